Context: an optimization exercise on an open-source flow, tuned for small area, a short achievable clock period and few clock cycles per item. The choices shown serve that exercise and are no tape-out recipe.
Where RTL was checked, it was by simulation tests only, not by an equivalence proof against the original.
Order is by start time. A run may have started before the one above it ended, and the first run may already hold edits.
The series may have gaps, and a smaller design here may also do less where the tests do not look.
No functional check of the RTL was part of runs 2, 3, 9, 16, 19 to 24, 26 and 33.

## design.v

```verilog
module invert (input wire i, output wire o);
   assign o = !i;
endmodule
module and2 (input wire i0, i1, output wire o);
  assign o = i0 & i1;
endmodule
module or2 (input wire i0, i1, output wire o);
  assign o = i0 | i1;
endmodule
module xor2 (input wire i0, i1, output wire o);
  assign o = i0 ^ i1;
endmodule
module nand2 (input wire i0, i1, output wire o);
   wire t;
   and2 and2_0 (i0, i1, t);
   invert invert_0 (t, o);
endmodule
module nor2 (input wire i0, i1, output wire o);
   wire t;
   or2 or2_0 (i0, i1, t);
   invert invert_0 (t, o);
endmodule
module xnor2 (input wire i0, i1, output wire o);
   wire t;
   xor2 xor2_0 (i0, i1, t);
   invert invert_0 (t, o);
endmodule
module and3 (input wire i0, i1, i2, output wire o);
   wire t;
   and2 and2_0 (i0, i1, t);
   and2 and2_1 (i2, t, o);
endmodule
module or3 (input wire i0, i1, i2, output wire o);
   wire t;
   or2 or2_0 (i0, i1, t);
   or2 or2_1 (i2, t, o);
endmodule
module nor3 (input wire i0, i1, i2, output wire o);
   wire t;
   or2 or2_0 (i0, i1, t);
   nor2 nor2_0 (i2, t, o);
endmodule
module nand3 (input wire i0, i1, i2, output wire o);
   wire t;
   and2 and2_0 (i0, i1, t);
   nand2 nand2_1 (i2, t, o);
endmodule
module xor3 (input wire i0, i1, i2, output wire o);
   wire t;
   xor2 xor2_0 (i0, i1, t);
   xor2 xor2_1 (i2, t, o);
endmodule
module xnor3 (input wire i0, i1, i2, output wire o);
   wire t;
   xor2 xor2_0 (i0, i1, t);
   xnor2 xnor2_0 (i2, t, o);
endmodule
module mux2 (input wire i0, i1, j, output wire o);
  assign o = (j==0)?i0:i1;
endmodule
module mux4 (input wire [0:3] i, input wire j1, j0, output wire o);
  wire  t0, t1;
  mux2 mux2_0 (i[0], i[1], j1, t0);
  mux2 mux2_1 (i[2], i[3], j1, t1);
  mux2 mux2_2 (t0, t1, j0, o);
endmodule
module mux8 (input wire [0:7] i, input wire j2, j1, j0, output wire o);
  wire  t0, t1;
  mux4 mux4_0 (i[0:3], j2, j1, t0);
  mux4 mux4_1 (i[4:7], j2, j1, t1);
  mux2 mux2_0 (t0, t1, j0, o);
endmodule
module demux2 (input wire i, j, output wire o0, o1);
  assign o0 = (j==0)?i:1'b0;
  assign o1 = (j==1)?i:1'b0;
endmodule
module demux4 (input wire i, j1, j0, output wire [0:3] o);
  wire  t0, t1;
  demux2 demux2_0 (i, j1, t0, t1);
  demux2 demux2_1 (t0, j0, o[0], o[1]);
  demux2 demux2_2 (t1, j0, o[2], o[3]);
endmodule
module demux8 (input wire i, j2, j1, j0, output wire [0:7] o);
  wire  t0, t1;
  demux2 demux2_0 (i, j2, t0, t1);
  demux4 demux4_0 (t0, j1, j0, o[0:3]);
  demux4 demux4_1 (t1, j1, j0, o[4:7]);
endmodule
module df (input wire clk, in, output wire out);
  reg df_out;
  always@(posedge clk) df_out <= in;
  assign out = df_out;
endmodule
module dfr (input wire clk, reset, in, output wire out);
  wire reset_, df_in;
  invert invert_0 (reset, reset_);
  and2 and2_0 (in, reset_, df_in);
  df df_0 (clk, df_in, out);
endmodule
module dfrl (input wire clk, reset, load, in, output wire out);
  wire _in;
  mux2 mux2_0(out, in, load, _in);
  dfr dfr_1(clk, reset, _in, out);
endmodule
module dfs (input wire clk, set, in, output wire out);
  wire dfr_in,dfr_out;
  invert invert_0(in, dfr_in);
  invert invert_1(dfr_out, out);
  dfr dfr_2(clk, set, dfr_in, dfr_out);
endmodule
module dfsl (input wire clk, set, load, in, output wire out);
  wire _in;
  mux2 mux2_0(out, in, load, _in);
  dfs dfs_1(clk, set, _in, out);
endmodule
module addsub (input wire addsub, i0, i1, cin, output wire sumdiff, cout);
  wire t;
  fa _i0 (i0, t, cin, sumdiff, cout);
  xor2 _i1 (i1, addsub, t);
endmodule
module fa (input wire i0, i1, cin, output wire sum, cout);
   wire t0, t1, t2;
   xor3 _i0 (i0, i1, cin, sum);
   and2 _i1 (i0, i1, t0);
   and2 _i2 (i1, cin, t1);
   and2 _i3 (cin, i0, t2);
   or3 _i4 (t0, t1, t2, cout);
endmodule
module alu_slice (input wire [1:0] op, input wire i0, i1, cin, output wire o, cout);
   wire t_sumdiff, t_and, t_or, t_andor;
   addsub _i0 (op[0], i0, i1, cin, t_sumdiff, cout);
   and2 _i1 (i0, i1, t_and);
   or2 _i2 (i0, i1, t_or);
   mux2 _i3 (t_and, t_or, op[0], t_andor);
   mux2 _i4 (t_sumdiff, t_andor, op[1], o);
endmodule
module alu (input wire [1:0] op, input wire [15:0] i0, i1,
    output wire [15:0] o, output wire cout);
   wire	[14:0] c;
   alu_slice _i0 (op, i0[0], i1[0], op[0] , o[0], c[0]);
   alu_slice _i1 (op, i0[1], i1[1], c[0], o[1], c[1]);
   alu_slice _i2 (op, i0[2], i1[2], c[1], o[2], c[2]);
   alu_slice _i3 (op, i0[3], i1[3], c[2], o[3], c[3]);
   alu_slice _i4 (op, i0[4], i1[4], c[3], o[4], c[4]);
   alu_slice _i5 (op, i0[5], i1[5], c[4], o[5], c[5]);
   alu_slice _i6 (op, i0[6], i1[6], c[5], o[6], c[6]);
   alu_slice _i7 (op, i0[7], i1[7], c[6], o[7], c[7]);
   alu_slice _i8 (op, i0[8], i1[8], c[7], o[8], c[8]);
   alu_slice _i9 (op, i0[9], i1[9], c[8], o[9], c[9]);
   alu_slice _i10 (op, i0[10], i1[10], c[9] , o[10], c[10]);
   alu_slice _i11 (op, i0[11], i1[11], c[10], o[11], c[11]);
   alu_slice _i12 (op, i0[12], i1[12], c[11], o[12], c[12]);
   alu_slice _i13 (op, i0[13], i1[13], c[12], o[13], c[13]);
   alu_slice _i14 (op, i0[14], i1[14], c[13], o[14], c[14]);
   alu_slice _i15 (op, i0[15], i1[15], c[14], o[15], cout);
endmodule
module pc_slice (input wire clk, reset, cin, load, inc, sub, offset,
  output wire cout, pc);
  wire in, inc_;
  invert invert_0 (inc, inc_);
  and2 and2_0 (offset, inc_, t);
  addsub addsub_0 (sub, pc, t, cin, in, cout);
  dfrl dfrl_0 (clk, reset, load, in, pc);
endmodule
module pc_slice0 (input wire clk, reset, cin, load, inc, sub, offset,
  output wire cout, pc);
  wire in;
  or2 or2_0 (offset, inc, t);
  addsub addsub_0 (sub, pc, t, cin, in, cout);
  dfrl dfrl_0 (clk, reset, load, in, pc);
endmodule
module pc (input wire clk, reset, inc, add, sub, input wire [15:0] offset,
  output wire [15:0] pc);
  wire load; wire [15:0] c;
  or3 or3_0 (inc, add, sub, load);
  pc_slice0 pc_slice_0 (clk, reset, sub, load, inc, sub, offset[0], c[0], pc[0]);
  pc_slice pc_slice_1 (clk, reset, c[0], load, inc, sub, offset[1], c[1], pc[1]);
  pc_slice pc_slice_2 (clk, reset, c[1], load, inc, sub, offset[2], c[2], pc[2]);
  pc_slice pc_slice_3 (clk, reset, c[2], load, inc, sub, offset[3], c[3], pc[3]);
  pc_slice pc_slice_4 (clk, reset, c[3], load, inc, sub, offset[4], c[4], pc[4]);
  pc_slice pc_slice_5 (clk, reset, c[4], load, inc, sub, offset[5], c[5], pc[5]);
  pc_slice pc_slice_6 (clk, reset, c[5], load, inc, sub, offset[6], c[6], pc[6]);
  pc_slice pc_slice_7 (clk, reset, c[6], load, inc, sub, offset[7], c[7], pc[7]);
  pc_slice pc_slice_8 (clk, reset, c[7], load, inc, sub, offset[8], c[8], pc[8]);
  pc_slice pc_slice_9 (clk, reset, c[8], load, inc, sub, offset[9], c[9], pc[9]);
  pc_slice pc_slice_10 (clk, reset, c[9], load, inc, sub, offset[10], c[10], pc[10]);
  pc_slice pc_slice_11 (clk, reset, c[10], load, inc, sub, offset[11], c[11], pc[11]);
  pc_slice pc_slice_12 (clk, reset, c[11], load, inc, sub, offset[12], c[12], pc[12]);
  pc_slice pc_slice_13 (clk, reset, c[12], load, inc, sub, offset[13], c[13], pc[13]);
  pc_slice pc_slice_14 (clk, reset, c[13], load, inc, sub, offset[14], c[14], pc[14]);
  pc_slice pc_slice_15 (clk, reset, c[14], load, inc, sub, offset[15], c[15], pc[15]);
endmodule
module reg_file_2_1 (input wire clk, reset, wr, rd_addr_a, rd_addr_b, wr_addr, d_in, output wire d_out_a, d_out_b);
  wire l0, l1, o0, o1;
  dfrl dfrl_0 (clk, reset, l0, d_in, o0);
  dfrl dfrl_1 (clk, reset, l1, d_in, o1);
  mux2 mux2_a (o0, o1, rd_addr_a, d_out_a);
  mux2 mux2_b (o0, o1, rd_addr_b, d_out_b);
  demux2 demux2_0 (wr, wr_addr, l0, l1);
endmodule
module _reg_file_2_1 (input wire clk, reset, wr, rd_addr_a, rd_addr_b, wr_addr, d_in, output wire d_out_a, d_out_b);
  wire l0, l1, o0, o1;
  dfsl dfsl_0 (clk, reset, l0, d_in, o0);
  dfrl dfrl_1 (clk, reset, l1, d_in, o1);
  mux2 mux2_a (o0, o1, rd_addr_a, d_out_a);
  mux2 mux2_b (o0, o1, rd_addr_b, d_out_b);
  demux2 demux2_0 (wr, wr_addr, l0, l1);
endmodule
module _reg_file_4_1 (input wire clk, reset, wr, input wire [1:0] rd_addr_a, rd_addr_b, wr_addr, input wire d_in, output wire d_out_a, d_out_b);
  wire wr0, wr1, o0_a, o0_b, o1_a, o1_b;
  _reg_file_2_1 reg_file_2_1_0 (clk, reset, wr0, rd_addr_a[0], rd_addr_b[0], wr_addr[0],
  d_in, o0_a, o0_b);
  reg_file_2_1 reg_file_2_1_1 (clk, reset, wr1, rd_addr_a[0], rd_addr_b[0], wr_addr[0],
  d_in, o1_a, o1_b);
  mux2 mux2_a (o0_a, o1_a, rd_addr_a[1], d_out_a);
  mux2 mux2_b (o0_b, o1_b, rd_addr_b[1], d_out_b);
  demux2 demux2_0 (wr, wr_addr[1], wr0, wr1);
endmodule
module reg_file_4_1 (input wire clk, reset, wr, input wire [1:0] rd_addr_a, rd_addr_b, wr_addr, input wire d_in, output wire d_out_a, d_out_b);
  wire wr0, wr1, o0_a, o0_b, o1_a, o1_b;
  reg_file_2_1 reg_file_2_1_0 (clk, reset, wr0, rd_addr_a[0], rd_addr_b[0], wr_addr[0],
  d_in, o0_a, o0_b);
  reg_file_2_1 reg_file_2_1_1 (clk, reset, wr1, rd_addr_a[0], rd_addr_b[0], wr_addr[0],
  d_in, o1_a, o1_b);
  mux2 mux2_a (o0_a, o1_a, rd_addr_a[1], d_out_a);
  mux2 mux2_b (o0_b, o1_b, rd_addr_b[1], d_out_b);
  demux2 demux2_0 (wr, wr_addr[1], wr0, wr1);
endmodule
module reg_file_8_1 (input wire clk, reset, wr, input wire [2:0] rd_addr_a, rd_addr_b, wr_addr, input wire d_in, output wire d_out_a, d_out_b);
  wire wr0, wr1, o0_a, o0_b, o1_a, o1_b;
  _reg_file_4_1 reg_file_4_1_0 (clk, reset, wr0, rd_addr_a[1:0], rd_addr_b[1:0], wr_addr[1:0],
  d_in, o0_a, o0_b);
  reg_file_4_1 reg_file_4_1_1 (clk, reset, wr1, rd_addr_a[1:0], rd_addr_b[1:0], wr_addr[1:0],
  d_in, o1_a, o1_b);
  mux2 mux2_a (o0_a, o1_a, rd_addr_a[2], d_out_a);
  mux2 mux2_b (o0_b, o1_b, rd_addr_b[2], d_out_b);
  demux2 demux2_0 (wr, wr_addr[2], wr0, wr1);
endmodule
module reg_file_8_4 (input wire clk, reset, wr, input wire [2:0] rd_addr_a, rd_addr_b, wr_addr, input wire [3:0] d_in, output wire [3:0] d_out_a, d_out_b);
  reg_file_8_1 reg_file_8_1_0 (clk, reset, wr, rd_addr_a, rd_addr_b, wr_addr,
  d_in[0], d_out_a[0], d_out_b[0]);
  reg_file_8_1 reg_file_8_1_1 (clk, reset, wr, rd_addr_a, rd_addr_b, wr_addr,
  d_in[1], d_out_a[1], d_out_b[1]);
  reg_file_8_1 reg_file_8_1_2 (clk, reset, wr, rd_addr_a, rd_addr_b, wr_addr,
  d_in[2], d_out_a[2], d_out_b[2]);
  reg_file_8_1 reg_file_8_1_3 (clk, reset, wr, rd_addr_a, rd_addr_b, wr_addr,
  d_in[3], d_out_a[3], d_out_b[3]);
endmodule
module reg_file (input wire clk, reset, wr, input wire [2:0] rd_addr_a, rd_addr_b, wr_addr, input wire [15:0] d_in, output wire [15:0] d_out_a, d_out_b);
  reg_file_8_4 reg_file_8_4_0 (clk, reset, wr, rd_addr_a, rd_addr_b, wr_addr,
  d_in[3:0], d_out_a[3:0], d_out_b[3:0]);
  reg_file_8_4 reg_file_8_4_1 (clk, reset, wr, rd_addr_a, rd_addr_b, wr_addr,
  d_in[7:4], d_out_a[7:4], d_out_b[7:4]);
  reg_file_8_4 reg_file_8_4_2 (clk, reset, wr, rd_addr_a, rd_addr_b, wr_addr,
  d_in[11:8], d_out_a[11:8], d_out_b[11:8]);
  reg_file_8_4 reg_file_8_4_3 (clk, reset, wr, rd_addr_a, rd_addr_b, wr_addr,
  d_in[15:12], d_out_a[15:12], d_out_b[15:12]);
endmodule
module mux2_4 (input wire [3:0] i0, i1, input wire j, output wire [3:0] o);
  mux2 mux2_0 (i0[0], i1[0], j, o[0]);
  mux2 mux2_1 (i0[1], i1[1], j, o[1]);
  mux2 mux2_2 (i0[2], i1[2], j, o[2]);
  mux2 mux2_3 (i0[3], i1[3], j, o[3]);
endmodule
module mux2_16 (input wire [15:0] i0, i1, input wire j, output wire [15:0] o);
  mux2_4 mux2_4_0 (i0[3:0], i1[3:0], j, o[3:0]);
  mux2_4 mux2_4_1 (i0[7:4], i1[7:4], j, o[7:4]);
  mux2_4 mux2_4_2 (i0[11:8], i1[11:8], j, o[11:8]);
  mux2_4 mux2_4_3 (i0[15:12], i1[15:12], j, o[15:12]);
endmodule
module reg_alu (input wire clk, reset, sel, wr, input wire [1:0] op, input wire [2:0] rd_addr_a,
  rd_addr_b, wr_addr, input wire [15:0] d_in, output wire [15:0] d_out_a, d_out_b, output wire cout,
  output wire [15:0] d_wr);
  wire [15:0] d_in_alu, d_in_reg; wire cout_0;
  alu alu_0 (op, d_out_a, d_out_b, d_in_alu, cout_0);
  reg_file reg_file_0 (clk, reset, wr, rd_addr_a, rd_addr_b, wr_addr, d_in_reg, d_out_a, d_out_b);
  mux2_16 mux2_16_0 (d_in, d_in_alu, sel, d_in_reg);
  dfr dfr_0 (clk, reset, cout_0, cout);
  assign d_wr = d_in_reg;
endmodule
module ir (input wire clk, reset, load, input wire [15:0] din, output wire [15:0] dout);
  dfrl dfrl_0 (clk, reset, load, din['h0], dout['h0]);
dfrl dfrl_1 (clk, reset, load, din['h1], dout['h1]);
 dfrl dfrl_2 (clk, reset, load, din['h2], dout['h2]);
dfrl dfrl_3 (clk, reset, load, din['h3], dout['h3]);
dfrl dfrl_4 (clk, reset, load, din['h4], dout['h4]);
dfrl dfrl_5 (clk, reset, load, din['h5], dout['h5]);
dfrl dfrl_6 (clk, reset, load, din['h6], dout['h6]);
dfrl dfrl_7 (clk, reset, load, din['h7], dout['h7]);
dfrl dfrl_8 (clk, reset, load, din['h8], dout['h8]);
dfrl dfrl_9 (clk, reset, load, din['h9], dout['h9]);
dfrl dfrl_a (clk, reset, load, din['ha], dout['ha]);
dfrl dfrl_b (clk, reset, load, din['hb], dout['hb]);
dfrl dfrl_c (clk, reset, load, din['hc], dout['hc]);
 dfrl dfrl_d (clk, reset, load, din['hd], dout['hd]);
dfrl dfrl_e (clk, reset, load, din['he], dout['he]);
 dfrl dfrl_f (clk, reset, load, din['hf], dout['hf]);
endmodule
module nor5 (input wire [0:4] i, output wire o);
wire t;
 or3 or3_0 (i[0], i[1], i[2], t);
 nor3 nor3_0 (t, i[3], i[4], o);
endmodule
module control_logic (input wire clk, reset, input wire [15:0] cur_ins, output wire [2:0] rd_addr_a, rd_addr_b, wr_addr, output wire [1:0] op, output wire pc_inc, load_ir, wr_reg);
wire t, alu_ins;
 dfsl fetch (clk, reset, 1'b1, wr_reg, pc_inc);
assign load_ir=pc_inc;
dfrl dec_exec (clk, reset, 1'b1, load_ir, t);
nor5 nor5_0 (cur_ins[15:11], alu_ins);
and2 and2_0 (t, alu_ins, wr_reg);
assign rd_addr_a = cur_ins[2:0];
assign rd_addr_b = cur_ins[5:3];
assign wr_addr = cur_ins[8:6];
assign op = cur_ins[10:9];
endmodule
module mproc (input wire clk, reset, input wire [15:0] ins, output wire [15:0] addr,
  output wire wb_en, output wire [2:0] wb_addr, output wire [15:0] wb_data, output wire cout);
  wire pc_inc, load_ir, wr_reg; wire [2:0] rd_addr_a, rd_addr_b, wr_addr; wire [1:0] op; wire [15:0] cur_ins, d_out_a, d_out_b;
  pc pc_0 (clk, reset, pc_inc, 1'b0, 1'b0, 16'b0, addr);
  ir ir_0 (clk, reset, load_ir, ins, cur_ins);
  control_logic control_logic_0 (clk, reset, cur_ins, rd_addr_a, rd_addr_b, wr_addr, op, pc_inc, load_ir, wr_reg);
  reg_alu reg_alu_0 (clk, reset, 1'b1, wr_reg, op, rd_addr_a, rd_addr_b, wr_addr, 16'b0, d_out_a, d_out_b, cout, wb_data);
  assign wb_en = wr_reg;
  assign wb_addr = wr_addr;
endmodule
```

## run.sh

```bash
#!/bin/bash
# synth_recipe.tcl (not shown) runs the flow's synth.tcl, then flattens the netlist and writes it again
# the make line also repeats each setting of config.mk as NAME=value (left out here)
make -C /OpenROAD-flow-scripts/flow DESIGN_CONFIG=/design/flow/config.mk WORK_HOME=/design/flow/orfs CLKGATE_MAP_FILE= SYNTH_SCRIPT=/design/flow/synth_recipe.tcl finish
```

## config.mk

```make
export PLATFORM = sky130hd
export DESIGN_NAME = mproc
export DESIGN_NICKNAME = mproc
export VERILOG_FILES = /design/flow/design.v
export SDC_FILE = /design/flow/constraint.sdc
export NUM_CORES = 4
export LEC_CHECK = 0
export CAP_MARGIN = 20
export CORE_MARGIN = 2
export CORE_UTILIZATION = 40
export SLEW_MARGIN = 20
```

## constraint.sdc

```tcl
create_clock -name core_clock -period 11.0 [get_ports {clk}]
set_input_delay 2.2000 -clock core_clock [delete_from_list [all_inputs] [get_ports {clk}]]
set_output_delay 2.2000 -clock core_clock [all_outputs]
set_load 0.01 [all_outputs]
```

==> flow_summary.ini, run 1 <==
[run_status]
outcome = complete, no violations

[routing]
routed_wl_mm = 31.60
wl_per_cell_microns = 21.31
route.met3.wl_mm = 2.060
viasPerCell = 5.809
drt-met1-wl_mm = 14.25
route.met2.wl_mm = 14.38
firstDrtPassIters = 5
highest_layer = met4
vias = 8615
drc = 0
drtAntennaViolNets = 0
drt_iter0_markers = 814

[clock_network]
cts.hold.buffers_added = 0
clockBufferDepth = 2
clk_pin_slew_worst_paths_ns = 0.07
htree_levels = 4
insertion_delay_ns = 0.45
root_buffer = clkbuf_16
clock_sink_count = 163
cts_buffers = 17
cts_tree = yes
cts_setup_buffers = 0

[final_layout]
final_core_util_pct = 45.21
drive_gt1_share_pct = 19.86
multiInputGateArea_sq_um = 6427
fillCellCount = 2462
antennaDiodeCount = 0
final_common_cell = nand2_1
mostFrequentLayoutCells = nand2_1, dfxtp_1, mux2i_1
seqCellArea_sq_um = 3274
areaGrowthSynthToFinish_pct = 11.82
num-nets-final = 1183

[sta]
fmax_mhz = 94.20
period_share_pct = 96.51
worst_pin_slew_ns = 1.032
setup_viol = 0
finalHoldViolations = 0
fin_crit_ns = 10.62
setup_tns_ns = 0
maxSlewHeadroom_pct = 31.22
slew_violations = 0
skew_ns = 0.01932
rsz0062_at_grt = no

[synthesis]
yosys.area_share.adder_pct = 5.710
syn_nets = 1209
ys.flop_type = dfxtp_1
synthXorXnorAreaFrac_pct = 0.8361
synth.distinct_cells = 54
synth-compound-area-share_pct = 27.01
synthSimpleGateAreaFrac_pct = 11.73
ys_ff_latch = 163
synthMuxAreaShare_pct = 15.28
avgSynthCellArea_sq_um = 9.022
synthTopCellsByArea = dfxtp_1, mux2i_1, a211oi_2
synth_area_sq_um = 10480
ys_seq_area_share_pct = 31.15
synth_edf_count = 0
syn_inst = 1161
synth_top_area_share_pct = 31.15
synth_top_family_by_area = compound AO/OA/AOI/OAI gates
async_flop_share_pct = 0
synth_warnings = 3
yosysTopAreaCell = dfxtp_1

[global_route]
grt_max_degree = 99
antenna_found_initial = 0
grt_pass1_vias = 8401
track_usage_pct = 22.90
grt_pass1_wl_mm = 49.31
grt.overflow.total = 0

[floorplanning]
die_y_microns = 165.8
core_sq_um = 25910
start_util_pct = 40.43
die-width_microns = 165.8
ioPinCount = 55
rows = 59
dieArea_sq_um = 27500

[worst_setup_path]
crit_path_end_kind = primary output
r2r_cells = 25
worstPathArrival_ns = 8.42
crit_start = ir_0.dfrl_5.dfr_1.df_0.df_out$_DFF_P_
critPathRequiredTime_ns = 8.80
path_class = register to primary output
cp-start-kind = register
r2r_start = ir_0.dfrl_5.dfr_1.df_0.df_out$_DFF_P_
cp_max_fo = 5

[min_path]
holdCritPathClass = register to register
holdPathStages = 2

[placement]
place.gp.congestion = 0.8562
io_buffers = 54
hpwl_mm = 19.79

[job]
drv_cap = 0
Yosys cell counts, types with 2 or more instances:
cell	instances
mux2_1	11
o211ai_1	17
buf_6	7
nand3_1	5
nor2_1	66
a211oi_2	79
o21ai_0	113
mux2_2	8
a22oi_1	9
inv_1	20
buf_12	2
a211oi_1	49
nor3_2	2
a221oi_2	5
o21ai_4	3
a21o_1	5
clkbuf_1	63
mux2i_1	116
or2_1	3
ha_1	15
fa_1	15
xnor2_1	10
o211ai_2	5
buf_4	40
a31oi_1	9
nor2b_1	19
o22ai_1	9
and2_1	6
dfxtp_1	163
nand2_1	166
mux4_2	10
nand2b_1	12
buf_1	8
buf_2	20
o21ai_1	21
a22oi_2	4
o2bb2ai_1	8
o21a_1	10
maj3_4	8
a21oi_1	4
a21bo_1	2
o21ai_2	2
final timing paths:
path | slack (ns) | end
worst max-delay path | 0.38 | wb_data[15]
worst min-delay path | 0.52 | register
worst max register to register | 2.37 | register
worst min register to register | 0.52 | register
through the flow:
step | setup slack (ns) | cells | hold slack, ns | instance area [sq um]
floorplan | 0.8471 | 1161 | 0.4844 | 10480
global placement | 0.1380 | 1450 | 0.4956 | 11030
finish | 0.3838 | 1483 | 0.5234 | 11710
detailed placement | 0.09606 | 1450 | 0.5072 | 11030
global route | 0.01488 | 1483 | 0.5366 | 11710
CTS | 0.02634 | 1483 | 0.5169 | 11710
critical path, cell delays in order, from the launching register on:
cell,delay [ns]
dfxtp_4,0.41
mux4_2,0.54
mux2i_4,0.18
nand2_1,0.07
nand2_1,0.10
fa_1,0.20
fa_1,0.18
inv_1,0.06
fa_2,0.42
fa_1,0.47
fa_2,0.43
fa_2,0.42
fa_1,0.45
fa_1,0.46
fa_1,0.47
fa_2,0.44
fa_1,0.47
fa_2,0.44
fa_1,0.47
fa_1,0.46
inv_1,0.10
fa_1,0.40
inv_1,0.07
mux2i_1,0.06
clkbuf_2,0.17
layout make-up:
| cell class | instances | area share, % |
|---|---|---|
| clock buffer | 17 | 3.632 |
| clock inverter | 15 | 1.677 |
| inverter | 22 | 0.7050 |
| multi-input combinational | 836 | 54.87 |
| sequential | 163 | 27.95 |
| tap | 335 | 3.578 |
| timing repair buffer | 95 | 7.584 |
routing by layer:
| layer | track usage [%] | vias up |
|---|---|---|
| met2 | 36.14 | 312 |
| met3 | 4.218 | 62 |
| met1 | 31.20 | 4150 |
| met4 | 8.771 | 0 |
| met5 | 0 | - |
| li1 | - | 4091 |
timing repair:
item	CTS	global route
cloned	1	0
resized for setup	10	4
endpoints found under the setup margin	2	2
pin swaps	0	0
logic make-up after synthesis:
group / Yosys count
buf+inv: 162
mux: 145
flops: 163
simple gates: 287
compound gates: 356
fa+ha+maj: 38
xor+xnor: 10
Testbench counts, summed over its fixed seeds: cycles 13,466, instrs 6,733.
Power of run 1 is not shown: the default activity estimate is doubtful for this run.
==> run 2: changes to the inputs <==
==> design.v (replaced) <==
module alu (input wire [1:0] op, input wire [15:0] i0, i1,
    output wire [15:0] o, output wire cout);
  wire [16:0] s = {1'b0, i0} + {1'b0, i1 ^ {16{op[0]}}} + {16'b0, op[0]};
  assign cout = s[16];
  assign o = op[1] ? (op[0] ? (i0 | i1) : (i0 & i1)) : s[15:0];
endmodule
module pc (input wire clk, reset, output reg [15:0] pc);
  always @(posedge clk)
    if (reset) pc <= 16'd0;
    else pc <= pc + 16'd1;
endmodule
module reg_alu (input wire clk, reset, ex, input wire [10:0] ir,
  output reg wb_en, output reg [2:0] wb_addr, output reg [15:0] wb_data, output reg cout);
  reg [15:0] r [0:7];
  reg c;
  wire [15:0] a = r[ir[2:0]];
  wire [15:0] b = r[ir[5:3]];
  wire [15:0] res;
  wire co;
  integer i;
  alu alu_0 (ir[10:9], a, b, res, co);
  always @(posedge clk) begin
    for (i = 0; i < 8; i = i + 1)
      if (reset) r[i] <= (i == 0) ? 16'hffff : 16'h0000;
      else if (ex && ir[8:6] == i) r[i] <= res;
    wb_en <= ex & ~reset;
    wb_addr <= ir[8:6];
    wb_data <= res;
    c <= co;
    cout <= c;
  end
endmodule
module mproc (input wire clk, reset, input wire [15:0] ins, output wire [15:0] addr,
  output wire wb_en, output wire [2:0] wb_addr, output wire [15:0] wb_data, output wire cout);
  wire [10:0] ir;
  wire halt_ir, ex;
  pc pc_0 (clk, reset, addr);
  ir ir_0 (clk, reset, ins, ir, halt_ir, ex);
  reg_alu reg_alu_0 (clk, reset, ex, ir, wb_en, wb_addr, wb_data, cout);
endmodule
module ir (input wire clk, reset, input wire [15:0] ins, output reg [10:0] ir,
  output reg halt_ir, output wire ex);
  reg valid, halted;
  always @(posedge clk) begin
    ir <= ins[10:0];
    halt_ir <= |ins[15:11];
    if (reset) begin
      valid <= 1'b0;
      halted <= 1'b0;
    end else begin
      valid <= 1'b1;
      if (valid & halt_ir) halted <= 1'b1;
    end
  end
  assign ex = valid & ~halt_ir & ~halted;
endmodule
==> flow_summary.ini, run 2 <==
[synthesis]
yosys.area_share.adder_pct = 3.948
synth-compound-area-share_pct = 22.73
synth_edf_count = 0
ys.flop_type = dfxtp_1
synthXorXnorAreaFrac_pct = 2.978
synthTopCellsByArea = dfxtp_1, mux4_2, nor2_1
synthSimpleGateAreaFrac_pct = 13.88
async_flop_share_pct = 0
yosysMostFrequentCell = dfxtp_1
ys_ff_latch = 180
yosysTopAreaCell = dfxtp_1
syn_inst = 1042
synth_warnings = 4
synthMuxAreaShare_pct = 12.59
yosys-top-cells-count = dfxtp_1, nor2_1, nand2_1
synth.distinct_cells = 77
synth_area_sq_um = 9412
synth_top_area_share_pct = 38.29
synth_top_family_by_area = compound AO/OA/AOI/OAI gates
syn_nets = 1077
avgSynthCellArea_sq_um = 9.032
ys_seq_area_share_pct = 38.29

[worst_setup_path]
critPathSlowestCell = nor2b_1
crit_top_cell = nor2b_1
cp_num_buf_inv = 2
path_cells = buf_4 > nor2b_1 > a22oi_1 > nor2_1 > o32a_1 > xnor2_1 > inv_1 > fa_1 > nor2b_1 > o21a_1 > o21ai_0 > a31oi_1 > a211o_1 > a211oi_1 > o22ai_2 > o22ai_1
cp_max_fo = 40
crit_path_end_kind = register
worstPathArrival_ns = 4.89
crit_family = compound AO/OA/AOI/OAI gates
cpPeakStageDelay_ns = 0.75
path_class = register to register
critPathRequiredTime_ns = 11.30
reg2reg_slack_ns = 6.41
cp-start-kind = register

[final_layout]
multiInputGateArea_sq_um = 5308
reg_top3 = reg_alu_0.r (128), pc_0.pc (16), reg_alu_0.wb_data (16)
antennaDiodeCount = 0
final_common_cell = dfxtp_1
regMostFlops = reg_alu_0.r
num-nets-final = 1087
seqCellArea_sq_um = 3608
largest_reg_flops = 128
fillCellCount = 2244
drive_gt1_share_pct = 13.33
mostFrequentLayoutCells = dfxtp_1, nor2_1, nand2_1
areaGrowthSynthToFinish_pct = 14.62

[routing]
drt_iter0_markers = 590
drc = 0
firstDrtPassIters = 5
drtAntennaViolNets = 0
wl_per_cell_microns = 18.79
viasPerCell = 5.691
vias = 7876
routed_wl_mm = 26.01

[sta]
skew_ns = 0.01299
maxSlewHeadroom_pct = 35.11
rsz0062_at_grt = no
finalHoldViolations = 0
slew_violations = 0
fin_crit_ns = 4.591
fmax_mhz = 217.8
setup_viol = 0
worst_pin_slew_ns = 0.9680
period_share_pct = 41.74
setup_tns_ns = 0

[global_route]
antenna_found_initial = 0
grt_pass1_wl_mm = 41.59
grt_util_met3_pct = 3.469
grt_pass1_vias = 7398
grt.overflow.total = 0
busiest_layer = met2
track_usage_pct = 21.53
grt_max_degree = 66
grt_use_met1_pct = 30.01
use_met2_pct = 33.83

[clock_network]
cts.hold.buffers_added = 0
clk_pin_slew_worst_paths_ns = 0.08
htree_levels = 4
root_buffer = clkbuf_16
insertion_delay_ns = 0.45
cts_buffers = 17
cts_setup_buffers = 0
cts_tree = yes
cts-resized-gates = 0
clockBufferDepth = 2
clock_sink_count = 180

[floorplanning]
ioPinCount = 55
start_util_pct = 40.46
die-width_microns = 157.4
core_sq_um = 23260
rows = 56
dieArea_sq_um = 24770
die_y_microns = 157.4

[min_path]
holdCritPathClass = register to register

[placement]
place.gp.congestion = 0.9478
hpwl_mm = 16.37
io_buffers = 54

[job]
drv_cap = 0

[run_status]
outcome = complete, no violations
[run 2: worst paths after layout]
| kind | start | endpoint | cells after the start |
|---|---|---|---|
| min | reg_alu_0.c$_DFF_P_ | reg_alu_0.cout$_DFF_P_ | 0 |
| max reg2reg | ir_0.ir[5]$_DFF_P_ | reg_alu_0.r[7][14]$_SDFFE_PP0P_ | 16 |
| min reg2reg | reg_alu_0.c$_DFF_P_ | reg_alu_0.cout$_DFF_P_ | 0 |
| max | ir_0.ir[5]$_DFF_P_ | reg_alu_0.r[7][14]$_SDFFE_PP0P_ | 16 |
[run 2: per-stage QoR]
step,utilization [%],instance area (sq um),cells,hold WS [ns],worst slack (ns)
global placement,43.66,10160,1352,0.3119,6.600
global route,46.37,10790,1384,0.3514,6.025
CTS,46.37,10790,1384,0.3326,6.465
detailed placement,43.66,10160,1352,0.3158,6.489
floorplan,-,9412,1042,0.3096,7.505
finish,46.37,10790,1384,0.3304,6.409
[run 2: layer usage]
metal | routed length, microns | up-vias | part of all wire (%)
met3 | 1269 | 44 | 4.9
met2 | 11760 | 243 | 45
met1 | 12340 | 3784 | 47
li1 | - | 3805 | -
met4 | 634 | 0 | 2.4
met5 | 0 | - | 0
[run 2: layout make-up]
cell class / instances / area share [%]
Tap cell: 319 / 3.700
Sequential cell: 180 / 33.45
Timing Repair Buffer: 73 / 6.309
Clock buffer: 17 / 3.943
Clock inverter: 15 / 1.902
Multi-Input combinational cell: 737 / 49.20
Inverter: 43 / 1.496
[run 2: kinds of logic (layout without fill, tap and decap cells)]
kind of cell    Yosys count  count (layout)
simple gates            288             288
fa+ha+maj                32              32
mux                      81              81
compound gates          304             304
flops                   180             180
buf+inv                 125             148
xor+xnor                 32              32
[run 2: worst register-to-register path, stage by stage, from the launching register on]
cell      delay (ns)
dfxtp_1         0.31
buf_4           0.42
nor2b_1         0.76
a22oi_1         0.16
nor2_1          0.14
o32a_1          0.21
xnor2_1         0.16
inv_1           0.10
fa_1            0.41
nor2b_1         0.16
o21a_1          0.14
o21ai_0         0.10
a31oi_1         0.43
a211o_1         0.27
a211oi_1        0.12
o22ai_2         0.41
o22ai_1         0.14
Power of run 2 is not shown: the default activity estimate is doubtful for this run.
==> run 3: changes to the inputs <==
--- a/design.v
+++ b/design.v
@@ -1,2 +1,8 @@
+module rf_bit (input wire clk, we, nwe, d, output reg q);
+  always @(posedge clk) q <= (q & nwe) | (d & we);
+endmodule
+module rd_bit (input wire [7:0] s, input wire [7:0] r, output wire o);
+  assign o = |(s & r);
+endmodule
 module alu (input wire [1:0] op, input wire [15:0] i0, i1,
     output wire [15:0] o, output wire cout);
@@ -12,16 +18,29 @@
 module reg_alu (input wire clk, reset, ex, input wire [10:0] ir,
   output reg wb_en, output reg [2:0] wb_addr, output reg [15:0] wb_data, output reg cout);
-  reg [15:0] r [0:7];
+  wire [15:0] q [0:7];
   reg c;
-  wire [15:0] a = r[ir[2:0]];
-  wire [15:0] b = r[ir[5:3]];
-  wire [15:0] res;
+  wire [15:0] a, b, res, d0, dn;
   wire co;
-  integer i;
+  wire [7:0] sa, sb, we, nwe;
+  assign sa = 8'd1 << ir[2:0];
+  assign sb = 8'd1 << ir[5:3];
+  assign we = ({8{ex}} & (8'd1 << ir[8:6])) | {8{reset}};
+  assign nwe = ~we;
+  assign d0 = res | {16{reset}};
+  assign dn = res & ~{16{reset}};
+  genvar i, j;
+  generate
+    for (i = 0; i < 8; i = i + 1) begin : g_reg
+      for (j = 0; j < 16; j = j + 1) begin : g_bit
+        rf_bit u (clk, we[i], nwe[i], (i == 0) ? d0[j] : dn[j], q[i][j]);
+      end
+    end
+    for (j = 0; j < 16; j = j + 1) begin : g_rd
+      rd_bit ua (sa, {q[7][j], q[6][j], q[5][j], q[4][j], q[3][j], q[2][j], q[1][j], q[0][j]}, a[j]);
+      rd_bit ub (sb, {q[7][j], q[6][j], q[5][j], q[4][j], q[3][j], q[2][j], q[1][j], q[0][j]}, b[j]);
+    end
+  endgenerate
   alu alu_0 (ir[10:9], a, b, res, co);
   always @(posedge clk) begin
-    for (i = 0; i < 8; i = i + 1)
-      if (reset) r[i] <= (i == 0) ? 16'hffff : 16'h0000;
-      else if (ex && ir[8:6] == i) r[i] <= res;
     wb_en <= ex & ~reset;
     wb_addr <= ir[8:6];
==> flow/run.sh (new file) <==
#!/bin/bash
MARGIN=$(cat flow/margin.txt)
bash standard.sh SETUP_SLACK_MARGIN=$MARGIN finish > standard.log 2>&1
==> flow/margin.txt (new file) <==
7.6
==> standard.sh (new file) <==
#!/bin/bash
# synth_recipe.tcl (not shown) runs the flow's synth.tcl, then flattens the netlist and writes it again
# the make line also repeats each setting of config.mk as NAME=value (left out here)
make -C /OpenROAD-flow-scripts/flow DESIGN_CONFIG=/design/flow/config.mk WORK_HOME=/design/flow/orfs CLKGATE_MAP_FILE= SYNTH_SCRIPT=/design/flow/synth_recipe.tcl "${@:-finish}"
--- a/config.mk
+++ b/config.mk
@@ -10,2 +10,3 @@
 export CORE_UTILIZATION = 40
 export SLEW_MARGIN = 20
+export SYNTH_HIERARCHICAL = 1
removed: run.sh
==> flow_summary.ini, run 3 <==
[run_status]
outcome = complete, no violations

[worst_setup_path]
reg2reg_slack_ns = 7.38
worstPathArrival_ns = 3.95
r2r_end = reg_alu_0.g_reg[0].g_bit[14].u.q$_DFF_P_
cp-start-kind = register
r2r_start = ir_0.ir[4]$_DFF_P_
path_cells = buf_6 > and3b_4 > buf_4 > a22oi_1 > nand4_1 > xor2_1 > ha_1 > a21o_1 > o41a_1 > a2111o_1 > and3_4 > or2_4 > a22o_1
r2r_cells = 13
cp_num_buf_inv = 2
critPathRequiredTime_ns = 11.33
cpPeakStageDelay_ns = 0.41
path_class = register to register
crit_family = compound AO/OA/AOI/OAI gates
cp_max_fo = 6
critPathSlowestCell = o41a_1
worstSetupPathDepth = 13
crit_path_end_kind = register

[routing]
routed_wl_mm = 28.23
drc = 0
firstDrtPassIters = 6
wl_per_cell_microns = 22.71
drtAntennaViolNets = 0
vias = 7925
viasPerCell = 6.376
drt_iter0_markers = 881

[clock_network]
clk_pin_slew_worst_paths_ns = 0.07
cts_tree = yes
root_buffer = clkbuf_16
cts_buffers = 17
clockBufferDepth = 2
insertion_delay_ns = 0.43
htree_levels = 4
cts.hold.buffers_added = 0
clock_sink_count = 180

[floorplanning]
core_sq_um = 20170
die-width_microns = 146.9
start_util_pct = 40.51
rows = 52
dieArea_sq_um = 21590
die_y_microns = 146.9
ioPinCount = 55

[synthesis]
synth_edf_count = 0
synth.distinct_cells = 64
synthTopCellsByArea = dfxtp_1, a22o_1, a22oi_1
synth_top_area_share_pct = 44.10
syn_inst = 805
ys.flop_type = dfxtp_1
synth_area_sq_um = 8170
ys_seq_area_share_pct = 44.10
yosysTopAreaCell = dfxtp_1
avgSynthCellArea_sq_um = 10.15
yosysMostFrequentCell = dfxtp_1
async_flop_share_pct = 0
synth_warnings = 10
ys_ff_latch = 180
yosys-top-cells-count = dfxtp_1, a22o_1, a22oi_1
syn_nets = 840

[placement]
dpl_cell_area_sq_um = 9189
io_buffers = 54
place.gp.congestion = 0.8158
hpwl_mm = 16.02

[final_layout]
areaGrowthSynthToFinish_pct = 33.43
reg_top3 = reg_alu_0.g.g_bit.u.q (128), pc_0.pc (16), reg_alu_0.wb_data (16)
antennaDiodeCount = 0
final_common_cell = dfxtp_1
drive_gt1_share_pct = 25.28
num-nets-final = 995
largest_reg_flops = 128
mostFrequentLayoutCells = dfxtp_1, a22o_1, a22oi_1
fillCellCount = 1767
final_area_sq_um = 10900
seqCellArea_sq_um = 3633
multiInputGateArea_sq_um = 4964
regMostFlops = reg_alu_0.g.g_bit.u.q

[sta]
setup_viol = 0
setup_tns_ns = 0
fin_crit_ns = 3.620
fmax_mhz = 276.2
worst_pin_slew_ns = 0.6723
whs_ns = 0.3291
skew_ns = 0.008197
rsz0062_at_grt = yes
slew_violations = 0
period_share_pct = 32.91
finalHoldViolations = 0
maxSlewHeadroom_pct = 55.18

[global_route]
grt.overflow.total = 0
track_usage_pct = 25.73
antenna_found_initial = 0
grt_pass1_wl_mm = 43.09
grt_pass1_vias = 7363
grt_max_degree = 68

[min_path]
holdPathStages = 0
hold_path.startpoint = reg_alu_0.c$_DFF_P_
holdPathEnd = reg_alu_0.cout$_DFF_P_
holdCritPathClass = register to register

[job]
drv_cap = 0
## run 3: changes by cell type in the layout (fill, tap and decap cells not counted), moves of 31 or more
cell	before	now
a22oi_1	8	122
a21oi_1	66	13
dlygate4sd2_1	0	37
nor2_1	118	33
inv_1	38	7
nand4_1	4	36
a22o_1	10	128
o21ai_0	53	15
a211oi_1	42	0
mux2i_1	36	1
nand2_1	68	22
buf_4	20	86
clkdlybuf4s50_1	53	16
## run 3: worst max-delay path by stage
stage	to	slack, ns	from
after detailed placement	reg_alu_0.g_reg[2].g_bit[12].u.q$_DFF_P_	6.59	ir_0.ir[4]$_DFF_P_
after floorplan	reg_alu_0.g_reg[5].g_bit[0].u.q$_DFF_P_	7.51	reset
after global placement	reg_alu_0.g_reg[2].g_bit[12].u.q$_DFF_P_	6.66	ir_0.ir[4]$_DFF_P_
after CTS	reg_alu_0.g_reg[0].g_bit[14].u.q$_DFF_P_	7.44	ir_0.ir[4]$_DFF_P_
final	reg_alu_0.g_reg[0].g_bit[14].u.q$_DFF_P_	7.38	ir_0.ir[4]$_DFF_P_
after global routing	reg_alu_0.g_reg[0].g_bit[15].u.q$_DFF_P_	7.27	ir_0.ir[4]$_DFF_P_
## run 3: area by class of cell
class	count	area share, %
clock buffers	22	4.350
well taps	270	3.099
repair buffers	154	12.34
multi-input cells	600	45.53
clock inverters	10	1.113
flip-flops and latches	180	33.33
inverters	7	0.2410
## run 3: per-stage QoR
stage / cells / setup WS [ns] / util [%]
2_1_floorplan: 805 / 7.505 / -
4_1_cts: 1227 / 7.436 / 52.74
3_5_place_dp: 1128 / 6.594 / 45.56
3_3_place_gp: 1128 / 6.661 / 45.56
5_1_grt: 1243 / 7.273 / 54.05
6_report: 1243 / 7.380 / 54.05
## run 3: cell families after synthesis
kind of cell               share of synthesized area (%)
buffers and inverters                              1.547
DFF                                                44.10
AOI/OAI and AO/OA                                  32.47
xor gates and xnor gates                           3.537
muxes                                             0.4287
and+or+nand+nor                                    13.87
adders and majority gates                          4.043
## run 3: modules after synthesis, one instance, submodules excluded, excerpt
module   area (sq um)  copies in the design  cells
reg_alu         968.4                     1    100
ir              312.8                     1     21
rf_bit          28.78                   128      2
pc              699.4                     1     76
rd_bit          36.28                    32      5
alu              1345                     1    192
## run 3: timing repair
action / in CTS / in global routing
buffers inserted: 66 / 16
gates resized for setup: 135 / 30
endpoints found under the setup margin: 171 / 117
pin swaps: 30 / 54
gates cloned: 1 / 0
## run 3: metal layers
metal | routed length, microns | part of all wire (%) | track usage (%)
met1 | 12570 | 45 | 36.79
met2 | 12070 | 43 | 37.82
met3 | 2757 | 9.8 | 6.242
met4 | 839 | 3.0 | 9.327
met5 | 0 | 0 | 0
Power of run 3 is not shown: the default activity estimate is doubtful for this run.
==> run 4: changes to the inputs <==
==> design.v (replaced) <==
module rf_bit (input wire clk, we, nwe, d, output reg q);
  always @(posedge clk) q <= (q & nwe) | (d & we);
endmodule
module rf_bit_s (input wire clk, we, nwe, s, d, output reg q);
  always @(posedge clk) q <= (q & nwe) | (d & we) | s;
endmodule
module rd_bit (input wire [7:0] s, input wire [7:0] r, output wire o);
  assign o = |(s & r);
endmodule
module alu (input wire [1:0] op, input wire [15:0] i0, i1,
    output wire [15:0] o, output wire cout);
  wire [16:0] s = {1'b0, i0} + {1'b0, i1 ^ {16{op[0]}}} + {16'b0, op[0]};
  assign cout = s[16];
  assign o = op[1] ? (op[0] ? (i0 | i1) : (i0 & i1)) : s[15:0];
endmodule
module pc (input wire clk, reset, output reg [15:0] pc);
  always @(posedge clk)
    if (reset) pc <= 16'd0;
    else pc <= pc + 16'd1;
endmodule
module reg_alu (input wire clk, reset, ex, input wire [7:0] sa, sb, input wire [2:0] d,
  input wire [1:0] op, output reg wb_en, output reg [2:0] wb_addr, output reg [15:0] wb_data,
  output reg cout);
  wire [15:0] q [0:7];
  reg c;
  wire [15:0] a, b, res;
  wire co;
  wire [7:0] wr, we, nwe;
  assign wr = {8{ex}} & (8'd1 << d);
  assign we = wr & ~{8{reset}};
  assign nwe = ~(wr | {8{reset}});
  genvar i, j;
  generate
    for (j = 0; j < 16; j = j + 1) begin : g_bit0
      rf_bit_s u (clk, we[0], nwe[0], reset, res[j], q[0][j]);
    end
    for (i = 1; i < 8; i = i + 1) begin : g_reg
      for (j = 0; j < 16; j = j + 1) begin : g_bit
        rf_bit u (clk, we[i], nwe[i], res[j], q[i][j]);
      end
    end
    for (j = 0; j < 16; j = j + 1) begin : g_rd
      rd_bit ua (sa, {q[7][j], q[6][j], q[5][j], q[4][j], q[3][j], q[2][j], q[1][j], q[0][j]}, a[j]);
      rd_bit ub (sb, {q[7][j], q[6][j], q[5][j], q[4][j], q[3][j], q[2][j], q[1][j], q[0][j]}, b[j]);
    end
  endgenerate
  alu alu_0 (op, a, b, res, co);
  always @(posedge clk) begin
    wb_en <= ex & ~reset;
    wb_addr <= d;
    wb_data <= res;
    c <= co;
    cout <= c;
  end
endmodule
module mproc (input wire clk, reset, input wire [15:0] ins, output wire [15:0] addr,
  output wire wb_en, output wire [2:0] wb_addr, output wire [15:0] wb_data, output wire cout);
  wire [7:0] sa, sb;
  wire [2:0] d;
  wire [1:0] op;
  wire ex;
  pc pc_0 (clk, reset, addr);
  ir ir_0 (clk, reset, ins, sa, sb, d, op, ex);
  reg_alu reg_alu_0 (clk, reset, ex, sa, sb, d, op, wb_en, wb_addr, wb_data, cout);
endmodule
module ir (input wire clk, reset, input wire [15:0] ins, output reg [7:0] sa, sb,
  output reg [2:0] d, output reg [1:0] op, output wire ex);
  reg valid, halted, halt_ir;
  always @(posedge clk) begin
    sa <= 8'd1 << ins[2:0];
    sb <= 8'd1 << ins[5:3];
    d <= ins[8:6];
    op <= ins[10:9];
    halt_ir <= |ins[15:11];
    if (reset) begin
      valid <= 1'b0;
      halted <= 1'b0;
    end else begin
      valid <= 1'b1;
      if (valid & halt_ir) halted <= 1'b1;
    end
  end
  assign ex = valid & ~halt_ir & ~halted;
endmodule
==> flow/run.sh (replaced) <==
#!/bin/bash
# Layout flow: the standard synthesis unchanged, then the standard ORFS
# steps with these changes (all from flow/params.sh):
#  - repair_timing is asked to leave a setup margin (SETUP_SLACK_MARGIN); the
#    design is still laid out and signed off at the design's clock period,
#    the margin only makes the resizer work harder;
#  - ports are buffered with plain buffers, and delay cells are not used as
#    buffers;
#  - optional extra ORFS settings (EXTRA).
set -uo pipefail
source flow/params.sh
bash standard.sh synth > synth.log 2>&1 || exit 1
export DONT_USE_CELLS="$EXTRA_DONT_USE"
bash standard.sh SETUP_SLACK_MARGIN=$MARGIN "BUFFER_PORTS_ARGS=$BUFFER_PORTS_ARGS" $EXTRA finish > layout.log 2>&1
==> flow/params.sh (new file) <==
MARGIN=7.8
BUFFER_PORTS_ARGS="-buffer_cell sky130_fd_sc_hd__buf_2"
EXTRA_DONT_USE="sky130_fd_sc_hd__dlygate4sd1_1 sky130_fd_sc_hd__dlygate4sd2_1 sky130_fd_sc_hd__dlygate4sd3_1 sky130_fd_sc_hd__clkdlybuf4s15_1 sky130_fd_sc_hd__clkdlybuf4s15_2 sky130_fd_sc_hd__clkdlybuf4s18_1 sky130_fd_sc_hd__clkdlybuf4s18_2 sky130_fd_sc_hd__clkdlybuf4s25_1 sky130_fd_sc_hd__clkdlybuf4s25_2 sky130_fd_sc_hd__clkdlybuf4s50_1 sky130_fd_sc_hd__clkdlybuf4s50_2 sky130_fd_sc_hd__dlymetal6s2s_1 sky130_fd_sc_hd__dlymetal6s4s_1 sky130_fd_sc_hd__dlymetal6s6s_1"
EXTRA=""
removed: flow/margin.txt
==> flow_summary.ini, run 4 <==
[final_layout]
num-nets-final = 917
final_common_cell = dfxtp_1
fillCellCount = 1889
regMostFlops = reg_alu_0.g.g_bit.u.q
areaGrowthSynthToFinish_pct = 21.96
final_area_sq_um = 9973
mostFrequentLayoutCells = dfxtp_1, a22oi_1, a22o_1
drive_gt1_share_pct = 21.79
seqCellArea_sq_um = 3875
final_core_util_pct = 49.45
multiInputGateArea_sq_um = 4521
largest_reg_flops = 112
antennaDiodeCount = 0

[global_route]
grt_pass1_vias = 7009
antenna_found_initial = 0
grt.overflow.total = 0
track_usage_pct = 24.30
grt_max_degree = 50
grt_pass1_wl_mm = 40.43

[floorplanning]
ioPinCount = 55
die_y_microns = 147.0
rows = 52
core_sq_um = 20170
start_util_pct = 40.55
dieArea_sq_um = 21600
die-width_microns = 147.0

[worst_setup_path]
critPathRequiredTime_ns = 11.33
cp-start-kind = register
r2r_start = ir_0.sb[0]$_SDFF_PP0_
worstPathArrival_ns = 3.56
cp_max_fo = 16
reg2reg_slack_ns = 7.77
path_class = register to register
r2r_cells = 10
crit_path_end_kind = register
r2r_end = reg_alu_0.g_bit0[14].u.q$_DFF_P_

[job]
drv_cap = 0

[synthesis]
ys_seq_area_share_pct = 46.51
async_flop_share_pct = 0
yosysTopAreaCell = dfxtp_1
syn_nets = 822
synth_warnings = 11
yosys-top-cells-count = dfxtp_1, a22oi_1, a22o_1
yosysMostFrequentCell = dfxtp_1
synth_top_area_share_pct = 46.51
ys.flop_type = dfxtp_1
synthTopCellsByArea = dfxtp_1, a22o_1, a22oi_1
synth.distinct_cells = 65
synth_area_sq_um = 8178
synth_edf_count = 0
ys_ff_latch = 190
syn_inst = 787
avgSynthCellArea_sq_um = 10.39

[placement]
hpwl_mm = 15.75
io_buffers = 54
dpl_cell_area_sq_um = 8890
place.gp.congestion = 0.8439

[clock_network]
clockBufferDepth = 2
cts_tree = yes
clock_sink_count = 190
insertion_delay_ns = 0.44
cts.hold.buffers_added = 0
cts_buffers = 17
root_buffer = clkbuf_16
htree_levels = 4
clk_pin_slew_worst_paths_ns = 0.07

[min_path]
holdPathEnd = reg_alu_0.cout$_DFF_P_
hold_path.startpoint = reg_alu_0.c$_DFF_P_
holdCritPathClass = register to register
holdPathStages = 0

[sta]
fin_crit_ns = 3.232
worst_pin_slew_ns = 0.8083
setup_viol = 0
rsz0062_at_grt = yes
period_share_pct = 29.38
fmax_mhz = 309.4
maxSlewHeadroom_pct = 45.86
skew_ns = 0.01023
slew_violations = 0
finalHoldViolations = 0
setup_tns_ns = 0

[run_status]
outcome = complete, no violations

[routing]
wl_per_cell_microns = 22.78
viasPerCell = 6.393
firstDrtPassIters = 5
drc = 0
routed_wl_mm = 26.53
drt_iter0_markers = 773
vias = 7448
drtAntennaViolNets = 0
==> run 4: cell count changes after synthesis, moves of 7 or more <==
cell and delta:
a221o_1 +16, a22o_1 -16, dfxtp_1 +10, nor2b_1 -10
or2_1 -10, xnor2_1 -7
==> run 4: area by class of cell <==
type,count,share of cell area (%)
multi-input combinational,576,45.33
clock inverter,12,1.480
inverter,7,0.2635
tap,270,3.387
timing repair buffer,90,6.110
sequential,190,38.85
clock buffer,20,4.579
==> run 4: Yosys stat by module, one instance, submodules excluded, a selection <==
module    cell area (sq um)  copies in the design
ir                    635.6                     1
rd_bit                36.28                    32
pc                    721.9                     1
alu                    1350                     1
rf_bit                28.78                   112
rf_bit_s              30.03                    16
reg_alu               605.6                     1
==> run 4: kinds of logic after synthesis <==
| logic type | synth area share [%] |
|---|---|
| muxes | 0.7956 |
| xor gates and xnor gates | 2.570 |
| DFF | 46.51 |
| buffers and inverters | 1.102 |
| and+or+nand+nor | 12.10 |
| AOI/OAI and AO/OA | 32.88 |
| adders and majority gates | 4.039 |
==> run 4: how the worst max path moves through the flow <==
stage | startpoint | end | slack (ns) | depth (start not counted)
after CTS | ir_0.sb[0]$_SDFF_PP0_ | reg_alu_0.g_bit0[14].u.q$_DFF_P_ | 7.80 | 10
after global placement | reset | reg_alu_0.g_reg[2].g_bit[8].u.q$_DFF_P_ | 6.70 | 4
after detailed placement | reset | reg_alu_0.g_reg[2].g_bit[4].u.q$_DFF_P_ | 6.70 | 4
after global routing | ir_0.sb[2]$_SDFF_PP0_ | reg_alu_0.g_bit0[14].u.q$_DFF_P_ | 7.68 | 10
after floorplan | reset | reg_alu_0.g_reg[3].g_bit[0].u.q$_DFF_P_ | 7.72 | 3
final | ir_0.sb[0]$_SDFF_PP0_ | reg_alu_0.g_bit0[14].u.q$_DFF_P_ | 7.77 | 10
==> run 4: layer usage <==
layer / routed length, microns / track usage [%] / up-vias
li1: - / - / 3421
met1: 11580 / 33.14 / 3617
met2: 12090 / 38.80 / 347
met3: 2133 / 4.348 / 63
met4: 729 / 8.846 / 0
met5: 0 / 0 / -
==> run 4: timing repair <==
action,in CTS,in global routing
setup endpoints to repair,153,49
buffers inserted,17,6
gates cloned,0,0
pin swaps,11,5
gates resized for setup,70,9
==> run 4: critical path: stages, from the launching register on <==
cell      delay, ns
dfxtp_4        0.44
a22oi_1        0.24
nand4_1        0.18
xor2_1         0.19
ha_1           0.36
a21oi_1        0.18
nor2_1         0.10
o41a_1         0.43
a2111o_1       0.39
and3_2         0.26
a221o_1        0.33
==> run 4: through the flow <==
step | instances | setup slack [ns] | hold WS [ns]
after global routing | 1165 | 7.681 | 0.3367
final | 1165 | 7.768 | 0.3292
after global placement | 1110 | 6.699 | 0.3126
after CTS | 1159 | 7.800 | 0.3314
after floorplan | 787 | 7.721 | 0.3096
after detailed placement | 1110 | 6.699 | 0.3157
Testbench counts for the RTL of run 4, summed over its fixed seeds: cycles 6,861, instrs 6,733.
Power of run 4 is not shown: the default activity estimate is doubtful for this run.
==> run 5: changes to the inputs <==
--- a/flow/run.sh
+++ b/flow/run.sh
@@ -12,3 +12,3 @@
 bash standard.sh synth > synth.log 2>&1 || exit 1
 export DONT_USE_CELLS="$EXTRA_DONT_USE"
-bash standard.sh SETUP_SLACK_MARGIN=$MARGIN "BUFFER_PORTS_ARGS=$BUFFER_PORTS_ARGS" $EXTRA finish > layout.log 2>&1
+bash standard.sh SETUP_SLACK_MARGIN=$MARGIN "BUFFER_PORTS_ARGS=$BUFFER_PORTS_ARGS" "${EXTRA[@]}" finish > layout.log 2>&1
==> flow/params.sh (replaced) <==
MARGIN=7.8
BUFFER_PORTS_ARGS="-buffer_cell sky130_fd_sc_hd__buf_2"
EXTRA_DONT_USE="sky130_fd_sc_hd__dlygate4sd1_1 sky130_fd_sc_hd__dlygate4sd2_1 sky130_fd_sc_hd__dlygate4sd3_1 sky130_fd_sc_hd__clkdlybuf4s15_1 sky130_fd_sc_hd__clkdlybuf4s15_2 sky130_fd_sc_hd__clkdlybuf4s18_1 sky130_fd_sc_hd__clkdlybuf4s18_2 sky130_fd_sc_hd__clkdlybuf4s25_1 sky130_fd_sc_hd__clkdlybuf4s25_2 sky130_fd_sc_hd__clkdlybuf4s50_1 sky130_fd_sc_hd__clkdlybuf4s50_2 sky130_fd_sc_hd__dlymetal6s2s_1 sky130_fd_sc_hd__dlymetal6s4s_1 sky130_fd_sc_hd__dlymetal6s6s_1"
EXTRA=("CTS_BUF_LIST=sky130_fd_sc_hd__clkbuf_4 sky130_fd_sc_hd__clkbuf_8")
==> flow_summary.ini, run 5 <==
[final_layout]
num-nets-final = 951
final_core_util_pct = 50.75
antennaDiodeCount = 0
regMostFlops = reg_alu_0.g.g_bit.u.q
largest_reg_flops = 112
multiInputGateArea_sq_um = 4612
seqCellArea_sq_um = 3890
drive_gt1_share_pct = 26.80
mostFrequentLayoutCells = dfxtp_1, a22oi_1, a22o_1
final_common_cell = dfxtp_1
fillCellCount = 1863
areaGrowthSynthToFinish_pct = 25.17

[clock_network]
htree_levels = 4
clockBufferDepth = 2
cts_buffers = 17
clk_pin_slew_worst_paths_ns = 0.10
clock_sink_count = 190
cts.hold.buffers_added = 0
root_buffer = clkbuf_8
cts_tree = yes
insertion_delay_ns = 0.49

[placement]
io_buffers = 54
hpwl_mm = 15.75
place.gp.congestion = 0.8439

[sta]
rsz0062_at_grt = yes
setup_viol = 0
fin_crit_ns = 3.221
worst_pin_slew_ns = 0.7792
setup_tns_ns = 0
maxSlewHeadroom_pct = 47.81
fmax_mhz = 310.5
finalHoldViolations = 0
slew_violations = 0
skew_ns = 0.01722
period_share_pct = 29.28

[synthesis]
ys.flop_type = dfxtp_1
yosys-top-cells-count = dfxtp_1, a22oi_1, a22o_1
synth_area_sq_um = 8178
async_flop_share_pct = 0
ys_seq_area_share_pct = 46.51
ys_ff_latch = 190
syn_inst = 787
yosysMostFrequentCell = dfxtp_1
synthTopCellsByArea = dfxtp_1, a22o_1, a22oi_1
synth_top_area_share_pct = 46.51
avgSynthCellArea_sq_um = 10.39
yosysTopAreaCell = dfxtp_1
synth_warnings = 11
synth_edf_count = 0
syn_nets = 822
synth.distinct_cells = 65

[global_route]
track_usage_pct = 24.73
grt_max_degree = 50
grt_pass1_vias = 7147
grt_pass1_wl_mm = 41.06
antenna_found_initial = 0
grt.overflow.total = 0

[worst_setup_path]
worstPathArrival_ns = 3.60
reg2reg_slack_ns = 7.78
r2r_start = ir_0.sb[0]$_SDFF_PP0_
r2r_cells = 12
r2r_end = reg_alu_0.g_bit0[13].u.q$_DFF_P_
endpoint = reg_alu_0.g_bit0[13].u.q$_DFF_P_
cp_max_fo = 6
crit_path_end_kind = register
critPathRequiredTime_ns = 11.38
crit_start = ir_0.sb[0]$_SDFF_PP0_
cp-start-kind = register
path_class = register to register

[floorplanning]
start_util_pct = 40.55
ioPinCount = 55
die_y_microns = 147.0
dieArea_sq_um = 21600
rows = 52
core_sq_um = 20170
die-width_microns = 147.0

[job]
drv_cap = 0

[routing]
vias = 7657
drt_iter0_markers = 746
routed_wl_mm = 27.38
drtAntennaViolNets = 0
firstDrtPassIters = 6
viasPerCell = 6.386
drc = 0
wl_per_cell_microns = 22.84

[run_status]
outcome = complete, no violations

[min_path]
holdCritPathClass = register to register
-- run 5: cell counts after synthesis --
No cell type changed its count.
-- run 5: timing repair --
item / 4_1_cts / 5_1_grt
endpoints found under the setup margin: 156 / 113
pin swaps: 11 / 17
gates resized for setup: 77 / 42
gates cloned: 0 / 1
buffers inserted: 34 / 22
-- run 5: stage by stage --
step / cell area (sq um) / setup WS, ns / hold WS (ns) / instances
finish: 10240 / 7.779 / 0.3346 / 1199
global route: 10240 / 7.709 / 0.3433 / 1199
CTS: 9843 / 7.803 / 0.3373 / 1176
detailed placement: 8890 / 6.699 / 0.3157 / 1110
global placement: 8885 / 6.699 / 0.3126 / 1110
floorplan: 8234 / 7.721 / 0.3096 / 787
-- run 5: layer usage --
metal / GRT usage (%) / wire length (microns) / vias to the layer above
met5: 0 / 0 / -
met4: 9.279 / 840 / 0
met3: 4.534 / 2248 / 80
met2: 39.53 / 12560 / 386
met1: 33.50 / 11740 / 3697
li1: - / - / 3494
-- run 5: cell families (layout without fill, tap and decap cells) --
family	after synthesis	after routing	share of synthesized area, %
compound gates	345	345	32.88
flops	190	190	46.51
simple gates	173	173	12.10
fa+ha+maj	28	28	4.039
xor+xnor	24	24	2.570
buf+inv	21	163	1.102
mux	6	6	0.7956
-- run 5: worst min path at each step --
stage,startpoint,to,cells after the start
floorplan,reg_alu_0.c$_DFF_P_,reg_alu_0.cout$_DFF_P_,0
global placement,reg_alu_0.c$_DFF_P_,reg_alu_0.cout$_DFF_P_,0
detailed placement,reg_alu_0.c$_DFF_P_,reg_alu_0.cout$_DFF_P_,0
CTS,reg_alu_0.c$_DFF_P_,reg_alu_0.cout$_DFF_P_,0
global route,reg_alu_0.c$_DFF_P_,reg_alu_0.cout$_DFF_P_,0
finish,reg_alu_0.c$_DFF_P_,reg_alu_0.cout$_DFF_P_,0
-- run 5: final cells by class --
type                    instances  area share (%)
clock inverters                12           1.442
flip-flops and latches        190           38.00
inverters                       7          0.2567
clock buffers                  20           2.628
repair buffers                124           9.314
multi-input cells             576           45.06
well taps                     270           3.300
-- run 5: critical path, stage by stage (launching register included) --
cell      delay [ns]
dfxtp_4         0.39
buf_6           0.16
a22oi_2         0.20
nand4_1         0.19
xor2_2          0.21
ha_4            0.28
a211o_1         0.31
a21o_1          0.22
a31oi_4         0.30
o2111a_1        0.28
a211oi_2        0.06
buf_4           0.18
a221o_1         0.31
-- run 5: modules after synthesis, one instance, submodules excluded, excerpt --
module,times used,cells,area (sq um)
rf_bit_s,16,2,30.03
rd_bit,32,5,36.28
ir,1,48,635.6
reg_alu,1,51,605.6
rf_bit,112,2,28.78
pc,1,80,721.9
alu,1,192,1350
Power of run 5 is not shown: the default activity estimate is doubtful for this run.
==> run 6: changes to the inputs <==
==> flow/params.sh (replaced) <==
MARGIN=7.8
BUFFER_PORTS_ARGS="-buffer_cell sky130_fd_sc_hd__buf_2"
EXTRA_DONT_USE="sky130_fd_sc_hd__dlygate4sd1_1 sky130_fd_sc_hd__dlygate4sd2_1 sky130_fd_sc_hd__dlygate4sd3_1 sky130_fd_sc_hd__clkdlybuf4s15_1 sky130_fd_sc_hd__clkdlybuf4s15_2 sky130_fd_sc_hd__clkdlybuf4s18_1 sky130_fd_sc_hd__clkdlybuf4s18_2 sky130_fd_sc_hd__clkdlybuf4s25_1 sky130_fd_sc_hd__clkdlybuf4s25_2 sky130_fd_sc_hd__clkdlybuf4s50_1 sky130_fd_sc_hd__clkdlybuf4s50_2 sky130_fd_sc_hd__dlymetal6s2s_1 sky130_fd_sc_hd__dlymetal6s4s_1 sky130_fd_sc_hd__dlymetal6s6s_1"
EXTRA=("CTS_CLUSTER_SIZE=50" "CTS_CLUSTER_DIAMETER=200")
==> flow_summary.ini, run 6 <==
[sta]
maxSlewHeadroom_pct = 45.86
slew_violations = 0
skew_ns = 0.01023
rsz0062_at_grt = yes
setup_tns_ns = 0
worst_pin_slew_ns = 0.8083
period_share_pct = 29.38
fmax_mhz = 309.4
fin_crit_ns = 3.232
setup_viol = 0
finalHoldViolations = 0

[final_layout]
num-nets-final = 917
fillCellCount = 1889
final_area_sq_um = 9973
largest_reg_flops = 112
final_common_cell = dfxtp_1
drive_gt1_share_pct = 21.79
regMostFlops = reg_alu_0.g.g_bit.u.q
areaGrowthSynthToFinish_pct = 21.96
mostFrequentLayoutCells = dfxtp_1, a22oi_1, a22o_1
antennaDiodeCount = 0

[synthesis]
synth_edf_count = 0
synth_warnings = 11
ys_ff_latch = 190
async_flop_share_pct = 0
yosysTopAreaCell = dfxtp_1
yosys-top-cells-count = dfxtp_1, a22oi_1, a22o_1
synth.distinct_cells = 65
yosysMostFrequentCell = dfxtp_1
avgSynthCellArea_sq_um = 10.39
ys_seq_area_share_pct = 46.51
synth_top_area_share_pct = 46.51
syn_nets = 822
synthTopCellsByArea = dfxtp_1, a22o_1, a22oi_1
syn_inst = 787
ys.flop_type = dfxtp_1
synth_area_sq_um = 8178

[clock_network]
clk_pin_slew_worst_paths_ns = 0.07
htree_levels = 4
cts_tree = yes
cts_buffers = 17
clock_sink_count = 190
clockBufferDepth = 2
root_buffer = clkbuf_16
cts.hold.buffers_added = 0
insertion_delay_ns = 0.44

[floorplanning]
rows = 52
core_sq_um = 20170
die-width_microns = 147.0
dieArea_sq_um = 21600
die_y_microns = 147.0
ioPinCount = 55
start_util_pct = 40.55

[routing]
drt_iter0_markers = 773
viasPerCell = 6.393
routed_wl_mm = 26.53
drc = 0
firstDrtPassIters = 5
wl_per_cell_microns = 22.78
vias = 7448
drtAntennaViolNets = 0

[global_route]
grt_pass1_vias = 7009
grt.overflow.total = 0
grt_max_degree = 50
grt_pass1_wl_mm = 40.43
track_usage_pct = 24.30
antenna_found_initial = 0

[worst_setup_path]
cpPeakStageDelay_ns = 0.44
path_class = register to register
crit_path_end_kind = register
worstPathArrival_ns = 3.56
path_cells = a22oi_1 > nand4_1 > xor2_1 > ha_1 > a21oi_1 > nor2_1 > o41a_1 > a2111o_1 > and3_2 > a221o_1
cp_max_fo = 16
critPathRequiredTime_ns = 11.33
cp-start-kind = register
cp_num_buf_inv = 0
critPathSlowestCell = dfxtp_4
crit_family = compound AO/OA/AOI/OAI gates

[placement]
io_buffers = 54
place.gp.congestion = 0.8439
dpl_cell_area_sq_um = 8890
hpwl_mm = 15.75

[run_status]
outcome = complete, no violations

[min_path]
holdCritPathClass = register to register

[job]
drv_cap = 0
==> run 6: Yosys stat by module, one instance, submodules excluded, a selection <==
module    times used  cells inside  area [sq um]  flip-flops and latches
ir                 1            48         635.6                      24
pc                 1            80         721.9                      16
reg_alu            1            51         605.6                      22
alu                1           192          1350                       0
rf_bit_s          16             2         30.03                       1
rd_bit            32             5         36.28                       0
rf_bit           112             2         28.78                       1
==> run 6: path summary, 6_finish.rpt <==
| check | cells past startpoint | from | slack, ns | end |
|---|---|---|---|---|
| max reg2reg | 10 | ir_0.sb[0]$_SDFF_PP0_ | 7.77 | reg_alu_0.g_bit0[14].u.q$_DFF_P_ |
| min | 0 | reg_alu_0.c$_DFF_P_ | 0.33 | reg_alu_0.cout$_DFF_P_ |
| min reg2reg | 0 | reg_alu_0.c$_DFF_P_ | 0.33 | reg_alu_0.cout$_DFF_P_ |
| max | 10 | ir_0.sb[0]$_SDFF_PP0_ | 7.77 | reg_alu_0.g_bit0[14].u.q$_DFF_P_ |
==> run 6: layout make-up <==
type                    count  area [sq um]  share of cell area [%]
multi-input cells         576          4521                   45.33
well taps                 270         337.8                   3.387
flip-flops and latches    190          3875                   38.85
repair buffers             90         609.3                   6.110
clock buffers              20         456.7                   4.579
inverters                   7         26.28                  0.2635
clock inverters            12         147.6                   1.480
==> run 6: worst register-to-register path, stage by stage (launching register included) <==
cell and delay [ns]:
dfxtp_4 0.44, a22oi_1 0.25, nand4_1 0.18, xor2_1 0.19, ha_1 0.36, a21oi_1 0.19
nor2_1 0.10, o41a_1 0.43, a2111o_1 0.39, and3_2 0.26, a221o_1 0.33
==> run 6: kinds of logic after synthesis <==
family / share of synthesized area (%)
AOI/OAI and AO/OA: 32.88
DFF: 46.51
and+or+nand+nor: 12.10
adders and majority gates: 4.039
xor gates and xnor gates: 2.570
buffers and inverters: 1.102
muxes: 0.7956
==> run 6: layer usage <==
layer	part of all wire (%)	vias up	track usage [%]	routed length, microns
li1	-	3421	-	-
met1	44	3617	33.14	11580
met2	46	347	38.80	12090
met3	8.0	63	4.348	2133
met4	2.7	0	8.846	729
met5	0	-	0	0
==> run 6: per-stage QoR <==
| stage | setup slack [ns] | utilization [%] | cells | hold WS [ns] |
|---|---|---|---|---|
| global route | 7.681 | 49.45 | 1165 | 0.3367 |
| CTS | 7.800 | 49.08 | 1159 | 0.3314 |
| detailed placement | 6.699 | 44.08 | 1110 | 0.3157 |
| floorplan | 7.721 | - | 787 | 0.3096 |
| finish | 7.768 | 49.45 | 1165 | 0.3292 |
| global placement | 6.699 | 44.05 | 1110 | 0.3126 |
==> run 6: timing repair <==
item,4_1_cts,5_1_grt
buffers inserted,17,6
resized for setup,70,9
pin swaps,11,5
setup endpoints to repair,153,49
Power of run 6 is not shown: the default activity estimate is doubtful for this run.
==> run 7: changes to the inputs <==
==> flow/params.sh (replaced) <==
MARGIN=7.8
BUFFER_PORTS_ARGS="-buffer_cell sky130_fd_sc_hd__buf_2"
EXTRA_DONT_USE="sky130_fd_sc_hd__dlygate4sd1_1 sky130_fd_sc_hd__dlygate4sd2_1 sky130_fd_sc_hd__dlygate4sd3_1 sky130_fd_sc_hd__clkdlybuf4s15_1 sky130_fd_sc_hd__clkdlybuf4s15_2 sky130_fd_sc_hd__clkdlybuf4s18_1 sky130_fd_sc_hd__clkdlybuf4s18_2 sky130_fd_sc_hd__clkdlybuf4s25_1 sky130_fd_sc_hd__clkdlybuf4s25_2 sky130_fd_sc_hd__clkdlybuf4s50_1 sky130_fd_sc_hd__clkdlybuf4s50_2 sky130_fd_sc_hd__dlymetal6s2s_1 sky130_fd_sc_hd__dlymetal6s4s_1 sky130_fd_sc_hd__dlymetal6s6s_1"
EXTRA=("CTS_CLUSTER_SIZE=30" "CTS_CLUSTER_DIAMETER=100")
==> flow_summary.ini, run 7 <==
[synthesis]
synth_top_family_by_area = compound AO/OA/AOI/OAI gates
yosysTopAreaCell = dfxtp_1
yosysMostFrequentCell = dfxtp_1
ys_ff_latch = 190
ys_seq_area_share_pct = 46.51
synthMuxAreaShare_pct = 0.7956
synthTopCellsByArea = dfxtp_1, a22o_1, a22oi_1
syn_nets = 822
synthSimpleGateAreaFrac_pct = 12.10
synth_area_sq_um = 8178
synth-compound-area-share_pct = 32.88
yosys.area_share.adder_pct = 4.039
syn_inst = 787
synth.distinct_cells = 65
synthXorXnorAreaFrac_pct = 2.570
avgSynthCellArea_sq_um = 10.39
ys.flop_type = dfxtp_1
async_flop_share_pct = 0
yosys-top-cells-count = dfxtp_1, a22oi_1, a22o_1
synth_warnings = 11
synth_edf_count = 0
synth_top_area_share_pct = 46.51

[worst_setup_path]
critPathRequiredTime_ns = 11.33
r2r_end = reg_alu_0.g_bit0[14].u.q$_DFF_P_
r2r_start = ir_0.sb[0]$_SDFF_PP0_
crit_start = ir_0.sb[0]$_SDFF_PP0_
worstPathArrival_ns = 3.56
reg2reg_slack_ns = 7.77
crit_path_end_kind = register
endpoint = reg_alu_0.g_bit0[14].u.q$_DFF_P_
cp_max_fo = 16
r2r_cells = 10
cp-start-kind = register
path_class = register to register

[global_route]
grt.overflow.total = 0
grt_pass1_wl_mm = 40.43
track_usage_pct = 24.30
grt_pass1_vias = 7009
grt_max_degree = 50
antenna_found_initial = 0

[final_layout]
regMostFlops = reg_alu_0.g.g_bit.u.q
antennaDiodeCount = 0
final_area_sq_um = 9973
areaGrowthSynthToFinish_pct = 21.96
largest_reg_flops = 112
seqCellArea_sq_um = 3875
multiInputGateArea_sq_um = 4521
drive_gt1_share_pct = 21.79
num-nets-final = 917
mostFrequentLayoutCells = dfxtp_1, a22oi_1, a22o_1
final_common_cell = dfxtp_1
fillCellCount = 1889

[sta]
setup_slack_ns = 7.768
slew_violations = 0
rsz0062_at_grt = yes
worst_pin_slew_ns = 0.8083
period_share_pct = 29.38
fmax_mhz = 309.4
setup_viol = 0
fin_crit_ns = 3.232
skew_ns = 0.01023
finalHoldViolations = 0
maxSlewHeadroom_pct = 45.86
setup_tns_ns = 0

[routing]
drtAntennaViolNets = 0
drt_iter0_markers = 773
wl_per_cell_microns = 22.78
firstDrtPassIters = 5
drc = 0
vias = 7448
viasPerCell = 6.393
routed_wl_mm = 26.53

[floorplanning]
rows = 52
ioPinCount = 55
die_y_microns = 147.0
dieArea_sq_um = 21600
start_util_pct = 40.55
die-width_microns = 147.0
core_sq_um = 20170

[clock_network]
cts_tree = yes
htree_levels = 4
clk_pin_slew_worst_paths_ns = 0.07
clock_sink_count = 190
cts_buffers = 17
clockBufferDepth = 2
cts.hold.buffers_added = 0
insertion_delay_ns = 0.44
root_buffer = clkbuf_16

[placement]
place.gp.congestion = 0.8439
dpl_cell_area_sq_um = 8890
io_buffers = 54
hpwl_mm = 15.75
pre_cts_ws_ns = 6.699

[run_status]
outcome = complete, no violations

[job]
drv_cap = 0

[min_path]
holdCritPathClass = register to register
==> run 7: how the worst min path moves through the flow <==
stage / from / to / slack [ns] / depth (start not counted)
global placement: reg_alu_0.c$_DFF_P_ / reg_alu_0.cout$_DFF_P_ / 0.31 / 0
finish: reg_alu_0.c$_DFF_P_ / reg_alu_0.cout$_DFF_P_ / 0.33 / 0
detailed placement: reg_alu_0.c$_DFF_P_ / reg_alu_0.cout$_DFF_P_ / 0.32 / 0
CTS: reg_alu_0.c$_DFF_P_ / reg_alu_0.cout$_DFF_P_ / 0.33 / 0
floorplan: reg_alu_0.c$_DFF_P_ / reg_alu_0.cout$_DFF_P_ / 0.31 / 0
global route: reg_alu_0.c$_DFF_P_ / reg_alu_0.cout$_DFF_P_ / 0.34 / 0
==> run 7: timing repair <==
item,4_1_cts,5_1_grt
buffers inserted,17,6
gates cloned,0,0
resized for setup,70,9
pin swaps,11,5
setup endpoints to repair,153,49
==> run 7: final cells by class <==
class / instances / share of cell area [%]
multi-input combinational: 576 / 45.33
sequential: 190 / 38.85
clock buffer: 20 / 4.579
tap: 270 / 3.387
clock inverter: 12 / 1.480
inverter: 7 / 0.2635
timing repair buffer: 90 / 6.110
==> run 7: modules after synthesis (local to each module, per instance), a selection <==
module | flip-flops and latches | cell area (sq um)
pc | 16 | 721.9
rf_bit_s | 1 | 30.03
ir | 24 | 635.6
rd_bit | 0 | 36.28
alu | 0 | 1350
reg_alu | 22 | 605.6
rf_bit | 1 | 28.78
==> run 7: kinds of logic (layout without fill, tap and decap cells) <==
| family | Yosys count | in the layout |
|---|---|---|
| xor gates and xnor gates | 24 | 24 |
| adders and majority gates | 28 | 28 |
| and+or+nand+nor | 173 | 173 |
| DFF | 190 | 190 |
| AOI/OAI and AO/OA | 345 | 345 |
| buffers and inverters | 21 | 129 |
| muxes | 6 | 6 |
==> run 7: routing by layer <==
metal,part of all wire (%),routed length (microns),GRT usage (%)
met1,44,11580,33.14
met3,8.0,2133,4.348
met4,2.7,729,8.846
met2,46,12090,38.80
met5,0,0,0
==> run 7: worst max-delay path, cell delays in order, from the launching register on <==
cell	delay, ns
dfxtp_4	0.44
a22oi_1	0.24
nand4_1	0.18
xor2_1	0.19
ha_1	0.36
a21oi_1	0.18
nor2_1	0.10
o41a_1	0.43
a2111o_1	0.39
and3_2	0.26
a221o_1	0.33
==> run 7: per-stage QoR <==
step / utilization, % / hold WS, ns / cells
finish: 49.45 / 0.3292 / 1165
global route: 49.45 / 0.3367 / 1165
CTS: 49.08 / 0.3314 / 1159
detailed placement: 44.08 / 0.3157 / 1110
global placement: 44.05 / 0.3126 / 1110
floorplan: - / 0.3096 / 787
Power of run 7 is not shown: the default activity estimate is doubtful for this run.
==> run 8: changes to the inputs <==
==> flow/params.sh (replaced) <==
MARGIN=7.8
BUFFER_PORTS_ARGS="-buffer_cell sky130_fd_sc_hd__buf_2"
EXTRA_DONT_USE="sky130_fd_sc_hd__dlygate4sd1_1 sky130_fd_sc_hd__dlygate4sd2_1 sky130_fd_sc_hd__dlygate4sd3_1 sky130_fd_sc_hd__clkdlybuf4s15_1 sky130_fd_sc_hd__clkdlybuf4s15_2 sky130_fd_sc_hd__clkdlybuf4s18_1 sky130_fd_sc_hd__clkdlybuf4s18_2 sky130_fd_sc_hd__clkdlybuf4s25_1 sky130_fd_sc_hd__clkdlybuf4s25_2 sky130_fd_sc_hd__clkdlybuf4s50_1 sky130_fd_sc_hd__clkdlybuf4s50_2 sky130_fd_sc_hd__dlymetal6s2s_1 sky130_fd_sc_hd__dlymetal6s4s_1 sky130_fd_sc_hd__dlymetal6s6s_1"
EXTRA=()
==> flow_summary.ini, run 8 <==
[global_route]
grt_pass1_wl_mm = 40.43
grt.overflow.total = 0
track_usage_pct = 24.30
grt_pass1_vias = 7009
grt_max_degree = 50
antenna_found_initial = 0

[placement]
hpwl_mm = 15.75
place.gp.congestion = 0.8439
io_buffers = 54
pre_cts_ws_ns = 6.699

[worst_setup_path]
reg2reg_slack_ns = 7.77
r2r_start = ir_0.sb[0]$_SDFF_PP0_
worstPathArrival_ns = 3.56
critPathRequiredTime_ns = 11.33
crit_path_end_kind = register
crit_family = compound AO/OA/AOI/OAI gates
path_class = register to register
cp_max_fo = 16
r2r_end = reg_alu_0.g_bit0[14].u.q$_DFF_P_
r2r_cells = 10
path_cells = a22oi_1 > nand4_1 > xor2_1 > ha_1 > a21oi_1 > nor2_1 > o41a_1 > a2111o_1 > and3_2 > a221o_1
critPathSlowestCell = dfxtp_4
cp_num_buf_inv = 0
cpPeakStageDelay_ns = 0.44
cp-start-kind = register

[final_layout]
areaGrowthSynthToFinish_pct = 21.96
drive_gt1_share_pct = 21.79
largest_reg_flops = 112
num-nets-final = 917
mostFrequentLayoutCells = dfxtp_1, a22oi_1, a22o_1
final_core_util_pct = 49.45
final_common_cell = dfxtp_1
regMostFlops = reg_alu_0.g.g_bit.u.q
antennaDiodeCount = 0

[synthesis]
synth-compound-area-share_pct = 32.88
synthTopCellsByArea = dfxtp_1, a22o_1, a22oi_1
async_flop_share_pct = 0
synth.distinct_cells = 65
avgSynthCellArea_sq_um = 10.39
yosys.area_share.adder_pct = 4.039
yosysTopAreaCell = dfxtp_1
synthSimpleGateAreaFrac_pct = 12.10
synthMuxAreaShare_pct = 0.7956
synth_area_sq_um = 8178
yosysMostFrequentCell = dfxtp_1
synth_top_family_by_area = compound AO/OA/AOI/OAI gates
ys_seq_area_share_pct = 46.51
syn_nets = 822
ys.flop_type = dfxtp_1
syn_inst = 787
ys_ff_latch = 190
synth_edf_count = 0
yosys-top-cells-count = dfxtp_1, a22oi_1, a22o_1
synth_top_area_share_pct = 46.51
synth_warnings = 11
synthXorXnorAreaFrac_pct = 2.570

[routing]
wl_per_cell_microns = 22.78
firstDrtPassIters = 5
routed_wl_mm = 26.53
drt_iter0_markers = 773
drtAntennaViolNets = 0
drc = 0
viasPerCell = 6.393
vias = 7448

[sta]
setup_viol = 0
maxSlewHeadroom_pct = 45.86
fin_crit_ns = 3.232
period_share_pct = 29.38
worst_pin_slew_ns = 0.8083
setup_slack_ns = 7.768
setup_tns_ns = 0
slew_violations = 0
finalHoldViolations = 0
rsz0062_at_grt = yes
fmax_mhz = 309.4
skew_ns = 0.01023

[clock_network]
clk_pin_slew_worst_paths_ns = 0.07
cts.hold.buffers_added = 0
insertion_delay_ns = 0.44
cts_tree = yes
cts_buffers = 17
clock_sink_count = 190
root_buffer = clkbuf_16
htree_levels = 4
clockBufferDepth = 2

[floorplanning]
core_sq_um = 20170
rows = 52
die-width_microns = 147.0
dieArea_sq_um = 21600
ioPinCount = 55
die_y_microns = 147.0
start_util_pct = 40.55

[min_path]
holdPathEnd = reg_alu_0.cout$_DFF_P_
hold_path.startpoint = reg_alu_0.c$_DFF_P_
holdPathStages = 0
holdCritPathClass = register to register

[run_status]
outcome = complete, no violations

[job]
drv_cap = 0
-- run 8: per-layer routing --
metal / vias up / GRT usage [%] / share of wire [%]
li1: 3421 / - / -
met1: 3617 / 33.14 / 44
met2: 347 / 38.80 / 46
met3: 63 / 4.348 / 8.0
met4: 0 / 8.846 / 2.7
met5: - / 0 / 0
-- run 8: cell type report --
| type | count | area (sq um) |
|---|---|---|
| repair buffers | 90 | 609.3 |
| inverters | 7 | 26.28 |
| fillers | 1889 | 10200 |
| clock inverters | 12 | 147.6 |
| multi-input cells | 576 | 4521 |
| flip-flops and latches | 190 | 3875 |
| well taps | 270 | 337.8 |
| clock buffers | 20 | 456.7 |
-- run 8: kinds of logic after synthesis --
group,count (synthesis)
compound gates,345
flops,190
simple gates,173
fa+ha+maj,28
xor+xnor,24
buf+inv,21
mux,6
-- run 8: timing repair --
item	in CTS	in global routing
buffers inserted	17	6
hold endpoints to repair	0	0
setup endpoints to repair	153	49
pin swaps	11	5
gates resized for setup	70	9
-- run 8: how the worst max path moves through the flow --
stage	from	end	slack, ns	cells after the start
after floorplan	reset	reg_alu_0.g_reg[3].g_bit[0].u.q$_DFF_P_	7.72	3
after global routing	ir_0.sb[2]$_SDFF_PP0_	reg_alu_0.g_bit0[14].u.q$_DFF_P_	7.68	10
after global placement	reset	reg_alu_0.g_reg[2].g_bit[8].u.q$_DFF_P_	6.70	4
after detailed placement	reset	reg_alu_0.g_reg[2].g_bit[4].u.q$_DFF_P_	6.70	4
after CTS	ir_0.sb[0]$_SDFF_PP0_	reg_alu_0.g_bit0[14].u.q$_DFF_P_	7.80	10
final	ir_0.sb[0]$_SDFF_PP0_	reg_alu_0.g_bit0[14].u.q$_DFF_P_	7.77	10
-- run 8: through the flow --
| stage | hold slack, ns | cells | area (sq um) |
|---|---|---|---|
| 3_3_place_gp | 0.3126 | 1110 | 8885 |
| 2_1_floorplan | 0.3096 | 787 | 8234 |
| 3_5_place_dp | 0.3157 | 1110 | 8890 |
| 5_1_grt | 0.3367 | 1165 | 9973 |
| 6_report | 0.3292 | 1165 | 9973 |
| 4_1_cts | 0.3314 | 1159 | 9899 |
-- run 8: worst reg2reg max path: stages (launching register included) --
cell and delay [ns]:
dfxtp_4 0.44, a22oi_1 0.25, nand4_1 0.18, xor2_1 0.19, ha_1 0.36, a21oi_1 0.19, nor2_1 0.10, o41a_1 0.43
a2111o_1 0.39, and3_2 0.26, a221o_1 0.33
-- run 8: modules after synthesis (local to each module, per instance), a selection --
module | cell area, sq um | flops+latches
alu | 1350 | 0
pc | 721.9 | 16
ir | 635.6 | 24
reg_alu | 605.6 | 22
rd_bit | 36.28 | 0
rf_bit_s | 30.03 | 1
rf_bit | 28.78 | 1
Power of run 8 is not shown: the default activity estimate is doubtful for this run.
==> run 9: changes to the inputs <==
--- a/design.v
+++ b/design.v
@@ -8,9 +8,402 @@
   assign o = |(s & r);
 endmodule
+module g_inv (input wire a, output wire y);
+  assign y = ~a;
+endmodule
+module g_nand2 (input wire a, b, output wire y);
+  assign y = ~(a & b);
+endmodule
+module g_nor2 (input wire a, b, output wire y);
+  assign y = ~(a | b);
+endmodule
+module g_andn (input wire a, b, output wire y);
+  assign y = a & ~b;
+endmodule
+module g_xor2 (input wire a, b, output wire y);
+  assign y = a ^ b;
+endmodule
+module g_xnor2 (input wire a, b, output wire y);
+  assign y = ~(a ^ b);
+endmodule
+module g_aoi21 (input wire a1, a2, b1, output wire y);
+  assign y = ~((a1 & a2) | b1);
+endmodule
+module g_oai21 (input wire a1, a2, b1, output wire y);
+  assign y = ~((a1 | a2) & b1);
+endmodule
+module alu_y (input wire a, b, input wire [1:0] op, output wire y);
+  assign y = op[1] ? ((a & b) | (op[0] & (a | b))) : (a ^ b ^ op[0]);
+endmodule
 module alu (input wire [1:0] op, input wire [15:0] i0, i1,
     output wire [15:0] o, output wire cout);
-  wire [16:0] s = {1'b0, i0} + {1'b0, i1 ^ {16{op[0]}}} + {16'b0, op[0]};
-  assign cout = s[16];
-  assign o = op[1] ? (op[0] ? (i0 | i1) : (i0 & i1)) : s[15:0];
+  wire bx0;
+  wire gn0;
+  wire pn0;
+  wire y0;
+  wire bx1;
+  wire gn1;
+  wire pn1;
+  wire y1;
+  wire bx2;
+  wire gn2;
+  wire pn2;
+  wire y2;
+  wire bx3;
+  wire gn3;
+  wire pn3;
+  wire y3;
+  wire bx4;
+  wire gn4;
+  wire pn4;
+  wire y4;
+  wire bx5;
+  wire gn5;
+  wire pn5;
+  wire y5;
+  wire bx6;
+  wire gn6;
+  wire pn6;
+  wire y6;
+  wire bx7;
+  wire gn7;
+  wire pn7;
+  wire y7;
+  wire bx8;
+  wire gn8;
+  wire pn8;
+  wire y8;
+  wire bx9;
+  wire gn9;
+  wire pn9;
+  wire y9;
+  wire bx10;
+  wire gn10;
+  wire pn10;
+  wire y10;
+  wire bx11;
+  wire gn11;
+  wire pn11;
+  wire y11;
+  wire bx12;
+  wire gn12;
+  wire pn12;
+  wire y12;
+  wire bx13;
+  wire gn13;
+  wire pn13;
+  wire y13;
+  wire bx14;
+  wire gn14;
+  wire pn14;
+  wire y14;
+  wire bx15;
+  wire gn15;
+  wire pn15;
+  wire y15;
+  wire nsub;
+  wire g1_1;
+  wire g1_2;
+  wire p1_2;
+  wire g1_3;
+  wire p1_3;
+  wire g1_4;
+  wire p1_4;
+  wire g1_5;
+  wire p1_5;
+  wire g1_6;
+  wire p1_6;
+  wire g1_7;
+  wire p1_7;
+  wire g1_8;
+  wire p1_8;
+  wire g1_9;
+  wire p1_9;
+  wire g1_10;
+  wire p1_10;
+  wire g1_11;
+  wire p1_11;
+  wire g1_12;
+  wire p1_12;
+  wire g1_13;
+  wire p1_13;
+  wire g1_14;
+  wire p1_14;
+  wire g1_15;
+  wire p1_15;
+  wire g1_16;
+  wire p1_16;
+  wire g2_2;
+  wire g2_3;
+  wire g2_4;
+  wire p2_4;
+  wire g2_5;
+  wire p2_5;
+  wire g2_6;
+  wire p2_6;
+  wire g2_7;
+  wire p2_7;
+  wire g2_8;
+  wire p2_8;
+  wire g2_9;
+  wire p2_9;
+  wire g2_10;
+  wire p2_10;
+  wire g2_11;
+  wire p2_11;
+  wire g2_12;
+  wire p2_12;
+  wire g2_13;
+  wire p2_13;
+  wire g2_14;
+  wire p2_14;
+  wire g2_15;
+  wire p2_15;
+  wire g2_16;
+  wire p2_16;
+  wire g3_4;
+  wire n_g1_1;
+  wire g3_5;
+  wire g3_6;
+  wire g3_7;
+  wire g3_8;
+  wire p3_8;
+  wire g3_9;
+  wire p3_9;
+  wire g3_10;
+  wire p3_10;
+  wire g3_11;
+  wire p3_11;
+  wire g3_12;
+  wire p3_12;
+  wire g3_13;
+  wire p3_13;
+  wire g3_14;
+  wire p3_14;
+  wire g3_15;
+  wire p3_15;
+  wire g3_16;
+  wire p3_16;
+  wire g4_8;
+  wire g4_9;
+  wire n_g2_2;
+  wire g4_10;
+  wire n_g2_3;
+  wire g4_11;
+  wire g4_12;
+  wire g4_13;
+  wire g4_14;
+  wire g4_15;
+  wire g4_16;
+  wire p4_16;
+  wire g5_16;
+  wire ca0;
+  wire ca1;
+  wire ca2;
+  wire ca3;
+  wire ca4;
+  wire ca5;
+  wire ca6;
+  wire ca7;
+  wire ca8;
+  wire ca9;
+  wire ca10;
+  wire ca11;
+  wire ca12;
+  wire ca13;
+  wire ca14;
+  wire ca15;
+  g_xor2 u1 (i1[0], op[0], bx0);
+  g_nand2 u2 (i0[0], bx0, gn0);
+  g_xnor2 u3 (i0[0], bx0, pn0);
+  alu_y u4 (i0[0], i1[0], op, y0);
+  g_xor2 u5 (i1[1], op[0], bx1);
+  g_nand2 u6 (i0[1], bx1, gn1);
+  g_xnor2 u7 (i0[1], bx1, pn1);
+  alu_y u8 (i0[1], i1[1], op, y1);
+  g_xor2 u9 (i1[2], op[0], bx2);
+  g_nand2 u10 (i0[2], bx2, gn2);
+  g_xnor2 u11 (i0[2], bx2, pn2);
+  alu_y u12 (i0[2], i1[2], op, y2);
+  g_xor2 u13 (i1[3], op[0], bx3);
+  g_nand2 u14 (i0[3], bx3, gn3);
+  g_xnor2 u15 (i0[3], bx3, pn3);
+  alu_y u16 (i0[3], i1[3], op, y3);
+  g_xor2 u17 (i1[4], op[0], bx4);
+  g_nand2 u18 (i0[4], bx4, gn4);
+  g_xnor2 u19 (i0[4], bx4, pn4);
+  alu_y u20 (i0[4], i1[4], op, y4);
+  g_xor2 u21 (i1[5], op[0], bx5);
+  g_nand2 u22 (i0[5], bx5, gn5);
+  g_xnor2 u23 (i0[5], bx5, pn5);
+  alu_y u24 (i0[5], i1[5], op, y5);
+  g_xor2 u25 (i1[6], op[0], bx6);
+  g_nand2 u26 (i0[6], bx6, gn6);
+  g_xnor2 u27 (i0[6], bx6, pn6);
+  alu_y u28 (i0[6], i1[6], op, y6);
+  g_xor2 u29 (i1[7], op[0], bx7);
+  g_nand2 u30 (i0[7], bx7, gn7);
+  g_xnor2 u31 (i0[7], bx7, pn7);
+  alu_y u32 (i0[7], i1[7], op, y7);
+  g_xor2 u33 (i1[8], op[0], bx8);
+  g_nand2 u34 (i0[8], bx8, gn8);
+  g_xnor2 u35 (i0[8], bx8, pn8);
+  alu_y u36 (i0[8], i1[8], op, y8);
+  g_xor2 u37 (i1[9], op[0], bx9);
+  g_nand2 u38 (i0[9], bx9, gn9);
+  g_xnor2 u39 (i0[9], bx9, pn9);
+  alu_y u40 (i0[9], i1[9], op, y9);
+  g_xor2 u41 (i1[10], op[0], bx10);
+  g_nand2 u42 (i0[10], bx10, gn10);
+  g_xnor2 u43 (i0[10], bx10, pn10);
+  alu_y u44 (i0[10], i1[10], op, y10);
+  g_xor2 u45 (i1[11], op[0], bx11);
+  g_nand2 u46 (i0[11], bx11, gn11);
+  g_xnor2 u47 (i0[11], bx11, pn11);
+  alu_y u48 (i0[11], i1[11], op, y11);
+  g_xor2 u49 (i1[12], op[0], bx12);
+  g_nand2 u50 (i0[12], bx12, gn12);
+  g_xnor2 u51 (i0[12], bx12, pn12);
+  alu_y u52 (i0[12], i1[12], op, y12);
+  g_xor2 u53 (i1[13], op[0], bx13);
+  g_nand2 u54 (i0[13], bx13, gn13);
+  g_xnor2 u55 (i0[13], bx13, pn13);
+  alu_y u56 (i0[13], i1[13], op, y13);
+  g_xor2 u57 (i1[14], op[0], bx14);
+  g_nand2 u58 (i0[14], bx14, gn14);
+  g_xnor2 u59 (i0[14], bx14, pn14);
+  alu_y u60 (i0[14], i1[14], op, y14);
+  g_xor2 u61 (i1[15], op[0], bx15);
+  g_nand2 u62 (i0[15], bx15, gn15);
+  g_xnor2 u63 (i0[15], bx15, pn15);
+  alu_y u64 (i0[15], i1[15], op, y15);
+  g_inv u65 (op[0], nsub);
+  g_oai21 u66 (pn0, nsub, gn0, g1_1);
+  g_oai21 u67 (pn1, gn0, gn1, g1_2);
+  g_nor2 u68 (pn1, pn0, p1_2);
+  g_oai21 u69 (pn2, gn1, gn2, g1_3);
+  g_nor2 u70 (pn2, pn1, p1_3);
+  g_oai21 u71 (pn3, gn2, gn3, g1_4);
+  g_nor2 u72 (pn3, pn2, p1_4);
+  g_oai21 u73 (pn4, gn3, gn4, g1_5);
+  g_nor2 u74 (pn4, pn3, p1_5);
+  g_oai21 u75 (pn5, gn4, gn5, g1_6);
+  g_nor2 u76 (pn5, pn4, p1_6);
+  g_oai21 u77 (pn6, gn5, gn6, g1_7);
+  g_nor2 u78 (pn6, pn5, p1_7);
+  g_oai21 u79 (pn7, gn6, gn7, g1_8);
+  g_nor2 u80 (pn7, pn6, p1_8);
+  g_oai21 u81 (pn8, gn7, gn8, g1_9);
+  g_nor2 u82 (pn8, pn7, p1_9);
+  g_oai21 u83 (pn9, gn8, gn9, g1_10);
+  g_nor2 u84 (pn9, pn8, p1_10);
+  g_oai21 u85 (pn10, gn9, gn10, g1_11);
+  g_nor2 u86 (pn10, pn9, p1_11);
+  g_oai21 u87 (pn11, gn10, gn11, g1_12);
+  g_nor2 u88 (pn11, pn10, p1_12);
+  g_oai21 u89 (pn12, gn11, gn12, g1_13);
+  g_nor2 u90 (pn12, pn11, p1_13);
+  g_oai21 u91 (pn13, gn12, gn13, g1_14);
+  g_nor2 u92 (pn13, pn12, p1_14);
+  g_oai21 u93 (pn14, gn13, gn14, g1_15);
+  g_nor2 u94 (pn14, pn13, p1_15);
+  g_oai21 u95 (pn15, gn14, gn15, g1_16);
+  g_nor2 u96 (pn15, pn14, p1_16);
+  g_aoi21 u97 (p1_2, op[0], g1_2, g2_2);
+  g_aoi21 u98 (p1_3, g1_1, g1_3, g2_3);
+  g_aoi21 u99 (p1_4, g1_2, g1_4, g2_4);
+  g_nand2 u100 (p1_4, p1_2, p2_4);
+  g_aoi21 u101 (p1_5, g1_3, g1_5, g2_5);
+  g_nand2 u102 (p1_5, p1_3, p2_5);
+  g_aoi21 u103 (p1_6, g1_4, g1_6, g2_6);
+  g_nand2 u104 (p1_6, p1_4, p2_6);
+  g_aoi21 u105 (p1_7, g1_5, g1_7, g2_7);
+  g_nand2 u106 (p1_7, p1_5, p2_7);
+  g_aoi21 u107 (p1_8, g1_6, g1_8, g2_8);
+  g_nand2 u108 (p1_8, p1_6, p2_8);
+  g_aoi21 u109 (p1_9, g1_7, g1_9, g2_9);
+  g_nand2 u110 (p1_9, p1_7, p2_9);
+  g_aoi21 u111 (p1_10, g1_8, g1_10, g2_10);
+  g_nand2 u112 (p1_10, p1_8, p2_10);
+  g_aoi21 u113 (p1_11, g1_9, g1_11, g2_11);
+  g_nand2 u114 (p1_11, p1_9, p2_11);
+  g_aoi21 u115 (p1_12, g1_10, g1_12, g2_12);
+  g_nand2 u116 (p1_12, p1_10, p2_12);
+  g_aoi21 u117 (p1_13, g1_11, g1_13, g2_13);
+  g_nand2 u118 (p1_13, p1_11, p2_13);
+  g_aoi21 u119 (p1_14, g1_12, g1_14, g2_14);
+  g_nand2 u120 (p1_14, p1_12, p2_14);
+  g_aoi21 u121 (p1_15, g1_13, g1_15, g2_15);
+  g_nand2 u122 (p1_15, p1_13, p2_15);
+  g_aoi21 u123 (p1_16, g1_14, g1_16, g2_16);
+  g_nand2 u124 (p1_16, p1_14, p2_16);
+  g_oai21 u125 (p2_4, nsub, g2_4, g3_4);
+  g_inv u126 (g1_1, n_g1_1);
+  g_oai21 u127 (p2_5, n_g1_1, g2_5, g3_5);
+  g_oai21 u128 (p2_6, g2_2, g2_6, g3_6);
+  g_oai21 u129 (p2_7, g2_3, g2_7, g3_7);
+  g_oai21 u130 (p2_8, g2_4, g2_8, g3_8);
+  g_nor2 u131 (p2_8, p2_4, p3_8);
+  g_oai21 u132 (p2_9, g2_5, g2_9, g3_9);
+  g_nor2 u133 (p2_9, p2_5, p3_9);
+  g_oai21 u134 (p2_10, g2_6, g2_10, g3_10);
+  g_nor2 u135 (p2_10, p2_6, p3_10);
+  g_oai21 u136 (p2_11, g2_7, g2_11, g3_11);
+  g_nor2 u137 (p2_11, p2_7, p3_11);
+  g_oai21 u138 (p2_12, g2_8, g2_12, g3_12);
+  g_nor2 u139 (p2_12, p2_8, p3_12);
+  g_oai21 u140 (p2_13, g2_9, g2_13, g3_13);
+  g_nor2 u141 (p2_13, p2_9, p3_13);
+  g_oai21 u142 (p2_14, g2_10, g2_14, g3_14);
+  g_nor2 u143 (p2_14, p2_10, p3_14);
+  g_oai21 u144 (p2_15, g2_11, g2_15, g3_15);
+  g_nor2 u145 (p2_15, p2_11, p3_15);
+  g_oai21 u146 (p2_16, g2_12, g2_16, g3_16);
+  g_nor2 u147 (p2_16, p2_12, p3_16);
+  g_aoi21 u148 (p3_8, op[0], g3_8, g4_8);
+  g_aoi21 u149 (p3_9, g1_1, g3_9, g4_9);
+  g_inv u150 (g2_2, n_g2_2);
+  g_aoi21 u151 (p3_10, n_g2_2, g3_10, g4_10);
+  g_inv u152 (g2_3, n_g2_3);
+  g_aoi21 u153 (p3_11, n_g2_3, g3_11, g4_11);
+  g_aoi21 u154 (p3_12, g3_4, g3_12, g4_12);
+  g_aoi21 u155 (p3_13, g3_5, g3_13, g4_13);
+  g_aoi21 u156 (p3_14, g3_6, g3_14, g4_14);
+  g_aoi21 u157 (p3_15, g3_7, g3_15, g4_15);
+  g_aoi21 u158 (p3_16, g3_8, g3_16, g4_16);
+  g_nand2 u159 (p3_16, p3_8, p4_16);
+  g_oai21 u160 (p4_16, nsub, g4_16, g5_16);
+  g_andn u161 (op[0], op[1], ca0);
+  g_xor2 u162 (y0, ca0, o[0]);
+  g_andn u163 (g1_1, op[1], ca1);
+  g_xor2 u164 (y1, ca1, o[1]);
+  g_nor2 u165 (g2_2, op[1], ca2);
+  g_xor2 u166 (y2, ca2, o[2]);
+  g_nor2 u167 (g2_3, op[1], ca3);
+  g_xor2 u168 (y3, ca3, o[3]);
+  g_andn u169 (g3_4, op[1], ca4);
+  g_xor2 u170 (y4, ca4, o[4]);
+  g_andn u171 (g3_5, op[1], ca5);
+  g_xor2 u172 (y5, ca5, o[5]);
+  g_andn u173 (g3_6, op[1], ca6);
+  g_xor2 u174 (y6, ca6, o[6]);
+  g_andn u175 (g3_7, op[1], ca7);
+  g_xor2 u176 (y7, ca7, o[7]);
+  g_nor2 u177 (g4_8, op[1], ca8);
+  g_xor2 u178 (y8, ca8, o[8]);
+  g_nor2 u179 (g4_9, op[1], ca9);
+  g_xor2 u180 (y9, ca9, o[9]);
+  g_nor2 u181 (g4_10, op[1], ca10);
+  g_xor2 u182 (y10, ca10, o[10]);
+  g_nor2 u183 (g4_11, op[1], ca11);
+  g_xor2 u184 (y11, ca11, o[11]);
+  g_nor2 u185 (g4_12, op[1], ca12);
+  g_xor2 u186 (y12, ca12, o[12]);
+  g_nor2 u187 (g4_13, op[1], ca13);
+  g_xor2 u188 (y13, ca13, o[13]);
+  g_nor2 u189 (g4_14, op[1], ca14);
+  g_xor2 u190 (y14, ca14, o[14]);
+  g_nor2 u191 (g4_15, op[1], ca15);
+  g_xor2 u192 (y15, ca15, o[15]);
+  assign cout = g5_16;
 endmodule
 module pc (input wire clk, reset, output reg [15:0] pc);
==> flow_summary.ini, run 9 <==
[run_status]
outcome = complete, no violations

[sta]
fmax_mhz = 314.7
slew_violations = 0
fin_crit_ns = 3.178
maxSlewHeadroom_pct = 30.88
period_share_pct = 28.89
worst_pin_slew_ns = 1.037
finalHoldViolations = 0
setup_tns_ns = 0
rsz0062_at_grt = yes
setup_viol = 0
skew_ns = 0.009442

[worst_setup_path]
critPathRequiredTime_ns = 8.80
cp-start-kind = register
critPathSlowestCell = dfxtp_4
cpPeakStageDelay_ns = 0.40
cp_max_fo = 6
r2r_end = reg_alu_0.g_bit0[13].u.q$_DFF_P_
r2r_cells = 11
path_class = register to primary output
r2r_start = ir_0.sb[0]$_SDFF_PP0_
path_cells = buf_2
cp_num_buf_inv = 1
crit_path_end_kind = primary output
reg2reg_slack_ns = 7.87
crit_family = flip-flops
worstPathArrival_ns = 0.98

[routing]
routed_wl_mm = 25.52
firstDrtPassIters = 5
drc = 0
viasPerCell = 6.171
vias = 7263
drt_iter0_markers = 696
drtAntennaViolNets = 0
wl_per_cell_microns = 21.69

[synthesis]
ys_seq_area_share_pct = 44.71
yosysTopAreaCell = dfxtp_1
async_flop_share_pct = 0
synth_warnings = 11
yosys-top-cells-count = dfxtp_1, a22oi_1, a22o_1
synth_edf_count = 0
syn_inst = 803
synthTopCellsByArea = dfxtp_1, a22o_1, a22oi_1
ys_ff_latch = 190
synth_area_sq_um = 8507
avgSynthCellArea_sq_um = 10.59
ys.flop_type = dfxtp_1
synth_top_area_share_pct = 44.71
synth.distinct_cells = 43
yosysMostFrequentCell = dfxtp_1
syn_nets = 838

[clock_network]
htree_levels = 4
insertion_delay_ns = 0.44
cts_buffers = 17
cts_tree = yes
root_buffer = clkbuf_16
clk_pin_slew_worst_paths_ns = 0.07
cts.hold.buffers_added = 0
clock_sink_count = 190
clockBufferDepth = 2

[floorplanning]
die-width_microns = 149.8
ioPinCount = 55
core_sq_um = 20960
start_util_pct = 40.60
rows = 53
dieArea_sq_um = 22450
die_y_microns = 149.8

[global_route]
grt.overflow.total = 0
track_usage_pct = 23.03
antenna_found_initial = 0
grt_pass1_vias = 6975
grt_pass1_wl_mm = 39.70
grt_max_degree = 50

[min_path]
holdCritPathClass = register to register
holdPathEnd = reg_alu_0.cout$_DFF_P_
holdPathStages = 0
hold_path.startpoint = reg_alu_0.c$_DFF_P_

[placement]
io_buffers = 54
place.gp.congestion = 0.8550
hpwl_mm = 16.93

[final_layout]
antennaDiodeCount = 0
regMostFlops = reg_alu_0.g.g_bit.u.q
num-nets-final = 924
final_common_cell = dfxtp_1
areaGrowthSynthToFinish_pct = 21.61
mostFrequentLayoutCells = dfxtp_1, a22oi_1, a22o_1
largest_reg_flops = 112
drive_gt1_share_pct = 24.83

[job]
drv_cap = 0
==> run 9: changes by cell type after synthesis, sizes merged, moves of 11 or more <==
cell	change
xnor2	+14
nand2	+11
maj3	-11
xor2	+13
fa	+15
mux2	+16
ha	-15
nor2	+20
==> run 9: cells by family (layout without fill, tap and decap cells) <==
kind of cell,after synthesis,after routing,synth area share (%)
AO/OA/AOI/OAI,333,333,30.49
flip-flops,190,190,44.71
AND/OR/NAND/NOR,180,180,11.71
XOR/XNOR,51,52,5.251
multiplexers,20,20,3.353
adder cells (fa/ha/maj),17,17,3.912
buffers and inverters,12,110,0.5737
==> run 9: final cells by class <==
class                      count  area [sq um]
inverter                       7         26.28
fill                        1927         10610
sequential                   190          3856
tap                          275         344.1
clock inverter                12         101.3
clock buffer                  20         466.7
multi-input combinational    602          5059
timing repair buffer          71         491.7
==> run 9: worst max path at each step <==
stage	start	end	depth (start not counted)
6_report	pc_0.pc[2]$_SDFF_PP0_	addr[2]	1
5_1_grt	ir_0.sb[0]$_SDFF_PP0_	reg_alu_0.g_reg[5].g_bit[8].u.q$_DFF_P_	11
4_1_cts	pc_0.pc[4]$_SDFF_PP0_	addr[4]	1
3_5_place_dp	reset	reg_alu_0.g_reg[2].g_bit[13].u.q$_DFF_P_	4
3_3_place_gp	reset	reg_alu_0.g_reg[1].g_bit[4].u.q$_DFF_P_	3
2_1_floorplan	reset	reg_alu_0.g_reg[3].g_bit[0].u.q$_DFF_P_	3
==> run 9: per-module statistics from Yosys, one instance, submodules excluded, excerpt <==
| module | cell area [sq um] | flip-flops and latches | cells | copies in the design |
|---|---|---|---|---|
| g_inv | 3.754 | 0 | 1 | 4 |
| reg_alu | 605.6 | 22 | 51 | 1 |
| g_nor2 | 3.754 | 0 | 1 | 34 |
| g_xor2 | 8.758 | 0 | 1 | 32 |
| ir | 635.6 | 24 | 48 | 1 |
| pc | 721.9 | 16 | 80 | 1 |
| rf_bit | 28.78 | 1 | 2 | 112 |
| alu_y | 35.03 | 0 | 2 | 16 |
| g_nand2 | 3.754 | 0 | 1 | 30 |
| g_aoi21 | 8.758 | 0 | 1 | 24 |
| g_andn | 13.76 | 0 | 1 | 6 |
| g_xnor2 | 8.758 | 0 | 1 | 16 |
==> run 9: per-stage QoR <==
stage / util, % / cell area [sq um] / setup WS (ns) / std cells / hold slack (ns)
after floorplan: - / 8563 / 7.721 / 803 / 0.3096
after global placement: 43.85 / 9189 / 6.855 / 1130 / 0.3131
after CTS: 48.34 / 10130 / 7.800 / 1172 / 0.3314
after detailed placement: 43.87 / 9193 / 6.844 / 1130 / 0.3154
after global routing: 49.37 / 10340 / 7.655 / 1177 / 0.3344
final: 49.37 / 10340 / 7.822 / 1177 / 0.3284
==> run 9: repair_timing <==
item | 4_1_cts | 5_1_grt
endpoints found under the setup margin | 153 | 133
pin swaps | 7 | 10
gates resized for setup | 54 | 23
setup buffers | 10 | 4
gates cloned | 0 | 1
==> run 9: per-layer routing <==
layer	GRT usage (%)	vias to the layer above	part of all wire, %	wire length, microns
li1	-	3345	-	-
met5	0	-	0	0
met4	6.934	0	2.1	529
met3	4.878	45	6.8	1745
met1	33.03	3577	47	12070
met2	34.77	296	44	11180
Power of run 9 is not shown: the default activity estimate is doubtful for this run.
==> run 10: changes to the inputs <==
==> design.v (replaced) <==
module rf_bit (input wire clk, we, nwe, d, output reg q);
  always @(posedge clk) q <= (q & nwe) | (d & we);
endmodule
module rf_bit_s (input wire clk, we, nwe, s, d, output reg q);
  always @(posedge clk) q <= (q & nwe) | (d & we) | s;
endmodule
module rd_bit (input wire [7:0] s, input wire [7:0] r, output wire o);
  assign o = |(s & r);
endmodule
module g_inv (input wire a, output wire y);
  assign y = ~a;
endmodule
module g_nand2 (input wire a, b, output wire y);
  assign y = ~(a & b);
endmodule
module g_nor2 (input wire a, b, output wire y);
  assign y = ~(a | b);
endmodule
module g_andn (input wire a, b, output wire y);
  assign y = a & ~b;
endmodule
module g_xor2 (input wire a, b, output wire y);
  assign y = a ^ b;
endmodule
module g_xnor2 (input wire a, b, output wire y);
  assign y = ~(a ^ b);
endmodule
module g_aoi21 (input wire a1, a2, b1, output wire y);
  assign y = ~((a1 & a2) | b1);
endmodule
module g_oai21 (input wire a1, a2, b1, output wire y);
  assign y = ~((a1 | a2) & b1);
endmodule
module g_maj3 (input wire a, b, c, output wire y);
  assign y = (a & b) | (c & (a | b));
endmodule
module g_a2bb2oi (input wire a1, a2, b1, b2, output wire y);
  assign y = ~((~a1 & ~a2) | (b1 & b2));
endmodule
module alu (input wire [1:0] op, input wire [15:0] i0, i1,
    output wire [15:0] o, output wire cout);
  wire nop1;
  wire bx0;
  wire gn0;
  wire pn0;
  wire l0;
  wire yn0;
  wire bx1;
  wire gn1;
  wire pn1;
  wire l1;
  wire yn1;
  wire bx2;
  wire gn2;
  wire pn2;
  wire l2;
  wire yn2;
  wire bx3;
  wire gn3;
  wire pn3;
  wire l3;
  wire yn3;
  wire bx4;
  wire gn4;
  wire pn4;
  wire l4;
  wire yn4;
  wire bx5;
  wire gn5;
  wire pn5;
  wire l5;
  wire yn5;
  wire bx6;
  wire gn6;
  wire pn6;
  wire l6;
  wire yn6;
  wire bx7;
  wire gn7;
  wire pn7;
  wire l7;
  wire yn7;
  wire bx8;
  wire gn8;
  wire pn8;
  wire l8;
  wire yn8;
  wire bx9;
  wire gn9;
  wire pn9;
  wire l9;
  wire yn9;
  wire bx10;
  wire gn10;
  wire pn10;
  wire l10;
  wire yn10;
  wire bx11;
  wire gn11;
  wire pn11;
  wire l11;
  wire yn11;
  wire bx12;
  wire gn12;
  wire pn12;
  wire l12;
  wire yn12;
  wire bx13;
  wire gn13;
  wire pn13;
  wire l13;
  wire yn13;
  wire bx14;
  wire gn14;
  wire pn14;
  wire l14;
  wire yn14;
  wire bx15;
  wire gn15;
  wire pn15;
  wire l15;
  wire yn15;
  wire nsub;
  wire g1_1;
  wire g1_2;
  wire p1_2;
  wire g1_3;
  wire p1_3;
  wire g1_4;
  wire p1_4;
  wire g1_5;
  wire p1_5;
  wire g1_6;
  wire p1_6;
  wire g1_7;
  wire p1_7;
  wire g1_8;
  wire p1_8;
  wire g1_9;
  wire p1_9;
  wire g1_10;
  wire p1_10;
  wire g1_11;
  wire p1_11;
  wire g1_12;
  wire p1_12;
  wire g1_13;
  wire p1_13;
  wire g1_14;
  wire p1_14;
  wire g1_15;
  wire p1_15;
  wire g1_16;
  wire p1_16;
  wire g2_2;
  wire g2_3;
  wire g2_4;
  wire p2_4;
  wire g2_5;
  wire p2_5;
  wire g2_6;
  wire p2_6;
  wire g2_7;
  wire p2_7;
  wire g2_8;
  wire p2_8;
  wire g2_9;
  wire p2_9;
  wire g2_10;
  wire p2_10;
  wire g2_11;
  wire p2_11;
  wire g2_12;
  wire p2_12;
  wire g2_13;
  wire p2_13;
  wire g2_14;
  wire p2_14;
  wire g2_15;
  wire p2_15;
  wire g2_16;
  wire p2_16;
  wire g3_4;
  wire n_g1_1;
  wire g3_5;
  wire g3_6;
  wire g3_7;
  wire g3_8;
  wire p3_8;
  wire g3_9;
  wire p3_9;
  wire g3_10;
  wire p3_10;
  wire g3_11;
  wire p3_11;
  wire g3_12;
  wire p3_12;
  wire g3_13;
  wire p3_13;
  wire g3_14;
  wire p3_14;
  wire g3_15;
  wire p3_15;
  wire g3_16;
  wire p3_16;
  wire g4_8;
  wire g4_9;
  wire n_g2_2;
  wire g4_10;
  wire n_g2_3;
  wire g4_11;
  wire g4_12;
  wire g4_13;
  wire g4_14;
  wire g4_15;
  wire g4_16;
  wire p4_16;
  wire g5_16;
  wire ca0;
  wire ca1;
  wire ca2;
  wire ca3;
  wire ca4;
  wire ca5;
  wire ca6;
  wire ca7;
  wire ca8;
  wire ca9;
  wire ca10;
  wire ca11;
  wire ca12;
  wire ca13;
  wire ca14;
  wire ca15;
  g_inv u1 (op[1], nop1);
  g_xor2 u2 (i1[0], op[0], bx0);
  g_nand2 u3 (i0[0], bx0, gn0);
  g_xnor2 u4 (i0[0], bx0, pn0);
  g_maj3 u5 (i0[0], i1[0], op[0], l0);
  g_a2bb2oi u6 (op[1], pn0, op[1], l0, yn0);
  g_xor2 u7 (i1[1], op[0], bx1);
  g_nand2 u8 (i0[1], bx1, gn1);
  g_xnor2 u9 (i0[1], bx1, pn1);
  g_maj3 u10 (i0[1], i1[1], op[0], l1);
  g_a2bb2oi u11 (op[1], pn1, op[1], l1, yn1);
  g_xor2 u12 (i1[2], op[0], bx2);
  g_nand2 u13 (i0[2], bx2, gn2);
  g_xnor2 u14 (i0[2], bx2, pn2);
  g_maj3 u15 (i0[2], i1[2], op[0], l2);
  g_a2bb2oi u16 (op[1], pn2, op[1], l2, yn2);
  g_xor2 u17 (i1[3], op[0], bx3);
  g_nand2 u18 (i0[3], bx3, gn3);
  g_xnor2 u19 (i0[3], bx3, pn3);
  g_maj3 u20 (i0[3], i1[3], op[0], l3);
  g_a2bb2oi u21 (op[1], pn3, op[1], l3, yn3);
  g_xor2 u22 (i1[4], op[0], bx4);
  g_nand2 u23 (i0[4], bx4, gn4);
  g_xnor2 u24 (i0[4], bx4, pn4);
  g_maj3 u25 (i0[4], i1[4], op[0], l4);
  g_a2bb2oi u26 (op[1], pn4, op[1], l4, yn4);
  g_xor2 u27 (i1[5], op[0], bx5);
  g_nand2 u28 (i0[5], bx5, gn5);
  g_xnor2 u29 (i0[5], bx5, pn5);
  g_maj3 u30 (i0[5], i1[5], op[0], l5);
  g_a2bb2oi u31 (op[1], pn5, op[1], l5, yn5);
  g_xor2 u32 (i1[6], op[0], bx6);
  g_nand2 u33 (i0[6], bx6, gn6);
  g_xnor2 u34 (i0[6], bx6, pn6);
  g_maj3 u35 (i0[6], i1[6], op[0], l6);
  g_a2bb2oi u36 (op[1], pn6, op[1], l6, yn6);
  g_xor2 u37 (i1[7], op[0], bx7);
  g_nand2 u38 (i0[7], bx7, gn7);
  g_xnor2 u39 (i0[7], bx7, pn7);
  g_maj3 u40 (i0[7], i1[7], op[0], l7);
  g_a2bb2oi u41 (op[1], pn7, op[1], l7, yn7);
  g_xor2 u42 (i1[8], op[0], bx8);
  g_nand2 u43 (i0[8], bx8, gn8);
  g_xnor2 u44 (i0[8], bx8, pn8);
  g_maj3 u45 (i0[8], i1[8], op[0], l8);
  g_a2bb2oi u46 (op[1], pn8, op[1], l8, yn8);
  g_xor2 u47 (i1[9], op[0], bx9);
  g_nand2 u48 (i0[9], bx9, gn9);
  g_xnor2 u49 (i0[9], bx9, pn9);
  g_maj3 u50 (i0[9], i1[9], op[0], l9);
  g_a2bb2oi u51 (op[1], pn9, op[1], l9, yn9);
  g_xor2 u52 (i1[10], op[0], bx10);
  g_nand2 u53 (i0[10], bx10, gn10);
  g_xnor2 u54 (i0[10], bx10, pn10);
  g_maj3 u55 (i0[10], i1[10], op[0], l10);
  g_a2bb2oi u56 (op[1], pn10, op[1], l10, yn10);
  g_xor2 u57 (i1[11], op[0], bx11);
  g_nand2 u58 (i0[11], bx11, gn11);
  g_xnor2 u59 (i0[11], bx11, pn11);
  g_maj3 u60 (i0[11], i1[11], op[0], l11);
  g_a2bb2oi u61 (op[1], pn11, op[1], l11, yn11);
  g_xor2 u62 (i1[12], op[0], bx12);
  g_nand2 u63 (i0[12], bx12, gn12);
  g_xnor2 u64 (i0[12], bx12, pn12);
  g_maj3 u65 (i0[12], i1[12], op[0], l12);
  g_a2bb2oi u66 (op[1], pn12, op[1], l12, yn12);
  g_xor2 u67 (i1[13], op[0], bx13);
  g_nand2 u68 (i0[13], bx13, gn13);
  g_xnor2 u69 (i0[13], bx13, pn13);
  g_maj3 u70 (i0[13], i1[13], op[0], l13);
  g_a2bb2oi u71 (op[1], pn13, op[1], l13, yn13);
  g_xor2 u72 (i1[14], op[0], bx14);
  g_nand2 u73 (i0[14], bx14, gn14);
  g_xnor2 u74 (i0[14], bx14, pn14);
  g_maj3 u75 (i0[14], i1[14], op[0], l14);
  g_a2bb2oi u76 (op[1], pn14, op[1], l14, yn14);
  g_xor2 u77 (i1[15], op[0], bx15);
  g_nand2 u78 (i0[15], bx15, gn15);
  g_xnor2 u79 (i0[15], bx15, pn15);
  g_maj3 u80 (i0[15], i1[15], op[0], l15);
  g_a2bb2oi u81 (op[1], pn15, op[1], l15, yn15);
  g_inv u82 (op[0], nsub);
  g_oai21 u83 (pn0, nsub, gn0, g1_1);
  g_oai21 u84 (pn1, gn0, gn1, g1_2);
  g_nor2 u85 (pn1, pn0, p1_2);
  g_oai21 u86 (pn2, gn1, gn2, g1_3);
  g_nor2 u87 (pn2, pn1, p1_3);
  g_oai21 u88 (pn3, gn2, gn3, g1_4);
  g_nor2 u89 (pn3, pn2, p1_4);
  g_oai21 u90 (pn4, gn3, gn4, g1_5);
  g_nor2 u91 (pn4, pn3, p1_5);
  g_oai21 u92 (pn5, gn4, gn5, g1_6);
  g_nor2 u93 (pn5, pn4, p1_6);
  g_oai21 u94 (pn6, gn5, gn6, g1_7);
  g_nor2 u95 (pn6, pn5, p1_7);
  g_oai21 u96 (pn7, gn6, gn7, g1_8);
  g_nor2 u97 (pn7, pn6, p1_8);
  g_oai21 u98 (pn8, gn7, gn8, g1_9);
  g_nor2 u99 (pn8, pn7, p1_9);
  g_oai21 u100 (pn9, gn8, gn9, g1_10);
  g_nor2 u101 (pn9, pn8, p1_10);
  g_oai21 u102 (pn10, gn9, gn10, g1_11);
  g_nor2 u103 (pn10, pn9, p1_11);
  g_oai21 u104 (pn11, gn10, gn11, g1_12);
  g_nor2 u105 (pn11, pn10, p1_12);
  g_oai21 u106 (pn12, gn11, gn12, g1_13);
  g_nor2 u107 (pn12, pn11, p1_13);
  g_oai21 u108 (pn13, gn12, gn13, g1_14);
  g_nor2 u109 (pn13, pn12, p1_14);
  g_oai21 u110 (pn14, gn13, gn14, g1_15);
  g_nor2 u111 (pn14, pn13, p1_15);
  g_oai21 u112 (pn15, gn14, gn15, g1_16);
  g_nor2 u113 (pn15, pn14, p1_16);
  g_aoi21 u114 (p1_2, op[0], g1_2, g2_2);
  g_aoi21 u115 (p1_3, g1_1, g1_3, g2_3);
  g_aoi21 u116 (p1_4, g1_2, g1_4, g2_4);
  g_nand2 u117 (p1_4, p1_2, p2_4);
  g_aoi21 u118 (p1_5, g1_3, g1_5, g2_5);
  g_nand2 u119 (p1_5, p1_3, p2_5);
  g_aoi21 u120 (p1_6, g1_4, g1_6, g2_6);
  g_nand2 u121 (p1_6, p1_4, p2_6);
  g_aoi21 u122 (p1_7, g1_5, g1_7, g2_7);
  g_nand2 u123 (p1_7, p1_5, p2_7);
  g_aoi21 u124 (p1_8, g1_6, g1_8, g2_8);
  g_nand2 u125 (p1_8, p1_6, p2_8);
  g_aoi21 u126 (p1_9, g1_7, g1_9, g2_9);
  g_nand2 u127 (p1_9, p1_7, p2_9);
  g_aoi21 u128 (p1_10, g1_8, g1_10, g2_10);
  g_nand2 u129 (p1_10, p1_8, p2_10);
  g_aoi21 u130 (p1_11, g1_9, g1_11, g2_11);
  g_nand2 u131 (p1_11, p1_9, p2_11);
  g_aoi21 u132 (p1_12, g1_10, g1_12, g2_12);
  g_nand2 u133 (p1_12, p1_10, p2_12);
  g_aoi21 u134 (p1_13, g1_11, g1_13, g2_13);
  g_nand2 u135 (p1_13, p1_11, p2_13);
  g_aoi21 u136 (p1_14, g1_12, g1_14, g2_14);
  g_nand2 u137 (p1_14, p1_12, p2_14);
  g_aoi21 u138 (p1_15, g1_13, g1_15, g2_15);
  g_nand2 u139 (p1_15, p1_13, p2_15);
  g_aoi21 u140 (p1_16, g1_14, g1_16, g2_16);
  g_nand2 u141 (p1_16, p1_14, p2_16);
  g_oai21 u142 (p2_4, nsub, g2_4, g3_4);
  g_inv u143 (g1_1, n_g1_1);
  g_oai21 u144 (p2_5, n_g1_1, g2_5, g3_5);
  g_oai21 u145 (p2_6, g2_2, g2_6, g3_6);
  g_oai21 u146 (p2_7, g2_3, g2_7, g3_7);
  g_oai21 u147 (p2_8, g2_4, g2_8, g3_8);
  g_nor2 u148 (p2_8, p2_4, p3_8);
  g_oai21 u149 (p2_9, g2_5, g2_9, g3_9);
  g_nor2 u150 (p2_9, p2_5, p3_9);
  g_oai21 u151 (p2_10, g2_6, g2_10, g3_10);
  g_nor2 u152 (p2_10, p2_6, p3_10);
  g_oai21 u153 (p2_11, g2_7, g2_11, g3_11);
  g_nor2 u154 (p2_11, p2_7, p3_11);
  g_oai21 u155 (p2_12, g2_8, g2_12, g3_12);
  g_nor2 u156 (p2_12, p2_8, p3_12);
  g_oai21 u157 (p2_13, g2_9, g2_13, g3_13);
  g_nor2 u158 (p2_13, p2_9, p3_13);
  g_oai21 u159 (p2_14, g2_10, g2_14, g3_14);
  g_nor2 u160 (p2_14, p2_10, p3_14);
  g_oai21 u161 (p2_15, g2_11, g2_15, g3_15);
  g_nor2 u162 (p2_15, p2_11, p3_15);
  g_oai21 u163 (p2_16, g2_12, g2_16, g3_16);
  g_nor2 u164 (p2_16, p2_12, p3_16);
  g_aoi21 u165 (p3_8, op[0], g3_8, g4_8);
  g_aoi21 u166 (p3_9, g1_1, g3_9, g4_9);
  g_inv u167 (g2_2, n_g2_2);
  g_aoi21 u168 (p3_10, n_g2_2, g3_10, g4_10);
  g_inv u169 (g2_3, n_g2_3);
  g_aoi21 u170 (p3_11, n_g2_3, g3_11, g4_11);
  g_aoi21 u171 (p3_12, g3_4, g3_12, g4_12);
  g_aoi21 u172 (p3_13, g3_5, g3_13, g4_13);
  g_aoi21 u173 (p3_14, g3_6, g3_14, g4_14);
  g_aoi21 u174 (p3_15, g3_7, g3_15, g4_15);
  g_aoi21 u175 (p3_16, g3_8, g3_16, g4_16);
  g_nand2 u176 (p3_16, p3_8, p4_16);
  g_oai21 u177 (p4_16, nsub, g4_16, g5_16);
  g_nand2 u178 (op[0], nop1, ca0);
  g_xor2 u179 (yn0, ca0, o[0]);
  g_nand2 u180 (g1_1, nop1, ca1);
  g_xor2 u181 (yn1, ca1, o[1]);
  g_nor2 u182 (g2_2, op[1], ca2);
  g_xnor2 u183 (yn2, ca2, o[2]);
  g_nor2 u184 (g2_3, op[1], ca3);
  g_xnor2 u185 (yn3, ca3, o[3]);
  g_nand2 u186 (g3_4, nop1, ca4);
  g_xor2 u187 (yn4, ca4, o[4]);
  g_nand2 u188 (g3_5, nop1, ca5);
  g_xor2 u189 (yn5, ca5, o[5]);
  g_nand2 u190 (g3_6, nop1, ca6);
  g_xor2 u191 (yn6, ca6, o[6]);
  g_nand2 u192 (g3_7, nop1, ca7);
  g_xor2 u193 (yn7, ca7, o[7]);
  g_nor2 u194 (g4_8, op[1], ca8);
  g_xnor2 u195 (yn8, ca8, o[8]);
  g_nor2 u196 (g4_9, op[1], ca9);
  g_xnor2 u197 (yn9, ca9, o[9]);
  g_nor2 u198 (g4_10, op[1], ca10);
  g_xnor2 u199 (yn10, ca10, o[10]);
  g_nor2 u200 (g4_11, op[1], ca11);
  g_xnor2 u201 (yn11, ca11, o[11]);
  g_nor2 u202 (g4_12, op[1], ca12);
  g_xnor2 u203 (yn12, ca12, o[12]);
  g_nor2 u204 (g4_13, op[1], ca13);
  g_xnor2 u205 (yn13, ca13, o[13]);
  g_nor2 u206 (g4_14, op[1], ca14);
  g_xnor2 u207 (yn14, ca14, o[14]);
  g_nor2 u208 (g4_15, op[1], ca15);
  g_xnor2 u209 (yn15, ca15, o[15]);
  assign cout = g5_16;
endmodule
module pc (input wire clk, reset, output reg [15:0] cnt);
  wire [16:0] c;
  assign c[0] = 1'b1;
  genvar i;
  generate
    for (i = 0; i < 16; i = i + 1) begin : g
      assign c[i+1] = c[i] & cnt[i];
    end
  endgenerate
  always @(posedge clk) cnt <= (cnt ^ c[15:0]) & ~{16{reset}};
endmodule
module reg_alu (input wire clk, reset, ex, input wire [7:0] sa, sb, input wire [2:0] d,
  input wire [1:0] op, output reg wb_en, output reg [2:0] wb_addr, output reg [15:0] wb_data,
  output reg cout);
  wire [15:0] q [0:7];
  reg c;
  wire [15:0] a, b, res;
  wire co;
  wire [7:0] wr, we, nwe;
  assign wr = {8{ex}} & (8'd1 << d);
  assign we = wr & ~{8{reset}};
  assign nwe = ~(wr | {8{reset}});
  genvar i, j;
  generate
    for (j = 0; j < 16; j = j + 1) begin : g_bit0
      rf_bit_s u (clk, we[0], nwe[0], reset, res[j], q[0][j]);
    end
    for (i = 1; i < 8; i = i + 1) begin : g_reg
      for (j = 0; j < 16; j = j + 1) begin : g_bit
        rf_bit u (clk, we[i], nwe[i], res[j], q[i][j]);
      end
    end
    for (j = 0; j < 16; j = j + 1) begin : g_rd
      rd_bit ua (sa, {q[7][j], q[6][j], q[5][j], q[4][j], q[3][j], q[2][j], q[1][j], q[0][j]}, a[j]);
      rd_bit ub (sb, {q[7][j], q[6][j], q[5][j], q[4][j], q[3][j], q[2][j], q[1][j], q[0][j]}, b[j]);
    end
  endgenerate
  alu alu_0 (op, a, b, res, co);
  always @(posedge clk) begin
    wb_en <= ex & ~reset;
    wb_addr <= d;
    wb_data <= res;
    c <= co;
    cout <= c;
  end
endmodule
module mproc (input wire clk, reset, input wire [15:0] ins, output wire [15:0] addr,
  output wire wb_en, output wire [2:0] wb_addr, output wire [15:0] wb_data, output wire cout);
  wire [7:0] sa, sb;
  wire [2:0] d;
  wire [1:0] op;
  wire ex;
  pc pc_0 (clk, reset, addr);
  ir ir_0 (clk, reset, ins, sa, sb, d, op, ex);
  reg_alu reg_alu_0 (clk, reset, ex, sa, sb, d, op, wb_en, wb_addr, wb_data, cout);
endmodule
module ir (input wire clk, reset, input wire [15:0] ins, output reg [7:0] sa, sb,
  output reg [2:0] d, output reg [1:0] op, output wire ex);
  reg valid, halted, halt_ir;
  always @(posedge clk) begin
    sa <= 8'd1 << ins[2:0];
    sb <= 8'd1 << ins[5:3];
    d <= ins[8:6];
    op <= ins[10:9];
    halt_ir <= |ins[15:11];
    if (reset) begin
      valid <= 1'b0;
      halted <= 1'b0;
    end else begin
      valid <= 1'b1;
      if (valid & halt_ir) halted <= 1'b1;
    end
  end
  assign ex = valid & ~halt_ir & ~halted;
endmodule
==> flow_summary.ini, run 10 <==
[run_status]
outcome = complete, no violations

[routing]
drtAntennaViolNets = 0
drc = 0
firstDrtPassIters = 6
viasPerCell = 6.234
routed_wl_mm = 26.02
vias = 7150
wl_per_cell_microns = 22.68
drt_iter0_markers = 714

[synthesis]
avgSynthCellArea_sq_um = 10.64
yosys-top-cells-count = dfxtp_1, a22oi_1, a22o_1
synth_warnings = 11
ys.flop_type = dfxtp_1
syn_nets = 805
synth_edf_count = 0
ys_seq_area_share_pct = 46.24
synthTopCellsByArea = dfxtp_1, a22o_1, a22oi_1
yosysMostFrequentCell = dfxtp_1
synth_top_area_share_pct = 46.24
syn_inst = 773
async_flop_share_pct = 0
yosysTopAreaCell = dfxtp_1
synth_area_sq_um = 8227
synth.distinct_cells = 31
ys_ff_latch = 190

[sta]
slew_violations = 0
skew_ns = 0.009317
fin_crit_ns = 3.158
setup_viol = 0
maxSlewHeadroom_pct = 44.65
fmax_mhz = 316.6
period_share_pct = 28.71
setup_slack_ns = 7.842
worst_pin_slew_ns = 0.8275
finalHoldViolations = 0
rsz0062_at_grt = yes
setup_tns_ns = 0

[worst_setup_path]
path_cells = a22oi_1 > nand4_1 > xor2_1 > xnor2_1 > nor2_1 > a21oi_2 > o21ai_1 > a21oi_2 > nor2_1 > xnor2_4 > a221o_1
cp-start-kind = register
cp_max_fo = 16
crit_path_end_kind = register
critPathSlowestCell = dfxtp_2
worstPathArrival_ns = 3.48
path_class = register to register
cpPeakStageDelay_ns = 0.47
critPathRequiredTime_ns = 11.32

[global_route]
track_usage_pct = 24.09
grt_max_degree = 46
grt_pass1_wl_mm = 39.88
grt.overflow.total = 0
antenna_found_initial = 0
grt_pass1_vias = 6788

[placement]
hpwl_mm = 16.36
dpl_cell_area_sq_um = 8930
place.gp.congestion = 0.8983
pre_cts_ws_ns = 6.821
placed_cells = 1099
io_buffers = 54

[clock_network]
cts.hold.buffers_added = 0
insertion_delay_ns = 0.44
clock_sink_count = 190
htree_levels = 4
clk_pin_slew_worst_paths_ns = 0.07
clockBufferDepth = 2
root_buffer = clkbuf_16
cts_buffers = 17
cts_tree = yes

[final_layout]
mostFrequentLayoutCells = dfxtp_1, a22oi_1, a22o_1
final_common_cell = dfxtp_1
regMostFlops = reg_alu_0.g.g_bit.u.q
areaGrowthSynthToFinish_pct = 22.45
num-nets-final = 896
drive_gt1_share_pct = 27.82
final_area_sq_um = 10070
final_cell_count_no_fill = 1147
antennaDiodeCount = 0
largest_reg_flops = 112

[job]
drv_cap = 0

[floorplanning]
start_util_pct = 40.66
rows = 52
ioPinCount = 55
die-width_microns = 147.4
core_sq_um = 20230
dieArea_sq_um = 21730
die_y_microns = 147.4

[min_path]
holdCritPathClass = register to register
==> run 10: metrics by stage <==
step	util [%]	hold WS, ns
finish	49.78	0.3420
floorplan	-	0.3096
global placement	44.09	0.3406
global route	49.78	0.3602
detailed placement	44.13	0.3341
CTS	48.83	0.3507
==> run 10: final cells by class <==
type	count	area (sq um)
tap	270	337.8
clock buffer	18	439.2
inverter	6	22.52
multi-input combinational	573	4786
timing repair buffer	76	504.2
fill	1873	10160
sequential	190	3847
clock inverter	14	136.4
==> run 10: final timing paths <==
path	startpoint	endpoint	slack (ns)	depth (start not counted)
max	ir_0.sb[6]$_SDFF_PN0_	reg_alu_0.g_bit0[13].u.q$_DFF_P_	7.84	11
min	reg_alu_0.c$_DFF_P_	reg_alu_0.cout$_DFF_P_	0.34	0
max reg2reg	ir_0.sb[6]$_SDFF_PN0_	reg_alu_0.g_bit0[13].u.q$_DFF_P_	7.84	11
min reg2reg	reg_alu_0.c$_DFF_P_	reg_alu_0.cout$_DFF_P_	0.34	0
==> run 10: Yosys stat by module (local to each module, per instance), excerpt <==
module	copies in the design	cells inside	cell area (sq um)	flops+latches
ir	1	49	638.1	24
reg_alu	1	51	605.6	22
rd_bit	32	5	36.28	0
rf_bit_s	16	2	30.03	1
g_a2bb2oi	16	1	15.01	0
g_maj3	16	1	11.26	0
g_xnor2	26	1	8.758	0
g_xor2	22	1	8.758	0
g_nor2	34	1	3.754	0
==> run 10: cells by family after synthesis <==
group | synth area share, %
DFF | 46.24
adders and majority gates | 4.319
and+or+nand+nor | 10.13
AOI/OAI and AO/OA | 33.51
xor gates and xnor gates | 5.217
buffers and inverters | 0.5931
==> run 10: what timing repair did <==
action | 4_1_cts | 5_1_grt
buffers inserted | 13 | 3
setup endpoints to repair | 143 | 106
pin swaps | 8 | 3
gates resized for setup | 45 | 31
==> run 10: routing by layer <==
layer	global-route usage (%)	wire [microns]	vias up
met4	9.135	842	0
met2	37.90	11870	362
met1	32.96	10940	3451
met3	4.630	2367	63
met5	0	0	-
li1	-	-	3274
==> run 10: critical path: cells and delay by family, from the launching register on <==
kind	cells	cell delay [ns]
AO/OA/AOI/OAI	5	1.12
flip-flops	1	0.47
XOR/XNOR	3	0.90
AND/OR/NAND/NOR	3	0.54
Testbench counts for the RTL of run 10, summed over its fixed seeds: cycles 6,861, instrs 6,733.
Power of run 10 is not shown: the default activity estimate is doubtful for this run.
==> run 11: changes to the inputs <==
==> flow/params.sh (replaced) <==
MARGIN=8.0
BUFFER_PORTS_ARGS="-buffer_cell sky130_fd_sc_hd__buf_2"
EXTRA_DONT_USE="sky130_fd_sc_hd__dlygate4sd1_1 sky130_fd_sc_hd__dlygate4sd2_1 sky130_fd_sc_hd__dlygate4sd3_1 sky130_fd_sc_hd__clkdlybuf4s15_1 sky130_fd_sc_hd__clkdlybuf4s15_2 sky130_fd_sc_hd__clkdlybuf4s18_1 sky130_fd_sc_hd__clkdlybuf4s18_2 sky130_fd_sc_hd__clkdlybuf4s25_1 sky130_fd_sc_hd__clkdlybuf4s25_2 sky130_fd_sc_hd__clkdlybuf4s50_1 sky130_fd_sc_hd__clkdlybuf4s50_2 sky130_fd_sc_hd__dlymetal6s2s_1 sky130_fd_sc_hd__dlymetal6s4s_1 sky130_fd_sc_hd__dlymetal6s6s_1"
EXTRA=()
==> flow_summary.ini, run 11 <==
[min_path]
hold_path.startpoint = reg_alu_0.c$_DFF_P_
holdCritPathClass = register to register

[final_layout]
areaGrowthSynthToFinish_pct = 33.51
fillCellCount = 1705
final_common_cell = dfxtp_1
mostFrequentLayoutCells = dfxtp_1, a22oi_1, a22o_1
num-nets-final = 924
drive_gt1_share_pct = 36.91
regMostFlops = reg_alu_0.g.g_bit.u.q
largest_reg_flops = 112
final_cell_count_no_fill = 1175
final_area_sq_um = 10980
antennaDiodeCount = 0

[synthesis]
syn_inst = 773
yosysMostFrequentCell = dfxtp_1
async_flop_share_pct = 0
synth_top_area_share_pct = 46.24
ys_ff_latch = 190
avgSynthCellArea_sq_um = 10.64
syn_nets = 805
synth_warnings = 11
synth_area_sq_um = 8227
yosysTopAreaCell = dfxtp_1
ys_seq_area_share_pct = 46.24
synth.distinct_cells = 31
ys.flop_type = dfxtp_1
synth_edf_count = 0
yosys-top-cells-count = dfxtp_1, a22oi_1, a22o_1
synthTopCellsByArea = dfxtp_1, a22o_1, a22oi_1

[job]
drv_cap = 0

[sta]
worst_pin_slew_ns = 0.8461
finalHoldViolations = 0
slew_violations = 0
rsz0062_at_grt = yes
period_share_pct = 28.10
setup_tns_ns = 0
maxSlewHeadroom_pct = 43.35
fin_crit_ns = 3.092
setup_viol = 0
skew_ns = 0.007672
fmax_mhz = 323.5

[routing]
wl_per_cell_microns = 23.30
routed_wl_mm = 27.38
firstDrtPassIters = 6
drtAntennaViolNets = 0
viasPerCell = 6.323
drt_iter0_markers = 905
vias = 7429
drc = 0

[worst_setup_path]
path_class = register to primary output
r2r_start = pc_0.cnt[0]$_DFF_P_
critPathRequiredTime_ns = 8.80
critPathSlowestCell = dfxtp_2
path_cells = buf_6
cpPeakStageDelay_ns = 0.35
crit_path_end_kind = primary output
cp_max_fo = 3
cp_num_buf_inv = 1
cp-start-kind = register
crit_start = pc_0.cnt[0]$_DFF_P_
crit_family = flip-flops
worstPathArrival_ns = 0.89

[global_route]
antenna_found_initial = 0
grt_pass1_vias = 6986
track_usage_pct = 24.66
grt_max_degree = 44
grt.overflow.total = 0
grt_pass1_wl_mm = 41.01

[clock_network]
clock_sink_count = 190
clockBufferDepth = 2
cts_buffers = 17
htree_levels = 4
insertion_delay_ns = 0.43
clk_pin_slew_worst_paths_ns = 0.07
root_buffer = clkbuf_16
cts_tree = yes

[floorplanning]
die-width_microns = 147.4
ioPinCount = 55
core_sq_um = 20230
start_util_pct = 40.66
dieArea_sq_um = 21730
die_y_microns = 147.4
rows = 52

[placement]
io_buffers = 54
dpl_cell_area_sq_um = 8946
place.gp.congestion = 0.8496
hpwl_mm = 16.17
placed_cells = 1099

[run_status]
outcome = complete, no violations
-- run 11: cell counts after synthesis --
Identical to the previous run, type by type.
-- run 11: final cells by class --
cell class | count | area [sq um] | area share (%)
timing repair buffer | 103 | 1056 | 9.615
clock buffer | 19 | 442.9 | 4.033
sequential | 190 | 3875 | 35.28
tap | 270 | 337.8 | 3.076
inverter | 6 | 22.52 | 0.2051
multi-input combinational | 574 | 5049 | 45.97
clock inverter | 13 | 200.2 | 1.823
-- run 11: per-stage QoR --
step                utilization [%]  hold slack, ns  worst slack, ns
floorplan                         -          0.3096            7.721
CTS                           51.57          0.3317            7.884
finish                        54.28          0.3301            7.908
global placement              44.14          0.3110            6.737
detailed placement            44.21          0.3154            6.794
global route                  54.28          0.3391            7.874
-- run 11: timing repair --
item | 4_1_cts | 5_1_grt
pin swaps | 14 | 20
endpoints found under the hold margin | 0 | 0
gates resized for setup | 103 | 76
hold buffers | 0 | 0
cloned | 5 | 1
endpoints found under the setup margin | 182 | 161
buffers inserted | 24 | 14
-- run 11: metal layers --
metal / GRT usage [%] / up-vias / share of wire (%) / routed length (microns)
met2: 39.91 / 410 / 47 / 12960
met1: 32.39 / 3601 / 41 / 11120
li1: - / 3343 / - / -
met5: 0 / - / 0 / 0
met4: 10.96 / 0 / 3.5 / 956
met3: 4.414 / 75 / 8.6 / 2341
-- run 11: logic make-up (layout without fill, tap and decap cells) --
kind of cell,Yosys count,after routing,share of synthesized area [%]
AO/OA/AOI/OAI,335,335,33.51
flip-flops,190,190,46.24
AND/OR/NAND/NOR,159,159,10.13
XOR/XNOR,49,50,5.217
adder cells (fa/ha/maj),30,30,4.319
buffers and inverters,10,141,0.5931
-- run 11: per-module statistics from Yosys (local to each module, per instance), a selection --
module	cells inside	area, sq um
g_aoi21	1	8.758
g_nand2	1	3.754
g_a2bb2oi	1	15.01
rf_bit	2	28.78
g_oai21	1	5.005
g_inv	1	3.754
g_maj3	1	11.26
pc	48	635.6
rd_bit	5	36.28
ir	49	638.1
rf_bit_s	2	30.03
-- run 11: worst paths after layout --
path	endpoint	slack, ns	cells after the start
setup / recovery	addr[0]	7.91	1
hold / removal	reg_alu_0.cout$_DFF_P_	0.33	0
setup reg to reg	pc_0.cnt[15]$_DFF_P_	8.06	16
hold reg to reg	reg_alu_0.cout$_DFF_P_	0.33	0
Power of run 11 is not shown: the default activity estimate is doubtful for this run.
==> run 12: changes to the inputs <==
==> flow/run.sh (replaced) <==
#!/bin/bash
# Layout flow: the standard synthesis unchanged, then the standard ORFS
# steps with these changes (settings in flow/params.sh):
#  - repair_timing is asked to leave a setup margin (SETUP_SLACK_MARGIN); the
#    design is still laid out and signed off at the design's clock period,
#    the margin only makes the resizer work harder;
#  - ports are buffered with plain buffers, and delay cells are not used as
#    buffers;
#  - clock tree buffers as set in CTS_ARGS;
#  - after global routing, cells are downsized where that keeps the setup
#    margin (flow/downsize.tcl).
# Each tool's output goes to its own log in this folder.
set -uo pipefail
source flow/params.sh
export FLOWDIR=$PWD/flow
export RES=$PWD/orfs/results/$FLOW_PLATFORM/mproc/base
bash standard.sh synth > synth.log 2>&1 || exit 1
export DONT_USE_CELLS="$EXTRA_DONT_USE"
VARS=(SETUP_SLACK_MARGIN=$MARGIN "BUFFER_PORTS_ARGS=$BUFFER_PORTS_ARGS" "${EXTRA[@]}")
bash standard.sh "${VARS[@]}" grt > layout_to_grt.log 2>&1 || exit 1
if [[ -n "${DOWNSIZE_MARGIN:-}" ]]; then
  export DOWNSIZE_MARGIN DOWNSIZE_HOLD_MARGIN
  openroad -no_init -exit flow/downsize_step.tcl > downsize.log 2>&1 || exit 1
fi
bash standard.sh "${VARS[@]}" finish > layout_finish.log 2>&1
==> flow/downsize.tcl (new file) <==
# Area recovery that keeps a setup margin: try each instance at the smallest
# smaller drive strength of the same cell that keeps the worst setup slack at
# or above the margin, hold slack at or above 0 and no max slew/capacitance
# violation; keep the change only then.
proc cell_area {m} { return [expr {[$m getWidth] * [$m getHeight] / 1e6}] }
proc core_area {} {
  set a 0
  foreach i [[ord::get_db_block] getInsts] {
    set m [$i getMaster]
    if {[$m getType] eq "CORE"} { set a [expr {$a + [cell_area $m]}] }
  }
  return $a
}
proc downsize {margin hold_margin} {
  set db [ord::get_db]
  set block [ord::get_db_block]
  set base_slew [sta::max_slew_violation_count]
  set base_cap [sta::max_capacitance_violation_count]
  set cands {}
  foreach inst [$block getInsts] {
    set m [$inst getMaster]
    if {[$m getType] ne "CORE"} continue
    set name [$m getName]
    if {![regexp {^(sky130_fd_sc_hd__[a-z0-9]+)_([0-9]+)$} $name -> base size]} continue
    if {[string match "*clkbuf*" $base] || [string match "*clkinv*" $base]} continue
    if {[string match "*dly*" $base] || [string match "*conb*" $base]} continue
    set smaller {}
    foreach s {0 1 2 3 4 6 8 12 16} {
      if {$s >= $size} break
      set mm [$db findMaster ${base}_$s]
      if {$mm eq "NULL"} continue
      if {[llength [get_lib_cells -quiet ${base}_$s]] == 0} continue
      lappend smaller $mm
    }
    if {[llength $smaller] == 0} continue
    lappend cands [list [expr {[cell_area $m] - [cell_area [lindex $smaller 0]]}] $inst $smaller]
  }
  set cands [lsort -real -decreasing -index 0 $cands]
  set n 0
  foreach c $cands {
    lassign $c gain inst smaller
    set orig [$inst getMaster]
    set iname [$inst getName]
    foreach mm $smaller {
      replace_cell $iname [$mm getName]
      if {[worst_slack -max] >= $margin && [worst_slack -min] >= $hold_margin
          && [sta::max_slew_violation_count] <= $base_slew
          && [sta::max_capacitance_violation_count] <= $base_cap} {
        incr n
        break
      }
      replace_cell $iname [$orig getName]
    }
  }
  return $n
}
==> flow/downsize_step.tcl (new file) <==
# Runs between ORFS's global route and detailed route: area recovery on the
# globally routed design (flow/downsize.tcl), keeping the setup margin.
set plat $::env(FLOW_HOME)/platforms/sky130hd
set res $::env(RES)
read_liberty $plat/lib/sky130_fd_sc_hd__tt_025C_1v80.lib
read_db $res/5_1_grt.odb
read_sdc $res/5_1_grt.sdc
source $plat/setRC.tcl
set_propagated_clock [all_clocks]
estimate_parasitics -global_routing
source $::env(FLOWDIR)/downsize.tcl
puts "before: area [core_area] setup ws [worst_slack -max] hold ws [worst_slack -min]"
set n [downsize $::env(DOWNSIZE_MARGIN) $::env(DOWNSIZE_HOLD_MARGIN)]
puts "after: $n resized, area [core_area] setup ws [worst_slack -max] hold ws [worst_slack -min]"
write_db $res/5_1_grt.odb
==> flow/params.sh (replaced) <==
MARGIN=7.8
BUFFER_PORTS_ARGS="-buffer_cell sky130_fd_sc_hd__buf_2"
EXTRA_DONT_USE="sky130_fd_sc_hd__dlygate4sd1_1 sky130_fd_sc_hd__dlygate4sd2_1 sky130_fd_sc_hd__dlygate4sd3_1 sky130_fd_sc_hd__clkdlybuf4s15_1 sky130_fd_sc_hd__clkdlybuf4s15_2 sky130_fd_sc_hd__clkdlybuf4s18_1 sky130_fd_sc_hd__clkdlybuf4s18_2 sky130_fd_sc_hd__clkdlybuf4s25_1 sky130_fd_sc_hd__clkdlybuf4s25_2 sky130_fd_sc_hd__clkdlybuf4s50_1 sky130_fd_sc_hd__clkdlybuf4s50_2 sky130_fd_sc_hd__dlymetal6s2s_1 sky130_fd_sc_hd__dlymetal6s4s_1 sky130_fd_sc_hd__dlymetal6s6s_1"
EXTRA=("CTS_ARGS=-sink_clustering_enable -repair_clock_nets -buf_list sky130_fd_sc_hd__clkbuf_8 -root_buf sky130_fd_sc_hd__clkbuf_16")
DOWNSIZE_MARGIN=7.75
DOWNSIZE_HOLD_MARGIN=0.05
==> flow_summary.ini, run 12 <==
[run_status]
outcome = finished with violations
failed_checks = max-capacitance violations, max-slew violations

[final_layout]
regMostFlops = reg_alu_0.g.g_bit.u.q
num-nets-final = 895
largest_reg_flops = 112
antennaDiodeCount = 0
drive_gt1_share_pct = 7.991
mostFrequentLayoutCells = dfxtp_1, a22oi_1, a22o_1
areaGrowthSynthToFinish_pct = 12.50
final_common_cell = dfxtp_1

[synthesis]
synth_edf_count = 0
avgSynthCellArea_sq_um = 10.64
syn_nets = 805
synth_warnings = 11
ys_ff_latch = 190
ys.flop_type = dfxtp_1
synth_area_sq_um = 8227
yosys-top-cells-count = dfxtp_1, a22oi_1, a22o_1
synth.distinct_cells = 31
synth_top_area_share_pct = 46.24
yosysTopAreaCell = dfxtp_1
yosysMostFrequentCell = dfxtp_1
async_flop_share_pct = 0
synthTopCellsByArea = dfxtp_1, a22o_1, a22oi_1
ys_seq_area_share_pct = 46.24
syn_inst = 773

[job]
drv_cap = 1

[placement]
place.gp.congestion = 0.8983
hpwl_mm = 16.36
io_buffers = 54

[routing]
wl_per_cell_microns = 22.70
viasPerCell = 6.216
drt_iter0_markers = 823
drc = 0
firstDrtPassIters = 6
routed_wl_mm = 26.01
vias = 7124
drtAntennaViolNets = 0

[global_route]
grt_pass1_vias = 6757
grt_pass1_wl_mm = 39.56
grt.overflow.total = 0
track_usage_pct = 23.86
antenna_found_initial = 0
grt_max_degree = 46

[sta]
fmax_mhz = 271.4
fin_crit_ns = 3.685
setup_viol = 0
finalHoldViolations = 0
skew_ns = 0.02903
period_share_pct = 33.50
slew_violations = 44
maxSlewHeadroom_pct = -21.21
setup_tns_ns = 0
rsz0062_at_grt = yes
worst_pin_slew_ns = 1.818

[clock_network]
clockBufferDepth = 2
clock_sink_count = 190
root_buffer = clkbuf_16
clk_pin_slew_worst_paths_ns = 0.10
cts.hold.buffers_added = 0
cts_buffers = 17
cts_tree = yes
insertion_delay_ns = 0.40
htree_levels = 4

[worst_setup_path]
crit_path_end_kind = register
path_class = register to register
critPathRequiredTime_ns = 11.29
cpPeakStageDelay_ns = 0.95
path_cells = a22oi_1 > nand4_1 > xnor2_2 > o21ai_0 > a21oi_1 > o21ai_0 > a21oi_1 > nor2_1 > xnor2_4 > a221o_1
critPathSlowestCell = dfxtp_1
cp_max_fo = 16
worstPathArrival_ns = 3.97
r2r_cells = 10
cp-start-kind = register

[floorplanning]
die-width_microns = 147.4
core_sq_um = 20230
dieArea_sq_um = 21730
start_util_pct = 40.66
ioPinCount = 55
rows = 52
die_y_microns = 147.4

[min_path]
holdCritPathClass = register to register
holdPathStages = 0
[run 12: cell types whose count changed in the layout (fill, tap and decap cells not counted), sizes merged]
cell	previous run	this run
buf	100	75
clkinv	1	5
bufinv	4	1
bufbuf	2	0
clkbuf	20	18
clkinvlp	3	4
inv	11	10
xnor2	28	27
[run 12: worst paths after layout]
path	start	endpoint	slack [ns]
worst max-delay path	ir_0.sa[7]$_SDFF_PN0_	reg_alu_0.g_bit0[15].u.q$_DFF_P_	7.31
worst min-delay path	reg_alu_0.c$_DFF_P_	reg_alu_0.cout$_DFF_P_	0.35
worst max register to register	ir_0.sa[7]$_SDFF_PN0_	reg_alu_0.g_bit0[15].u.q$_DFF_P_	7.31
worst min register to register	reg_alu_0.c$_DFF_P_	reg_alu_0.cout$_DFF_P_	0.35
[run 12: stage by stage]
| step | std cells | util (%) | setup WS [ns] | area (sq um) | hold slack [ns] |
|---|---|---|---|---|---|
| 2_1_floorplan | 773 | - | 7.721 | 8283 | 0.3096 |
| 3_3_place_gp | 1099 | 44.09 | 6.847 | 8921 | 0.3406 |
| 3_5_place_dp | 1099 | 44.13 | 6.821 | 8930 | 0.3341 |
| 4_1_cts | 1143 | 47.89 | 7.812 | 9691 | 0.3552 |
| 5_1_grt | 1146 | 48.86 | 7.735 | 9886 | 0.3649 |
| 6_report | 1146 | 45.74 | 7.315 | 9255 | 0.3485 |
[run 12: worst max-delay path, delay by kind of cell, from the launching register on]
kind / cells / cell delay (ns)
compound gates: 6 / 1.70
flops: 1 / 0.95
xor+xnor: 2 / 0.32
simple gates: 2 / 0.58
[run 12: final cells by class]
type / count / area (sq um)
clock buffers: 18 / 259.0
clock inverters: 14 / 126.4
fillers: 2037 / 10980
inverters: 6 / 22.52
multi-input cells: 573 / 4384
flip-flops and latches: 190 / 3819
well taps: 270 / 337.8
repair buffers: 75 / 306.5
[run 12: Yosys stat by module (local to each module, per instance), excerpt]
module     times used  cell area [sq um]  cells
rd_bit             32              36.28      5
rf_bit_s           16              30.03      2
rf_bit            112              28.78      2
reg_alu             1              605.6     51
g_xor2             22              8.758      1
ir                  1              638.1     49
pc                  1              635.6     48
g_maj3             16              11.26      1
g_nor2             34              3.754      1
g_inv               5              3.754      1
g_a2bb2oi          16              15.01      1
g_xnor2            26              8.758      1
[run 12: cells by family (layout without fill, tap and decap cells)]
family          after synthesis  in the layout  share of synthesized area [%]
fa+ha+maj                    30             30                          4.319
buf+inv                      10            113                         0.5931
simple gates                159            159                          10.13
xor+xnor                     49             49                          5.217
flops                       190            190                          46.24
compound gates              335            335                          33.51
[run 12: layer usage]
layer	GRT usage, %	up-vias	wire length (microns)
met3	4.630	47	2333
met5	0	-	0
met1	32.63	3450	11110
met2	37.36	367	11840
li1	-	3260	-
met4	9.423	0	723
[run 12: what timing repair did]
action	CTS	global route
endpoints found under the setup margin	144	110
pin swaps	6	5
resized for setup	44	31
setup buffers	12	3
Power of run 12 is not shown: the default activity estimate is doubtful for this run.
==> run 13: changes to the inputs <==
==> flow/params.sh (replaced) <==
MARGIN=8.0
BUFFER_PORTS_ARGS="-buffer_cell sky130_fd_sc_hd__buf_2"
EXTRA_DONT_USE="sky130_fd_sc_hd__dlygate4sd1_1 sky130_fd_sc_hd__dlygate4sd2_1 sky130_fd_sc_hd__dlygate4sd3_1 sky130_fd_sc_hd__clkdlybuf4s15_1 sky130_fd_sc_hd__clkdlybuf4s15_2 sky130_fd_sc_hd__clkdlybuf4s18_1 sky130_fd_sc_hd__clkdlybuf4s18_2 sky130_fd_sc_hd__clkdlybuf4s25_1 sky130_fd_sc_hd__clkdlybuf4s25_2 sky130_fd_sc_hd__clkdlybuf4s50_1 sky130_fd_sc_hd__clkdlybuf4s50_2 sky130_fd_sc_hd__dlymetal6s2s_1 sky130_fd_sc_hd__dlymetal6s4s_1 sky130_fd_sc_hd__dlymetal6s6s_1"
EXTRA=("CTS_ARGS=-sink_clustering_enable -repair_clock_nets -buf_list sky130_fd_sc_hd__clkbuf_8 -root_buf sky130_fd_sc_hd__clkbuf_16")
DOWNSIZE_MARGIN=7.95
DOWNSIZE_HOLD_MARGIN=0.05
==> flow_summary.ini, run 13 <==
[final_layout]
final_common_cell = dfxtp_1
num-nets-final = 920
mostFrequentLayoutCells = dfxtp_1, a22oi_1, a22o_1
largest_reg_flops = 112
areaGrowthSynthToFinish_pct = 31.13
regMostFlops = reg_alu_0.g.g_bit.u.q
drive_gt1_share_pct = 36.40
antennaDiodeCount = 0

[synthesis]
async_flop_share_pct = 0
yosysMostFrequentCell = dfxtp_1
synthTopCellsByArea = dfxtp_1, a22o_1, a22oi_1
synth_warnings = 11
syn_nets = 805
synth_edf_count = 0
avgSynthCellArea_sq_um = 10.64
ys.flop_type = dfxtp_1
synth.distinct_cells = 31
synth_area_sq_um = 8227
syn_inst = 773
ys_ff_latch = 190
yosysTopAreaCell = dfxtp_1
ys_seq_area_share_pct = 46.24
yosys-top-cells-count = dfxtp_1, a22oi_1, a22o_1
synth_top_area_share_pct = 46.24

[global_route]
grt_pass1_wl_mm = 40.95
grt.overflow.total = 0
grt_max_degree = 44
track_usage_pct = 24.66
grt_pass1_vias = 7035
antenna_found_initial = 0

[sta]
finalHoldViolations = 0
period_share_pct = 27.88
worst_pin_slew_ns = 0.8323
setup_tns_ns = 0
setup_viol = 0
rsz0062_at_grt = yes
fmax_mhz = 326.1
fin_crit_ns = 3.067
slew_violations = 0
maxSlewHeadroom_pct = 44.32
skew_ns = 0.01350

[worst_setup_path]
path_cells = buf_6
cp-start-kind = register
path_class = register to primary output
crit_family = flip-flops
worstPathArrival_ns = 0.87
cpPeakStageDelay_ns = 0.37
cp_max_fo = 3
cp_num_buf_inv = 1
critPathRequiredTime_ns = 8.80
reg2reg_slack_ns = 8.06
crit_path_end_kind = primary output
critPathSlowestCell = dfxtp_2

[clock_network]
clk_pin_slew_worst_paths_ns = 0.10
htree_levels = 4
insertion_delay_ns = 0.40
cts_buffers = 17
root_buffer = clkbuf_16
clock_sink_count = 190
cts_tree = yes
clockBufferDepth = 2

[job]
drv_cap = 0

[routing]
wl_per_cell_microns = 23.24
drc = 0
vias = 7405
drt_iter0_markers = 880
firstDrtPassIters = 7
viasPerCell = 6.324
routed_wl_mm = 27.21
drtAntennaViolNets = 0

[floorplanning]
start_util_pct = 40.66
core_sq_um = 20230
ioPinCount = 55
die_y_microns = 147.4
dieArea_sq_um = 21730
die-width_microns = 147.4
rows = 52

[min_path]
holdCritPathClass = register to register

[run_status]
outcome = complete, no violations

[placement]
place.gp.congestion = 0.8496
hpwl_mm = 16.17
io_buffers = 54
[run 13: cell families after synthesis]
family          Yosys count  share of synthesized area, %
compound gates          335                         33.51
xor+xnor                 49                         5.217
fa+ha+maj                30                         4.319
buf+inv                  10                        0.5931
flops                   190                         46.24
simple gates            159                         10.13
[run 13: Yosys stat by module, one instance, submodules excluded, a selection]
module,flops+latches,times used,cell area (sq um),cells inside
ir,24,1,638.1,49
pc,16,1,635.6,48
reg_alu,22,1,605.6,51
rd_bit,0,32,36.28,5
rf_bit,1,112,28.78,2
g_a2bb2oi,0,16,15.01,1
g_xnor2,0,26,8.758,1
g_aoi21,0,24,8.758,1
g_nor2,0,34,3.754,1
g_nand2,0,36,3.754,1
[run 13: timing repair]
action / CTS / global route
pin swaps: 15 / 13
hold buffers: 0 / 0
endpoints found under the setup margin: 182 / 169
cloned: 4 / 1
setup buffers: 24 / 11
resized for setup: 102 / 68
[run 13: worst paths after layout]
check,from,endpoint,cells after the start
setup / recovery,pc_0.cnt[0]$_DFF_P_,addr[0],1
hold / removal,reg_alu_0.c$_DFF_P_,reg_alu_0.cout$_DFF_P_,0
setup reg to reg,pc_0.cnt[0]$_DFF_P_,pc_0.cnt[15]$_DFF_P_,16
hold reg to reg,reg_alu_0.c$_DFF_P_,reg_alu_0.cout$_DFF_P_,0
[run 13: through the flow]
| stage | setup slack [ns] | hold slack [ns] | cell area (sq um) | instances | util, % |
|---|---|---|---|---|---|
| finish | 7.933 | 0.3345 | 10790 | 1171 | 53.31 |
| global route | 7.895 | 0.3457 | 10790 | 1171 | 53.31 |
| CTS | 7.915 | 0.3378 | 10280 | 1159 | 50.80 |
| detailed placement | 6.794 | 0.3154 | 8946 | 1099 | 44.21 |
| global placement | 6.737 | 0.3110 | 8932 | 1099 | 44.14 |
| floorplan | 7.721 | 0.3096 | 8295 | 773 | - |
[run 13: per-layer routing]
metal	global-route usage (%)	routed length (microns)	part of all wire, %	vias to the layer above
met3	4.167	2021	7.4	95
met2	39.95	12700	47	371
li1	-	-	-	3328
met4	11.59	1267	4.7	0
met1	32.27	11220	41	3611
met5	0	0	0	-
[run 13: layout make-up]
class | count | area [sq um]
inverter | 6 | 22.52
sequential | 190 | 3875
fill | 1735 | 9447
multi-input combinational | 574 | 5041
clock buffer | 18 | 259.0
clock inverter | 14 | 203.9
timing repair buffer | 99 | 1049
tap | 270 | 337.8
Power of run 13 is not shown: the default activity estimate is doubtful for this run.
==> run 14: changes to the inputs <==
--- a/flow/run.sh
+++ b/flow/run.sh
@@ -14,12 +14,10 @@
 source flow/params.sh
 export FLOWDIR=$PWD/flow
-export RES=$PWD/orfs/results/$FLOW_PLATFORM/mproc/base
 bash standard.sh synth > synth.log 2>&1 || exit 1
 export DONT_USE_CELLS="$EXTRA_DONT_USE"
 VARS=(SETUP_SLACK_MARGIN=$MARGIN "BUFFER_PORTS_ARGS=$BUFFER_PORTS_ARGS" "${EXTRA[@]}")
-bash standard.sh "${VARS[@]}" grt > layout_to_grt.log 2>&1 || exit 1
 if [[ -n "${DOWNSIZE_MARGIN:-}" ]]; then
   export DOWNSIZE_MARGIN DOWNSIZE_HOLD_MARGIN
-  openroad -no_init -exit flow/downsize_step.tcl > downsize.log 2>&1 || exit 1
+  VARS+=("POST_GLOBAL_ROUTE_TCL=$FLOWDIR/downsize_hook.tcl")
 fi
-bash standard.sh "${VARS[@]}" finish > layout_finish.log 2>&1
+bash standard.sh "${VARS[@]}" finish > layout.log 2>&1
--- a/flow/downsize.tcl
+++ b/flow/downsize.tcl
@@ -1,3 +1,4 @@
-# Area recovery that keeps a setup margin: try each instance at the smallest
+# Area recovery that keeps a setup margin (global-routing parasitics are
+# re-estimated after every change): try each instance at the smallest
 # smaller drive strength of the same cell that keeps the worst setup slack at
 # or above the margin, hold slack at or above 0 and no max slew/capacitance
@@ -44,4 +45,5 @@
     foreach mm $smaller {
       replace_cell $iname [$mm getName]
+      estimate_parasitics -global_routing
       if {[worst_slack -max] >= $margin && [worst_slack -min] >= $hold_margin
           && [sta::max_slew_violation_count] <= $base_slew
@@ -51,4 +53,5 @@
       }
       replace_cell $iname [$orig getName]
+      estimate_parasitics -global_routing
     }
   }
==> flow/downsize_hook.tcl (new file) <==
# POST_GLOBAL_ROUTE_TCL hook (runs inside ORFS's global_route.tcl after its
# repairs): area recovery on the globally routed design (flow/downsize.tcl)
# that keeps the setup margin, then detailed placement and incremental global
# routing of what changed, as ORFS does after its own repairs.
source $::env(FLOWDIR)/downsize.tcl
estimate_parasitics -global_routing
set ws [worst_slack -max]
set target [expr {min($::env(DOWNSIZE_MARGIN), $ws)}]
puts "downsize: before: area [core_area] setup ws $ws hold ws [worst_slack -min] target $target"
set n [downsize $target $::env(DOWNSIZE_HOLD_MARGIN)]
puts "downsize: after: $n resized, area [core_area] setup ws [worst_slack -max] hold ws [worst_slack -min]"
global_route -start_incremental
detailed_placement
global_route -end_incremental
estimate_parasitics -global_routing
puts "downsize: after reroute: setup ws [worst_slack -max] hold ws [worst_slack -min]"
==> flow/params.sh (replaced) <==
MARGIN=8.0
BUFFER_PORTS_ARGS="-buffer_cell sky130_fd_sc_hd__buf_2"
EXTRA_DONT_USE="sky130_fd_sc_hd__dlygate4sd1_1 sky130_fd_sc_hd__dlygate4sd2_1 sky130_fd_sc_hd__dlygate4sd3_1 sky130_fd_sc_hd__clkdlybuf4s15_1 sky130_fd_sc_hd__clkdlybuf4s15_2 sky130_fd_sc_hd__clkdlybuf4s18_1 sky130_fd_sc_hd__clkdlybuf4s18_2 sky130_fd_sc_hd__clkdlybuf4s25_1 sky130_fd_sc_hd__clkdlybuf4s25_2 sky130_fd_sc_hd__clkdlybuf4s50_1 sky130_fd_sc_hd__clkdlybuf4s50_2 sky130_fd_sc_hd__dlymetal6s2s_1 sky130_fd_sc_hd__dlymetal6s4s_1 sky130_fd_sc_hd__dlymetal6s6s_1"
EXTRA=("CTS_ARGS=-sink_clustering_enable -repair_clock_nets -buf_list sky130_fd_sc_hd__clkbuf_8 -root_buf sky130_fd_sc_hd__clkbuf_16")
DOWNSIZE_MARGIN=8.0
DOWNSIZE_HOLD_MARGIN=0.05
removed: flow/downsize_step.tcl
==> flow_summary.ini, run 14 <==
[sta]
slew_violations = 0
setup_viol = 0
period_share_pct = 28.10
worst_pin_slew_ns = 0.8397
skew_ns = 0.03170
fin_crit_ns = 3.090
finalHoldViolations = 0
setup_tns_ns = 0
fmax_mhz = 323.6
maxSlewHeadroom_pct = 43.83

[routing]
viasPerCell = 6.309
vias = 7388
drc = 0
drtAntennaViolNets = 0
wl_per_cell_microns = 23.41
drt_iter0_markers = 808
firstDrtPassIters = 5
routed_wl_mm = 27.41

[final_layout]
final_cell_count_no_fill = 1171
drive_gt1_share_pct = 20.09
regMostFlops = reg_alu_0.g.g_bit.u.q
antennaDiodeCount = 0
largest_reg_flops = 112
final_common_cell = dfxtp_1
mostFrequentLayoutCells = dfxtp_1, a22oi_1, a22o_1
areaGrowthSynthToFinish_pct = 18.39
final_core_util_pct = 48.13
num-nets-final = 920
fillCellCount = 1932

[synthesis]
ys.flop_type = dfxtp_1
ys_ff_latch = 190
avgSynthCellArea_sq_um = 10.64
yosysMostFrequentCell = dfxtp_1
synth_warnings = 11
synth.distinct_cells = 31
synth_top_area_share_pct = 46.24
synth_edf_count = 0
ys_seq_area_share_pct = 46.24
synth_area_sq_um = 8227
yosys-top-cells-count = dfxtp_1, a22oi_1, a22o_1
async_flop_share_pct = 0
syn_nets = 805
syn_inst = 773
yosysTopAreaCell = dfxtp_1
synthTopCellsByArea = dfxtp_1, a22o_1, a22oi_1

[clock_network]
cts-resized-gates = 102
cts.hold.buffers_added = 0
cts_setup_buffers = 24
clock_sink_count = 190
clk_pin_slew_worst_paths_ns = 0.08
clockBufferDepth = 2
root_buffer = clkbuf_16
insertion_delay_ns = 0.40
cts_tree = yes
htree_levels = 4
cts_buffers = 17

[worst_setup_path]
crit_path_end_kind = register
critPathRequiredTime_ns = 11.33
path_class = input port to register
path_cells = buf_6 > or3b_4 > buf_2 > nor2_1 > buf_4 > a22o_1
cp-start-kind = input port
critPathSlowestCell = or3b_4
cp_num_buf_inv = 3
worstPathArrival_ns = 3.42
cp_max_fo = 10
crit_family = simple AND/OR/NAND/NOR gates
cpPeakStageDelay_ns = 0.39

[floorplanning]
ioPinCount = 55
dieArea_sq_um = 21730
core_sq_um = 20230
rows = 52
start_util_pct = 40.66
die-width_microns = 147.4
die_y_microns = 147.4

[global_route]
grt.overflow.total = 0
grt_max_degree = 44
antenna_found_initial = 0
grt_pass1_vias = 7035
track_usage_pct = 24.66
grt_pass1_wl_mm = 40.95

[placement]
placed_cells = 1099
hpwl_mm = 16.17
io_buffers = 54
place.gp.congestion = 0.8496

[run_status]
outcome = complete, no violations

[min_path]
holdCritPathClass = register to register

[job]
drv_cap = 0
[run 14: kinds of logic (layout without fill, tap and decap cells)]
logic type,count (synthesis),in the layout,share of synthesized area [%]
simple gates,159,159,10.13
flops,190,190,46.24
xor+xnor,49,50,5.217
buf+inv,10,137,0.5931
fa+ha+maj,30,30,4.319
compound gates,335,335,33.51
[run 14: worst reg2reg max path: stages (launching register included)]
cell and delay, ns:
dfxtp_2 0.35, ha_2 0.17, ha_1 0.17, ha_2 0.16, ha_2 0.16, ha_2 0.16
ha_2 0.16, ha_2 0.17, ha_2 0.17, ha_2 0.17, ha_2 0.16, ha_2 0.17
ha_2 0.16, ha_2 0.16, ha_1 0.26, nor2b_1 0.13
[run 14: per-module statistics from Yosys, one instance, submodules excluded, a selection]
| module | cell area [sq um] | cells | flip-flops and latches |
|---|---|---|---|
| g_nand2 | 3.754 | 1 | 0 |
| g_inv | 3.754 | 1 | 0 |
| rf_bit_s | 30.03 | 2 | 1 |
| rd_bit | 36.28 | 5 | 0 |
| rf_bit | 28.78 | 2 | 1 |
| g_maj3 | 11.26 | 1 | 0 |
| g_aoi21 | 8.758 | 1 | 0 |
| g_xnor2 | 8.758 | 1 | 0 |
| g_xor2 | 8.758 | 1 | 0 |
[run 14: area by class of cell]
class	instances	area [sq um]	share of cell area, %
Clock buffer	18	259.0	2.659
Timing Repair Buffer	99	550.5	5.653
Clock inverter	14	128.9	1.323
Multi-Input combinational cell	574	4582	47.05
Tap cell	270	337.8	3.469
Inverter	6	22.52	0.2312
Sequential cell	190	3859	39.62
[run 14: per-stage QoR]
step	area (sq um)	hold slack (ns)	setup WS (ns)
after floorplan	8295	0.3096	7.721
after global placement	8932	0.3110	6.737
after detailed placement	8946	0.3154	6.794
after CTS	10280	0.3378	7.915
final	9739	0.3279	7.910
[run 14: routing by layer]
| layer | share of wire (%) | up-vias | global-route usage (%) | wire length, microns |
|---|---|---|---|---|
| li1 | - | 3319 | - | - |
| met1 | 42 | 3610 | 32.27 | 11420 |
| met2 | 46 | 378 | 39.95 | 12710 |
| met3 | 7.5 | 81 | 4.167 | 2056 |
| met4 | 4.5 | 0 | 11.59 | 1223 |
| met5 | 0 | - | 0 | 0 |
[run 14: path summary, 6_finish.rpt]
| kind | startpoint | endpoint | slack [ns] | cells after the start |
|---|---|---|---|---|
| worst max-delay path | reset | reg_alu_0.g_reg[3].g_bit[10].u.q$_DFF_P_ | 7.91 | 6 |
| worst min-delay path | reg_alu_0.c$_DFF_P_ | reg_alu_0.cout$_DFF_P_ | 0.33 | 0 |
| worst max register to register | pc_0.cnt[0]$_DFF_P_ | pc_0.cnt[14]$_DFF_P_ | 8.00 | 15 |
| worst min register to register | reg_alu_0.c$_DFF_P_ | reg_alu_0.cout$_DFF_P_ | 0.33 | 0 |
Power of run 14 is not shown: the default activity estimate is doubtful for this run.
==> run 15: changes to the inputs <==
==> flow/params.sh (replaced) <==
MARGIN=7.8
BUFFER_PORTS_ARGS="-buffer_cell sky130_fd_sc_hd__buf_2"
EXTRA_DONT_USE="sky130_fd_sc_hd__dlygate4sd1_1 sky130_fd_sc_hd__dlygate4sd2_1 sky130_fd_sc_hd__dlygate4sd3_1 sky130_fd_sc_hd__clkdlybuf4s15_1 sky130_fd_sc_hd__clkdlybuf4s15_2 sky130_fd_sc_hd__clkdlybuf4s18_1 sky130_fd_sc_hd__clkdlybuf4s18_2 sky130_fd_sc_hd__clkdlybuf4s25_1 sky130_fd_sc_hd__clkdlybuf4s25_2 sky130_fd_sc_hd__clkdlybuf4s50_1 sky130_fd_sc_hd__clkdlybuf4s50_2 sky130_fd_sc_hd__dlymetal6s2s_1 sky130_fd_sc_hd__dlymetal6s4s_1 sky130_fd_sc_hd__dlymetal6s6s_1"
EXTRA=("CTS_ARGS=-sink_clustering_enable -repair_clock_nets -buf_list sky130_fd_sc_hd__clkbuf_8 -root_buf sky130_fd_sc_hd__clkbuf_16")
DOWNSIZE_MARGIN=7.8
DOWNSIZE_HOLD_MARGIN=0.05
==> flow_summary.ini, run 15 <==
[worst_setup_path]
cp_max_fo = 45
critPathRequiredTime_ns = 11.33
path_class = input port to register
reg2reg_slack_ns = 7.82
worstPathArrival_ns = 3.54
crit_path_end_kind = register
cp-start-kind = input port

[synthesis]
avgSynthCellArea_sq_um = 10.64
yosys-top-cells-count = dfxtp_1, a22oi_1, a22o_1
synth_top_area_share_pct = 46.24
ys.flop_type = dfxtp_1
syn_inst = 773
syn_nets = 805
synth.distinct_cells = 31
synth_edf_count = 0
synth_area_sq_um = 8227
synthTopCellsByArea = dfxtp_1, a22o_1, a22oi_1
synth_warnings = 11
yosysTopAreaCell = dfxtp_1
async_flop_share_pct = 0
ys_ff_latch = 190
yosysMostFrequentCell = dfxtp_1
ys_seq_area_share_pct = 46.24

[floorplanning]
core_sq_um = 20230
start_util_pct = 40.66
rows = 52
dieArea_sq_um = 21730
die-width_microns = 147.4
ioPinCount = 55
die_y_microns = 147.4

[job]
drv_cap = 0

[min_path]
holdCritPathClass = register to register

[routing]
viasPerCell = 6.238
vias = 7149
drc = 0
drt_iter0_markers = 854
firstDrtPassIters = 6
drtAntennaViolNets = 0
routed_wl_mm = 26.09
wl_per_cell_microns = 22.77

[final_layout]
regMostFlops = reg_alu_0.g.g_bit.u.q
num-nets-final = 895
drive_gt1_share_pct = 11.76
seqCellArea_sq_um = 3841
multiInputGateArea_sq_um = 4429
final_common_cell = dfxtp_1
antennaDiodeCount = 0
final_area_sq_um = 9320
areaGrowthSynthToFinish_pct = 13.29
largest_reg_flops = 112
fillCellCount = 2017
mostFrequentLayoutCells = dfxtp_1, a22oi_1, a22o_1

[sta]
whs_ns = 0.3468
fin_crit_ns = 3.210
setup_slack_ns = 7.790
fmax_mhz = 311.5
slew_violations = 0
maxSlewHeadroom_pct = 30.88
setup_viol = 0
setup_tns_ns = 0
period_share_pct = 29.18
worst_pin_slew_ns = 1.037
finalHoldViolations = 0
skew_ns = 0.02649

[clock_network]
root_buffer = clkbuf_16
htree_levels = 4
cts-resized-gates = 44
cts_tree = yes
clk_pin_slew_worst_paths_ns = 0.09
cts_setup_buffers = 12
insertion_delay_ns = 0.39
cts_buffers = 17
clock_sink_count = 190
cts.hold.buffers_added = 0
clockBufferDepth = 2

[global_route]
grt_pass1_vias = 6757
grt_max_degree = 46
track_usage_pct = 23.86
grt_pass1_wl_mm = 39.56
grt.overflow.total = 0
antenna_found_initial = 0

[placement]
hpwl_mm = 16.36
pre_cts_ws_ns = 6.821
dpl_cell_area_sq_um = 8930
place.gp.congestion = 0.8983
io_buffers = 54

[run_status]
outcome = complete, no violations
run 15: cell types whose count changed in the layout (fill, tap and decap cells not counted), sizes merged:
cell,previous run,this run
buf,95,75
clkinv,1,5
bufbuf,3,0
bufinv,4,1
inv,12,10
clkbuf,19,18
clkinvlp,3,4
xnor2,28,27
run 15: cell type report:
class | instances | area share [%]
Timing Repair Buffer | 75 | 3.477
Clock inverter | 14 | 1.141
Multi-Input combinational cell | 573 | 47.52
Tap cell | 270 | 3.625
Inverter | 6 | 0.2416
Clock buffer | 18 | 2.779
Sequential cell | 190 | 41.21
run 15: worst paths after layout:
| check | startpoint | end | cells after the start |
|---|---|---|---|
| worst max-delay path | reset | reg_alu_0.g_reg[2].g_bit[0].u.q$_DFF_P_ | 5 |
| worst min-delay path | reg_alu_0.c$_DFF_P_ | reg_alu_0.cout$_DFF_P_ | 0 |
| worst max register to register | ir_0.sb[6]$_SDFF_PN0_ | reg_alu_0.g_bit0[13].u.q$_DFF_P_ | 11 |
| worst min register to register | reg_alu_0.c$_DFF_P_ | reg_alu_0.cout$_DFF_P_ | 0 |
run 15: per-stage QoR:
step	utilization, %	std cells
finish	46.06	1146
global placement	44.09	1099
detailed placement	44.13	1099
floorplan	-	773
CTS	47.89	1143
run 15: cells by family (layout without fill, tap and decap cells):
| group | after synthesis | in the layout | share of synthesized area, % |
|---|---|---|---|
| simple gates | 159 | 159 | 10.13 |
| compound gates | 335 | 335 | 33.51 |
| buf+inv | 10 | 113 | 0.5931 |
| flops | 190 | 190 | 46.24 |
| xor+xnor | 49 | 49 | 5.217 |
| fa+ha+maj | 30 | 30 | 4.319 |
run 15: critical path, stage by stage:
cell	delay, ns
buf_8	0.18
or3b_4	0.44
nor2_1	0.11
buf_2	0.40
a22o_1	0.20
run 15: Yosys stat by module, one instance, submodules excluded, a selection:
module / times used / area, sq um / flip-flops and latches / cells
g_inv: 5 / 3.754 / 0 / 1
g_xor2: 22 / 8.758 / 0 / 1
rf_bit_s: 16 / 30.03 / 1 / 2
pc: 1 / 635.6 / 16 / 48
g_a2bb2oi: 16 / 15.01 / 0 / 1
g_oai21: 30 / 5.005 / 0 / 1
g_nand2: 36 / 3.754 / 0 / 1
reg_alu: 1 / 605.6 / 22 / 51
g_nor2: 34 / 3.754 / 0 / 1
run 15: routing by layer:
layer  vias up  track usage (%)  share of wire (%)
met3        60            4.630                8.4
met5         -                0                  0
met1      3471            32.63                 43
li1       3264                -                  -
met4         0            9.423                3.2
met2       354            37.36                 45
Power of run 15 is not shown: the default activity estimate is doubtful for this run.
==> run 16: changes to the inputs <==
==> design.v (replaced) <==
module rf_bit (input wire clk, we, nwe, d, output reg q);
  always @(posedge clk) q <= (q & nwe) | (d & we);
endmodule
module rf_bit_s (input wire clk, we, nwe, s, d, output reg q);
  always @(posedge clk) q <= (q & nwe) | (d & we) | s;
endmodule
module rd_bit (input wire [7:0] s, input wire [7:0] r, output wire o);
  assign o = |(s & r);
endmodule
module g_inv (input wire a, output wire y);
  assign y = ~a;
endmodule
module g_nand2 (input wire a, b, output wire y);
  assign y = ~(a & b);
endmodule
module g_nor2 (input wire a, b, output wire y);
  assign y = ~(a | b);
endmodule
module g_andn (input wire a, b, output wire y);
  assign y = a & ~b;
endmodule
module g_xor2 (input wire a, b, output wire y);
  assign y = a ^ b;
endmodule
module g_xnor2 (input wire a, b, output wire y);
  assign y = ~(a ^ b);
endmodule
module g_aoi21 (input wire a1, a2, b1, output wire y);
  assign y = ~((a1 & a2) | b1);
endmodule
module g_oai21 (input wire a1, a2, b1, output wire y);
  assign y = ~((a1 | a2) & b1);
endmodule
module g_maj3 (input wire a, b, c, output wire y);
  assign y = (a & b) | (c & (a | b));
endmodule
module g_a2bb2oi (input wire a1, a2, b1, b2, output wire y);
  assign y = ~((~a1 & ~a2) | (b1 & b2));
endmodule
module g_aoi211 (input wire a1, a2, b1, c1, output wire y);
  assign y = ~((a1 & a2) | b1 | c1);
endmodule
module g_mux2i (input wire a0, a1, s, output wire y);
  assign y = ~(s ? a1 : a0);
endmodule
module alu (input wire [1:0] op, input wire [15:0] i0, i1,
    output wire [15:0] o, output wire cout);
  wire nop1;
  wire bx0;
  wire gn0;
  wire pn0;
  wire l0;
  wire bx1;
  wire gn1;
  wire pn1;
  wire l1;
  wire bx2;
  wire gn2;
  wire pn2;
  wire l2;
  wire bx3;
  wire gn3;
  wire pn3;
  wire l3;
  wire bx4;
  wire gn4;
  wire pn4;
  wire l4;
  wire bx5;
  wire gn5;
  wire pn5;
  wire l5;
  wire bx6;
  wire gn6;
  wire pn6;
  wire l6;
  wire bx7;
  wire gn7;
  wire pn7;
  wire l7;
  wire bx8;
  wire gn8;
  wire pn8;
  wire l8;
  wire bx9;
  wire gn9;
  wire pn9;
  wire l9;
  wire bx10;
  wire gn10;
  wire pn10;
  wire l10;
  wire bx11;
  wire gn11;
  wire pn11;
  wire l11;
  wire bx12;
  wire gn12;
  wire pn12;
  wire l12;
  wire bx13;
  wire gn13;
  wire pn13;
  wire l13;
  wire bx14;
  wire gn14;
  wire pn14;
  wire l14;
  wire bx15;
  wire gn15;
  wire pn15;
  wire l15;
  wire nsub;
  wire g1_1;
  wire g1_2;
  wire p1_2;
  wire g1_3;
  wire p1_3;
  wire g1_4;
  wire p1_4;
  wire g1_5;
  wire p1_5;
  wire g1_6;
  wire p1_6;
  wire g1_7;
  wire p1_7;
  wire g1_8;
  wire p1_8;
  wire g1_9;
  wire p1_9;
  wire g1_10;
  wire p1_10;
  wire g1_11;
  wire p1_11;
  wire g1_12;
  wire p1_12;
  wire g1_13;
  wire p1_13;
  wire g1_14;
  wire p1_14;
  wire g1_15;
  wire p1_15;
  wire g1_16;
  wire p1_16;
  wire g2_2;
  wire g2_3;
  wire g2_4;
  wire p2_4;
  wire g2_5;
  wire p2_5;
  wire g2_6;
  wire p2_6;
  wire g2_7;
  wire p2_7;
  wire g2_8;
  wire p2_8;
  wire g2_9;
  wire p2_9;
  wire g2_10;
  wire p2_10;
  wire g2_11;
  wire p2_11;
  wire g2_12;
  wire p2_12;
  wire g2_13;
  wire p2_13;
  wire g2_14;
  wire p2_14;
  wire g2_15;
  wire p2_15;
  wire g2_16;
  wire p2_16;
  wire g3_4;
  wire n_g1_1;
  wire g3_5;
  wire g3_6;
  wire g3_7;
  wire g3_8;
  wire p3_8;
  wire g3_9;
  wire p3_9;
  wire g3_10;
  wire p3_10;
  wire g3_11;
  wire p3_11;
  wire g3_12;
  wire p3_12;
  wire g3_13;
  wire p3_13;
  wire g3_14;
  wire p3_14;
  wire g3_15;
  wire p3_15;
  wire g3_16;
  wire p3_16;
  wire g4_8;
  wire g4_9;
  wire n_g2_2;
  wire g4_10;
  wire n_g2_3;
  wire g4_11;
  wire g4_12;
  wire g4_13;
  wire g4_14;
  wire g4_15;
  wire g4_16;
  wire p4_16;
  wire g5_16;
  wire yn0;
  wire ca0;
  wire yn1;
  wire ca1;
  wire yn2;
  wire ca2;
  wire yn3;
  wire ca3;
  wire yn4;
  wire ca4;
  wire yn5;
  wire ca5;
  wire yn6;
  wire ca6;
  wire yn7;
  wire ca7;
  wire y8;
  wire y9;
  wire y10;
  wire y11;
  wire y12;
  wire y13;
  wire y14;
  wire y15;
  g_inv u1 (op[1], nop1);
  g_xor2 u2 (i1[0], op[0], bx0);
  g_nand2 u3 (i0[0], bx0, gn0);
  g_xnor2 u4 (i0[0], bx0, pn0);
  g_maj3 u5 (i0[0], i1[0], op[0], l0);
  g_xor2 u6 (i1[1], op[0], bx1);
  g_nand2 u7 (i0[1], bx1, gn1);
  g_xnor2 u8 (i0[1], bx1, pn1);
  g_maj3 u9 (i0[1], i1[1], op[0], l1);
  g_xor2 u10 (i1[2], op[0], bx2);
  g_nand2 u11 (i0[2], bx2, gn2);
  g_xnor2 u12 (i0[2], bx2, pn2);
  g_maj3 u13 (i0[2], i1[2], op[0], l2);
  g_xor2 u14 (i1[3], op[0], bx3);
  g_nand2 u15 (i0[3], bx3, gn3);
  g_xnor2 u16 (i0[3], bx3, pn3);
  g_maj3 u17 (i0[3], i1[3], op[0], l3);
  g_xor2 u18 (i1[4], op[0], bx4);
  g_nand2 u19 (i0[4], bx4, gn4);
  g_xnor2 u20 (i0[4], bx4, pn4);
  g_maj3 u21 (i0[4], i1[4], op[0], l4);
  g_xor2 u22 (i1[5], op[0], bx5);
  g_nand2 u23 (i0[5], bx5, gn5);
  g_xnor2 u24 (i0[5], bx5, pn5);
  g_maj3 u25 (i0[5], i1[5], op[0], l5);
  g_xor2 u26 (i1[6], op[0], bx6);
  g_nand2 u27 (i0[6], bx6, gn6);
  g_xnor2 u28 (i0[6], bx6, pn6);
  g_maj3 u29 (i0[6], i1[6], op[0], l6);
  g_xor2 u30 (i1[7], op[0], bx7);
  g_nand2 u31 (i0[7], bx7, gn7);
  g_xnor2 u32 (i0[7], bx7, pn7);
  g_maj3 u33 (i0[7], i1[7], op[0], l7);
  g_xor2 u34 (i1[8], op[0], bx8);
  g_nand2 u35 (i0[8], bx8, gn8);
  g_xnor2 u36 (i0[8], bx8, pn8);
  g_maj3 u37 (i0[8], i1[8], op[0], l8);
  g_xor2 u38 (i1[9], op[0], bx9);
  g_nand2 u39 (i0[9], bx9, gn9);
  g_xnor2 u40 (i0[9], bx9, pn9);
  g_maj3 u41 (i0[9], i1[9], op[0], l9);
  g_xor2 u42 (i1[10], op[0], bx10);
  g_nand2 u43 (i0[10], bx10, gn10);
  g_xnor2 u44 (i0[10], bx10, pn10);
  g_maj3 u45 (i0[10], i1[10], op[0], l10);
  g_xor2 u46 (i1[11], op[0], bx11);
  g_nand2 u47 (i0[11], bx11, gn11);
  g_xnor2 u48 (i0[11], bx11, pn11);
  g_maj3 u49 (i0[11], i1[11], op[0], l11);
  g_xor2 u50 (i1[12], op[0], bx12);
  g_nand2 u51 (i0[12], bx12, gn12);
  g_xnor2 u52 (i0[12], bx12, pn12);
  g_maj3 u53 (i0[12], i1[12], op[0], l12);
  g_xor2 u54 (i1[13], op[0], bx13);
  g_nand2 u55 (i0[13], bx13, gn13);
  g_xnor2 u56 (i0[13], bx13, pn13);
  g_maj3 u57 (i0[13], i1[13], op[0], l13);
  g_xor2 u58 (i1[14], op[0], bx14);
  g_nand2 u59 (i0[14], bx14, gn14);
  g_xnor2 u60 (i0[14], bx14, pn14);
  g_maj3 u61 (i0[14], i1[14], op[0], l14);
  g_xor2 u62 (i1[15], op[0], bx15);
  g_nand2 u63 (i0[15], bx15, gn15);
  g_xnor2 u64 (i0[15], bx15, pn15);
  g_maj3 u65 (i0[15], i1[15], op[0], l15);
  g_inv u66 (op[0], nsub);
  g_oai21 u67 (pn0, nsub, gn0, g1_1);
  g_oai21 u68 (pn1, gn0, gn1, g1_2);
  g_nor2 u69 (pn1, pn0, p1_2);
  g_oai21 u70 (pn2, gn1, gn2, g1_3);
  g_nor2 u71 (pn2, pn1, p1_3);
  g_oai21 u72 (pn3, gn2, gn3, g1_4);
  g_nor2 u73 (pn3, pn2, p1_4);
  g_oai21 u74 (pn4, gn3, gn4, g1_5);
  g_nor2 u75 (pn4, pn3, p1_5);
  g_oai21 u76 (pn5, gn4, gn5, g1_6);
  g_nor2 u77 (pn5, pn4, p1_6);
  g_oai21 u78 (pn6, gn5, gn6, g1_7);
  g_nor2 u79 (pn6, pn5, p1_7);
  g_oai21 u80 (pn7, gn6, gn7, g1_8);
  g_nor2 u81 (pn7, pn6, p1_8);
  g_oai21 u82 (pn8, gn7, gn8, g1_9);
  g_nor2 u83 (pn8, pn7, p1_9);
  g_oai21 u84 (pn9, gn8, gn9, g1_10);
  g_nor2 u85 (pn9, pn8, p1_10);
  g_oai21 u86 (pn10, gn9, gn10, g1_11);
  g_nor2 u87 (pn10, pn9, p1_11);
  g_oai21 u88 (pn11, gn10, gn11, g1_12);
  g_nor2 u89 (pn11, pn10, p1_12);
  g_oai21 u90 (pn12, gn11, gn12, g1_13);
  g_nor2 u91 (pn12, pn11, p1_13);
  g_oai21 u92 (pn13, gn12, gn13, g1_14);
  g_nor2 u93 (pn13, pn12, p1_14);
  g_oai21 u94 (pn14, gn13, gn14, g1_15);
  g_nor2 u95 (pn14, pn13, p1_15);
  g_oai21 u96 (pn15, gn14, gn15, g1_16);
  g_nor2 u97 (pn15, pn14, p1_16);
  g_aoi21 u98 (p1_2, op[0], g1_2, g2_2);
  g_aoi21 u99 (p1_3, g1_1, g1_3, g2_3);
  g_aoi21 u100 (p1_4, g1_2, g1_4, g2_4);
  g_nand2 u101 (p1_4, p1_2, p2_4);
  g_aoi21 u102 (p1_5, g1_3, g1_5, g2_5);
  g_nand2 u103 (p1_5, p1_3, p2_5);
  g_aoi21 u104 (p1_6, g1_4, g1_6, g2_6);
  g_nand2 u105 (p1_6, p1_4, p2_6);
  g_aoi21 u106 (p1_7, g1_5, g1_7, g2_7);
  g_nand2 u107 (p1_7, p1_5, p2_7);
  g_aoi21 u108 (p1_8, g1_6, g1_8, g2_8);
  g_nand2 u109 (p1_8, p1_6, p2_8);
  g_aoi21 u110 (p1_9, g1_7, g1_9, g2_9);
  g_nand2 u111 (p1_9, p1_7, p2_9);
  g_aoi21 u112 (p1_10, g1_8, g1_10, g2_10);
  g_nand2 u113 (p1_10, p1_8, p2_10);
  g_aoi21 u114 (p1_11, g1_9, g1_11, g2_11);
  g_nand2 u115 (p1_11, p1_9, p2_11);
  g_aoi21 u116 (p1_12, g1_10, g1_12, g2_12);
  g_nand2 u117 (p1_12, p1_10, p2_12);
  g_aoi21 u118 (p1_13, g1_11, g1_13, g2_13);
  g_nand2 u119 (p1_13, p1_11, p2_13);
  g_aoi21 u120 (p1_14, g1_12, g1_14, g2_14);
  g_nand2 u121 (p1_14, p1_12, p2_14);
  g_aoi21 u122 (p1_15, g1_13, g1_15, g2_15);
  g_nand2 u123 (p1_15, p1_13, p2_15);
  g_aoi21 u124 (p1_16, g1_14, g1_16, g2_16);
  g_nand2 u125 (p1_16, p1_14, p2_16);
  g_oai21 u126 (p2_4, nsub, g2_4, g3_4);
  g_inv u127 (g1_1, n_g1_1);
  g_oai21 u128 (p2_5, n_g1_1, g2_5, g3_5);
  g_oai21 u129 (p2_6, g2_2, g2_6, g3_6);
  g_oai21 u130 (p2_7, g2_3, g2_7, g3_7);
  g_oai21 u131 (p2_8, g2_4, g2_8, g3_8);
  g_nor2 u132 (p2_8, p2_4, p3_8);
  g_oai21 u133 (p2_9, g2_5, g2_9, g3_9);
  g_nor2 u134 (p2_9, p2_5, p3_9);
  g_oai21 u135 (p2_10, g2_6, g2_10, g3_10);
  g_nor2 u136 (p2_10, p2_6, p3_10);
  g_oai21 u137 (p2_11, g2_7, g2_11, g3_11);
  g_nor2 u138 (p2_11, p2_7, p3_11);
  g_oai21 u139 (p2_12, g2_8, g2_12, g3_12);
  g_nor2 u140 (p2_12, p2_8, p3_12);
  g_oai21 u141 (p2_13, g2_9, g2_13, g3_13);
  g_nor2 u142 (p2_13, p2_9, p3_13);
  g_oai21 u143 (p2_14, g2_10, g2_14, g3_14);
  g_nor2 u144 (p2_14, p2_10, p3_14);
  g_oai21 u145 (p2_15, g2_11, g2_15, g3_15);
  g_nor2 u146 (p2_15, p2_11, p3_15);
  g_oai21 u147 (p2_16, g2_12, g2_16, g3_16);
  g_nor2 u148 (p2_16, p2_12, p3_16);
  g_aoi211 u149 (p3_8, op[0], g3_8, op[1], g4_8);
  g_aoi211 u150 (p3_9, g1_1, g3_9, op[1], g4_9);
  g_inv u151 (g2_2, n_g2_2);
  g_aoi211 u152 (p3_10, n_g2_2, g3_10, op[1], g4_10);
  g_inv u153 (g2_3, n_g2_3);
  g_aoi211 u154 (p3_11, n_g2_3, g3_11, op[1], g4_11);
  g_aoi211 u155 (p3_12, g3_4, g3_12, op[1], g4_12);
  g_aoi211 u156 (p3_13, g3_5, g3_13, op[1], g4_13);
  g_aoi211 u157 (p3_14, g3_6, g3_14, op[1], g4_14);
  g_aoi211 u158 (p3_15, g3_7, g3_15, op[1], g4_15);
  g_aoi21 u159 (p3_16, g3_8, g3_16, g4_16);
  g_nand2 u160 (p3_16, p3_8, p4_16);
  g_oai21 u161 (p4_16, nsub, g4_16, g5_16);
  g_a2bb2oi u162 (op[1], pn0, op[1], l0, yn0);
  g_nand2 u163 (op[0], nop1, ca0);
  g_xor2 u164 (yn0, ca0, o[0]);
  g_a2bb2oi u165 (op[1], pn1, op[1], l1, yn1);
  g_nand2 u166 (g1_1, nop1, ca1);
  g_xor2 u167 (yn1, ca1, o[1]);
  g_a2bb2oi u168 (op[1], pn2, op[1], l2, yn2);
  g_nor2 u169 (g2_2, op[1], ca2);
  g_xnor2 u170 (yn2, ca2, o[2]);
  g_a2bb2oi u171 (op[1], pn3, op[1], l3, yn3);
  g_nor2 u172 (g2_3, op[1], ca3);
  g_xnor2 u173 (yn3, ca3, o[3]);
  g_a2bb2oi u174 (op[1], pn4, op[1], l4, yn4);
  g_nand2 u175 (g3_4, nop1, ca4);
  g_xor2 u176 (yn4, ca4, o[4]);
  g_a2bb2oi u177 (op[1], pn5, op[1], l5, yn5);
  g_nand2 u178 (g3_5, nop1, ca5);
  g_xor2 u179 (yn5, ca5, o[5]);
  g_a2bb2oi u180 (op[1], pn6, op[1], l6, yn6);
  g_nand2 u181 (g3_6, nop1, ca6);
  g_xor2 u182 (yn6, ca6, o[6]);
  g_a2bb2oi u183 (op[1], pn7, op[1], l7, yn7);
  g_nand2 u184 (g3_7, nop1, ca7);
  g_xor2 u185 (yn7, ca7, o[7]);
  g_mux2i u186 (pn8, l8, op[1], y8);
  g_xnor2 u187 (y8, g4_8, o[8]);
  g_mux2i u188 (pn9, l9, op[1], y9);
  g_xnor2 u189 (y9, g4_9, o[9]);
  g_mux2i u190 (pn10, l10, op[1], y10);
  g_xnor2 u191 (y10, g4_10, o[10]);
  g_mux2i u192 (pn11, l11, op[1], y11);
  g_xnor2 u193 (y11, g4_11, o[11]);
  g_mux2i u194 (pn12, l12, op[1], y12);
  g_xnor2 u195 (y12, g4_12, o[12]);
  g_mux2i u196 (pn13, l13, op[1], y13);
  g_xnor2 u197 (y13, g4_13, o[13]);
  g_mux2i u198 (pn14, l14, op[1], y14);
  g_xnor2 u199 (y14, g4_14, o[14]);
  g_mux2i u200 (pn15, l15, op[1], y15);
  g_xnor2 u201 (y15, g4_15, o[15]);
  assign cout = g5_16;
endmodule
module pc (input wire clk, reset, output reg [15:0] cnt);
  wire [16:0] c;
  assign c[0] = 1'b1;
  genvar i;
  generate
    for (i = 0; i < 16; i = i + 1) begin : g
      assign c[i+1] = c[i] & cnt[i];
    end
  endgenerate
  always @(posedge clk) cnt <= (cnt ^ c[15:0]) & ~{16{reset}};
endmodule
module reg_alu (input wire clk, reset, ex, clr, input wire [7:0] sa, sb, wr, input wire [2:0] d,
  input wire [1:0] op, output reg wb_en, output reg [2:0] wb_addr, output reg [15:0] wb_data,
  output reg cout);
  wire [15:0] q [0:7];
  reg c;
  wire [15:0] a, b, res;
  wire co;
  wire [7:0] we, nwe;
  assign we = wr;
  genvar i, j;
  generate
    for (i = 0; i < 8; i = i + 1) begin : g_we
      g_nor2 u (we[i], clr, nwe[i]);
    end
  endgenerate
  generate
    for (j = 0; j < 16; j = j + 1) begin : g_bit0
      rf_bit_s u (clk, we[0], nwe[0], clr, res[j], q[0][j]);
    end
    for (i = 1; i < 8; i = i + 1) begin : g_reg
      for (j = 0; j < 16; j = j + 1) begin : g_bit
        rf_bit u (clk, we[i], nwe[i], res[j], q[i][j]);
      end
    end
    for (j = 0; j < 16; j = j + 1) begin : g_rd
      rd_bit ua (sa, {q[7][j], q[6][j], q[5][j], q[4][j], q[3][j], q[2][j], q[1][j], q[0][j]}, a[j]);
      rd_bit ub (sb, {q[7][j], q[6][j], q[5][j], q[4][j], q[3][j], q[2][j], q[1][j], q[0][j]}, b[j]);
    end
  endgenerate
  alu alu_0 (op, a, b, res, co);
  always @(posedge clk) begin
    wb_en <= ex & ~reset;
    wb_addr <= d;
    wb_data <= res;
    c <= co;
    cout <= c;
  end
endmodule
module mproc (input wire clk, reset, input wire [15:0] ins, output wire [15:0] addr,
  output wire wb_en, output wire [2:0] wb_addr, output wire [15:0] wb_data, output wire cout);
  wire [7:0] sa, sb, wr;
  wire [2:0] d;
  wire [1:0] op;
  wire ex, clr;
  pc pc_0 (clk, reset, addr);
  ir ir_0 (clk, reset, ins, sa, sb, wr, d, op, ex, clr);
  reg_alu reg_alu_0 (clk, reset, ex, clr, sa, sb, wr, d, op, wb_en, wb_addr, wb_data, cout);
endmodule
module ir (input wire clk, reset, input wire [15:0] ins, output reg [7:0] sa, sb, wr,
  output reg [2:0] d, output reg [1:0] op, output wire ex, output reg clr);
  reg halted, halt_ir;
  wire halt_in = |ins[15:11];
  wire halted_nx = halted | (~clr & halt_ir);
  always @(posedge clk) begin
    sa <= 8'd1 << ins[2:0];
    sb <= 8'd1 << ins[5:3];
    wr <= (reset | halt_in | halted_nx) ? 8'd0 : (8'd1 << ins[8:6]);
    d <= ins[8:6];
    op <= ins[10:9];
    halt_ir <= halt_in;
    clr <= reset;
    halted <= reset ? 1'b0 : halted_nx;
  end
  assign ex = ~clr & ~halt_ir & ~halted;
endmodule
==> flow_summary.ini, run 16 <==
[run_status]
outcome = complete, no violations

[clock_network]
root_buffer = clkbuf_16
clockBufferDepth = 2
htree_levels = 4
cts_tree = yes
insertion_delay_ns = 0.40
cts_buffers = 17
clk_pin_slew_worst_paths_ns = 0.12
clock_sink_count = 198
cts_setup_buffers = 1
cts.hold.buffers_added = 0
cts-resized-gates = 21

[global_route]
antenna_found_initial = 0
grt_pass1_vias = 6790
grt.overflow.total = 0
grt_max_degree = 37
track_usage_pct = 24.19
grt_pass1_wl_mm = 40.05

[floorplanning]
die_y_microns = 148.5
core_sq_um = 20360
die-width_microns = 148.5
dieArea_sq_um = 22060
ioPinCount = 55
start_util_pct = 41.04
rows = 52

[routing]
wl_per_cell_microns = 23.60
drt_iter0_markers = 646
drc = 0
routed_wl_mm = 26.64
viasPerCell = 6.316
drtAntennaViolNets = 0
firstDrtPassIters = 5
vias = 7131

[synthesis]
synth_area_sq_um = 8357
yosysMostFrequentCell = dfxtp_1
syn_nets = 800
synthSimpleGateAreaFrac_pct = 10.42
yosys-top-cells-count = dfxtp_1, a22oi_1, a22o_1
yosysTopAreaCell = dfxtp_1
synth-compound-area-share_pct = 31.26
yosys.area_share.adder_pct = 4.252
async_flop_share_pct = 0
ys_seq_area_share_pct = 47.43
synth_warnings = 11
synthMuxAreaShare_pct = 0.9582
synth_top_family_by_area = compound AO/OA/AOI/OAI gates
syn_inst = 768
synth_top_area_share_pct = 47.43
synthXorXnorAreaFrac_pct = 5.135
ys.flop_type = dfxtp_1
ys_ff_latch = 198
avgSynthCellArea_sq_um = 10.88
synth.distinct_cells = 31
synth_edf_count = 0
synthTopCellsByArea = dfxtp_1, a22o_1, a22oi_1

[worst_setup_path]
cpPeakStageDelay_ns = 0.56
crit_path_end_kind = register
path_cells = buf_6 > or4_4 > or4_4 > nor4b_4
worstSetupPathDepth = 4
crit_family = simple AND/OR/NAND/NOR gates
cp_num_buf_inv = 1
r2r_cells = 10
cp-start-kind = input port
critPathRequiredTime_ns = 11.33
worstPathArrival_ns = 3.59
crit_start = ins[13]
crit_top_cell = or4_4
cp_max_fo = 6
r2r_start = ir_0.sb[7]$_SDFF_PN0_
path_class = input port to register
critPathSlowestCell = or4_4

[placement]
io_buffers = 54
hpwl_mm = 15.65
place.gp.congestion = 0.9266

[job]
drv_cap = 0

[final_layout]
antennaDiodeCount = 0
mostFrequentLayoutCells = dfxtp_1, a22oi_1, a22o_1
final_common_cell = dfxtp_1
areaGrowthSynthToFinish_pct = 11.45
largest_reg_flops = 112
fillCellCount = 1975
drive_gt1_share_pct = 9.895
regMostFlops = reg_alu_0.g.g_bit.u.q
final_core_util_pct = 45.74
num-nets-final = 878

[sta]
skew_ns = 0.04196
slew_violations = 0
worst_pin_slew_ns = 1.353
finalHoldViolations = 0
fin_crit_ns = 3.263
maxSlewHeadroom_pct = 9.803
period_share_pct = 29.67
setup_viol = 0
setup_tns_ns = 0
fmax_mhz = 306.4

[min_path]
hold_path.startpoint = ir_0.d[1]$_DFF_P_
holdCritPathClass = register to register
holdPathStages = 0
==> run 16: worst paths after layout <==
| check | to | slack (ns) |
|---|---|---|
| worst max-delay path | ir_0.wr[2]$_SDFF_PP0_ | 7.74 |
| worst min-delay path | reg_alu_0.wb_addr[1]$_DFF_P_ | 0.34 |
| worst max register to register | reg_alu_0.g_bit0[11].u.q$_DFF_P_ | 7.80 |
| worst min register to register | reg_alu_0.wb_addr[1]$_DFF_P_ | 0.34 |
==> run 16: area by class of cell <==
class                   instances  area [sq um]  share of cell area (%)
multi-input cells             562          4312                   46.29
flip-flops and latches        198          4004                   42.99
inverters                       6         22.52                  0.2418
clock buffers                  17         245.2                   2.633
well taps                     270         337.8                   3.627
clock inverters                15         151.4                   1.625
repair buffers                 61         241.5                   2.593
==> run 16: metrics by stage <==
stage                     hold WS (ns)  instance area, sq um  worst slack, ns  instances
after floorplan                 0.3096                  8357            7.386        768
after global placement          0.3109                  9010            7.314       1096
after detailed placement        0.3143                  9010            7.286       1096
after CTS                       0.3476                  9494            7.744       1129
final                           0.3439                  9314            7.737       1129
==> run 16: kinds of logic (layout without fill, tap and decap cells) <==
group	after synthesis	in the layout
AOI/OAI and AO/OA	318	318
DFF	198	198
and+or+nand+nor	157	157
xor gates and xnor gates	49	49
adders and majority gates	30	30
muxes	8	8
buffers and inverters	8	99
==> run 16: Yosys stat by module (local to each module, per instance), a selection <==
module,flops+latches,cell area [sq um]
pc,16,635.6
reg_alu,22,454.2
g_aoi21,0,8.758
g_a2bb2oi,0,15.01
rf_bit_s,1,30.03
rf_bit,1,28.78
g_oai21,0,5.005
g_mux2i,0,10.01
g_xnor2,0,8.758
g_maj3,0,11.26
g_aoi211,0,12.51
g_inv,0,3.754
==> run 16: per-layer routing <==
metal,GRT usage (%),share of wire [%]
met4,9.476,3.1
met2,37.62,45
met5,0,0
met3,5.276,8.7
met1,32.88,43
Power of run 16 is not shown: the default activity estimate is doubtful for this run.
==> run 17: changes to the inputs <==
--- a/design.v
+++ b/design.v
@@ -445,5 +445,5 @@
   always @(posedge clk) cnt <= (cnt ^ c[15:0]) & ~{16{reset}};
 endmodule
-module reg_alu (input wire clk, reset, ex, clr, input wire [7:0] sa, sb, wr, input wire [2:0] d,
+module reg_alu (input wire clk, reset, ex, clr, input wire [7:0] sa, sb, input wire [2:0] d,
   input wire [1:0] op, output reg wb_en, output reg [2:0] wb_addr, output reg [15:0] wb_data,
   output reg cout);
@@ -453,5 +453,5 @@
   wire co;
   wire [7:0] we, nwe;
-  assign we = wr;
+  assign we = {8{ex}} & (8'd1 << d);
   genvar i, j;
   generate
@@ -485,27 +485,30 @@
 module mproc (input wire clk, reset, input wire [15:0] ins, output wire [15:0] addr,
   output wire wb_en, output wire [2:0] wb_addr, output wire [15:0] wb_data, output wire cout);
-  wire [7:0] sa, sb, wr;
+  wire [7:0] sa, sb;
   wire [2:0] d;
   wire [1:0] op;
   wire ex, clr;
   pc pc_0 (clk, reset, addr);
-  ir ir_0 (clk, reset, ins, sa, sb, wr, d, op, ex, clr);
-  reg_alu reg_alu_0 (clk, reset, ex, clr, sa, sb, wr, d, op, wb_en, wb_addr, wb_data, cout);
+  ir ir_0 (clk, reset, ins, sa, sb, d, op, ex, clr);
+  reg_alu reg_alu_0 (clk, reset, ex, clr, sa, sb, d, op, wb_en, wb_addr, wb_data, cout);
 endmodule
-module ir (input wire clk, reset, input wire [15:0] ins, output reg [7:0] sa, sb, wr,
-  output reg [2:0] d, output reg [1:0] op, output wire ex, output reg clr);
-  reg halted, halt_ir;
-  wire halt_in = |ins[15:11];
-  wire halted_nx = halted | (~clr & halt_ir);
+module ir (input wire clk, reset, input wire [15:0] ins, output reg [7:0] sa, sb,
+  output reg [2:0] d, output reg [1:0] op, output wire ex, clr);
+  reg valid, halted, halt_ir;
   always @(posedge clk) begin
     sa <= 8'd1 << ins[2:0];
     sb <= 8'd1 << ins[5:3];
-    wr <= (reset | halt_in | halted_nx) ? 8'd0 : (8'd1 << ins[8:6]);
     d <= ins[8:6];
     op <= ins[10:9];
-    halt_ir <= halt_in;
-    clr <= reset;
-    halted <= reset ? 1'b0 : halted_nx;
+    halt_ir <= |ins[15:11];
+    if (reset) begin
+      valid <= 1'b0;
+      halted <= 1'b0;
+    end else begin
+      valid <= 1'b1;
+      if (valid & halt_ir) halted <= 1'b1;
+    end
   end
-  assign ex = ~clr & ~halt_ir & ~halted;
+  assign ex = valid & ~halt_ir & ~halted;
+  assign clr = ~valid;
 endmodule
==> flow_summary.ini, run 17 <==
[floorplanning]
rows = 52
dieArea_sq_um = 21550
ioPinCount = 55
die-width_microns = 146.8
core_sq_um = 20100
start_util_pct = 40.57
die_y_microns = 146.8

[sta]
skew_ns = 0.03269
finalHoldViolations = 0
setup_slack_ns = 7.862
slew_violations = 0
period_share_pct = 28.52
fmax_mhz = 318.7
setup_tns_ns = 0
setup_viol = 0
maxSlewHeadroom_pct = 24.32
fin_crit_ns = 3.138
worst_pin_slew_ns = 1.134

[global_route]
track_usage_pct = 23.19
grt_pass1_wl_mm = 38.38
antenna_found_initial = 0
grt_pass1_vias = 6567
grt_max_degree = 37
grt.overflow.total = 0

[final_layout]
drive_gt1_share_pct = 11.02
num-nets-final = 863
largest_reg_flops = 112
fillCellCount = 1973
areaGrowthSynthToFinish_pct = 11.74
final_common_cell = dfxtp_1
antennaDiodeCount = 0
regMostFlops = reg_alu_0.g.g_bit.u.q
mostFrequentLayoutCells = dfxtp_1, a22oi_1, a22o_1

[synthesis]
ys_seq_area_share_pct = 46.64
synth.distinct_cells = 31
avgSynthCellArea_sq_um = 10.82
synth_warnings = 11
synth_area_sq_um = 8155
async_flop_share_pct = 0
ys_ff_latch = 190
synthTopCellsByArea = dfxtp_1, a22o_1, a22oi_1
synth_top_area_share_pct = 46.64
syn_nets = 786
synth_edf_count = 0
ys.flop_type = dfxtp_1
yosysMostFrequentCell = dfxtp_1
yosys-top-cells-count = dfxtp_1, a22oi_1, a22o_1
syn_inst = 754
yosysTopAreaCell = dfxtp_1

[clock_network]
clock_sink_count = 190
cts-resized-gates = 18
clockBufferDepth = 2
htree_levels = 4
cts_tree = yes
root_buffer = clkbuf_16
cts.hold.buffers_added = 0
clk_pin_slew_worst_paths_ns = 0.09
insertion_delay_ns = 0.40
cts_setup_buffers = 0
cts_buffers = 17

[routing]
viasPerCell = 6.297
firstDrtPassIters = 7
drt_iter0_markers = 762
drtAntennaViolNets = 0
drc = 0
wl_per_cell_microns = 22.47
vias = 7015
routed_wl_mm = 25.03

[worst_setup_path]
cp_max_fo = 2
cpPeakStageDelay_ns = 0.38
critPathSlowestCell = dfxtp_1
cp_num_buf_inv = 1
crit_path_end_kind = primary output
path_cells = buf_1
worstPathArrival_ns = 0.94
cp-start-kind = register
crit_family = flip-flops
path_class = register to primary output
critPathRequiredTime_ns = 8.80

[run_status]
outcome = complete, no violations

[placement]
hpwl_mm = 15.25
pre_cts_ws_ns = 7.588
io_buffers = 54
place.gp.congestion = 0.9232

[job]
drv_cap = 0

[min_path]
holdCritPathClass = register to register
[run 17: path summary, 6_finish.rpt]
kind                        start                                       end  slack [ns]  depth (start not counted)
min           reg_alu_0.c$_DFF_P_                    reg_alu_0.cout$_DFF_P_        0.34                          0
max reg2reg    ir_0.valid$_DFF_P_  reg_alu_0.g_reg[5].g_bit[12].u.q$_DFF_P_        7.88                          6
max          pc_0.cnt[15]$_DFF_P_                                  addr[15]        7.86                          1
min reg2reg   reg_alu_0.c$_DFF_P_                    reg_alu_0.cout$_DFF_P_        0.34                          0
[run 17: cells by family after synthesis]
group	synth area share (%)
adder cells (fa/ha/maj)	4.357
XOR/XNOR	5.262
AO/OA/AOI/OAI	32.10
AND/OR/NAND/NOR	10.20
multiplexers	0.9819
buffers and inverters	0.4603
flip-flops	46.64
[run 17: per-module statistics from Yosys, one instance, submodules excluded, excerpt]
module,times used,cell area (sq um)
g_oai21,30,5.005
rf_bit_s,16,30.03
g_maj3,16,11.26
rf_bit,112,28.78
g_nor2,34,3.754
g_mux2i,8,10.01
g_xnor2,26,8.758
[run 17: routing by layer]
metal	vias to the layer above	global-route usage, %	part of all wire (%)
li1	3185	-	-
met1	3376	31.19	43
met2	383	34.98	44
met3	71	6.429	9.3
met4	0	10.05	3.4
met5	-	0	0
[run 17: final cells by class]
cell class	count	area [sq um]	share of cell area, %
multi-input combinational	556	4313	47.33
sequential	190	3827	42.00
tap	270	337.8	3.707
clock buffer	17	245.2	2.691
timing repair buffer	59	236.5	2.595
clock inverter	15	122.6	1.346
inverter	7	30.03	0.3295
[run 17: through the flow]
stage / cells / instance area, sq um / hold WS (ns) / utilization [%]
6_report: 1114 / 9112 / 0.3368 / 45.33
4_1_cts: 1114 / 9295 / 0.3466 / 46.23
3_5_place_dp: 1082 / 8820 / 0.3242 / 43.87
3_3_place_gp: 1081 / 8806 / 0.3105 / 43.80
2_1_floorplan: 754 / 8155 / 0.3096 / -
Testbench counts for the RTL of run 17, summed over its fixed seeds: cycles 6,861, instrs 6,733.
Power of run 17 is not shown: the default activity estimate is doubtful for this run.
==> run 18: changes to the inputs <==
--- a/config.mk
+++ b/config.mk
@@ -8,5 +8,5 @@
 export CAP_MARGIN = 20
 export CORE_MARGIN = 2
-export CORE_UTILIZATION = 40
+export CORE_UTILIZATION = 55
 export SLEW_MARGIN = 20
 export SYNTH_HIERARCHICAL = 1
==> flow_summary.ini, run 18 <==
[sta]
setup_viol = 0
fin_crit_ns = 3.158
slew_violations = 0
worst_pin_slew_ns = 1.291
finalHoldViolations = 0
period_share_pct = 28.71
skew_ns = 0.02320
setup_tns_ns = 0
fmax_mhz = 316.6
maxSlewHeadroom_pct = 13.81

[clock_network]
cts.hold.buffers_added = 0
cts-resized-gates = 17
clock_sink_count = 190
cts_buffers = 17
cts_tree = yes
clockBufferDepth = 2
insertion_delay_ns = 0.40
root_buffer = clkbuf_16
cts_setup_buffers = 1
htree_levels = 4
clk_pin_slew_worst_paths_ns = 0.10

[synthesis]
ys_seq_area_share_pct = 46.64
avgSynthCellArea_sq_um = 10.82
yosysTopAreaCell = dfxtp_1
synth_edf_count = 0
async_flop_share_pct = 0
synthTopCellsByArea = dfxtp_1, a22o_1, a22oi_1
synth_top_area_share_pct = 46.64
ys_ff_latch = 190
synth_warnings = 11
yosys-top-cells-count = dfxtp_1, a22oi_1, a22o_1
yosysMostFrequentCell = dfxtp_1
synth_area_sq_um = 8155
syn_inst = 754
ys.flop_type = dfxtp_1
synth.distinct_cells = 31
syn_nets = 786

[worst_setup_path]
reg2reg_slack_ns = 7.91
r2r_cells = 10
cp_max_fo = 2
r2r_end = reg_alu_0.g_bit0[14].u.q$_DFF_P_
critPathRequiredTime_ns = 8.80
cp-start-kind = register
path_class = register to primary output
crit_start = pc_0.cnt[0]$_DFF_P_
worstPathArrival_ns = 0.96
crit_path_end_kind = primary output
r2r_start = ir_0.sb[0]$_SDFF_PP0_

[global_route]
busiest_layer = met2
antenna_found_initial = 0
grt_pass1_vias = 6848
use_met2_pct = 47.76
grt_max_degree = 37
grt_pass1_wl_mm = 38.72
grt.overflow.total = 0
grt_util_met3_pct = 7.859
track_usage_pct = 31.41
grt_use_met1_pct = 41.78

[min_path]
hold_path.startpoint = reg_alu_0.c$_DFF_P_
holdCritPathClass = register to register
holdPathStages = 0
holdPathEnd = reg_alu_0.cout$_DFF_P_

[floorplanning]
die-width_microns = 125.8
rows = 44
start_util_pct = 56.11
dieArea_sq_um = 15820
ioPinCount = 55
core_sq_um = 14530
die_y_microns = 125.8

[placement]
hpwl_mm = 15.10
io_buffers = 54
place.gp.congestion = 0.9389

[final_layout]
largest_reg_flops = 112
antennaDiodeCount = 0
fillCellCount = 1279
mostFrequentLayoutCells = dfxtp_1, a22oi_1, a22o_1
seqCellArea_sq_um = 3830
regMostFlops = reg_alu_0.g.g_bit.u.q
drive_gt1_share_pct = 11.76
multiInputGateArea_sq_um = 4325
num-nets-final = 861
final_common_cell = dfxtp_1
areaGrowthSynthToFinish_pct = 10.65

[routing]
drt_iter0_markers = 923
drtAntennaViolNets = 0
vias = 7222
viasPerCell = 7.039
routed_wl_mm = 25.02
drc = 0
wl_per_cell_microns = 24.39
firstDrtPassIters = 5

[job]
drv_cap = 0

[run_status]
outcome = complete, no violations
==> run 18: cell count changes in the layout (fill, tap and decap cells not counted), sizes merged <==
cell,change
clkinv,+2
inv,-1
bufinv,-2
buf,-2
clkbuf,+2
clkinvlp,-1
==> run 18: cell families after synthesis <==
kind of cell / Yosys count / synth area share, %
buffers and inverters: 8 / 0.4603
and+or+nand+nor: 150 / 10.20
muxes: 8 / 0.9819
adders and majority gates: 30 / 4.357
DFF: 190 / 46.64
AOI/OAI and AO/OA: 319 / 32.10
xor gates and xnor gates: 49 / 5.262
==> run 18: stage by stage <==
stage | setup slack [ns] | cell area, sq um | hold slack, ns | utilization [%] | instances
2_1_floorplan | 7.901 | 8155 | 0.3096 | - | 754
3_3_place_gp | 7.672 | 8675 | 0.3165 | 59.68 | 992
3_5_place_dp | 7.607 | 8690 | 0.3197 | 59.79 | 993
4_1_cts | 7.793 | 9154 | 0.3407 | 62.98 | 1026
6_report | 7.842 | 9024 | 0.3399 | 62.09 | 1026
==> run 18: how the worst max path moves through the flow <==
stage	endpoint	depth (start not counted)
floorplan	reg_alu_0.g_bit0[15].u.q$_DFF_P_	8
global placement	reg_alu_0.g_bit0[14].u.q$_DFF_P_	10
detailed placement	reg_alu_0.g_bit0[14].u.q$_DFF_P_	10
CTS	addr[0]	2
finish	addr[0]	2
==> run 18: area by class of cell <==
class / count / share of cell area [%]
Clock buffer: 19 / 3.023
Clock inverter: 13 / 1.082
Inverter: 7 / 0.2912
Multi-Input combinational cell: 556 / 47.93
Sequential cell: 190 / 42.44
Tap cell: 184 / 2.551
Timing Repair Buffer: 57 / 2.676
==> run 18: worst max-delay path, cell delays in order (launching register included) <==
cell and delay (ns):
dfxtp_2 0.34, buf_6 0.11, buf_6 0.11
==> run 18: per-module statistics from Yosys, one instance, submodules excluded, excerpt <==
module,cell area (sq um),cells inside
ir,639.4,50
pc,635.6,48
reg_alu,543.0,31
rd_bit,36.28,5
rf_bit_s,30.03,2
rf_bit,28.78,2
g_a2bb2oi,15.01,1
g_aoi211,12.51,1
g_maj3,11.26,1
g_mux2i,10.01,1
g_xor2,8.758,1
g_xnor2,8.758,1
g_aoi21,8.758,1
g_oai21,5.005,1
g_nand2,3.754,1
g_nor2,3.754,1
==> run 18: routing by layer <==
| layer | part of all wire (%) | wire length [microns] |
|---|---|---|
| met3 | 10 | 2618 |
| met5 | 0 | 0 |
| met4 | 5.0 | 1259 |
| met2 | 44 | 10940 |
| met1 | 41 | 10200 |
Power of run 18 is not shown: the default activity estimate is doubtful for this run.
==> run 19: changes to the inputs <==
--- a/design.v
+++ b/design.v
@@ -44,4 +44,10 @@
   assign y = ~(s ? a1 : a0);
 endmodule
+module g_nor3 (input wire a, b, c, output wire y);
+  assign y = ~(a | b | c);
+endmodule
+module g_nand3 (input wire a, b, c, output wire y);
+  assign y = ~(a & b & c);
+endmodule
 module alu (input wire [1:0] op, input wire [15:0] i0, i1,
     output wire [15:0] o, output wire cout);
@@ -445,5 +451,5 @@
   always @(posedge clk) cnt <= (cnt ^ c[15:0]) & ~{16{reset}};
 endmodule
-module reg_alu (input wire clk, reset, ex, clr, input wire [7:0] sa, sb, input wire [2:0] d,
+module reg_alu (input wire clk, reset, ex, clr, input wire [7:0] sa, sb, wr, input wire [2:0] d,
   input wire [1:0] op, output reg wb_en, output reg [2:0] wb_addr, output reg [15:0] wb_data,
   output reg cout);
@@ -453,5 +459,5 @@
   wire co;
   wire [7:0] we, nwe;
-  assign we = {8{ex}} & (8'd1 << d);
+  assign we = wr;
   genvar i, j;
   generate
@@ -485,30 +491,48 @@
 module mproc (input wire clk, reset, input wire [15:0] ins, output wire [15:0] addr,
   output wire wb_en, output wire [2:0] wb_addr, output wire [15:0] wb_data, output wire cout);
-  wire [7:0] sa, sb;
+  wire [7:0] sa, sb, wr;
   wire [2:0] d;
   wire [1:0] op;
   wire ex, clr;
   pc pc_0 (clk, reset, addr);
-  ir ir_0 (clk, reset, ins, sa, sb, d, op, ex, clr);
-  reg_alu reg_alu_0 (clk, reset, ex, clr, sa, sb, d, op, wb_en, wb_addr, wb_data, cout);
+  ir ir_0 (clk, reset, ins, sa, sb, wr, d, op, ex, clr);
+  reg_alu reg_alu_0 (clk, reset, ex, clr, sa, sb, wr, d, op, wb_en, wb_addr, wb_data, cout);
 endmodule
-module ir (input wire clk, reset, input wire [15:0] ins, output reg [7:0] sa, sb,
-  output reg [2:0] d, output reg [1:0] op, output wire ex, clr);
-  reg valid, halted, halt_ir;
+module ir (input wire clk, reset, input wire [15:0] ins, output reg [7:0] sa, sb, wr,
+  output reg [2:0] d, output reg [1:0] op, output wire ex, output reg clr);
+  reg halted, halt_ir;
+  wire [8:0] insn;
+  wire [7:0] sa_d, sb_d, wdn, wr_d;
+  wire z1, z2, z3, halt_in, nclr, nhalted_nx, okn, halted_d;
+  genvar k;
+  generate
+    for (k = 0; k < 9; k = k + 1) begin : g_insn
+      g_inv u (ins[k], insn[k]);
+    end
+    for (k = 0; k < 8; k = k + 1) begin : g_dec
+      g_nor3 ua (k[0] ? insn[0] : ins[0], k[1] ? insn[1] : ins[1], k[2] ? insn[2] : ins[2], sa_d[k]);
+      g_nor3 ub (k[0] ? insn[3] : ins[3], k[1] ? insn[4] : ins[4], k[2] ? insn[5] : ins[5], sb_d[k]);
+      g_nand3 uw (k[0] ? ins[6] : insn[6], k[1] ? ins[7] : insn[7], k[2] ? ins[8] : insn[8], wdn[k]);
+      g_nor2 ue (okn, wdn[k], wr_d[k]);
+    end
+  endgenerate
+  g_nor3 u_z1 (ins[15], ins[14], ins[13], z1);
+  g_nor2 u_z3 (ins[12], ins[11], z3);
+  g_nand2 u_h (z1, z3, halt_in);
+  g_inv u_nclr (clr, nclr);
+  g_aoi21 u_hn (nclr, halt_ir, halted, nhalted_nx);
+  g_nor2 u_hd (reset, nhalted_nx, halted_d);
+  g_nor3 u_z2 (ins[12], ins[11], reset, z2);
+  g_nand3 u_ok (z1, z2, nhalted_nx, okn);
   always @(posedge clk) begin
-    sa <= 8'd1 << ins[2:0];
-    sb <= 8'd1 << ins[5:3];
+    sa <= sa_d;
+    sb <= sb_d;
+    wr <= wr_d;
     d <= ins[8:6];
     op <= ins[10:9];
-    halt_ir <= |ins[15:11];
-    if (reset) begin
-      valid <= 1'b0;
-      halted <= 1'b0;
-    end else begin
-      valid <= 1'b1;
-      if (valid & halt_ir) halted <= 1'b1;
-    end
+    halt_ir <= halt_in;
+    clr <= reset;
+    halted <= halted_d;
   end
-  assign ex = valid & ~halt_ir & ~halted;
-  assign clr = ~valid;
+  assign ex = ~clr & ~halt_ir & ~halted;
 endmodule
--- a/flow/run.sh
+++ b/flow/run.sh
@@ -8,6 +8,7 @@
 #    buffers;
 #  - clock tree buffers as set in CTS_ARGS;
-#  - after global routing, cells are downsized where that keeps the setup
-#    margin (flow/downsize.tcl).
+#  - after global routing, optionally the worst paths are upsized
+#    (flow/upsize.tcl), then cells are downsized where that keeps the setup
+#    slack (flow/downsize.tcl).
 # Each tool's output goes to its own log in this folder.
 set -uo pipefail
@@ -18,5 +19,5 @@
 VARS=(SETUP_SLACK_MARGIN=$MARGIN "BUFFER_PORTS_ARGS=$BUFFER_PORTS_ARGS" "${EXTRA[@]}")
 if [[ -n "${DOWNSIZE_MARGIN:-}" ]]; then
-  export DOWNSIZE_MARGIN DOWNSIZE_HOLD_MARGIN
+  export DOWNSIZE_MARGIN DOWNSIZE_HOLD_MARGIN UPSIZE_TARGET=${UPSIZE_TARGET:-}
   VARS+=("POST_GLOBAL_ROUTE_TCL=$FLOWDIR/downsize_hook.tcl")
 fi
==> flow/downsize_hook.tcl (replaced) <==
# POST_GLOBAL_ROUTE_TCL hook (runs inside ORFS's global_route.tcl after its
# repairs): optional greedy upsizing of the worst paths (flow/upsize.tcl),
# then area recovery (flow/downsize.tcl) that keeps the setup slack reached,
# then detailed placement and incremental global routing of what changed, as
# ORFS does after its own repairs.
source $::env(FLOWDIR)/downsize.tcl
source $::env(FLOWDIR)/upsize.tcl
estimate_parasitics -global_routing
puts "downsize: before: area [core_area] setup ws [worst_slack -max] hold ws [worst_slack -min]"
if {[info exists ::env(UPSIZE_TARGET)] && $::env(UPSIZE_TARGET) ne ""} {
  set n [upsize $::env(UPSIZE_TARGET) $::env(DOWNSIZE_HOLD_MARGIN) 400]
  puts "downsize: upsized $n: area [core_area] setup ws [worst_slack -max]"
}
set ws [worst_slack -max]
set target [expr {min($::env(DOWNSIZE_MARGIN), $ws)}]
set n [downsize $target $::env(DOWNSIZE_HOLD_MARGIN)]
puts "downsize: after: $n resized, target $target, area [core_area] setup ws [worst_slack -max] hold ws [worst_slack -min]"
global_route -start_incremental
detailed_placement
global_route -end_incremental
estimate_parasitics -global_routing
puts "downsize: after reroute: setup ws [worst_slack -max] hold ws [worst_slack -min]"
==> flow/upsize.tcl (new file) <==
# Greedy sizing of the worst path: for the path to the worst endpoint, try
# each instance on it at each larger drive strength of its cell and keep the
# change that raises that endpoint's slack most without lowering the worst
# slack; stop at the target slack or
# when no change helps. Global-routing parasitics are re-estimated after each
# change, and hold slack and max slew/capacitance are kept.
proc upsize_sizes {inst} {
  set db [ord::get_db]
  set m [$inst getMaster]
  set name [$m getName]
  if {![regexp {^(sky130_fd_sc_hd__[a-z0-9]+)_([0-9]+)$} $name -> base size]} { return {} }
  if {[string match "*clkbuf*" $base] || [string match "*clkinv*" $base]} { return {} }
  if {[string match "*dly*" $base] || [string match "*conb*" $base]} { return {} }
  set bigger {}
  foreach s {1 2 3 4 6 8 12 16} {
    if {$s <= $size} continue
    set mm [$db findMaster ${base}_$s]
    if {$mm eq "NULL"} continue
    if {[llength [get_lib_cells -quiet ${base}_$s]] == 0} continue
    lappend bigger [$mm getName]
  }
  return $bigger
}
proc upsize {target hold_margin maxiter} {
  set block [ord::get_db_block]
  set base_slew [sta::max_slew_violation_count]
  set base_cap [sta::max_capacitance_violation_count]
  set n 0
  for {set it 0} {$it < $maxiter} {incr it} {
    set ws [worst_slack -max]
    if {$ws >= $target} break
    set path [lindex [find_timing_paths -path_delay max -group_path_count 1] 0]
    set insts {}
    foreach pt [get_property $path points] {
      set pin [get_property $pt pin]
      if {[get_property $pin is_port]} continue
      set inst [sta::sta_to_db_inst [get_cells -of_objects $pin]]
      if {[lsearch -exact $insts $inst] < 0} { lappend insts $inst }
    }
    set ep [get_property $path endpoint]
    set ep_slack [get_property $ep slack_max]
    set best_ep $ep_slack
    set best {}
    foreach inst $insts {
      set iname [$inst getName]
      set orig [[$inst getMaster] getName]
      foreach cell [upsize_sizes $inst] {
        replace_cell $iname $cell
        estimate_parasitics -global_routing
        set e [get_property $ep slack_max]
        if {$e > $best_ep + 0.0005 && [worst_slack -max] >= $ws - 0.0001
            && [worst_slack -min] >= $hold_margin
            && [sta::max_slew_violation_count] <= $base_slew
            && [sta::max_capacitance_violation_count] <= $base_cap} {
          set best_ep $e
          set best [list $iname $cell]
        }
        replace_cell $iname $orig
        estimate_parasitics -global_routing
      }
    }
    if {$best eq {}} break
    lassign $best iname cell
    replace_cell $iname $cell
    estimate_parasitics -global_routing
    incr n
  }
  return $n
}
--- a/config.mk
+++ b/config.mk
@@ -8,5 +8,5 @@
 export CAP_MARGIN = 20
 export CORE_MARGIN = 2
-export CORE_UTILIZATION = 55
+export CORE_UTILIZATION = 40
 export SLEW_MARGIN = 20
 export SYNTH_HIERARCHICAL = 1
==> flow_summary.ini, run 19 <==
[run_status]
outcome = complete, no violations

[synthesis]
synth_warnings = 11
async_flop_share_pct = 0
yosys-top-cells-count = dfxtp_1, a22oi_1, a22o_1
synth_edf_count = 0
yosysTopAreaCell = dfxtp_1
avgSynthCellArea_sq_um = 10.78
ys_ff_latch = 198
yosysMostFrequentCell = dfxtp_1
synthTopCellsByArea = dfxtp_1, a22o_1, a22oi_1
ys.flop_type = dfxtp_1
synth_top_area_share_pct = 47.24
syn_inst = 778
synth.distinct_cells = 24
syn_nets = 810
ys_seq_area_share_pct = 47.24
synth_area_sq_um = 8391

[routing]
routed_wl_mm = 25.97
vias = 7150
drc = 0
drt_iter0_markers = 826
firstDrtPassIters = 6
viasPerCell = 6.283
drtAntennaViolNets = 0
wl_per_cell_microns = 22.82

[global_route]
grt_pass1_vias = 6658
track_usage_pct = 23.48
grt_pass1_wl_mm = 39.59
grt_max_degree = 37
antenna_found_initial = 0
grt.overflow.total = 0

[clock_network]
clockBufferDepth = 2
cts-resized-gates = 23
cts.hold.buffers_added = 0
clk_pin_slew_worst_paths_ns = 0.10
clock_sink_count = 198
cts_tree = yes
root_buffer = clkbuf_16
insertion_delay_ns = 0.40
htree_levels = 4
cts_setup_buffers = 0
cts_buffers = 17

[worst_setup_path]
crit_path_end_kind = primary output
cp_max_fo = 2
cpPeakStageDelay_ns = 0.39
path_class = register to primary output
cp_num_buf_inv = 1
critPathRequiredTime_ns = 8.80
worstPathArrival_ns = 0.95
critPathSlowestCell = dfxtp_1
path_cells = buf_1
cp-start-kind = register
crit_family = flip-flops
reg2reg_slack_ns = 7.90

[final_layout]
num-nets-final = 888
antennaDiodeCount = 0
regMostFlops = reg_alu_0.g.g_bit.u.q
mostFrequentLayoutCells = dfxtp_1, a22oi_1, a22o_1
areaGrowthSynthToFinish_pct = 10.83
largest_reg_flops = 112
final_core_util_pct = 45.52
final_common_cell = dfxtp_1
drive_gt1_share_pct = 10.60

[floorplanning]
core_sq_um = 20430
dieArea_sq_um = 22150
ioPinCount = 55
rows = 52
start_util_pct = 41.07
die-width_microns = 148.8
die_y_microns = 148.8

[placement]
pre_cts_ws_ns = 7.494
hpwl_mm = 16.45
place.gp.congestion = 0.9026
io_buffers = 54

[sta]
maxSlewHeadroom_pct = 27.26
fin_crit_ns = 3.146
whs_ns = 0.3351
slew_violations = 0
worst_pin_slew_ns = 1.090
setup_viol = 0
fmax_mhz = 317.9
finalHoldViolations = 0
setup_tns_ns = 0
period_share_pct = 28.60
setup_slack_ns = 7.854
skew_ns = 0.02375

[min_path]
holdCritPathClass = register to register

[job]
drv_cap = 0
run 19: path summary, 6_finish.rpt:
path,from,end,cells past startpoint
setup / recovery,pc_0.cnt[15]$_DFF_P_,addr[15],1
hold / removal,reg_alu_0.c$_DFF_P_,reg_alu_0.cout$_DFF_P_,0
setup reg to reg,ir_0.sb[1]$_DFF_P_,reg_alu_0.g_bit0[12].u.q$_DFF_P_,10
hold reg to reg,reg_alu_0.c$_DFF_P_,reg_alu_0.cout$_DFF_P_,0
run 19: layout make-up:
type	count	area [sq um]
clock buffer	20	286.5
clock inverter	11	78.83
fill	2025	11130
inverter	15	56.30
multi-input combinational	564	4325
sequential	198	3986
tap	270	337.8
timing repair buffer	60	227.7
run 19: modules after synthesis (local to each module, per instance), a selection:
| module | cells | area (sq um) |
|---|---|---|
| g_mux2i | 1 | 10.01 |
| g_maj3 | 1 | 11.26 |
| rf_bit_s | 2 | 30.03 |
| rd_bit | 5 | 36.28 |
| g_nor2 | 1 | 3.754 |
| g_a2bb2oi | 1 | 15.01 |
| pc | 48 | 635.6 |
| g_aoi211 | 1 | 12.51 |
| rf_bit | 2 | 28.78 |
| g_nor3 | 1 | 10.01 |
| g_xnor2 | 1 | 8.758 |
| g_nand3 | 1 | 5.005 |
| g_aoi21 | 1 | 8.758 |
| g_xor2 | 1 | 8.758 |
run 19: metal layers:
layer	wire, microns	track usage [%]
met1	11910	33.75
met2	10960	34.95
met3	2494	5.260
met4	604	7.667
met5	0	0
run 19: kinds of logic (layout without fill, tap and decap cells):
group / Yosys count / count (layout) / synth area share, %
xor+xnor: 49 / 49 / 5.115
buf+inv: 16 / 106 / 0.8052
fa+ha+maj: 30 / 30 / 4.235
simple gates: 158 / 158 / 10.41
mux: 8 / 8 / 0.9544
flops: 198 / 198 / 47.24
compound gates: 319 / 319 / 31.24
run 19: per-stage QoR:
stage               instances  area (sq um)
finish                   1138          9299
CTS                      1138          9532
detailed placement       1107          9045
global placement         1107          9045
floorplan                 778          8391
Power of run 19 is not shown: the default activity estimate is doubtful for this run.
==> run 20: changes to the inputs <==
==> flow/params.sh (replaced) <==
MARGIN=7.8
BUFFER_PORTS_ARGS="-buffer_cell sky130_fd_sc_hd__buf_2"
EXTRA_DONT_USE="sky130_fd_sc_hd__dlygate4sd1_1 sky130_fd_sc_hd__dlygate4sd2_1 sky130_fd_sc_hd__dlygate4sd3_1 sky130_fd_sc_hd__clkdlybuf4s15_1 sky130_fd_sc_hd__clkdlybuf4s15_2 sky130_fd_sc_hd__clkdlybuf4s18_1 sky130_fd_sc_hd__clkdlybuf4s18_2 sky130_fd_sc_hd__clkdlybuf4s25_1 sky130_fd_sc_hd__clkdlybuf4s25_2 sky130_fd_sc_hd__clkdlybuf4s50_1 sky130_fd_sc_hd__clkdlybuf4s50_2 sky130_fd_sc_hd__dlymetal6s2s_1 sky130_fd_sc_hd__dlymetal6s4s_1 sky130_fd_sc_hd__dlymetal6s6s_1"
EXTRA=("CTS_ARGS=-sink_clustering_enable -repair_clock_nets -buf_list sky130_fd_sc_hd__clkbuf_8 -root_buf sky130_fd_sc_hd__clkbuf_16")
DOWNSIZE_MARGIN=8.0
DOWNSIZE_HOLD_MARGIN=0.05
UPSIZE_TARGET=8.0
==> flow_summary.ini, run 20 <==
[min_path]
holdCritPathClass = register to register
hold_path.startpoint = reg_alu_0.c$_DFF_P_

[worst_setup_path]
crit_family = flip-flops
cp-start-kind = register
path_class = register to primary output
cp_num_buf_inv = 1
worstPathArrival_ns = 0.88
crit_start = pc_0.cnt[0]$_DFF_P_
crit_path_end_kind = primary output
r2r_start = pc_0.cnt[0]$_DFF_P_
cpPeakStageDelay_ns = 0.37
critPathRequiredTime_ns = 8.80
path_cells = buf_6
critPathSlowestCell = dfxtp_4
cp_max_fo = 3

[routing]
drc = 0
routed_wl_mm = 25.88
drtAntennaViolNets = 0
wl_per_cell_microns = 22.74
viasPerCell = 6.264
drt_iter0_markers = 774
vias = 7129
firstDrtPassIters = 5

[floorplanning]
die-width_microns = 148.8
core_sq_um = 20430
rows = 52
die_y_microns = 148.8
ioPinCount = 55
start_util_pct = 41.07
dieArea_sq_um = 22150

[global_route]
grt.overflow.total = 0
grt_pass1_vias = 6658
track_usage_pct = 23.48
grt_max_degree = 37
antenna_found_initial = 0
grt_pass1_wl_mm = 39.59

[sta]
fin_crit_ns = 3.079
period_share_pct = 27.99
slew_violations = 0
finalHoldViolations = 0
setup_tns_ns = 0
maxSlewHeadroom_pct = 28.18
worst_pin_slew_ns = 1.076
setup_viol = 0
skew_ns = 0.02522
fmax_mhz = 324.8

[synthesis]
syn_inst = 778
yosys-top-cells-count = dfxtp_1, a22oi_1, a22o_1
syn_nets = 810
yosys.area_share.adder_pct = 4.235
synth-compound-area-share_pct = 31.24
synthXorXnorAreaFrac_pct = 5.115
synth_top_area_share_pct = 47.24
synthMuxAreaShare_pct = 0.9544
async_flop_share_pct = 0
synth_area_sq_um = 8391
synth_edf_count = 0
synth_warnings = 11
ys_ff_latch = 198
synthTopCellsByArea = dfxtp_1, a22o_1, a22oi_1
synthSimpleGateAreaFrac_pct = 10.41
synth.distinct_cells = 24
synth_top_family_by_area = compound AO/OA/AOI/OAI gates
avgSynthCellArea_sq_um = 10.78
ys_seq_area_share_pct = 47.24
ys.flop_type = dfxtp_1
yosysMostFrequentCell = dfxtp_1
yosysTopAreaCell = dfxtp_1

[clock_network]
cts.hold.buffers_added = 0
cts_tree = yes
insertion_delay_ns = 0.39
clk_pin_slew_worst_paths_ns = 0.10
clockBufferDepth = 2
htree_levels = 4
cts_buffers = 17
root_buffer = clkbuf_16
cts_setup_buffers = 0
clock_sink_count = 198
cts-resized-gates = 23

[final_layout]
fillCellCount = 1995
largest_reg_flops = 112
regMostFlops = reg_alu_0.g.g_bit.u.q
antennaDiodeCount = 0
seqCellArea_sq_um = 4016
mostFrequentLayoutCells = dfxtp_1, a22oi_1, a22o_1
num-nets-final = 888
final_common_cell = dfxtp_1
areaGrowthSynthToFinish_pct = 13.39
drive_gt1_share_pct = 16.94
final_area_sq_um = 9514
multiInputGateArea_sq_um = 4452

[placement]
io_buffers = 54
hpwl_mm = 16.45
dpl_cell_area_sq_um = 9045
place.gp.congestion = 0.9026

[run_status]
outcome = complete, no violations

[job]
drv_cap = 0
## run 20: cell counts after synthesis
No cell type changed its count.
## run 20: cells by family after synthesis
| logic type | Yosys count |
|---|---|
| flops | 198 |
| buf+inv | 16 |
| mux | 8 |
| xor+xnor | 49 |
| fa+ha+maj | 30 |
| compound gates | 319 |
| simple gates | 158 |
## run 20: path summary, 6_finish.rpt
| kind | endpoint | slack, ns | cells after the start |
|---|---|---|---|
| max | addr[0] | 7.92 | 1 |
| min | reg_alu_0.cout$_DFF_P_ | 0.33 | 0 |
| max reg2reg | pc_0.cnt[15]$_DFF_P_ | 8.00 | 16 |
| min reg2reg | reg_alu_0.cout$_DFF_P_ | 0.33 | 0 |
## run 20: per-stage QoR
| stage | cells | worst slack [ns] | util (%) | hold slack, ns |
|---|---|---|---|---|
| after detailed placement | 1107 | 7.494 | 44.27 | 0.3147 |
| final | 1138 | 7.921 | 46.57 | 0.3344 |
| after global placement | 1107 | 7.457 | 44.27 | 0.3126 |
| after CTS | 1138 | 7.815 | 46.66 | 0.3402 |
| after floorplan | 778 | 7.903 | - | 0.3096 |
## run 20: cell type report
class / count / area share [%]
multi-input combinational: 564 / 46.79
clock buffer: 20 / 3.012
tap: 270 / 3.551
sequential: 198 / 42.21
inverter: 15 / 0.5918
timing repair buffer: 60 / 2.880
clock inverter: 11 / 0.9600
## run 20: per-module statistics from Yosys, one instance, submodules excluded, a selection
module   flops+latches  area, sq um  cells inside  copies in the design
g_aoi21              0        8.758             1                    17
ir                  32        650.6            33                     1
g_nor3               0        10.01             1                    18
g_maj3               0        11.26             1                    16
rf_bit               1        28.78             2                   112
g_mux2i              0        10.01             1                     8
g_nand2              0        3.754             1                    37
g_nand3              0        5.005             1                     9
## run 20: metal layers
layer	GRT usage (%)	wire, microns
met1	33.75	11750
met2	34.95	10950
met3	5.260	2638
met4	7.667	544
met5	0	0
Power of run 20 is not shown: the default activity estimate is doubtful for this run.
==> run 21: changes to the inputs <==
--- a/design.v
+++ b/design.v
@@ -2,7 +2,4 @@
   always @(posedge clk) q <= (q & nwe) | (d & we);
 endmodule
-module rf_bit_s (input wire clk, we, nwe, s, d, output reg q);
-  always @(posedge clk) q <= (q & nwe) | (d & we) | s;
-endmodule
 module rd_bit (input wire [7:0] s, input wire [7:0] r, output wire o);
   assign o = |(s & r);
@@ -468,5 +465,8 @@
   generate
     for (j = 0; j < 16; j = j + 1) begin : g_bit0
-      rf_bit_s u (clk, we[0], nwe[0], clr, res[j], q[0][j]);
+      wire resn, qn;
+      g_inv ud (res[j], resn);
+      rf_bit u (clk, we[0], nwe[0], resn, qn);
+      g_inv uq (qn, q[0][j]);
     end
     for (i = 1; i < 8; i = i + 1) begin : g_reg
==> flow_summary.ini, run 21 <==
[placement]
place.gp.congestion = 0.9857
io_buffers = 54
hpwl_mm = 15.53

[sta]
period_share_pct = 28.71
setup_viol = 0
fin_crit_ns = 3.158
skew_ns = 0.02740
fmax_mhz = 316.7
maxSlewHeadroom_pct = 22.78
setup_tns_ns = 0
slew_violations = 0
worst_pin_slew_ns = 1.157
finalHoldViolations = 0

[final_layout]
antennaDiodeCount = 0
regMostFlops = reg_alu_0.g.g_bit.u.q
num-nets-final = 919
drive_gt1_share_pct = 10.11
mostFrequentLayoutCells = dfxtp_1, a22o_1, a22oi_1
final_common_cell = dfxtp_1
areaGrowthSynthToFinish_pct = 10.20
fillCellCount = 2096
largest_reg_flops = 112

[routing]
drc = 0
drtAntennaViolNets = 0
wl_per_cell_microns = 21.44
vias = 7170
viasPerCell = 6.102
routed_wl_mm = 25.19
firstDrtPassIters = 6
drt_iter0_markers = 678

[synthesis]
avgSynthCellArea_sq_um = 10.48
yosysMostFrequentCell = dfxtp_1
synth_top_area_share_pct = 46.68
synth.distinct_cells = 23
synth_edf_count = 0
yosysTopAreaCell = dfxtp_1
synth_area_sq_um = 8491
ys_seq_area_share_pct = 46.68
synth_warnings = 10
yosys-top-cells-count = dfxtp_1, a22o_1, a22oi_1
async_flop_share_pct = 0
ys_ff_latch = 198
synthTopCellsByArea = dfxtp_1, a22o_1, a22oi_1
syn_nets = 842
ys.flop_type = dfxtp_1
syn_inst = 810

[worst_setup_path]
worstPathArrival_ns = 0.96
r2r_cells = 16
cp-start-kind = register
cp_max_fo = 2
reg2reg_slack_ns = 7.99
path_class = register to primary output
r2r_start = pc_0.cnt[0]$_DFF_P_
crit_start = pc_0.cnt[0]$_DFF_P_
r2r_end = pc_0.cnt[15]$_DFF_P_
critPathRequiredTime_ns = 8.80
crit_path_end_kind = primary output

[min_path]
holdCritPathClass = register to register
holdPathEnd = reg_alu_0.wb_addr[0]$_DFF_P_
hold_path.startpoint = ir_0.d[0]$_DFF_P_
holdPathStages = 0

[clock_network]
cts_buffers = 17
cts_tree = yes
cts_setup_buffers = 1
cts.hold.buffers_added = 0
cts-resized-gates = 19
clk_pin_slew_worst_paths_ns = 0.10
insertion_delay_ns = 0.40
root_buffer = clkbuf_16
clockBufferDepth = 2
htree_levels = 4
clock_sink_count = 198

[job]
drv_cap = 0

[global_route]
antenna_found_initial = 0
grt_pass1_vias = 6767
grt_max_degree = 37
track_usage_pct = 22.71
grt.overflow.total = 0
grt_pass1_wl_mm = 38.61

[floorplanning]
die_y_microns = 149.7
ioPinCount = 55
dieArea_sq_um = 22410
core_sq_um = 20960
rows = 53
start_util_pct = 40.52
die-width_microns = 149.7

[run_status]
outcome = complete, no violations
[run 21: final cells by class]
class,count,area [sq um],share of cell area (%)
clock buffers,17,245.2,2.621
clock inverters,15,113.9,1.217
inverters,47,176.4,1.886
multi-input cells,564,4248,45.40
flip-flops and latches,198,3988,42.62
well taps,275,344.1,3.677
repair buffers,59,241.5,2.581
[run 21: worst max path at each step]
stage	to	slack, ns	depth (start not counted)
after floorplan	pc_0.cnt[14]$_DFF_P_	7.93	15
after global placement	reg_alu_0.g_bit0[15].u.q$_DFF_P_	7.56	11
after detailed placement	reg_alu_0.g_bit0[15].u.q$_DFF_P_	7.52	11
after CTS	addr[0]	7.80	2
final	addr[0]	7.84	2
[run 21: Yosys stat by module (local to each module, per instance), excerpt]
module     area, sq um  flip-flops and latches  times used
g_a2bb2oi        15.01                       0           8
g_aoi21          8.758                       0          17
g_aoi211         12.51                       0           8
g_inv            3.754                       0          47
g_maj3           11.26                       0          16
g_mux2i          10.01                       0           8
g_nand2          3.754                       0          37
g_nor2           3.754                       0          44
g_nor3           10.01                       0          18
g_oai21          5.005                       0          30
g_xnor2          8.758                       0          26
ir               650.6                      32           1
pc               635.6                      16           1
rd_bit           36.28                       0          32
reg_alu          454.2                      22           1
rf_bit           28.78                       1         128
[run 21: critical path: stages, from the launching register on]
cell and delay [ns]:
dfxtp_2 0.34, buf_6 0.11, buf_6 0.11
[run 21: logic make-up (layout without fill, tap and decap cells)]
group,Yosys count,count (layout),synth area share [%]
mux,8,8,0.9432
fa+ha+maj,30,30,4.185
flops,198,198,46.68
buf+inv,48,138,2.210
compound gates,319,319,30.64
xor+xnor,49,49,5.055
simple gates,158,158,10.29
[run 21: per-layer routing]
metal / global-route usage [%] / vias up / wire (microns)
met5: 0 / - / 0
met2: 35.67 / 367 / 11390
li1: - / 3289 / -
met1: 30.16 / 3450 / 10850
met4: 8.349 / 0 / 754
met3: 5.854 / 64 / 2202
[run 21: through the flow]
step / setup slack (ns) / cells / utilization (%) / cell area (sq um) / hold WS [ns]
floorplan: 7.932 / 810 / - / 8492 / 0.3096
global placement: 7.559 / 1140 / 43.58 / 9131 / 0.3099
detailed placement: 7.519 / 1140 / 43.58 / 9131 / 0.3147
CTS: 7.797 / 1173 / 45.86 / 9610 / 0.3407
finish: 7.842 / 1175 / 44.65 / 9356 / 0.3360
Power of run 21 is not shown: the default activity estimate is doubtful for this run.
==> run 22: changes to the inputs <==
--- a/design.v
+++ b/design.v
@@ -448,5 +448,5 @@
   always @(posedge clk) cnt <= (cnt ^ c[15:0]) & ~{16{reset}};
 endmodule
-module reg_alu (input wire clk, reset, ex, clr, input wire [7:0] sa, sb, wr, input wire [2:0] d,
+module reg_alu (input wire clk, reset, exn, clr, input wire [7:0] sa, sb, input wire [2:0] d,
   input wire [1:0] op, output reg wb_en, output reg [2:0] wb_addr, output reg [15:0] wb_data,
   output reg cout);
@@ -455,10 +455,15 @@
   wire [15:0] a, b, res;
   wire co;
-  wire [7:0] we, nwe;
-  assign we = wr;
+  wire [7:0] we, nwe, wdn;
+  wire [2:0] dn;
   genvar i, j;
   generate
+    for (i = 0; i < 3; i = i + 1) begin : g_dn
+      g_inv u (d[i], dn[i]);
+    end
     for (i = 0; i < 8; i = i + 1) begin : g_we
-      g_nor2 u (we[i], clr, nwe[i]);
+      g_nand3 ud (i[0] ? d[0] : dn[0], i[1] ? d[1] : dn[1], i[2] ? d[2] : dn[2], wdn[i]);
+      g_nor2 ue (exn, wdn[i], we[i]);
+      g_nor2 un (we[i], clr, nwe[i]);
     end
   endgenerate
@@ -482,5 +487,5 @@
   alu alu_0 (op, a, b, res, co);
   always @(posedge clk) begin
-    wb_en <= ex & ~reset;
+    wb_en <= ~exn & ~reset;
     wb_addr <= d;
     wb_data <= res;
@@ -491,21 +496,21 @@
 module mproc (input wire clk, reset, input wire [15:0] ins, output wire [15:0] addr,
   output wire wb_en, output wire [2:0] wb_addr, output wire [15:0] wb_data, output wire cout);
-  wire [7:0] sa, sb, wr;
+  wire [7:0] sa, sb;
   wire [2:0] d;
   wire [1:0] op;
-  wire ex, clr;
+  wire exn, clr;
   pc pc_0 (clk, reset, addr);
-  ir ir_0 (clk, reset, ins, sa, sb, wr, d, op, ex, clr);
-  reg_alu reg_alu_0 (clk, reset, ex, clr, sa, sb, wr, d, op, wb_en, wb_addr, wb_data, cout);
+  ir ir_0 (clk, reset, ins, sa, sb, d, op, exn, clr);
+  reg_alu reg_alu_0 (clk, reset, exn, clr, sa, sb, d, op, wb_en, wb_addr, wb_data, cout);
 endmodule
-module ir (input wire clk, reset, input wire [15:0] ins, output reg [7:0] sa, sb, wr,
-  output reg [2:0] d, output reg [1:0] op, output wire ex, output reg clr);
+module ir (input wire clk, reset, input wire [15:0] ins, output reg [7:0] sa, sb,
+  output reg [2:0] d, output reg [1:0] op, output reg exn, output reg clr);
   reg halted, halt_ir;
-  wire [8:0] insn;
-  wire [7:0] sa_d, sb_d, wdn, wr_d;
+  wire [5:0] insn;
+  wire [7:0] sa_d, sb_d;
   wire z1, z2, z3, halt_in, nclr, nhalted_nx, okn, halted_d;
   genvar k;
   generate
-    for (k = 0; k < 9; k = k + 1) begin : g_insn
+    for (k = 0; k < 6; k = k + 1) begin : g_insn
       g_inv u (ins[k], insn[k]);
     end
@@ -513,6 +518,4 @@
       g_nor3 ua (k[0] ? insn[0] : ins[0], k[1] ? insn[1] : ins[1], k[2] ? insn[2] : ins[2], sa_d[k]);
       g_nor3 ub (k[0] ? insn[3] : ins[3], k[1] ? insn[4] : ins[4], k[2] ? insn[5] : ins[5], sb_d[k]);
-      g_nand3 uw (k[0] ? ins[6] : insn[6], k[1] ? ins[7] : insn[7], k[2] ? ins[8] : insn[8], wdn[k]);
-      g_nor2 ue (okn, wdn[k], wr_d[k]);
     end
   endgenerate
@@ -528,11 +531,10 @@
     sa <= sa_d;
     sb <= sb_d;
-    wr <= wr_d;
     d <= ins[8:6];
     op <= ins[10:9];
     halt_ir <= halt_in;
+    exn <= okn;
     clr <= reset;
     halted <= halted_d;
   end
-  assign ex = ~clr & ~halt_ir & ~halted;
 endmodule
==> flow_summary.ini, run 22 <==
[run_status]
outcome = complete, no violations

[synthesis]
synth_top_area_share_pct = 45.90
syn_inst = 802
synth_area_sq_um = 8330
synth.distinct_cells = 22
synthTopCellsByArea = dfxtp_1, a22o_1, a22oi_1
synth_warnings = 10
ys_seq_area_share_pct = 45.90
ys_ff_latch = 191
yosys-top-cells-count = dfxtp_1, a22o_1, a22oi_1
async_flop_share_pct = 0
yosysTopAreaCell = dfxtp_1
synth_edf_count = 0
syn_nets = 834
ys.flop_type = dfxtp_1
yosysMostFrequentCell = dfxtp_1
avgSynthCellArea_sq_um = 10.39

[worst_setup_path]
crit_start = pc_0.cnt[0]$_DFF_P_
crit_path_end_kind = primary output
cpPeakStageDelay_ns = 0.37
critPathRequiredTime_ns = 8.80
crit_family = flip-flops
cp_max_fo = 3
r2r_start = ir_0.d[2]$_DFF_P_
path_cells = buf_6
cp_num_buf_inv = 1
cp-start-kind = register
worstPathArrival_ns = 0.89
critPathSlowestCell = dfxtp_4
path_class = register to primary output

[sta]
maxSlewHeadroom_pct = 3.361
fin_crit_ns = 3.093
skew_ns = 0.02869
setup_tns_ns = 0
whs_ns = 0.3469
worst_pin_slew_ns = 1.450
setup_viol = 0
period_share_pct = 28.11
slew_violations = 0
finalHoldViolations = 0
fmax_mhz = 323.3

[clock_network]
cts.hold.buffers_added = 0
root_buffer = clkbuf_16
clockBufferDepth = 2
cts-resized-gates = 23
cts_tree = yes
insertion_delay_ns = 0.41
clk_pin_slew_worst_paths_ns = 0.09
htree_levels = 4
cts_setup_buffers = 0
clock_sink_count = 191
cts_buffers = 17

[routing]
drt_iter0_markers = 897
firstDrtPassIters = 6
drc = 0
drtAntennaViolNets = 0
wl_per_cell_microns = 21.85
viasPerCell = 6.057
vias = 7123
routed_wl_mm = 25.70

[floorplanning]
rows = 52
die_y_microns = 148.3
core_sq_um = 20360
die-width_microns = 148.3
dieArea_sq_um = 22000
start_util_pct = 40.91
ioPinCount = 55

[final_layout]
areaGrowthSynthToFinish_pct = 12.96
regMostFlops = reg_alu_0.g.g_bit.u.q
antennaDiodeCount = 0
num-nets-final = 925
drive_gt1_share_pct = 14.79
fillCellCount = 1984
largest_reg_flops = 112
final_common_cell = dfxtp_1
mostFrequentLayoutCells = dfxtp_1, a22o_1, a22oi_1

[global_route]
grt_pass1_vias = 7062
grt.overflow.total = 0
grt_max_degree = 37
grt_pass1_wl_mm = 40.34
track_usage_pct = 23.73
antenna_found_initial = 0

[min_path]
holdCritPathClass = register to register
hold_path.startpoint = reg_alu_0.c$_DFF_P_

[placement]
hpwl_mm = 15.90
io_buffers = 54
place.gp.congestion = 0.9554

[job]
drv_cap = 0
==> run 22: changes by cell type after synthesis <==
cell / change
nor2b_4: -1
dfxtp_1: -7
nor2_1: +1
nor3_2: -1
==> run 22: logic make-up (layout without fill, tap and decap cells) <==
family	count (synthesis)	count (layout)	share of synthesized area, %
XOR/XNOR	49	49	5.152
AO/OA/AOI/OAI	319	319	31.23
flip-flops	191	191	45.90
adder cells (fa/ha/maj)	30	30	4.266
multiplexers	8	8	0.9613
buffers and inverters	48	152	2.253
AND/OR/NAND/NOR	157	157	10.24
==> run 22: final cells by class <==
cell class | instances | area (sq um) | area share (%)
multi-input cells | 563 | 4338 | 46.10
clock buffers | 17 | 245.2 | 2.606
inverters | 47 | 176.4 | 1.875
repair buffers | 73 | 325.3 | 3.457
flip-flops and latches | 191 | 3874 | 41.16
clock inverters | 15 | 113.9 | 1.210
well taps | 270 | 337.8 | 3.590
==> run 22: final timing paths <==
kind | endpoint | slack [ns] | cells after the start
worst max-delay path | addr[0] | 7.91 | 1
worst min-delay path | reg_alu_0.cout$_DFF_P_ | 0.35 | 0
worst max register to register | reg_alu_0.g_bit0[5].u.q$_DFF_P_ | 7.99 | 7
worst min register to register | reg_alu_0.cout$_DFF_P_ | 0.35 | 0
==> run 22: layer usage <==
metal	routed length, microns	up-vias	GRT usage [%]
met5	0	-	0
met4	922	0	10.62
met3	2161	78	4.939
met2	11410	330	37.08
met1	11200	3421	31.74
li1	-	3294	-
==> run 22: through the flow <==
stage               util [%]  setup WS [ns]  cells  cell area, sq um
floorplan                  -          7.932    802              8332
global placement       44.32          7.387   1135              9025
detailed placement     44.32          7.397   1135              9025
CTS                    46.74          7.801   1167              9519
finish                 46.21          7.907   1176              9410
==> run 22: per-module statistics from Yosys (local to each module, per instance), excerpt <==
module     area [sq um]  cells inside
g_a2bb2oi         15.01             1
g_xor2            8.758             1
g_xnor2           8.758             1
g_maj3            11.26             1
g_mux2i           10.01             1
g_nand3           5.005             1
g_aoi21           8.758             1
reg_alu           444.2            23
g_nor3            10.01             1
ir                500.5            25
g_inv             3.754             1
Power of run 22 is not shown: the default activity estimate is doubtful for this run.
==> run 23: changes to the inputs <==
--- a/design.v
+++ b/design.v
@@ -2,6 +2,13 @@
   always @(posedge clk) q <= (q & nwe) | (d & we);
 endmodule
+module rf_bit_s (input wire clk, we, nwe, s, d, output reg q);
+  always @(posedge clk) q <= (q & nwe) | (d & we) | s;
+endmodule
 module rd_bit (input wire [7:0] s, input wire [7:0] r, output wire o);
-  assign o = |(s & r);
+  wire x0, x1, x2;
+  g_aoi222 u0 (s[0], r[0], s[1], r[1], s[2], r[2], x0);
+  g_aoi222 u1 (s[3], r[3], s[4], r[4], s[5], r[5], x1);
+  g_aoi22 u2 (s[6], r[6], s[7], r[7], x2);
+  g_nand3 u3 (x0, x1, x2, o);
 endmodule
 module g_inv (input wire a, output wire y);
@@ -41,6 +48,9 @@
   assign y = ~(s ? a1 : a0);
 endmodule
-module g_nor3 (input wire a, b, c, output wire y);
-  assign y = ~(a | b | c);
+module g_aoi222 (input wire a1, a2, b1, b2, c1, c2, output wire y);
+  assign y = ~((a1 & a2) | (b1 & b2) | (c1 & c2));
+endmodule
+module g_aoi22 (input wire a1, a2, b1, b2, output wire y);
+  assign y = ~((a1 & a2) | (b1 & b2));
 endmodule
 module g_nand3 (input wire a, b, c, output wire y);
@@ -448,5 +458,5 @@
   always @(posedge clk) cnt <= (cnt ^ c[15:0]) & ~{16{reset}};
 endmodule
-module reg_alu (input wire clk, reset, exn, clr, input wire [7:0] sa, sb, input wire [2:0] d,
+module reg_alu (input wire clk, reset, ex, clr, input wire [7:0] sa, sb, input wire [2:0] d,
   input wire [1:0] op, output reg wb_en, output reg [2:0] wb_addr, output reg [15:0] wb_data,
   output reg cout);
@@ -455,23 +465,15 @@
   wire [15:0] a, b, res;
   wire co;
-  wire [7:0] we, nwe, wdn;
-  wire [2:0] dn;
+  wire [7:0] we, nwe;
+  assign we = {8{ex}} & (8'd1 << d);
   genvar i, j;
   generate
-    for (i = 0; i < 3; i = i + 1) begin : g_dn
-      g_inv u (d[i], dn[i]);
-    end
     for (i = 0; i < 8; i = i + 1) begin : g_we
-      g_nand3 ud (i[0] ? d[0] : dn[0], i[1] ? d[1] : dn[1], i[2] ? d[2] : dn[2], wdn[i]);
-      g_nor2 ue (exn, wdn[i], we[i]);
-      g_nor2 un (we[i], clr, nwe[i]);
+      g_nor2 u (we[i], clr, nwe[i]);
     end
   endgenerate
   generate
     for (j = 0; j < 16; j = j + 1) begin : g_bit0
-      wire resn, qn;
-      g_inv ud (res[j], resn);
-      rf_bit u (clk, we[0], nwe[0], resn, qn);
-      g_inv uq (qn, q[0][j]);
+      rf_bit_s u (clk, we[0], nwe[0], clr, res[j], q[0][j]);
     end
     for (i = 1; i < 8; i = i + 1) begin : g_reg
@@ -487,5 +489,5 @@
   alu alu_0 (op, a, b, res, co);
   always @(posedge clk) begin
-    wb_en <= ~exn & ~reset;
+    wb_en <= ex & ~reset;
     wb_addr <= d;
     wb_data <= res;
@@ -499,42 +501,27 @@
   wire [2:0] d;
   wire [1:0] op;
-  wire exn, clr;
+  wire ex, clr;
   pc pc_0 (clk, reset, addr);
-  ir ir_0 (clk, reset, ins, sa, sb, d, op, exn, clr);
-  reg_alu reg_alu_0 (clk, reset, exn, clr, sa, sb, d, op, wb_en, wb_addr, wb_data, cout);
+  ir ir_0 (clk, reset, ins, sa, sb, d, op, ex, clr);
+  reg_alu reg_alu_0 (clk, reset, ex, clr, sa, sb, d, op, wb_en, wb_addr, wb_data, cout);
 endmodule
 module ir (input wire clk, reset, input wire [15:0] ins, output reg [7:0] sa, sb,
-  output reg [2:0] d, output reg [1:0] op, output reg exn, output reg clr);
-  reg halted, halt_ir;
-  wire [5:0] insn;
-  wire [7:0] sa_d, sb_d;
-  wire z1, z2, z3, halt_in, nclr, nhalted_nx, okn, halted_d;
-  genvar k;
-  generate
-    for (k = 0; k < 6; k = k + 1) begin : g_insn
-      g_inv u (ins[k], insn[k]);
-    end
-    for (k = 0; k < 8; k = k + 1) begin : g_dec
-      g_nor3 ua (k[0] ? insn[0] : ins[0], k[1] ? insn[1] : ins[1], k[2] ? insn[2] : ins[2], sa_d[k]);
-      g_nor3 ub (k[0] ? insn[3] : ins[3], k[1] ? insn[4] : ins[4], k[2] ? insn[5] : ins[5], sb_d[k]);
-    end
-  endgenerate
-  g_nor3 u_z1 (ins[15], ins[14], ins[13], z1);
-  g_nor2 u_z3 (ins[12], ins[11], z3);
-  g_nand2 u_h (z1, z3, halt_in);
-  g_inv u_nclr (clr, nclr);
-  g_aoi21 u_hn (nclr, halt_ir, halted, nhalted_nx);
-  g_nor2 u_hd (reset, nhalted_nx, halted_d);
-  g_nor3 u_z2 (ins[12], ins[11], reset, z2);
-  g_nand3 u_ok (z1, z2, nhalted_nx, okn);
+  output reg [2:0] d, output reg [1:0] op, output wire ex, clr);
+  reg valid, halted, halt_ir;
   always @(posedge clk) begin
-    sa <= sa_d;
-    sb <= sb_d;
+    sa <= 8'd1 << ins[2:0];
+    sb <= 8'd1 << ins[5:3];
     d <= ins[8:6];
     op <= ins[10:9];
-    halt_ir <= halt_in;
-    exn <= okn;
-    clr <= reset;
-    halted <= halted_d;
+    halt_ir <= |ins[15:11];
+    if (reset) begin
+      valid <= 1'b0;
+      halted <= 1'b0;
+    end else begin
+      valid <= 1'b1;
+      if (valid & halt_ir) halted <= 1'b1;
+    end
   end
+  assign ex = valid & ~halt_ir & ~halted;
+  assign clr = ~valid;
 endmodule
==> flow_summary.ini, run 23 <==
[global_route]
grt_pass1_wl_mm = 39.37
grt_pass1_vias = 6932
grt_max_degree = 37
track_usage_pct = 23.40
grt.overflow.total = 0
antenna_found_initial = 0

[worst_setup_path]
r2r_start = ir_0.sb[4]$_SDFF_PN0_
cp-start-kind = register
worstPathArrival_ns = 0.97
path_class = register to primary output
r2r_cells = 10
cp_max_fo = 2
r2r_end = reg_alu_0.g_bit0[14].u.q$_DFF_P_
crit_path_end_kind = primary output
critPathRequiredTime_ns = 8.80
reg2reg_slack_ns = 7.89

[final_layout]
num-nets-final = 837
largest_reg_flops = 112
drive_gt1_share_pct = 12.35
mostFrequentLayoutCells = dfxtp_1, a22o_1, a222oi_1
final_area_sq_um = 9105
regMostFlops = reg_alu_0.g.g_bit.u.q
areaGrowthSynthToFinish_pct = 11.10
final_core_util_pct = 45.14
final_cell_count_no_fill = 1088
final_common_cell = dfxtp_1
antennaDiodeCount = 0

[routing]
vias = 7178
drt_iter0_markers = 987
viasPerCell = 6.597
firstDrtPassIters = 9
wl_per_cell_microns = 23.79
routed_wl_mm = 25.89
drc = 0
drtAntennaViolNets = 0

[floorplanning]
rows = 52
die-width_microns = 147.1
core_sq_um = 20170
ioPinCount = 55
start_util_pct = 40.63
dieArea_sq_um = 21650
die_y_microns = 147.1

[min_path]
hold_path.startpoint = reg_alu_0.c$_DFF_P_
holdPathEnd = reg_alu_0.cout$_DFF_P_
holdPathStages = 0
holdCritPathClass = register to register

[clock_network]
cts_setup_buffers = 1
cts.hold.buffers_added = 0
htree_levels = 4
root_buffer = clkbuf_16
insertion_delay_ns = 0.41
clock_sink_count = 190
cts-resized-gates = 28
clk_pin_slew_worst_paths_ns = 0.11
cts_buffers = 17
cts_tree = yes
clockBufferDepth = 2

[sta]
worst_pin_slew_ns = 1.234
setup_viol = 0
maxSlewHeadroom_pct = 17.65
finalHoldViolations = 0
fin_crit_ns = 3.171
skew_ns = 0.04750
fmax_mhz = 315.3
period_share_pct = 28.83
setup_tns_ns = 0
slew_violations = 0

[synthesis]
ys_seq_area_share_pct = 46.41
ys.flop_type = dfxtp_1
avgSynthCellArea_sq_um = 11.35
async_flop_share_pct = 0
ys_ff_latch = 190
yosysMostFrequentCell = dfxtp_1
syn_inst = 722
synth_area_sq_um = 8195
synth_top_area_share_pct = 46.41
syn_nets = 754
synthTopCellsByArea = dfxtp_1, a22o_1, a222oi_1
synth.distinct_cells = 32
synth_edf_count = 0
synth_warnings = 11
yosys-top-cells-count = dfxtp_1, a22o_1, a222oi_1
yosysTopAreaCell = dfxtp_1

[placement]
io_buffers = 54
dpl_cell_area_sq_um = 8855
place.gp.congestion = 0.9794
hpwl_mm = 15.58
placed_cells = 1051

[run_status]
outcome = complete, no violations

[job]
drv_cap = 0
==> run 23: modules after synthesis, one instance, submodules excluded, excerpt <==
module,cells,times used,flops+latches,area [sq um]
ir,50,1,24,639.4
g_aoi222,1,64,0,10.01
g_aoi21,1,16,0,8.758
g_xor2,1,22,0,8.758
g_oai21,1,30,0,5.005
g_nand3,1,32,0,5.005
g_nor2,1,34,0,3.754
==> run 23: per-stage QoR <==
step | setup slack, ns | hold slack (ns)
after floorplan | 7.901 | 0.3096
after global placement | 7.537 | 0.3108
after detailed placement | 7.431 | 0.3143
after CTS | 7.787 | 0.3384
final | 7.829 | 0.3298
==> run 23: final cells by class <==
class	count	area, sq um
clock buffer	17	245.2
clock inverter	15	128.9
fill	1974	11060
inverter	7	26.28
multi-input combinational	524	4263
sequential	190	3837
tap	270	337.8
timing repair buffer	65	266.5
==> run 23: kinds of logic after synthesis <==
family                     after synthesis  synth area share [%]
buffers and inverters                    8                0.4581
adders and majority gates               30                 4.336
AOI/OAI and AO/OA                      287                 32.92
and+or+nand+nor                        150                 9.664
DFF                                    190                 46.41
xor gates and xnor gates                49                 5.237
muxes                                    8                0.9771
==> run 23: layer usage <==
| metal | global-route usage [%] | wire length, microns |
|---|---|---|
| met2 | 36.14 | 11530 |
| met3 | 5.155 | 2344 |
| met4 | 11.30 | 1071 |
| met5 | 0 | 0 |
| met1 | 31.14 | 10940 |
==> run 23: worst max-delay path by stage <==
stage	cells after the start	slack (ns)	start	end
final	2	7.83	pc_0.cnt[0]$_DFF_P_	addr[0]
after CTS	2	7.79	pc_0.cnt[0]$_DFF_P_	addr[0]
after detailed placement	10	7.43	ir_0.sb[6]$_SDFF_PN0_	reg_alu_0.g_bit0[15].u.q$_DFF_P_
after global placement	10	7.54	ir_0.sb[6]$_SDFF_PN0_	reg_alu_0.g_bit0[15].u.q$_DFF_P_
after floorplan	8	7.90	ir_0.op[0]$_DFF_P_	reg_alu_0.g_bit0[15].u.q$_DFF_P_
==> run 23: worst max-delay path, cell delays in order, from the launching register on <==
cell,delay (ns)
dfxtp_2,0.34
buf_6,0.11
buf_6,0.11
Power of run 23 is not shown: the default activity estimate is doubtful for this run.
==> run 24: changes to the inputs <==
--- a/design.v
+++ b/design.v
@@ -2,7 +2,4 @@
   always @(posedge clk) q <= (q & nwe) | (d & we);
 endmodule
-module rf_bit_s (input wire clk, we, nwe, s, d, output reg q);
-  always @(posedge clk) q <= (q & nwe) | (d & we) | s;
-endmodule
 module rd_bit (input wire [7:0] s, input wire [7:0] r, output wire o);
   wire x0, x1, x2;
@@ -48,4 +45,10 @@
   assign y = ~(s ? a1 : a0);
 endmodule
+module g_nor3 (input wire a, b, c, output wire y);
+  assign y = ~(a | b | c);
+endmodule
+module g_nand3 (input wire a, b, c, output wire y);
+  assign y = ~(a & b & c);
+endmodule
 module g_aoi222 (input wire a1, a2, b1, b2, c1, c2, output wire y);
   assign y = ~((a1 & a2) | (b1 & b2) | (c1 & c2));
@@ -54,7 +57,4 @@
   assign y = ~((a1 & a2) | (b1 & b2));
 endmodule
-module g_nand3 (input wire a, b, c, output wire y);
-  assign y = ~(a & b & c);
-endmodule
 module alu (input wire [1:0] op, input wire [15:0] i0, i1,
     output wire [15:0] o, output wire cout);
@@ -458,5 +458,5 @@
   always @(posedge clk) cnt <= (cnt ^ c[15:0]) & ~{16{reset}};
 endmodule
-module reg_alu (input wire clk, reset, ex, clr, input wire [7:0] sa, sb, input wire [2:0] d,
+module reg_alu (input wire clk, reset, exn, clr, input wire [7:0] sa, sb, input wire [2:0] d,
   input wire [1:0] op, output reg wb_en, output reg [2:0] wb_addr, output reg [15:0] wb_data,
   output reg cout);
@@ -465,15 +465,23 @@
   wire [15:0] a, b, res;
   wire co;
-  wire [7:0] we, nwe;
-  assign we = {8{ex}} & (8'd1 << d);
+  wire [7:0] we, nwe, wdn;
+  wire [2:0] dn;
   genvar i, j;
   generate
+    for (i = 0; i < 3; i = i + 1) begin : g_dn
+      g_inv u (d[i], dn[i]);
+    end
     for (i = 0; i < 8; i = i + 1) begin : g_we
-      g_nor2 u (we[i], clr, nwe[i]);
+      g_nand3 ud (i[0] ? d[0] : dn[0], i[1] ? d[1] : dn[1], i[2] ? d[2] : dn[2], wdn[i]);
+      g_nor2 ue (exn, wdn[i], we[i]);
+      g_nor2 un (we[i], clr, nwe[i]);
     end
   endgenerate
   generate
     for (j = 0; j < 16; j = j + 1) begin : g_bit0
-      rf_bit_s u (clk, we[0], nwe[0], clr, res[j], q[0][j]);
+      wire resn, qn;
+      g_inv ud (res[j], resn);
+      rf_bit u (clk, we[0], nwe[0], resn, qn);
+      g_inv uq (qn, q[0][j]);
     end
     for (i = 1; i < 8; i = i + 1) begin : g_reg
@@ -489,5 +497,5 @@
   alu alu_0 (op, a, b, res, co);
   always @(posedge clk) begin
-    wb_en <= ex & ~reset;
+    wb_en <= ~exn & ~reset;
     wb_addr <= d;
     wb_data <= res;
@@ -501,27 +509,42 @@
   wire [2:0] d;
   wire [1:0] op;
-  wire ex, clr;
+  wire exn, clr;
   pc pc_0 (clk, reset, addr);
-  ir ir_0 (clk, reset, ins, sa, sb, d, op, ex, clr);
-  reg_alu reg_alu_0 (clk, reset, ex, clr, sa, sb, d, op, wb_en, wb_addr, wb_data, cout);
+  ir ir_0 (clk, reset, ins, sa, sb, d, op, exn, clr);
+  reg_alu reg_alu_0 (clk, reset, exn, clr, sa, sb, d, op, wb_en, wb_addr, wb_data, cout);
 endmodule
 module ir (input wire clk, reset, input wire [15:0] ins, output reg [7:0] sa, sb,
-  output reg [2:0] d, output reg [1:0] op, output wire ex, clr);
-  reg valid, halted, halt_ir;
+  output reg [2:0] d, output reg [1:0] op, output reg exn, output reg clr);
+  reg halted, halt_ir;
+  wire [5:0] insn;
+  wire [7:0] sa_d, sb_d;
+  wire z1, z2, z3, halt_in, nclr, nhalted_nx, okn, halted_d;
+  genvar k;
+  generate
+    for (k = 0; k < 6; k = k + 1) begin : g_insn
+      g_inv u (ins[k], insn[k]);
+    end
+    for (k = 0; k < 8; k = k + 1) begin : g_dec
+      g_nor3 ua (k[0] ? insn[0] : ins[0], k[1] ? insn[1] : ins[1], k[2] ? insn[2] : ins[2], sa_d[k]);
+      g_nor3 ub (k[0] ? insn[3] : ins[3], k[1] ? insn[4] : ins[4], k[2] ? insn[5] : ins[5], sb_d[k]);
+    end
+  endgenerate
+  g_nor3 u_z1 (ins[15], ins[14], ins[13], z1);
+  g_nor2 u_z3 (ins[12], ins[11], z3);
+  g_nand2 u_h (z1, z3, halt_in);
+  g_inv u_nclr (clr, nclr);
+  g_aoi21 u_hn (nclr, halt_ir, halted, nhalted_nx);
+  g_nor2 u_hd (reset, nhalted_nx, halted_d);
+  g_nor3 u_z2 (ins[12], ins[11], reset, z2);
+  g_nand3 u_ok (z1, z2, nhalted_nx, okn);
   always @(posedge clk) begin
-    sa <= 8'd1 << ins[2:0];
-    sb <= 8'd1 << ins[5:3];
+    sa <= sa_d;
+    sb <= sb_d;
     d <= ins[8:6];
     op <= ins[10:9];
-    halt_ir <= |ins[15:11];
-    if (reset) begin
-      valid <= 1'b0;
-      halted <= 1'b0;
-    end else begin
-      valid <= 1'b1;
-      if (valid & halt_ir) halted <= 1'b1;
-    end
+    halt_ir <= halt_in;
+    exn <= okn;
+    clr <= reset;
+    halted <= halted_d;
   end
-  assign ex = valid & ~halt_ir & ~halted;
-  assign clr = ~valid;
 endmodule
==> flow_summary.ini, run 24 <==
[global_route]
antenna_found_initial = 0
grt_pass1_vias = 6643
grt_max_degree = 37
track_usage_pct = 22.54
grt_pass1_wl_mm = 37.96
grt.overflow.total = 0

[clock_network]
htree_levels = 4
cts_setup_buffers = 2
cts_buffers = 17
clock_sink_count = 191
cts-resized-gates = 26
clockBufferDepth = 2
root_buffer = clkbuf_16
clk_pin_slew_worst_paths_ns = 0.10
cts.hold.buffers_added = 0
insertion_delay_ns = 0.40
cts_tree = yes

[worst_setup_path]
cp_num_buf_inv = 1
worstPathArrival_ns = 0.88
path_class = register to primary output
critPathRequiredTime_ns = 8.80
crit_path_end_kind = primary output
cp_max_fo = 2
cpPeakStageDelay_ns = 0.37
path_cells = buf_6
crit_family = flip-flops
cp-start-kind = register
critPathSlowestCell = dfxtp_4

[synthesis]
yosysTopAreaCell = dfxtp_1
synth_top_family_by_area = compound AO/OA/AOI/OAI gates
yosys-top-cells-count = dfxtp_1, a22o_1, a222oi_1
synthSimpleGateAreaFrac_pct = 9.716
synth_area_sq_um = 8371
ys_ff_latch = 191
synth.distinct_cells = 22
synthXorXnorAreaFrac_pct = 5.127
synthTopCellsByArea = dfxtp_1, a22o_1, a222oi_1
ys_seq_area_share_pct = 45.68
synth_top_area_share_pct = 45.68
synth-compound-area-share_pct = 32.03
ys.flop_type = dfxtp_1
yosysMostFrequentCell = dfxtp_1
syn_nets = 802
synthMuxAreaShare_pct = 0.9567
syn_inst = 770
synth_warnings = 10
async_flop_share_pct = 0
avgSynthCellArea_sq_um = 10.87
yosys.area_share.adder_pct = 4.245
synth_edf_count = 0

[sta]
maxSlewHeadroom_pct = 12.49
period_share_pct = 28.00
worst_pin_slew_ns = 1.313
skew_ns = 0.02603
finalHoldViolations = 0
fmax_mhz = 324.6
setup_tns_ns = 0
setup_viol = 0
fin_crit_ns = 3.080
slew_violations = 0

[floorplanning]
die_y_microns = 148.7
dieArea_sq_um = 22100
start_util_pct = 41.10
core_sq_um = 20360
die-width_microns = 148.7
ioPinCount = 55
rows = 52

[final_layout]
drive_gt1_share_pct = 17.41
areaGrowthSynthToFinish_pct = 14.07
multiInputGateArea_sq_um = 4403
final_common_cell = dfxtp_1
regMostFlops = reg_alu_0.g.g_bit.u.q
seqCellArea_sq_um = 3871
largest_reg_flops = 112
antennaDiodeCount = 0
fillCellCount = 1959
mostFrequentLayoutCells = dfxtp_1, a22o_1, a222oi_1
num-nets-final = 898

[routing]
wl_per_cell_microns = 21.86
viasPerCell = 6.134
drt_iter0_markers = 967
routed_wl_mm = 25.12
drtAntennaViolNets = 0
vias = 7048
drc = 0
firstDrtPassIters = 9

[run_status]
outcome = complete, no violations

[placement]
io_buffers = 54
place.gp.congestion = 0.9200
hpwl_mm = 15.04

[min_path]
holdCritPathClass = register to register

[job]
drv_cap = 0
## run 24: cell count changes after synthesis, moves of 4 or more
| cell | previous run | this run |
|---|---|---|
| inv_1 | 7 | 47 |
| nor3_2 | 0 | 18 |
| a221o_1 | 16 | 0 |
| a22o_1 | 112 | 128 |
| nand3_1 | 32 | 41 |
| nor2_1 | 40 | 47 |
| nor3b_1 | 6 | 0 |
| and3b_2 | 4 | 0 |
| nor3_1 | 4 | 0 |
## run 24: routing by layer
metal  wire length, microns  GRT usage (%)
met5                      0              0
met2                  11130          34.49
met3                   2057          5.123
met1                  11160          30.79
met4                    765          9.238
## run 24: final cells by class
cell class                 instances  share of cell area [%]
inverter                          47                   1.874
timing repair buffer              78                   3.682
tap                              270                   3.538
clock buffer                      19                   2.857
clock inverter                    13                   1.389
sequential                       191                   40.55
multi-input combinational        531                   46.11
## run 24: metrics by stage
| stage | cell area [sq um] | setup slack, ns | std cells | hold WS, ns | utilization, % |
|---|---|---|---|---|---|
| 6_report | 9548 | 7.920 | 1149 | 0.3383 | 46.89 |
| 2_1_floorplan | 8372 | 7.932 | 770 | 0.3096 | - |
| 3_3_place_gp | 9067 | 7.266 | 1104 | 0.3127 | 44.53 |
| 4_1_cts | 9618 | 7.802 | 1138 | 0.3406 | 47.23 |
| 3_5_place_dp | 9067 | 7.199 | 1104 | 0.3186 | 44.53 |
## run 24: cells by family (layout without fill, tap and decap cells)
family / Yosys count / after routing
compound gates: 287 / 287
xor+xnor: 49 / 49
fa+ha+maj: 30 / 30
buf+inv: 48 / 157
flops: 191 / 191
mux: 8 / 8
simple gates: 157 / 157
## run 24: worst paths after layout
| path | depth (start not counted) | end | from | slack (ns) |
|---|---|---|---|---|
| setup / recovery | 1 | addr[14] | pc_0.cnt[14]$_DFF_P_ | 7.92 |
| hold / removal | 0 | reg_alu_0.cout$_DFF_P_ | reg_alu_0.c$_DFF_P_ | 0.34 |
| setup reg to reg | 10 | reg_alu_0.g_reg[1].g_bit[13].u.q$_DFF_P_ | ir_0.sa[0]$_DFF_P_ | 8.00 |
| hold reg to reg | 0 | reg_alu_0.cout$_DFF_P_ | reg_alu_0.c$_DFF_P_ | 0.34 |
## run 24: per-module statistics from Yosys (local to each module, per instance), excerpt
module     cells inside  flops+latches  cell area (sq um)  times used
pc                   48             16              635.6           1
rf_bit                2              1              28.78         128
g_a2bb2oi             1              0              15.01           8
g_aoi211              1              0              12.51           8
g_aoi222              1              0              10.01          64
g_nor3                1              0              10.01          18
g_nand2               1              0              3.754          37
Power of run 24 is not shown: the default activity estimate is doubtful for this run.
==> run 25: changes to the inputs <==
==> design.v: back to that of run 17 <==
==> flow_summary.ini, run 25 <==
[synthesis]
synth_warnings = 11
synth.distinct_cells = 31
syn_nets = 786
ys.flop_type = dfxtp_1
synth_area_sq_um = 8155
syn_inst = 754
ys_seq_area_share_pct = 46.64
synth_edf_count = 0
synth_top_area_share_pct = 46.64
async_flop_share_pct = 0
avgSynthCellArea_sq_um = 10.82
yosysMostFrequentCell = dfxtp_1
yosysTopAreaCell = dfxtp_1
synthTopCellsByArea = dfxtp_1, a22o_1, a22oi_1
yosys-top-cells-count = dfxtp_1, a22oi_1, a22o_1
ys_ff_latch = 190

[final_layout]
largest_reg_flops = 112
num-nets-final = 863
seqCellArea_sq_um = 3839
multiInputGateArea_sq_um = 4383
mostFrequentLayoutCells = dfxtp_1, a22oi_1, a22o_1
final_core_util_pct = 45.89
antennaDiodeCount = 0
areaGrowthSynthToFinish_pct = 13.13
fillCellCount = 1961
final_common_cell = dfxtp_1
regMostFlops = reg_alu_0.g.g_bit.u.q
drive_gt1_share_pct = 15.05

[sta]
period_share_pct = 27.97
maxSlewHeadroom_pct = 24.22
slew_violations = 0
setup_tns_ns = 0
worst_pin_slew_ns = 1.135
finalHoldViolations = 0
skew_ns = 0.03315
fin_crit_ns = 3.076
setup_viol = 0
fmax_mhz = 325.1

[worst_setup_path]
cp-start-kind = register
critPathSlowestCell = dfxtp_2
critPathRequiredTime_ns = 8.80
path_class = register to primary output
cp_max_fo = 2
r2r_cells = 6
worstPathArrival_ns = 0.88
crit_path_end_kind = primary output
cp_num_buf_inv = 1
path_cells = buf_1
cpPeakStageDelay_ns = 0.34
crit_family = flip-flops
worstSetupPathDepth = 1

[routing]
viasPerCell = 6.243
drt_iter0_markers = 797
drc = 0
drtAntennaViolNets = 0
routed_wl_mm = 25.04
vias = 6955
wl_per_cell_microns = 22.47
firstDrtPassIters = 6

[global_route]
grt_max_degree = 37
grt_pass1_vias = 6567
grt_pass1_wl_mm = 38.38
antenna_found_initial = 0
track_usage_pct = 23.19
grt.overflow.total = 0

[clock_network]
cts_tree = yes
cts_setup_buffers = 0
clock_sink_count = 190
htree_levels = 4
root_buffer = clkbuf_16
clockBufferDepth = 2
insertion_delay_ns = 0.40
clk_pin_slew_worst_paths_ns = 0.09
cts-resized-gates = 18
cts.hold.buffers_added = 0
cts_buffers = 17

[floorplanning]
dieArea_sq_um = 21550
core_sq_um = 20100
start_util_pct = 40.57
rows = 52
die_y_microns = 146.8
die-width_microns = 146.8
ioPinCount = 55

[min_path]
holdCritPathClass = register to register
holdPathStages = 0

[run_status]
outcome = complete, no violations

[job]
drv_cap = 0

[placement]
io_buffers = 54
hpwl_mm = 15.25
place.gp.congestion = 0.9232
==> run 25: cell types whose count changed after synthesis, moves of 6 or more <==
cell	before	now
a22oi_1	0	128
a222oi_1	64	0
nand3_1	41	0
inv_1	47	7
a22oi_2	32	0
nand4_1	0	32
nor3_2	18	0
a221o_1	0	16
a22o_1	128	112
nor2_1	47	40
nor3b_1	0	6
==> run 25: layout make-up <==
type | instances | area share (%)
clock inverter | 15 | 1.302
multi-input combinational | 556 | 47.50
clock buffer | 17 | 2.658
timing repair buffer | 59 | 2.943
inverter | 7 | 0.3255
sequential | 190 | 41.61
tap | 270 | 3.662
==> run 25: worst paths after layout <==
check	from	endpoint	slack [ns]
worst min register to register	reg_alu_0.c$_DFF_P_	reg_alu_0.cout$_DFF_P_	0.34
worst min-delay path	reg_alu_0.c$_DFF_P_	reg_alu_0.cout$_DFF_P_	0.34
worst max register to register	ir_0.valid$_DFF_P_	reg_alu_0.g_bit0[12].u.q$_DFF_P_	7.95
worst max-delay path	pc_0.cnt[14]$_DFF_P_	addr[14]	7.92
==> run 25: kinds of logic after synthesis <==
family	after synthesis	share of synthesized area [%]
simple gates	150	10.20
compound gates	319	32.10
buf+inv	8	0.4603
mux	8	0.9819
flops	190	46.64
xor+xnor	49	5.262
fa+ha+maj	30	4.357
==> run 25: per-layer routing <==
metal	up-vias	routed length (microns)	GRT usage, %
met5	-	0	0
met4	0	853	10.05
met3	71	2329	6.429
met2	363	11030	34.98
met1	3337	10830	31.19
li1	3184	-	-
==> run 25: metrics by stage <==
stage / instances / worst slack [ns] / hold WS, ns / area, sq um
finish: 1114 / 7.924 / 0.3369 / 9226
detailed placement: 1082 / 7.588 / 0.3242 / 8820
floorplan: 754 / 7.901 / 0.3096 / 8155
CTS: 1114 / 7.805 / 0.3466 / 9295
global placement: 1081 / 7.232 / 0.3105 / 8806
==> run 25: modules after synthesis, one instance, submodules excluded, a selection <==
module,copies in the design,cells,flip-flops and latches
rf_bit_s,16,2,1
rd_bit,32,5,0
reg_alu,1,31,22
g_nor2,34,1,0
g_aoi211,8,1,0
g_xor2,22,1,0
g_inv,5,1,0
Testbench counts for the RTL of run 25, summed over its fixed seeds: cycles 6,861, instrs 6,733.
Power of run 25 is not shown: the default activity estimate is doubtful for this run.
==> run 26: changes to the inputs <==
--- a/design.v
+++ b/design.v
@@ -44,4 +44,10 @@
   assign y = ~(s ? a1 : a0);
 endmodule
+module g_nor3 (input wire a, b, c, output wire y);
+  assign y = ~(a | b | c);
+endmodule
+module g_nand3 (input wire a, b, c, output wire y);
+  assign y = ~(a & b & c);
+endmodule
 module alu (input wire [1:0] op, input wire [15:0] i0, i1,
     output wire [15:0] o, output wire cout);
@@ -445,5 +451,5 @@
   always @(posedge clk) cnt <= (cnt ^ c[15:0]) & ~{16{reset}};
 endmodule
-module reg_alu (input wire clk, reset, ex, clr, input wire [7:0] sa, sb, input wire [2:0] d,
+module reg_alu (input wire clk, reset, exn, clr, input wire [7:0] sa, sb, input wire [2:0] d,
   input wire [1:0] op, output reg wb_en, output reg [2:0] wb_addr, output reg [15:0] wb_data,
   output reg cout);
@@ -452,10 +458,15 @@
   wire [15:0] a, b, res;
   wire co;
-  wire [7:0] we, nwe;
-  assign we = {8{ex}} & (8'd1 << d);
+  wire [7:0] we, nwe, wdn;
+  wire [2:0] dn;
   genvar i, j;
   generate
+    for (i = 0; i < 3; i = i + 1) begin : g_dn
+      g_inv u (d[i], dn[i]);
+    end
     for (i = 0; i < 8; i = i + 1) begin : g_we
-      g_nor2 u (we[i], clr, nwe[i]);
+      g_nand3 ud (i[0] ? d[0] : dn[0], i[1] ? d[1] : dn[1], i[2] ? d[2] : dn[2], wdn[i]);
+      g_nor2 ue (exn, wdn[i], we[i]);
+      g_nor2 un (we[i], clr, nwe[i]);
     end
   endgenerate
@@ -476,5 +487,5 @@
   alu alu_0 (op, a, b, res, co);
   always @(posedge clk) begin
-    wb_en <= ex & ~reset;
+    wb_en <= ~exn & ~reset;
     wb_addr <= d;
     wb_data <= res;
@@ -488,27 +499,39 @@
   wire [2:0] d;
   wire [1:0] op;
-  wire ex, clr;
+  wire exn, clr;
   pc pc_0 (clk, reset, addr);
-  ir ir_0 (clk, reset, ins, sa, sb, d, op, ex, clr);
-  reg_alu reg_alu_0 (clk, reset, ex, clr, sa, sb, d, op, wb_en, wb_addr, wb_data, cout);
+  ir ir_0 (clk, reset, ins, sa, sb, d, op, exn, clr);
+  reg_alu reg_alu_0 (clk, reset, exn, clr, sa, sb, d, op, wb_en, wb_addr, wb_data, cout);
 endmodule
 module ir (input wire clk, reset, input wire [15:0] ins, output reg [7:0] sa, sb,
-  output reg [2:0] d, output reg [1:0] op, output wire ex, clr);
-  reg valid, halted, halt_ir;
+  output reg [2:0] d, output reg [1:0] op, output reg exn, output reg clr);
+  reg halted;
+  wire [5:0] insn;
+  wire [7:0] sa_d, sb_d;
+  wire z1, z2, nclr, nhalted_nx, okn, halted_d;
+  genvar k;
+  generate
+    for (k = 0; k < 6; k = k + 1) begin : g_insn
+      g_inv u (ins[k], insn[k]);
+    end
+    for (k = 0; k < 8; k = k + 1) begin : g_dec
+      g_nor3 ua (k[0] ? insn[0] : ins[0], k[1] ? insn[1] : ins[1], k[2] ? insn[2] : ins[2], sa_d[k]);
+      g_nor3 ub (k[0] ? insn[3] : ins[3], k[1] ? insn[4] : ins[4], k[2] ? insn[5] : ins[5], sb_d[k]);
+    end
+  endgenerate
+  g_nor3 u_z1 (ins[15], ins[14], ins[13], z1);
+  g_inv u_nclr (clr, nclr);
+  g_aoi21 u_hn (nclr, exn, halted, nhalted_nx);
+  g_nor2 u_hd (reset, nhalted_nx, halted_d);
+  g_nor3 u_z2 (ins[12], ins[11], reset, z2);
+  g_nand3 u_ok (z1, z2, nhalted_nx, okn);
   always @(posedge clk) begin
-    sa <= 8'd1 << ins[2:0];
-    sb <= 8'd1 << ins[5:3];
+    sa <= sa_d;
+    sb <= sb_d;
     d <= ins[8:6];
     op <= ins[10:9];
-    halt_ir <= |ins[15:11];
-    if (reset) begin
-      valid <= 1'b0;
-      halted <= 1'b0;
-    end else begin
-      valid <= 1'b1;
-      if (valid & halt_ir) halted <= 1'b1;
-    end
+    exn <= okn;
+    clr <= reset;
+    halted <= halted_d;
   end
-  assign ex = valid & ~halt_ir & ~halted;
-  assign clr = ~valid;
 endmodule
==> flow_summary.ini, run 26 <==
[routing]
wl_per_cell_microns = 23.68
drc = 0
routed_wl_mm = 26.87
drtAntennaViolNets = 0
vias = 7254
viasPerCell = 6.391
firstDrtPassIters = 7
drt_iter0_markers = 870

[worst_setup_path]
critPathRequiredTime_ns = 8.80
cp_max_fo = 2
worstPathArrival_ns = 0.91
crit_path_end_kind = primary output
critPathSlowestCell = dfxtp_1
cpPeakStageDelay_ns = 0.35
crit_family = flip-flops
path_class = register to primary output
path_cells = buf_1
r2r_cells = 10
cp_num_buf_inv = 1
worstSetupPathDepth = 1
cp-start-kind = register

[synthesis]
async_flop_share_pct = 0
syn_inst = 767
synth.distinct_cells = 23
yosysMostFrequentCell = dfxtp_1
ys.flop_type = dfxtp_1
avgSynthCellArea_sq_um = 10.69
ys_ff_latch = 190
ys_seq_area_share_pct = 46.37
yosys-top-cells-count = dfxtp_1, a22oi_1, a22o_1
synth_warnings = 11
synthTopCellsByArea = dfxtp_1, a22o_1, a22oi_1
synth_area_sq_um = 8203
yosysTopAreaCell = dfxtp_1
synth_top_area_share_pct = 46.37
syn_nets = 799
synth_edf_count = 0

[sta]
finalHoldViolations = 0
fmax_mhz = 321.6
setup_tns_ns = 0
worst_pin_slew_ns = 1.371
fin_crit_ns = 3.109
period_share_pct = 28.27
maxSlewHeadroom_pct = 8.575
setup_viol = 0
setup_slack_ns = 7.891
slew_violations = 0
skew_ns = 0.02803

[global_route]
antenna_found_initial = 0
grt.overflow.total = 0
grt_pass1_vias = 6539
grt_pass1_wl_mm = 39.93
grt_max_degree = 37
track_usage_pct = 24.34

[final_layout]
mostFrequentLayoutCells = dfxtp_1, a22oi_1, a22o_1
largest_reg_flops = 112
fillCellCount = 2054
areaGrowthSynthToFinish_pct = 12.36
num-nets-final = 884
drive_gt1_share_pct = 11.91
antennaDiodeCount = 0
final_core_util_pct = 45.69
final_cell_count_no_fill = 1135
final_common_cell = dfxtp_1
regMostFlops = reg_alu_0.g.g_bit.u.q

[floorplanning]
dieArea_sq_um = 21670
ioPinCount = 55
start_util_pct = 40.67
die-width_microns = 147.2
rows = 52
core_sq_um = 20170
die_y_microns = 147.2

[placement]
placed_cells = 1100
hpwl_mm = 15.95
io_buffers = 54
place.gp.congestion = 0.9217
pre_cts_ws_ns = 7.324

[clock_network]
cts_buffers = 17
clk_pin_slew_worst_paths_ns = 0.10
cts.hold.buffers_added = 0
cts-resized-gates = 24
clockBufferDepth = 2
htree_levels = 4
insertion_delay_ns = 0.40
cts_tree = yes
root_buffer = clkbuf_16
clock_sink_count = 190
cts_setup_buffers = 0

[run_status]
outcome = complete, no violations

[job]
drv_cap = 0

[min_path]
holdCritPathClass = register to register
holdPathStages = 0
## run 26: cell count changes after synthesis, sizes merged, moves of 2 or more
cell    change
nor2        +6
and3        -2
nor3       +14
inv         +8
and3b       -4
nand2       -3
and4bb      -3
and4b       -3
nor3b       -6
nand3       +9
## run 26: cells by family (layout without fill, tap and decap cells)
logic type      Yosys count  count (layout)  synth area share (%)
xor+xnor                 49              49                 5.232
fa+ha+maj                30              30                 4.332
simple gates            155             155                 10.31
compound gates          319             319                 31.96
flops                   190             190                 46.37
buf+inv                  16             114                0.8236
mux                       8               8                0.9762
## run 26: metrics by stage
| step | area, sq um | hold slack [ns] |
|---|---|---|
| 2_1_floorplan | 8203 | 0.3096 |
| 3_3_place_gp | 8897 | 0.3103 |
| 3_5_place_dp | 8897 | 0.3190 |
| 4_1_cts | 9428 | 0.3502 |
| 6_report | 9216 | 0.3411 |
## run 26: worst reg2reg max path: stages, from the launching register on
cell and delay (ns):
dfxtp_4 0.46, a22oi_1 0.25, nand4_1 0.27, xor2_1 0.25, xnor2_1 0.37, o21ai_1 0.16, a21oi_1 0.13, o21ai_0 0.11
a211oi_2 0.30, xnor2_2 0.25, a221o_1 0.37
## run 26: modules after synthesis, one instance, submodules excluded, excerpt
| module | flip-flops and latches | copies in the design |
|---|---|---|
| g_a2bb2oi | 0 | 8 |
| g_aoi21 | 0 | 17 |
| g_aoi211 | 0 | 8 |
| g_inv | 0 | 15 |
| g_maj3 | 0 | 16 |
| g_mux2i | 0 | 8 |
| g_nand2 | 0 | 36 |
| g_nor3 | 0 | 18 |
| g_xor2 | 0 | 22 |
| ir | 24 | 1 |
| pc | 16 | 1 |
| rd_bit | 0 | 32 |
| reg_alu | 22 | 1 |
| rf_bit | 1 | 112 |
| rf_bit_s | 1 | 16 |
## run 26: worst paths after layout
check	slack (ns)	start	to
worst max-delay path	7.89	pc_0.cnt[7]$_DFF_P_	addr[7]
worst min register to register	0.34	reg_alu_0.c$_DFF_P_	reg_alu_0.cout$_DFF_P_
worst max register to register	7.98	ir_0.sb[3]$_DFF_P_	reg_alu_0.g_bit0[14].u.q$_DFF_P_
worst min-delay path	0.34	reg_alu_0.c$_DFF_P_	reg_alu_0.cout$_DFF_P_
## run 26: area by class of cell
cell class,instances,area (sq um),share of cell area [%]
inverter,15,56.30,0.6109
sequential,190,3850,41.77
clock inverter,14,116.4,1.263
timing repair buffer,67,260.3,2.824
clock buffer,18,259.0,2.810
multi-input combinational,561,4337,47.05
tap,270,337.8,3.665
## run 26: layer usage
layer	track usage, %	vias to the layer above	part of all wire (%)	wire, microns
met5	0	-	0	0
met4	9.760	0	4.0	1081
met3	7.174	92	11	2830
met2	34.60	453	42	11160
met1	34.54	3486	44	11800
li1	-	3223	-	-
Power of run 26 is not shown: the default activity estimate is doubtful for this run.
==> run 27: changes to the inputs <==
--- a/design.v
+++ b/design.v
@@ -506,8 +506,8 @@
 module ir (input wire clk, reset, input wire [15:0] ins, output reg [7:0] sa, sb,
   output reg [2:0] d, output reg [1:0] op, output reg exn, output reg clr);
-  reg halted;
+  reg halted, halt_ir;
   wire [5:0] insn;
   wire [7:0] sa_d, sb_d;
-  wire z1, z2, nclr, nhalted_nx, okn, halted_d;
+  wire z1, z2, z3, halt_in, nclr, nhalted_nx, okn, halted_d;
   genvar k;
   generate
@@ -521,6 +521,8 @@
   endgenerate
   g_nor3 u_z1 (ins[15], ins[14], ins[13], z1);
+  g_nor2 u_z3 (ins[12], ins[11], z3);
+  g_nand2 u_h (z1, z3, halt_in);
   g_inv u_nclr (clr, nclr);
-  g_aoi21 u_hn (nclr, exn, halted, nhalted_nx);
+  g_aoi21 u_hn (nclr, halt_ir, halted, nhalted_nx);
   g_nor2 u_hd (reset, nhalted_nx, halted_d);
   g_nor3 u_z2 (ins[12], ins[11], reset, z2);
@@ -531,4 +533,5 @@
     d <= ins[8:6];
     op <= ins[10:9];
+    halt_ir <= halt_in;
     exn <= okn;
     clr <= reset;
==> flow_summary.ini, run 27 <==
[routing]
drc = 0
vias = 6964
drt_iter0_markers = 692
viasPerCell = 6.136
drtAntennaViolNets = 0
wl_per_cell_microns = 21.71
routed_wl_mm = 24.64
firstDrtPassIters = 6

[worst_setup_path]
cp_max_fo = 2
worstSetupPathDepth = 1
path_cells = buf_6
cpPeakStageDelay_ns = 0.37
reg2reg_slack_ns = 7.99
crit_family = flip-flops
r2r_end = pc_0.cnt[15]$_DFF_P_
cp-start-kind = register
endpoint = addr[14]
critPathRequiredTime_ns = 8.80
worstPathArrival_ns = 0.87
path_class = register to primary output
crit_start = pc_0.cnt[14]$_DFF_P_
crit_path_end_kind = primary output
critPathSlowestCell = dfxtp_2
cp_num_buf_inv = 1
r2r_cells = 16
r2r_start = pc_0.cnt[0]$_DFF_P_

[synthesis]
ys_ff_latch = 191
yosys-top-cells-count = dfxtp_1, a22oi_1, a22o_1
synth.distinct_cells = 23
yosysTopAreaCell = dfxtp_1
synthTopCellsByArea = dfxtp_1, a22o_1, a22oi_1
syn_nets = 802
synth_top_area_share_pct = 46.46
yosysMostFrequentCell = dfxtp_1
ys.flop_type = dfxtp_1
synth_area_sq_um = 8230
avgSynthCellArea_sq_um = 10.69
syn_inst = 770
async_flop_share_pct = 0
ys_seq_area_share_pct = 46.46
synth_warnings = 11
synth_edf_count = 0

[clock_network]
clockBufferDepth = 2
root_buffer = clkbuf_16
cts_buffers = 17
clock_sink_count = 191
htree_levels = 4
cts.hold.buffers_added = 0
cts_setup_buffers = 0
clk_pin_slew_worst_paths_ns = 0.10
insertion_delay_ns = 0.40
cts_tree = yes
cts-resized-gates = 18

[min_path]
holdCritPathClass = register to register

[final_layout]
fillCellCount = 1963
largest_reg_flops = 112
mostFrequentLayoutCells = dfxtp_1, a22oi_1, a22o_1
seqCellArea_sq_um = 3876
final_core_util_pct = 45.64
antennaDiodeCount = 0
regMostFlops = reg_alu_0.g.g_bit.u.q
multiInputGateArea_sq_um = 4300
final_common_cell = dfxtp_1
areaGrowthSynthToFinish_pct = 12.21
num-nets-final = 884
drive_gt1_share_pct = 16.07

[sta]
slew_violations = 0
fin_crit_ns = 3.075
period_share_pct = 27.95
worst_pin_slew_ns = 1.310
maxSlewHeadroom_pct = 12.69
whs_ns = 0.3346
setup_slack_ns = 7.925
skew_ns = 0.03274
fmax_mhz = 325.2
setup_viol = 0
finalHoldViolations = 0
setup_tns_ns = 0

[global_route]
track_usage_pct = 22.34
grt.overflow.total = 0
antenna_found_initial = 0
grt_max_degree = 37
grt_pass1_wl_mm = 37.09
busiest_layer = met2
grt_util_met3_pct = 5.463
grt_pass1_vias = 6355
use_met2_pct = 32.64
grt_use_met1_pct = 31.53

[job]
drv_cap = 0

[floorplanning]
core_sq_um = 20230
dieArea_sq_um = 21740
die-width_microns = 147.4
die_y_microns = 147.4
ioPinCount = 55
start_util_pct = 40.68
rows = 52

[placement]
pre_cts_ws_ns = 7.555
io_buffers = 54
place.gp.congestion = 0.9189
hpwl_mm = 14.84

[run_status]
outcome = complete, no violations
==> run 27: worst min path at each step <==
stage                                   start                     end  cells after the start
after floorplan           reg_alu_0.c$_DFF_P_  reg_alu_0.cout$_DFF_P_                      0
after global placement    reg_alu_0.c$_DFF_P_  reg_alu_0.cout$_DFF_P_                      0
after detailed placement  reg_alu_0.c$_DFF_P_  reg_alu_0.cout$_DFF_P_                      0
after CTS                 reg_alu_0.c$_DFF_P_  reg_alu_0.cout$_DFF_P_                      0
final                     reg_alu_0.c$_DFF_P_  reg_alu_0.cout$_DFF_P_                      0
==> run 27: cells by family (layout without fill, tap and decap cells) <==
| family | after synthesis | count (layout) | share of synthesized area (%) |
|---|---|---|---|
| AO/OA/AOI/OAI | 319 | 319 | 31.85 |
| flip-flops | 191 | 191 | 46.46 |
| AND/OR/NAND/NOR | 157 | 157 | 10.37 |
| XOR/XNOR | 49 | 49 | 5.214 |
| adder cells (fa/ha/maj) | 30 | 30 | 4.317 |
| buffers and inverters | 16 | 111 | 0.8209 |
| multiplexers | 8 | 8 | 0.9730 |
==> run 27: cell type report <==
type | instances | share of cell area (%)
clock buffers | 18 | 2.804
clock inverters | 14 | 1.097
inverters | 15 | 0.6097
multi-input cells | 563 | 46.57
flip-flops and latches | 191 | 41.97
well taps | 270 | 3.658
repair buffers | 64 | 3.292
==> run 27: per-layer routing <==
layer,vias up,share of wire [%],wire length (microns)
li1,3227,-,-
met5,-,0,0
met2,357,43,10500
met3,70,8.8,2160
met1,3310,45,11120
met4,0,3.5,858
==> run 27: per-module statistics from Yosys, one instance, submodules excluded, a selection <==
| module | cells inside | copies in the design |
|---|---|---|
| pc | 48 | 1 |
| ir | 25 | 1 |
| reg_alu | 23 | 1 |
| rd_bit | 5 | 32 |
| rf_bit_s | 2 | 16 |
| g_a2bb2oi | 1 | 8 |
| g_aoi211 | 1 | 8 |
| g_maj3 | 1 | 16 |
| g_mux2i | 1 | 8 |
| g_aoi21 | 1 | 17 |
| g_oai21 | 1 | 30 |
| g_nand3 | 1 | 9 |
| g_nor2 | 1 | 44 |
| g_inv | 1 | 15 |
==> run 27: through the flow <==
stage | cells | instance area [sq um]
3_3_place_gp | 1102 | 8917
4_1_cts | 1134 | 9334
2_1_floorplan | 770 | 8230
3_5_place_dp | 1102 | 8917
6_report | 1135 | 9235
Testbench counts for the RTL of run 27, summed over its fixed seeds: cycles 6,861, instrs 6,733.
Power of run 27 is not shown: the default activity estimate is doubtful for this run.
==> run 28: changes to the inputs <==
--- a/flow/params.sh
+++ b/flow/params.sh
@@ -1,3 +1,3 @@
-MARGIN=7.8
+MARGIN=8.0
 BUFFER_PORTS_ARGS="-buffer_cell sky130_fd_sc_hd__buf_2"
 EXTRA_DONT_USE="sky130_fd_sc_hd__dlygate4sd1_1 sky130_fd_sc_hd__dlygate4sd2_1 sky130_fd_sc_hd__dlygate4sd3_1 sky130_fd_sc_hd__clkdlybuf4s15_1 sky130_fd_sc_hd__clkdlybuf4s15_2 sky130_fd_sc_hd__clkdlybuf4s18_1 sky130_fd_sc_hd__clkdlybuf4s18_2 sky130_fd_sc_hd__clkdlybuf4s25_1 sky130_fd_sc_hd__clkdlybuf4s25_2 sky130_fd_sc_hd__clkdlybuf4s50_1 sky130_fd_sc_hd__clkdlybuf4s50_2 sky130_fd_sc_hd__dlymetal6s2s_1 sky130_fd_sc_hd__dlymetal6s4s_1 sky130_fd_sc_hd__dlymetal6s6s_1"
==> flow_summary.ini, run 28 <==
[run_status]
outcome = complete, no violations

[synthesis]
synth_warnings = 11
ys_seq_area_share_pct = 46.46
syn_nets = 802
syn_inst = 770
synth_top_area_share_pct = 46.46
ys_ff_latch = 191
yosysMostFrequentCell = dfxtp_1
synth_area_sq_um = 8230
async_flop_share_pct = 0
ys.flop_type = dfxtp_1
synthTopCellsByArea = dfxtp_1, a22o_1, a22oi_1
yosys-top-cells-count = dfxtp_1, a22oi_1, a22o_1
avgSynthCellArea_sq_um = 10.69
synth_edf_count = 0
synth.distinct_cells = 23
yosysTopAreaCell = dfxtp_1

[routing]
viasPerCell = 6.211
vias = 7136
drc = 0
wl_per_cell_microns = 22.85
routed_wl_mm = 26.26
firstDrtPassIters = 6
drt_iter0_markers = 887
drtAntennaViolNets = 0

[final_layout]
num-nets-final = 898
areaGrowthSynthToFinish_pct = 11.86
mostFrequentLayoutCells = dfxtp_1, a22oi_1, a22o_1
largest_reg_flops = 112
antennaDiodeCount = 0
final_common_cell = dfxtp_1
regMostFlops = reg_alu_0.g.g_bit.u.q
drive_gt1_share_pct = 12.74

[floorplanning]
ioPinCount = 55
rows = 52
core_sq_um = 20230
dieArea_sq_um = 21740
start_util_pct = 40.68
die_y_microns = 147.4
die-width_microns = 147.4

[clock_network]
cts-resized-gates = 75
clk_pin_slew_worst_paths_ns = 0.11
cts_setup_buffers = 8
clockBufferDepth = 2
cts.hold.buffers_added = 0
insertion_delay_ns = 0.41
clock_sink_count = 191
htree_levels = 4
root_buffer = clkbuf_16
cts_tree = yes
cts_buffers = 17

[global_route]
antenna_found_initial = 0
grt_use_met1_pct = 32.41
busiest_layer = met2
grt_max_degree = 37
grt_pass1_vias = 6707
grt.overflow.total = 0
grt_util_met3_pct = 5.340
grt_pass1_wl_mm = 39.77
use_met2_pct = 36.43
track_usage_pct = 23.94

[placement]
io_buffers = 54
hpwl_mm = 15.63
place.gp.congestion = 0.9345

[sta]
period_share_pct = 28.05
slew_violations = 0
skew_ns = 0.03542
fmax_mhz = 324.1
maxSlewHeadroom_pct = 5.812
fin_crit_ns = 3.086
setup_tns_ns = 0
finalHoldViolations = 0
worst_pin_slew_ns = 1.413
setup_viol = 0

[worst_setup_path]
cp-start-kind = register
cp_num_buf_inv = 1
critPathRequiredTime_ns = 8.80
crit_path_end_kind = primary output
critPathSlowestCell = dfxtp_2
path_cells = buf_2
path_class = register to primary output
cp_max_fo = 2
cpPeakStageDelay_ns = 0.35
crit_family = flip-flops
worstPathArrival_ns = 0.89

[min_path]
holdCritPathClass = register to register

[job]
drv_cap = 0
-- run 28: cell types whose count changed in the layout (fill, tap and decap cells not counted), moves of 3 or more --
cell,before,now
buf_1,33,60
inv_1,21,25
ha_2,8,11
dfxtp_2,30,19
clkinvlp_4,4,1
dfxtp_1,157,163
o21ai_0,17,21
dfxtp_4,4,9
o21ai_1,12,9
buf_2,27,16
-- run 28: layout make-up --
type / instances / area, sq um
inverter: 15 / 56.30
multi-input combinational: 563 / 4264
clock inverter: 14 / 80.08
clock buffer: 18 / 259.0
timing repair buffer: 78 / 327.8
sequential: 191 / 3881
tap: 270 / 337.8
fill: 1997 / 11030
-- run 28: path summary, 6_finish.rpt --
kind	startpoint	to	slack (ns)	depth (start not counted)
setup / recovery	pc_0.cnt[5]$_DFF_P_	addr[5]	7.91	1
hold reg to reg	reg_alu_0.c$_DFF_P_	reg_alu_0.cout$_DFF_P_	0.33	0
setup reg to reg	pc_0.cnt[0]$_DFF_P_	pc_0.cnt[14]$_DFF_P_	7.96	15
hold / removal	reg_alu_0.c$_DFF_P_	reg_alu_0.cout$_DFF_P_	0.33	0
-- run 28: cell families after synthesis --
family | after synthesis | synth area share, %
XOR/XNOR | 49 | 5.214
AND/OR/NAND/NOR | 157 | 10.37
flip-flops | 191 | 46.46
multiplexers | 8 | 0.9730
adder cells (fa/ha/maj) | 30 | 4.317
AO/OA/AOI/OAI | 319 | 31.85
buffers and inverters | 16 | 0.8209
-- run 28: metal layers --
layer  routed length, microns  vias up  share of wire [%]
met5                        0        -                  0
met4                      975        0                3.7
met3                     2427       95                9.2
met2                    11600      411                 44
met1                    11250     3373                 43
li1                         -     3257                  -
-- run 28: per-module statistics from Yosys (local to each module, per instance), a selection --
module / times used / cell area (sq um)
reg_alu: 1 / 444.2
rf_bit_s: 16 / 30.03
ir: 1 / 500.5
g_nor2: 44 / 3.754
g_nor3: 18 / 10.01
rf_bit: 112 / 28.78
g_nand3: 9 / 5.005
g_a2bb2oi: 8 / 15.01
rd_bit: 32 / 36.28
g_mux2i: 8 / 10.01
g_xor2: 22 / 8.758
g_aoi21: 17 / 8.758
g_nand2: 37 / 3.754
g_oai21: 30 / 5.005
-- run 28: stage by stage --
step	std cells	cell area [sq um]	worst slack (ns)	hold slack (ns)	util [%]
floorplan	770	8243	8.012	0.3096	-
global placement	1102	8929	7.509	0.3173	44.13
detailed placement	1102	8929	7.445	0.3191	44.13
CTS	1142	9659	7.906	0.3417	47.74
finish	1149	9206	7.914	0.3324	45.50
Power of run 28 is not shown: the default activity estimate is doubtful for this run.
==> run 29: changes to the inputs <==
--- a/flow/run.sh
+++ b/flow/run.sh
@@ -19,5 +19,5 @@
 VARS=(SETUP_SLACK_MARGIN=$MARGIN "BUFFER_PORTS_ARGS=$BUFFER_PORTS_ARGS" "${EXTRA[@]}")
 if [[ -n "${DOWNSIZE_MARGIN:-}" ]]; then
-  export DOWNSIZE_MARGIN DOWNSIZE_HOLD_MARGIN UPSIZE_TARGET=${UPSIZE_TARGET:-}
+  export DOWNSIZE_MARGIN DOWNSIZE_HOLD_MARGIN UPSIZE_TARGET=${UPSIZE_TARGET:-} SIZING_ROUNDS=${SIZING_ROUNDS:-1}
   VARS+=("POST_GLOBAL_ROUTE_TCL=$FLOWDIR/downsize_hook.tcl")
 fi
==> flow/downsize_hook.tcl (replaced) <==
# POST_GLOBAL_ROUTE_TCL hook (runs inside ORFS's global_route.tcl after its
# repairs): SIZING_ROUNDS rounds of optional greedy upsizing of the worst
# paths (flow/upsize.tcl) and area recovery (flow/downsize.tcl) that keeps
# the setup slack reached,
# then detailed placement and incremental global routing of what changed, as
# ORFS does after its own repairs.
source $::env(FLOWDIR)/downsize.tcl
source $::env(FLOWDIR)/upsize.tcl
estimate_parasitics -global_routing
puts "downsize: before: area [core_area] setup ws [worst_slack -max] hold ws [worst_slack -min]"
set rounds 1
if {[info exists ::env(SIZING_ROUNDS)] && $::env(SIZING_ROUNDS) ne ""} { set rounds $::env(SIZING_ROUNDS) }
for {set r 0} {$r < $rounds} {incr r} {
  if {[info exists ::env(UPSIZE_TARGET)] && $::env(UPSIZE_TARGET) ne ""} {
    set n [upsize $::env(UPSIZE_TARGET) $::env(DOWNSIZE_HOLD_MARGIN) 400]
    puts "downsize: round $r: upsized $n: area [core_area] setup ws [worst_slack -max]"
  }
  set ws [worst_slack -max]
  set target [expr {min($::env(DOWNSIZE_MARGIN), $ws)}]
  set n [downsize $target $::env(DOWNSIZE_HOLD_MARGIN)]
  puts "downsize: round $r: $n resized, target $target, area [core_area] setup ws [worst_slack -max] hold ws [worst_slack -min]"
}
global_route -start_incremental
detailed_placement
global_route -end_incremental
estimate_parasitics -global_routing
puts "downsize: after reroute: setup ws [worst_slack -max] hold ws [worst_slack -min]"
--- a/flow/params.sh
+++ b/flow/params.sh
@@ -1,3 +1,3 @@
-MARGIN=8.0
+MARGIN=7.8
 BUFFER_PORTS_ARGS="-buffer_cell sky130_fd_sc_hd__buf_2"
 EXTRA_DONT_USE="sky130_fd_sc_hd__dlygate4sd1_1 sky130_fd_sc_hd__dlygate4sd2_1 sky130_fd_sc_hd__dlygate4sd3_1 sky130_fd_sc_hd__clkdlybuf4s15_1 sky130_fd_sc_hd__clkdlybuf4s15_2 sky130_fd_sc_hd__clkdlybuf4s18_1 sky130_fd_sc_hd__clkdlybuf4s18_2 sky130_fd_sc_hd__clkdlybuf4s25_1 sky130_fd_sc_hd__clkdlybuf4s25_2 sky130_fd_sc_hd__clkdlybuf4s50_1 sky130_fd_sc_hd__clkdlybuf4s50_2 sky130_fd_sc_hd__dlymetal6s2s_1 sky130_fd_sc_hd__dlymetal6s4s_1 sky130_fd_sc_hd__dlymetal6s6s_1"
@@ -6,2 +6,3 @@
 DOWNSIZE_HOLD_MARGIN=0.05
 UPSIZE_TARGET=8.0
+SIZING_ROUNDS=2
==> flow_summary.ini, run 29 <==
[floorplanning]
dieArea_sq_um = 21740
die-width_microns = 147.4
start_util_pct = 40.68
rows = 52
ioPinCount = 55
die_y_microns = 147.4
core_sq_um = 20230

[synthesis]
yosys-top-cells-count = dfxtp_1, a22oi_1, a22o_1
avgSynthCellArea_sq_um = 10.69
ys_seq_area_share_pct = 46.46
synth_top_area_share_pct = 46.46
synth_area_sq_um = 8230
synthTopCellsByArea = dfxtp_1, a22o_1, a22oi_1
synth_warnings = 11
synth.distinct_cells = 23
ys.flop_type = dfxtp_1
ys_ff_latch = 191
yosysTopAreaCell = dfxtp_1
syn_nets = 802
synth_edf_count = 0
syn_inst = 770
yosysMostFrequentCell = dfxtp_1
async_flop_share_pct = 0

[clock_network]
cts.hold.buffers_added = 0
clock_sink_count = 191
cts_tree = yes
cts_setup_buffers = 0
clk_pin_slew_worst_paths_ns = 0.10
cts_buffers = 17
htree_levels = 4
clockBufferDepth = 2
root_buffer = clkbuf_16
insertion_delay_ns = 0.40
cts-resized-gates = 18

[sta]
slew_violations = 0
finalHoldViolations = 0
setup_tns_ns = 0
setup_viol = 0
fin_crit_ns = 3.075
maxSlewHeadroom_pct = 12.64
period_share_pct = 27.95
worst_pin_slew_ns = 1.310
fmax_mhz = 325.2
skew_ns = 0.03342

[min_path]
holdCritPathClass = register to register

[routing]
drc = 0
drtAntennaViolNets = 0
routed_wl_mm = 24.65
viasPerCell = 6.198
vias = 7035
wl_per_cell_microns = 21.72
drt_iter0_markers = 693
firstDrtPassIters = 8

[final_layout]
final_common_cell = dfxtp_1
areaGrowthSynthToFinish_pct = 12.21
largest_reg_flops = 112
num-nets-final = 884
antennaDiodeCount = 0
regMostFlops = reg_alu_0.g.g_bit.u.q
mostFrequentLayoutCells = dfxtp_1, a22oi_1, a22o_1
drive_gt1_share_pct = 15.95
final_cell_count_no_fill = 1135

[global_route]
antenna_found_initial = 0
grt_max_degree = 37
grt.overflow.total = 0
grt_pass1_vias = 6355
grt_pass1_wl_mm = 37.09
track_usage_pct = 22.34

[worst_setup_path]
r2r_start = pc_0.cnt[0]$_DFF_P_
crit_path_end_kind = primary output
endpoint = addr[14]
r2r_cells = 16
critPathSlowestCell = dfxtp_2
cpPeakStageDelay_ns = 0.37
worstSetupPathDepth = 1
cp_max_fo = 2
r2r_end = pc_0.cnt[15]$_DFF_P_
crit_family = flip-flops
cp_num_buf_inv = 1
path_cells = buf_6
worstPathArrival_ns = 0.87
crit_start = pc_0.cnt[14]$_DFF_P_
cp-start-kind = register
path_class = register to primary output
critPathRequiredTime_ns = 8.80
reg2reg_slack_ns = 7.98

[job]
drv_cap = 0

[placement]
place.gp.congestion = 0.9189
io_buffers = 54
hpwl_mm = 14.84
placed_cells = 1102

[run_status]
outcome = complete, no violations
==> run 29: cell counts after synthesis <==
Identical to the previous run, type by type.
==> run 29: cell families (layout without fill, tap and decap cells) <==
group                    Yosys count  after routing  synth area share, %
AO/OA/AOI/OAI                    319            319                31.85
XOR/XNOR                          49             49                5.214
adder cells (fa/ha/maj)           30             30                4.317
buffers and inverters             16            111               0.8209
flip-flops                       191            191                46.46
multiplexers                       8              8               0.9730
AND/OR/NAND/NOR                  157            157                10.37
==> run 29: worst min-delay path by stage <==
stage                         from                      to  cells after the start
2_1_floorplan  reg_alu_0.c$_DFF_P_  reg_alu_0.cout$_DFF_P_                      0
3_3_place_gp   reg_alu_0.c$_DFF_P_  reg_alu_0.cout$_DFF_P_                      0
3_5_place_dp   reg_alu_0.c$_DFF_P_  reg_alu_0.cout$_DFF_P_                      0
4_1_cts        reg_alu_0.c$_DFF_P_  reg_alu_0.cout$_DFF_P_                      0
6_report       reg_alu_0.c$_DFF_P_  reg_alu_0.cout$_DFF_P_                      0
==> run 29: per-layer routing <==
layer  global-route usage [%]  up-vias  part of all wire [%]  routed length, microns
met5                        0        -                     0                       0
met4                    9.423        0                   3.5                     851
met3                    5.463       72                   8.8                    2174
met2                    32.64      368                    43                   10540
met1                    31.53     3367                    45                   11090
li1                         -     3228                     -                       -
==> run 29: cell type report <==
class	count	area [sq um]
Fill cell	1963	11000
Multi-Input combinational cell	563	4293
Sequential cell	191	3876
Tap cell	270	337.8
Timing Repair Buffer	64	311.5
Clock buffer	18	259.0
Clock inverter	14	101.3
Inverter	15	56.30
==> run 29: metrics by stage <==
stage / setup slack [ns] / area [sq um] / utilization [%] / hold slack, ns
after floorplan: 7.903 / 8230 / - / 0.3096
after global placement: 7.557 / 8917 / 44.07 / 0.3126
after detailed placement: 7.555 / 8917 / 44.07 / 0.3121
after CTS: 7.812 / 9334 / 46.13 / 0.3353
final: 7.925 / 9235 / 45.64 / 0.3347
==> run 29: modules after synthesis, one instance, submodules excluded, excerpt <==
module     cells  copies in the design
g_nor3         1                    18
pc            48                     1
g_aoi211       1                     8
ir            25                     1
g_mux2i        1                     8
g_aoi21        1                    17
g_oai21        1                    30
rd_bit         5                    32
g_xnor2        1                    26
g_a2bb2oi      1                     8
Power of run 29 is not shown: the default activity estimate is doubtful for this run.
==> run 30: changes to the inputs <==
--- a/flow/run.sh
+++ b/flow/run.sh
@@ -19,5 +19,5 @@
 VARS=(SETUP_SLACK_MARGIN=$MARGIN "BUFFER_PORTS_ARGS=$BUFFER_PORTS_ARGS" "${EXTRA[@]}")
 if [[ -n "${DOWNSIZE_MARGIN:-}" ]]; then
-  export DOWNSIZE_MARGIN DOWNSIZE_HOLD_MARGIN UPSIZE_TARGET=${UPSIZE_TARGET:-} SIZING_ROUNDS=${SIZING_ROUNDS:-1}
+  export DOWNSIZE_MARGIN DOWNSIZE_HOLD_MARGIN UPSIZE_TARGET=${UPSIZE_TARGET:-}
   VARS+=("POST_GLOBAL_ROUTE_TCL=$FLOWDIR/downsize_hook.tcl")
 fi
==> flow/downsize_hook.tcl (replaced) <==
# POST_GLOBAL_ROUTE_TCL hook (runs inside ORFS's global_route.tcl after its
# repairs): optional greedy upsizing of the worst paths (flow/upsize.tcl),
# then area recovery (flow/downsize.tcl) that keeps the setup slack reached,
# then detailed placement and incremental global routing of what changed, as
# ORFS does after its own repairs.
source $::env(FLOWDIR)/downsize.tcl
source $::env(FLOWDIR)/upsize.tcl
estimate_parasitics -global_routing
puts "downsize: before: area [core_area] setup ws [worst_slack -max] hold ws [worst_slack -min]"
if {[info exists ::env(UPSIZE_TARGET)] && $::env(UPSIZE_TARGET) ne ""} {
  set n [upsize $::env(UPSIZE_TARGET) $::env(DOWNSIZE_HOLD_MARGIN) 400]
  puts "downsize: upsized $n: area [core_area] setup ws [worst_slack -max]"
}
set ws [worst_slack -max]
set target [expr {min($::env(DOWNSIZE_MARGIN), $ws)}]
set n [downsize $target $::env(DOWNSIZE_HOLD_MARGIN)]
puts "downsize: after: $n resized, target $target, area [core_area] setup ws [worst_slack -max] hold ws [worst_slack -min]"
global_route -start_incremental
detailed_placement
global_route -end_incremental
estimate_parasitics -global_routing
puts "downsize: after reroute: setup ws [worst_slack -max] hold ws [worst_slack -min]"
--- a/flow/params.sh
+++ b/flow/params.sh
@@ -6,3 +6,2 @@
 DOWNSIZE_HOLD_MARGIN=0.05
 UPSIZE_TARGET=8.0
-SIZING_ROUNDS=2
--- a/config.mk
+++ b/config.mk
@@ -8,5 +8,5 @@
 export CAP_MARGIN = 20
 export CORE_MARGIN = 2
-export CORE_UTILIZATION = 40
+export CORE_UTILIZATION = 55
 export SLEW_MARGIN = 20
 export SYNTH_HIERARCHICAL = 1
==> flow_summary.ini, run 30 <==
[final_layout]
regMostFlops = reg_alu_0.g.g_bit.u.q
mostFrequentLayoutCells = dfxtp_1, a22oi_1, a22o_1
drive_gt1_share_pct = 10.64
final_common_cell = dfxtp_1
fillCellCount = 1272
multiInputGateArea_sq_um = 4280
largest_reg_flops = 112
num-nets-final = 884
areaGrowthSynthToFinish_pct = 9.836
antennaDiodeCount = 0
seqCellArea_sq_um = 3850

[floorplanning]
die-width_microns = 126.3
rows = 44
start_util_pct = 56.42
dieArea_sq_um = 15960
ioPinCount = 55
core_sq_um = 14590
die_y_microns = 126.3

[worst_setup_path]
path_cells = buf_6 > buf_6
r2r_start = pc_0.cnt[0]$_DFF_P_
cp-start-kind = register
crit_top_cell = buf_6
critPathSlowestCell = dfxtp_2
crit_family = flip-flops
worstPathArrival_ns = 0.95
critPathRequiredTime_ns = 8.80
path_class = register to primary output
cp_max_fo = 2
crit_path_end_kind = primary output
cp_num_buf_inv = 2
crit_start = pc_0.cnt[0]$_DFF_P_
cpPeakStageDelay_ns = 0.34

[synthesis]
syn_nets = 802
avgSynthCellArea_sq_um = 10.69
yosysTopAreaCell = dfxtp_1
yosysMostFrequentCell = dfxtp_1
synth.distinct_cells = 23
synth_top_area_share_pct = 46.46
yosys-top-cells-count = dfxtp_1, a22oi_1, a22o_1
synth_area_sq_um = 8230
ys.flop_type = dfxtp_1
ys_seq_area_share_pct = 46.46
synth_edf_count = 0
syn_inst = 770
synthTopCellsByArea = dfxtp_1, a22o_1, a22oi_1
ys_ff_latch = 191
synth_warnings = 11
async_flop_share_pct = 0

[routing]
viasPerCell = 7.040
drc = 0
vias = 7385
wl_per_cell_microns = 24.29
drt_iter0_markers = 1097
drtAntennaViolNets = 0
routed_wl_mm = 25.48
firstDrtPassIters = 7

[global_route]
track_usage_pct = 31.54
grt_pass1_vias = 7184
antenna_found_initial = 0
grt_pass1_wl_mm = 39.01
grt.overflow.total = 0
grt_max_degree = 37

[sta]
fmax_mhz = 317.2
worst_pin_slew_ns = 1.339
maxSlewHeadroom_pct = 10.71
period_share_pct = 28.66
setup_viol = 0
skew_ns = 0.02889
finalHoldViolations = 0
setup_tns_ns = 0
fin_crit_ns = 3.153
slew_violations = 0

[clock_network]
htree_levels = 4
root_buffer = clkbuf_16
clk_pin_slew_worst_paths_ns = 0.10
clock_sink_count = 191
cts.hold.buffers_added = 0
cts_buffers = 17
insertion_delay_ns = 0.40
clockBufferDepth = 2
cts_setup_buffers = 0
cts_tree = yes
cts-resized-gates = 20

[min_path]
hold_path.startpoint = reg_alu_0.c$_DFF_P_
holdCritPathClass = register to register

[run_status]
outcome = complete, no violations

[job]
drv_cap = 0

[placement]
hpwl_mm = 15.50
place.gp.congestion = 0.9408
io_buffers = 54
==> run 30: final cells by class <==
| type | instances | area share (%) |
|---|---|---|
| Inverter | 15 | 0.6228 |
| Clock buffer | 18 | 2.865 |
| Timing Repair Buffer | 64 | 2.851 |
| Tap cell | 184 | 2.547 |
| Clock inverter | 14 | 1.176 |
| Multi-Input combinational cell | 563 | 47.35 |
| Sequential cell | 191 | 42.59 |
==> run 30: layer usage <==
layer	track usage (%)	wire [microns]
met1	40.19	10030
met2	49.68	11310
met3	8.941	2851
met4	14.87	1289
met5	0	0
==> run 30: per-stage QoR <==
step                      std cells  cell area, sq um  hold WS, ns  worst slack, ns  utilization [%]
after CTS                      1048              9293       0.3490            7.801            63.70
after floorplan                 770              8230       0.3096            7.903                -
after global placement         1016              8810       0.3360            7.628            60.39
after detailed placement       1016              8810       0.3302            7.546            60.39
final                          1049              9040       0.3676            7.847            61.96
==> run 30: cell families after synthesis <==
group	synth area share, %
compound gates	31.85
xor+xnor	5.214
fa+ha+maj	4.317
buf+inv	0.8209
flops	46.46
mux	0.9730
simple gates	10.37
==> run 30: worst paths after layout <==
kind,end,slack [ns],depth (start not counted)
setup / recovery,addr[0],7.85,2
hold / removal,reg_alu_0.cout$_DFF_P_,0.37,0
setup reg to reg,pc_0.cnt[14]$_DFF_P_,7.92,15
hold reg to reg,reg_alu_0.cout$_DFF_P_,0.37,0
==> run 30: worst register-to-register path: stages, from the launching register on <==
cell and delay (ns):
dfxtp_2 0.34, ha_2 0.17, ha_1 0.18, ha_1 0.18, ha_1 0.18, ha_1 0.18, ha_1 0.18, ha_1 0.18
ha_1 0.18, ha_2 0.17, ha_2 0.16, ha_1 0.18, ha_2 0.16, ha_1 0.18, ha_2 0.30, nor2b_1 0.12
==> run 30: Yosys stat by module, one instance, submodules excluded, excerpt <==
module    copies in the design  flip-flops and latches  area [sq um]
g_aoi21                     17                       0         8.758
g_aoi211                     8                       0         12.51
g_maj3                      16                       0         11.26
g_mux2i                      8                       0         10.01
g_xor2                      22                       0         8.758
ir                           1                      25         500.5
rd_bit                      32                       0         36.28
reg_alu                      1                      22         444.2
rf_bit_s                    16                       1         30.03
Power of run 30 is not shown: the default activity estimate is doubtful for this run.
==> run 31: changes to the inputs <==
==> flow/params.sh (replaced) <==
MARGIN=7.8
BUFFER_PORTS_ARGS="-buffer_cell sky130_fd_sc_hd__buf_2"
EXTRA_DONT_USE="sky130_fd_sc_hd__dlygate4sd1_1 sky130_fd_sc_hd__dlygate4sd2_1 sky130_fd_sc_hd__dlygate4sd3_1 sky130_fd_sc_hd__clkdlybuf4s15_1 sky130_fd_sc_hd__clkdlybuf4s15_2 sky130_fd_sc_hd__clkdlybuf4s18_1 sky130_fd_sc_hd__clkdlybuf4s18_2 sky130_fd_sc_hd__clkdlybuf4s25_1 sky130_fd_sc_hd__clkdlybuf4s25_2 sky130_fd_sc_hd__clkdlybuf4s50_1 sky130_fd_sc_hd__clkdlybuf4s50_2 sky130_fd_sc_hd__dlymetal6s2s_1 sky130_fd_sc_hd__dlymetal6s4s_1 sky130_fd_sc_hd__dlymetal6s6s_1"
EXTRA=("CTS_ARGS=-repair_clock_nets -buf_list sky130_fd_sc_hd__clkbuf_8 -root_buf sky130_fd_sc_hd__clkbuf_16")
DOWNSIZE_MARGIN=8.0
DOWNSIZE_HOLD_MARGIN=0.05
UPSIZE_TARGET=8.0
--- a/config.mk
+++ b/config.mk
@@ -8,5 +8,5 @@
 export CAP_MARGIN = 20
 export CORE_MARGIN = 2
-export CORE_UTILIZATION = 55
+export CORE_UTILIZATION = 40
 export SLEW_MARGIN = 20
 export SYNTH_HIERARCHICAL = 1
==> flow_summary.ini, run 31 <==
[worst_setup_path]
cp-start-kind = register
critPathSlowestCell = dfxtp_2
crit_family = flip-flops
cp_max_fo = 2
cpPeakStageDelay_ns = 0.37
worstPathArrival_ns = 0.87
cp_num_buf_inv = 1
crit_path_end_kind = primary output
path_class = register to primary output
path_cells = buf_6
critPathRequiredTime_ns = 8.80

[clock_network]
insertion_delay_ns = 0.40
root_buffer = clkbuf_16
cts.hold.buffers_added = 0
cts_buffers = 17
clock_sink_count = 191
cts_setup_buffers = 0
cts_tree = yes
cts-resized-gates = 18
clk_pin_slew_worst_paths_ns = 0.10
clockBufferDepth = 2
htree_levels = 4

[floorplanning]
rows = 52
die_y_microns = 147.4
dieArea_sq_um = 21740
start_util_pct = 40.68
core_sq_um = 20230
ioPinCount = 55
die-width_microns = 147.4

[synthesis]
synth_edf_count = 0
async_flop_share_pct = 0
avgSynthCellArea_sq_um = 10.69
synthTopCellsByArea = dfxtp_1, a22o_1, a22oi_1
ys_ff_latch = 191
ys.flop_type = dfxtp_1
yosysTopAreaCell = dfxtp_1
syn_inst = 770
syn_nets = 802
yosysMostFrequentCell = dfxtp_1
synth.distinct_cells = 23
yosys-top-cells-count = dfxtp_1, a22oi_1, a22o_1
synth_warnings = 11
synth_area_sq_um = 8230
synth_top_area_share_pct = 46.46
ys_seq_area_share_pct = 46.46

[sta]
setup_tns_ns = 0
skew_ns = 0.03274
maxSlewHeadroom_pct = 12.69
slew_violations = 0
period_share_pct = 27.95
setup_viol = 0
fin_crit_ns = 3.075
finalHoldViolations = 0
worst_pin_slew_ns = 1.310
fmax_mhz = 325.2

[routing]
viasPerCell = 6.136
wl_per_cell_microns = 21.71
drtAntennaViolNets = 0
firstDrtPassIters = 6
routed_wl_mm = 24.64
drc = 0
drt_iter0_markers = 692
vias = 6964

[job]
drv_cap = 0

[placement]
io_buffers = 54
hpwl_mm = 14.84
place.gp.congestion = 0.9189

[final_layout]
final_common_cell = dfxtp_1
regMostFlops = reg_alu_0.g.g_bit.u.q
mostFrequentLayoutCells = dfxtp_1, a22oi_1, a22o_1
drive_gt1_share_pct = 16.07
seqCellArea_sq_um = 3876
num-nets-final = 884
antennaDiodeCount = 0
multiInputGateArea_sq_um = 4300
areaGrowthSynthToFinish_pct = 12.21
largest_reg_flops = 112
fillCellCount = 1963

[run_status]
outcome = complete, no violations

[global_route]
grt.overflow.total = 0
antenna_found_initial = 0
track_usage_pct = 22.34
grt_pass1_vias = 6355
grt_pass1_wl_mm = 37.09
grt_max_degree = 37

[min_path]
holdCritPathClass = register to register
run 31: cell counts after synthesis:
Identical to the previous run, type by type.
run 31: through the flow:
step	hold slack, ns	setup WS (ns)	utilization, %	instances	cell area [sq um]
2_1_floorplan	0.3096	7.903	-	770	8230
3_3_place_gp	0.3126	7.557	44.07	1102	8917
3_5_place_dp	0.3121	7.555	44.07	1102	8917
4_1_cts	0.3353	7.812	46.13	1134	9334
6_report	0.3346	7.925	45.64	1135	9235
run 31: worst reg2reg max path, stage by stage, from the launching register on:
cell	delay, ns
dfxtp_2	0.35
ha_2	0.18
ha_2	0.16
ha_2	0.16
ha_2	0.17
ha_1	0.17
ha_1	0.17
ha_1	0.18
ha_2	0.17
ha_1	0.17
ha_1	0.18
ha_2	0.17
ha_2	0.16
ha_2	0.18
ha_4	0.16
xnor2_1	0.13
nor2_1	0.05
run 31: final cells by class:
class	instances	share of cell area, %
Timing Repair Buffer	64	3.292
Tap cell	270	3.658
Sequential cell	191	41.97
Clock inverter	14	1.097
Clock buffer	18	2.804
Inverter	15	0.6097
Multi-Input combinational cell	563	46.57
run 31: cells by family after synthesis:
family                     after synthesis  share of synthesized area [%]
AOI/OAI and AO/OA                      319                          31.85
xor gates and xnor gates                49                          5.214
adders and majority gates               30                          4.317
buffers and inverters                   16                         0.8209
DFF                                    191                          46.46
muxes                                    8                         0.9730
and+or+nand+nor                        157                          10.37
run 31: per-layer routing:
layer / part of all wire, % / global-route usage [%] / vias to the layer above
met3: 8.8 / 5.463 / 70
li1: - / - / 3227
met4: 3.5 / 9.423 / 0
met1: 45 / 31.53 / 3310
met2: 43 / 32.64 / 357
met5: 0 / 0 / -
run 31: worst paths after layout:
path	startpoint	to	slack, ns	depth (start not counted)
max reg2reg	pc_0.cnt[0]$_DFF_P_	pc_0.cnt[15]$_DFF_P_	7.99	16
min reg2reg	reg_alu_0.c$_DFF_P_	reg_alu_0.cout$_DFF_P_	0.33	0
min	reg_alu_0.c$_DFF_P_	reg_alu_0.cout$_DFF_P_	0.33	0
max	pc_0.cnt[14]$_DFF_P_	addr[14]	7.93	1
run 31: Yosys stat by module, one instance, submodules excluded, a selection:
module,cells inside,flip-flops and latches
g_aoi211,1,0
g_maj3,1,0
g_nand3,1,0
g_oai21,1,0
g_nor2,1,0
g_xor2,1,0
g_inv,1,0
g_aoi21,1,0
rd_bit,5,0
pc,48,16
rf_bit,2,1
g_a2bb2oi,1,0
g_mux2i,1,0
reg_alu,23,22
g_nand2,1,0
g_nor3,1,0
Power of run 31 is not shown: the default activity estimate is doubtful for this run.
==> run 32: changes to the inputs <==
==> flow/params.sh (replaced) <==
MARGIN=7.8
BUFFER_PORTS_ARGS="-buffer_cell sky130_fd_sc_hd__buf_2"
EXTRA_DONT_USE="sky130_fd_sc_hd__dlygate4sd1_1 sky130_fd_sc_hd__dlygate4sd2_1 sky130_fd_sc_hd__dlygate4sd3_1 sky130_fd_sc_hd__clkdlybuf4s15_1 sky130_fd_sc_hd__clkdlybuf4s15_2 sky130_fd_sc_hd__clkdlybuf4s18_1 sky130_fd_sc_hd__clkdlybuf4s18_2 sky130_fd_sc_hd__clkdlybuf4s25_1 sky130_fd_sc_hd__clkdlybuf4s25_2 sky130_fd_sc_hd__clkdlybuf4s50_1 sky130_fd_sc_hd__clkdlybuf4s50_2 sky130_fd_sc_hd__dlymetal6s2s_1 sky130_fd_sc_hd__dlymetal6s4s_1 sky130_fd_sc_hd__dlymetal6s6s_1"
EXTRA=("CTS_ARGS=-sink_clustering_enable -repair_clock_nets -dont_use_dummy_load -buf_list sky130_fd_sc_hd__clkbuf_8 -root_buf sky130_fd_sc_hd__clkbuf_16")
DOWNSIZE_MARGIN=8.0
DOWNSIZE_HOLD_MARGIN=0.05
UPSIZE_TARGET=8.0
==> flow_summary.ini, run 32 <==
[run_status]
outcome = complete, no violations

[floorplanning]
die_y_microns = 147.4
ioPinCount = 55
rows = 52
start_util_pct = 40.68
dieArea_sq_um = 21740
core_sq_um = 20230
die-width_microns = 147.4

[routing]
viasPerCell = 6.236
firstDrtPassIters = 5
drt_iter0_markers = 724
drc = 0
vias = 6984
drtAntennaViolNets = 0
wl_per_cell_microns = 21.87
routed_wl_mm = 24.50

[synthesis]
synth_top_family_by_area = compound AO/OA/AOI/OAI gates
ys.flop_type = dfxtp_1
syn_inst = 770
synthSimpleGateAreaFrac_pct = 10.37
yosys-top-cells-count = dfxtp_1, a22oi_1, a22o_1
synth_edf_count = 0
avgSynthCellArea_sq_um = 10.69
synthXorXnorAreaFrac_pct = 5.214
async_flop_share_pct = 0
synthMuxAreaShare_pct = 0.9729
synth_warnings = 11
synthTopCellsByArea = dfxtp_1, a22o_1, a22oi_1
yosysTopAreaCell = dfxtp_1
synth-compound-area-share_pct = 31.85
yosys.area_share.adder_pct = 4.317
ys_seq_area_share_pct = 46.46
syn_nets = 802
synth_area_sq_um = 8230
ys_ff_latch = 191
yosysMostFrequentCell = dfxtp_1
synth.distinct_cells = 23
synth_top_area_share_pct = 46.46

[global_route]
grt_pass1_vias = 6271
track_usage_pct = 22.11
grt_max_degree = 37
antenna_found_initial = 0
grt_pass1_wl_mm = 36.73
grt.overflow.total = 0

[worst_setup_path]
r2r_end = pc_0.cnt[15]$_DFF_P_
critPathSlowestCell = dfxtp_2
path_class = register to primary output
cp_max_fo = 2
cp_num_buf_inv = 1
crit_family = flip-flops
cp-start-kind = register
critPathRequiredTime_ns = 8.80
reg2reg_slack_ns = 7.99
r2r_start = pc_0.cnt[0]$_DFF_P_
r2r_cells = 16
worstPathArrival_ns = 0.87
worstSetupPathDepth = 1
crit_path_end_kind = primary output
path_cells = buf_2
cpPeakStageDelay_ns = 0.35

[sta]
slew_violations = 0
finalHoldViolations = 0
fmax_mhz = 325.6
setup_tns_ns = 0
setup_viol = 0
skew_ns = 0.03394
fin_crit_ns = 3.071
whs_ns = 0.3309
setup_slack_ns = 7.929
period_share_pct = 27.92
worst_pin_slew_ns = 1.310
maxSlewHeadroom_pct = 12.67

[final_layout]
final_common_cell = dfxtp_1
areaGrowthSynthToFinish_pct = 10.52
largest_reg_flops = 112
regMostFlops = reg_alu_0.g.g_bit.u.q
antennaDiodeCount = 0
mostFrequentLayoutCells = dfxtp_1, a22oi_1, a22o_1
fillCellCount = 1982
drive_gt1_share_pct = 14.12
final_area_sq_um = 9096
num-nets-final = 884

[clock_network]
cts-resized-gates = 18
insertion_delay_ns = 0.40
clockBufferDepth = 2
cts_tree = yes
cts.hold.buffers_added = 0
clock_sink_count = 191
clk_pin_slew_worst_paths_ns = 0.08
cts_buffers = 17
root_buffer = clkbuf_16
htree_levels = 4
cts_setup_buffers = 0

[placement]
hpwl_mm = 14.84
dpl_cell_area_sq_um = 8917
place.gp.congestion = 0.9189
pre_cts_ws_ns = 7.555
io_buffers = 54

[min_path]
holdPathStages = 0
hold_path.startpoint = reg_alu_0.c$_DFF_P_
holdCritPathClass = register to register
holdPathEnd = reg_alu_0.cout$_DFF_P_

[job]
drv_cap = 0
## run 32: cell counts after synthesis
No cell type changed its count.
## run 32: cell families (layout without fill, tap and decap cells)
family	after synthesis	count (layout)
buffers and inverters	16	96
XOR/XNOR	49	49
AND/OR/NAND/NOR	157	157
AO/OA/AOI/OAI	319	319
flip-flops	191	191
multiplexers	8	8
adder cells (fa/ha/maj)	30	30
## run 32: worst max path at each step
stage                              start                          endpoint  slack (ns)
floorplan             ir_0.op[0]$_DFF_P_  reg_alu_0.g_bit0[15].u.q$_DFF_P_        7.90
global placement      ir_0.sb[0]$_DFF_P_  reg_alu_0.g_bit0[15].u.q$_DFF_P_        7.56
detailed placement    ir_0.sb[3]$_DFF_P_  reg_alu_0.g_bit0[15].u.q$_DFF_P_        7.56
CTS                  pc_0.cnt[0]$_DFF_P_              pc_0.cnt[14]$_DFF_P_        7.80
finish              pc_0.cnt[14]$_DFF_P_                          addr[14]        7.93
## run 32: final cells by class
cell class                      count  area, sq um  share of cell area [%]
Multi-Input combinational cell    563         4295                   47.22
Sequential cell                   191         3872                   42.57
Tap cell                          270        337.8                   3.714
Timing Repair Buffer               64        289.0                   3.177
Clock buffer                       17        245.2                   2.696
Inverter                           15        56.30                  0.6190
## run 32: stage by stage
stage	util, %	cells
finish	44.95	1120
CTS	45.40	1119
detailed placement	44.07	1102
global placement	44.07	1102
floorplan	-	770
## run 32: routing by layer
| layer | wire length [microns] | vias up | GRT usage [%] | part of all wire [%] |
|---|---|---|---|---|
| met3 | 2056 | 62 | 5.123 | 8.4 |
| li1 | - | 3218 | - | - |
| met5 | 0 | - | 0 | 0 |
| met2 | 10510 | 378 | 32.29 | 43 |
| met4 | 727 | 0 | 8.990 | 3.0 |
| met1 | 11200 | 3326 | 31.55 | 46 |
## run 32: modules after synthesis (local to each module, per instance), excerpt
module	copies in the design	cells	area, sq um
g_nor2	44	1	3.754
pc	1	48	635.6
g_nand3	9	1	5.005
g_maj3	16	1	11.26
reg_alu	1	23	444.2
ir	1	25	500.5
rf_bit_s	16	2	30.03
g_mux2i	8	1	10.01
rd_bit	32	5	36.28
g_inv	15	1	3.754
Power of run 32 is not shown: the default activity estimate is doubtful for this run.
==> run 33: changes to the inputs <==
--- a/design.v
+++ b/design.v
@@ -506,8 +506,8 @@
 module ir (input wire clk, reset, input wire [15:0] ins, output reg [7:0] sa, sb,
   output reg [2:0] d, output reg [1:0] op, output reg exn, output reg clr);
-  reg halted, halt_ir;
+  reg halted;
   wire [5:0] insn;
   wire [7:0] sa_d, sb_d;
-  wire z1, z2, z3, halt_in, nclr, nhalted_nx, okn, halted_d;
+  wire z1, z2, nclr, nhalted_nx, okn, halted_d;
   genvar k;
   generate
@@ -521,8 +521,6 @@
   endgenerate
   g_nor3 u_z1 (ins[15], ins[14], ins[13], z1);
-  g_nor2 u_z3 (ins[12], ins[11], z3);
-  g_nand2 u_h (z1, z3, halt_in);
   g_inv u_nclr (clr, nclr);
-  g_aoi21 u_hn (nclr, halt_ir, halted, nhalted_nx);
+  g_aoi21 u_hn (nclr, exn, halted, nhalted_nx);
   g_nor2 u_hd (reset, nhalted_nx, halted_d);
   g_nor3 u_z2 (ins[12], ins[11], reset, z2);
@@ -533,5 +531,4 @@
     d <= ins[8:6];
     op <= ins[10:9];
-    halt_ir <= halt_in;
     exn <= okn;
     clr <= reset;
==> flow_summary.ini, run 33 <==
[clock_network]
root_buffer = clkbuf_16
cts_tree = yes
insertion_delay_ns = 0.40
htree_levels = 4
clk_pin_slew_worst_paths_ns = 0.11
cts_setup_buffers = 0
clockBufferDepth = 2
clock_sink_count = 190
cts-resized-gates = 24
cts.hold.buffers_added = 0
cts_buffers = 17

[synthesis]
synth-compound-area-share_pct = 31.96
yosysMostFrequentCell = dfxtp_1
synthSimpleGateAreaFrac_pct = 10.31
synthTopCellsByArea = dfxtp_1, a22o_1, a22oi_1
synth.distinct_cells = 23
synth_area_sq_um = 8203
synth_warnings = 11
yosys.area_share.adder_pct = 4.332
synth_top_family_by_area = compound AO/OA/AOI/OAI gates
synth_edf_count = 0
synth_top_area_share_pct = 46.37
avgSynthCellArea_sq_um = 10.69
async_flop_share_pct = 0
syn_nets = 799
syn_inst = 767
ys.flop_type = dfxtp_1
ys_seq_area_share_pct = 46.37
synthXorXnorAreaFrac_pct = 5.232
yosysTopAreaCell = dfxtp_1
synthMuxAreaShare_pct = 0.9762
yosys-top-cells-count = dfxtp_1, a22oi_1, a22o_1
ys_ff_latch = 190

[routing]
vias = 7154
viasPerCell = 6.382
drt_iter0_markers = 904
wl_per_cell_microns = 23.75
firstDrtPassIters = 6
routed_wl_mm = 26.62
drtAntennaViolNets = 0
drc = 0

[floorplanning]
ioPinCount = 55
rows = 52
start_util_pct = 40.67
dieArea_sq_um = 21670
die-width_microns = 147.2
die_y_microns = 147.2
core_sq_um = 20170

[min_path]
hold_path.startpoint = reg_alu_0.c$_DFF_P_
holdPathStages = 0
holdCritPathClass = register to register
holdPathEnd = reg_alu_0.cout$_DFF_P_

[worst_setup_path]
worstPathArrival_ns = 0.91
r2r_end = reg_alu_0.g_bit0[14].u.q$_DFF_P_
path_cells = buf_1
cpPeakStageDelay_ns = 0.36
cp-start-kind = register
r2r_start = ir_0.sb[3]$_DFF_P_
cp_max_fo = 2
r2r_cells = 10
critPathSlowestCell = dfxtp_2
critPathRequiredTime_ns = 8.80
crit_family = flip-flops
crit_path_end_kind = primary output
cp_num_buf_inv = 1
reg2reg_slack_ns = 7.93
path_class = register to primary output

[sta]
setup_slack_ns = 7.885
fmax_mhz = 321.0
fin_crit_ns = 3.115
worst_pin_slew_ns = 1.373
maxSlewHeadroom_pct = 8.477
finalHoldViolations = 0
skew_ns = 0.03578
slew_violations = 0
setup_tns_ns = 0
setup_viol = 0
period_share_pct = 28.32

[final_layout]
regMostFlops = reg_alu_0.g.g_bit.u.q
mostFrequentLayoutCells = dfxtp_1, a22oi_1, a22o_1
areaGrowthSynthToFinish_pct = 11.21
drive_gt1_share_pct = 11.16
final_area_sq_um = 9123
num-nets-final = 885
antennaDiodeCount = 0
final_common_cell = dfxtp_1
largest_reg_flops = 112

[placement]
dpl_cell_area_sq_um = 8897
io_buffers = 54
pre_cts_ws_ns = 7.324
place.gp.congestion = 0.9217
hpwl_mm = 15.95

[global_route]
grt_pass1_vias = 6486
antenna_found_initial = 0
track_usage_pct = 24.19
grt_pass1_wl_mm = 39.70
grt_max_degree = 37
grt.overflow.total = 0

[run_status]
outcome = complete, no violations

[job]
drv_cap = 0
[run 33: cell families after synthesis]
group | Yosys count
flops | 190
xor+xnor | 49
buf+inv | 16
simple gates | 155
mux | 8
compound gates | 319
fa+ha+maj | 30
[run 33: Yosys stat by module (local to each module, per instance), a selection]
module | flip-flops and latches | times used | area, sq um | cells
g_oai21 | 0 | 30 | 5.005 | 1
pc | 16 | 1 | 635.6 | 48
ir | 24 | 1 | 480.5 | 24
g_nor2 | 0 | 43 | 3.754 | 1
g_xor2 | 0 | 22 | 8.758 | 1
reg_alu | 22 | 1 | 444.2 | 23
g_a2bb2oi | 0 | 8 | 15.01 | 1
g_nand2 | 0 | 36 | 3.754 | 1
rf_bit | 1 | 112 | 28.78 | 2
g_nand3 | 0 | 9 | 5.005 | 1
[run 33: worst max path at each step]
stage / startpoint / slack, ns / to / cells after the start
after floorplan: ir_0.op[0]$_DFF_P_ / 7.90 / reg_alu_0.g_bit0[15].u.q$_DFF_P_ / 8
after global placement: ir_0.sb[3]$_DFF_P_ / 7.34 / reg_alu_0.g_bit0[15].u.q$_DFF_P_ / 10
after detailed placement: ir_0.sb[3]$_DFF_P_ / 7.32 / reg_alu_0.g_bit0[15].u.q$_DFF_P_ / 10
after CTS: ir_0.sb[3]$_DFF_P_ / 7.80 / reg_alu_0.g_bit0[8].u.q$_DFF_P_ / 10
final: pc_0.cnt[15]$_DFF_P_ / 7.89 / addr[15] / 1
[run 33: layout make-up]
cell class / count / area [sq um]
fillers: 2050 / 11050
repair buffers: 68 / 261.5
well taps: 270 / 337.8
inverters: 15 / 56.30
multi-input cells: 561 / 4372
flip-flops and latches: 190 / 3850
clock buffers: 17 / 245.2
[run 33: routing by layer]
layer  share of wire [%]  global-route usage (%)
met1                  44                   34.69
met2                  42                   34.14
met3                  10                   6.584
met4                 4.0                   10.14
met5                   0                       0
[run 33: per-stage QoR]
| step | hold slack (ns) | utilization [%] | cells |
|---|---|---|---|
| finish | 0.3401 | 45.23 | 1121 |
| CTS | 0.3478 | 45.70 | 1117 |
| detailed placement | 0.3190 | 44.11 | 1100 |
| global placement | 0.3103 | 44.11 | 1100 |
| floorplan | 0.3096 | - | 767 |
Power of run 33 is not shown: the default activity estimate is doubtful for this run.

## what the ideal ports hide
How much do the figures lean on ideal ports? The routed layouts below were timed once more, with nothing changed but the port constraints.
Step 1, drivers: a clkbuf_16 drives clk and a buf_2 each remaining input, both assumed.
Step 2 times the ports against the registers' clock, not the clock port: input delays grow and output delays shrink by t, the midpoint of the rising clock arrivals with the driver on.
a / b / c = ideal / step 1 / step 2; a / b = the first two.
| run | t (ns) | setup WS [ns] | worst register clock-pin slew, ns |
|---|---|---|---|
| run 1 | 0.487 | 0.384 / 0.337 / 0.824 | 0.09 / 0.09 |
| run 2 | 0.487 | 6.409 / 6.409 / 6.409 | 0.08 / 0.08 |
| run 3 | 0.476 | 7.380 / 7.380 / 7.223 | 0.07 / 0.07 |
| run 4 | 0.482 | 7.768 / 7.768 / 7.380 | 0.07 / 0.07 |
| run 5 | 0.520 | 7.779 / 7.779 / 7.368 | 0.11 / 0.11 |
| run 6 | 0.482 | 7.768 / 7.768 / 7.380 | 0.07 / 0.07 |
| run 7 | 0.482 | 7.768 / 7.768 / 7.380 | 0.07 / 0.07 |
| run 8 | 0.482 | 7.768 / 7.768 / 7.380 | 0.07 / 0.07 |
| run 9 | 0.479 | 7.822 / 7.776 / 7.403 | 0.07 / 0.07 |
| run 10 | 0.475 | 7.842 / 7.806 / 7.395 | 0.07 / 0.07 |
| run 11 | 0.474 | 7.908 / 7.864 / 7.411 | 0.08 / 0.08 |
| run 12 | 0.421 | 7.315 / 7.315 / 7.282 | 0.11 / 0.11 |
| run 13 | 0.433 | 7.933 / 7.879 / 7.445 | 0.10 / 0.10 |
| run 14 | 0.427 | 7.910 / 7.861 / 7.434 | 0.10 / 0.10 |
| run 15 | 0.420 | 7.790 / 7.792 / 7.372 | 0.10 / 0.10 |
| run 16 | 0.433 | 7.737 / 7.751 / 7.318 | 0.12 / 0.12 |
| run 17 | 0.430 | 7.862 / 7.819 / 7.876 | 0.11 / 0.11 |
| run 18 | 0.433 | 7.842 / 7.799 / 7.914 | 0.10 / 0.10 |
| run 19 | 0.429 | 7.854 / 7.809 / 7.903 | 0.10 / 0.10 |
| run 20 | 0.426 | 7.921 / 7.877 / 7.950 | 0.10 / 0.10 |
| run 21 | 0.428 | 7.842 / 7.800 / 7.900 | 0.11 / 0.11 |
| run 22 | 0.436 | 7.907 / 7.865 / 7.993 | 0.10 / 0.10 |
| run 23 | 0.427 | 7.829 / 7.784 / 7.891 | 0.11 / 0.11 |
| run 24 | 0.429 | 7.920 / 7.878 / 7.998 | 0.10 / 0.10 |
| run 25 | 0.428 | 7.924 / 7.880 / 7.953 | 0.11 / 0.11 |
| run 26 | 0.434 | 7.891 / 7.846 / 7.977 | 0.11 / 0.11 |
| run 27 | 0.424 | 7.925 / 7.882 / 7.985 | 0.10 / 0.10 |
| run 28 | 0.436 | 7.914 / 7.867 / 7.964 | 0.11 / 0.11 |
| run 29 | 0.425 | 7.925 / 7.883 / 7.985 | 0.10 / 0.10 |
| run 30 | 0.426 | 7.847 / 7.806 / 7.919 | 0.10 / 0.10 |
| run 31 | 0.424 | 7.925 / 7.882 / 7.985 | 0.10 / 0.10 |
| run 32 | 0.423 | 7.929 / 7.885 / 7.988 | 0.10 / 0.10 |
| run 33 | 0.430 | 7.885 / 7.839 / 7.932 | 0.11 / 0.11 |
For run 11, which loses most, drivers alone change the setup slack by -0.044 ns; drivers and shift together by -0.497 ns.
